From an optimization exercise on the open Yosys and OpenROAD flow, aimed at small area and a short achievable clock period; shortcuts taken in it are not production practice.
Where RTL was checked, it was by simulation tests only, not by an equivalence proof against the original.
Runs are listed by start time; runs that overlapped did not see each other's results, and the first one shown may already differ from the original design.
Not every run is shown, and edits may drop behaviour that the tests do not exercise.
For runs 5 to 16, 18, 21, 23 to 36, 41, 43 to 46, 49, 53, 54 and 60, only the layout was checked, not whether the RTL still works.
Power figures rest on the tool's default switching activity, not on a simulated workload.

===== design/flow/run.sh =====
#!/bin/bash
# synth_recipe.tcl (not shown) runs the flow's synth.tcl, then flattens the netlist and writes it again
# the make line also repeats each setting of config.mk as NAME=value (left out here)
make -C /OpenROAD-flow-scripts/flow DESIGN_CONFIG=/design/flow/config.mk WORK_HOME=/design/flow/orfs CLKGATE_MAP_FILE= SYNTH_SCRIPT=/design/flow/synth_recipe.tcl finish

===== design/flow/design.v =====
module FSM (clk, reset, mode, valid_in, last_in, enable_mode0, enable_mode1, valid_out, done);
input wire clk, reset;
input wire mode, valid_in, last_in;
output reg enable_mode0, enable_mode1, valid_out, done;
parameter MODE_0 = 1'b0;
parameter MODE_1 = 1'b1;
reg old_valid, last_input;
always @ (posedge clk or posedge reset) begin
	if (reset == 1'b1) begin
		enable_mode0 <= 1'b0;
		enable_mode1 <= 1'b0;
		valid_out <= 1'b0;
		last_input <= 1'b0;
		old_valid <= 1'b0;
		done <= 1'b0;
	end
	else begin
		case (mode)
		MODE_0: begin
			enable_mode0 <= 1'b1;
			enable_mode1 <= 1'b0;
			valid_out <= old_valid;
			last_input <= 1'b0;
			old_valid <= valid_in;
			done <= 0;
		end
		MODE_1: begin
			enable_mode0 <= 1'b0;
			enable_mode1 <= 1'b1;
			valid_out <= last_input;
			last_input <= last_in;
			old_valid <= valid_in;
			done <= last_in;
		end
		endcase
	end
end
endmodule
module Quadratic_Equation (clk, reset, enable,in_a, in_x, in_b, in_c, result);
input wire clk, reset, enable;
input wire [7:0]in_a;
input wire [7:0]in_x;
input wire [7:0]in_b;
input wire [7:0]in_c;
output reg [15:0]result;
reg [7:0]C;
reg [7:0]rX;
reg [15:0]R;
always @ ( posedge clk or posedge reset ) begin
    if (reset == 1) begin
        R <= 16'b0;
        C <= 8'b0;
        result <= 16'b0;
    end
    else begin
        if (enable == 1) begin
            rX <= in_x;
            C <= in_c;
            R <= (in_a * in_x) + in_b;
        end
        else begin
            rX <= 0;
            C <= 0;
            R <= 0;
        end
        result <= (R * rX) + C;
    end
end
endmodule  
module Product_Sum (clk, reset, enable, valid_in, done, in_ai, in_xi, result);
input wire clk, reset;
input wire done, enable, valid_in;
input wire [7:0]in_ai;
input wire [7:0]in_xi;
output reg [15:0]result;
reg [15:0]mult_reg;
reg [15:0]register;
wire [15:0]mult_result;
wire [15:0]result_w;
assign mult_result = in_ai*in_xi;
assign result_w = mult_reg + register;
always @ (posedge clk or posedge reset) begin
	if (reset == 1'b1) begin
		register <= 16'b0;
		mult_reg <= 16'b0;
	end
	else begin
		if (enable == 1) begin
			if (valid_in == 1) begin
				mult_reg <= mult_result;
			end
			else begin
				mult_reg <= 16'b0;
			end
			if (done == 0) begin
				register <= result_w;
			end
			else begin
				register <= 16'b0;
			end
			result <= result_w;
		end
		else begin
			register <= 16'b0;
		end
	end
end
endmodule
module QE_M (clk, reset, in_a, in_b, in_c, in_x, mode, valid_in, last_input, valid_out, result);
input wire clk, reset, mode;
input wire [7:0]in_a;
input wire [7:0]in_b;
input wire [7:0]in_c;
input wire [7:0]in_x;
input wire valid_in, last_input;
output wire valid_out;
output wire [15:0]result;
wire [15:0]result_0;
wire [15:0]result_1;
wire enable_mode0, enable_mode1, done;
assign result = (mode == 1'b0) ? result_0 : result_1;
Quadratic_Equation Quadratic_Equation (
	.clk		(clk),
	.reset 		(reset),
	.enable		(enable_mode0),
	.in_a 		(in_a),
	.in_x 		(in_x),
	.in_b 		(in_b),
	.in_c 		(in_c),
	.result		(result_0)
);
Product_Sum Product_Sum (
	.clk 		(clk),
	.reset 		(reset),
	.enable		(enable_mode1),
	.valid_in	(valid_in),
	.done		(done),
	.in_ai 		(in_a),
	.in_xi		(in_x),
	.result		(result_1)
);
FSM FSM (
	.clk			(clk),
	.reset 			(reset),
	.mode 			(mode),
	.valid_in 		(valid_in),
	.last_in		(last_input),
	.enable_mode0 	(enable_mode0),
	.enable_mode1 	(enable_mode1),
	.valid_out 		(valid_out),
	.done			(done)
);
endmodule

===== design/flow/constraint.sdc =====
create_clock -name core_clock -period 6.5 [get_ports {clk}]
set_input_delay 1.3000 -clock core_clock [delete_from_list [all_inputs] [get_ports {clk}]]
set_output_delay 1.3000 -clock core_clock [all_outputs]
set_load 0.01 [all_outputs]

===== design/flow/config.mk =====
export PLATFORM = sky130hd
export DESIGN_NAME = QE_M
export DESIGN_NICKNAME = QE_M
export VERILOG_FILES = /design/flow/design.v
export SDC_FILE = /design/flow/constraint.sdc
export NUM_CORES = 4
export LEC_CHECK = 0
export CAP_MARGIN = 20
export CORE_MARGIN = 2
export CORE_UTILIZATION = 40
export SLEW_MARGIN = 20

==> out/metrics.cfg, run 1 <==
[status]
status=no timing/DRC/antenna violations

[floorplanning]
die_area_mm2=0.02555
initial_core_util_pct=40.30
die_w_um=159.9
core_area_mm2=0.02411
die_h_um=159.9
pin_count=54
rows=57

[global_route]
grt_pass1_vias=7186
grt_pass1_wl_um=36510
grtUsageMet1_pct=23.77
gr-usage-met2_pct=31.46
grt-ovfl-total=0
met3_usage_pct=1.818
busiest_layer=met2
antenna_found_initial=0
grt_max_degree=48
grt.total_usage_pct=17.94

[clock_tree]
htreeDepth=3
cts_tree=done
cts_setup_buffers=0
clk_pin_slew_ns=0.07
cts_sinks=101
post_cts_resized=0
clkLatencyLatePin_ns=0.35
clockBufferDepth=2
hold_buffers=0
cts-root-buf=clkbuf_16
cts_made_buffers=9

[routing]
routed_wl_um=21580
drtPass1Iterations=4
initialDrtViolationCount=285
wire_per_inst_um=15.75
vias_per_cell=4.928
drcViolationCount=0
ant_nets=0
vias=6752

[logic_synthesis]
synth_cells=981
synth.distinct_cells=56
synth-edff-count=24
syn_avg_cell_area_um2=9.904
ys_ff_latch=101
ys_warn_count=3
seq_area_frac_synth_pct=27.25
synthArstFlopShare_pct=76.24
netlist_area_mm2=0.009716
synth_ff_type=dfrtp_1

[setup_path]
critical-path-top-delay-family=adder cells
critPathMaxFanout=6
arrival_ns=6.26
cp-end-kind=flop
rr_worst_depth=13
critPathRequiredTime_ns=6.72
crit_type=primary input to flop
crit_chain=clkdlybuf4s50_1, and2_1, fa_1, fa_1, inv_1, fa_1, fa_1, inv_1, ha_1, a21oi_1, xnor2_1, ha_1, o21ai_0, nand2b_1, inv_1, a211o_1, or4_4, nor4_1, nor3_1
path_buf_inv=4
worstReg2RegStart=Quadratic_Equation.rX[0]
start_kind=primary input
regToRegSetupSlack_ns=1.30
slowest_delay_ns=0.53
slowest_stage=clkdlybuf4s50_1
crit_path_frequent_cell=fa_1
r2r_end=Quadratic_Equation.result[13]

[hold_path]
hold_class=flop to flop
hp-start=Quadratic_Equation.C[0]
min_to=Quadratic_Equation.result[0]
holdPathStages=1

[timing]
maxSlewHeadroom_pct=39.70
fin_hold_ws_ns=0.4881
worst-slew-pin-transition_ns=0.9017
fin_crit_sh_pct=92.87
tns_ns=0
grt_setup_unrepaired=no
hold_viol=0
finalCriticalPeriod_ns=6.037
setup_viol=0
final_max_slew_viol_count=0
fmax_mhz=165.7
fin_skew_ns=0.006529

[power_and_ir_drop]
p_int_w=0.002442
sequentialPowerShare_pct=22.0
total_leakage_power_nw=5.214
p_sw_share_pct=45.26
power_density_mw_per_mm2=404.9
clkPwrFrac_pct=12.8
comb_power_share_pct=65.2
switchingPower_w=0.002019
ir_drop_mv=0.2172

[placement]
gp_congestion=0.8369
portBuffers=53
dp_hpwl_um=17460

[flow_run]
max_cap_violations=0

[finish]
fillers=2366
multi_input_area_mm2=0.006356
fin_nets=1274
diodes=0
drive_above_1_share_pct=5.832
area_growth_pct=13.42
seq_area_mm2=0.002648

[layer usage]
layer	wire length, um	share of wire (%)	vias up
li1	-	-	3274
met1	9573	44	3353
met2	11130	52	108
met3	610	2.8	17
met4	261	1.2	0
met5	0	0	-
[kinds of logic after synthesis]
logic type                 synth area share (%)
AOI/OAI and AO/OA                         7.920
xor gates and xnor gates                  4.688
adders and majority gates                 33.35
buffers and inverters                     7.328
DFF                                       27.25
muxes                                     2.176
and+or+nand+nor                           17.28
[layout make-up]
class,count,share of cell area (%)
timing repair buffer,70,5.973
clock inverter,7,0.8630
tap,324,3.679
multi-input combinational,691,57.68
clock buffer,9,2.044
inverter,168,5.734
sequential,101,24.03
[cell usage in the layout, fill, tap and decap left out, types with 20 or more instances in the layout]
cell type / synthesis / final
clkdlybuf4s50_1: 0 / 53
inv_1: 168 / 167
dfrtp_1: 77 / 77
a21oi_1: 20 / 20
and2_1: 130 / 130
nor2_1: 30 / 30
fa_1: 105 / 105
xnor2_1: 32 / 32
o21ai_0: 31 / 31
nand2_1: 75 / 75
edfxtp_1: 24 / 24
ha_1: 91 / 91
xor2_1: 20 / 20
[power groups by stage]
stage / logic (W) / clock network (W) / registers, W
6_report: 0.00291 / 0.000571 / 0.000984
5_1_grt: 0.00330 / 0.000608 / 0.00100
4_1_cts: 0.00296 / 0.000586 / 0.000989
3_5_place_dp: 0.00294 / 0 / 0.00100
3_3_place_gp: 0.00291 / 0 / 0.00100
2_1_floorplan: 0.00214 / 0 / 0.000925
[stage by stage]
step                      area [um^2]  worst slack [ns]  total power [W]  utilization [%]  cells
after floorplan                  9716            0.8885         0.003068                -    981
after global placement          10700            0.1457         0.003907            44.38   1354
after detailed placement        10700           0.06255         0.003944            44.38   1354
after CTS                       11020            0.4307         0.004538            45.71   1370
after global routing            11020            0.1208         0.004911            45.71   1370
final                           11020            0.4632         0.004461            45.71   1370
[worst max path at each step]
stage,from,end,slack [ns],cells after the start
after floorplan,in_a[3],Quadratic_Equation.R[15],0.89,18
after global placement,in_x[3],Quadratic_Equation.R[15],0.15,19
after detailed placement,in_x[3],Quadratic_Equation.R[15],0.06,19
after CTS,in_x[3],Quadratic_Equation.R[15],0.43,17
after global routing,in_x[3],Quadratic_Equation.R[15],0.12,19
final,in_a[3],Quadratic_Equation.R[15],0.46,19
[cells in the mapped netlist (17+ instances only)]
cell	number	share of area, %
a21oi_1	20	1.0
and2_1	130	8.4
clkbuf_1	19	0.73
dfrtp_1	77	20
edfxtp_1	24	7.4
fa_1	105	22
ha_1	91	12
inv_1	168	6.5
mux2_2	17	2.0
nand2_1	75	2.9
nor2_1	30	1.2
o21ai_0	31	1.6
xnor2_1	32	2.9
xor2_1	20	1.8
==> inputs of run 2 (changes only) <==
==> design/flow/design.v (replaced) <==
module QE_M (clk, reset, in_a, in_b, in_c, in_x, mode, valid_in, last_input, valid_out, result);
input wire clk, reset, mode;
input wire [7:0] in_a;
input wire [7:0] in_b;
input wire [7:0] in_c;
input wire [7:0] in_x;
input wire valid_in, last_input;
output reg valid_out;
output wire [15:0] result;
reg [15:0] R;
reg [7:0]  X1;
reg [7:0]  C1;
reg [15:0] Y;
reg        q1;      
reg        fresh;   
wire       clr = valid_out | fresh;
wire [15:0] Z = mode ? (clr ? 16'd0 : Y) : {8'd0, C1};
always @(posedge clk) begin
	R  <= in_a * in_x + (mode ? 8'd0 : in_b);
	X1 <= mode ? {7'd0, valid_in} : in_x;
	C1 <= in_c;
	Y  <= R * X1 + Z;
end
always @(posedge clk or posedge reset) begin
	if (reset) begin
		q1 <= 1'b0;
		valid_out <= 1'b0;
		fresh <= 1'b1;
	end else begin
		q1 <= mode ? last_input : valid_in;
		valid_out <= q1;
		fresh <= fresh & ~valid_in;
	end
end
assign result = Y;
endmodule
==> run 2 against run 1 <==
Effect of this change: routed wire length decreased by 39%; clock skew increased by 0.0017 ns; die area decreased by 30%.
==> out/metrics.cfg, run 2 <==
[setup_path]
slowest_delay_ns=0.54  ; about the same
critical-path-top-delay-family=adder cells
cp-end-kind=flop
start_kind=primary input
arrival_ns=6.06  ; -0.20 ns
path_buf_inv=5  ; +1
slowest_stage=fa_1
crit_type=primary input to flop
crit_chain=clkdlybuf4s50_1, nor3b_4, buf_4, nand2_1, fa_1, inv_1, fa_1, fa_1, inv_1, fa_1, inv_1, ha_1, or3_1, a31oi_1, a21oi_1, a31o_1, xor2_1
critPathMaxFanout=9  ; +3
crit_path_frequent_cell=fa_1
critPathRequiredTime_ns=6.68  ; -0.04 ns

[logic_synthesis]
synth.distinct_cells=37  ; -34%
synth-edff-count=0  ; -100%
synth_ff_type=dfxtp_1
ys_warn_count=1  ; -2
syn_avg_cell_area_um2=9.328  ; -5.8%
yosysTopAreaCell=fa_1
seq_area_frac_synth_pct=15.49  ; -12 points
ys_top_cells_by_area=fa_1, dfxtp_1, ha_1, inv_1, and2_1
synthArstFlopShare_pct=5.882  ; -70 points
netlist_area_mm2=0.006698  ; -31%
synth.most_common_cell=inv_1
synth_commonest_cells=inv_1, fa_1, and2_1
ys_ff_latch=51  ; -50%
synth_cells=718  ; -27%
synth_top_area_share_pct=35.27  ; +14 points

[routing]
wire_per_inst_um=13.22  ; -16%
drcViolationCount=0  ; unchanged
dr_wl_met2_um=6521  ; -41%
vias_per_cell=4.587  ; -6.9%
vias=4541  ; -33%
route.met3.wl_um=330  ; -46%
initialDrtViolationCount=168  ; -41%
ant_nets=0  ; unchanged
met1Wirelength_um=6145  ; -36%
drtPass1Iterations=4  ; unchanged
routed.top_layer=met4
routed_wl_um=13080  ; -39%

[finish]
diodes=0  ; unchanged
layout_commonest_cell=inv_1
drive_above_1_share_pct=2.468  ; -3.4 points
fin_nets=985  ; -23%
area_growth_pct=13.92
reg_top3=R x16, Y x16
final_cell_mix=inv_1, fa_1, and2_1

[floorplanning]
die_w_um=133.4  ; -17%
initial_core_util_pct=40.68  ; +0.37 points
core_area_mm2=0.01647  ; -32%
rows=47  ; -18%
pin_count=54  ; unchanged
die_h_um=133.4  ; -17%
die_area_mm2=0.01780  ; -30%

[global_route]
grt-ovfl-total=0  ; unchanged
grt_pass1_wl_um=22980  ; -37%
grt.total_usage_pct=15.69  ; -2.3 points
grt_max_degree=26  ; -46%
antenna_found_initial=0  ; unchanged
grt_pass1_vias=4988  ; -31%

[clock_tree]
clockBufferDepth=2  ; unchanged
cts_sinks=51  ; -50%
cts_setup_buffers=0  ; unchanged
cts-root-buf=clkbuf_16
cts_made_buffers=5  ; -4
htreeDepth=2  ; -1
hold_buffers=0  ; unchanged
clk_pin_slew_ns=0.08  ; about the same
cts_tree=done
clkLatencyLatePin_ns=0.30  ; -0.05 ns
post_cts_resized=0  ; unchanged

[flow_run]
max_cap_violations=0  ; unchanged

[timing]
fin_crit_sh_pct=90.35  ; -2.5 points
finalCriticalPeriod_ns=5.873  ; -0.1643 ns
fin_skew_ns=0.008184  ; +0.001655 ns
grt_setup_unrepaired=no
setup_viol=0  ; unchanged
fmax_mhz=170.3  ; +2.8%
tns_ns=0  ; unchanged
final_max_slew_viol_count=0  ; unchanged
maxSlewHeadroom_pct=58.59  ; +19 points
worst-slew-pin-transition_ns=0.6203  ; -0.2814 ns
hold_viol=0  ; unchanged

[placement]
portBuffers=53  ; unchanged
dp_hpwl_um=11180  ; -36%
gp_congestion=0.8159  ; -2.5%

[status]
status=no timing/DRC/antenna violations

[hold_path]
hold_class=flop to flop

[run 2: through the flow]
step	area [um^2]	setup slack, ns	util, %	instances	hold WS [ns]
2_1_floorplan	6698	0.9275	-	718	0.3312
3_3_place_gp	7477	0.3375	45.41	982	0.3322
3_5_place_dp	7477	0.2599	45.41	982	0.3458
4_1_cts	7630	0.5860	46.34	990	0.3648
5_1_grt	7630	0.3539	46.34	990	0.3817
6_report	7630	0.6275	46.34	990	0.3584
[run 2: final cells by class]
class | count | area, um^2
fillers | 1573 | 8836
multi-input cells | 487 | 4985
flip-flops and latches | 51 | 1037
inverters | 169 | 634.4
repair buffers | 55 | 545.5
well taps | 220 | 275.3
clock buffers | 5 | 125.1
clock inverters | 3 | 27.53
[run 2: path summary, 6_finish.rpt]
path                       startpoint  slack (ns)  cells after the start         to
min in group asynchronous       reset        1.15                      2         q1
max reg2reg                 valid_out        1.68                     16      Y[14]
min                                q1        0.36                      0  valid_out
max in group asynchronous       reset        5.14                      2      fresh
max                              mode        0.63                     17      Y[14]
min reg2reg                        q1        0.36                      0  valid_out
[run 2: worst reg2reg max path, delay by kind of cell, from the launching register on]
family          cells  cell delay, ns
fa+ha+maj           5            2.24
simple gates        3            0.87
compound gates      3            0.67
flops               1            0.41
buf+inv             4            0.38
xor+xnor            1            0.13
[run 2: kinds of logic (layout without fill, tap and decap cells)]
logic type                 after synthesis  in the layout  synth area share, %
adders and majority gates              179            179                46.67
and+or+nand+nor                        218            218                17.49
DFF                                     51             51                15.49
AOI/OAI and AO/OA                       53             53                5.362
buffers and inverters                  180            232                10.09
muxes                                    2              2               0.3362
xor gates and xnor gates                35             35                4.577
[run 2: per-layer routing]
layer / up-vias / track usage [%]
li1: 2219 / -
met1: 2260 / 20.67
met2: 55 / 28.41
met3: 7 / 1.560
met4: 0 / 2.660
met5: - / 0
Power of run 2 is not shown: the default activity estimate is doubtful for this run.
==> inputs of run 3 (changes only) <==
--- a/design/flow/config.mk
+++ b/design/flow/config.mk
@@ -9,3 +9,4 @@
 export CORE_MARGIN = 2
 export CORE_UTILIZATION = 40
+export SETUP_SLACK_MARGIN = 1.5
 export SLEW_MARGIN = 20
==> run 3 against run 2 <==
Effect of this change: worst hold slack lost 0.0058 ns; first-iteration DRC count shrank 18%; critical path type unchanged; clock skew grew 0.00080 ns; via count grew 4.0%; critical path depth grew 1; routed wire length grew 9.0%; global-route usage grew 1.5 points; fmax grew 15%; worst setup slack gained 0.75 ns; sequential cell count is the same; still clean; cell area grew 6.2%.
==> out/metrics.cfg, run 3 <==
[clock_tree]
post_cts_resized=76  ; +76
cts_sinks=51  ; unchanged
htreeDepth=2  ; unchanged
cts-root-buf=clkbuf_16
cts_tree=done
clockBufferDepth=2  ; unchanged
clkLatencyLatePin_ns=0.30  ; about the same
hold_buffers=0  ; unchanged
clk_pin_slew_ns=0.07  ; about the same
cts_made_buffers=5  ; unchanged
cts_setup_buffers=11  ; +11

[floorplanning]
pin_count=54  ; unchanged
initial_core_util_pct=40.68  ; unchanged
die_w_um=133.4  ; unchanged
die_area_mm2=0.01780  ; unchanged
core_area_mm2=0.01647  ; unchanged
rows=47  ; unchanged
die_h_um=133.4  ; unchanged

[setup_path]
cp-end-kind=flop
arrival_ns=5.31  ; -0.75 ns
critPathMaxFanout=8  ; -1
start_kind=primary input
crit_type=primary input to flop
worstReg2RegStart=fresh
regToRegSetupSlack_ns=2.00  ; +0.32 ns
rr_worst_depth=17  ; +1
critPathRequiredTime_ns=6.68  ; about the same
r2r_end=Y[15]

[placement]
portBuffers=53  ; unchanged
dp_hpwl_um=11580  ; +3.6%
gp_congestion=0.8263  ; +1.3%

[timing]
worst-slew-pin-transition_ns=0.6386  ; +0.01831 ns
maxSlewHeadroom_pct=57.37  ; -1.2 points
fin_skew_ns=0.008987  ; +0.0008027 ns
grt_setup_unrepaired=yes
tns_ns=0  ; unchanged
setup_viol=0  ; unchanged
final_max_slew_viol_count=0  ; unchanged
fin_crit_sh_pct=78.83  ; -12 points
fmax_mhz=195.2  ; +15%
hold_viol=0  ; unchanged
finalCriticalPeriod_ns=5.124  ; -0.7485 ns

[finish]
seq_area_mm2=0.001037  ; unchanged
area_growth_pct=20.94
reg_top3=R x16, Y x16
fillers=1568  ; -0.32%
fin_nets=1005  ; +2.0%
diodes=0  ; unchanged
multi_input_area_mm2=0.005320  ; +6.7%
layout_commonest_cell=inv_1
final_cell_mix=inv_1, fa_1, and2_1
drive_above_1_share_pct=14.94  ; +12 points

[global_route]
grt_max_degree=26  ; unchanged
grt-ovfl-total=0  ; unchanged
grt_pass1_vias=5244  ; +5.1%
grt_pass1_wl_um=24980  ; +8.7%
grt.total_usage_pct=17.21  ; +1.5 points
antenna_found_initial=0  ; unchanged

[logic_synthesis]
synth_ff_type=dfxtp_1
ys_top_cells_by_area=fa_1, dfxtp_1, ha_1, inv_1, and2_1
synth_cells=718  ; unchanged
ys_warn_count=1  ; unchanged
ys_ff_latch=51  ; unchanged
synthArstFlopShare_pct=5.882  ; unchanged
netlist_area_mm2=0.006698  ; unchanged
seq_area_frac_synth_pct=15.49  ; unchanged
syn_avg_cell_area_um2=9.328  ; unchanged
synth.most_common_cell=inv_1
synth_commonest_cells=inv_1, fa_1, and2_1
synth_top_area_share_pct=35.27  ; unchanged
yosysTopAreaCell=fa_1
synth.distinct_cells=37  ; unchanged
synth-edff-count=0  ; unchanged

[hold_path]
hp-start=q1
min_to=valid_out
hold_class=flop to flop
holdPathStages=0  ; unchanged

[routing]
drtPass1Iterations=4  ; unchanged
routed_wl_um=14250  ; +9.0%
initialDrtViolationCount=137  ; -18%
ant_nets=0  ; unchanged
vias_per_cell=4.675  ; +1.9%
drcViolationCount=0  ; unchanged
wire_per_inst_um=14.11  ; +6.8%
vias=4722  ; +4.0%

[flow_run]
max_cap_violations=0  ; unchanged

[status]
status=no timing/DRC/antenna violations

[run 3: worst max path at each step]
stage | end | slack, ns | cells after the start | from
floorplan | Y[15] | 1.22 | 18 | mode
global placement | Y[14] | 0.47 | 18 | mode
detailed placement | Y[14] | 0.33 | 18 | mode
CTS | Y[14] | 1.49 | 17 | mode
global route | Y[15] | 1.29 | 22 | mode
finish | Y[15] | 1.38 | 18 | mode
[run 3: routing by layer]
metal / share of wire (%) / wire length (um) / track usage (%) / up-vias
met3: 1.8 / 253 / 1.408 / 12
met2: 52 / 7343 / 31.44 / 61
met4: 1.1 / 153 / 3.369 / 0
li1: - / - / - / 2260
met1: 46 / 6503 / 22.47 / 2389
met5: 0 / 0 / 0 / -
[run 3: final cells by class]
cell class                      count  share of cell area, %
Clock buffer                        5                  1.545
Clock inverter                      3                 0.3398
Inverter                          169                  7.831
Multi-Input combinational cell    487                  65.68
Sequential cell                    51                  12.81
Tap cell                          220                  3.398
Timing Repair Buffer               75                  8.403
[run 3: worst max-delay path, stage by stage]
cell	delay, ns
buf_8	0.10
nor3b_4	0.15
buf_12	0.15
buf_8	0.12
buf_4	0.12
buf_4	0.13
and2_1	0.19
fa_1	0.53
inv_1	0.05
fa_1	0.47
fa_1	0.50
fa_1	0.40
xor2_1	0.17
xnor2_1	0.21
xnor2_1	0.16
xnor2_1	0.11
xnor2_1	0.32
xnor2_1	0.11
[run 3: cell families after synthesis]
logic type / after synthesis / share of synthesized area, %
simple gates: 218 / 17.49
buf+inv: 180 / 10.09
fa+ha+maj: 179 / 46.67
compound gates: 53 / 5.362
flops: 51 / 15.49
xor+xnor: 35 / 4.577
mux: 2 / 0.3362
[run 3: through the flow]
stage          cell area (um^2)  cells  utilization [%]  hold WS [ns]  worst slack (ns)
6_report                   8100   1010            49.19        0.3527             1.376
3_5_place_dp               7567    982            45.96        0.3371            0.3297
3_3_place_gp               7567    982            45.96        0.3339            0.4698
4_1_cts                    7896   1001            47.96        0.3551             1.489
2_1_floorplan              6800    718                -        0.3312             1.222
5_1_grt                    8100   1010            49.19        0.3664             1.286
Power of run 3 is not shown: the default activity estimate is doubtful for this run.
==> inputs of run 4 (changes only) <==
--- a/design/flow/config.mk
+++ b/design/flow/config.mk
@@ -6,7 +6,7 @@
 export NUM_CORES = 4
 export LEC_CHECK = 0
+export ABC_AREA = 1
 export CAP_MARGIN = 20
 export CORE_MARGIN = 2
 export CORE_UTILIZATION = 40
-export SETUP_SLACK_MARGIN = 1.5
 export SLEW_MARGIN = 20
==> run 4 against run 3 <==
Effect of this change: synthesized cell count rose by 31%; die area rose by 6.4%; via count rose by 14%; sequential cell count did not move.
==> out/metrics.cfg, run 4 <==
[routing]
routed_wl_um=14760  ; +3.5%
ant_nets=0  ; unchanged
wire_per_inst_um=12.42  ; -12%
vias_per_cell=4.521  ; -3.3%
drtPass1Iterations=4  ; unchanged
drcViolationCount=0  ; unchanged
vias=5371  ; +14%
initialDrtViolationCount=174  ; +27%

[logic_synthesis]
yosysTopAreaCell=fa_1
synth.distinct_cells=36  ; -2.7%
ys_ff_latch=51  ; unchanged
synth-edff-count=0  ; unchanged
synth.most_common_cell=inv_1
synth_top_area_share_pct=33.08  ; -2.2 points
syn_avg_cell_area_um2=7.596  ; -19%
seq_area_frac_synth_pct=14.53  ; -0.96 points
ys_top_cells_by_area=fa_1, inv_1, dfxtp_1, nand2_1, ha_1
synthArstFlopShare_pct=5.882  ; unchanged
synth_ff_type=dfxtp_1
ys_warn_count=1  ; unchanged
netlist_area_mm2=0.007141  ; +6.6%
synth_cells=940  ; +31%
synth_commonest_cells=inv_1, nand2_1, fa_1

[setup_path]
critPathMaxFanout=17  ; +9
start_kind=primary input
cp-end-kind=flop
endpoint=Y[14]
worstReg2RegStart=valid_out
arrival_ns=5.82  ; +0.51 ns
slowest_delay_ns=0.54  ; about the same
regToRegSetupSlack_ns=1.93  ; -0.07 ns
crit_chain=clkdlybuf4s50_1, buf_4, inv_2, a22o_1, inv_1, fa_1, inv_1, fa_1, fa_1, inv_1, fa_1, inv_1, ha_1, nand2_1, nor2_1, nand2_1, o211ai_2, nand4_1, nand2_1, xor2_1
crit_path_start=mode
critPathRequiredTime_ns=6.72  ; +0.04 ns
slowest_stage=fa_1
r2r_end=Y[14]
rr_worst_depth=19  ; +2
crit_type=primary input to flop

[floorplanning]
core_area_mm2=0.01736  ; +5.4%
rows=48  ; +2.1%
die_area_mm2=0.01894  ; +6.4%
initial_core_util_pct=41.14  ; +0.46 points
pin_count=54  ; unchanged
die_h_um=137.6  ; +3.2%
die_w_um=137.6  ; +3.2%

[timing]
finalCriticalPeriod_ns=5.596  ; +0.4719 ns
grt_setup_unrepaired=no
worst-slew-pin-transition_ns=0.6533  ; +0.01473 ns
fin_skew_ns=0.01086  ; +0.001875 ns
hold_viol=0  ; unchanged
maxSlewHeadroom_pct=56.39  ; -0.98 points
tns_ns=0  ; unchanged
setup_viol=0  ; unchanged
fin_crit_sh_pct=86.09  ; +7.3 points
fmax_mhz=178.7  ; -8.4%
final_max_slew_viol_count=0  ; unchanged

[global_route]
grt_pass1_wl_um=26350  ; +5.5%
antenna_found_initial=0  ; unchanged
grt_max_degree=19  ; -27%
grt.total_usage_pct=17.71  ; +0.49 points
grt-ovfl-total=0  ; unchanged
grt_pass1_vias=5682  ; +8.4%

[finish]
diodes=0  ; unchanged
fin_nets=1178  ; +17%
layout_commonest_cell=inv_1
area_growth_pct=11.39
reg_top3=R x16, Y x16
postLayoutCellArea_mm2=0.007954  ; -1.8%
drive_above_1_share_pct=2.596  ; -12 points
fillers=1781  ; +14%
final_cell_mix=inv_1, nand2_1, fa_1

[status]
status=no timing/DRC/antenna violations

[placement]
gp_congestion=0.8067  ; -2.4%
dp_hpwl_um=12420  ; +7.2%
portBuffers=53  ; unchanged
placed_cell_area_mm2=0.007804  ; +3.1%

[clock_tree]
cts_tree=done
clkLatencyLatePin_ns=0.31  ; about the same
hold_buffers=0  ; unchanged
cts_made_buffers=5  ; unchanged
cts-root-buf=clkbuf_16
clk_pin_slew_ns=0.08  ; about the same
htreeDepth=2  ; unchanged
cts_sinks=51  ; unchanged
cts_setup_buffers=0  ; -11
post_cts_resized=0  ; -100%
clockBufferDepth=2  ; unchanged

[hold_path]
hold_class=flop to flop

[flow_run]
max_cap_violations=0  ; unchanged

## run 4: cell count changes after synthesis, sizes merged, moves of 8 or more
cell / change
nor2: +20
xnor2: -16
inv: +132
clkbuf: +22
nand3: +20
and2: -97
nand2: +164
nand2b: -8
o21a: -8
nor2b: -15
## run 4: cells by family after synthesis
family                   share of synthesized area [%]
adder cells (fa/ha/maj)                          43.77
AO/OA/AOI/OAI                                    3.907
XOR/XNOR                                         2.926
AND/OR/NAND/NOR                                  16.68
flip-flops                                       14.53
buffers and inverters                            18.19
## run 4: worst min path at each step
stage	start	end	slack [ns]	depth (start not counted)
after floorplan	q1	valid_out	0.33	0
after global placement	q1	valid_out	0.34	0
after detailed placement	q1	valid_out	0.35	0
after CTS	q1	valid_out	0.38	0
after global routing	q1	valid_out	0.40	0
final	q1	valid_out	0.38	0
## run 4: layout make-up
class                      instances  area (um^2)  area share [%]
timing repair buffer              54        538.0           6.764
clock inverter                     3        25.02          0.3146
multi-input combinational        546         4805           60.41
inverter                         304         1142           14.36
tap                              225        281.5           3.539
sequential                        51         1037           13.04
clock buffer                       5        125.1           1.573
## run 4: critical path: cells and delay by family
family,cells,cell delay (ns)
AO/OA/AOI/OAI,2,0.31
XOR/XNOR,1,0.17
adder cells (fa/ha/maj),5,2.41
buffers and inverters,7,1.15
AND/OR/NAND/NOR,5,0.45
## run 4: metal layers
layer	up-vias	wire length (um)	global-route usage (%)	share of wire [%]
met4	0	176	3.952	1.2
met3	15	524	2.355	3.6
met2	80	7281	31.37	49
met1	2589	6774	22.98	46
met5	-	0	0	0
li1	2687	-	-	-
## run 4: through the flow
| step | setup slack, ns | hold WS (ns) | cells | utilization [%] |
|---|---|---|---|---|
| after global routing | 0.6649 | 0.4002 | 1188 | 45.83 |
| after global placement | 0.6805 | 0.3393 | 1180 | 44.96 |
| final | 0.9041 | 0.3803 | 1188 | 45.83 |
| after floorplan | 1.483 | 0.3312 | 940 | - |
| after CTS | 0.9248 | 0.3834 | 1188 | 45.83 |
| after detailed placement | 0.6170 | 0.3543 | 1180 | 44.96 |
Power of run 4 is not shown: the default activity estimate is doubtful for this run.
==> inputs of run 5 (changes only) <==
==> design/flow/design.v (replaced) <==
module QE_M (clk, reset, in_a, in_b, in_c, in_x, mode, valid_in, last_input, valid_out, result);
input wire clk, reset, mode;
input wire [7:0] in_a;
input wire [7:0] in_b;
input wire [7:0] in_c;
input wire [7:0] in_x;
input wire valid_in, last_input;
output reg valid_out;
output wire [15:0] result;
reg [7:0]  A0, B0, C0, X0;
reg        m0, v0, f0;
reg [15:0] R;
reg [7:0]  X1;
reg [7:0]  C1;
reg        m1, f1;
reg [15:0] Y;
reg        q0, q1;     
reg        lastd;      
wire [15:0] Z = m1 ? (f1 ? 16'd0 : Y) : {8'd0, C1};
always @(posedge clk) begin
	A0 <= in_a;
	B0 <= in_b;
	C0 <= in_c;
	X0 <= in_x;
	m0 <= mode;
	v0 <= valid_in;
	f0 <= lastd;
	R  <= A0 * X0 + (m0 ? 8'd0 : B0);
	X1 <= m0 ? {7'd0, v0} : X0;
	C1 <= C0;
	m1 <= m0;
	f1 <= f0;
	Y  <= R * X1 + Z;
end
always @(posedge clk or posedge reset) begin
	if (reset) begin
		q0 <= 1'b0;
		q1 <= 1'b0;
		valid_out <= 1'b0;
		lastd <= 1'b1;
	end else begin
		q0 <= mode ? last_input : valid_in;
		q1 <= q0;
		valid_out <= q1;
		lastd <= last_input;
	end
end
assign result = Y;
endmodule
--- a/design/flow/config.mk
+++ b/design/flow/config.mk
@@ -6,7 +6,7 @@
 export NUM_CORES = 4
 export LEC_CHECK = 0
-export ABC_AREA = 1
 export CAP_MARGIN = 20
 export CORE_MARGIN = 2
 export CORE_UTILIZATION = 40
+export SETUP_SLACK_MARGIN = 1.5
 export SLEW_MARGIN = 20
==> run 5 against run 4 <==
Effect of this change: fmax is 23% higher; count of clock-buffer cells in the layout increased by 4; cell area rose by 7.9%; worst setup slack improved by 1.0 ns.
==> out/metrics.cfg, run 5 <==
[routing]
drtPass1Iterations=5  ; +1
ant_nets=0  ; unchanged
routed_wl_um=13990  ; -5.2%
initialDrtViolationCount=161  ; -7.5%
wire_per_inst_um=13.17  ; +6.0%
dr_wl_met2_um=6525  ; -10%
routed.top_layer=met4
vias=4782  ; -11%
route.met3.wl_um=353  ; -33%
met1Wirelength_um=6947  ; +2.6%
vias_per_cell=4.503  ; -0.40%
drcViolationCount=0  ; unchanged

[finish]
layout_commonest_cell=inv_1
reg_top3=R x16, Y x16
area_growth_pct=14.69
drive_above_1_share_pct=3.019  ; +0.42 points
fin_nets=1039  ; -12%
fillers=1786  ; +0.28%
final_cell_mix=inv_1, fa_1, and2_1
diodes=0  ; unchanged

[setup_path]
crit_path_start=m0
crit_type=flop to flop
rr_worst_depth=14  ; -5
slowest_delay_ns=0.55  ; about the same
cp-end-kind=flop
crit_path_frequent_cell=fa_1
regToRegSetupSlack_ns=1.95  ; +0.02 ns
r2r_end=R[15]
endpoint=R[15]
critPathMaxFanout=17  ; unchanged
critical-path-top-delay-family=adder cells
arrival_ns=4.79  ; -1.03 ns
worstReg2RegStart=m0
start_kind=flop
crit_chain=nand2b_1, fa_1, inv_1, fa_1, inv_1, fa_1, fa_1, inv_1, ha_1, o21ai_0, a21boi_1, o21ai_1, a311o_1, xnor2_1
slowest_stage=fa_1
path_depth=14  ; -30%
critPathRequiredTime_ns=6.74  ; +0.02 ns
path_buf_inv=3  ; -4

[global_route]
grt-ovfl-total=0  ; unchanged
grt_pass1_wl_um=25190  ; -4.4%
met3_usage_pct=2.853  ; +0.50 points
grt_pass1_vias=5271  ; -7.2%
busiest_layer=met2
grt.total_usage_pct=15.86  ; -1.8 points
antenna_found_initial=0  ; unchanged
grtUsageMet1_pct=21.53  ; -1.4 points
grt_max_degree=20  ; +1
gr-usage-met2_pct=26.50  ; -4.9 points

[timing]
grt_setup_unrepaired=no
worst-slew-pin-transition_ns=0.6395  ; -0.01382 ns
setup_viol=0  ; unchanged
hold_viol=0  ; unchanged
fin_skew_ns=0.01284  ; +0.001983 ns
tns_ns=0  ; unchanged
final_max_slew_viol_count=0  ; unchanged
maxSlewHeadroom_pct=57.31  ; +0.92 points
finalCriticalPeriod_ns=4.554  ; -1.042 ns
fmax_mhz=219.6  ; +23%
fin_crit_sh_pct=70.06  ; -16 points

[clock_tree]
cts_setup_buffers=0  ; unchanged
clkLatencyLatePin_ns=0.36  ; +0.05 ns
hold_buffers=0  ; unchanged
cts_made_buffers=9  ; +4
clockBufferDepth=2  ; unchanged
clk_pin_slew_ns=0.07  ; about the same
cts-root-buf=clkbuf_16
htreeDepth=3  ; +1
cts_sinks=89  ; +75%
cts_tree=done

[floorplanning]
die_area_mm2=0.01982  ; +4.7%
rows=50  ; +4.2%
initial_core_util_pct=40.43  ; -0.71 points
die_h_um=140.8  ; +2.3%
die_w_um=140.8  ; +2.3%
pin_count=54  ; unchanged
core_area_mm2=0.01852  ; +6.7%

[placement]
dp_hpwl_um=11470  ; -7.6%
portBuffers=53  ; unchanged
gp_congestion=0.7827  ; -3.0%

[logic_synthesis]
ys_top_cells_by_area=fa_1, dfxtp_1, ha_1, inv_1, and2_1
synth_commonest_cells=inv_1, fa_1, and2_1
synth_ff_type=dfxtp_1
yosysTopAreaCell=fa_1
synth_cells=769  ; -18%
seq_area_frac_synth_pct=24.08  ; +9.6 points
ys_ff_latch=89  ; +75%
netlist_area_mm2=0.007486  ; +4.8%
synth_top_area_share_pct=31.56  ; -1.5 points
synth-edff-count=0  ; unchanged
synth.most_common_cell=inv_1
synthArstFlopShare_pct=4.494  ; -1.4 points
synth.distinct_cells=35  ; -2.8%
syn_avg_cell_area_um2=9.735  ; +28%
ys_warn_count=1  ; unchanged

[hold_path]
hold_class=flop to flop

[flow_run]
max_cap_violations=0  ; unchanged

[status]
status=no timing/DRC/antenna violations

## run 5: cell types whose count changed in the layout (fill, tap and decap cells not counted), moves of 10 or more
cell / before / now
and2_1: 0 / 92
dfxtp_1: 48 / 83
inv_1: 298 / 171
nand2_1: 239 / 86
nand2b_1: 0 / 10
nand3_1: 19 / 1
nor2_1: 27 / 12
nor2b_1: 0 / 20
xnor2_1: 10 / 27
## run 5: cell families (layout without fill, tap and decap cells)
| group | after synthesis | count (layout) | synth area share [%] |
|---|---|---|---|
| and+or+nand+nor | 229 | 229 | 15.83 |
| buffers and inverters | 181 | 240 | 9.076 |
| adders and majority gates | 179 | 179 | 41.75 |
| DFF | 89 | 89 | 24.08 |
| AOI/OAI and AO/OA | 53 | 53 | 4.730 |
| xor gates and xnor gates | 35 | 35 | 4.095 |
| muxes | 3 | 3 | 0.4345 |
## run 5: worst min-delay path by stage
stage / from / endpoint / cells after the start
2_1_floorplan: C0[0] / C1[0] / 0
5_1_grt: C0[6] / C1[6] / 0
3_3_place_gp: C0[1] / C1[1] / 0
3_5_place_dp: C0[0] / C1[0] / 0
4_1_cts: C0[4] / C1[4] / 0
6_report: C0[0] / C1[0] / 0
## run 5: what timing repair did
item	in CTS	in global routing
resized for setup	1	4
setup endpoints to repair	1	2
pin swaps	0	0
## run 5: layout make-up
cell class,instances,area (um^2),area share (%)
Multi-Input combinational cell,499,5011,58.36
Clock inverter,7,78.83,0.9181
Timing Repair Buffer,53,530.5,6.179
Clock buffer,9,225.2,2.623
Inverter,171,641.9,7.476
Sequential cell,89,1805,21.03
Tap cell,234,292.8,3.410
## run 5: per-stage QoR
stage	cells	utilization, %	cell area, um^2	hold slack, ns	setup WS, ns
floorplan	769	-	7486	0.3096	1.912
finish	1062	46.36	8586	0.3288	1.946
global placement	1046	44.67	8272	0.3097	1.635
detailed placement	1046	44.67	8272	0.3121	1.481
global route	1062	46.36	8586	0.3373	1.580
CTS	1062	46.32	8577	0.3312	1.647
Power of run 5 is not shown: the default activity estimate is doubtful for this run.
==> inputs of run 6 (changes only) <==
--- a/design/flow/config.mk
+++ b/design/flow/config.mk
@@ -9,4 +9,3 @@
 export CORE_MARGIN = 2
 export CORE_UTILIZATION = 40
-export SETUP_SLACK_MARGIN = 1.5
 export SLEW_MARGIN = 20
==> run 6 against run 5 <==
Effect of this change: still clean; count of clock-buffer cells in the layout is the same; utilization down 0.054 points; fmax shrank 9.3%; clock skew fell by 0.00073 ns; critical path type unchanged; highest routed layer unchanged.
==> out/metrics.cfg, run 6 <==
[finish]
area_growth_pct=14.56
fillers=1791  ; +0.28%
fin_nets=1039  ; unchanged
postLayoutCellArea_mm2=0.008576  ; -0.12%
multi_input_area_mm2=0.005004  ; -0.15%
final_cell_mix=inv_1, fa_1, and2_1

[hold_path]
hold_class=flop to flop
holdPathStages=0  ; unchanged
min_to=C1[4]
hp-start=C0[4]

[clock_tree]
clockBufferDepth=2  ; unchanged
clk_pin_slew_ns=0.07  ; about the same
cts_tree=done
cts-root-buf=clkbuf_16
cts_sinks=89  ; unchanged
hold_buffers=0  ; unchanged
cts_made_buffers=9  ; unchanged
clkLatencyLatePin_ns=0.36  ; about the same

[logic_synthesis]
netlist_area_mm2=0.007486  ; unchanged
synth.distinct_cells=35  ; unchanged
synth_xor_xnor_area_share_pct=4.095  ; unchanged
synth_top_family_by_area=adder cells
synth_commonest_cells=inv_1, fa_1, and2_1
synth_compound_area_share_pct=4.730  ; unchanged
synth.most_common_cell=inv_1
synthAdderAreaFrac_pct=41.75  ; unchanged
ys_ff_latch=89  ; unchanged
syn_avg_cell_area_um2=9.735  ; unchanged

[routing]
ant_nets=0  ; unchanged
initialDrtViolationCount=146  ; -9.3%
drtPass1Iterations=4  ; -1
met1Wirelength_um=6951  ; about the same
vias=4780  ; -0.042%
dr_wl_met2_um=6532  ; +0.11%
route.met3.wl_um=347  ; -1.7%
wire_per_inst_um=13.18  ; about the same

[setup_path]
arrival_ns=5.26  ; +0.47 ns
crit_type=flop to flop
critical-path-top-delay-family=adder cells
critPathRequiredTime_ns=6.73  ; about the same
slowest_stage=fa_1
path_buf_inv=3  ; unchanged
critPathMaxFanout=15  ; -2
slowest_delay_ns=0.56  ; about the same
crit_path_frequent_cell=fa_1

[global_route]
busiest_layer=met2
gr-usage-met2_pct=26.50  ; unchanged
grt_pass1_wl_um=25190  ; unchanged
grt-ovfl-total=0  ; unchanged
met3_usage_pct=2.853  ; unchanged
antenna_found_initial=0  ; unchanged
grt_max_degree=20  ; unchanged
grt_pass1_vias=5271  ; unchanged

[floorplanning]
die_w_um=140.8  ; unchanged
die_h_um=140.8  ; unchanged
rows=50  ; unchanged
die_area_mm2=0.01982  ; unchanged
core_area_mm2=0.01852  ; unchanged

[timing]
fin_skew_ns=0.01212  ; -0.0007256 ns
final_max_slew_viol_count=0  ; unchanged
worst-slew-pin-transition_ns=0.6417  ; +0.002201 ns
setup_viol=0  ; unchanged
fin_crit_sh_pct=77.27  ; +7.2 points
tns_ns=0  ; unchanged
maxSlewHeadroom_pct=57.16  ; -0.15 points
hold_viol=0  ; unchanged

[placement]
dpl_worst_slack_ns=1.481  ; unchanged
placed_cell_area_mm2=0.008272  ; unchanged
portBuffers=53  ; unchanged

[status]
status=no timing/DRC/antenna violations

[flow_run]
max_cap_violations=0  ; unchanged

==> run 6: cell types whose count changed in the layout (fill, tap and decap cells not counted) <==
cell     previous run  this run
dfxtp_2             2         0
dfxtp_1            83        85
and2b_4             1         0
o31ai_2             1         0
o31ai_1             1         2
and2b_1             0         1
==> run 6: per-stage QoR <==
step                hold slack, ns  cells  utilization [%]
CTS                         0.3312   1062            46.31
global route                0.3373   1062            46.31
global placement            0.3097   1046            44.67
detailed placement          0.3121   1046            44.67
finish                      0.3286   1062            46.31
floorplan                   0.3096    769                -
==> run 6: worst max-delay path by stage <==
stage          from  endpoint  slack (ns)  cells past startpoint
2_1_floorplan    m1     Y[15]        1.91                     17
3_3_place_gp     m1     Y[15]        1.64                     17
3_5_place_dp     m1     Y[15]        1.48                     16
4_1_cts          m1     Y[15]        1.47                     16
5_1_grt          m1     Y[15]        1.07                     16
6_report         m1     Y[15]        1.48                     16
==> run 6: worst reg2reg max path, cell delays in order, from the launching register on <==
cell	delay, ns
dfxtp_1	0.49
and2b_1	0.52
a21oi_1	0.21
fa_1	0.56
inv_1	0.05
fa_1	0.49
inv_1	0.05
fa_1	0.49
fa_1	0.49
inv_1	0.04
ha_1	0.32
o21ai_0	0.16
nor2_1	0.08
o21a_1	0.20
o31ai_1	0.41
o21ai_0	0.20
xnor2_1	0.15
==> run 6: kinds of logic after synthesis <==
| kind of cell | after synthesis |
|---|---|
| xor gates and xnor gates | 35 |
| DFF | 89 |
| muxes | 3 |
| buffers and inverters | 181 |
| and+or+nand+nor | 229 |
| adders and majority gates | 179 |
| AOI/OAI and AO/OA | 53 |
==> run 6: final cells by class <==
cell class	count	share of cell area [%]
Inverter	171	7.485
Multi-Input combinational cell	499	58.35
Clock buffer	9	2.626
Clock inverter	7	0.9192
Tap cell	234	3.414
Sequential cell	89	21.02
Timing Repair Buffer	53	6.186
==> run 6: power by group <==
part | internal [W] | switching, W | total, W | leakage, nW
logic | 0.00132 | 0.00144 | 0.00276 | 3.27
clock network | 0.000273 | 0.000252 | 0.000525 | 0.148
registers | 0.000705 | 0.000148 | 0.000853 | 0.762
--- run 7: outline of the changes from run 6 ---
design/flow/design.v: 49 -> 535 lines; modules unchanged: 0
  QE_M: edited, 49 -> 535 lines, not shown
==> run 7 against run 6 <==
Effect of this change: die area shrank 2.9%; non-clock buffer count stayed put; critical path depth down 3; critical path type unchanged; sequential share of layout area hardly changed; final cell count decreased by 3.8%; clock skew down 0.0045 ns; count of clock-buffer cells in the layout increased by 1; synthesized cell count down 3.9%; worst setup slack better by 0.48 ns; fmax grew 11%; still clean; worst hold slack got worse by 0.0015 ns.
==> out/metrics.cfg, run 7 <==
[status]
status=no timing/DRC/antenna violations

[setup_path]
slowest_stage=dfxtp_1
crit_chain=nand2_1, fa_1, fa_1, inv_1, fa_1, fa_1, fa_1, ha_1, nand2_1, or3_1, o21a_1, a211o_1, o211ai_1
arrival_ns=4.82  ; -0.44 ns
crit_type=flop to flop
critPathMaxFanout=16  ; +1
start_kind=flop
crit_path_frequent_cell=fa_1
path_buf_inv=1  ; -2
critical-path-top-delay-family=adder cells
cp-end-kind=flop
slowest_delay_ns=0.62  ; +0.06 ns
critPathRequiredTime_ns=6.78  ; +0.05 ns

[global_route]
grt_max_degree=20  ; unchanged
met3_usage_pct=2.693  ; -0.16 points
grt.total_usage_pct=15.94
grt_pass1_vias=5248  ; -0.44%
grt_pass1_wl_um=24760  ; -1.7%
antenna_found_initial=0  ; unchanged
gr-usage-met2_pct=27.31  ; +0.81 points
grtUsageMet1_pct=20.60
busiest_layer=met2
grt-ovfl-total=0  ; unchanged

[clock_tree]
hold_buffers=0  ; unchanged
post_cts_resized=0
cts-root-buf=clkbuf_16
cts_setup_buffers=0
cts_tree=done
cts_sinks=87  ; -2.2%
clockBufferDepth=2  ; unchanged
clkLatencyLatePin_ns=0.35  ; about the same
cts_made_buffers=9  ; unchanged
htreeDepth=3
clk_pin_slew_ns=0.07  ; about the same

[finish]
layout_commonest_cell=inv_1
final_cell_mix=inv_1, fa_1, and2_1
area_growth_pct=15.19
diodes=0
reg_top3=R x16, Y x16
drive_above_1_share_pct=3.026
fin_nets=983  ; -5.4%

[logic_synthesis]
synth_top_area_share_pct=31.42
seq_area_frac_synth_pct=24.27
synth_commonest_cells=inv_1, fa_1, and2_1
synth_ff_type=dfxtp_1
synth.distinct_cells=46  ; +31%
ys_ff_latch=87  ; -2.2%
synth-edff-count=0
yosysTopAreaCell=fa_1
ys_top_cells_by_area=fa_1, dfxtp_1, and2_1, ha_1, inv_1
synth_cells=739
synthArstFlopShare_pct=4.598
ys_warn_count=1
synth.most_common_cell=inv_1
netlist_area_mm2=0.007263  ; -3.0%
syn_avg_cell_area_um2=9.828  ; +0.96%

[placement]
dp_hpwl_um=11180
portBuffers=53  ; unchanged
gp_congestion=0.8407

[timing]
setup_viol=0  ; unchanged
fmax_mhz=220.1
worst-slew-pin-transition_ns=0.7286  ; +0.08689 ns
tns_ns=0  ; unchanged
hold_viol=0  ; unchanged
fin_crit_sh_pct=69.91  ; -7.4 points
finalCriticalPeriod_ns=4.544
maxSlewHeadroom_pct=51.36  ; -5.8 points
grt_setup_unrepaired=no
fin_skew_ns=0.007650  ; -0.004468 ns
final_max_slew_viol_count=0  ; unchanged

[routing]
met1Wirelength_um=6546  ; -5.8%
drcViolationCount=0
initialDrtViolationCount=152  ; +4.1%
vias=4793  ; +0.27%
routed.top_layer=met4
route.met3.wl_um=378  ; +8.9%
vias_per_cell=4.690
dr_wl_met2_um=6693  ; +2.5%
routed_wl_um=13850
wire_per_inst_um=13.55  ; +2.9%
ant_nets=0  ; unchanged
drtPass1Iterations=4  ; unchanged

[flow_run]
max_cap_violations=0  ; unchanged

[floorplanning]
die_w_um=138.8  ; -1.5%
pin_count=54
die_area_mm2=0.01925  ; -2.9%
initial_core_util_pct=40.57
core_area_mm2=0.01790  ; -3.3%
rows=49  ; -2.0%
die_h_um=138.8  ; -1.5%

[hold_path]
hold_class=flop to flop

[run 7: cell count changes in the layout (fill, tap and decap cells not counted), sizes merged, moves of 4 or more]
cell | before | now
and2 | 92 | 105
ha | 61 | 44
inv | 175 | 121
nor2b | 20 | 28
fa | 118 | 114
nor2 | 12 | 7
nand3 | 1 | 7
nand2b | 10 | 3
xor2 | 8 | 12
a21o | 5 | 19
[run 7: cells by family after synthesis]
family	synth area share [%]
flip-flops	24.27
AND/OR/NAND/NOR	17.85
XOR/XNOR	4.462
adder cells (fa/ha/maj)	39.00
buffers and inverters	7.011
multiplexers	0.1550
AO/OA/AOI/OAI	7.253
[run 7: cell type report]
| type | count | area (um^2) |
|---|---|---|
| multi-input combinational | 517 | 4991 |
| inverter | 120 | 450.4 |
| tap | 229 | 286.5 |
| sequential | 87 | 1763 |
| clock inverter | 6 | 116.4 |
| clock buffer | 10 | 229.0 |
| timing repair buffer | 53 | 530.5 |
| fill | 1753 | 9535 |
[run 7: metrics by stage]
| step | instances | util, % | instance area (um^2) | worst slack [ns] | hold WS [ns] |
|---|---|---|---|---|---|
| after floorplan | 739 | - | 7263 | 2.263 | 0.3096 |
| after global placement | 1006 | 44.81 | 8021 | 2.084 | 0.3119 |
| after detailed placement | 1006 | 44.81 | 8021 | 1.966 | 0.3144 |
| after CTS | 1022 | 46.74 | 8367 | 1.948 | 0.3303 |
| after global routing | 1022 | 46.74 | 8367 | 1.707 | 0.3340 |
| final | 1022 | 46.74 | 8367 | 1.956 | 0.3271 |
[run 7: final timing paths]
path / from / to / slack, ns / cells after the start
max in group asynchronous: reset / lastd / 5.15 / 2
setup / recovery: X1[0] / Y[14] / 1.96 / 13
setup reg to reg: X1[0] / Y[14] / 1.96 / 13
min in group asynchronous: reset / q0 / 1.12 / 2
hold reg to reg: C0[6] / C1[6] / 0.33 / 0
hold / removal: C0[6] / C1[6] / 0.33 / 0
Power of run 7 is not shown: the default activity estimate is doubtful for this run.
==> inputs of run 8 (changes only) <==
--- a/design/flow/config.mk
+++ b/design/flow/config.mk
@@ -9,3 +9,4 @@
 export CORE_MARGIN = 2
 export CORE_UTILIZATION = 40
+export SETUP_SLACK_MARGIN = 2.5
 export SLEW_MARGIN = 20
==> run 8 against run 7 <==
Effect of this change: cell area is 6.3% higher; worst hold slack better by 0.0015 ns; global-route usage is 0.57 points higher; via count is 5.2% higher; sequential share of layout area is 0.13 points lower; largest cell class unchanged; highest routed layer unchanged; critical path depth is 1 higher; critical path type unchanged; worst setup slack better by 0.48 ns; count of clock-buffer cells in the layout stayed put; routed wire length is 10% higher; utilization is 2.9 points higher; sequential cell count stayed put; synthesized area stayed put.
==> out/metrics.cfg, run 8 <==
[placement]
gp_congestion=0.8525  ; +1.4%
portBuffers=53  ; unchanged
dpl_worst_slack_ns=2.028  ; +0.06168 ns
dp_cells=1006  ; unchanged
dp_hpwl_um=11840  ; +5.9%

[setup_path]
rr_worst_depth=14  ; +1
slowest_delay_ns=0.49  ; -0.13 ns
regToRegSetupSlack_ns=2.44  ; +0.48 ns
path_depth=14  ; +1
cp-end-kind=flop
critPathMaxFanout=6  ; -10
critical-path-top-delay-family=adder cells
crit_chain=buf_6, nand2_4, fa_2, fa_2, inv_2, fa_1, fa_2, fa_1, ha_4, nand2_2, or3_1, o21a_1, a211o_1, o211ai_1
worstReg2RegStart=X1[0]
r2r_end=Y[14]
start_kind=flop
critPathRequiredTime_ns=6.77  ; about the same
arrival_ns=4.33  ; -0.49 ns
crit_type=flop to flop
path_buf_inv=2  ; +1
slowest_stage=fa_1
crit_path_frequent_cell=fa_2

[routing]
wire_per_inst_um=14.55  ; +7.4%
drcViolationCount=0  ; unchanged
vias_per_cell=4.802  ; +2.4%
ant_nets=0  ; unchanged
drtPass1Iterations=8  ; +4
initialDrtViolationCount=199  ; +31%
routed_wl_um=15280  ; +10%
vias=5042  ; +5.2%

[status]
status=no timing/DRC/antenna violations

[logic_synthesis]
synth_ff_type=dfxtp_1
synth-edff-count=0  ; unchanged
netlist_area_mm2=0.007263  ; unchanged
ys_top_cells_by_area=fa_1, dfxtp_1, and2_1, ha_1, inv_1
synth_top_area_share_pct=31.42  ; unchanged
synth_commonest_cells=inv_1, fa_1, and2_1
synthArstFlopShare_pct=4.598  ; unchanged
yosysTopAreaCell=fa_1
synth.most_common_cell=inv_1
ys_warn_count=1  ; unchanged
ys_ff_latch=87  ; unchanged
synth.distinct_cells=46  ; unchanged
synth_cells=739  ; unchanged
seq_area_frac_synth_pct=24.27  ; unchanged
syn_avg_cell_area_um2=9.828  ; unchanged

[timing]
hold_viol=0  ; unchanged
fmax_mhz=246.2  ; +12%
grt_setup_unrepaired=yes
worst-slew-pin-transition_ns=0.6703  ; -0.05826 ns
final_max_slew_viol_count=0  ; unchanged
fin_crit_sh_pct=62.49  ; -7.4 points
setup_viol=0  ; unchanged
tns_ns=0  ; unchanged
fin_skew_ns=0.009432  ; +0.001782 ns
fin_ws_ns=2.438  ; +0.4821 ns
finalCriticalPeriod_ns=4.062  ; -0.4821 ns
maxSlewHeadroom_pct=55.17  ; +3.8 points

[floorplanning]
core_area_mm2=0.01790  ; unchanged
die_w_um=138.8  ; unchanged
rows=49  ; unchanged
die_h_um=138.8  ; unchanged
pin_count=54  ; unchanged
die_area_mm2=0.01925  ; unchanged
initial_core_util_pct=40.57  ; unchanged

[clock_tree]
cts-root-buf=clkbuf_16
clkLatencyLatePin_ns=0.35  ; about the same
cts_made_buffers=9  ; unchanged
clk_pin_slew_ns=0.07  ; about the same
clockBufferDepth=2  ; unchanged
cts_sinks=87  ; unchanged
cts_tree=done
htreeDepth=3  ; unchanged

[global_route]
grt-ovfl-total=0  ; unchanged
grt_max_degree=20  ; unchanged
grt_pass1_wl_um=25850  ; +4.4%
grt_pass1_vias=5527  ; +5.3%
antenna_found_initial=0  ; unchanged
grt.total_usage_pct=16.51  ; +0.57 points

[finish]
fin_nets=1011  ; +2.8%
drive_above_1_share_pct=15.83  ; +13 points
multi_input_area_mm2=0.005228  ; +4.7%
layout_commonest_cell=inv_1
fillers=1657  ; -5.5%
reg_top3=R x16, Y x16
final_cell_mix=inv_1, fa_1, and2_1
area_growth_pct=22.43
instances_no_fill=1050  ; +2.7%
seq_area_mm2=0.001862  ; +5.6%
diodes=0  ; unchanged

[hold_path]
holdPathStages=0  ; unchanged
min_to=C1[2]
hold_class=flop to flop
hp-start=C0[2]

[flow_run]
max_cap_violations=0  ; unchanged

## run 8: layout make-up
cell class | instances | share of cell area, %
well taps | 229 | 3.222
repair buffers | 81 | 8.442
clock buffers | 10 | 2.814
flip-flops and latches | 87 | 20.94
inverters | 120 | 5.065
multi-input cells | 517 | 58.79
clock inverters | 6 | 0.7317
## run 8: worst max path at each step
stage           from     to  slack, ns
6_report       X1[0]  Y[14]       2.44
5_1_grt        X1[0]  Y[14]       2.35
4_1_cts        X1[0]  Y[14]       2.47
3_5_place_dp   keep1  Y[15]       2.03
3_3_place_gp   keep1  Y[14]       2.22
2_1_floorplan  X1[3]  Y[14]       2.50
## run 8: per-stage QoR
stage	hold slack, ns	utilization, %	area (um^2)
after global routing	0.3335	49.67	8892
after detailed placement	0.3121	45.03	8061
after CTS	0.3292	48.17	8623
final	0.3286	49.67	8892
after global placement	0.3163	45.03	8061
after floorplan	0.3096	-	7355
## run 8: metal layers
metal | part of all wire, % | global-route usage [%] | wire length [um]
met2 | 51 | 29.70 | 7830
met3 | 3.0 | 3.280 | 457
met1 | 44 | 20.10 | 6764
met5 | 0 | 0 | 0
met4 | 1.5 | 4.838 | 222
## run 8: logic make-up (layout without fill, tap and decap cells)
family	Yosys count	after routing	synth area share, %
and+or+nand+nor	246	246	17.85
adders and majority gates	158	158	39.00
buffers and inverters	135	217	7.011
DFF	87	87	24.27
AOI/OAI and AO/OA	75	75	7.253
xor gates and xnor gates	37	37	4.462
muxes	1	1	0.1550
## run 8: what timing repair did
item,4_1_cts,5_1_grt
resized for setup,63,44
pin swaps,8,19
hold buffers,0,0
endpoints found under the setup margin,12,14
setup buffers,12,16
Power of run 8 is not shown: the default activity estimate is doubtful for this run.
--- run 9: outline of the changes from run 8 ---
design/flow/design.v: 535 -> 412 lines; modules unchanged: 0
  QE_M: edited, 535 -> 402 lines, shown in part
  qe_fa: new, 5 lines
  qe_ha: new, 5 lines
==> module QE_M as of run 9, first 21 of 402 lines <==
module QE_M (clk, reset, in_a, in_b, in_c, in_x, mode, valid_in, last_input, valid_out, result);
input wire clk, reset, mode;
input wire [7:0] in_a;
input wire [7:0] in_b;
input wire [7:0] in_c;
input wire [7:0] in_x;
input wire valid_in, last_input;
output reg valid_out;
output wire [15:0] result;
reg [7:0]  A0, B0, C0, X0;
reg        m0, f0;
reg [15:0] R;
reg [7:0]  X1, C1;
reg        keep1;      
reg [15:0] Y;
reg        q0, q1;     
reg        lastd;      
wire [15:0] Z = (Y & {16{keep1}}) | {8'd0, C1};
wire p1_0_0, p1_0_1, p1_0_2, p1_0_3, p1_0_4, p1_0_5, p1_0_6, p1_0_7;
wire p1_1_0, p1_1_1, p1_1_2, p1_1_3, p1_1_4, p1_1_5, p1_1_6, p1_1_7;
wire p1_2_0, p1_2_1, p1_2_2, p1_2_3, p1_2_4, p1_2_5, p1_2_6, p1_2_7;
==> module qe_fa as of run 9 <==
module qe_fa (a, b, c, s, co);
input wire a, b, c;
output wire s, co;
assign {co, s} = a + b + c;
endmodule
==> module qe_ha as of run 9 <==
module qe_ha (a, b, s, co);
input wire a, b;
output wire s, co;
assign {co, s} = a + b;
endmodule
--- a/design/flow/config.mk
+++ b/design/flow/config.mk
@@ -9,4 +9,4 @@
 export CORE_MARGIN = 2
 export CORE_UTILIZATION = 40
-export SETUP_SLACK_MARGIN = 2.5
 export SLEW_MARGIN = 20
+export SYNTH_HIERARCHICAL = 1
==> run 9 against run 8 <==
Effect of this change: count of clock-buffer cells in the layout unchanged; cell area down 7.2%; routed wire length down 3.3%; worst setup slack worse by 0.21 ns; synthesized cell count down 13%; largest cell class unchanged; final cell count down 12%; sequential share of layout area up 0.42 points; critical path type unchanged; utilization down 3.2 points.
==> out/metrics.cfg, run 9 <==
[routing]
wire_per_inst_um=15.90  ; +9.3%
drcViolationCount=0  ; unchanged
drtPass1Iterations=4  ; -4
vias_per_cell=5.081  ; +5.8%

[floorplanning]
pin_count=54  ; unchanged
die_h_um=138.1  ; -0.50%
initial_core_util_pct=40.43  ; -0.14 points
core_area_mm2=0.01778  ; -0.68%

[placement]
dp_hpwl_um=12120  ; +2.4%
placed_cell_area_mm2=0.007965  ; -1.2%
gp_congestion=0.9100  ; +6.7%
portBuffers=53  ; unchanged
dpl_worst_slack_ns=2.207  ; +0.1789 ns

[setup_path]
arrival_ns=4.54  ; +0.21 ns
crit_chain=and2_1, fa_1, fa_1, fa_1, fa_1, fa_1, ha_1, nand2_1, a2111oi_2, o21bai_1, and4_1, a211oi_1
crit_type=flop to flop
slowest_stage=dfxtp_1
slowest_delay_ns=0.46  ; -0.03 ns
critPathMaxFanout=16  ; +10
crit_path_frequent_cell=fa_1
path_buf_inv=0  ; -2
start_kind=flop
cp-end-kind=flop

[finish]
fillers=1658  ; +0.060%
diodes=0  ; unchanged
fin_util_pct=46.43  ; -3.2 points
reg_top3=R x16, Y x16
drive_above_1_share_pct=3.857  ; -12 points
final_cell_mix=and2_1, fa_1, dfxtp_1
multi_input_area_mm2=0.005348  ; +2.3%
layout_commonest_cell=and2_1
area_growth_pct=14.83
fin_nets=897  ; -11%
postLayoutCellArea_mm2=0.008254  ; -7.2%

[logic_synthesis]
synthArstFlopShare_pct=4.598  ; unchanged
synth.distinct_cells=49  ; +6.5%
synth.most_common_cell=and2_1
synth_top_family_by_area=adder cells
synth_cells=641  ; -13%
synthAdderAreaFrac_pct=41.36  ; +2.4 points
synth_top_area_share_pct=33.70  ; +2.3 points
seq_area_frac_synth_pct=24.53  ; +0.25 points
synth_commonest_cells=and2_1, fa_1, dfxtp_1
yosysTopAreaCell=fa_1
synth_compound_area_share_pct=8.164  ; +0.91 points
syn_avg_cell_area_um2=11.21  ; +14%
muxShareOfSynthArea_pct=0.1567  ; +0.0016 points

[timing]
maxSlewHeadroom_pct=59.72  ; +4.5 points
worst-slew-pin-transition_ns=0.6023  ; -0.06803 ns
grt_setup_unrepaired=no
tns_ns=0  ; unchanged
fin_skew_ns=0.01011  ; +0.0006808 ns
fin_ws_ns=2.232  ; -0.2059 ns
hold_viol=0  ; unchanged
fmax_mhz=234.3  ; -4.8%
fin_crit_sh_pct=65.66  ; +3.2 points
setup_viol=0  ; unchanged
finalCriticalPeriod_ns=4.268  ; +0.2059 ns

[clock_tree]
cts_made_buffers=9  ; unchanged
clk_pin_slew_ns=0.07  ; about the same
hold_buffers=0  ; unchanged
cts_tree=done
cts_setup_buffers=0  ; -12
clockBufferDepth=2  ; unchanged

[global_route]
grt-ovfl-total=0  ; unchanged
grt_pass1_vias=5335  ; -3.5%
grt_max_degree=20  ; unchanged
antenna_found_initial=0  ; unchanged
grt.total_usage_pct=16.68  ; +0.17 points

[hold_path]
hold_class=flop to flop

[status]
status=no timing/DRC/antenna violations

==> run 9: cell count changes after synthesis, moves of 5 or more <==
cell / delta
inv_1: -110
nor2_1: +8
fa_1: +7
clkbuf_1: -5
xnor2_1: -10
and2_1: +76
nand2_1: -70
==> run 9: cells by family (layout without fill, tap and decap cells) <==
logic type,Yosys count,after routing
mux,1,1
fa+ha+maj,165,165
xor+xnor,24,24
buf+inv,20,79
compound gates,80,80
flops,87,87
simple gates,264,264
==> run 9: through the flow <==
step	std cells	hold slack, ns
3_3_place_gp	913	0.3170
2_1_floorplan	641	0.3096
4_1_cts	929	0.3241
5_1_grt	929	0.3268
3_5_place_dp	913	0.3136
6_report	929	0.3201
==> run 9: routing by layer <==
layer | up-vias | global-route usage [%] | share of wire [%]
li1 | 2218 | - | -
met1 | 2386 | 20.55 | 44
met2 | 95 | 30.35 | 51
met3 | 21 | 2.459 | 2.7
met4 | 0 | 4.887 | 1.6
met5 | - | 0 | 0
==> run 9: final timing paths <==
kind / startpoint / to / slack, ns / cells after the start
worst max-delay path: X1[0] / Y[15] / 2.23 / 12
worst min-delay path: C0[5] / C1[5] / 0.32 / 0
worst max register to register: X1[0] / Y[15] / 2.23 / 12
worst min register to register: C0[5] / C1[5] / 0.32 / 0
max in group asynchronous: reset / lastd / 5.15 / 2
min in group asynchronous: reset / q0 / 1.13 / 2
==> run 9: per-module statistics from Yosys (local to each module, per instance) <==
module	cells	flip-flops and latches	cell area, um^2
QE_M	508	87	4631
qe_fa	1	0	20.02
qe_ha	1	0	12.51
==> run 9: final cells by class <==
type | count | share of cell area, %
inverter | 10 | 0.4548
multi-input combinational | 534 | 64.79
clock inverter | 6 | 0.6063
sequential | 87 | 21.36
timing repair buffer | 53 | 6.427
tap | 229 | 3.471
clock buffer | 10 | 2.895
==> run 9: worst register-to-register path, stage by stage, from the launching register on <==
cell and delay [ns]:
dfxtp_1 0.46, and2_1 0.24, fa_1 0.45, fa_1 0.39, fa_1 0.46, fa_1 0.40
fa_1 0.45, ha_1 0.40, nand2_1 0.13, a2111oi_2 0.30, o21bai_1 0.17, and4_1 0.20
a211oi_1 0.16
Power of run 9 is not shown: the default activity estimate is doubtful for this run.
==> inputs of run 10 (changes only) <==
--- a/design/flow/config.mk
+++ b/design/flow/config.mk
@@ -9,4 +9,5 @@
 export CORE_MARGIN = 2
 export CORE_UTILIZATION = 40
+export SETUP_SLACK_MARGIN = 3
 export SLEW_MARGIN = 20
 export SYNTH_HIERARCHICAL = 1
==> run 10 against run 9 <==
Effect of this change: highest routed layer unchanged; global-route usage increased by 1.1 points; cell area increased by 12%; still clean on timing, DRC and antenna; critical path depth unchanged.
==> out/metrics.cfg, run 10 <==
[placement]
gp_congestion=0.8422  ; -7.5%
portBuffers=53  ; unchanged
dp_hpwl_um=12220  ; +0.82%
dpl_worst_slack_ns=2.349  ; +0.1425 ns
placed_cell_area_mm2=0.008152  ; +2.3%
dp_cells=913  ; unchanged

[timing]
tns_ns=0  ; unchanged
fin_crit_sh_pct=58.63  ; -7.0 points
final_max_slew_viol_count=0
setup_viol=0  ; unchanged
finalCriticalPeriod_ns=3.811  ; -0.4572 ns
fin_hold_ws_ns=0.3257  ; +0.005603 ns
fin_skew_ns=0.01020  ; +0.00009080 ns
fin_ws_ns=2.689  ; +0.4572 ns
worst-slew-pin-transition_ns=0.6541  ; +0.05183 ns
maxSlewHeadroom_pct=56.25  ; -3.5 points
grt_setup_unrepaired=yes
fmax_mhz=262.4  ; +12%
hold_viol=0  ; unchanged

[setup_path]
worstReg2RegStart=R[5]
start_kind=flop
arrival_ns=4.09  ; -0.45 ns
crit_type=flop to flop
rr_worst_depth=12  ; unchanged
regToRegSetupSlack_ns=2.69  ; +0.46 ns
cp-end-kind=flop
critPathRequiredTime_ns=6.77
critPathMaxFanout=8  ; -8
r2r_end=Y[15]

[hold_path]
hold_class=flop to flop
hp-start=C0[0]
holdPathStages=0  ; unchanged
min_to=C1[0]

[finish]
multi_input_area_mm2=0.005904  ; +10%
fillers=1557  ; -6.1%
seq_area_mm2=0.001849
instances_no_fill=969  ; +4.3%
drive_above_1_share_pct=26.49  ; +23 points
layout_commonest_cell=and2_1
diodes=0  ; unchanged
postLayoutCellArea_mm2=0.009256  ; +12%
area_growth_pct=28.77
reg_top3=R x16, Y x16
fin_util_pct=52.06  ; +5.6 points
fin_nets=938  ; +4.6%
final_cell_mix=and2_1, fa_1, clkdlybuf4s50_1

[logic_synthesis]
seq_area_frac_synth_pct=24.53  ; unchanged
synth_cells=641  ; unchanged
synthArstFlopShare_pct=4.598  ; unchanged
synth.most_common_cell=and2_1
netlist_area_mm2=0.007188
synth-edff-count=0
synth.distinct_cells=49  ; unchanged
synth_ff_type=dfxtp_1
syn_avg_cell_area_um2=11.21  ; unchanged
ys_ff_latch=87
synth_commonest_cells=and2_1, fa_1, dfxtp_1
synth_top_area_share_pct=33.70  ; unchanged
ys_warn_count=7
ys_top_cells_by_area=fa_1, dfxtp_1, and2_1, ha_1, a21o_1
yosysTopAreaCell=fa_1

[global_route]
grt_pass1_vias=5512  ; +3.3%
grt_pass1_wl_um=27330
grt-ovfl-total=0  ; unchanged
grt_max_degree=20  ; unchanged
antenna_found_initial=0  ; unchanged
grt.total_usage_pct=17.73  ; +1.1 points

[clock_tree]
cts_tree=done
clockBufferDepth=2  ; unchanged
clk_pin_slew_ns=0.07  ; about the same
cts_made_buffers=9  ; unchanged
cts_sinks=87
hold_buffers=0  ; unchanged
htreeDepth=3
cts-root-buf=clkbuf_16
clkLatencyLatePin_ns=0.35

[floorplanning]
core_area_mm2=0.01778  ; unchanged
die_h_um=138.1  ; unchanged
die_area_mm2=0.01906
initial_core_util_pct=40.43  ; unchanged
rows=49
pin_count=54  ; unchanged
die_w_um=138.1

[routing]
routed_wl_um=15730
ant_nets=0
vias=4799
initialDrtViolationCount=195
drcViolationCount=0  ; unchanged
vias_per_cell=4.953  ; -2.5%
wire_per_inst_um=16.23  ; +2.1%
drtPass1Iterations=4  ; unchanged

[status]
status=no timing/DRC/antenna violations

[flow_run]
max_cap_violations=0

run 10: cell count changes in the layout (fill, tap and decap cells not counted), sizes merged:
cell / before / now
inv: 14 / 11
clkinvlp: 2 / 0
buf: 0 / 41
bufinv: 0 / 1
clkinv: 0 / 3
run 10: worst max path at each step:
stage | depth (start not counted) | to | startpoint | slack [ns]
after floorplan | 13 | Y[14] | X1[2] | 2.73
after detailed placement | 11 | Y[15] | keep1 | 2.35
final | 12 | Y[15] | R[5] | 2.69
after global routing | 12 | Y[15] | X1[1] | 2.56
after CTS | 11 | Y[15] | X1[0] | 2.67
after global placement | 11 | Y[14] | keep1 | 2.43
run 10: worst max-delay path, cell delays in order, from the launching register on:
cell       delay (ns)
dfxtp_4          0.37
and2_4           0.17
fa_2             0.39
fa_2             0.35
fa_1             0.46
fa_2             0.37
fa_1             0.52
ha_4             0.33
nand2_4          0.07
a2111oi_4        0.25
o21bai_2         0.13
and4_1           0.20
a211oi_2         0.15
run 10: routing by layer:
| metal | track usage (%) | up-vias | routed length [um] |
|---|---|---|---|
| met4 | 5.908 | 0 | 265 |
| li1 | - | 2295 | - |
| met2 | 32.31 | 66 | 8199 |
| met1 | 21.46 | 2416 | 6946 |
| met3 | 2.667 | 22 | 317 |
| met5 | 0 | - | 0 |
run 10: repair_timing:
item	in CTS	in global routing
endpoints found under the hold margin	0	0
pin swaps	52	26
setup buffers	33	8
endpoints found under the setup margin	16	16
gates resized for setup	106	26
run 10: cell families (layout without fill, tap and decap cells):
kind of cell / count (synthesis) / count (layout) / synth area share (%)
and+or+nand+nor: 264 / 264 / 21.79
buffers and inverters: 20 / 119 / 1.079
muxes: 1 / 1 / 0.1566
adders and majority gates: 165 / 165 / 41.36
DFF: 87 / 87 / 24.53
xor gates and xnor gates: 24 / 24 / 2.924
AOI/OAI and AO/OA: 80 / 80 / 8.164
run 10: final cells by class:
class	count	share of cell area, %
inverters	10	0.4055
well taps	229	3.095
clock inverters	5	0.7029
flip-flops and latches	87	19.98
repair buffers	94	9.327
multi-input cells	534	63.79
clock buffers	10	2.703
Power of run 10 is not shown: the default activity estimate is doubtful for this run.
--- run 11: outline of the changes from run 10 ---
design/flow/design.v: 412 -> 509 lines; modules unchanged: 2
  QE_M: edited, 402 -> 499 lines, not shown
--- a/design/flow/config.mk
+++ b/design/flow/config.mk
@@ -9,5 +9,4 @@
 export CORE_MARGIN = 2
 export CORE_UTILIZATION = 40
-export SETUP_SLACK_MARGIN = 3
 export SLEW_MARGIN = 20
 export SYNTH_HIERARCHICAL = 1
==> run 11 against run 10 <==
Effect of this change: die area grew 24%; non-clock buffer count down 41; final cell count grew 11%; routed wire length shrank 2.0%; highest routed layer unchanged.
==> out/metrics.cfg, run 11 <==
[setup_path]
cp-end-kind=flop
critical-path-top-delay-family=simple AND/OR/NAND/NOR gates
slowest_stage=dfxtp_1
crit_type=flop to flop
slowest_delay_ns=0.57  ; +0.05 ns
start_kind=flop
rr_worst_depth=9  ; -3
arrival_ns=3.42  ; -0.67 ns
r2r_end=Y[15]
crit_chain=and2_1, fa_1, ha_1, a21oi_2, o21ai_0, nor2_1, o21ai_2, or4_1, and3_1
regToRegSetupSlack_ns=3.41  ; +0.72 ns
critPathMaxFanout=16  ; +8
critPathRequiredTime_ns=6.82  ; +0.05 ns
worstReg2RegStart=keep3
path_buf_inv=0  ; unchanged

[clock_tree]
cts_setup_buffers=0  ; -100%
post_cts_resized=0  ; -100%
cts-root-buf=clkbuf_16
clkLatencyLatePin_ns=0.43  ; +0.08 ns
clk_pin_slew_ns=0.07  ; about the same
cts_sinks=169  ; +94%
clockBufferDepth=2  ; unchanged
cts_tree=done
hold_buffers=0  ; unchanged
htreeDepth=4  ; +1
cts_made_buffers=17  ; +8

[finish]
instances_no_fill=1073  ; +11%
final_cell_mix=and2_1, dfxtp_1, fa_1
seq_area_mm2=0.003415  ; +85%
multi_input_area_mm2=0.005451  ; -7.7%
area_growth_pct=16.34
layout_commonest_cell=and2_1
reg_top3=R x16, Y x16
fillers=1999  ; +28%
diodes=0  ; unchanged
fin_util_pct=47.48  ; -4.6 points
postLayoutCellArea_mm2=0.01039  ; +12%
drive_above_1_share_pct=5.044  ; -21 points
fin_nets=999  ; +6.5%

[logic_synthesis]
synth_ff_type=dfxtp_1
synth.distinct_cells=41  ; -16%
synthArstFlopShare_pct=3.550  ; -1.0 points
synth_cells=717  ; +12%
synth-edff-count=0  ; unchanged
ys_ff_latch=169  ; +94%
seq_area_frac_synth_pct=38.22  ; +14 points
synth_top_area_share_pct=36.53  ; +2.8 points
yosysTopAreaCell=dfxtp_1
synth_commonest_cells=and2_1, dfxtp_1, fa_1
netlist_area_mm2=0.008934  ; +24%
ys_top_cells_by_area=dfxtp_1, fa_1, and2_1, ha_1, nor2b_1
syn_avg_cell_area_um2=12.46  ; +11%
ys_warn_count=7  ; unchanged
synth.most_common_cell=and2_1

[timing]
fin_hold_ws_ns=0.3149  ; -0.01083 ns
fin_crit_sh_pct=47.59  ; -11 points
hold_viol=0  ; unchanged
fin_ws_ns=3.407  ; +0.7177 ns
grt_setup_unrepaired=no
final_max_slew_viol_count=0  ; unchanged
setup_viol=0  ; unchanged
worst-slew-pin-transition_ns=0.6846  ; +0.03042 ns
tns_ns=0  ; unchanged
finalCriticalPeriod_ns=3.093  ; -0.7177 ns
fin_skew_ns=0.01475  ; +0.004550 ns
fmax_mhz=323.3  ; +23%
maxSlewHeadroom_pct=54.22  ; -2.0 points

[floorplanning]
die_area_mm2=0.02355  ; +24%
die_w_um=153.4  ; +11%
rows=54  ; +10%
initial_core_util_pct=40.81  ; +0.38 points
pin_count=54  ; unchanged
core_area_mm2=0.02189  ; +23%
die_h_um=153.4  ; +11%

[placement]
placed_cell_area_mm2=0.009784  ; +20%
dpl_worst_slack_ns=3.378  ; +1.028 ns
portBuffers=53  ; unchanged
gp_congestion=0.8189  ; -2.8%
dp_cells=1042  ; +14%
dp_hpwl_um=12080  ; -1.1%

[routing]
drcViolationCount=0  ; unchanged
initialDrtViolationCount=233  ; +19%
drtPass1Iterations=4  ; unchanged
wire_per_inst_um=14.37  ; -11%
routed_wl_um=15420  ; -2.0%
ant_nets=0  ; unchanged
vias_per_cell=4.722  ; -4.6%
vias=5067  ; +5.6%

[global_route]
grt.total_usage_pct=14.03  ; -3.7 points
grt_max_degree=20  ; unchanged
grt-ovfl-total=0  ; unchanged
antenna_found_initial=0  ; unchanged
grt_pass1_wl_um=26680  ; -2.4%
grt_pass1_vias=5640  ; +2.3%

[power_and_ir_drop]
total_leakage_power_nw=4.724
finalPower_w=0.004293
ir_drop_mv=0.1784
power_density_mw_per_mm2=413.0

[hold_path]
min_to=X2[2]
holdPathStages=0  ; unchanged
hp-start=X1[2]
hold_class=flop to flop

[flow_run]
max_cap_violations=0  ; unchanged

[status]
status=no timing/DRC/antenna violations

## run 11: cell types whose count changed in the layout (fill, tap and decap cells not counted), sizes merged, moves of 5 or more
cell | previous run | this run
dfxtp | 83 | 163
a21o | 20 | 14
ha | 44 | 53
o21a | 0 | 5
and2 | 180 | 188
nand2 | 16 | 9
fa | 121 | 128
buf | 41 | 0
clkbuf | 10 | 19
## run 11: cells by family after synthesis
group / Yosys count / share of synthesized area [%]
XOR/XNOR: 23 / 2.255
multiplexers: 2 / 0.2521
AND/OR/NAND/NOR: 263 / 17.73
flip-flops: 169 / 38.22
buffers and inverters: 18 / 0.7564
AO/OA/AOI/OAI: 61 / 4.678
adder cells (fa/ha/maj): 181 / 36.11
## run 11: power by group
| group | switching (W) | internal [W] | total (W) |
|---|---|---|---|
| Clock | 0.000414 | 0.000618 | 0.00103 |
| Sequential | 0.000175 | 0.00131 | 0.00148 |
| Combinational | 0.000892 | 0.000887 | 0.00178 |
## run 11: per-module statistics from Yosys (local to each module, per instance)
module / area (um^2) / cells inside / flops+latches / times used
qe_fa: 20.02 / 1 / 0 / 126
qe_ha: 12.51 / 1 / 0 / 23
QE_M: 6123 / 568 / 169 / 1
## run 11: metal layers
metal	vias up	share of wire, %	track usage, %
met3	19	3.0	2.920
li1	2438	-	-
met1	2511	47	17.53
met2	99	49	23.94
met4	0	1.6	5.461
met5	-	0	0
## run 11: area by class of cell
type	count	area share [%]
Clock buffer	19	4.261
Clock inverter	12	1.601
Inverter	10	0.3611
Multi-Input combinational cell	530	52.45
Sequential cell	169	32.85
Tap cell	280	3.371
Timing Repair Buffer	53	5.104
## run 11: worst max-delay path by stage
stage             to   from  slack (ns)  cells past startpoint
2_1_floorplan  S3b10  X2[1]        3.62                      7
3_3_place_gp   Y[15]  keep3        3.46                      9
3_5_place_dp   Y[15]  keep3        3.38                      9
4_1_cts        Y[15]  keep3        3.39                      9
5_1_grt        Y[15]  keep3        3.11                      9
6_report       Y[15]  keep3        3.41                      9
## Run 12: large edit since run 11, in outline
design/flow/design.v: 509 -> 488 lines; modules unchanged: 2
  QE_M: edited, 499 -> 478 lines, not shown
==> run 12 against run 11 <==
Effect of this change: largest cell class unchanged; critical path depth shrank 4; non-clock buffer count grew 1; via count grew 2.7%; critical endpoint is now T1b7; register-to-register slack lost 0.24 ns; die area shrank 7.5%; worst hold slack gained 0.0057 ns; final cell count shrank 3.8%; worst setup slack lost 0.59 ns; clock skew shrank 0.0086 ns.
==> out/metrics.cfg, run 12 <==
[timing]
finalCriticalPeriod_ns=3.686  ; +0.5927 ns
fin_skew_ns=0.006132  ; -0.008621 ns
final_max_slew_viol_count=0  ; unchanged
hold_viol=0  ; unchanged
worst-slew-pin-transition_ns=0.9801  ; +0.2956 ns
fmax_mhz=271.3  ; -16%
fin_hold_ws_ns=0.3206  ; +0.005695 ns
maxSlewHeadroom_pct=34.45  ; -20 points
grt_setup_unrepaired=no
tns_ns=0  ; unchanged
fin_crit_sh_pct=56.70  ; +9.1 points

[setup_path]
critPathMaxFanout=26  ; +10
arrival_ns=3.98  ; +0.56 ns
slowest_delay_ns=1.11  ; +0.54 ns
critPathRequiredTime_ns=6.80  ; -0.02 ns
critical-path-top-delay-family=adder cells

[power_and_ir_drop]
sequentialPowerShare_pct=31.9  ; -2.6 points
total_leakage_power_nw=4.222  ; -11%
switchingPower_w=0.001522  ; +2.8%
comb_power_share_pct=45.7  ; +4.3 points
clkPwrFrac_pct=22.4  ; -1.7 points
finalPower_w=0.004068  ; -5.2%
power_density_mw_per_mm2=423.5  ; +2.5%
p_sw_share_pct=37.42  ; +2.9 points
ir_drop_mv=0.1329  ; -25%
p_int_w=0.002546  ; -9.5%

[global_route]
grtUsageMet1_pct=19.95  ; +2.4 points
met3_usage_pct=3.117  ; +0.20 points
grt.total_usage_pct=16.02  ; +2.0 points
antenna_found_initial=0  ; unchanged
busiest_layer=met2
grt_max_degree=33  ; +65%

[finish]
reg_top3=R x16, Y x16
final_cell_mix=and2_1, dfxtp_1, fa_1
layout_commonest_cell=and2_1
area_growth_pct=16.55
fin_nets=953  ; -4.6%
postLayoutCellArea_mm2=0.009607  ; -7.6%
drive_above_1_share_pct=4.856  ; -0.19 points
diodes=0  ; unchanged

[hold_path]
hold_class=flop to flop

[clock_tree]
htreeDepth=4  ; unchanged
hold_buffers=0  ; unchanged
post_cts_resized=0  ; unchanged
cts_tree=done
clockBufferDepth=2  ; unchanged
clkLatencyLatePin_ns=0.42  ; about the same
clk_pin_slew_ns=0.06  ; about the same

[logic_synthesis]
synth-edff-count=0  ; unchanged
ys_ff_latch=140  ; -17%
synth_cells=692  ; -3.5%
synth_commonest_cells=and2_1, dfxtp_1, fa_1
synth.most_common_cell=and2_1
synth_top_area_share_pct=32.79  ; -3.7 points
synth_ff_type=dfxtp_1
synth.distinct_cells=50  ; +22%
synthArstFlopShare_pct=3.571  ; +0.021 points
seq_area_frac_synth_pct=34.32  ; -3.9 points
netlist_area_mm2=0.008243  ; -7.7%
yosysTopAreaCell=dfxtp_1

[floorplanning]
die_area_mm2=0.02177  ; -7.5%
die_w_um=147.6  ; -3.8%
rows=52  ; -3.7%
pin_count=54  ; unchanged

[status]
status=no timing/DRC/antenna violations

[routing]
routed.top_layer=met4
vias=5204  ; +2.7%
route.met3.wl_um=570  ; +23%
routed_wl_um=16420  ; +6.5%
met1Wirelength_um=7414  ; +2.6%

[placement]
gp_congestion=0.8752  ; +6.9%

run 12: cell types whose count changed after synthesis, moves of 3 or more:
cell	delta
fa_1	-12
buf_2	+3
clkbuf_1	+4
a41oi_1	+3
o21ai_1	+11
nand3_1	+7
a211oi_1	+4
a22o_1	+29
a21o_1	-5
dfxtp_1	-28
and2_1	-49
nand2_1	+8
run 12: path summary, 6_finish.rpt:
check	start	slack, ns	endpoint	cells past startpoint
min reg2reg	C1[6]	0.32	C2[6]	0
max	mode	2.81	T1b7	5
min	C1[6]	0.32	C2[6]	0
min in group asynchronous	reset	1.07	valid_out	2
max reg2reg	X2[1]	3.17	S3b11	6
max in group asynchronous	reset	5.19	lastd	2
run 12: cells by family after synthesis:
family	count (synthesis)	synth area share, %
compound gates	113	10.22
xor+xnor	20	2.125
fa+ha+maj	167	35.91
buf+inv	25	1.275
flops	140	34.32
mux	2	0.2732
simple gates	225	15.88
run 12: stage by stage:
step / cells / worst slack [ns] / utilization (%)
4_1_cts: 1032 / 2.767 / 47.48
3_5_place_dp: 1000 / 2.311 / 44.71
6_report: 1032 / 2.814 / 47.48
3_3_place_gp: 1000 / 2.384 / 44.71
2_1_floorplan: 692 / 3.221 / -
5_1_grt: 1032 / 2.651 / 47.48
run 12: power by group through the flow:
stage	clock [W]	combinational, W	sequential (W)
after global placement	0	0.00179	0.00131
after floorplan	0	0.00138	0.00126
after CTS	0.000933	0.00187	0.00130
after detailed placement	0	0.00186	0.00132
final	0.000911	0.00186	0.00130
after global routing	0.000975	0.00214	0.00133
run 12: final cells by class:
| class | instances | area (um^2) | area share, % |
|---|---|---|---|
| sequential | 140 | 2829 | 29.45 |
| clock buffer | 21 | 450.4 | 4.689 |
| tap | 270 | 337.8 | 3.517 |
| clock inverter | 11 | 108.9 | 1.133 |
| inverter | 9 | 33.78 | 0.3517 |
| multi-input combinational | 527 | 5309 | 55.26 |
| timing repair buffer | 54 | 538.0 | 5.600 |
## Run 13: large edit since run 12, in outline
design/flow/design.v: 488 -> 495 lines; modules unchanged: 2
  QE_M: edited, 478 -> 485 lines, not shown
==> run 13 against run 12 <==
Effect of this change: worst setup slack gained 0.42 ns; final cell count grew 0.58%; via count shrank 0.90%; die area grew 1.6%; largest power group unchanged; first-iteration DRC count shrank 34%.
==> out/metrics.cfg, run 13 <==
[logic_synthesis]
synthArstFlopShare_pct=3.425  ; -0.15 points
synth_commonest_cells=dfxtp_1, and2_1, fa_1
ys_top_cells_by_area=dfxtp_1, fa_1, and2_1, ha_1, a22o_1
ys_ff_latch=146  ; +4.3%
yosysTopAreaCell=dfxtp_1
synth-edff-count=0  ; unchanged
synth.distinct_cells=50  ; unchanged
netlist_area_mm2=0.008376  ; +1.6%
ys_warn_count=7
synth.most_common_cell=dfxtp_1
syn_avg_cell_area_um2=11.98
seq_area_frac_synth_pct=35.21  ; +0.89 points
synth_top_area_share_pct=33.70  ; +0.91 points
synth_ff_type=dfxtp_1
synth_cells=699  ; +1.0%

[timing]
grt_setup_unrepaired=no
finalCriticalPeriod_ns=3.265  ; -0.4211 ns
fin_crit_sh_pct=50.23  ; -6.5 points
worst-slew-pin-transition_ns=0.9473  ; -0.03282 ns
fin_skew_ns=0.008722  ; +0.002590 ns
maxSlewHeadroom_pct=36.65  ; +2.2 points
hold_viol=0  ; unchanged
fmax_mhz=306.3  ; +13%
fin_ws_ns=3.235  ; +0.4211 ns
fin_hold_ws_ns=0.3253  ; +0.004657 ns
setup_viol=0
final_max_slew_viol_count=0  ; unchanged
tns_ns=0  ; unchanged

[setup_path]
cp-end-kind=flop
slowest_delay_ns=1.09  ; -0.02 ns
start_kind=primary input
slowest_stage=clkdlybuf4s50_1
crit_type=primary input to flop
arrival_ns=3.57  ; -0.41 ns
crit_path_frequent_cell=fa_1
critical-path-top-delay-family=buffers and inverters
crit_path_start=mode
critPathRequiredTime_ns=6.80  ; about the same
regToRegSetupSlack_ns=3.40  ; +0.23 ns
path_buf_inv=1
critPathMaxFanout=26  ; unchanged
worstReg2RegStart=X2[1]
crit_chain=clkdlybuf4s50_1, nor2b_1, fa_1, fa_1

[finish]
fin_util_pct=47.89  ; +0.42 points
reg_top3=R x16, Y x16
final_cell_mix=dfxtp_1, and2_1, fa_1
area_growth_pct=16.45  ; about the same
diodes=0  ; unchanged
postLayoutCellArea_mm2=0.009753  ; +1.5%
instances_no_fill=1038  ; +0.58%
drive_above_1_share_pct=4.818  ; -0.038 points
layout_commonest_cell=dfxtp_1
fin_nets=960  ; +0.73%

[power_and_ir_drop]
finalPower_w=0.004162  ; +2.3%
ir_drop_mv=0.2112  ; +59%
power_density_mw_per_mm2=426.7  ; +0.77%
total_leakage_power_nw=4.293  ; +1.7%

[global_route]
grt_pass1_vias=5740
grt_pass1_wl_um=28260
grt.total_usage_pct=16.31  ; +0.29 points
grt_max_degree=33  ; unchanged
antenna_found_initial=0  ; unchanged
grt-ovfl-total=0

[floorplanning]
die_area_mm2=0.02211  ; +1.6%
initial_core_util_pct=41.13
rows=52  ; unchanged
die_h_um=148.7
die_w_um=148.7  ; +0.78%
pin_count=54  ; unchanged
core_area_mm2=0.02036

[placement]
placed_cell_area_mm2=0.009173
dpl_worst_slack_ns=2.741  ; +0.4301 ns
dp_cells=1006  ; +0.60%
portBuffers=53
dp_hpwl_um=13060
gp_congestion=0.8747  ; about the same

[clock_tree]
clkLatencyLatePin_ns=0.43  ; about the same
post_cts_resized=0  ; unchanged
cts_sinks=146
clockBufferDepth=2  ; unchanged
cts_tree=done
cts-root-buf=clkbuf_16
cts_setup_buffers=0
hold_buffers=0  ; unchanged
htreeDepth=4  ; unchanged
cts_made_buffers=17
clk_pin_slew_ns=0.06  ; about the same

[routing]
vias_per_cell=4.968
ant_nets=0
initialDrtViolationCount=181
drtPass1Iterations=4
wire_per_inst_um=15.98
drcViolationCount=0
vias=5157  ; -0.90%
routed_wl_um=16580  ; +0.98%

[status]
status=no timing/DRC/antenna violations

[hold_path]
hold_class=flop to flop
hp-start=X1[2]

[flow_run]
max_cap_violations=0

[run 13: changes by cell type after synthesis, sizes merged]
cell / previous run / this run
dfxtp: 135 / 141
ha: 51 / 52
[run 13: modules after synthesis, one instance, submodules excluded]
module / flops+latches / cell area [um^2] / cells / copies in the design
qe_fa: 0 / 20.02 / 1 / 114
qe_ha: 0 / 12.51 / 1 / 22
QE_M: 146 / 5818 / 563 / 1
[run 13: power breakdown]
group	total (W)	internal [W]	switching, W	leakage, nW
Combinational	0.00186	0.000882	0.000978	2.78
Sequential	0.00135	0.00116	0.000187	1.24
Clock	0.000956	0.000577	0.000379	0.278
[run 13: logic make-up (layout without fill, tap and decap cells)]
| family | after synthesis | after routing | share of synthesized area (%) |
|---|---|---|---|
| AOI/OAI and AO/OA | 113 | 113 | 10.05 |
| xor gates and xnor gates | 20 | 20 | 2.091 |
| adders and majority gates | 168 | 168 | 35.49 |
| buffers and inverters | 25 | 94 | 1.255 |
| DFF | 146 | 146 | 35.21 |
| muxes | 2 | 2 | 0.2689 |
| and+or+nand+nor | 225 | 225 | 15.63 |
[run 13: final timing paths]
check | endpoint | cells after the start
setup / recovery | T1c7 | 4
hold / removal | X2[2] | 0
setup reg to reg | S3b10 | 5
hold reg to reg | X2[2] | 0
max in group asynchronous | lastd | 2
min in group asynchronous | q3 | 2
[run 13: layer usage]
layer	wire length (um)	global-route usage (%)
met1	7458	20.19
met2	8222	27.89
met3	674	3.957
met4	227	5.810
met5	0	0
[run 13: area by class of cell]
cell class | count | area [um^2]
fill | 1796 | 10610
multi-input combinational | 528 | 5321
sequential | 146 | 2950
timing repair buffer | 53 | 530.5
clock buffer | 21 | 450.4
tap | 270 | 337.8
clock inverter | 11 | 128.9
inverter | 9 | 33.78
==> inputs of run 14 (changes only) <==
--- a/design/flow/design.v
+++ b/design/flow/design.v
@@ -8,5 +8,5 @@
 output reg valid_out;
 output wire [15:0] result;
-reg T1a14, T1a13, T1b13, T1c13, T1a12, T1b12, T1c12, T1a11, T1b11, T1c11, T1a10, T1b10, T1c10, T1a9, T1b9, T1c9, T1a8, T1b8, T1c8, T1a7, T1b7, T1c7, T1a6, T1b6, T1c6, T1a5, T1b5, T1c5, T1a4, T1b4, T1c4, T1a3, T1b3, T1c3, T1a2, T1b2, T1c2, T1a1, T1b1, T1c1, T1a0, T1b0;
+reg T1a14, T1a13, T1b13, T1a12, T1b12, T1c12, T1d12, T1a11, T1b11, T1c11, T1d11, T1a10, T1b10, T1c10, T1d10, T1a9, T1b9, T1c9, T1d9, T1a8, T1b8, T1c8, T1d8, T1a7, T1b7, T1c7, T1d7, T1a6, T1b6, T1c6, T1d6, T1a5, T1b5, T1c5, T1d5, T1a4, T1b4, T1c4, T1d4, T1a3, T1b3, T1c3, T1d3, T1a2, T1b2, T1c2, T1d2, T1a1, T1b1, T1c1, T1a0, T1b0;
 reg [7:0]  X1, C1;
 reg        m1, f1;
@@ -112,7 +112,5 @@
 wire ta_33, ta_34, ta_35, ta_36, ta_37, ta_38, ta_39, ta_40;
 wire ta_41, ta_42, ta_43, ta_44, ta_45, ta_46, ta_47, ta_48;
-wire ta_49, ta_50, ta_51, ta_52, ta_53, ta_54, ta_55, ta_56;
-wire ta_57, ta_58, ta_59, ta_60, ta_61, ta_62, ta_63, ta_64;
-wire ta_65, ta_66, ta_67, ta_68, ta_69, ta_70, ta_71, ta_72;
+wire ta_49, ta_50;
 qe_ha ta_ha0 (.a(pa_0_5), .b(pa_1_4), .s(ta_1), .co(ta_2));
 qe_fa ta_fa0 (.a(pa_0_6), .b(pa_1_5), .c(pa_2_4), .s(ta_3), .co(ta_4));
@@ -140,34 +138,36 @@
 qe_fa ta_fa18 (.a(pa_6_4), .b(pa_7_3), .c(ta_18), .s(ta_47), .co(ta_48));
 qe_fa ta_fa19 (.a(pa_4_7), .b(pa_5_6), .c(pa_6_5), .s(ta_49), .co(ta_50));
-qe_ha ta_ha5 (.a(pa_0_2), .b(pa_1_1), .s(ta_51), .co(ta_52));
-qe_fa ta_fa20 (.a(pa_2_1), .b(pa_3_0), .c(bg[3]), .s(ta_53), .co(ta_54));
-qe_fa ta_fa21 (.a(bg[4]), .b(ta_20), .c(ta_23), .s(ta_55), .co(ta_56));
-qe_fa ta_fa22 (.a(ta_24), .b(ta_22), .c(ta_25), .s(ta_57), .co(ta_58));
-qe_fa ta_fa23 (.a(ta_26), .b(ta_29), .c(ta_28), .s(ta_59), .co(ta_60));
-qe_fa ta_fa24 (.a(ta_30), .b(ta_33), .c(ta_32), .s(ta_61), .co(ta_62));
-qe_fa ta_fa25 (.a(ta_34), .b(ta_36), .c(ta_37), .s(ta_63), .co(ta_64));
-qe_fa ta_fa26 (.a(ta_41), .b(ta_38), .c(ta_40), .s(ta_65), .co(ta_66));
-qe_fa ta_fa27 (.a(ta_42), .b(ta_45), .c(ta_44), .s(ta_67), .co(ta_68));
-qe_fa ta_fa28 (.a(pa_7_4), .b(ta_46), .c(ta_49), .s(ta_69), .co(ta_70));
-qe_fa ta_fa29 (.a(pa_5_7), .b(pa_6_6), .c(pa_7_5), .s(ta_71), .co(ta_72));
 wire tb_1, tb_2, tb_3, tb_4, tb_5, tb_6, tb_7, tb_8;
 wire tb_9, tb_10, tb_11, tb_12, tb_13, tb_14, tb_15, tb_16;
 wire tb_17, tb_18, tb_19, tb_20, tb_21, tb_22, tb_23, tb_24;
-wire tb_25, tb_26;
-qe_ha tb_ha0 (.a(T1a1), .b(T1b1), .s(tb_1), .co(tb_2));
-qe_fa tb_fa0 (.a(T1a2), .b(T1b2), .c(T1c2), .s(tb_3), .co(tb_4));
-qe_fa tb_fa1 (.a(T1a3), .b(T1b3), .c(T1c3), .s(tb_5), .co(tb_6));
-qe_fa tb_fa2 (.a(T1a4), .b(T1b4), .c(T1c4), .s(tb_7), .co(tb_8));
-qe_fa tb_fa3 (.a(T1a5), .b(T1b5), .c(T1c5), .s(tb_9), .co(tb_10));
-qe_fa tb_fa4 (.a(T1a6), .b(T1b6), .c(T1c6), .s(tb_11), .co(tb_12));
-qe_fa tb_fa5 (.a(T1a7), .b(T1b7), .c(T1c7), .s(tb_13), .co(tb_14));
-qe_fa tb_fa6 (.a(T1a8), .b(T1b8), .c(T1c8), .s(tb_15), .co(tb_16));
-qe_fa tb_fa7 (.a(T1a9), .b(T1b9), .c(T1c9), .s(tb_17), .co(tb_18));
-qe_fa tb_fa8 (.a(T1a10), .b(T1b10), .c(T1c10), .s(tb_19), .co(tb_20));
-qe_fa tb_fa9 (.a(T1a11), .b(T1b11), .c(T1c11), .s(tb_21), .co(tb_22));
-qe_fa tb_fa10 (.a(T1a12), .b(T1b12), .c(T1c12), .s(tb_23), .co(tb_24));
-qe_fa tb_fa11 (.a(T1a13), .b(T1b13), .c(T1c13), .s(tb_25), .co(tb_26));
-wire [15:0] SBa = {1'b0, T1a14, tb_24, tb_22, tb_20, tb_18, tb_16, tb_14, tb_12, tb_10, tb_8, tb_6, tb_4, tb_2, T1c1, T1a0};
-wire [15:0] SBb = {1'b0, tb_26, tb_25, tb_23, tb_21, tb_19, tb_17, tb_15, tb_13, tb_11, tb_9, tb_7, tb_5, tb_3, tb_1, T1b0};
+wire tb_25, tb_26, tb_27, tb_28, tb_29, tb_30, tb_31, tb_32;
+wire tb_33, tb_34, tb_35, tb_36, tb_37, tb_38, tb_39, tb_40;
+wire tb_41, tb_42, tb_43, tb_44, tb_45, tb_46, tb_47, tb_48;
+qe_ha tb_ha0 (.a(T1a2), .b(T1b2), .s(tb_1), .co(tb_2));
+qe_fa tb_fa0 (.a(T1a3), .b(T1b3), .c(T1c3), .s(tb_3), .co(tb_4));
+qe_fa tb_fa1 (.a(T1a4), .b(T1b4), .c(T1c4), .s(tb_5), .co(tb_6));
+qe_fa tb_fa2 (.a(T1a5), .b(T1b5), .c(T1c5), .s(tb_7), .co(tb_8));
+qe_fa tb_fa3 (.a(T1a6), .b(T1b6), .c(T1c6), .s(tb_9), .co(tb_10));
+qe_fa tb_fa4 (.a(T1a7), .b(T1b7), .c(T1c7), .s(tb_11), .co(tb_12));
+qe_fa tb_fa5 (.a(T1a8), .b(T1b8), .c(T1c8), .s(tb_13), .co(tb_14));
+qe_fa tb_fa6 (.a(T1a9), .b(T1b9), .c(T1c9), .s(tb_15), .co(tb_16));
+qe_fa tb_fa7 (.a(T1a10), .b(T1b10), .c(T1c10), .s(tb_17), .co(tb_18));
+qe_fa tb_fa8 (.a(T1a11), .b(T1b11), .c(T1c11), .s(tb_19), .co(tb_20));
+qe_fa tb_fa9 (.a(T1a12), .b(T1b12), .c(T1c12), .s(tb_21), .co(tb_22));
+qe_ha tb_ha1 (.a(T1a1), .b(T1b1), .s(tb_23), .co(tb_24));
+qe_fa tb_fa10 (.a(T1c2), .b(T1d2), .c(tb_1), .s(tb_25), .co(tb_26));
+qe_fa tb_fa11 (.a(T1d3), .b(tb_2), .c(tb_3), .s(tb_27), .co(tb_28));
+qe_fa tb_fa12 (.a(T1d4), .b(tb_4), .c(tb_5), .s(tb_29), .co(tb_30));
+qe_fa tb_fa13 (.a(T1d5), .b(tb_6), .c(tb_7), .s(tb_31), .co(tb_32));
+qe_fa tb_fa14 (.a(T1d6), .b(tb_8), .c(tb_9), .s(tb_33), .co(tb_34));
+qe_fa tb_fa15 (.a(T1d7), .b(tb_10), .c(tb_11), .s(tb_35), .co(tb_36));
+qe_fa tb_fa16 (.a(T1d8), .b(tb_12), .c(tb_13), .s(tb_37), .co(tb_38));
+qe_fa tb_fa17 (.a(T1d9), .b(tb_14), .c(tb_15), .s(tb_39), .co(tb_40));
+qe_fa tb_fa18 (.a(T1d10), .b(tb_16), .c(tb_17), .s(tb_41), .co(tb_42));
+qe_fa tb_fa19 (.a(T1d11), .b(tb_18), .c(tb_19), .s(tb_43), .co(tb_44));
+qe_fa tb_fa20 (.a(T1d12), .b(tb_20), .c(tb_21), .s(tb_45), .co(tb_46));
+qe_fa tb_fa21 (.a(T1a13), .b(T1b13), .c(tb_22), .s(tb_47), .co(tb_48));
+wire [15:0] SBa = {1'b0, T1a14, tb_46, tb_44, tb_42, tb_40, tb_38, tb_36, tb_34, tb_32, tb_30, tb_28, tb_26, tb_24, T1c1, T1a0};
+wire [15:0] SBb = {1'b0, tb_48, tb_47, tb_45, tb_43, tb_41, tb_39, tb_37, tb_35, tb_33, tb_31, tb_29, tb_27, tb_25, tb_23, T1b0};
 assign pc_0_0 = R[0] & X2[0];
 assign pc_1_0 = R[1] & X2[0];
@@ -386,38 +386,48 @@
 	T1a13 <= pa_6_7;
 	T1b13 <= pa_7_6;
-	T1c13 <= ta_72;
-	T1a12 <= ta_50;
-	T1b12 <= ta_71;
-	T1c12 <= ta_70;
-	T1a11 <= ta_48;
-	T1b11 <= ta_69;
-	T1c11 <= ta_68;
-	T1a10 <= ta_47;
-	T1b10 <= ta_66;
-	T1c10 <= ta_67;
-	T1a9 <= ta_43;
-	T1b9 <= ta_64;
-	T1c9 <= ta_65;
-	T1a8 <= ta_39;
-	T1b8 <= ta_62;
-	T1c8 <= ta_63;
-	T1a7 <= ta_35;
-	T1b7 <= ta_60;
-	T1c7 <= ta_61;
-	T1a6 <= ta_58;
-	T1b6 <= ta_31;
-	T1c6 <= ta_59;
-	T1a5 <= ta_56;
-	T1b5 <= ta_27;
-	T1c5 <= ta_57;
-	T1a4 <= ta_54;
-	T1b4 <= ta_21;
-	T1c4 <= ta_55;
-	T1a3 <= ta_52;
-	T1b3 <= ta_19;
-	T1c3 <= ta_53;
-	T1a2 <= pa_2_0;
-	T1b2 <= bg[2];
-	T1c2 <= ta_51;
+	T1a12 <= pa_5_7;
+	T1b12 <= pa_6_6;
+	T1c12 <= pa_7_5;
+	T1d12 <= ta_50;
+	T1a11 <= pa_7_4;
+	T1b11 <= ta_46;
+	T1c11 <= ta_49;
+	T1d11 <= ta_48;
+	T1a10 <= ta_42;
+	T1b10 <= ta_45;
+	T1c10 <= ta_44;
+	T1d10 <= ta_47;
+	T1a9 <= ta_41;
+	T1b9 <= ta_38;
+	T1c9 <= ta_40;
+	T1d9 <= ta_43;
+	T1a8 <= ta_34;
+	T1b8 <= ta_36;
+	T1c8 <= ta_37;
+	T1d8 <= ta_39;
+	T1a7 <= ta_30;
+	T1b7 <= ta_33;
+	T1c7 <= ta_32;
+	T1d7 <= ta_35;
+	T1a6 <= ta_26;
+	T1b6 <= ta_29;
+	T1c6 <= ta_28;
+	T1d6 <= ta_31;
+	T1a5 <= ta_24;
+	T1b5 <= ta_22;
+	T1c5 <= ta_25;
+	T1d5 <= ta_27;
+	T1a4 <= bg[4];
+	T1b4 <= ta_20;
+	T1c4 <= ta_23;
+	T1d4 <= ta_21;
+	T1a3 <= pa_2_1;
+	T1b3 <= pa_3_0;
+	T1c3 <= bg[3];
+	T1d3 <= ta_19;
+	T1a2 <= pa_0_2;
+	T1b2 <= pa_1_1;
+	T1c2 <= pa_2_0;
+	T1d2 <= bg[2];
 	T1a1 <= pa_0_1;
 	T1b1 <= pa_1_0;
==> run 14 against run 13 <==
Effect of this change: highest routed layer unchanged; critical path depth rose by 1; sequential share of layout area rose by 1.4 points; power rose by 1.2%; clock power fell by 1%; final cell count rose by 1.4%; die area rose by 2.3%; still clean; worst hold slack got worse by 0.0016 ns; first-iteration DRC count rose by 100%; global-route usage rose by 0.19 points.
==> out/metrics.cfg, run 14 <==
[power_and_ir_drop]
total_leakage_power_nw=4.372  ; +1.8%
power_density_mw_per_mm2=423.5  ; -0.75%
ir_drop_mv=0.2140  ; +1.3%

[finish]
seq_area_mm2=0.003151  ; +6.8%
final_cell_mix=dfxtp_1, and2_1, fa_1
fin_util_pct=47.31  ; -0.59 points
fin_nets=971  ; +1.1%
diodes=0  ; unchanged
multi_input_area_mm2=0.005321  ; unchanged
reg_top3=R x16, Y x16
area_growth_pct=15.96
fillers=1896  ; +5.6%
drive_above_1_share_pct=4.884  ; +0.067 points
postLayoutCellArea_mm2=0.009945  ; +2.0%
layout_commonest_cell=dfxtp_1

[routing]
vias_per_cell=5.019  ; +1.0%
drtPass1Iterations=4  ; unchanged
vias=5285  ; +2.5%
wire_per_inst_um=16.29  ; +2.0%
initialDrtViolationCount=370  ; +100%
drcViolationCount=0  ; unchanged
routed_wl_um=17160  ; +3.4%
ant_nets=0  ; unchanged

[clock_tree]
clkLatencyLatePin_ns=0.42  ; about the same
clockBufferDepth=2  ; unchanged
clk_pin_slew_ns=0.06  ; about the same
cts-root-buf=clkbuf_16
cts_made_buffers=17  ; unchanged
post_cts_resized=0  ; unchanged
cts_sinks=156  ; +6.8%
cts_setup_buffers=0  ; unchanged
hold_buffers=0  ; unchanged
cts_tree=done
htreeDepth=4  ; unchanged

[floorplanning]
initial_core_util_pct=40.80  ; -0.33 points
die_h_um=150.4  ; +1.2%
die_area_mm2=0.02263  ; +2.3%
pin_count=54  ; unchanged
rows=53  ; +1.9%
die_w_um=150.4  ; +1.2%
core_area_mm2=0.02102  ; +3.2%

[logic_synthesis]
ys_warn_count=7  ; unchanged
ys_ff_latch=156  ; +6.8%
synth.distinct_cells=50  ; unchanged
ys_top_cells_by_area=dfxtp_1, fa_1, and2_1, ha_1, a22o_1
syn_avg_cell_area_um2=12.10  ; +0.95%
synth_ff_type=dfxtp_1
netlist_area_mm2=0.008576  ; +2.4%
synth.most_common_cell=dfxtp_1
synth-edff-count=0  ; unchanged
synth_commonest_cells=dfxtp_1, and2_1, fa_1
synth_cells=709  ; +1.4%
synth_top_area_share_pct=35.25  ; +1.5 points
seq_area_frac_synth_pct=36.72  ; +1.5 points
yosysTopAreaCell=dfxtp_1
synthArstFlopShare_pct=3.205  ; -0.22 points

[timing]
fmax_mhz=331.1  ; +8.1%
fin_crit_sh_pct=46.46  ; -3.8 points
hold_viol=0  ; unchanged
fin_hold_ws_ns=0.3236  ; -0.001607 ns
fin_skew_ns=0.01031  ; +0.001586 ns
finalCriticalPeriod_ns=3.020  ; -0.2449 ns
setup_viol=0  ; unchanged
final_max_slew_viol_count=0  ; unchanged
grt_setup_unrepaired=no
maxSlewHeadroom_pct=52.63  ; +16 points
worst-slew-pin-transition_ns=0.7096  ; -0.2377 ns
tns_ns=0  ; unchanged

[setup_path]
start_kind=flop
cp-end-kind=flop
arrival_ns=3.31  ; -0.26 ns
critPathMaxFanout=15  ; -42%
crit_type=flop to flop
critPathRequiredTime_ns=6.79  ; about the same

[global_route]
grt-ovfl-total=0  ; unchanged
antenna_found_initial=0  ; unchanged
grt_max_degree=33  ; unchanged
grt_pass1_wl_um=28970  ; +2.5%
grt.total_usage_pct=16.50  ; +0.19 points
grt_pass1_vias=5928  ; +3.3%

[status]
status=no timing/DRC/antenna violations

[placement]
placed_cell_area_mm2=0.009387  ; +2.3%
gp_congestion=0.8299  ; -5.1%
dp_hpwl_um=13160  ; +0.73%
portBuffers=53  ; unchanged

[hold_path]
hold_class=flop to flop

[flow_run]
max_cap_violations=0  ; unchanged

-- run 14: changes by cell type in the layout (fill, tap and decap cells not counted) --
cell | previous run | this run
buf_4 | 0 | 1
bufinv_16 | 2 | 1
clkbuf_1 | 3 | 2
clkinv_4 | 3 | 1
dfxtp_1 | 140 | 150
inv_6 | 2 | 4
inv_8 | 0 | 1
-- run 14: worst max-delay path, stage by stage (launching register included) --
cell	delay (ns)
dfxtp_1	0.78
a22o_1	0.29
fa_1	0.46
fa_1	0.43
fa_1	0.53
fa_1	0.41
-- run 14: logic make-up (layout without fill, tap and decap cells) --
kind of cell,after synthesis,in the layout,synth area share [%]
adder cells (fa/ha/maj),168,168,34.67
buffers and inverters,25,94,1.225
flip-flops,156,156,36.72
AO/OA/AOI/OAI,113,113,9.819
multiplexers,2,2,0.2626
AND/OR/NAND/NOR,225,225,15.26
XOR/XNOR,20,20,2.043
-- run 14: power by group --
| group | internal (W) | switching (W) |
|---|---|---|
| Sequential | 0.00121 | 0.000192 |
| Combinational | 0.000881 | 0.000981 |
| Clock | 0.000542 | 0.000402 |
-- run 14: per-layer routing --
metal	global-route usage, %	wire length, um	vias up
li1	-	-	2505
met1	20.40	7682	2641
met2	28.66	8512	118
met3	3.636	707	21
met4	5.330	252	0
met5	0	0	-
-- run 14: through the flow --
stage                     worst slack (ns)  std cells  total power [W]
after detailed placement             3.210       1022         0.003280
after CTS                            3.199       1053         0.004248
after global routing                 3.415       1053         0.004571
after global placement               3.248       1022         0.003211
final                                3.480       1053         0.004212
after floorplan                      3.731        709         0.002746
-- run 14: layout make-up --
cell class	count	area share, %
clock buffer	20	4.492
timing repair buffer	54	5.410
tap	275	3.460
sequential	156	31.68
clock inverter	11	1.107
multi-input combinational	528	53.51
inverter	9	0.3397
-- run 14: final timing paths --
check                      start    end  slack, ns  cells after the start
max                        X2[1]  S3b15       3.48                      5
min                        X1[0]  X2[0]       0.32                      0
max reg2reg                X2[1]  S3b15       3.48                      5
min reg2reg                X1[0]  X2[0]       0.32                      0
max in group asynchronous  reset  lastd       5.18                      2
min in group asynchronous  reset     q3       1.08                      2
==> inputs of run 15 (changes only) <==
==> design/flow/flow/run.sh (new file) <==
#!/bin/bash
# The standard layout, with buf_2 cells as the port buffers.
bash standard.sh "BUFFER_PORTS_ARGS=-buffer_cell sky130_fd_sc_hd__buf_2" finish > standard.log 2>&1
==> design/flow/standard.sh (new file) <==
#!/bin/bash
# synth_recipe.tcl (not shown) runs the flow's synth.tcl, then flattens the netlist and writes it again
# the make line also repeats each setting of config.mk as NAME=value (left out here)
make -C /OpenROAD-flow-scripts/flow DESIGN_CONFIG=/design/flow/config.mk WORK_HOME=/design/flow/orfs CLKGATE_MAP_FILE= SYNTH_SCRIPT=/design/flow/synth_recipe.tcl "${@:-finish}"
removed: design/flow/run.sh
==> run 15 against run 14 <==
Effect of this change: still clean on timing, DRC and antenna; synthesized cell count is the same; count of clock-buffer cells in the layout did not move; clock skew down 0.00071 ns; via count up 0.49%; fmax is 0.11% lower; sequential cell count unchanged; synthesized area unchanged; cell area is 2.2% lower; critical endpoint is now S3b10; highest routed layer unchanged.
==> out/metrics.cfg, run 15 <==
[status]
status=no timing/DRC/antenna violations

[floorplanning]
die_area_mm2=0.02263  ; unchanged
die_w_um=150.4  ; unchanged
core_area_mm2=0.02102  ; unchanged
rows=53  ; unchanged
die_h_um=150.4  ; unchanged

[power_and_ir_drop]
sequentialPowerShare_pct=33.1  ; -0.3 points
p_comb_w=0.00182  ; -2%
clock_power_w=0.00102  ; +8%
seq_cell_power_w=0.00140  ; about the same
finalPower_w=0.004243  ; +0.75%
power_density_mw_per_mm2=436.3  ; +3.0%
total_leakage_power_nw=4.389  ; +0.39%
p_int_w=0.002651  ; +0.56%
top_power_group=combinational logic

[logic_synthesis]
yosysTopAreaCell=dfxtp_1
synth_top_family_by_area=adder cells
synth_top_area_share_pct=35.25  ; unchanged
ys_top_cells_by_area=dfxtp_1, fa_1, and2_1, ha_1, a22o_1
synth_xor_xnor_area_share_pct=2.043  ; unchanged
synth.most_common_cell=dfxtp_1
netlist_area_mm2=0.008576  ; unchanged
synthSimpleGateAreaFrac_pct=15.26  ; unchanged
synthAdderAreaFrac_pct=34.67  ; unchanged
synthArstFlopShare_pct=3.205  ; unchanged
synth_commonest_cells=dfxtp_1, and2_1, fa_1
syn_avg_cell_area_um2=12.10  ; unchanged
synth_compound_area_share_pct=9.819  ; unchanged
ys_ff_latch=156  ; unchanged
muxShareOfSynthArea_pct=0.2626  ; unchanged

[flow_run]
max_cap_violations=0  ; unchanged

[hold_path]
hp-start=C1[0]
holdPathStages=0  ; unchanged
hold_class=flop to flop

[clock_tree]
clk_pin_slew_ns=0.07  ; about the same
clockBufferDepth=2  ; unchanged
htreeDepth=4  ; unchanged
post_cts_resized=0  ; unchanged
cts_tree=done
cts_setup_buffers=0  ; unchanged
cts_sinks=156  ; unchanged
clkLatencyLatePin_ns=0.42  ; about the same

[global_route]
grt_pass1_wl_um=28820  ; -0.50%
grt.total_usage_pct=16.52  ; +0.021 points
grt_pass1_vias=5805  ; -2.1%
grt_max_degree=33  ; unchanged
grt-ovfl-total=0  ; unchanged

[setup_path]
critPathMaxFanout=15  ; unchanged
regToRegSetupSlack_ns=3.48  ; about the same
cp-end-kind=flop
r2r_end=S3b10
worstReg2RegStart=X2[1]
crit_type=flop to flop
critPathRequiredTime_ns=6.80  ; about the same
arrival_ns=3.32  ; about the same
rr_worst_depth=5  ; unchanged

[routing]
ant_nets=0  ; unchanged
wire_per_inst_um=16.44  ; +0.91%
initialDrtViolationCount=182  ; -51%
vias_per_cell=5.048  ; +0.59%
vias=5311  ; +0.49%

[finish]
layout_commonest_cell=dfxtp_1
fin_nets=970  ; -0.10%
drive_above_1_share_pct=11.84  ; +7.0 points
diodes=0  ; unchanged

[timing]
final_max_slew_viol_count=0  ; unchanged
finalCriticalPeriod_ns=3.023  ; +0.003470 ns

[placement]
dp_hpwl_um=13250  ; +0.72%
gp_congestion=0.8314  ; +0.18%
portBuffers=53  ; unchanged
dp_cells=1021  ; -0.098%

[run 15: cell types whose count changed in the layout (fill, tap and decap cells not counted), sizes merged]
cell | previous run | this run
clkinv | 3 | 2
inv | 14 | 12
buf | 1 | 53
bufinv | 1 | 2
clkdlybuf4s50 | 53 | 0
clkinvlp | 2 | 4
[run 15: stage by stage]
step                worst slack [ns]  utilization (%)  cell area, um^2
finish                         3.477            46.27             9726
global route                   3.374            46.27             9726
CTS                            3.170            46.26             9724
detailed placement             3.195            43.35             9114
global placement               3.255            43.35             9114
floorplan                      3.731                -             8576
[run 15: layer usage]
| metal | vias to the layer above | share of wire [%] | global-route usage, % |
|---|---|---|---|
| met3 | 28 | 4.2 | 3.788 |
| met4 | 0 | 2.1 | 5.566 |
| met5 | - | 0 | 0 |
| met1 | 2640 | 45 | 20.49 |
| li1 | 2504 | - | - |
| met2 | 139 | 49 | 28.41 |
[run 15: worst max path at each step]
stage,startpoint,endpoint,slack [ns],depth (start not counted)
after global routing,X2[1],S3b14,3.37,5
after CTS,keep2,S3b11,3.17,5
after detailed placement,keep2,S3b11,3.20,5
final,X2[1],S3b10,3.48,5
after global placement,keep2,S3b14,3.25,5
after floorplan,X2[1],S3b10,3.73,6
[run 15: cell families (layout without fill, tap and decap cells)]
group | Yosys count | after routing
multiplexers | 2 | 2
flip-flops | 156 | 156
adder cells (fa/ha/maj) | 168 | 168
buffers and inverters | 25 | 93
AND/OR/NAND/NOR | 225 | 225
AO/OA/AOI/OAI | 113 | 113
XOR/XNOR | 20 | 20
[run 15: worst max-delay path: stages (launching register included)]
cell and delay [ns]:
dfxtp_1 0.76, a22o_1 0.29, fa_1 0.45, fa_1 0.43, fa_1 0.54, fa_1 0.42
[run 15: final cells by class]
type | count | area (um^2)
well taps | 275 | 344.1
flip-flops and latches | 156 | 3151
repair buffers | 53 | 265.3
clock buffers | 20 | 478.0
inverters | 9 | 33.78
multi-input cells | 528 | 5321
clock inverters | 11 | 132.6
fillers | 1914 | 11300
==> inputs of run 16 (changes only) <==
--- a/design/flow/config.mk
+++ b/design/flow/config.mk
@@ -6,4 +6,5 @@
 export NUM_CORES = 4
 export LEC_CHECK = 0
+export ABC_CLOCK_PERIOD_IN_PS = 1500
 export CAP_MARGIN = 20
 export CORE_MARGIN = 2
==> run 16 against run 15 <==
Effect of this change: still clean on timing, DRC and antenna; combinational power barely moved; worst setup slack did not move; routed wire length unchanged; utilization stayed put; final cell count stayed put; sequential power barely moved; register-to-register slack about the same; global-route usage unchanged; count of clock-buffer cells in the layout is the same; critical path depth unchanged; non-clock buffer count is the same; power unchanged; largest cell class unchanged; largest power group unchanged.
==> out/metrics.cfg, run 16 <==
[status]
status=no timing/DRC/antenna violations

[setup_path]
start_kind=flop
arrival_ns=3.32  ; about the same
crit_type=flop to flop
rr_worst_depth=5  ; unchanged
critPathMaxFanout=15  ; unchanged
worstReg2RegStart=X2[1]
regToRegSetupSlack_ns=3.48  ; about the same
cp-end-kind=flop
critPathRequiredTime_ns=6.80  ; about the same
r2r_end=S3b10

[logic_synthesis]
ys_warn_count=7
syn_avg_cell_area_um2=12.10  ; unchanged
ys_top_cells_by_area=dfxtp_1, fa_1, and2_1, ha_1, a22o_1
synth_top_area_share_pct=35.25  ; unchanged
yosysTopAreaCell=dfxtp_1
synth_cells=709
ys_ff_latch=156  ; unchanged
synth_ff_type=dfxtp_1
synth.distinct_cells=50
seq_area_frac_synth_pct=36.72
synthArstFlopShare_pct=3.205  ; unchanged
netlist_area_mm2=0.008576  ; unchanged
synth_commonest_cells=dfxtp_1, and2_1, fa_1
synth-edff-count=0
synth.most_common_cell=dfxtp_1

[floorplanning]
initial_core_util_pct=40.80
die_w_um=150.4  ; unchanged
die_h_um=150.4  ; unchanged
core_area_mm2=0.02102  ; unchanged
pin_count=54
rows=53  ; unchanged
die_area_mm2=0.02263  ; unchanged

[global_route]
grt.total_usage_pct=16.52  ; unchanged
grt_pass1_wl_um=28820  ; unchanged
antenna_found_initial=0
grt-ovfl-total=0  ; unchanged
busiest_layer=met2
gr-usage-met2_pct=28.41  ; unchanged
grt_pass1_vias=5805  ; unchanged
grtUsageMet1_pct=20.49  ; unchanged
grt_max_degree=33  ; unchanged
met3_usage_pct=3.788  ; unchanged

[clock_tree]
cts_made_buffers=17
cts_setup_buffers=0  ; unchanged
htreeDepth=4  ; unchanged
cts_sinks=156  ; unchanged
clkLatencyLatePin_ns=0.42  ; about the same
cts-root-buf=clkbuf_16
post_cts_resized=0  ; unchanged
clk_pin_slew_ns=0.07  ; about the same
cts_tree=done
clockBufferDepth=2  ; unchanged
hold_buffers=0

[hold_path]
hp-start=C1[0]
min_to=C2[0]
hold_class=flop to flop
holdPathStages=0  ; unchanged

[finish]
layout_commonest_cell=dfxtp_1
postLayoutCellArea_mm2=0.009726  ; unchanged
instances_no_fill=1052
area_growth_pct=13.41
diodes=0  ; unchanged
drive_above_1_share_pct=11.84  ; unchanged
reg_top3=R x16, Y x16
fillers=1914  ; unchanged
fin_nets=970  ; unchanged
fin_util_pct=46.27  ; unchanged
final_cell_mix=dfxtp_1, and2_1, fa_1

[timing]
fin_crit_sh_pct=46.51
final_max_slew_viol_count=0  ; unchanged
hold_viol=0
maxSlewHeadroom_pct=53.66
setup_viol=0
grt_setup_unrepaired=no
fmax_mhz=330.8
fin_skew_ns=0.009601
tns_ns=0
worst-slew-pin-transition_ns=0.6941
finalCriticalPeriod_ns=3.023  ; unchanged

[routing]
vias=5311  ; unchanged
dr_wl_met2_um=8417  ; unchanged
route.met3.wl_um=730  ; unchanged
routed.top_layer=met4
vias_per_cell=5.048  ; unchanged
drtPass1Iterations=6
drcViolationCount=0
wire_per_inst_um=16.44  ; unchanged
routed_wl_um=17300
met1Wirelength_um=7782  ; unchanged
ant_nets=0  ; unchanged
initialDrtViolationCount=182  ; unchanged

[placement]
placed_cell_area_mm2=0.009114  ; unchanged
dp_hpwl_um=13250  ; unchanged
portBuffers=53  ; unchanged
dp_cells=1021  ; unchanged
gp_congestion=0.8314  ; unchanged

[power_and_ir_drop]
ir_drop_mv=0.2155
power_density_mw_per_mm2=436.3  ; unchanged
total_leakage_power_nw=4.389  ; unchanged

[flow_run]
max_cap_violations=0  ; unchanged

## run 16: cell counts in the layout (fill, tap and decap cells not counted)
Identical to the previous run, type by type.
## run 16: cell type report
cell class	count	area (um^2)	area share (%)
Multi-Input combinational cell	528	5321	54.71
Clock buffer	20	478.0	4.914
Sequential cell	156	3151	32.39
Clock inverter	11	132.6	1.364
Inverter	9	33.78	0.3474
Tap cell	275	344.1	3.538
Timing Repair Buffer	53	265.3	2.727
## run 16: kinds of logic (layout without fill, tap and decap cells)
logic type / Yosys count / count (layout) / share of synthesized area, %
compound gates: 113 / 113 / 9.819
simple gates: 225 / 225 / 15.26
xor+xnor: 20 / 20 / 2.043
fa+ha+maj: 168 / 168 / 34.67
flops: 156 / 156 / 36.72
buf+inv: 25 / 93 / 1.225
mux: 2 / 2 / 0.2626
## run 16: Yosys stat by module, one instance, submodules excluded
module | cells inside | cell area [um^2]
qe_fa | 1 | 20.02
QE_M | 573 | 6018
qe_ha | 1 | 12.51
## run 16: critical path, cell delays in order, from the launching register on
cell     delay [ns]
dfxtp_1        0.76
a22o_1         0.29
fa_1           0.45
fa_1           0.43
fa_1           0.54
fa_1           0.42
## run 16: worst max-delay path by stage
stage / slack (ns) / from / endpoint / cells past startpoint
after detailed placement: 3.20 / keep2 / S3b11 / 5
after CTS: 3.17 / keep2 / S3b11 / 5
after global routing: 3.37 / X2[1] / S3b14 / 5
after floorplan: 3.73 / X2[1] / S3b10 / 6
final: 3.48 / X2[1] / S3b10 / 5
after global placement: 3.25 / keep2 / S3b14 / 5
## run 16: power breakdown
group | internal, W | switching [W]
clock | 0.000612 | 0.000412
sequential | 0.00121 | 0.000191
combinational | 0.000826 | 0.000990
total | 0.00265 | 0.00159
## run 16: per-stage QoR
step | total power (W) | worst slack, ns | hold WS, ns
2_1_floorplan | 0.002746 | 3.731 | 0.3096
3_3_place_gp | 0.003136 | 3.255 | 0.3107
3_5_place_dp | 0.003236 | 3.195 | 0.3121
4_1_cts | 0.004269 | 3.170 | 0.3211
5_1_grt | 0.004587 | 3.374 | 0.3256
6_report | 0.004243 | 3.477 | 0.3191
==> run 17: too many edits to list; what changed since run 16 <==
design/flow/design.v: 505 -> 441 lines; modules unchanged: 2
  QE_M: edited, 495 -> 431 lines, not shown
--- a/design/flow/config.mk
+++ b/design/flow/config.mk
@@ -6,5 +6,4 @@
 export NUM_CORES = 4
 export LEC_CHECK = 0
-export ABC_CLOCK_PERIOD_IN_PS = 1500
 export CAP_MARGIN = 20
 export CORE_MARGIN = 2
==> run 17 against run 16 <==
Effect of this change: still clean; critical path depth is the same; global-route usage grew 0.16 points; utilization shrank 0.68 points; clock power shrank 6%; routed wire length shrank 0.31%; synthesized cell count grew 0.99%; clock skew is essentially flat; count of clock-buffer cells in the layout is the same.
==> out/metrics.cfg, run 17 <==
[placement]
portBuffers=53  ; unchanged
dp_cells=1011  ; -0.98%
dp_hpwl_um=12880  ; -2.8%
gp_congestion=0.8576  ; +3.2%

[timing]
final_max_slew_viol_count=0  ; unchanged
fin_crit_sh_pct=45.19  ; -1.3 points
worst-slew-pin-transition_ns=1.059  ; +0.3645 ns
fin_hold_ws_ns=0.3220  ; +0.002890 ns
setup_viol=0  ; unchanged
finalCriticalPeriod_ns=2.938  ; -0.08569 ns
fin_skew_ns=0.009727  ; +0.0001265 ns
tns_ns=0  ; unchanged

[routing]
routed.top_layer=met4
routed_wl_um=17240  ; -0.31%
initialDrtViolationCount=553  ; +200%
met1Wirelength_um=7759  ; -0.30%
ant_nets=0  ; unchanged
drcViolationCount=0  ; unchanged
drtPass1Iterations=9  ; +3
vias=5386  ; +1.4%

[status]
status=no timing/DRC/antenna violations

[global_route]
grt_max_degree=33  ; unchanged
grt_pass1_wl_um=29370  ; +1.9%
antenna_found_initial=0  ; unchanged
grt_pass1_vias=5971  ; +2.9%
gr-usage-met2_pct=28.46  ; +0.054 points
grt-ovfl-total=0  ; unchanged
grtUsageMet1_pct=21.11  ; +0.62 points

[logic_synthesis]
synth_top_area_share_pct=36.59  ; +1.3 points
seq_area_frac_synth_pct=38.08  ; +1.4 points
synth-edff-count=0  ; unchanged
ys_top_cells_by_area=dfxtp_1, fa_1, ha_1, xnor2_1, and2_1
synth_cells=716  ; +0.99%
synth.distinct_cells=57  ; +14%
ys_warn_count=7  ; unchanged
synth_commonest_cells=dfxtp_1, fa_1, and2_1

[finish]
fin_nets=931  ; -4.0%
area_growth_pct=12.29
reg_top3=R x16, Y x16
instances_no_fill=1043  ; -0.86%
final_cell_mix=dfxtp_1, fa_1, and2_1
fillers=1946  ; +1.7%
diodes=0  ; unchanged

[flow_run]
max_cap_violations=0  ; unchanged

[power_and_ir_drop]
p_sw_share_pct=38.43  ; +0.91 points
p_int_w=0.002712  ; +2.3%
ir_drop_mv=0.2212  ; +2.6%
finalPower_w=0.004404  ; +3.8%
sequentialPowerShare_pct=33.9  ; +0.8 points
power_density_mw_per_mm2=462.5  ; +6.0%

[clock_tree]
clockBufferDepth=2  ; unchanged
cts-root-buf=clkbuf_16
hold_buffers=0  ; unchanged
cts_setup_buffers=0  ; unchanged
cts_tree=done
clkLatencyLatePin_ns=0.42  ; about the same
cts_made_buffers=17  ; unchanged

[setup_path]
start_kind=flop
critPathRequiredTime_ns=6.80  ; about the same
critPathMaxFanout=32  ; +17
crit_type=flop to flop
regToRegSetupSlack_ns=3.56  ; +0.09 ns
critical-path-top-delay-family=adder cells
path_buf_inv=0  ; unchanged
slowest_stage=dfxtp_1
cp-end-kind=flop

[floorplanning]
die_area_mm2=0.02238  ; -1.1%
die_h_um=149.6  ; -0.54%
pin_count=54  ; unchanged
die_w_um=149.6  ; -0.54%
core_area_mm2=0.02089  ; -0.63%

-- run 17: cell types whose count changed after synthesis, sizes merged, moves of 8 or more --
cell | before | now
a21oi | 17 | 28
a222oi | 0 | 24
a22o | 29 | 0
a22oi | 0 | 26
and2 | 139 | 79
clkbuf | 12 | 26
fa | 116 | 86
nor2 | 17 | 9
xnor2 | 12 | 63
-- run 17: worst paths after layout --
check,from,endpoint,cells past startpoint
worst max register to register,keep2,S3b11,5
min in group asynchronous,reset,valid_out,2
worst max-delay path,keep2,S3b11,5
worst min register to register,C1[6],C2[6],0
worst min-delay path,C1[6],C2[6],0
max in group asynchronous,reset,lastd,2
-- run 17: cell type report --
cell class	count	area [um^2]	share of cell area, %
clock buffers	20	467.9	4.914
clock inverters	12	98.84	1.038
inverters	7	26.28	0.2759
multi-input cells	516	5091	53.46
flip-flops and latches	160	3229	33.91
well taps	275	344.1	3.613
repair buffers	53	265.3	2.785
-- run 17: power groups by stage --
stage	Clock (W)	Sequential, W	Combinational, W
6_report	0.000955	0.00149	0.00195
5_1_grt	0.00102	0.00152	0.00223
4_1_cts	0.000980	0.00149	0.00196
3_5_place_dp	0	0.00151	0.00194
3_3_place_gp	0	0.00151	0.00187
2_1_floorplan	0	0.00140	0.00157
-- run 17: through the flow --
stage | util [%] | setup WS, ns
floorplan | - | 3.843
global placement | 42.88 | 3.647
detailed placement | 42.88 | 3.627
CTS | 45.59 | 3.622
global route | 45.59 | 3.434
finish | 45.59 | 3.562
-- run 17: worst register-to-register path: stages (launching register included) --
cell and delay (ns):
dfxtp_1 1.02, a222oi_1 0.26, xnor2_1 0.20, fa_1 0.43, fa_1 0.51, fa_1 0.40
-- run 17: cell families after synthesis --
kind of cell	after synthesis	share of synthesized area, %
flip-flops	160	38.08
buffers and inverters	40	1.888
XOR/XNOR	77	7.952
AO/OA/AOI/OAI	137	12.28
AND/OR/NAND/NOR	159	11.15
adder cells (fa/ha/maj)	139	28.12
multiplexers	4	0.5311
==> inputs of run 18 (changes only) <==
==> design/flow/design.v: back to that of run 14 <==
--- a/design/flow/config.mk
+++ b/design/flow/config.mk
@@ -9,4 +9,5 @@
 export CORE_MARGIN = 2
 export CORE_UTILIZATION = 40
+export SETUP_SLACK_MARGIN = 4
 export SLEW_MARGIN = 20
 export SYNTH_HIERARCHICAL = 1
==> run 18 against run 17 <==
Effect of this change: synthesized cell count is 0.98% lower; worst hold slack better by 0.0026 ns; die area is 1.1% higher; highest routed layer unchanged; critical endpoint is now S3b10; clock power is 8% higher; sequential power is 5% lower; utilization is 2.9 points higher.
==> out/metrics.cfg, run 18 <==
[logic_synthesis]
synthSimpleGateAreaFrac_pct=15.26  ; +4.1 points
ys_warn_count=7  ; unchanged
synth_top_family_by_area=adder cells
synthArstFlopShare_pct=3.205
ys_ff_latch=156
synth.distinct_cells=50  ; -12%
syn_avg_cell_area_um2=12.10
synthAdderAreaFrac_pct=34.67  ; +6.5 points
yosysTopAreaCell=dfxtp_1
synth_cells=709  ; -0.98%
synth_compound_area_share_pct=9.819  ; -2.5 points
synth.most_common_cell=dfxtp_1
synth_top_area_share_pct=35.25  ; -1.3 points
synth_commonest_cells=dfxtp_1, and2_1, fa_1
ys_top_cells_by_area=dfxtp_1, fa_1, and2_1, ha_1, a22o_1
muxShareOfSynthArea_pct=0.2626  ; -0.27 points
netlist_area_mm2=0.008576
synth_xor_xnor_area_share_pct=2.043  ; -5.9 points
seq_area_frac_synth_pct=36.72  ; -1.4 points
synth-edff-count=0  ; unchanged
synth_ff_type=dfxtp_1

[floorplanning]
rows=53
pin_count=54  ; unchanged
core_area_mm2=0.02102  ; +0.63%
die_area_mm2=0.02263  ; +1.1%
die_w_um=150.4  ; +0.54%
initial_core_util_pct=40.80
die_h_um=150.4  ; +0.54%

[setup_path]
crit_type=flop to flop
critPathMaxFanout=16  ; -50%
arrival_ns=3.04
start_kind=flop
slowest_stage=fa_2
path_buf_inv=1  ; +1
critical-path-top-delay-family=adder cells
crit_chain=buf_12, a22o_4, fa_2, fa_2, fa_1, fa_2
cp-end-kind=flop
regToRegSetupSlack_ns=3.83  ; +0.27 ns
critPathRequiredTime_ns=6.87  ; +0.07 ns
crit_path_frequent_cell=fa_2
slowest_delay_ns=0.55

[clock_tree]
htreeDepth=4
cts_setup_buffers=11  ; +11
clkLatencyLatePin_ns=0.43  ; about the same
post_cts_resized=46
hold_buffers=0  ; unchanged
clockBufferDepth=2  ; unchanged
clk_pin_slew_ns=0.06
cts_made_buffers=17  ; unchanged
cts_sinks=156
cts_tree=done
cts-root-buf=clkbuf_16

[routing]
vias_per_cell=5.039
drtPass1Iterations=4  ; -5
drcViolationCount=0  ; unchanged
vias=5377  ; -0.17%
initialDrtViolationCount=329  ; -41%
ant_nets=0  ; unchanged
routed_wl_um=17620  ; +2.2%
wire_per_inst_um=16.51

[power_and_ir_drop]
p_sw_share_pct=37.16  ; -1.3 points
comb_power_share_pct=45.7
sequentialPowerShare_pct=31.4  ; -2.5 points
ir_drop_mv=0.2000  ; -9.6%
clock_power_w=0.00103  ; +8%
top_power_group=combinational logic
seq_cell_power_w=0.00142  ; -5%
total_leakage_power_nw=4.464
p_comb_w=0.00206  ; +6%
power_density_mw_per_mm2=441.7  ; -4.5%
switchingPower_w=0.001674
p_int_w=0.002831  ; +4.4%
clkPwrFrac_pct=22.9

[finish]
area_growth_pct=18.94
instances_no_fill=1067  ; +2.3%
drive_above_1_share_pct=23.11
diodes=0  ; unchanged
reg_top3=R x16, Y x16
final_cell_mix=and2_1, dfxtp_1, fa_1
fin_nets=984  ; +5.7%
layout_commonest_cell=and2_1
fillers=1851  ; -4.9%

[placement]
gp_congestion=0.8428  ; -1.7%
portBuffers=53  ; unchanged
dp_hpwl_um=13130  ; +1.9%
dp_cells=1021  ; +0.99%

[global_route]
grt-ovfl-total=0  ; unchanged
grt_max_degree=27  ; -18%
grt_pass1_vias=5986  ; +0.25%
grt_pass1_wl_um=29970  ; +2.0%
antenna_found_initial=0  ; unchanged
grt.total_usage_pct=17.20

[status]
status=no timing/DRC/antenna violations

[timing]
fin_crit_sh_pct=41.07  ; -4.1 points
tns_ns=0  ; unchanged
fmax_mhz=374.6
maxSlewHeadroom_pct=65.94
fin_skew_ns=0.007628  ; -0.002100 ns
final_max_slew_viol_count=0  ; unchanged
grt_setup_unrepaired=yes
worst-slew-pin-transition_ns=0.5109  ; -0.5477 ns
setup_viol=0  ; unchanged
finalCriticalPeriod_ns=2.669  ; -0.2682 ns
hold_viol=0

[flow_run]
max_cap_violations=0  ; unchanged

[hold_path]
hold_class=flop to flop

run 18: cell types whose count changed after synthesis, sizes merged, moves of 5 or more:
cell / delta
a21oi: -11
a222oi: -24
a22o: +29
a22oi: -26
and2: +60
clkbuf: -14
fa: +30
nand3: +5
nand3b: -5
nor2: +8
xnor2: -51
xor2: -6
run 18: path summary, 6_finish.rpt:
check	startpoint	end	cells past startpoint
worst max-delay path	keep2	S3b10	6
worst min-delay path	X1[1]	X2[1]	0
worst max register to register	keep2	S3b10	6
worst min register to register	X1[1]	X2[1]	0
max in group asynchronous	reset	lastd	2
min in group asynchronous	reset	q3	2
run 18: per-module statistics from Yosys, one instance, submodules excluded:
module,cells inside,times used
qe_ha,1,22
QE_M,573,1
qe_fa,1,114
run 18: routing by layer:
metal | up-vias | track usage, % | part of all wire [%]
li1 | 2526 | - | -
met1 | 2701 | 21.60 | 45
met2 | 129 | 29.39 | 49
met3 | 21 | 3.667 | 4.6
met4 | 0 | 5.943 | 1.6
met5 | - | 0 | 0
run 18: logic make-up (layout without fill, tap and decap cells):
| group | Yosys count | count (layout) |
|---|---|---|
| fa+ha+maj | 168 | 168 |
| mux | 2 | 2 |
| simple gates | 225 | 225 |
| xor+xnor | 20 | 20 |
| flops | 156 | 156 |
| buf+inv | 25 | 108 |
| compound gates | 113 | 113 |
run 18: cell type report:
type	instances	area [um^2]	area share, %
clock buffer	20	456.7	4.477
clock inverter	12	158.9	1.558
inverter	9	33.78	0.3312
multi-input combinational	528	5619	55.09
sequential	156	3184	31.22
tap	275	344.1	3.373
timing repair buffer	67	402.9	3.950
run 18: metrics by stage:
step	total power (W)	area [um^2]	hold slack (ns)	worst slack [ns]	util, %
2_1_floorplan	0.002803	8730	0.3095	3.951	-
3_3_place_gp	0.003218	9224	0.3108	3.728	43.88
3_5_place_dp	0.003282	9224	0.3121	3.678	43.88
4_1_cts	0.004464	10110	0.3235	3.836	48.07
5_1_grt	0.004881	10200	0.3279	3.733	48.52
6_report	0.004505	10200	0.3247	3.831	48.52
==> inputs of run 19 (changes only) <==
==> design/flow/design.v: back to that of run 17 <==
--- a/design/flow/config.mk
+++ b/design/flow/config.mk
@@ -9,5 +9,5 @@
 export CORE_MARGIN = 2
 export CORE_UTILIZATION = 40
-export SETUP_SLACK_MARGIN = 4
+export SETUP_SLACK_MARGIN = 3
 export SLEW_MARGIN = 20
 export SYNTH_HIERARCHICAL = 1
==> run 19 against run 18 <==
Effect of this change: still clean; synthesized area decreased by 1.1%; worst setup slack got worse by 0.27 ns; register-to-register slack got worse by 0.27 ns; largest power group unchanged; highest routed layer unchanged.
==> out/metrics.cfg, run 19 <==
[clock_tree]
clk_pin_slew_ns=0.06  ; about the same
cts_made_buffers=17  ; unchanged
cts_setup_buffers=0  ; -11
htreeDepth=4  ; unchanged
cts_tree=done
cts_sinks=160  ; +2.6%
post_cts_resized=0  ; -100%
clkLatencyLatePin_ns=0.42  ; about the same
hold_buffers=0  ; unchanged
cts-root-buf=clkbuf_16
clockBufferDepth=2  ; unchanged

[timing]
maxSlewHeadroom_pct=29.33  ; -37 points
worst-slew-pin-transition_ns=1.059  ; +0.5477 ns
grt_setup_unrepaired=no
tns_ns=0  ; unchanged
finalCriticalPeriod_ns=2.938  ; +0.2682 ns
setup_viol=0  ; unchanged
fin_skew_ns=0.009727  ; +0.002100 ns
final_max_slew_viol_count=0  ; unchanged
hold_viol=0  ; unchanged
fmax_mhz=340.4  ; -9.1%
fin_crit_sh_pct=45.19  ; +4.1 points

[setup_path]
path_depth=5  ; -1
worstReg2RegStart=keep2
crit_chain=a222oi_1, xnor2_1, fa_1, fa_1, fa_1
rr_worst_depth=5  ; -1
critPathRequiredTime_ns=6.80  ; -0.07 ns
start_kind=flop
arrival_ns=3.24  ; +0.20 ns
r2r_end=S3b11
critical-path-top-delay-family=adder cells
path_buf_inv=0  ; -1
crit_type=flop to flop
slowest_stage=dfxtp_1
cp-end-kind=flop
crit_path_frequent_cell=fa_1
regToRegSetupSlack_ns=3.56  ; -0.27 ns
slowest_delay_ns=1.02  ; +0.47 ns

[placement]
dp_hpwl_um=12880  ; -1.9%
gp_congestion=0.8576  ; +1.8%
dp_cells=1011  ; -0.98%
portBuffers=53  ; unchanged
dpl_worst_slack_ns=3.627  ; -0.05131 ns

[routing]
wire_per_inst_um=16.53  ; +0.11%
drcViolationCount=0  ; unchanged
initialDrtViolationCount=553  ; +68%
routed_wl_um=17240  ; -2.1%
vias=5386  ; +0.17%
ant_nets=0  ; unchanged
drtPass1Iterations=9  ; +5

[global_route]
grt_max_degree=33  ; +22%
grt.total_usage_pct=16.68  ; -0.51 points
grt-ovfl-total=0  ; unchanged
grt_pass1_vias=5971  ; -0.25%
grt_pass1_wl_um=29370  ; -2.0%
antenna_found_initial=0  ; unchanged

[logic_synthesis]
ys_warn_count=7  ; unchanged
ys_ff_latch=160  ; +2.6%
synth.distinct_cells=57  ; +14%
synth_cells=716  ; +0.99%
synthArstFlopShare_pct=3.125  ; -0.080 points
netlist_area_mm2=0.008481  ; -1.1%
synth_commonest_cells=dfxtp_1, fa_1, and2_1
synth_ff_type=dfxtp_1
ys_top_cells_by_area=dfxtp_1, fa_1, ha_1, xnor2_1, and2_1
yosysTopAreaCell=dfxtp_1
seq_area_frac_synth_pct=38.08  ; +1.4 points
synth-edff-count=0  ; unchanged
synth.most_common_cell=dfxtp_1
synth_top_area_share_pct=36.59  ; +1.3 points
syn_avg_cell_area_um2=11.84  ; -2.1%

[status]
status=no timing/DRC/antenna violations

[power_and_ir_drop]
sequentialPowerShare_pct=33.9  ; +2.5 points
p_sw_share_pct=38.43  ; +1.3 points
total_leakage_power_nw=4.015  ; -10%
p_int_w=0.002712  ; -4.2%
switchingPower_w=0.001692  ; +1.1%
ir_drop_mv=0.2212  ; +11%
comb_power_share_pct=44.4  ; -1.3 points
finalPower_w=0.004404  ; -2.2%
clkPwrFrac_pct=21.7  ; -1.2 points

[finish]
drive_above_1_share_pct=13.41  ; -9.7 points
layout_commonest_cell=dfxtp_1
diodes=0  ; unchanged
fin_nets=931  ; -5.4%
seq_area_mm2=0.003229  ; +1.4%
multi_input_area_mm2=0.005091  ; -9.4%
instances_no_fill=1043  ; -2.2%
fillers=1946  ; +5.1%
final_cell_mix=dfxtp_1, fa_1, and2_1
reg_top3=R x16, Y x16
area_growth_pct=12.29

[hold_path]
hp-start=C1[6]
hold_class=flop to flop
min_to=C2[6]

[floorplanning]
initial_core_util_pct=40.60  ; -0.20 points
die_h_um=149.6  ; -0.54%
die_area_mm2=0.02238  ; -1.1%
pin_count=54  ; unchanged
rows=53  ; unchanged
core_area_mm2=0.02089  ; -0.63%

[flow_run]
max_cap_violations=0  ; unchanged

## run 19: changes by cell type after synthesis, sizes merged, moves of 6 or more
| cell | delta |
|---|---|
| a21oi | +11 |
| a222oi | +24 |
| a22oi | +26 |
| xor2 | +6 |
| nor2 | -8 |
| clkbuf | +14 |
| fa | -30 |
| xnor2 | +51 |
| and2 | -60 |
| a22o | -29 |
## run 19: how the worst max path moves through the flow
stage	start	end
3_3_place_gp	keep2	S3b8
4_1_cts	keep2	S3b11
2_1_floorplan	T1a6	R[15]
6_report	keep2	S3b11
3_5_place_dp	keep2	S3b8
5_1_grt	keep2	S3b15
## run 19: metrics by stage
step           cell area (um^2)  util, %
6_report                   9523    45.59
3_5_place_dp               8956    42.88
4_1_cts                    9523    45.59
2_1_floorplan              8481        -
3_3_place_gp               8956    42.88
5_1_grt                    9523    45.59
## run 19: cell type report
class | instances | share of cell area (%)
Tap cell | 275 | 3.613
Timing Repair Buffer | 53 | 2.785
Inverter | 7 | 0.2759
Clock inverter | 12 | 1.038
Multi-Input combinational cell | 516 | 53.46
Clock buffer | 20 | 4.914
Sequential cell | 160 | 33.91
## run 19: cells by family after synthesis
logic type / count (synthesis) / synth area share (%)
AO/OA/AOI/OAI: 137 / 12.28
AND/OR/NAND/NOR: 159 / 11.15
buffers and inverters: 40 / 1.888
multiplexers: 4 / 0.5311
adder cells (fa/ha/maj): 139 / 28.12
XOR/XNOR: 77 / 7.952
flip-flops: 160 / 38.08
## run 19: power groups by stage
stage          logic, W  registers (W)  clock network (W)
2_1_floorplan   0.00157        0.00140                  0
3_3_place_gp    0.00187        0.00151                  0
3_5_place_dp    0.00194        0.00151                  0
4_1_cts         0.00196        0.00149           0.000980
5_1_grt         0.00223        0.00152            0.00102
6_report        0.00195        0.00149           0.000955
## run 19: metal layers
layer  GRT usage (%)  wire length (um)  vias up
met3           2.927               789       24
li1                -                 -     2563
met1           21.11              7759     2640
met2           28.46              8388      159
met4           6.429               303        0
met5               0                 0        -
==> inputs of run 20 (changes only) <==
--- a/design/flow/config.mk
+++ b/design/flow/config.mk
@@ -9,5 +9,5 @@
 export CORE_MARGIN = 2
 export CORE_UTILIZATION = 40
-export SETUP_SLACK_MARGIN = 3
+export SETUP_SLACK_MARGIN = 4.5
 export SLEW_MARGIN = 20
 export SYNTH_HIERARCHICAL = 1
==> run 20 against run 19 <==
Effect of this change: global-route usage increased by 1.0 points; sequential cell count is the same; first-iteration DRC count down 9.9%; non-clock buffer count grew 41; count of clock-buffer cells in the layout fell by 1; fmax increased by 7.9%; combinational power increased by 21%; final cell count up 3.9%; clock skew barely moved; die area is the same; via count grew 3.6%.
==> out/metrics.cfg, run 20 <==
[setup_path]
critical-path-top-delay-family=adder cells
slowest_stage=fa_1
crit_path_start=T1b3
arrival_ns=3.08  ; -0.16 ns
critPathRequiredTime_ns=6.86  ; +0.06 ns
crit_chain=fa_1, fa_1, ha_4, a211oi_4, o21a_1, o211ai_2, a2111oi_2, nand3b_1
critPathMaxFanout=5
start_kind=flop
crit_type=flop to flop
slowest_delay_ns=0.58  ; -0.44 ns
cp-end-kind=flop
worstReg2RegStart=T1b3
crit_path_frequent_cell=fa_1
path_buf_inv=0  ; unchanged

[status]
status=no timing/DRC/antenna violations

[global_route]
grt.total_usage_pct=17.73  ; +1.0 points
grt-ovfl-total=0  ; unchanged
grt_pass1_wl_um=30890  ; +5.2%
grt_max_degree=27  ; -18%
antenna_found_initial=0  ; unchanged
grt_pass1_vias=6091  ; +2.0%

[clock_tree]
cts-root-buf=clkbuf_16
cts_made_buffers=17  ; unchanged
hold_buffers=0  ; unchanged
post_cts_resized=105  ; +105
clockBufferDepth=2  ; unchanged
cts_tree=done
clk_pin_slew_ns=0.07  ; about the same
cts_sinks=160  ; unchanged
cts_setup_buffers=35  ; +35
clkLatencyLatePin_ns=0.42  ; about the same
htreeDepth=4  ; unchanged

[finish]
fin_nets=972  ; +4.4%
reg_top3=R x16, Y x16
area_growth_pct=25.14
drive_above_1_share_pct=33.99  ; +21 points
final_cell_mix=dfxtp_1, xnor2_1, and2_1
layout_commonest_cell=dfxtp_1
diodes=0  ; unchanged
postLayoutCellArea_mm2=0.01061  ; +11%
fin_util_pct=50.81  ; +5.2 points
fillers=1799  ; -7.6%

[timing]
grt_setup_unrepaired=yes
fin_ws_ns=3.777
fmax_mhz=367.3  ; +7.9%
final_max_slew_viol_count=0  ; unchanged
fin_hold_ws_ns=0.3226
setup_viol=0  ; unchanged
fin_crit_sh_pct=41.89  ; -3.3 points
maxSlewHeadroom_pct=61.47  ; +32 points
worst-slew-pin-transition_ns=0.5780  ; -0.4806 ns
hold_viol=0  ; unchanged
finalCriticalPeriod_ns=2.723  ; -0.2148 ns
fin_skew_ns=0.009808  ; +0.00008099 ns
tns_ns=0  ; unchanged

[logic_synthesis]
ys_warn_count=7  ; unchanged
ys_top_cells_by_area=dfxtp_1, fa_1, ha_1, xnor2_1, and2_1
seq_area_frac_synth_pct=38.08  ; unchanged
synth_cells=716  ; unchanged
syn_avg_cell_area_um2=11.84  ; unchanged
synth.distinct_cells=57  ; unchanged
ys_ff_latch=160  ; unchanged
netlist_area_mm2=0.008481  ; unchanged
synthArstFlopShare_pct=3.125  ; unchanged
synth.most_common_cell=dfxtp_1
synth-edff-count=0  ; unchanged
synth_top_area_share_pct=36.59  ; unchanged
yosysTopAreaCell=dfxtp_1
synth_ff_type=dfxtp_1
synth_commonest_cells=dfxtp_1, fa_1, and2_1

[routing]
drcViolationCount=0  ; unchanged
vias_per_cell=5.149
wire_per_inst_um=17.41  ; +5.3%
drtPass1Iterations=8  ; -1
vias=5582  ; +3.6%
routed_wl_um=18870  ; +9.5%
initialDrtViolationCount=498  ; -9.9%
ant_nets=0  ; unchanged

[floorplanning]
die_h_um=149.6  ; unchanged
die_w_um=149.6
initial_core_util_pct=40.60  ; unchanged
pin_count=54  ; unchanged
core_area_mm2=0.02089  ; unchanged
die_area_mm2=0.02238  ; unchanged
rows=53  ; unchanged

[placement]
portBuffers=53  ; unchanged
gp_congestion=0.8252  ; -3.8%
placed_cell_area_mm2=0.009228  ; +3.0%
dpl_worst_slack_ns=3.706  ; +0.07891 ns
dp_hpwl_um=13270  ; +3.0%

[flow_run]
max_cap_violations=0  ; unchanged

[hold_path]
hold_class=flop to flop
hp-start=C1[6]

[power_and_ir_drop]
total_leakage_power_nw=4.332  ; +7.9%
power_density_mw_per_mm2=458.9
ir_drop_mv=0.2024  ; -8.5%

run 20: metrics by stage:
| stage | total power [W] | instances |
|---|---|---|
| 3_3_place_gp | 0.003532 | 1011 |
| 6_report | 0.004870 | 1084 |
| 4_1_cts | 0.004765 | 1078 |
| 2_1_floorplan | 0.003125 | 716 |
| 3_5_place_dp | 0.003615 | 1011 |
| 5_1_grt | 0.005222 | 1084 |
run 20: kinds of logic (layout without fill, tap and decap cells):
family	Yosys count	in the layout	synth area share (%)
compound gates	137	137	12.28
flops	160	160	38.08
xor+xnor	77	77	7.952
simple gates	159	159	11.15
mux	4	4	0.5311
buf+inv	40	133	1.888
fa+ha+maj	139	139	28.12
run 20: per-layer routing:
| metal | track usage, % | up-vias | part of all wire (%) |
|---|---|---|---|
| met5 | 0 | - | 0 |
| met4 | 6.381 | 0 | 1.7 |
| met3 | 3.323 | 25 | 3.9 |
| met2 | 31.10 | 149 | 51 |
| met1 | 21.73 | 2757 | 44 |
| li1 | - | 2651 | - |
run 20: cell type report:
cell class,count,area [um^2],share of cell area (%)
Multi-Input combinational cell,516,5555,52.35
Sequential cell,160,3281,30.91
Clock inverter,13,151.4,1.427
Tap cell,275,344.1,3.242
Inverter,7,26.28,0.2476
Timing Repair Buffer,94,822.0,7.746
Clock buffer,19,432.9,4.079
run 20: modules after synthesis, one instance, submodules excluded:
module  cells  flops+latches
QE_M      609            160
qe_fa       1              0
qe_ha       1              0
run 20: where the power goes:
part,switching [W],internal [W]
clock network,0.000427,0.000574
logic,0.00118,0.00118
registers,0.000240,0.00127
run 20: worst reg2reg max path: cells and delay by family (launching register included):
family | cells | cell delay [ns]
fa+ha+maj | 3 | 1.26
simple gates | 1 | 0.15
compound gates | 4 | 0.93
flops | 1 | 0.32
run 20: final timing paths:
kind                             end  slack [ns]  cells after the start
min reg2reg                    C2[6]        0.32                      0
min in group asynchronous  valid_out        0.76                      2
max                            R[12]        3.78                      8
min                            C2[6]        0.32                      0
max in group asynchronous      lastd        5.50                      2
max reg2reg                    R[12]        3.78                      8
--- run 21: outline of the changes from run 20 ---
design/flow/design.v: 441 -> 533 lines; modules unchanged: 2
  QE_M: edited, 431 -> 513 lines, not shown
  qe_fs: new, 5 lines
  qe_fc: new, 5 lines
==> module qe_fs as of run 21 <==
module qe_fs (a, b, c, s);
input wire a, b, c;
output wire s;
assign s = a ^ b ^ c;
endmodule
==> module qe_fc as of run 21 <==
module qe_fc (a, b, c, co);
input wire a, b, c;
output wire co;
assign co = (a & b) | (c & (a | b));
endmodule
--- a/design/flow/config.mk
+++ b/design/flow/config.mk
@@ -9,5 +9,5 @@
 export CORE_MARGIN = 2
 export CORE_UTILIZATION = 40
-export SETUP_SLACK_MARGIN = 4.5
+export SETUP_SLACK_MARGIN = 4
 export SLEW_MARGIN = 20
 export SYNTH_HIERARCHICAL = 1
==> run 21 against run 20 <==
Effect of this change: final cell count increased by 2.1%; highest routed layer unchanged; count of clock-buffer cells in the layout down 1; routed wire length increased by 0.30%; worst hold slack worse by 0.0012 ns; non-clock buffer count is 39 lower; critical path depth stayed put; still clean on timing, DRC and antenna.
==> out/metrics.cfg, run 21 <==
[timing]
hold_viol=0  ; unchanged
worst-slew-pin-transition_ns=0.9316  ; +0.3535 ns
grt_setup_unrepaired=yes
finalCriticalPeriod_ns=2.505  ; -0.2173 ns
fin_skew_ns=0.01025  ; +0.0004411 ns
fmax_mhz=399.1  ; +8.7%
tns_ns=0  ; unchanged
final_max_slew_viol_count=0  ; unchanged

[clock_tree]
htreeDepth=4  ; unchanged
cts_tree=done
clockBufferDepth=2  ; unchanged
hold_buffers=0  ; unchanged
cts_made_buffers=17  ; unchanged
cts-root-buf=clkbuf_16

[setup_path]
start_kind=flop
slowest_delay_ns=0.43  ; -0.15 ns
slowest_stage=xor3_1
cp-end-kind=flop
crit_type=flop to flop
crit_chain=xor3_1, maj3_2, ha_4, o21ai_0, o21ai_1, a2111oi_1, or3_1, xnor2_1
arrival_ns=2.82  ; -0.26 ns
critPathMaxFanout=5  ; unchanged
critPathRequiredTime_ns=6.81  ; -0.05 ns

[finish]
multi_input_comb_cells=572  ; +11%
postLayoutCellArea_mm2=0.01050  ; -1.0%
fin_nets=920  ; -5.3%
diodes=0  ; unchanged
n_sequential_cell=160  ; unchanged
seq_share_pct=30.81  ; -0.10 points
fin_util_pct=46.24  ; -4.6 points
bufAreaShareNonClock_pct=2.669  ; -5.1 points
buffers=55  ; -41%
reg_top3=R x16, Y x16

[floorplanning]
pin_count=54  ; unchanged
die_h_um=156.4  ; +4.5%
die_w_um=156.4  ; +4.5%
die_area_mm2=0.02446  ; +9.3%

[logic_synthesis]
muxShareOfSynthArea_pct=0.5792  ; +0.048 points
synth.distinct_cells=52  ; -8.8%
netlist_area_mm2=0.009289  ; +9.5%
ys_top_cells_by_area=dfxtp_1, xor3_1, maj3_2, ha_1, xnor2_1
synth_commonest_cells=dfxtp_1, and2_1, xnor2_1
yosysTopAreaCell=dfxtp_1
synth_top_area_share_pct=33.41  ; -3.2 points
ys_ff_latch=160  ; unchanged
synthArstFlopShare_pct=3.125  ; unchanged
synth_xor_xnor_area_share_pct=24.02  ; +16 points
seq_area_frac_synth_pct=34.77  ; -3.3 points
ys_warn_count=7  ; unchanged
synth_ff_type=dfxtp_1
synthAdderAreaFrac_pct=19.14  ; -9.0 points
synth.most_common_cell=dfxtp_1
synth-edff-count=0  ; unchanged
synth_top_family_by_area=XOR/XNOR gates

[hold_path]
hold_class=flop to flop

[routing]
routed_wl_um=18930  ; +0.30%
wire_per_inst_um=17.10  ; -1.8%
vias_per_cell=5.253  ; +2.0%
vias=5815  ; +4.2%
initialDrtViolationCount=439  ; -12%
drcViolationCount=0  ; unchanged

[power_and_ir_drop]
power_density_mw_per_mm2=488.7  ; +6.5%
ir_drop_mv=0.1867  ; -7.8%

[global_route]
grt-ovfl-total=0  ; unchanged
grt.total_usage_pct=16.22  ; -1.5 points
grt_pass1_vias=5871  ; -3.6%
grt_pass1_wl_um=30770  ; -0.40%
antenna_found_initial=0  ; unchanged

[status]
status=no timing/DRC/antenna violations

[placement]
placed_cell_area_mm2=0.009796  ; +6.2%
dp_cells=1073  ; +6.1%

[run 21: cell count changes after synthesis, sizes merged, moves of 3 or more]
cell and delta:
fa -64, xor3 +64, maj3 +61, nor2 +9
a21oi -5, nand3 +5, inv -4, xnor2 +4
buf -3
[run 21: worst max-delay path: cells and delay by family (launching register included)]
family	cells	cell delay [ns]
flip-flops	1	0.33
AND/OR/NAND/NOR	1	0.34
adder cells (fa/ha/maj)	2	0.64
AO/OA/AOI/OAI	3	0.52
XOR/XNOR	2	0.56
[run 21: path summary, 6_finish.rpt]
check                           cells after the start    end  slack (ns)   from
worst max-delay path                                8  R[12]        3.99   T1b3
worst min-delay path                                0  C2[4]        0.32  C1[4]
worst max register to register                      8  R[12]        3.99   T1b3
worst min register to register                      0  C2[4]        0.32  C1[4]
max in group asynchronous                           2  lastd        5.50  reset
min in group asynchronous                           2     q3        0.76  reset
[run 21: repair_timing]
| action | in CTS | in global routing |
|---|---|---|
| pin swaps | 6 | 6 |
| cloned | 0 | 0 |
| resized for setup | 10 | 13 |
| setup endpoints to repair | 26 | 18 |
| setup buffers | 0 | 2 |
[run 21: power by group]
group	switching, W	internal (W)
registers	0.000262	0.00126
clock network	0.000445	0.000554
logic	0.00108	0.00152
[run 21: cells by family (layout without fill, tap and decap cells)]
kind of cell,count (synthesis),after routing
AOI/OAI and AO/OA,119,119
xor gates and xnor gates,145,145
adders and majority gates,135,135
buffers and inverters,34,90
DFF,160,160
muxes,5,5
and+or+nand+nor,168,168
[run 21: metrics by stage]
step,setup WS (ns),hold WS (ns)
finish,3.995,0.3215
global route,3.875,0.3260
CTS,3.958,0.3239
detailed placement,3.719,0.3121
global placement,3.714,0.3118
floorplan,3.977,0.3096
[run 21: layer usage]
metal / global-route usage [%] / part of all wire, % / wire (um)
met5: 0 / 0 / 0
met4: 4.718 / 1.3 / 250
met1: 21.66 / 47 / 8918
met3: 3.655 / 4.9 / 932
met2: 26.41 / 47 / 8826
==> inputs of run 22 (changes only) <==
==> design/flow/design.v: back to that of run 17 <==
==> run 22 against run 21 <==
Effect of this change: power decreased by 6.0%; die area decreased by 8.5%; non-clock buffer count increased by 24; sequential share of layout area increased by 1.6 points; synthesized cell count decreased by 6.5%; critical path type unchanged.
==> out/metrics.cfg, run 22 <==
[global_route]
busiest_layer=met2
grt_max_degree=33
gr-usage-met2_pct=29.68  ; +3.3 points
grt-ovfl-total=0  ; unchanged
grt_pass1_wl_um=29730  ; -3.4%
grtUsageMet1_pct=20.77  ; -0.89 points
antenna_found_initial=0  ; unchanged
grt.total_usage_pct=16.99  ; +0.77 points
met3_usage_pct=3.780  ; +0.12 points
grt_pass1_vias=5922  ; +0.87%

[clock_tree]
cts_tree=done
cts-root-buf=clkbuf_16
clk_pin_slew_ns=0.07
clkLatencyLatePin_ns=0.42
clockBufferDepth=2  ; unchanged
htreeDepth=4  ; unchanged
cts_made_buffers=17  ; unchanged

[routing]
route.met3.wl_um=1065  ; +14%
met1Wirelength_um=7723  ; -13%
drcViolationCount=0  ; unchanged
vias=5571  ; -4.2%
dr_wl_met2_um=9363  ; +6.1%
wire_per_inst_um=17.36  ; +1.5%
routed.top_layer=met4
ant_nets=0
routed_wl_um=18560  ; -1.9%
initialDrtViolationCount=480  ; +9.3%
vias_per_cell=5.211  ; -0.79%
drtPass1Iterations=8

[placement]
dp_hpwl_um=13320
portBuffers=53
gp_congestion=0.8473
dp_cells=1011  ; -5.8%

[setup_path]
crit_path_frequent_cell=fa_1
critPathMaxFanout=5  ; unchanged
slowest_delay_ns=0.55  ; +0.12 ns
arrival_ns=2.98  ; +0.16 ns
critPathRequiredTime_ns=6.81  ; about the same
path_buf_inv=0  ; unchanged
crit_chain=fa_1, fa_1, ha_4, a21oi_2, nor2_1, nor3_4, o21ai_2, a221o_1
start_kind=flop
slowest_stage=fa_1
cp-end-kind=flop
crit_type=flop to flop
critical-path-top-delay-family=adder cells

[logic_synthesis]
yosysTopAreaCell=dfxtp_1
synth_top_area_share_pct=36.59  ; +3.2 points
synth_ff_type=dfxtp_1
seq_area_frac_synth_pct=38.08  ; +3.3 points
ys_ff_latch=160  ; unchanged
synth_compound_area_share_pct=12.28
netlist_area_mm2=0.008481  ; -8.7%
synth_xor_xnor_area_share_pct=7.952  ; -16 points
synthAdderAreaFrac_pct=28.12  ; +9.0 points
synth_top_family_by_area=adder cells
ys_top_cells_by_area=dfxtp_1, fa_1, ha_1, xnor2_1, and2_1
synth_cells=716
synth_commonest_cells=dfxtp_1, fa_1, and2_1
muxShareOfSynthArea_pct=0.5311  ; -0.048 points
ys_warn_count=7  ; unchanged
synth.distinct_cells=57  ; +9.6%
synth.most_common_cell=dfxtp_1
synthArstFlopShare_pct=3.125  ; unchanged
syn_avg_cell_area_um2=11.84
synth-edff-count=0  ; unchanged

[timing]
worst-slew-pin-transition_ns=0.5225  ; -0.4091 ns
tns_ns=0  ; unchanged
fin_skew_ns=0.008245  ; -0.002005 ns
finalCriticalPeriod_ns=2.664  ; +0.1585 ns
setup_viol=0
final_max_slew_viol_count=0  ; unchanged
fmax_mhz=375.4  ; -5.9%
fin_crit_sh_pct=40.98
maxSlewHeadroom_pct=64.27
hold_viol=0  ; unchanged
grt_setup_unrepaired=yes

[power_and_ir_drop]
switchingPower_w=0.001849  ; +3.3%
power_density_mw_per_mm2=479.2  ; -1.9%
clkPwrFrac_pct=20.1  ; +0.6 points
sequentialPowerShare_pct=31.2  ; +1.5 points
seq_cell_power_w=0.00150  ; about the same
top_power_group=combinational logic
p_sw_share_pct=38.32  ; +3.4 points
clock_power_w=0.000969  ; about the same
ir_drop_mv=0.2202  ; +18%
p_int_w=0.002976  ; -11%
comb_power_share_pct=48.7  ; -2.1 points
p_comb_w=0.00235  ; -10%

[finish]
fin_nets=957  ; +4.0%
layout_commonest_cell=dfxtp_1
reg_top3=R x16, Y x16
multi_input_area_mm2=0.005375
final_cell_mix=dfxtp_1, and2_1, fa_1
diodes=0  ; unchanged

[status]
status=no timing/DRC/antenna violations

[floorplanning]
die_w_um=149.6  ; -4.3%
pin_count=54  ; unchanged
initial_core_util_pct=40.60
die_h_um=149.6  ; -4.3%
die_area_mm2=0.02238  ; -8.5%

[hold_path]
hold_class=flop to flop

[flow_run]
max_cap_violations=0

run 22: cell types whose count changed in the layout (fill, tap and decap cells not counted), moves of 6 or more:
| cell | delta |
|---|---|
| buf_4 | +18 |
| buf_6 | +6 |
| dfxtp_1 | -17 |
| dfxtp_2 | +14 |
| fa_1 | +54 |
| fa_2 | +10 |
| maj3_2 | -61 |
| nor2_1 | -8 |
| xnor2_1 | -6 |
| xor3_1 | -63 |
run 22: final timing paths:
| path | to | cells after the start | slack, ns | from |
|---|---|---|---|---|
| setup / recovery | R[15] | 8 | 3.84 | T1c4 |
| max in group asynchronous | lastd | 2 | 5.50 | reset |
| hold / removal | C2[5] | 0 | 0.32 | C1[5] |
| hold reg to reg | C2[5] | 0 | 0.32 | C1[5] |
| min in group asynchronous | q3 | 2 | 0.76 | reset |
| setup reg to reg | R[15] | 8 | 3.84 | T1c4 |
run 22: timing repair:
action / CTS / global route
hold endpoints to repair: 0 / 0
endpoints found under the setup margin: 33 / 23
setup buffers: 6 / 20
pin swaps: 12 / 52
gates resized for setup: 28 / 53
gates cloned: 0 / 0
hold buffers: 0 / 0
run 22: modules after synthesis, one instance, submodules excluded:
| module | flip-flops and latches | copies in the design | cells inside |
|---|---|---|---|
| qe_fa | 0 | 84 | 1 |
| QE_M | 160 | 1 | 609 |
| qe_ha | 0 | 23 | 1 |
run 22: cell type report:
class | instances | area share (%)
Clock buffer | 18 | 4.262
Clock inverter | 14 | 1.429
Inverter | 7 | 0.2982
Multi-Input combinational cell | 516 | 53.38
Sequential cell | 160 | 32.42
Tap cell | 275 | 3.417
Timing Repair Buffer | 79 | 4.796
run 22: stage by stage:
step	instance area, um^2	power, W	worst slack, ns	util [%]	hold WS [ns]
after floorplan	8564	0.003035	3.975	-	0.3096
after global placement	9040	0.003452	3.623	43.28	0.3108
after detailed placement	9040	0.003535	3.519	43.28	0.3121
after CTS	9751	0.004633	3.847	46.68	0.3232
after global routing	10070	0.005211	3.759	48.21	0.3323
final	10070	0.004826	3.836	48.21	0.3208
==> run 23: too many edits to list; what changed since run 22 <==
design/flow/design.v: 441 -> 558 lines; modules unchanged: 2
  QE_M: edited, 431 -> 538 lines, shown in part
  qe_fs: new, 5 lines
  qe_fc: new, 5 lines
==> module QE_M as of run 23, first 17 of 538 lines <==
module QE_M (clk, reset, in_a, in_b, in_c, in_x, mode, valid_in, last_input, valid_out, result);
input wire clk, reset, mode;
input wire [7:0] in_a;
input wire [7:0] in_b;
input wire [7:0] in_c;
input wire [7:0] in_x;
input wire valid_in, last_input;
output reg valid_out;
output wire [15:0] result;
reg T1a14, T1a13, T1b13, T1a12, T1b12, T1c12, T1d12, T1a11, T1b11, T1c11, T1d11, T1a10, T1b10, T1c10, T1d10, T1a9, T1b9, T1c9, T1d9, T1a8, T1b8, T1c8, T1d8, T1a7, T1b7, T1c7, T1d7, T1a6, T1b6, T1c6, T1d6, T1a5, T1b5, T1c5, T1d5, T1a4, T1b4, T1c4, T1d4, T1a3, T1b3, T1c3, T1d3, T1a2, T1b2, T1c2, T1d2, T1a1, T1b1, T1c1, T1a0, T1b0;
reg [7:0]  X1, C1;
reg        m1, f1;
reg [15:0] R;
reg [3:0]  bo, bt, bn;   
reg        x7;
reg [7:0]  C2;
reg        keep2;
==> module qe_fs as of run 23 <==
module qe_fs (a, b, c, s);
input wire a, b, c;
output wire s;
assign s = a ^ b ^ c;
endmodule
==> module qe_fc as of run 23 <==
module qe_fc (a, b, c, co);
input wire a, b, c;
output wire co;
assign co = (a & b) | (c & (a | b));
endmodule
==> run 23 against run 22 <==
Effect of this change: die area is 14% higher; final cell count is 12% higher; clock power is 5% higher; via count is 12% higher; utilization is 2.0 points lower; global-route usage is 0.82 points lower; combinational power is 26% higher; synthesized cell count is 14% higher; critical path type unchanged; routed wire length is 9.4% higher; critical path depth stayed put; highest routed layer unchanged; sequential cell count stayed put; largest power group unchanged; sequential share of layout area is 3.3 points lower.
==> out/metrics.cfg, run 23 <==
[status]
status=no timing/DRC/antenna violations

[logic_synthesis]
synth_commonest_cells=dfxtp_1, xor3_1, and2_1, maj3_2, xnor2_1
synth_xor_xnor_area_share_pct=27.36  ; +19 points
netlist_area_mm2=0.009731  ; +15%
synth_top_area_share_pct=31.89  ; -4.7 points
ys_ff_latch=160  ; unchanged
muxShareOfSynthArea_pct=0.4500  ; -0.081 points
synth_top_family_by_area=XOR/XNOR gates
seq_area_frac_synth_pct=33.19  ; -4.9 points
synth-edff-count=0  ; unchanged
synth.most_common_cell=dfxtp_1
synth_compound_area_share_pct=10.08  ; -2.2 points
synthArstFlopShare_pct=3.125  ; unchanged
syn_avg_cell_area_um2=11.95  ; +0.93%
synth_cells=814  ; +14%
synthAdderAreaFrac_pct=16.47  ; -12 points

[setup_path]
cp-end-kind=flop
critPathRequiredTime_ns=6.85  ; +0.04 ns
slowest_stage=xor3_1
critPathMaxFanout=5  ; unchanged
crit_type=flop to flop
slowest_delay_ns=0.43  ; -0.12 ns
arrival_ns=2.84  ; -0.14 ns
path_buf_inv=0  ; unchanged
start_kind=flop
crit_path_start=T1c7
critical-path-top-delay-family=adder cells
worstReg2RegStart=T1c7

[timing]
fin_skew_ns=0.01620  ; +0.007954 ns
worst-slew-pin-transition_ns=0.9086  ; +0.3861 ns
final_max_slew_viol_count=0  ; unchanged
fin_ws_ns=4.011  ; +0.1754 ns
fin_crit_sh_pct=38.29  ; -2.7 points
setup_viol=0  ; unchanged
fmax_mhz=401.8  ; +7.0%
maxSlewHeadroom_pct=39.35  ; -25 points
hold_viol=0  ; unchanged
finalCriticalPeriod_ns=2.489  ; -0.1754 ns

[global_route]
grt.total_usage_pct=16.17  ; -0.82 points
grt_max_degree=33  ; unchanged
grt_pass1_wl_um=32660  ; +9.9%
antenna_found_initial=0  ; unchanged

[routing]
initialDrtViolationCount=481  ; +0.21%
drtPass1Iterations=9  ; +1
routed_wl_um=20300  ; +9.4%
ant_nets=0  ; unchanged
vias=6216  ; +12%

[flow_run]
max_cap_violations=0  ; unchanged

[finish]
fin_nets=956  ; -0.10%
final_cell_mix=dfxtp_1, xor3_1, and2_1, maj3_2, xnor2_1

[clock_tree]
htreeDepth=4  ; unchanged
post_cts_resized=8  ; -71%
cts_setup_buffers=0  ; -6
clockBufferDepth=2  ; unchanged
cts_tree=done

[power_and_ir_drop]
p_sw_share_pct=35.72  ; -2.6 points
top_power_group=combinational logic
p_int_w=0.003536  ; +19%
clkPwrFrac_pct=18.5  ; -1.6 points
switchingPower_w=0.001965  ; +6.2%
clock_power_w=0.00102  ; +5%
power_density_mw_per_mm2=493.8  ; +3.0%

[placement]
dp_cells=1159  ; +15%
dp_hpwl_um=14760  ; +11%
dpl_worst_slack_ns=3.873  ; +0.3540 ns
portBuffers=53  ; unchanged
gp_congestion=0.7711  ; -9.0%

[floorplanning]
initial_core_util_pct=40.37  ; -0.23 points
die_area_mm2=0.02559  ; +14%

[hold_path]
hold_class=flop to flop
hp-start=C1[7]

run 23: cell types whose count changed in the layout (fill, tap and decap cells not counted), moves of 6 or more:
cell | before | now
xor3_1 | 0 | 84
maj3_2 | 0 | 81
fa_1 | 76 | 2
dfxtp_1 | 133 | 146
dfxtp_2 | 19 | 8
fa_2 | 10 | 0
buf_4 | 20 | 11
a21oi_2 | 7 | 0
nor2_1 | 9 | 16
buf_6 | 6 | 0
o21ai_2 | 6 | 0
run 23: worst paths after layout:
check | to | slack [ns] | depth (start not counted)
worst max-delay path | R[15] | 4.01 | 8
worst min-delay path | C2[7] | 0.32 | 0
worst max register to register | R[15] | 4.01 | 8
worst min register to register | C2[7] | 0.32 | 0
max in group asynchronous | lastd | 5.49 | 2
min in group asynchronous | valid_out | 0.77 | 2
run 23: layout make-up:
| type | instances | area, um^2 | share of cell area (%) |
|---|---|---|---|
| clock buffer | 18 | 439.2 | 3.943 |
| clock inverter | 14 | 166.4 | 1.494 |
| inverter | 7 | 26.28 | 0.2359 |
| multi-input combinational | 614 | 6491 | 58.27 |
| sequential | 160 | 3243 | 29.11 |
| tap | 324 | 405.4 | 3.639 |
| timing repair buffer | 65 | 367.9 | 3.302 |
run 23: per-module statistics from Yosys (local to each module, per instance):
module / times used / cells inside / flops+latches / area, um^2
qe_fc: 81 / 1 / 0 / 11.26
qe_fs: 84 / 1 / 0 / 23.77
QE_M: 1 / 649 / 160 / 6822
run 23: worst register-to-register path, stage by stage, from the launching register on:
cell and delay [ns]:
dfxtp_2 0.34, xor3_1 0.43, maj3_2 0.35, ha_4 0.32, nand2_4 0.07, or3_4 0.40, o31ai_4 0.24, nand4_1 0.13
a21oi_1 0.15
run 23: routing by layer:
metal  wire, um  global-route usage, %
met3        937                  2.987
met5          0                      0
met2       9695                  27.17
met4        251                  4.627
met1       9415                  21.38
run 23: stage by stage:
step,area (um^2),hold WS (ns)
finish,11140,0.3242
global route,11140,0.3344
CTS,10920,0.3278
detailed placement,10270,0.3121
global placement,10270,0.3121
floorplan,9731,0.3096
==> run 24: too many edits to list; what changed since run 23 <==
design/flow/design.v: 558 -> 615 lines; modules unchanged: 4
  QE_M: edited, 538 -> 585 lines, shown in part
  qe_x2: new, 5 lines
  qe_cy: new, 5 lines
==> module QE_M as of run 24, first 17 of 585 lines <==
module QE_M (clk, reset, in_a, in_b, in_c, in_x, mode, valid_in, last_input, valid_out, result);
input wire clk, reset, mode;
input wire [7:0] in_a;
input wire [7:0] in_b;
input wire [7:0] in_c;
input wire [7:0] in_x;
input wire valid_in, last_input;
output reg valid_out;
output wire [15:0] result;
reg T1a14, T1a13, T1b13, T1a12, T1b12, T1c12, T1d12, T1a11, T1b11, T1c11, T1d11, T1a10, T1b10, T1c10, T1d10, T1a9, T1b9, T1c9, T1d9, T1a8, T1b8, T1c8, T1d8, T1a7, T1b7, T1c7, T1d7, T1a6, T1b6, T1c6, T1d6, T1a5, T1b5, T1c5, T1d5, T1a4, T1b4, T1c4, T1d4, T1a3, T1b3, T1c3, T1d3, T1a2, T1b2, T1c2, T1d2, T1a1, T1b1, T1c1, T1a0, T1b0;
reg [7:0]  X1, C1;
reg        m1, f1;
reg [15:0] R;
reg [3:0]  bo, bt, bn;   
reg        x7;
reg [7:0]  C2;
reg        keep2;
==> module qe_x2 as of run 24 <==
module qe_x2 (a, b, y);
input wire a, b;
output wire y;
assign y = a ^ b;
endmodule
==> module qe_cy as of run 24 <==
module qe_cy (a, b, c, p, co);
input wire a, b, c, p;
output wire co;
assign co = (a & b) | (c & p);
endmodule
==> run 24 against run 23 <==
Effect of this change: critical endpoint is now R[12]; highest routed layer unchanged; largest power group unchanged; worst setup slack got worse by 0.066 ns; combinational power fell by 19%; sequential cell count did not move; still clean on timing, DRC and antenna; synthesized cell count rose by 2.1%.
==> out/metrics.cfg, run 24 <==
[logic_synthesis]
ys_top_cells_by_area=dfxtp_1, xor2_1, ha_1, xnor2_1, a22o_1
yosysTopAreaCell=dfxtp_1
syn_avg_cell_area_um2=10.52  ; -12%
ys_ff_latch=160  ; unchanged
synthArstFlopShare_pct=3.125  ; unchanged
synth_cells=831  ; +2.1%
synth_top_area_share_pct=35.50  ; +3.6 points
synth.most_common_cell=dfxtp_1
synth_commonest_cells=dfxtp_1, xor2_1, and2_1
ys_warn_count=7
synth_ff_type=dfxtp_1
netlist_area_mm2=0.008741  ; -10%
synth.distinct_cells=50
seq_area_frac_synth_pct=36.95  ; +3.8 points
synth-edff-count=0  ; unchanged

[timing]
fin_hold_ws_ns=0.3267  ; +0.002433 ns
tns_ns=0
hold_viol=0  ; unchanged
fmax_mhz=391.4  ; -2.6%
setup_viol=0  ; unchanged
grt_setup_unrepaired=yes
fin_crit_sh_pct=39.30  ; +1.0 points
final_max_slew_viol_count=0  ; unchanged
fin_skew_ns=0.01160  ; -0.004596 ns
fin_ws_ns=3.945  ; -0.06605 ns
finalCriticalPeriod_ns=2.555  ; +0.06605 ns
worst-slew-pin-transition_ns=0.9828  ; +0.07425 ns
maxSlewHeadroom_pct=34.39  ; -5.0 points

[global_route]
grt_pass1_vias=5922
antenna_found_initial=0  ; unchanged
busiest_layer=met2
gr-usage-met2_pct=26.47  ; -0.71 points
grt_max_degree=33  ; unchanged
grt-ovfl-total=0
met3_usage_pct=3.508  ; +0.52 points
grt_pass1_wl_um=30020  ; -8.1%
grt.total_usage_pct=16.04  ; -0.14 points
grtUsageMet1_pct=21.25  ; -0.13 points

[clock_tree]
clkLatencyLatePin_ns=0.42
cts_tree=done
cts_made_buffers=17
hold_buffers=0
cts-root-buf=clkbuf_16
clk_pin_slew_ns=0.07
clockBufferDepth=2  ; unchanged
htreeDepth=4  ; unchanged

[finish]
reg_top3=R x16, Y x16
instances_no_fill=1172
final_cell_mix=dfxtp_1, xor2_1, and2_1
fillers=2041
drive_above_1_share_pct=16.03
seq_area_mm2=0.003241  ; about the same
multi_input_area_mm2=0.005597  ; -14%
fin_nets=991  ; +3.7%
postLayoutCellArea_mm2=0.01012  ; -9.1%

[setup_path]
start_kind=flop
critPathRequiredTime_ns=6.81  ; -0.04 ns
slowest_stage=ha_2
cp-end-kind=flop
critical-path-top-delay-family=compound AO/OA/AOI/OAI gates
crit_type=flop to flop
crit_chain=xor2_2, a22o_1, xor2_2, a22o_1, ha_2, a21oi_1, o21ai_2, a2111oi_0, or3_1, xnor2_1
slowest_delay_ns=0.39  ; -0.04 ns
path_buf_inv=0  ; unchanged
critPathMaxFanout=6  ; +1
arrival_ns=2.86  ; +0.02 ns

[power_and_ir_drop]
clkPwrFrac_pct=20.3  ; +1.8 points
top_power_group=combinational logic
clock_power_w=0.000999  ; about the same
switchingPower_w=0.001921  ; -2.2%
total_leakage_power_nw=4.452
sequentialPowerShare_pct=30.7
seq_cell_power_w=0.00151
p_sw_share_pct=38.94  ; +3.2 points
power_density_mw_per_mm2=487.4  ; -1.3%
p_int_w=0.003012  ; -15%
p_comb_w=0.00242

[routing]
routed.top_layer=met4
met1Wirelength_um=8496  ; -9.8%
route.met3.wl_um=865  ; -7.7%
vias_per_cell=5.243
vias=6145  ; -1.1%
dr_wl_met2_um=8889  ; -8.3%
routed_wl_um=18440  ; -9.2%
drtPass1Iterations=7  ; -2
drcViolationCount=0
ant_nets=0  ; unchanged
initialDrtViolationCount=453  ; -5.8%

[floorplanning]
die_h_um=151.8
initial_core_util_pct=40.43  ; +0.062 points
die_area_mm2=0.02305  ; -9.9%
rows=54
die_w_um=151.8

[hold_path]
hold_class=flop to flop

[placement]
dp_hpwl_um=13680  ; -7.3%
placed_cell_area_mm2=0.009249  ; -10%
dpl_worst_slack_ns=3.767  ; -0.1053 ns
portBuffers=53  ; unchanged
dp_cells=1134  ; -2.2%
gp_congestion=0.7976  ; +3.4%

[status]
status=no timing/DRC/antenna violations

[flow_run]
max_cap_violations=0  ; unchanged

-- run 24: cell count changes in the layout (fill, tap and decap cells not counted), moves of 14 or more --
cell,previous run,this run
a22o_1,0,60
xor2_2,0,14
xor3_1,84,0
fa_1,2,22
xor2_1,12,128
maj3_2,81,0
-- run 24: per-module statistics from Yosys, one instance, submodules excluded --
module	area, um^2	flops+latches	cells
qe_x2	8.758	0	1
qe_cy	8.758	0	1
qe_fa	20.02	0	1
qe_ha	12.51	0	1
QE_M	6623	160	617
-- run 24: final cells by class --
class | count | area share (%)
Inverter | 3 | 0.1113
Clock inverter | 12 | 1.483
Tap cell | 280 | 3.461
Timing Repair Buffer | 61 | 3.251
Multi-Input combinational cell | 637 | 55.30
Sequential cell | 160 | 32.02
Clock buffer | 19 | 4.376
-- run 24: cells by family (layout without fill, tap and decap cells) --
group           after synthesis  count (layout)  share of synthesized area (%)
compound gates              181             181                          16.52
buf+inv                      34              95                          1.503
fa+ha+maj                    74              74                          12.48
flops                       160             160                          36.95
simple gates                168             168                          10.99
mux                           5               5                         0.6155
xor+xnor                    209             209                          20.94
-- run 24: what timing repair did --
action	4_1_cts	5_1_grt
buffers inserted	2	5
gates cloned	0	0
pin swaps	3	17
resized for setup	3	44
setup endpoints to repair	5	21
-- run 24: worst paths after layout --
path	slack, ns	end	startpoint	cells after the start
worst max-delay path	3.95	R[12]	T1b5	10
worst min-delay path	0.33	C2[0]	C1[0]	0
worst max register to register	3.95	R[12]	T1b5	10
worst min register to register	0.33	C2[0]	C1[0]	0
max in group asynchronous	5.48	lastd	reset	2
min in group asynchronous	0.77	valid_out	reset	2
-- run 24: worst reg2reg max path, cell delays in order (launching register included) --
cell,delay [ns]
dfxtp_1,0.33
xor2_2,0.18
a22o_1,0.25
xor2_2,0.20
a22o_1,0.21
ha_2,0.39
a21oi_1,0.11
o21ai_2,0.21
a2111oi_0,0.09
or3_1,0.34
xnor2_1,0.13
==> inputs of run 25 (changes only) <==
--- a/design/flow/design.v
+++ b/design/flow/design.v
@@ -110,30 +110,77 @@
 wire ta_33, ta_34, ta_35, ta_36, ta_37, ta_38, ta_39, ta_40;
 wire ta_41, ta_42, ta_43, ta_44, ta_45, ta_46, ta_47, ta_48;
-wire ta_49, ta_50;
-qe_ha ta_ha0 (.a(pa_0_5), .b(pa_1_4), .s(ta_1), .co(ta_2));
-qe_fa ta_fa0 (.a(pa_0_6), .b(pa_1_5), .c(pa_2_4), .s(ta_3), .co(ta_4));
-qe_ha ta_ha1 (.a(pa_3_3), .b(pa_4_2), .s(ta_5), .co(ta_6));
-qe_fa ta_fa1 (.a(pa_0_7), .b(pa_1_6), .c(pa_2_5), .s(ta_7), .co(ta_8));
-qe_fa ta_fa2 (.a(pa_3_4), .b(pa_4_3), .c(pa_5_2), .s(ta_9), .co(ta_10));
-qe_ha ta_ha2 (.a(pa_6_1), .b(pa_7_0), .s(ta_11), .co(ta_12));
-qe_fa ta_fa3 (.a(pa_1_7), .b(pa_2_6), .c(pa_3_5), .s(ta_13), .co(ta_14));
-qe_fa ta_fa4 (.a(pa_4_4), .b(pa_5_3), .c(pa_6_2), .s(ta_15), .co(ta_16));
-qe_fa ta_fa5 (.a(pa_2_7), .b(pa_3_6), .c(pa_4_5), .s(ta_17), .co(ta_18));
-qe_ha ta_ha3 (.a(pa_0_3), .b(pa_1_2), .s(ta_19), .co(ta_20));
-qe_fa ta_fa6 (.a(pa_0_4), .b(pa_1_3), .c(pa_2_2), .s(ta_21), .co(ta_22));
-qe_ha ta_ha4 (.a(pa_3_1), .b(pa_4_0), .s(ta_23), .co(ta_24));
-qe_fa ta_fa7 (.a(pa_2_3), .b(pa_3_2), .c(pa_4_1), .s(ta_25), .co(ta_26));
-qe_fa ta_fa8 (.a(pa_5_0), .b(bg[5]), .c(ta_1), .s(ta_27), .co(ta_28));
-qe_fa ta_fa9 (.a(pa_5_1), .b(pa_6_0), .c(bg[6]), .s(ta_29), .co(ta_30));
-qe_fa ta_fa10 (.a(ta_2), .b(ta_5), .c(ta_3), .s(ta_31), .co(ta_32));
-qe_fa ta_fa11 (.a(bg[7]), .b(ta_6), .c(ta_11), .s(ta_33), .co(ta_34));
-qe_fa ta_fa12 (.a(ta_4), .b(ta_7), .c(ta_9), .s(ta_35), .co(ta_36));
-qe_fa ta_fa13 (.a(pa_7_1), .b(ta_12), .c(ta_8), .s(ta_37), .co(ta_38));
-qe_fa ta_fa14 (.a(ta_10), .b(ta_13), .c(ta_15), .s(ta_39), .co(ta_40));
-qe_fa ta_fa15 (.a(pa_5_4), .b(pa_6_3), .c(pa_7_2), .s(ta_41), .co(ta_42));
-qe_fa ta_fa16 (.a(ta_14), .b(ta_16), .c(ta_17), .s(ta_43), .co(ta_44));
-qe_fa ta_fa17 (.a(pa_3_7), .b(pa_4_6), .c(pa_5_5), .s(ta_45), .co(ta_46));
-qe_fa ta_fa18 (.a(pa_6_4), .b(pa_7_3), .c(ta_18), .s(ta_47), .co(ta_48));
-qe_fa ta_fa19 (.a(pa_4_7), .b(pa_5_6), .c(pa_6_5), .s(ta_49), .co(ta_50));
+wire ta_49, ta_50, ta_51, ta_52, ta_53, ta_54, ta_55, ta_56;
+wire ta_57, ta_58, ta_59, ta_60, ta_61, ta_62, ta_63, ta_64;
+wire ta_65, ta_66, ta_67, ta_68, ta_69, ta_70;
+assign ta_1 = pa_0_5 ^ pa_1_4;
+assign ta_2 = pa_0_5 & pa_1_4;
+qe_x2 ta_xp0 (.a(pa_0_6), .b(pa_1_5), .y(ta_5));
+qe_x2 ta_xs0 (.a(ta_5), .b(pa_2_4), .y(ta_3));
+qe_cy ta_cy0 (.a(pa_0_6), .b(pa_1_5), .c(pa_2_4), .p(ta_5), .co(ta_4));
+assign ta_6 = pa_3_3 ^ pa_4_2;
+assign ta_7 = pa_3_3 & pa_4_2;
+qe_x2 ta_xp1 (.a(pa_0_7), .b(pa_1_6), .y(ta_10));
+qe_x2 ta_xs1 (.a(ta_10), .b(pa_2_5), .y(ta_8));
+qe_cy ta_cy1 (.a(pa_0_7), .b(pa_1_6), .c(pa_2_5), .p(ta_10), .co(ta_9));
+qe_x2 ta_xp2 (.a(pa_3_4), .b(pa_4_3), .y(ta_13));
+qe_x2 ta_xs2 (.a(ta_13), .b(pa_5_2), .y(ta_11));
+qe_cy ta_cy2 (.a(pa_3_4), .b(pa_4_3), .c(pa_5_2), .p(ta_13), .co(ta_12));
+assign ta_14 = pa_6_1 ^ pa_7_0;
+assign ta_15 = pa_6_1 & pa_7_0;
+qe_x2 ta_xp3 (.a(pa_1_7), .b(pa_2_6), .y(ta_18));
+qe_x2 ta_xs3 (.a(ta_18), .b(pa_3_5), .y(ta_16));
+qe_cy ta_cy3 (.a(pa_1_7), .b(pa_2_6), .c(pa_3_5), .p(ta_18), .co(ta_17));
+qe_x2 ta_xp4 (.a(pa_4_4), .b(pa_5_3), .y(ta_21));
+qe_x2 ta_xs4 (.a(ta_21), .b(pa_6_2), .y(ta_19));
+qe_cy ta_cy4 (.a(pa_4_4), .b(pa_5_3), .c(pa_6_2), .p(ta_21), .co(ta_20));
+qe_x2 ta_xp5 (.a(pa_2_7), .b(pa_3_6), .y(ta_24));
+qe_x2 ta_xs5 (.a(ta_24), .b(pa_4_5), .y(ta_22));
+qe_cy ta_cy5 (.a(pa_2_7), .b(pa_3_6), .c(pa_4_5), .p(ta_24), .co(ta_23));
+assign ta_25 = pa_0_3 ^ pa_1_2;
+assign ta_26 = pa_0_3 & pa_1_2;
+qe_x2 ta_xp6 (.a(pa_0_4), .b(pa_1_3), .y(ta_29));
+qe_x2 ta_xs6 (.a(ta_29), .b(pa_2_2), .y(ta_27));
+qe_cy ta_cy6 (.a(pa_0_4), .b(pa_1_3), .c(pa_2_2), .p(ta_29), .co(ta_28));
+assign ta_30 = pa_3_1 ^ pa_4_0;
+assign ta_31 = pa_3_1 & pa_4_0;
+qe_x2 ta_xp7 (.a(pa_2_3), .b(pa_3_2), .y(ta_34));
+qe_x2 ta_xs7 (.a(ta_34), .b(pa_4_1), .y(ta_32));
+qe_cy ta_cy7 (.a(pa_2_3), .b(pa_3_2), .c(pa_4_1), .p(ta_34), .co(ta_33));
+qe_x2 ta_xp8 (.a(pa_5_0), .b(bg[5]), .y(ta_37));
+qe_x2 ta_xs8 (.a(ta_37), .b(ta_1), .y(ta_35));
+qe_cy ta_cy8 (.a(pa_5_0), .b(bg[5]), .c(ta_1), .p(ta_37), .co(ta_36));
+qe_x2 ta_xp9 (.a(pa_5_1), .b(pa_6_0), .y(ta_40));
+qe_x2 ta_xs9 (.a(ta_40), .b(bg[6]), .y(ta_38));
+qe_cy ta_cy9 (.a(pa_5_1), .b(pa_6_0), .c(bg[6]), .p(ta_40), .co(ta_39));
+qe_x2 ta_xp10 (.a(ta_2), .b(ta_6), .y(ta_43));
+qe_x2 ta_xs10 (.a(ta_43), .b(ta_3), .y(ta_41));
+qe_cy ta_cy10 (.a(ta_2), .b(ta_6), .c(ta_3), .p(ta_43), .co(ta_42));
+qe_x2 ta_xp11 (.a(bg[7]), .b(ta_7), .y(ta_46));
+qe_x2 ta_xs11 (.a(ta_46), .b(ta_14), .y(ta_44));
+qe_cy ta_cy11 (.a(bg[7]), .b(ta_7), .c(ta_14), .p(ta_46), .co(ta_45));
+qe_x2 ta_xp12 (.a(ta_4), .b(ta_8), .y(ta_49));
+qe_x2 ta_xs12 (.a(ta_49), .b(ta_11), .y(ta_47));
+qe_cy ta_cy12 (.a(ta_4), .b(ta_8), .c(ta_11), .p(ta_49), .co(ta_48));
+qe_x2 ta_xp13 (.a(pa_7_1), .b(ta_15), .y(ta_52));
+qe_x2 ta_xs13 (.a(ta_52), .b(ta_9), .y(ta_50));
+qe_cy ta_cy13 (.a(pa_7_1), .b(ta_15), .c(ta_9), .p(ta_52), .co(ta_51));
+qe_x2 ta_xp14 (.a(ta_12), .b(ta_16), .y(ta_55));
+qe_x2 ta_xs14 (.a(ta_55), .b(ta_19), .y(ta_53));
+qe_cy ta_cy14 (.a(ta_12), .b(ta_16), .c(ta_19), .p(ta_55), .co(ta_54));
+qe_x2 ta_xp15 (.a(pa_5_4), .b(pa_6_3), .y(ta_58));
+qe_x2 ta_xs15 (.a(ta_58), .b(pa_7_2), .y(ta_56));
+qe_cy ta_cy15 (.a(pa_5_4), .b(pa_6_3), .c(pa_7_2), .p(ta_58), .co(ta_57));
+qe_x2 ta_xp16 (.a(ta_17), .b(ta_20), .y(ta_61));
+qe_x2 ta_xs16 (.a(ta_61), .b(ta_22), .y(ta_59));
+qe_cy ta_cy16 (.a(ta_17), .b(ta_20), .c(ta_22), .p(ta_61), .co(ta_60));
+qe_x2 ta_xp17 (.a(pa_3_7), .b(pa_4_6), .y(ta_64));
+qe_x2 ta_xs17 (.a(ta_64), .b(pa_5_5), .y(ta_62));
+qe_cy ta_cy17 (.a(pa_3_7), .b(pa_4_6), .c(pa_5_5), .p(ta_64), .co(ta_63));
+qe_x2 ta_xp18 (.a(pa_6_4), .b(pa_7_3), .y(ta_67));
+qe_x2 ta_xs18 (.a(ta_67), .b(ta_23), .y(ta_65));
+qe_cy ta_cy18 (.a(pa_6_4), .b(pa_7_3), .c(ta_23), .p(ta_67), .co(ta_66));
+qe_x2 ta_xp19 (.a(pa_4_7), .b(pa_5_6), .y(ta_70));
+qe_x2 ta_xs19 (.a(ta_70), .b(pa_6_5), .y(ta_68));
+qe_cy ta_cy19 (.a(pa_4_7), .b(pa_5_6), .c(pa_6_5), .p(ta_70), .co(ta_69));
 wire [7:0] xm = {X1[6:0], 1'b0};   
 integer i;
@@ -474,41 +521,41 @@
 	T1b12 <= pa_6_6;
 	T1c12 <= pa_7_5;
-	T1d12 <= ta_50;
+	T1d12 <= ta_69;
 	T1a11 <= pa_7_4;
-	T1b11 <= ta_46;
-	T1c11 <= ta_49;
-	T1d11 <= ta_48;
-	T1a10 <= ta_42;
-	T1b10 <= ta_45;
-	T1c10 <= ta_44;
-	T1d10 <= ta_47;
-	T1a9 <= ta_41;
-	T1b9 <= ta_38;
-	T1c9 <= ta_40;
-	T1d9 <= ta_43;
-	T1a8 <= ta_34;
-	T1b8 <= ta_36;
-	T1c8 <= ta_37;
-	T1d8 <= ta_39;
-	T1a7 <= ta_30;
-	T1b7 <= ta_33;
-	T1c7 <= ta_32;
-	T1d7 <= ta_35;
-	T1a6 <= ta_26;
-	T1b6 <= ta_29;
-	T1c6 <= ta_28;
-	T1d6 <= ta_31;
-	T1a5 <= ta_24;
-	T1b5 <= ta_22;
-	T1c5 <= ta_25;
-	T1d5 <= ta_27;
+	T1b11 <= ta_63;
+	T1c11 <= ta_68;
+	T1d11 <= ta_66;
+	T1a10 <= ta_57;
+	T1b10 <= ta_62;
+	T1c10 <= ta_60;
+	T1d10 <= ta_65;
+	T1a9 <= ta_56;
+	T1b9 <= ta_51;
+	T1c9 <= ta_54;
+	T1d9 <= ta_59;
+	T1a8 <= ta_45;
+	T1b8 <= ta_48;
+	T1c8 <= ta_50;
+	T1d8 <= ta_53;
+	T1a7 <= ta_39;
+	T1b7 <= ta_44;
+	T1c7 <= ta_42;
+	T1d7 <= ta_47;
+	T1a6 <= ta_33;
+	T1b6 <= ta_38;
+	T1c6 <= ta_36;
+	T1d6 <= ta_41;
+	T1a5 <= ta_31;
+	T1b5 <= ta_28;
+	T1c5 <= ta_32;
+	T1d5 <= ta_35;
 	T1a4 <= bg[4];
-	T1b4 <= ta_20;
-	T1c4 <= ta_23;
-	T1d4 <= ta_21;
+	T1b4 <= ta_26;
+	T1c4 <= ta_30;
+	T1d4 <= ta_27;
 	T1a3 <= pa_2_1;
 	T1b3 <= pa_3_0;
 	T1c3 <= bg[3];
-	T1d3 <= ta_19;
+	T1d3 <= ta_25;
 	T1a2 <= pa_0_2;
 	T1b2 <= pa_1_1;
==> run 25 against run 24 <==
Effect of this change: still clean; non-clock buffer count increased by 1; register-to-register slack hardly changed; worst setup slack better by 0.0043 ns; cell area rose by 2.9%; critical path type unchanged; critical endpoint is now R[11]; highest routed layer unchanged.
==> out/metrics.cfg, run 25 <==
[status]
status=no timing/DRC/antenna violations

[clock_tree]
clk_pin_slew_ns=0.07  ; about the same
htreeDepth=4  ; unchanged
cts_tree=done
post_cts_resized=21  ; +18
cts_made_buffers=17  ; unchanged

[timing]
grt_setup_unrepaired=yes
setup_viol=0  ; unchanged
tns_ns=0  ; unchanged
finalCriticalPeriod_ns=2.550  ; -0.004260 ns
final_max_slew_viol_count=0  ; unchanged
fmax_mhz=392.1  ; +0.17%
fin_crit_sh_pct=39.24  ; -0.066 points
worst-slew-pin-transition_ns=0.9809  ; -0.001922 ns
fin_skew_ns=0.007646  ; -0.003956 ns
maxSlewHeadroom_pct=34.52  ; +0.13 points

[placement]
gp_congestion=0.8137  ; +2.0%
dp_hpwl_um=14110  ; +3.1%

[logic_synthesis]
seq_area_frac_synth_pct=35.87  ; -1.1 points
synth_commonest_cells=xor2_1, dfxtp_1, a22o_1, and2_1, xnor2_1
ys_top_cells_by_area=dfxtp_1, xor2_1, a22o_1, ha_1, xnor2_1
netlist_area_mm2=0.009002  ; +3.0%
synth_ff_type=dfxtp_1
yosysTopAreaCell=dfxtp_1
synth_top_area_share_pct=34.47  ; -1.0 points
synth.most_common_cell=xor2_1
ys_ff_latch=160  ; unchanged
synth.distinct_cells=60  ; +20%
synthArstFlopShare_pct=3.125  ; unchanged

[power_and_ir_drop]
p_int_w=0.003077  ; +2.2%
power_density_mw_per_mm2=496.6  ; +1.9%
p_comb_w=0.00267  ; +10%
p_sw_share_pct=40.49  ; +1.5 points
clkPwrFrac_pct=19.3  ; -1.0 points
total_leakage_power_nw=4.654  ; +4.6%
top_power_group=combinational logic

[setup_path]
r2r_end=R[11]
path_depth=10  ; unchanged
crit_type=flop to flop
rr_worst_depth=10  ; unchanged
path_buf_inv=1  ; +1
critPathRequiredTime_ns=6.81  ; about the same
critical-path-top-delay-family=compound AO/OA/AOI/OAI gates
slowest_stage=dfxtp_2
start_kind=flop
critPathMaxFanout=7  ; +1
slowest_delay_ns=0.34  ; -0.05 ns
crit_path_start=T1a7
cp-end-kind=flop
endpoint=R[11]

[routing]
initialDrtViolationCount=470  ; +3.8%
drcViolationCount=0  ; unchanged
routed_wl_um=19200  ; +4.1%
vias_per_cell=5.303  ; +1.1%
drtPass1Iterations=8  ; +1

[finish]
reg_top3=R x16, Y x16
drive_above_1_share_pct=15.22  ; -0.81 points
seq_area_mm2=0.003244  ; +0.12%
fin_nets=1037  ; +4.6%
final_cell_mix=xor2_1, dfxtp_1, and2_1, a22o_1, xnor2_1
fillers=2065  ; +1.2%

[global_route]
grt_max_degree=33  ; unchanged
grt_pass1_wl_um=31240  ; +4.1%
grt_pass1_vias=6368  ; +7.5%
grt-ovfl-total=0  ; unchanged
grt.total_usage_pct=16.51  ; +0.47 points

[floorplanning]
die_h_um=154.0  ; +1.4%
die_area_mm2=0.02372  ; +2.9%
die_w_um=154.0  ; +1.4%
initial_core_util_pct=41.00  ; +0.57 points

[flow_run]
max_cap_violations=0  ; unchanged

[run 25: worst reg2reg max path: stages (launching register included)]
cell	delay (ns)
dfxtp_2	0.34
xor2_2	0.18
a22o_1	0.22
xor2_2	0.20
a22o_1	0.23
ha_4	0.28
a41o_4	0.28
a221oi_4	0.32
o31ai_4	0.12
buf_4	0.15
xor2_1	0.13
[run 25: worst min path at each step]
| stage | start | end | cells past startpoint |
|---|---|---|---|
| 4_1_cts | C1[1] | C2[1] | 0 |
| 3_3_place_gp | C1[1] | C2[1] | 0 |
| 3_5_place_dp | C1[1] | C2[1] | 0 |
| 5_1_grt | C1[2] | C2[2] | 0 |
| 6_report | C1[1] | C2[1] | 0 |
| 2_1_floorplan | C1[0] | C2[0] | 0 |
[run 25: stage by stage]
stage / util, % / cell area [um^2] / hold WS [ns] / std cells
2_1_floorplan: - / 9002 / 0.3096 / 898
3_3_place_gp: 43.22 / 9490 / 0.3105 / 1199
3_5_place_dp: 43.22 / 9490 / 0.3132 / 1199
4_1_cts: 46.62 / 10240 / 0.3297 / 1235
5_1_grt: 47.41 / 10410 / 0.3404 / 1239
6_report: 47.41 / 10410 / 0.3272 / 1239
[run 25: kinds of logic (layout without fill, tap and decap cells)]
family | after synthesis | after routing | synth area share (%)
and+or+nand+nor | 183 | 183 | 11.66
muxes | 4 | 4 | 0.4864
adders and majority gates | 54 | 54 | 7.672
xor gates and xnor gates | 244 | 244 | 23.74
buffers and inverters | 40 | 101 | 1.793
AOI/OAI and AO/OA | 213 | 213 | 18.78
DFF | 160 | 160 | 35.87
[run 25: layout make-up]
type,count,share of cell area [%]
Tap cell,280,3.365
Sequential cell,160,31.16
Timing Repair Buffer,62,3.197
Multi-Input combinational cell,698,56.29
Clock inverter,14,1.610
Inverter,7,0.2524
Clock buffer,18,4.122
[run 25: routing by layer]
| layer | GRT usage, % | up-vias | wire, um |
|---|---|---|---|
| met5 | 0 | - | 0 |
| met1 | 20.69 | 3104 | 8917 |
| li1 | - | 3294 | - |
| met2 | 28.57 | 150 | 9305 |
| met3 | 3.157 | 22 | 695 |
| met4 | 5.385 | 0 | 282 |
==> run 26: too many edits to list; what changed since run 25 <==
design/flow/design.v: 662 -> 845 lines; modules unchanged: 6
  QE_M: edited, 632 -> 815 lines, not shown
==> run 26 against run 25 <==
Effect of this change: critical path depth up 1; sequential power about the same; via count down 12%.
==> out/metrics.cfg, run 26 <==
[routing]
drtPass1Iterations=6  ; -2
drcViolationCount=0  ; unchanged
routed_wl_um=16930  ; -12%
initialDrtViolationCount=352  ; -25%
vias=5767
vias_per_cell=5.041  ; -4.9%

[finish]
largest_cell_class=multi-input combinational cells
seq_share_pct=32.86  ; +1.7 points
fillers=1919  ; -7.1%
buffers=75  ; +21%
layout.clock_buffers=18  ; unchanged
area_growth_pct=16.61
bufAreaShareNonClock_pct=4.400  ; +1.2 points
seq_area_mm2=0.003242  ; about the same
fin_nets=935  ; -9.8%
inverters=11  ; +4
final_cell_mix=xor2_1, dfxtp_1, and2_1
instances_no_fill=1144  ; -7.7%
drive_above_1_share_pct=17.49  ; +2.3 points
clock_tree_area_fraction_pct=6.112  ; +0.38 points
reg_top3=R x16, Y x16
n_sequential_cell=160  ; unchanged
fin_util_pct=47.24  ; -0.18 points
multi_input_comb_cells=591  ; -15%
multi_input_area_share_pct=52.73  ; -3.6 points
multi_input_area_mm2=0.005202
postLayoutCellArea_mm2=0.009867  ; -5.2%

[placement]
gp_congestion=0.7931  ; -2.5%
dp_cells=1091  ; -9.0%
dp_hpwl_um=12190  ; -14%
dpl_worst_slack_ns=3.696
placed_cell_area_mm2=0.008977  ; -5.4%

[global_route]
gr-usage-met2_pct=25.18  ; -3.4 points
met3_usage_pct=3.323  ; +0.17 points
grt_max_degree=33  ; unchanged
grt_pass1_wl_um=27770  ; -11%
grtUsageMet1_pct=21.13  ; +0.44 points
grt_pass1_vias=5651  ; -11%
antenna_found_initial=0
busiest_layer=met2
grt.total_usage_pct=15.76  ; -0.75 points
grt-ovfl-total=0  ; unchanged

[logic_synthesis]
synth_ff_type=dfxtp_1
seq_area_frac_synth_pct=38.16  ; +2.3 points
yosysTopAreaCell=dfxtp_1
synth-edff-count=0
netlist_area_mm2=0.008462  ; -6.0%
synth.distinct_cells=39  ; -35%
ys_top_cells_by_area=dfxtp_1, xor2_1, a22o_1, and2_1, xnor2_1
ys_warn_count=7
synth.most_common_cell=xor2_1
ys_ff_latch=160  ; unchanged
synth_top_area_share_pct=36.67  ; +2.2 points
synthArstFlopShare_pct=3.125  ; unchanged
synth_commonest_cells=xor2_1, dfxtp_1, and2_1
synth_cells=789

[power_and_ir_drop]
total_leakage_power_nw=4.452  ; -4.3%
p_sw_share_pct=38.65  ; -1.8 points
clock_power_w=0.00102
sequentialPowerShare_pct=32.9
top_power_group=combinational logic
clkPwrFrac_pct=21.6  ; +2.3 points
finalPower_w=0.004698
p_comb_w=0.00214  ; -20%
p_int_w=0.002882  ; -6.3%
seq_cell_power_w=0.00154
power_density_mw_per_mm2=476.2  ; -4.1%
comb_power_share_pct=45.5

[timing]
worst-slew-pin-transition_ns=0.9985  ; +0.01756 ns
fmax_mhz=384.4  ; -2.0%
tns_ns=0  ; unchanged
maxSlewHeadroom_pct=33.34  ; -1.2 points
final_max_slew_viol_count=0  ; unchanged
finalCriticalPeriod_ns=2.602  ; +0.05120 ns
fin_hold_ws_ns=0.3264  ; -0.0007650 ns
grt_setup_unrepaired=yes
setup_viol=0  ; unchanged
fin_skew_ns=0.008204  ; +0.0005581 ns
fin_crit_sh_pct=40.02  ; +0.79 points

[setup_path]
start_kind=flop
cp-end-kind=flop
crit_type=flop to flop
slowest_stage=dfxtp_2
critPathMaxFanout=3  ; -4
arrival_ns=2.91
slowest_delay_ns=0.34  ; about the same
critPathRequiredTime_ns=6.81  ; about the same

[clock_tree]
hold_buffers=0
cts_made_buffers=17  ; unchanged
cts_tree=done
htreeDepth=4  ; unchanged
cts-root-buf=clkbuf_16
clk_pin_slew_ns=0.07  ; about the same

[floorplanning]
die_area_mm2=0.02233  ; -5.9%
rows=53
initial_core_util_pct=40.51  ; -0.49 points
tap_cells=275  ; -1.8%
die_w_um=149.4  ; -3.0%
die_h_um=149.4  ; -3.0%
pin_count=54

[flow_run]
max_cap_violations=0  ; unchanged

[status]
status=no timing/DRC/antenna violations

[run 26: changes by cell type after synthesis, moves of 5 or more]
| cell | change |
|---|---|
| xor2_1 | +16 |
| a211oi_1 | -5 |
| nor2_1 | -14 |
| nor2b_1 | -5 |
| ha_1 | -30 |
| xnor2_1 | -12 |
| a32o_1 | +6 |
| a21o_1 | -8 |
| a21oi_1 | -23 |
| a22o_1 | -16 |
| nor3_1 | -7 |
| fa_1 | +18 |
[run 26: routing by layer]
metal | vias up | share of wire [%]
met3 | 15 | 4.6
met4 | 0 | 1.1
met1 | 2730 | 48
met5 | - | 0
met2 | 140 | 46
li1 | 2882 | -
[run 26: final timing paths]
| kind | start | cells after the start | endpoint | slack [ns] |
|---|---|---|---|---|
| setup reg to reg | T1a3 | 11 | R[10] | 3.90 |
| hold / removal | C1[0] | 0 | C2[0] | 0.33 |
| setup / recovery | T1a3 | 11 | R[10] | 3.90 |
| hold reg to reg | C1[0] | 0 | C2[0] | 0.33 |
| min in group asynchronous | reset | 2 | valid_out | 0.75 |
| max in group asynchronous | reset | 2 | lastd | 5.51 |
[run 26: critical path, delay by kind of cell, from the launching register on]
family	cells	cell delay, ns
buf+inv	1	0.18
xor+xnor	4	0.67
compound gates	6	1.28
flops	1	0.34
[run 26: Yosys stat by module (local to each module, per instance)]
module	flops+latches	cells inside
QE_M	160	511
qe_ha	0	1
qe_x2	0	1
qe_cy	0	1
qe_fa	0	1
[run 26: what timing repair did]
| item | 4_1_cts | 5_1_grt |
|---|---|---|
| gates resized for setup | 12 | 21 |
| pin swaps | 22 | 19 |
| buffers inserted | 16 | 5 |
| setup endpoints to repair | 8 | 21 |
[run 26: kinds of logic (layout without fill, tap and decap cells)]
family                   count (synthesis)  after routing  synth area share (%)
AO/OA/AOI/OAI                          158            158                 16.35
XOR/XNOR                               248            248                 25.67
adder cells (fa/ha/maj)                 42             42                 7.985
buffers and inverters                   41            118                 1.878
flip-flops                             160            160                 38.16
multiplexers                             2              2                0.2661
other                                    1              4               0.04432
AND/OR/NAND/NOR                        137            137                 9.641
==> inputs of run 27 (changes only) <==
==> design/flow/design.v: back to that of run 24 <==
--- a/design/flow/config.mk
+++ b/design/flow/config.mk
@@ -9,4 +9,5 @@
 export CORE_MARGIN = 2
 export CORE_UTILIZATION = 40
+export CTS_BUF_LIST = sky130_fd_sc_hd__clkbuf_8
 export SETUP_SLACK_MARGIN = 4
 export SLEW_MARGIN = 20
==> run 27 against run 26 <==
Effect of this change: still clean; worst hold slack improved by 0.0046 ns; non-clock buffer count decreased by 14; synthesized cell count increased by 5.3%; cell area decreased by 0.16%; final cell count increased by 2.4%.
==> out/metrics.cfg, run 27 <==
[status]
status=no timing/DRC/antenna violations

[timing]
fmax_mhz=397.4  ; +3.4%
hold_viol=0
final_max_slew_viol_count=0  ; unchanged
setup_viol=0  ; unchanged
maxSlewHeadroom_pct=34.46  ; +1.1 points
fin_skew_ns=0.01650  ; +0.008294 ns
finalCriticalPeriod_ns=2.516  ; -0.08518 ns
tns_ns=0  ; unchanged
fin_crit_sh_pct=38.71  ; -1.3 points
worst-slew-pin-transition_ns=0.9817  ; -0.01678 ns
grt_setup_unrepaired=yes

[setup_path]
crit_type=flop to flop
cp-end-kind=flop
critPathMaxFanout=6  ; +3
rr_worst_depth=10  ; -1
critPathRequiredTime_ns=6.84  ; +0.03 ns
arrival_ns=2.86  ; -0.05 ns
start_kind=flop

[logic_synthesis]
syn_avg_cell_area_um2=10.52
synth_ff_type=dfxtp_1
synth-edff-count=0  ; unchanged
synth.distinct_cells=50  ; +28%
synth_cells=831  ; +5.3%
ys_top_cells_by_area=dfxtp_1, xor2_1, ha_1, xnor2_1, a22o_1
netlist_area_mm2=0.008741  ; +3.3%
synth.most_common_cell=dfxtp_1
yosysTopAreaCell=dfxtp_1
synthArstFlopShare_pct=3.125  ; unchanged
synth_commonest_cells=dfxtp_1, xor2_1, and2_1
ys_ff_latch=160  ; unchanged
synth_top_area_share_pct=35.50  ; -1.2 points
ys_warn_count=7  ; unchanged
seq_area_frac_synth_pct=36.95  ; -1.2 points

[finish]
instances_no_fill=1172  ; +2.4%
fin_nets=991  ; +6.0%
diodes=0
postLayoutCellArea_mm2=0.009851  ; -0.16%
drive_above_1_share_pct=15.02  ; -2.5 points
reg_top3=R x16, Y x16
fillers=2075  ; +8.1%
layout_commonest_cell=dfxtp_1
area_growth_pct=12.70
final_cell_mix=dfxtp_1, xor2_1, and2_1

[global_route]
antenna_found_initial=0  ; unchanged
grt.total_usage_pct=16.05  ; +0.29 points
busiest_layer=met2
grt_pass1_vias=5912  ; +4.6%
gr-usage-met2_pct=26.49  ; +1.3 points
grt-ovfl-total=0  ; unchanged
grtUsageMet1_pct=21.32  ; +0.20 points
grt_max_degree=33  ; unchanged
met3_usage_pct=3.166  ; -0.16 points
grt_pass1_wl_um=29980  ; +8.0%

[floorplanning]
core_area_mm2=0.02162
pin_count=54  ; unchanged
initial_core_util_pct=40.43  ; -0.081 points
die_area_mm2=0.02305  ; +3.2%
die_h_um=151.8  ; +1.6%
rows=54  ; +1.9%
die_w_um=151.8  ; +1.6%

[power_and_ir_drop]
total_leakage_power_nw=4.352  ; -2.2%
ir_drop_mv=0.1582
power_density_mw_per_mm2=469.0  ; -1.5%

[hold_path]
hold_class=flop to flop
holdPathStages=0  ; unchanged

[clock_tree]
cts-root-buf=clkbuf_8
clockBufferDepth=2
post_cts_resized=3  ; -9
clk_pin_slew_ns=0.08  ; about the same
hold_buffers=0  ; unchanged
htreeDepth=4  ; unchanged
cts_sinks=160
cts_setup_buffers=2  ; -14
cts_tree=done
clkLatencyLatePin_ns=0.46
cts_made_buffers=17  ; unchanged

[routing]
met1Wirelength_um=8457  ; +3.6%
routed.top_layer=met4
initialDrtViolationCount=490  ; +39%
routed_wl_um=18300  ; +8.1%
vias=6120  ; +6.1%
wire_per_inst_um=15.61
vias_per_cell=5.222  ; +3.6%
drcViolationCount=0  ; unchanged
dr_wl_met2_um=8733  ; +12%
route.met3.wl_um=857  ; +9.6%
ant_nets=0
drtPass1Iterations=7  ; +1

[placement]
dp_cells=1134  ; +3.9%
portBuffers=53
dp_hpwl_um=13680  ; +12%
gp_congestion=0.7976  ; +0.57%
placed_cell_area_mm2=0.009249  ; +3.0%

[flow_run]
max_cap_violations=0  ; unchanged

[run 27: worst paths after layout]
| check | slack [ns] | startpoint | end |
|---|---|---|---|
| worst max-delay path | 3.98 | T1b7 | R[12] |
| worst min-delay path | 0.33 | C1[0] | C2[0] |
| worst max register to register | 3.98 | T1b7 | R[12] |
| worst min register to register | 0.33 | C1[0] | C2[0] |
| max in group asynchronous | 5.52 | reset | lastd |
| min in group asynchronous | 0.73 | reset | q1 |
[run 27: area by class of cell]
cell class              instances  area (um^2)  share of cell area [%]
multi-input cells             637         5520                   56.04
flip-flops and latches        160         3238                   32.87
well taps                     280        350.3                   3.556
repair buffers                 61        329.1                   3.341
clock buffers                  18        247.7                   2.515
clock inverters                13        153.9                   1.562
inverters                       3        11.26                  0.1143
[run 27: worst max-delay path, cell delays in order, from the launching register on]
cell and delay, ns:
dfxtp_1 0.34, xor2_2 0.19, a22o_1 0.21, xor2_1 0.18
a22o_1 0.19, ha_2 0.40, nand2_1 0.12, nor3_2 0.20
a2111oi_0 0.12, or3_1 0.33, xnor2_1 0.13
[run 27: where the power goes]
part           switching, W  total (W)  internal, W
Clock              0.000387   0.000745     0.000358
Combinational       0.00123    0.00237      0.00113
Sequential         0.000245    0.00151      0.00126
Total               0.00187    0.00462      0.00275
[run 27: metrics by stage]
stage	util, %	hold WS, ns	setup WS [ns]	total power, W
after floorplan	-	0.3096	3.977	0.003322
after global placement	42.78	0.3117	3.803	0.003764
after detailed placement	42.78	0.3121	3.767	0.003789
after CTS	44.75	0.3323	3.932	0.004560
after global routing	45.56	0.3368	3.867	0.004993
final	45.56	0.3310	3.984	0.004620
[run 27: kinds of logic (layout without fill, tap and decap cells)]
kind of cell / count (synthesis) / after routing / synth area share [%]
xor gates and xnor gates: 209 / 209 / 20.94
and+or+nand+nor: 168 / 168 / 10.99
AOI/OAI and AO/OA: 181 / 181 / 16.52
adders and majority gates: 74 / 74 / 12.48
DFF: 160 / 160 / 36.95
buffers and inverters: 34 / 95 / 1.503
muxes: 5 / 5 / 0.6155
==> run 28: too many edits to list; what changed since run 27 <==
design/flow/design.v: 615 -> 850 lines; modules unchanged: 6
  QE_M: edited, 585 -> 820 lines, not shown
==> run 28 against run 27 <==
Effect of this change: sequential share of layout area shrank 0.19 points; first-iteration DRC count grew 3.9%; combinational power grew 8%; clock skew is essentially flat; count of clock-buffer cells in the layout shrank 1; still clean; global-route usage is essentially flat; worst setup slack lost 0.44 ns; die area shrank 0.61%.
==> out/metrics.cfg, run 28 <==
[setup_path]
worstReg2RegStart=T1a4
slowest_delay_ns=0.35  ; -0.05 ns
start_kind=flop
cp-end-kind=flop
critPathMaxFanout=3  ; -3
critPathRequiredTime_ns=6.84  ; about the same
critical-path-top-delay-family=compound AO/OA/AOI/OAI gates
arrival_ns=3.29  ; +0.43 ns
regToRegSetupSlack_ns=3.55  ; -0.44 ns
crit_chain=xor2_2, a22o_1, xor2_2, xor2_1, buf_4, buf_4, buf_4, buf_4, o22ai_2, o221a_4, o41ai_4, buf_4, o21bai_4, nand2_2, o21ai_0, xor2_1

[placement]
portBuffers=53  ; unchanged
dp_hpwl_um=12320  ; -10%
dp_cells=1181  ; +4.1%
gp_congestion=0.7898  ; -0.98%

[routing]
initialDrtViolationCount=509  ; +3.9%
vias_per_cell=4.935  ; -5.5%
ant_nets=0  ; unchanged
routed_wl_um=17520  ; -4.3%
drcViolationCount=0  ; unchanged
vias=6109  ; -0.18%

[logic_synthesis]
synth-edff-count=0  ; unchanged
synthArstFlopShare_pct=3.125  ; unchanged
ys_warn_count=7  ; unchanged
ys_ff_latch=160  ; unchanged
seq_area_frac_synth_pct=37.18  ; +0.23 points
ys_top_cells_by_area=dfxtp_1, xor2_1, a22o_1, fa_1, xnor2_1
syn_avg_cell_area_um2=9.748  ; -7.3%
synth_top_area_share_pct=35.72  ; +0.23 points

[power_and_ir_drop]
clock_power_w=0.000762  ; +2%
seq_cell_power_w=0.00154  ; about the same
p_comb_w=0.00256  ; +8%
finalPower_w=0.004867  ; +5.4%
switchingPower_w=0.001999  ; +7.1%
sequentialPowerShare_pct=31.7  ; -1.0 points
ir_drop_mv=0.1530  ; -3.2%
top_power_group=combinational logic
power_density_mw_per_mm2=490.0  ; +4.5%
clkPwrFrac_pct=15.7  ; -0.4 points
p_int_w=0.002868  ; +4.1%
total_leakage_power_nw=4.323  ; -0.65%

[status]
status=no timing/DRC/antenna violations

[floorplanning]
core_area_mm2=0.02115  ; -2.2%
die_area_mm2=0.02291  ; -0.61%
die_w_um=151.4  ; -0.31%
rows=53  ; -1.9%

[finish]
fin_util_pct=46.95  ; +1.4 points
layout_commonest_cell=xor2_1
final_cell_mix=xor2_1, dfxtp_1, inv_1
instances_no_fill=1238  ; +5.6%
fillers=1988  ; -4.2%
reg_top3=R x16, Y x16
fin_nets=1029  ; +3.8%
diodes=0  ; unchanged
drive_above_1_share_pct=17.13  ; +2.1 points
area_growth_pct=14.35

[timing]
fmax_mhz=338.5  ; -15%
worst-slew-pin-transition_ns=0.6633  ; -0.3184 ns
maxSlewHeadroom_pct=55.72  ; +21 points
tns_ns=0  ; unchanged
grt_setup_unrepaired=yes
final_max_slew_viol_count=0  ; unchanged
fin_skew_ns=0.01640  ; -0.0001019 ns

[flow_run]
max_cap_violations=0  ; unchanged

[clock_tree]
clk_pin_slew_ns=0.09  ; about the same
cts-root-buf=clkbuf_8
cts_tree=done
hold_buffers=0  ; unchanged
cts_sinks=160  ; unchanged
clockBufferDepth=2  ; unchanged

[global_route]
antenna_found_initial=0  ; unchanged

[hold_path]
hp-start=C1[0]

[run 28: cell type report]
cell class	instances	area, um^2	share of cell area (%)
inverters	86	326.6	3.288
well taps	275	344.1	3.464
multi-input cells	606	5145	51.80
repair buffers	79	464.2	4.674
clock buffers	17	234.0	2.356
flip-flops and latches	160	3246	32.68
clock inverters	15	172.7	1.738
[run 28: Yosys stat by module (local to each module, per instance)]
module	cells inside	flip-flops and latches	cell area, um^2	copies in the design
qe_cy	1	0	8.758	61
qe_x2	1	0	8.758	192
qe_fa	1	0	20.02	20
QE_M	618	160	6070	1
[run 28: through the flow]
stage	instance area (um^2)	hold WS (ns)	setup WS, ns
2_1_floorplan	8870	0.3096	3.827
3_5_place_dp	9208	0.3128	3.589
5_1_grt	9932	0.3440	3.361
3_3_place_gp	9208	0.3119	3.660
6_report	9932	0.3289	3.546
4_1_cts	9774	0.3306	3.697
[run 28: per-layer routing]
layer | track usage [%] | wire, um | share of wire (%)
met3 | 3.072 | 788 | 4.5
met4 | 4.533 | 161 | 0.92
met2 | 26.52 | 8281 | 47
met1 | 21.43 | 8289 | 47
met5 | 0 | 0 | 0
[run 28: logic make-up (layout without fill, tap and decap cells)]
logic type	count (synthesis)	count (layout)	share of synthesized area [%]
buf+inv	127	197	5.503
flops	160	160	37.18
xor+xnor	248	248	25.01
other cells	2	4	0.08646
compound gates	157	157	15.54
mux	2	2	0.2593
fa+ha+maj	42	42	7.779
simple gates	153	153	8.643
[run 28: worst max-delay path by stage]
| stage | depth (start not counted) | endpoint | slack [ns] | start |
|---|---|---|---|---|
| floorplan | 12 | R[15] | 3.83 | T1a3 |
| global placement | 12 | R[15] | 3.66 | T1b5 |
| detailed placement | 12 | R[15] | 3.59 | T1a3 |
| CTS | 13 | R[15] | 3.70 | T1a4 |
| global route | 13 | R[15] | 3.36 | T1b4 |
| finish | 16 | R[13] | 3.55 | T1a4 |
[run 28: repair_timing]
item | 4_1_cts | 5_1_grt
buffers inserted | 16 | 9
cloned | 0 | 0
endpoints found under the setup margin | 8 | 32
endpoints found under the hold margin | 0 | 0
resized for setup | 8 | 22
pin swaps | 5 | 15
==> run 29: too many edits to list; what changed since run 28 <==
design/flow/design.v: 850 -> 882 lines; modules unchanged: 6
  QE_M: edited, 820 -> 852 lines, not shown
==> run 29 against run 28 <==
Effect of this change: clock skew is 0.0039 ns lower; worst setup slack better by 0.49 ns; critical path depth shrank 8; synthesized cell count increased by 3.1%; largest power group unchanged; count of clock-buffer cells in the layout rose by 2; critical endpoint is now T1c8; non-clock buffer count fell by 16.
==> out/metrics.cfg, run 29 <==
[status]
status=no timing/DRC/antenna violations

[logic_synthesis]
synth.distinct_cells=50
synth_cells=919
seq_area_frac_synth_pct=34.98  ; -2.2 points
synthArstFlopShare_pct=3.333  ; +0.21 points
synth.most_common_cell=xor2_1
ys_ff_latch=150  ; -6.3%
synth-edff-count=0  ; unchanged
netlist_area_mm2=0.008660
ys_top_cells_by_area=dfxtp_1, xor2_1, a22o_1, xnor2_1, inv_1
synth_commonest_cells=xor2_1, dfxtp_1, a22o_1
yosysTopAreaCell=dfxtp_1
syn_avg_cell_area_um2=9.423  ; -3.3%
ys_warn_count=7  ; unchanged
synth_top_area_share_pct=33.52  ; -2.2 points
synth_ff_type=dfxtp_1

[power_and_ir_drop]
power_density_mw_per_mm2=495.1  ; +1.0%
ir_drop_mv=0.1614  ; +5.5%
total_leakage_power_nw=4.283  ; -0.94%

[placement]
placed_cell_area_mm2=0.009223  ; +0.16%
dp_cells=1209  ; +2.4%
dpl_worst_slack_ns=3.559  ; -0.03060 ns
gp_congestion=0.7982  ; +1.1%
portBuffers=53  ; unchanged
dp_hpwl_um=12850  ; +4.3%

[timing]
finalCriticalPeriod_ns=2.468
hold_viol=0
fin_hold_ws_ns=0.3328  ; +0.003837 ns
fin_skew_ns=0.01255  ; -0.003850 ns
worst-slew-pin-transition_ns=0.6916  ; +0.02830 ns
final_max_slew_viol_count=0  ; unchanged
maxSlewHeadroom_pct=53.83  ; -1.9 points
tns_ns=0  ; unchanged
fin_ws_ns=4.032  ; +0.4858 ns
grt_setup_unrepaired=no
fmax_mhz=405.1  ; +20%
fin_crit_sh_pct=37.97
setup_viol=0

[setup_path]
worstReg2RegStart=T1b5
cp-end-kind=flop
crit_type=primary input to flop
start_kind=primary input
critPathRequiredTime_ns=6.89  ; +0.05 ns
endpoint=T1c8
rr_worst_depth=9
arrival_ns=2.86  ; -0.43 ns
regToRegSetupSlack_ns=4.11  ; +0.56 ns
slowest_delay_ns=0.23  ; -0.12 ns
critical-path-top-delay-family=XOR/XNOR gates
crit_chain=buf_2, nand2_2, xor2_2, xor2_2, xor2_1, a22o_1, xor2_1, xor2_1
crit_path_frequent_cell=xor2_1
path_buf_inv=1
path_depth=8  ; -8
r2r_end=R[14]
critPathMaxFanout=9  ; +6
crit_path_start=in_x[7]
slowest_stage=xor2_2

[clock_tree]
cts_made_buffers=17
htreeDepth=4
cts-root-buf=clkbuf_8
clk_pin_slew_ns=0.09  ; about the same
cts_tree=done
clockBufferDepth=2  ; unchanged
cts_sinks=150  ; -6.3%
clkLatencyLatePin_ns=0.46

[floorplanning]
initial_core_util_pct=40.94
die_w_um=151.1  ; -0.15%
rows=53  ; unchanged
die_area_mm2=0.02284  ; -0.30%
die_h_um=151.1
core_area_mm2=0.02115  ; unchanged
pin_count=54

[global_route]
grt-ovfl-total=0
antenna_found_initial=0  ; unchanged
grt_pass1_wl_um=28980
grt_max_degree=33
grt.total_usage_pct=16.08
grt_pass1_vias=6024

[routing]
drcViolationCount=0  ; unchanged
initialDrtViolationCount=405  ; -20%
wire_per_inst_um=13.93
drtPass1Iterations=7
vias_per_cell=4.993  ; +1.2%
ant_nets=0  ; unchanged
routed_wl_um=17410  ; -0.65%
vias=6241  ; +2.2%

[flow_run]
max_cap_violations=0  ; unchanged

[finish]
reg_top3=R x16, Y x16
multi_input_area_mm2=0.005400  ; +5.0%
fin_nets=1021  ; -0.78%
seq_area_mm2=0.003038  ; -6.4%
layout_commonest_cell=xor2_1
area_growth_pct=13.45
instances_no_fill=1250  ; +0.97%
final_cell_mix=xor2_1, dfxtp_1, a22o_1
postLayoutCellArea_mm2=0.009824  ; -1.1%
drive_above_1_share_pct=16.21  ; -0.93 points
fillers=2031  ; +2.2%
diodes=0  ; unchanged

[hold_path]
hold_class=flop to flop

## run 29: final cells by class
type                       instances  share of cell area, %
tap                              275                  3.502
sequential                       150                  30.92
inverter                          80                  3.095
clock inverter                    13                  1.388
multi-input combinational        650                  54.97
clock buffer                      19                  2.662
timing repair buffer              63                  3.464
## run 29: cell families (layout without fill, tap and decap cells)
kind of cell	after synthesis	after routing	synth area share [%]
XOR/XNOR	288	288	29.13
other	2	4	0.08673
AND/OR/NAND/NOR	158	158	9.377
buffers and inverters	121	175	5.303
AO/OA/AOI/OAI	176	176	17.69
multiplexers	2	2	0.2601
adder cells (fa/ha/maj)	22	22	3.179
flip-flops	150	150	34.98
## run 29: modules after synthesis, one instance, submodules excluded
module / flops+latches / times used / cell area, um^2
QE_M: 150 / 1 / 5918
qe_x2: 0 / 232 / 8.758
qe_cy: 0 / 81 / 8.758
## run 29: metal layers
layer / global-route usage [%] / part of all wire (%)
met4: 5.467 / 1.1
met2: 26.86 / 47
met5: 0 / 0
met3: 2.922 / 3.7
met1: 20.94 / 48
## run 29: repair_timing
action                                  in CTS  in global routing
pin swaps                                    1                 14
setup buffers                                1                  8
hold buffers                                 0                  0
gates resized for setup                      0                 26
endpoints found under the setup margin       1                 30
hold endpoints to repair                     0                  0
## run 29: metrics by stage
step	power, W	util [%]
3_3_place_gp	0.003982	43.60
4_1_cts	0.004769	45.51
3_5_place_dp	0.004023	43.60
2_1_floorplan	0.003573	-
5_1_grt	0.005308	46.44
6_report	0.004864	46.44
## run 29: worst min-delay path by stage
stage	startpoint	end	slack [ns]	cells after the start
2_1_floorplan	C1[0]	C2[0]	0.31	0
3_3_place_gp	C1[1]	C2[1]	0.31	0
3_5_place_dp	C1[0]	C2[0]	0.31	0
4_1_cts	C1[0]	C2[0]	0.34	0
5_1_grt	C1[4]	C2[4]	0.34	0
6_report	C1[0]	C2[0]	0.33	0
## run 29: power breakdown
part	total [W]	switching (W)	internal (W)	leakage, nW
registers	0.00152	0.000271	0.00125	1.28
logic	0.00262	0.00138	0.00124	2.80
clock network	0.000725	0.000389	0.000336	0.205
==> run 30: too many edits to list; what changed since run 29 <==
design/flow/design.v: 882 -> 845 lines; modules unchanged: 6
  QE_M: edited, 852 -> 815 lines, not shown
==> run 30 against run 29 <==
Effect of this change: sequential cell count rose by 10; via count fell by 4.1%; worst hold slack worse by 0.0016 ns; non-clock buffer count grew 12; register-to-register slack lost 0.35 ns; first-iteration DRC count increased by 8.9%; worst setup slack lost 0.28 ns; utilization about the same; synthesized area about the same.
==> out/metrics.cfg, run 30 <==
[placement]
placed_cell_area_mm2=0.009189  ; -0.37%
gp_congestion=0.7860  ; -1.5%
dp_hpwl_um=12300  ; -4.2%
portBuffers=53  ; unchanged
dpl_worst_slack_ns=3.587  ; +0.02818 ns

[status]
status=no timing/DRC/antenna violations

[finish]
seq_share_pct=32.97  ; +2.0 points
multi_input_area_mm2=0.005166  ; -4.3%
layout_commonest_cell=xor2_1
largest_cell_class=multi-input combinational cells
multi_input_area_share_pct=52.54  ; -2.4 points
reg_top3=R x16, Y x16
fin_nets=1005  ; -1.6%
layout.clock_buffers=17  ; -2
n_sequential_cell=160  ; +6.7%
drive_above_1_share_pct=15.25  ; -0.96 points
area_growth_pct=13.59
fillers=2028  ; -0.15%
clock_tree_area_fraction_pct=3.830  ; -0.22 points
diodes=0  ; unchanged

[clock_tree]
cts_tree=done
cts-root-buf=clkbuf_8
clkLatencyLatePin_ns=0.45  ; about the same
hold_buffers=0  ; unchanged
cts_sinks=160  ; +6.7%
cts_made_buffers=17  ; unchanged
clk_pin_slew_ns=0.09  ; about the same

[global_route]
grt_pass1_vias=5773  ; -4.2%
grt_max_degree=33  ; unchanged
grt_pass1_wl_um=28030  ; -3.3%
grt.total_usage_pct=15.65  ; -0.44 points

[logic_synthesis]
synth.distinct_cells=48  ; -4.0%
ys_ff_latch=160  ; +6.7%
synth_ff_type=dfxtp_1
netlist_area_mm2=0.008657  ; about the same
synth-edff-count=0  ; unchanged
ys_top_cells_by_area=dfxtp_1, xor2_1, a22o_1, and2_1, fa_1
seq_area_frac_synth_pct=37.30  ; +2.3 points
synth_top_area_share_pct=35.84  ; +2.3 points
yosysTopAreaCell=dfxtp_1

[routing]
wire_per_inst_um=14.00  ; +0.55%
vias_per_cell=4.936  ; -1.1%
drtPass1Iterations=6  ; -1
drcViolationCount=0  ; unchanged
vias=5987  ; -4.1%
ant_nets=0  ; unchanged
routed_wl_um=16990  ; -2.4%

[hold_path]
holdPathStages=0  ; unchanged
hold_class=flop to flop

[power_and_ir_drop]
finalPower_w=0.004591  ; -5.6%
ir_drop_mv=0.1415  ; -12%
total_leakage_power_nw=4.478  ; +4.6%
power_density_mw_per_mm2=466.9  ; -5.7%

[timing]
fin_skew_ns=0.01266  ; +0.0001150 ns
fin_crit_sh_pct=42.23  ; +4.3 points
maxSlewHeadroom_pct=56.37  ; +2.5 points
fmax_mhz=364.3  ; -10%
setup_viol=0  ; unchanged
finalCriticalPeriod_ns=2.745  ; +0.2765 ns
fin_hold_ws_ns=0.3311  ; -0.001633 ns
hold_viol=0  ; unchanged

[floorplanning]
die_w_um=151.1  ; about the same
die_area_mm2=0.02284  ; about the same
pin_count=54  ; unchanged
core_area_mm2=0.02115  ; unchanged

[setup_path]
crit_type=flop to flop
critPathMaxFanout=3  ; -6
start_kind=flop
path_depth=12  ; +4
slowest_delay_ns=0.35  ; +0.12 ns
path_buf_inv=2  ; +1

## run 30: logic make-up after synthesis
logic type	count (synthesis)	share of synthesized area (%)
XOR/XNOR	248	25.09
flip-flops	160	37.30
AO/OA/AOI/OAI	157	15.22
AND/OR/NAND/NOR	148	9.886
buffers and inverters	100	4.394
adder cells (fa/ha/maj)	42	7.805
multiplexers	2	0.2601
other	1	0.04332
## run 30: power breakdown
part	switching [W]	total, W	internal (W)
Combinational	0.00123	0.00234	0.00111
Sequential	0.000253	0.00154	0.00128
Clock	0.000372	0.000710	0.000338
Total	0.00185	0.00459	0.00274
## run 30: layer usage
| layer | up-vias | global-route usage (%) | part of all wire [%] |
|---|---|---|---|
| met2 | 124 | 25.77 | 47 |
| met3 | 13 | 2.771 | 3.8 |
| met5 | - | 0 | 0 |
| li1 | 3007 | - | - |
| met4 | 0 | 4.626 | 1.1 |
| met1 | 2843 | 21.03 | 48 |
## run 30: final timing paths
path,startpoint,end,slack (ns)
max,T1a3,R[10],3.76
min,C1[4],C2[4],0.33
max reg2reg,T1a3,R[10],3.76
min reg2reg,C1[4],C2[4],0.33
max in group asynchronous,reset,lastd,5.54
min in group asynchronous,reset,valid_out,0.73
## run 30: modules after synthesis (local to each module, per instance)
module | times used | flip-flops and latches | cells | area, um^2
QE_M | 1 | 160 | 580 | 5978
qe_fa | 20 | 0 | 1 | 20.02
qe_ha | 5 | 0 | 1 | 12.51
qe_cy | 61 | 0 | 1 | 8.758
qe_x2 | 192 | 0 | 1 | 8.758
## run 30: timing repair
item	4_1_cts	5_1_grt
endpoints found under the hold margin	0	0
buffers inserted	16	5
endpoints found under the setup margin	8	27
gates cloned	0	0
resized for setup	3	19
pin swaps	12	20
## run 30: stage by stage
| stage | utilization [%] | cells |
|---|---|---|
| after global placement | 43.44 | 1161 |
| final | 46.48 | 1213 |
| after global routing | 46.48 | 1213 |
| after detailed placement | 43.44 | 1161 |
| after floorplan | - | 861 |
| after CTS | 45.83 | 1208 |
==> inputs of run 31 (changes only) <==
==> design/flow/design.v: back to that of run 26 <==
==> run 31 against run 30 <==
Effect of this change: fmax rose by 4.5%; worst setup slack improved by 0.12 ns; clock skew rose by 0.0060 ns; register-to-register slack improved by 0.12 ns; critical path depth did not move; cell area fell by 1.6%; combinational power fell by 8.5%; final cell count fell by 5.9%; utilization fell by 0.14 points; non-clock buffer count fell by 2; worst hold slack barely moved; sequential power barely moved; highest routed layer unchanged.
==> out/metrics.cfg, run 31 <==
[finish]
layout_commonest_cell=xor2_1
reg_top3=R x16, Y x16
drive_above_1_share_pct=17.53  ; +2.3 points
diodes=0  ; unchanged
area_growth_pct=14.40
fin_nets=933  ; -7.2%

[floorplanning]
die_w_um=149.4  ; -1.1%
pin_count=54  ; unchanged
die_area_mm2=0.02233  ; -2.2%
core_area_mm2=0.02089  ; -1.3%

[logic_synthesis]
synthAdderAreaFrac_pct=7.985  ; +0.18 points
seq_area_frac_synth_pct=38.16  ; +0.86 points
netlist_area_mm2=0.008462  ; -2.3%
synth_xor_xnor_area_share_pct=25.67  ; +0.58 points
muxShareOfSynthArea_pct=0.2662  ; +0.0060 points
synth_top_area_share_pct=36.67  ; +0.83 points
synth.most_common_cell=xor2_1
synthSimpleGateAreaFrac_pct=9.641  ; -0.25 points
synth_ff_type=dfxtp_1
ys_top_cells_by_area=dfxtp_1, xor2_1, a22o_1, and2_1, xnor2_1
synth_compound_area_share_pct=16.35  ; +1.1 points
synth-edff-count=0  ; unchanged
yosysTopAreaCell=dfxtp_1
synth.distinct_cells=39  ; -19%
ys_ff_latch=160  ; unchanged

[timing]
hold_viol=0  ; unchanged
fin_skew_ns=0.01865  ; +0.005993 ns
fmax_mhz=380.5  ; +4.5%
fin_crit_sh_pct=40.43  ; -1.8 points
finalCriticalPeriod_ns=2.628  ; -0.1170 ns
setup_viol=0  ; unchanged

[setup_path]
path_depth=12  ; unchanged
slowest_delay_ns=0.35  ; about the same
crit_path_start=T1a3
crit_type=flop to flop
path_buf_inv=2  ; unchanged
r2r_end=R[10]
worstReg2RegStart=T1a3
start_kind=flop

[routing]
wire_per_inst_um=14.70  ; +5.0%
route.met3.wl_um=706  ; +8.6%
routed.top_layer=met4
drtPass1Iterations=6  ; unchanged
drcViolationCount=0  ; unchanged
vias=5732  ; -4.3%

[clock_tree]
cts_setup_buffers=15  ; -1
cts_made_buffers=17  ; unchanged
clk_pin_slew_ns=0.10  ; about the same
cts_sinks=160  ; unchanged
post_cts_resized=11  ; +8
cts-root-buf=clkbuf_8
clkLatencyLatePin_ns=0.46  ; about the same

[placement]
placed_cell_area_mm2=0.008977  ; -2.3%
dpl_worst_slack_ns=3.696  ; +0.1093 ns
portBuffers=53  ; unchanged

[status]
status=no timing/DRC/antenna violations

[global_route]
busiest_layer=met2
grt.total_usage_pct=15.57  ; -0.077 points
grt_pass1_vias=5634  ; -2.4%
gr-usage-met2_pct=25.09  ; -0.68 points
grt_max_degree=33  ; unchanged
grtUsageMet1_pct=21.09  ; +0.055 points
grt_pass1_wl_um=27620  ; -1.5%

[power_and_ir_drop]
clkPwrFrac_pct=17.1  ; +1.6 points
total_leakage_power_nw=4.357  ; -2.7%
ir_drop_mv=0.1783  ; +26%
power_density_mw_per_mm2=459.4  ; -1.6%
p_int_w=0.002656  ; -2.9%
switchingPower_w=0.001792  ; -3.4%
sequentialPowerShare_pct=34.7  ; +1.2 points
comb_power_share_pct=48.2  ; -2.9 points

run 31: cell count changes after synthesis, moves of 8 or more:
cell,previous run,this run
nand2_1,26,18
nand2b_1,13,3
inv_1,70,11
xnor2_1,39,52
xor2_1,209,196
and2_1,66,78
run 31: per-module statistics from Yosys, one instance, submodules excluded:
| module | flops+latches | cells inside | times used | cell area (um^2) |
|---|---|---|---|---|
| qe_cy | 0 | 1 | 61 | 8.758 |
| qe_ha | 0 | 1 | 5 | 12.51 |
| qe_fa | 0 | 1 | 20 | 20.02 |
| QE_M | 160 | 511 | 1 | 5783 |
| qe_x2 | 0 | 1 | 192 | 8.758 |
run 31: power by group through the flow:
| stage | Sequential (W) | Combinational [W] | Clock [W] |
|---|---|---|---|
| 6_report | 0.00154 | 0.00214 | 0.000760 |
| 5_1_grt | 0.00158 | 0.00240 | 0.000827 |
| 4_1_cts | 0.00154 | 0.00209 | 0.000789 |
| 3_5_place_dp | 0.00156 | 0.00198 | 0 |
| 3_3_place_gp | 0.00156 | 0.00196 | 0 |
| 2_1_floorplan | 0.00144 | 0.00171 | 0 |
run 31: stage by stage:
stage | std cells | hold slack (ns) | power, W
detailed placement | 1091 | 0.3121 | 0.003542
global route | 1142 | 0.3400 | 0.004799
CTS | 1138 | 0.3337 | 0.004416
finish | 1142 | 0.3316 | 0.004448
floorplan | 792 | 0.3096 | 0.003158
global placement | 1091 | 0.3112 | 0.003520
run 31: how the worst min path moves through the flow:
stage          depth (start not counted)  endpoint  startpoint
6_report                               0     C2[0]       C1[0]
3_3_place_gp                           0     C2[0]       C1[0]
2_1_floorplan                          0     C2[0]       C1[0]
5_1_grt                                0     C2[0]       C1[0]
4_1_cts                                0     C2[3]       C1[3]
3_5_place_dp                           0     C2[0]       C1[0]
run 31: final cells by class:
| type | instances | area, um^2 |
|---|---|---|
| clock buffers | 17 | 234.0 |
| clock inverters | 15 | 177.7 |
| fillers | 1945 | 11210 |
| inverters | 11 | 41.29 |
| multi-input cells | 591 | 5226 |
| flip-flops and latches | 160 | 3242 |
| well taps | 275 | 344.1 |
| repair buffers | 73 | 415.4 |
==> run 32: too many edits to list; what changed since run 31 <==
design/flow/design.v: 845 -> 887 lines; modules unchanged: 6
  QE_M: edited, 815 -> 852 lines, not shown
  qe_xn: new, 5 lines
==> module qe_xn as of run 32 <==
module qe_xn (a, b, y);
input wire a, b;
output wire y;
assign y = ~(a ^ b);
endmodule
==> run 32 against run 31 <==
Effect of this change: via count grew 8.6%; worst setup slack gained 0.18 ns; routed wire length grew 2.9%; combinational power grew 18%; worst hold slack lost 0.0022 ns; count of clock-buffer cells in the layout is the same; sequential share of layout area shrank 2.1 points; cell area is essentially flat; fmax grew 7.3%; synthesized cell count grew 16%.
==> out/metrics.cfg, run 32 <==
[routing]
drtPass1Iterations=5  ; -1
wire_per_inst_um=13.84  ; -5.8%
vias=6224  ; +8.6%
vias_per_cell=4.991
routed_wl_um=17260

[finish]
drive_above_1_share_pct=16.36  ; -1.2 points
area_growth_pct=12.98
fillers=2031  ; +4.4%
fin_util_pct=46.01
diodes=0  ; unchanged
instances_no_fill=1247  ; +9.2%
layout_commonest_cell=xor2_1
reg_top3=R x16, Y x16

[clock_tree]
clk_pin_slew_ns=0.08  ; -0.02 ns
cts-root-buf=clkbuf_8
cts_sinks=150  ; -6.3%
clkLatencyLatePin_ns=0.46  ; about the same
cts_made_buffers=17  ; unchanged

[setup_path]
worstReg2RegStart=T1a2
start_kind=primary input
crit_path_frequent_cell=xor2_1
critPathRequiredTime_ns=6.89
crit_type=primary input to flop
crit_path_start=in_a[0]
slowest_delay_ns=0.24  ; -0.11 ns

[timing]
fin_skew_ns=0.01223  ; -0.006427 ns
fin_crit_sh_pct=37.68  ; -2.7 points
fmax_mhz=408.3  ; +7.3%
setup_viol=0  ; unchanged
fin_hold_ws_ns=0.3294  ; -0.002238 ns

[power_and_ir_drop]
ir_drop_mv=0.1408  ; -21%
power_density_mw_per_mm2=500.3  ; +8.9%
p_comb_w=0.00252  ; +18%
sequentialPowerShare_pct=31.7  ; -3.0 points
seq_cell_power_w=0.00154  ; about the same
clock_power_w=0.000787  ; +3.6%
top_power_group=combinational logic
finalPower_w=0.004839  ; +8.8%
total_leakage_power_nw=3.871  ; -11%
comb_power_share_pct=52.0  ; +3.8 points
switchingPower_w=0.001993  ; +11%
p_int_w=0.002846  ; +7.2%

[placement]
placed_cell_area_mm2=0.009047  ; +0.78%
dpl_worst_slack_ns=3.523  ; -0.1731 ns
portBuffers=53  ; unchanged

[global_route]
grt_max_degree=27  ; -18%
grt-ovfl-total=0
grt.total_usage_pct=15.68  ; +0.12 points
grt_pass1_wl_um=28000  ; +1.4%

[logic_synthesis]
synthAdderAreaFrac_pct=0  ; -8.0 points
synth.most_common_cell=xor2_1
muxShareOfSynthArea_pct=0.2631  ; -0.0031 points
synth.distinct_cells=52  ; +33%
synth_compound_area_share_pct=18.25  ; +1.9 points
synth_top_area_share_pct=33.91  ; -2.8 points
netlist_area_mm2=0.008561  ; +1.2%
yosysTopAreaCell=dfxtp_1
synth_ff_type=dfxtp_1
seq_area_frac_synth_pct=35.38  ; -2.8 points
synth_xor_xnor_area_share_pct=31.72  ; +6.0 points
ys_ff_latch=150  ; -6.3%
synth_cells=919
ys_top_cells_by_area=dfxtp_1, xor2_1, a22o_1, xnor2_1, nand2_1
synth-edff-count=0  ; unchanged

[flow_run]
max_cap_violations=0

[floorplanning]
core_area_mm2=0.02102  ; +0.63%
die_area_mm2=0.02259  ; +1.1%
die_w_um=150.3  ; +0.57%
pin_count=54  ; unchanged

[hold_path]
hp-start=C1[7]

[status]
status=no timing/DRC/antenna violations

==> run 32: cell types whose count changed after synthesis, moves of 17 or more <==
| cell | delta |
|---|---|
| ha_1 | -22 |
| a222oi_1 | -24 |
| and2_1 | -78 |
| nor2_1 | +17 |
| xor2_1 | +39 |
| or2_2 | +17 |
| o21ai_0 | +28 |
| xnor2_1 | +23 |
| nand2_1 | +87 |
| nand2b_1 | +18 |
| fa_1 | -20 |
==> run 32: critical path: cells and delay by family <==
family / cells / cell delay [ns]
buffers and inverters: 1 / 0.20
and+or+nand+nor: 1 / 0.10
AOI/OAI and AO/OA: 1 / 0.23
xor gates and xnor gates: 5 / 1.00
==> run 32: cell type report <==
| class | count | area, um^2 | share of cell area [%] |
|---|---|---|---|
| sequential | 150 | 3040 | 31.44 |
| multi-input combinational | 714 | 5440 | 56.25 |
| inverter | 14 | 63.81 | 0.6598 |
| timing repair inverter | 2 | 15.01 | 0.1552 |
| tap | 275 | 344.1 | 3.558 |
| timing repair buffer | 60 | 330.3 | 3.415 |
| clock buffer | 17 | 234.0 | 2.419 |
| clock inverter | 15 | 203.9 | 2.109 |
==> run 32: layer usage <==
| layer | vias up | GRT usage, % | part of all wire [%] | wire, um |
|---|---|---|---|---|
| met5 | - | 0 | 0 | 0 |
| met4 | 0 | 5.991 | 1.5 | 261 |
| met3 | 19 | 2.848 | 3.4 | 588 |
| met2 | 120 | 24.82 | 46 | 7889 |
| met1 | 2899 | 21.25 | 49 | 8525 |
| li1 | 3186 | - | - | - |
==> run 32: final timing paths <==
kind | slack, ns | to | cells past startpoint
max | 4.05 | T1c8 | 8
min | 0.33 | C2[7] | 0
max reg2reg | 4.09 | R[15] | 9
min reg2reg | 0.33 | C2[7] | 0
max in group asynchronous | 5.54 | lastd | 2
min in group asynchronous | 0.71 | valid_out | 2
==> run 32: timing repair <==
item                                    CTS  global route
endpoints found under the hold margin     0             0
endpoints found under the setup margin   22            33
resized for setup                         7            24
buffers inserted                          2             5
cloned                                    1             1
pin swaps                                 5             6
==> inputs of run 33 (changes only) <==
==> design/flow/design.v: back to that of run 29 <==
--- a/design/flow/config.mk
+++ b/design/flow/config.mk
@@ -10,4 +10,6 @@
 export CORE_UTILIZATION = 40
 export CTS_BUF_LIST = sky130_fd_sc_hd__clkbuf_8
+export CTS_CLUSTER_DIAMETER = 100
+export CTS_CLUSTER_SIZE = 40
 export SETUP_SLACK_MARGIN = 4
 export SLEW_MARGIN = 20
==> run 33 against run 32 <==
Effect of this change: critical path depth stayed put; combinational power grew 4%; highest routed layer unchanged; synthesized area rose by 1.2%; synthesized cell count is the same; clock power fell by 7.9%; critical path type unchanged.
==> out/metrics.cfg, run 33 <==
[power_and_ir_drop]
power_density_mw_per_mm2=495.1  ; -1.0%
p_int_w=0.002829  ; -0.62%
ir_drop_mv=0.1614  ; +15%
switchingPower_w=0.002036  ; +2.2%
sequentialPowerShare_pct=31.3  ; -0.4 points
finalPower_w=0.004864  ; +0.52%
comb_power_share_pct=53.8  ; +1.8 points
total_leakage_power_nw=4.283  ; +11%
clkPwrFrac_pct=14.9

[logic_synthesis]
muxShareOfSynthArea_pct=0.2601  ; -0.0030 points
synth_ff_type=dfxtp_1
seq_area_frac_synth_pct=34.98  ; -0.40 points
synth_top_area_share_pct=33.52  ; -0.39 points
synth_compound_area_share_pct=17.69  ; -0.57 points
netlist_area_mm2=0.008660  ; +1.2%
synth_commonest_cells=xor2_1, dfxtp_1, a22o_1
ys_ff_latch=150  ; unchanged
synthAdderAreaFrac_pct=3.179  ; +3.2 points
syn_avg_cell_area_um2=9.423
synth_cells=919  ; unchanged
ys_top_cells_by_area=dfxtp_1, xor2_1, a22o_1, xnor2_1, inv_1
synth_xor_xnor_area_share_pct=29.13  ; -2.6 points
synth.distinct_cells=50  ; -3.8%
synth.most_common_cell=xor2_1
synth-edff-count=0  ; unchanged
synthArstFlopShare_pct=3.333
yosysTopAreaCell=dfxtp_1

[setup_path]
regToRegSetupSlack_ns=4.11  ; +0.02 ns
arrival_ns=2.86
start_kind=primary input
worstReg2RegStart=T1b5
endpoint=T1c8
rr_worst_depth=9  ; unchanged
r2r_end=R[14]
crit_path_start=in_x[7]
critPathRequiredTime_ns=6.89  ; about the same
crit_type=primary input to flop
cp-end-kind=flop

[routing]
route.met3.wl_um=645  ; +9.7%
vias_per_cell=4.993  ; about the same
initialDrtViolationCount=405
met1Wirelength_um=8381  ; -1.7%
dr_wl_met2_um=8182  ; +3.7%
drtPass1Iterations=7  ; +2
vias=6241  ; +0.27%
ant_nets=0
drcViolationCount=0
routed.top_layer=met4
routed_wl_um=17410  ; +0.83%
wire_per_inst_um=13.93  ; +0.59%

[timing]
grt_setup_unrepaired=no
fin_hold_ws_ns=0.3328  ; +0.003378 ns
finalCriticalPeriod_ns=2.468
final_max_slew_viol_count=0
hold_viol=0
tns_ns=0
maxSlewHeadroom_pct=53.83
setup_viol=0  ; unchanged
fin_crit_sh_pct=37.97  ; +0.29 points
fin_skew_ns=0.01255  ; +0.0003192 ns
fmax_mhz=405.1  ; -0.77%

[floorplanning]
pin_count=54  ; unchanged
die_area_mm2=0.02284  ; +1.1%
rows=53
core_area_mm2=0.02115  ; +0.63%
die_w_um=151.1  ; +0.56%
initial_core_util_pct=40.94

[clock_tree]
clkLatencyLatePin_ns=0.46  ; about the same
cts_sinks=150  ; unchanged
htreeDepth=4
cts_made_buffers=17  ; unchanged
cts-root-buf=clkbuf_8
hold_buffers=0
cts_tree=done
clk_pin_slew_ns=0.09  ; about the same
clockBufferDepth=2

[global_route]
gr-usage-met2_pct=26.86  ; +2.0 points
grt_pass1_wl_um=28980  ; +3.5%
grt-ovfl-total=0  ; unchanged
met3_usage_pct=2.922  ; +0.073 points
busiest_layer=met2
grtUsageMet1_pct=20.94  ; -0.31 points
grt_max_degree=33  ; +22%
grt.total_usage_pct=16.08  ; +0.40 points

[finish]
instances_no_fill=1250  ; +0.24%
diodes=0  ; unchanged
fin_util_pct=46.44  ; +0.43 points
postLayoutCellArea_mm2=0.009824
drive_above_1_share_pct=16.21  ; -0.15 points
layout_commonest_cell=xor2_1
area_growth_pct=13.45
reg_top3=R x16, Y x16
fin_nets=1021

[placement]
portBuffers=53  ; unchanged
dp_hpwl_um=12850
placed_cell_area_mm2=0.009223  ; +1.9%
dpl_worst_slack_ns=3.559  ; +0.03557 ns
gp_congestion=0.7982
dp_cells=1209

[flow_run]
max_cap_violations=0  ; unchanged

[status]
status=no timing/DRC/antenna violations

[hold_path]
hold_class=flop to flop

run 33: cell count changes after synthesis, sizes merged, moves of 8 or more:
cell / before / now
a21oi: 16 / 0
a222oi: 0 / 24
a22oi: 34 / 26
and2: 0 / 12
ha: 0 / 22
inv: 13 / 79
nand2: 105 / 77
nor2: 19 / 11
o21ai: 40 / 15
or2: 17 / 2
xnor2: 75 / 39
xor2: 235 / 249
run 33: how the worst min path moves through the flow:
stage          cells past startpoint    end  slack [ns]  startpoint
3_3_place_gp                       0  C2[1]        0.31       C1[1]
2_1_floorplan                      0  C2[0]        0.31       C1[0]
5_1_grt                            0  C2[4]        0.34       C1[4]
4_1_cts                            0  C2[0]        0.34       C1[0]
3_5_place_dp                       0  C2[0]        0.31       C1[0]
6_report                           0  C2[0]        0.33       C1[0]
run 33: repair_timing:
action | in CTS | in global routing
pin swaps | 1 | 14
buffers inserted | 1 | 8
gates resized for setup | 0 | 26
endpoints found under the setup margin | 1 | 30
gates cloned | 0 | 0
run 33: final cells by class:
cell class / count / area [um^2]
Tap cell: 275 / 344.1
Sequential cell: 150 / 3038
Timing Repair Buffer: 63 / 340.3
Multi-Input combinational cell: 650 / 5400
Fill cell: 2031 / 11330
Clock buffer: 19 / 261.5
Inverter: 80 / 304.0
Clock inverter: 13 / 136.4
run 33: power by group through the flow:
stage | combinational, W | sequential (W) | clock, W
finish | 0.00262 | 0.00152 | 0.000725
global route | 0.00295 | 0.00156 | 0.000792
CTS | 0.00250 | 0.00152 | 0.000751
detailed placement | 0.00248 | 0.00154 | 0
global placement | 0.00245 | 0.00153 | 0
floorplan | 0.00214 | 0.00144 | 0
run 33: per-module statistics from Yosys, one instance, submodules excluded:
module,area (um^2),times used
qe_cy,8.758,81
QE_M,5918,1
qe_x2,8.758,232
run 33: critical path, cell delays in order:
cell and delay (ns):
buf_2 0.20, nand2_2 0.11, xor2_2 0.23, xor2_2 0.19, xor2_1 0.23, a22o_1 0.22
xor2_1 0.22, xor2_1 0.16
## Run 34: large edit since run 33, in outline
design/flow/design.v: 882 -> 887 lines; modules unchanged: 6
  QE_M: edited, 852 -> 852 lines, not shown
  qe_xn: new, 5 lines
==> module qe_xn as of run 34 <==
module qe_xn (a, b, y);
input wire a, b;
output wire y;
assign y = ~(a ^ b);
endmodule
--- a/design/flow/config.mk
+++ b/design/flow/config.mk
@@ -10,6 +10,4 @@
 export CORE_UTILIZATION = 40
 export CTS_BUF_LIST = sky130_fd_sc_hd__clkbuf_8
-export CTS_CLUSTER_DIAMETER = 100
-export CTS_CLUSTER_SIZE = 40
 export SETUP_SLACK_MARGIN = 4
 export SLEW_MARGIN = 20
==> run 34 against run 33 <==
Effect of this change: sequential power hardly changed; via count is 0.91% higher; still clean; critical path type is now flop to flop; worst hold slack worse by 0.0050 ns; count of clock-buffer cells in the layout is 1 lower; critical endpoint is now S3a9.
==> out/metrics.cfg, run 34 <==
[timing]
final_max_slew_viol_count=0  ; unchanged
tns_ns=0  ; unchanged
fmax_mhz=414.4  ; +2.3%
fin_crit_sh_pct=37.13  ; -0.85 points
hold_viol=0  ; unchanged

[routing]
route.met3.wl_um=735  ; +14%
drtPass1Iterations=5  ; -2
routed.top_layer=met4
initialDrtViolationCount=376  ; -7.2%
vias_per_cell=5.038  ; +0.91%
wire_per_inst_um=14.00  ; +0.56%
vias=6298  ; +0.91%
dr_wl_met2_um=8022  ; -2.0%
routed_wl_um=17510  ; +0.56%

[finish]
seq_area_mm2=0.003042  ; +0.12%
buffers=65  ; +3.2%
multi_input_area_share_pct=56.60  ; +1.6 points
multi_input_area_mm2=0.005494  ; +1.7%
inverters=16  ; -80%
clock_tree_area_fraction_pct=3.919  ; -0.13 points
area_growth_pct=13.39  ; about the same
seq_share_pct=31.34  ; +0.41 points
largest_cell_class=multi-input combinational cells
reg_top3=R x16, Y x16
layout.clock_buffers=18  ; -1

[setup_path]
crit_chain=clkinvlp_4, buf_4, o21ai_0, xnor2_1, or2_2, xor2_1, a22o_1, xor2_1, a22o_1
regToRegSetupSlack_ns=4.09  ; -0.02 ns
arrival_ns=2.76  ; -0.10 ns
rr_worst_depth=9  ; unchanged
cp-end-kind=flop
slowest_stage=dfxtp_4
path_buf_inv=2  ; +1
r2r_end=S3a9
critical-path-top-delay-family=compound AO/OA/AOI/OAI gates
start_kind=flop
crit_type=flop to flop

[floorplanning]
die_area_mm2=0.02259  ; -1.1%
initial_core_util_pct=40.72  ; -0.21 points
rows=53  ; unchanged
pin_count=54  ; unchanged
tap_cells=275  ; unchanged
core_area_mm2=0.02102  ; -0.63%

[power_and_ir_drop]
power_density_mw_per_mm2=498.1  ; +0.60%
ir_drop_mv=0.1514  ; -6.2%
total_leakage_power_nw=3.909  ; -8.7%

[flow_run]
max_cap_violations=0  ; unchanged

[logic_synthesis]
yosysTopAreaCell=dfxtp_1
muxShareOfSynthArea_pct=0.2631  ; +0.0030 points
synth_cells=919  ; unchanged
synth.distinct_cells=52  ; +4.0%
netlist_area_mm2=0.008561  ; -1.1%
synth.most_common_cell=xor2_1
synth_commonest_cells=xor2_1, dfxtp_1, nand2_1
ys_top_cells_by_area=dfxtp_1, xor2_1, a22o_1, xnor2_1, nand2_1
synth_top_area_share_pct=33.91  ; +0.39 points
seq_area_frac_synth_pct=35.38  ; +0.40 points
synth-edff-count=0  ; unchanged
synth_ff_type=dfxtp_1

[clock_tree]
clockBufferDepth=2  ; unchanged
cts_tree=done
clk_pin_slew_ns=0.09  ; about the same
htreeDepth=4  ; unchanged
clkLatencyLatePin_ns=0.45  ; about the same

[hold_path]
hold_class=flop to flop
hp-start=C1[7]
holdPathStages=0  ; unchanged

[global_route]
grt_pass1_wl_um=29080  ; +0.36%
busiest_layer=met2
gr-usage-met2_pct=26.07  ; -0.80 points

[placement]
gp_congestion=0.8123  ; +1.8%

[status]
status=no timing/DRC/antenna violations

[run 34: changes by cell type after synthesis, sizes merged, moves of 14 or more]
| cell | change |
|---|---|
| or2 | +15 |
| xnor2 | +36 |
| xor2 | -14 |
| nand2 | +28 |
| ha | -22 |
| a222oi | -24 |
| o21ai | +25 |
| inv | -66 |
| a21oi | +16 |
[run 34: per-module statistics from Yosys, one instance, submodules excluded]
| module | cells | cell area [um^2] | times used |
|---|---|---|---|
| qe_xn | 1 | 8.758 | 23 |
| QE_M | 583 | 5618 | 1 |
| qe_x2 | 1 | 8.758 | 232 |
| qe_cy | 1 | 8.758 | 81 |
[run 34: power breakdown]
part	total [W]	switching (W)	internal [W]
registers	0.00154	0.000291	0.00125
logic	0.00260	0.00138	0.00122
clock network	0.000698	0.000349	0.000349
[run 34: worst max-delay path by stage]
stage	start	to	slack [ns]	cells past startpoint
detailed placement	mode	T1c7	3.68	6
floorplan	in_a[3]	T1b9	3.98	7
global placement	mode	T1c7	3.74	6
global route	T1a2	R[13]	3.93	9
CTS	keep2	S3a14	4.00	8
finish	keep2	S3a9	4.09	9
[run 34: kinds of logic (layout without fill, tap and decap cells)]
family | count (synthesis) | in the layout
AO/OA/AOI/OAI | 199 | 199
XOR/XNOR | 310 | 310
buffers and inverters | 57 | 111
flip-flops | 150 | 150
multiplexers | 2 | 2
other | 2 | 4
AND/OR/NAND/NOR | 199 | 199
[run 34: repair_timing]
| item | 4_1_cts | 5_1_grt |
|---|---|---|
| gates cloned | 1 | 1 |
| endpoints found under the setup margin | 21 | 32 |
| pin swaps | 6 | 10 |
| buffers inserted | 4 | 8 |
| resized for setup | 4 | 24 |
[run 34: through the flow]
stage | instance area [um^2] | util [%] | total power, W | instances | setup WS, ns
finish | 9707 | 46.18 | 0.004835 | 1250 | 4.087
global route | 9707 | 46.18 | 0.005245 | 1250 | 3.930
CTS | 9525 | 45.31 | 0.004839 | 1241 | 3.999
detailed placement | 9097 | 43.28 | 0.004113 | 1206 | 3.678
global placement | 9097 | 43.28 | 0.004064 | 1206 | 3.744
floorplan | 8825 | - | 0.003686 | 921 | 3.978
==> inputs of run 35 (changes only) <==
==> design/flow/design.v: back to that of run 32 <==
--- a/design/flow/config.mk
+++ b/design/flow/config.mk
@@ -8,5 +8,5 @@
 export CAP_MARGIN = 20
 export CORE_MARGIN = 2
-export CORE_UTILIZATION = 40
+export CORE_UTILIZATION = 60
 export CTS_BUF_LIST = sky130_fd_sc_hd__clkbuf_8
 export SETUP_SLACK_MARGIN = 4
==> run 35 against run 34 <==
Effect of this change: sequential power is essentially flat; clock power is 5.4% higher; final cell count down 7.6%; synthesized area unchanged; non-clock buffer count shrank 1; register-to-register slack got worse by 0.13 ns; cell area fell by 1.4%; die area shrank 33%; global-route usage rose by 7.8 points.
==> out/metrics.cfg, run 35 <==
[routing]
drtPass1Iterations=5  ; unchanged
routed.top_layer=met4
drcViolationCount=0
vias=6405  ; +1.7%
vias_per_cell=5.545  ; +10%
initialDrtViolationCount=342  ; -9.0%
wire_per_inst_um=15.21  ; +8.6%
routed_wl_um=17570  ; +0.35%
route.met3.wl_um=663  ; -9.8%
dr_wl_met2_um=8836  ; +10%

[power_and_ir_drop]
switchingPower_w=0.002047  ; +1.6%
total_leakage_power_nw=3.879  ; -0.75%
clkPwrFrac_pct=15.1  ; +0.7 points
power_density_mw_per_mm2=508.5  ; +2.1%
finalPower_w=0.004865  ; +0.61%
comb_power_share_pct=53.3  ; -0.4 points
p_int_w=0.002818  ; about the same
ir_drop_mv=0.1704  ; +13%
sequentialPowerShare_pct=31.6  ; -0.3 points
p_sw_share_pct=42.08  ; +0.39 points

[finish]
area_growth_pct=11.75
fillers=1134
reg_top3=R x16, Y x16
seq_area_mm2=0.003044  ; about the same
postLayoutCellArea_mm2=0.009567  ; -1.4%
diodes=0
fin_util_pct=68.65  ; +22 points
drive_above_1_share_pct=16.72
final_cell_mix=xor2_1, dfxtp_1, nand2_1
multi_input_area_mm2=0.005458  ; -0.66%
instances_no_fill=1155  ; -7.6%
layout_commonest_cell=xor2_1

[logic_synthesis]
syn_avg_cell_area_um2=9.315
synth.most_common_cell=xor2_1
synth-edff-count=0  ; unchanged
ys_ff_latch=150
synth_cells=919  ; unchanged
synth_ff_type=dfxtp_1
ys_top_cells_by_area=dfxtp_1, xor2_1, a22o_1, xnor2_1, nand2_1
synthArstFlopShare_pct=3.333
seq_area_frac_synth_pct=35.38  ; unchanged
synth.distinct_cells=52  ; unchanged
synth_top_area_share_pct=33.91  ; unchanged
netlist_area_mm2=0.008561  ; unchanged
ys_warn_count=7
synth_commonest_cells=xor2_1, dfxtp_1, nand2_1
yosysTopAreaCell=dfxtp_1

[clock_tree]
clk_pin_slew_ns=0.09  ; about the same
htreeDepth=4  ; unchanged
cts_tree=done
clockBufferDepth=2  ; unchanged
clkLatencyLatePin_ns=0.45  ; about the same
cts_sinks=150
cts_setup_buffers=3  ; -1
cts-root-buf=clkbuf_8
post_cts_resized=10  ; +6
hold_buffers=0

[timing]
worst-slew-pin-transition_ns=0.7146
fin_crit_sh_pct=39.19  ; +2.1 points
grt_setup_unrepaired=yes
tns_ns=0  ; unchanged
setup_viol=0
fin_ws_ns=3.952  ; -0.1343 ns
maxSlewHeadroom_pct=52.29
hold_viol=0  ; unchanged
final_max_slew_viol_count=0  ; unchanged
fmax_mhz=392.5  ; -5.3%
fin_skew_ns=0.01224

[global_route]
antenna_found_initial=0
busiest_layer=met2
grt_max_degree=27
grt-ovfl-total=0
gr-usage-met2_pct=41.79  ; +16 points
grtUsageMet1_pct=29.53
grt_pass1_vias=6132
grt_pass1_wl_um=28700  ; -1.3%
grt.total_usage_pct=24.03

[floorplanning]
die_w_um=123.5
initial_core_util_pct=61.43  ; +21 points
die_area_mm2=0.01524  ; -33%
core_area_mm2=0.01393  ; -34%
die_h_um=123.5
pin_count=54  ; unchanged
rows=43  ; -19%

[setup_path]
crit_chain=xor2_1, xor2_2, xor2_1, o21bai_1, o311ai_4, o221ai_4, buf_4, a21oi_1, o22ai_1, xor2_1
slowest_delay_ns=0.35
arrival_ns=2.93  ; +0.17 ns
crit_type=flop to flop
critPathMaxFanout=4
cp-end-kind=flop
slowest_stage=dfxtp_1
start_kind=flop
crit_path_frequent_cell=xor2_1
critPathRequiredTime_ns=6.88

[placement]
dpl_worst_slack_ns=3.535  ; -0.1429 ns
gp_congestion=0.8558  ; +5.4%
dp_cells=1111  ; -7.9%
dp_hpwl_um=12710
placed_cell_area_mm2=0.008929  ; -1.9%

[flow_run]
max_cap_violations=0  ; unchanged

[status]
status=no timing/DRC/antenna violations

[hold_path]
hold_class=flop to flop

-- run 35: cell counts after synthesis --
No cell type changed its count.
-- run 35: path summary, 6_finish.rpt --
kind | depth (start not counted) | slack [ns] | endpoint | startpoint
worst max-delay path | 10 | 3.95 | R[10] | T1a3
worst min register to register | 0 | 0.33 | C2[6] | C1[6]
min in group asynchronous | 2 | 0.73 | valid_out | reset
max in group asynchronous | 2 | 5.54 | lastd | reset
worst min-delay path | 0 | 0.33 | C2[6] | C1[6]
worst max register to register | 10 | 3.95 | R[10] | T1a3
-- run 35: critical path: cells and delay by family, from the launching register on --
| kind | cells | cell delay [ns] |
|---|---|---|
| XOR/XNOR | 4 | 1.07 |
| buffers and inverters | 1 | 0.17 |
| flip-flops | 1 | 0.35 |
| AO/OA/AOI/OAI | 5 | 0.90 |
-- run 35: logic make-up (layout without fill, tap and decap cells) --
kind of cell    after synthesis  in the layout  synth area share, %
compound gates              199            199                18.26
xor+xnor                    310            310                31.72
flops                       150            150                35.38
buf+inv                      57            111                2.601
other cells                   2              4              0.08773
mux                           2              2               0.2631
simple gates                199            199                11.69
-- run 35: per-module statistics from Yosys, one instance, submodules excluded --
module,copies in the design,cells,flip-flops and latches,area (um^2)
QE_M,1,583,150,5618
qe_cy,81,1,0,8.758
qe_x2,232,1,0,8.758
qe_xn,23,1,0,8.758
-- run 35: final cells by class --
| cell class | count | share of cell area (%) |
|---|---|---|
| inverters | 14 | 0.6670 |
| repair inverters | 1 | 0.07847 |
| repair buffers | 64 | 3.714 |
| clock buffers | 18 | 2.590 |
| multi-input cells | 714 | 57.05 |
| clock inverters | 14 | 1.726 |
| flip-flops and latches | 150 | 31.82 |
| well taps | 180 | 2.354 |
-- run 35: power groups by stage --
| stage | logic (W) | registers (W) | clock network (W) |
|---|---|---|---|
| after floorplan | 0.00218 | 0.00144 | 0 |
| after global placement | 0.00241 | 0.00154 | 0 |
| after detailed placement | 0.00251 | 0.00155 | 0 |
| after CTS | 0.00254 | 0.00153 | 0.000754 |
| after global routing | 0.00287 | 0.00158 | 0.000799 |
| final | 0.00259 | 0.00153 | 0.000736 |
==> inputs of run 36 (changes only) <==
==> design/flow/design.v: back to that of run 34 <==
--- a/design/flow/config.mk
+++ b/design/flow/config.mk
@@ -8,5 +8,5 @@
 export CAP_MARGIN = 20
 export CORE_MARGIN = 2
-export CORE_UTILIZATION = 60
+export CORE_UTILIZATION = 30
 export CTS_BUF_LIST = sky130_fd_sc_hd__clkbuf_8
 export SETUP_SLACK_MARGIN = 4
==> run 36 against run 35 <==
Effect of this change: routed wire length grew 5.0%; still clean; highest routed layer unchanged; critical endpoint is now S3b8; first-iteration DRC count shrank 0.58%; combinational power grew 4%; via count shrank 0.36%; synthesized area is the same; die area grew 96%; synthesized cell count is the same; sequential power is essentially flat; fmax grew 5.3%.
==> out/metrics.cfg, run 36 <==
[status]
status=no timing/DRC/antenna violations

[timing]
maxSlewHeadroom_pct=55.92  ; +3.6 points
hold_viol=0  ; unchanged
finalCriticalPeriod_ns=2.420
fin_skew_ns=0.01630  ; +0.004068 ns
tns_ns=0  ; unchanged
fin_hold_ws_ns=0.3305
fin_crit_sh_pct=37.23  ; -2.0 points
final_max_slew_viol_count=0  ; unchanged
grt_setup_unrepaired=yes
setup_viol=0  ; unchanged
fmax_mhz=413.2  ; +5.3%
worst-slew-pin-transition_ns=0.6603  ; -0.05431 ns
fin_ws_ns=4.080  ; +0.1274 ns

[clock_tree]
cts_sinks=150  ; unchanged
cts-root-buf=clkbuf_8
cts_made_buffers=17
clockBufferDepth=2  ; unchanged
cts_tree=done
hold_buffers=0  ; unchanged
clkLatencyLatePin_ns=0.45  ; about the same
htreeDepth=4  ; unchanged
clk_pin_slew_ns=0.08  ; about the same

[power_and_ir_drop]
total_leakage_power_nw=3.984  ; +2.7%
power_density_mw_per_mm2=510.2  ; +0.35%
ir_drop_mv=0.1915  ; +12%
finalPower_w=0.005100  ; +4.8%

[logic_synthesis]
synth_top_area_share_pct=33.91  ; unchanged
ys_top_cells_by_area=dfxtp_1, xor2_1, a22o_1, xnor2_1, nand2_1
synth_commonest_cells=xor2_1, dfxtp_1, nand2_1
synth_cells=919  ; unchanged
syn_avg_cell_area_um2=9.315  ; unchanged
synth.most_common_cell=xor2_1
netlist_area_mm2=0.008561  ; unchanged
seq_area_frac_synth_pct=35.38  ; unchanged
synth.distinct_cells=52  ; unchanged
ys_ff_latch=150  ; unchanged
synth_ff_type=dfxtp_1
synthArstFlopShare_pct=3.333  ; unchanged
ys_warn_count=7  ; unchanged
synth-edff-count=0  ; unchanged
yosysTopAreaCell=dfxtp_1

[placement]
portBuffers=53
dp_cells=1309  ; +18%
placed_cell_area_mm2=0.009226  ; +3.3%
gp_congestion=0.7954  ; -7.1%
dpl_worst_slack_ns=3.660  ; +0.1251 ns
dp_hpwl_um=13490  ; +6.2%

[floorplanning]
rows=61  ; +42%
die_w_um=172.9  ; +40%
pin_count=54  ; unchanged
die_area_mm2=0.02990  ; +96%
initial_core_util_pct=30.65  ; -31 points
die_h_um=172.9  ; +40%
core_area_mm2=0.02793  ; +100%

[setup_path]
critPathMaxFanout=10  ; +6
critPathRequiredTime_ns=6.88  ; about the same
slowest_delay_ns=0.45  ; +0.10 ns
path_buf_inv=2  ; +1
start_kind=flop
slowest_stage=dfxtp_4
cp-end-kind=flop
crit_path_frequent_cell=xor2_1
critical-path-top-delay-family=XOR/XNOR gates
crit_type=flop to flop
crit_chain=clkinvlp_4, buf_4, o21ai_0, xnor2_1, or2_2, xor2_1, a22o_1, xor2_1, xor2_1
arrival_ns=2.80  ; -0.13 ns

[flow_run]
max_cap_violations=0  ; unchanged

[finish]
fin_nets=1006
area_growth_pct=16.75
postLayoutCellArea_mm2=0.009995  ; +4.5%
reg_top3=R x16, Y x16
diodes=0  ; unchanged
layout_commonest_cell=xor2_1
instances_no_fill=1360  ; +18%
final_cell_mix=xor2_1, dfxtp_1, nand2_1
drive_above_1_share_pct=18.02  ; +1.3 points
fin_util_pct=35.78  ; -33 points
fillers=2948  ; +160%

[global_route]
grt-ovfl-total=0  ; unchanged
grt.total_usage_pct=12.25  ; -12 points
grt_pass1_vias=6033  ; -1.6%
grt_pass1_wl_um=29980  ; +4.5%
antenna_found_initial=0  ; unchanged
grt_max_degree=27  ; unchanged

[routing]
drcViolationCount=0  ; unchanged
vias=6382  ; -0.36%
routed_wl_um=18440  ; +5.0%
ant_nets=0
vias_per_cell=4.693  ; -15%
initialDrtViolationCount=340  ; -0.58%
wire_per_inst_um=13.56  ; -11%
drtPass1Iterations=5  ; unchanged

[hold_path]
hold_class=flop to flop

[run 36: cell counts after synthesis]
No cell type changed its count.
[run 36: per-module statistics from Yosys, one instance, submodules excluded]
| module | flops+latches | cell area [um^2] | times used |
|---|---|---|---|
| qe_xn | 0 | 8.758 | 23 |
| QE_M | 150 | 5618 | 1 |
| qe_cy | 0 | 8.758 | 81 |
| qe_x2 | 0 | 8.758 | 232 |
[run 36: layout make-up]
type                            count  area [um^2]  area share (%)
Clock buffer                       17        234.0           2.341
Timing Repair Buffer               70        392.9           3.931
Sequential cell                   150         3045           30.47
Multi-Input combinational cell    714         5519           55.22
Timing Repair inverter              2        15.01          0.1502
Inverter                           14        63.81          0.6385
Clock inverter                     15        251.5           2.516
Tap cell                          378        473.0           4.732
[run 36: worst paths after layout]
path	startpoint	end	depth (start not counted)	slack, ns
worst max-delay path	keep2	S3b8	9	4.08
max in group asynchronous	reset	lastd	2	5.54
worst min-delay path	C1[0]	C2[0]	0	0.33
min in group asynchronous	reset	q3	2	0.72
worst min register to register	C1[0]	C2[0]	0	0.33
worst max register to register	keep2	S3b8	9	4.08
[run 36: report_power, final]
part | switching, W | total [W] | internal [W]
Combinational | 0.00143 | 0.00269 | 0.00127
Clock | 0.000359 | 0.000860 | 0.000501
Sequential | 0.000295 | 0.00155 | 0.00125
Total | 0.00208 | 0.00510 | 0.00302
[run 36: logic make-up (layout without fill, tap and decap cells)]
group / after synthesis / after routing / synth area share (%)
xor gates and xnor gates: 310 / 310 / 31.72
AOI/OAI and AO/OA: 199 / 199 / 18.26
and+or+nand+nor: 199 / 199 / 11.69
DFF: 150 / 150 / 35.38
buffers and inverters: 57 / 118 / 2.601
other: 2 / 4 / 0.08773
muxes: 2 / 2 / 0.2631
[run 36: layer usage]
metal,GRT usage [%],wire length [um]
met4,3.672,193
met3,2.661,713
met5,0,0
met2,20.55,8675
met1,15.75,8857
[run 36: timing repair]
| item | CTS | global route |
|---|---|---|
| buffers inserted | 5 | 12 |
| resized for setup | 8 | 24 |
| endpoints found under the setup margin | 20 | 31 |
| pin swaps | 5 | 13 |
| gates cloned | 1 | 1 |
## Run 37: large edit since run 36, in outline
design/flow/design.v: 887 -> 809 lines; modules unchanged: 7
  QE_M: edited, 852 -> 774 lines, shown in part
==> module QE_M as of run 37, first 17 of 774 lines <==
module QE_M (clk, reset, in_a, in_b, in_c, in_x, mode, valid_in, last_input, valid_out, result);
input wire clk, reset, mode;
input wire [7:0] in_a;
input wire [7:0] in_b;
input wire [7:0] in_c;
input wire [7:0] in_x;
input wire valid_in, last_input;
output reg valid_out;
output wire [15:0] result;
reg T1a14, T1a13, T1b13, T1c13, T1a12, T1b12, T1c12, T1a11, T1b11, T1c11, T1a10, T1b10, T1c10, T1a9, T1b9, T1c9, T1a8, T1b8, T1c8, T1a7, T1b7, T1c7, T1a6, T1b6, T1c6, T1a5, T1b5, T1c5, T1a4, T1b4, T1c4, T1a3, T1b3, T1c3, T1a2, T1b2, T1c2, T1a1, T1b1, T1c1, T1a0, T1b0;
reg [7:0]  X1, C1;
reg        m1, f1;
reg [15:0] R;
reg [3:0]  bo, bt, bn;   
reg        x7;
reg [7:0]  C2;
reg        keep2;
--- a/design/flow/config.mk
+++ b/design/flow/config.mk
@@ -8,7 +8,7 @@
 export CAP_MARGIN = 20
 export CORE_MARGIN = 2
-export CORE_UTILIZATION = 30
+export CORE_UTILIZATION = 40
 export CTS_BUF_LIST = sky130_fd_sc_hd__clkbuf_8
-export SETUP_SLACK_MARGIN = 4
+export SETUP_SLACK_MARGIN = 3.8
 export SLEW_MARGIN = 20
 export SYNTH_HIERARCHICAL = 1
==> run 37 against run 36 <==
Effect of this change: still clean; die area decreased by 26%; via count decreased by 9.8%; utilization grew 9.6 points; synthesized area fell by 2.6%; register-to-register slack worse by 0.14 ns.
==> out/metrics.cfg, run 37 <==
[status]
status=no timing/DRC/antenna violations

[timing]
setup_viol=0  ; unchanged
maxSlewHeadroom_pct=55.30  ; -0.62 points
worst-slew-pin-transition_ns=0.6696  ; +0.009294 ns
fmax_mhz=390.4  ; -5.5%
fin_crit_sh_pct=39.41  ; +2.2 points
final_max_slew_viol_count=0  ; unchanged
hold_viol=0  ; unchanged
tns_ns=0  ; unchanged
fin_skew_ns=0.01554  ; -0.0007674 ns

[global_route]
grt-ovfl-total=0  ; unchanged
grt.total_usage_pct=16.17  ; +3.9 points
grt_pass1_vias=5710  ; -5.4%
grt_pass1_wl_um=28370  ; -5.4%

[power_and_ir_drop]
ir_drop_mv=0.1673  ; -13%
clkPwrFrac_pct=15.4  ; -1.5 points
finalPower_w=0.004514  ; -11%
sequentialPowerShare_pct=33.6  ; +3.3 points
power_density_mw_per_mm2=488.5  ; -4.3%

[floorplanning]
die_w_um=148.4  ; -14%
pin_count=54  ; unchanged
die_h_um=148.4  ; -14%
initial_core_util_pct=40.94  ; +10 points
die_area_mm2=0.02202  ; -26%
core_area_mm2=0.02036  ; -27%

[setup_path]
crit_chain=xor2_2, xor2_2, xor2_1, nor3b_2, o311ai_4, o221ai_4, a211oi_4, o221ai_2, xor2_1
r2r_end=R[15]
critPathMaxFanout=4  ; -6
crit_type=flop to flop
regToRegSetupSlack_ns=3.94  ; -0.14 ns
cp-end-kind=flop
arrival_ns=2.90  ; +0.10 ns
start_kind=flop
slowest_delay_ns=0.38  ; -0.07 ns
critical-path-top-delay-family=compound AO/OA/AOI/OAI gates
worstReg2RegStart=T1a2
path_buf_inv=0  ; -2
rr_worst_depth=9  ; unchanged
path_depth=9  ; unchanged

[finish]
fin_util_pct=45.38  ; +9.6 points
reg_top3=R x16, Y x16
final_cell_mix=xor2_1, dfxtp_1, nand2_1
fillers=1989  ; -33%
area_growth_pct=10.83
drive_above_1_share_pct=15.05  ; -3.0 points
diodes=0  ; unchanged
layout_commonest_cell=xor2_1
postLayoutCellArea_mm2=0.009241  ; -7.5%

[clock_tree]
cts_tree=done
htreeDepth=4  ; unchanged
clkLatencyLatePin_ns=0.46  ; about the same
cts_made_buffers=17  ; unchanged
hold_buffers=0  ; unchanged

[hold_path]
hold_class=flop to flop
hp-start=C1[4]
holdPathStages=0  ; unchanged

[routing]
initialDrtViolationCount=347  ; +2.1%
vias_per_cell=4.932  ; +5.1%
vias=5756  ; -9.8%
wire_per_inst_um=14.24  ; +5.0%

[placement]
dp_hpwl_um=11920  ; -12%

[logic_synthesis]
synth-edff-count=0  ; unchanged
seq_area_frac_synth_pct=36.33  ; +0.95 points
ys_top_cells_by_area=dfxtp_1, xor2_1, fa_1, xnor2_1, a22o_1
synth.distinct_cells=53  ; +1.9%
synth_ff_type=dfxtp_1
synth_commonest_cells=xor2_1, dfxtp_1, nand2_1
syn_avg_cell_area_um2=9.856  ; +5.8%
ys_ff_latch=150  ; unchanged
synthArstFlopShare_pct=3.333  ; unchanged

[flow_run]
max_cap_violations=0  ; unchanged

run 37: layout make-up:
class                           instances  area, um^2  share of cell area (%)
Multi-Input combinational cell        641        5114                   55.33
Sequential cell                       150        3033                   32.82
Tap cell                              270       337.8                   3.656
Timing Repair Buffer                   58       302.8                   3.276
Clock buffer                           18       247.7                   2.681
Clock inverter                         14       133.9                   1.449
Inverter                               14       60.06                  0.6499
Timing Repair inverter                  2       12.51                  0.1354
run 37: metal layers:
| layer | up-vias | routed length (um) | global-route usage, % |
|---|---|---|---|
| met1 | 2717 | 8138 | 22.37 |
| met4 | 0 | 180 | 4.905 |
| met3 | 17 | 742 | 3.742 |
| met5 | - | 0 | 0 |
| met2 | 130 | 7557 | 25.23 |
| li1 | 2892 | - | - |
run 37: repair_timing:
action,4_1_cts,5_1_grt
endpoints found under the setup margin,1,22
gates resized for setup,3,5
buffers inserted,0,5
cloned,1,1
pin swaps,0,7
run 37: power by group through the flow:
stage	Clock [W]	Sequential [W]	Combinational (W)
floorplan	0	0.00142	0.00199
global placement	0	0.00153	0.00226
detailed placement	0	0.00154	0.00230
CTS	0.000710	0.00151	0.00231
global route	0.000763	0.00156	0.00262
finish	0.000694	0.00152	0.00230
run 37: cell families after synthesis:
family / count (synthesis) / share of synthesized area, %
buffers and inverters: 57 / 2.671
AND/OR/NAND/NOR: 199 / 12.00
adder cells (fa/ha/maj): 37 / 8.884
AO/OA/AOI/OAI: 163 / 14.96
other: 2 / 0.09007
flip-flops: 150 / 36.33
multiplexers: 2 / 0.2701
XOR/XNOR: 236 / 24.79
run 37: through the flow:
step,std cells,setup slack (ns)
after floorplan,848,3.812
after global placement,1128,3.680
after detailed placement,1128,3.654
after CTS,1161,3.806
after global routing,1167,3.792
final,1167,3.938
run 37: how the worst max path moves through the flow:
stage	from	end
6_report	T1a2	R[15]
5_1_grt	T1a2	R[15]
4_1_cts	bn[1]	S3a10
3_5_place_dp	mode	T1c7
3_3_place_gp	in_x[6]	T1c9
2_1_floorplan	in_a[5]	T1a8
==> inputs of run 38 (changes only) <==
--- a/design/flow/config.mk
+++ b/design/flow/config.mk
@@ -10,5 +10,5 @@
 export CORE_UTILIZATION = 40
 export CTS_BUF_LIST = sky130_fd_sc_hd__clkbuf_8
-export SETUP_SLACK_MARGIN = 3.8
+export SETUP_SLACK_MARGIN = 4.2
 export SLEW_MARGIN = 20
 export SYNTH_HIERARCHICAL = 1
==> run 38 against run 37 <==
Effect of this change: still clean; fmax increased by 6.5%; sequential share of layout area decreased by 2.2 points; final cell count increased by 1.5%; routed wire length increased by 4.1%; critical path type unchanged; critical endpoint unchanged; highest routed layer unchanged.
==> out/metrics.cfg, run 38 <==
[power_and_ir_drop]
ir_drop_mv=0.1384  ; -17%
finalPower_w=0.004858  ; +7.6%
total_leakage_power_nw=3.885
power_density_mw_per_mm2=487.5  ; -0.20%

[floorplanning]
initial_core_util_pct=40.94  ; unchanged
pin_count=54  ; unchanged
die_area_mm2=0.02202  ; unchanged
core_area_mm2=0.02036  ; unchanged
die_w_um=148.4  ; unchanged
die_h_um=148.4  ; unchanged
rows=52

[timing]
final_max_slew_viol_count=0  ; unchanged
worst-slew-pin-transition_ns=0.4978  ; -0.1718 ns
grt_setup_unrepaired=yes
setup_viol=0  ; unchanged
fin_ws_ns=4.096  ; +0.1572 ns
fin_crit_sh_pct=36.99  ; -2.4 points
hold_viol=0  ; unchanged
finalCriticalPeriod_ns=2.404
fin_skew_ns=0.01454  ; -0.0009976 ns
maxSlewHeadroom_pct=66.76  ; +11 points
tns_ns=0  ; unchanged
fmax_mhz=415.9  ; +6.5%
fin_hold_ws_ns=0.3298

[clock_tree]
htreeDepth=4  ; unchanged
clkLatencyLatePin_ns=0.45  ; about the same
cts_tree=done
cts-root-buf=clkbuf_8
hold_buffers=0  ; unchanged
clk_pin_slew_ns=0.09
clockBufferDepth=2
cts_made_buffers=17  ; unchanged
cts_sinks=150

[placement]
dp_cells=1128  ; unchanged
dpl_worst_slack_ns=3.652  ; -0.002060 ns
dp_hpwl_um=12130  ; +1.8%
gp_congestion=0.8002
portBuffers=53
placed_cell_area_mm2=0.008932

[setup_path]
crit_type=flop to flop
crit_path_start=T1b2
worstReg2RegStart=T1b2
start_kind=flop
cp-end-kind=flop
critPathMaxFanout=4  ; unchanged
critPathRequiredTime_ns=6.84
arrival_ns=2.74  ; -0.16 ns

[global_route]
grt-ovfl-total=0  ; unchanged
antenna_found_initial=0
grt_pass1_vias=5778  ; +1.2%
grt_pass1_wl_um=28550  ; +0.61%
grt.total_usage_pct=16.32  ; +0.16 points
grt_max_degree=27

[logic_synthesis]
muxShareOfSynthArea_pct=0.2701  ; unchanged
syn_avg_cell_area_um2=9.856  ; unchanged
seq_area_frac_synth_pct=36.33  ; unchanged
synth.most_common_cell=xor2_1
synthArstFlopShare_pct=3.333  ; unchanged
yosysTopAreaCell=dfxtp_1
ys_top_cells_by_area=dfxtp_1, xor2_1, fa_1, xnor2_1, a22o_1
synth_top_area_share_pct=34.81
synth_compound_area_share_pct=14.96  ; unchanged
synth_xor_xnor_area_share_pct=24.79  ; unchanged
synth_cells=846
synthAdderAreaFrac_pct=8.884  ; unchanged
synth.distinct_cells=53  ; unchanged
netlist_area_mm2=0.008338
synthSimpleGateAreaFrac_pct=12.00  ; unchanged
ys_warn_count=7
synth_ff_type=dfxtp_1
synth-edff-count=0  ; unchanged
synth_commonest_cells=xor2_1, dfxtp_1, nand2_1
synth_top_family_by_area=XOR/XNOR gates
ys_ff_latch=150  ; unchanged

[flow_run]
max_cap_violations=0  ; unchanged

[finish]
fin_util_pct=48.93  ; +3.6 points
fin_nets=975
postLayoutCellArea_mm2=0.009965  ; +7.8%
instances_no_fill=1184  ; +1.5%
diodes=0  ; unchanged
layout_commonest_cell=dfxtp_1
reg_top3=R x16, Y x16
area_growth_pct=19.51
drive_above_1_share_pct=26.48  ; +11 points
final_cell_mix=dfxtp_1, xor2_1, nand2_1

[routing]
ant_nets=0
drcViolationCount=0
routed_wl_um=17300
initialDrtViolationCount=258  ; -26%
drtPass1Iterations=5
vias=5846  ; +1.6%
wire_per_inst_um=14.61  ; +2.6%
vias_per_cell=4.938  ; +0.11%

[hold_path]
hp-start=C1[3]
hold_class=flop to flop

[status]
status=no timing/DRC/antenna violations

run 38: cell counts after synthesis:
Identical to the previous run, type by type.
run 38: Yosys stat by module (local to each module, per instance):
module,flops+latches,copies in the design,cells
qe_cy,0,45,1
qe_fa,0,37,1
qe_xn,0,23,1
QE_M,150,1,583
qe_x2,0,158,1
run 38: routing by layer:
layer,global-route usage (%),up-vias,routed length (um)
li1,-,2893,-
met1,22.18,2801,8275
met2,26.25,128,8086
met3,2.945,24,634
met4,5.667,0,303
met5,0,-,0
run 38: area by class of cell:
type	count	area (um^2)
flip-flops and latches	150	3050
multi-input cells	641	5624
clock buffers	18	247.7
fillers	1899	10400
repair inverters	3	22.52
clock inverters	14	150.1
repair buffers	74	469.2
inverters	14	62.56
well taps	270	337.8
run 38: kinds of logic after synthesis:
group / after synthesis
XOR/XNOR: 236
adder cells (fa/ha/maj): 37
multiplexers: 2
AND/OR/NAND/NOR: 199
other: 2
buffers and inverters: 57
AO/OA/AOI/OAI: 163
flip-flops: 150
run 38: repair_timing:
item / in CTS / in global routing
pin swaps: 14 / 56
setup buffers: 9 / 12
resized for setup: 25 / 89
setup endpoints to repair: 40 / 48
gates cloned: 3 / 0
run 38: path summary, 6_finish.rpt:
| check | to | slack (ns) | cells past startpoint |
|---|---|---|---|
| min in group asynchronous | q3 | 0.73 | 2 |
| setup / recovery | R[15] | 4.10 | 9 |
| max in group asynchronous | lastd | 5.53 | 2 |
| hold / removal | C2[3] | 0.33 | 0 |
| hold reg to reg | C2[3] | 0.33 | 0 |
| setup reg to reg | R[15] | 4.10 | 9 |
run 38: report_power, final:
group / switching [W] / internal (W)
logic: 0.00134 / 0.00126
registers: 0.000293 / 0.00124
clock network: 0.000371 / 0.000356
run 38: worst max-delay path, cell delays in order, from the launching register on:
cell and delay, ns:
dfxtp_2 0.36, xor2_2 0.21, xor2_2 0.23, xor2_2 0.13
nor3b_4 0.18, o311ai_4 0.34, o221ai_4 0.18, a211oi_4 0.36
o221ai_2 0.15, xor2_1 0.15
==> inputs of run 39 (changes only) <==
--- a/design/flow/config.mk
+++ b/design/flow/config.mk
@@ -10,5 +10,5 @@
 export CORE_UTILIZATION = 40
 export CTS_BUF_LIST = sky130_fd_sc_hd__clkbuf_8
-export SETUP_SLACK_MARGIN = 4.2
+export SETUP_SLACK_MARGIN = 4
 export SLEW_MARGIN = 20
 export SYNTH_HIERARCHICAL = 1
==> run 39 against run 38 <==
Effect of this change: clock power down 2%; first-iteration DRC count grew 9.7%; global-route usage down 0.14 points; die area unchanged; worst setup slack improved by 0.0031 ns; register-to-register slack about the same; count of clock-buffer cells in the layout grew 2.
==> out/metrics.cfg, run 39 <==
[setup_path]
crit_chain=xor2_2, xor2_2, buf_4, buf_4, o32ai_2, o311ai_4, o221ai_4, a211oi_4, o22ai_1, xor2_1
critical-path-top-delay-family=compound AO/OA/AOI/OAI gates
path_buf_inv=2  ; +2
start_kind=flop
slowest_stage=o311ai_4
crit_type=flop to flop
arrival_ns=2.74  ; about the same
worstReg2RegStart=T1a2
rr_worst_depth=10  ; +1

[timing]
setup_viol=0  ; unchanged
fin_ws_ns=4.099  ; +0.003100 ns
fin_hold_ws_ns=0.3309  ; +0.001079 ns
maxSlewHeadroom_pct=54.93  ; -12 points
fin_skew_ns=0.01529  ; +0.0007523 ns
final_max_slew_viol_count=0  ; unchanged
worst-slew-pin-transition_ns=0.6751  ; +0.1773 ns
fin_crit_sh_pct=36.94  ; -0.048 points
tns_ns=0  ; unchanged

[logic_synthesis]
ys_top_cells_by_area=dfxtp_1, xor2_1, fa_1, xnor2_1, a22o_1
synth_ff_type=dfxtp_1
synth_commonest_cells=xor2_1, dfxtp_1, nand2_1
syn_avg_cell_area_um2=9.856  ; unchanged
yosysTopAreaCell=dfxtp_1
seq_area_frac_synth_pct=36.33  ; unchanged
synth-edff-count=0  ; unchanged
ys_warn_count=7  ; unchanged
synth.distinct_cells=53  ; unchanged
synth_top_area_share_pct=34.81  ; unchanged
netlist_area_mm2=0.008338  ; unchanged
ys_ff_latch=150  ; unchanged

[power_and_ir_drop]
p_int_w=0.002768  ; -2.9%
p_sw_share_pct=41.17  ; -0.12 points
sequentialPowerShare_pct=32.3  ; +0.7 points
ir_drop_mv=0.1690  ; +22%
top_power_group=combinational logic
clkPwrFrac_pct=15.1  ; about the same

[routing]
routed_wl_um=16850  ; -2.6%
initialDrtViolationCount=283  ; +9.7%
vias=5791  ; -0.94%
vias_per_cell=4.920  ; -0.35%
wire_per_inst_um=14.32  ; -2.0%

[flow_run]
max_cap_violations=0  ; unchanged

[clock_tree]
clk_pin_slew_ns=0.08  ; about the same
clkLatencyLatePin_ns=0.47  ; +0.02 ns
cts_made_buffers=17  ; unchanged
cts_tree=done
cts_sinks=150  ; unchanged
clockBufferDepth=2  ; unchanged
htreeDepth=4  ; unchanged

[floorplanning]
initial_core_util_pct=40.94  ; unchanged
die_h_um=148.4  ; unchanged
core_area_mm2=0.02036  ; unchanged
die_w_um=148.4  ; unchanged
rows=52  ; unchanged

[global_route]
antenna_found_initial=0  ; unchanged
grt_pass1_vias=5776  ; -0.035%
grt_max_degree=27  ; unchanged
grt.total_usage_pct=16.18  ; -0.14 points
grt-ovfl-total=0  ; unchanged
grt_pass1_wl_um=28430  ; -0.39%

[finish]
seq_area_mm2=0.003045  ; -0.16%
layout_commonest_cell=xor2_1
final_cell_mix=xor2_1, dfxtp_1, nand2_1
area_growth_pct=15.43
diodes=0  ; unchanged

[placement]
dp_hpwl_um=12180  ; +0.39%
portBuffers=53  ; unchanged
gp_congestion=0.8164  ; +2.0%
dpl_worst_slack_ns=3.658  ; +0.005220 ns
placed_cell_area_mm2=0.008891  ; -0.46%

[status]
status=no timing/DRC/antenna violations

-- run 39: cell counts after synthesis --
Identical to the previous run, type by type.
-- run 39: per-layer routing --
layer / GRT usage, % / up-vias / share of wire (%)
li1: - / 2893 / -
met3: 2.853 / 21 / 3.2
met4: 5.571 / 0 / 1.6
met2: 26.09 / 113 / 47
met1: 22.01 / 2764 / 49
met5: 0 / - / 0
-- run 39: cells by family after synthesis --
logic type	share of synthesized area (%)
AOI/OAI and AO/OA	14.96
adders and majority gates	8.884
and+or+nand+nor	12.00
other	0.09007
buffers and inverters	2.671
muxes	0.2701
DFF	36.33
xor gates and xnor gates	24.79
-- run 39: repair_timing --
item | 4_1_cts | 5_1_grt
hold endpoints to repair | 0 | 0
cloned | 1 | 0
pin swaps | 7 | 22
resized for setup | 5 | 42
hold buffers | 0 | 0
setup buffers | 9 | 7
endpoints found under the setup margin | 28 | 27
-- run 39: area by class of cell --
| class | instances | share of cell area, % |
|---|---|---|
| Clock inverter | 12 | 1.248 |
| Timing Repair Buffer | 69 | 4.004 |
| Timing Repair inverter | 1 | 0.07800 |
| Clock buffer | 20 | 2.860 |
| Sequential cell | 150 | 31.64 |
| Tap cell | 270 | 3.510 |
| Inverter | 14 | 0.6370 |
| Multi-Input combinational cell | 641 | 56.02 |
-- run 39: Yosys stat by module, one instance, submodules excluded --
module / cell area (um^2) / flops+latches / copies in the design / cells
qe_xn: 8.758 / 0 / 23 / 1
QE_M: 5618 / 150 / 1 / 583
qe_cy: 8.758 / 0 / 45 / 1
qe_fa: 20.02 / 0 / 37 / 1
qe_x2: 8.758 / 0 / 158 / 1
-- run 39: worst max path at each step --
stage | start | endpoint | slack [ns] | cells past startpoint
6_report | T1a2 | R[13] | 4.10 | 10
5_1_grt | T1a2 | R[13] | 3.95 | 10
4_1_cts | T1b2 | R[15] | 4.00 | 9
3_5_place_dp | in_x[7] | T1b9 | 3.66 | 7
3_3_place_gp | mode | T1b7 | 3.70 | 5
2_1_floorplan | in_x[2] | T1a8 | 3.97 | 4
==> inputs of run 40 (changes only) <==
--- a/design/flow/config.mk
+++ b/design/flow/config.mk
@@ -10,4 +10,5 @@
 export CORE_UTILIZATION = 40
 export CTS_BUF_LIST = sky130_fd_sc_hd__clkbuf_8
+export PLACE_DENSITY = 0.8
 export SETUP_SLACK_MARGIN = 4
 export SLEW_MARGIN = 20
==> run 40 against run 39 <==
Effect of this change: sequential cell count unchanged; critical path depth decreased by 1; sequential power about the same; register-to-register slack got worse by 0.02 ns; non-clock buffer count decreased by 5; worst setup slack got worse by 0.023 ns; synthesized area unchanged; highest routed layer unchanged; cell area decreased by 0.58%; via count increased by 3.7%; clock skew decreased by 0.0044 ns; routed wire length increased by 2.6%; count of clock-buffer cells in the layout decreased by 2.
==> out/metrics.cfg, run 40 <==
[finish]
area_growth_pct=14.75
diodes=0  ; unchanged
drive_above_1_share_pct=19.91
postLayoutCellArea_mm2=0.009568
layout_commonest_cell=xor2_1
fin_util_pct=46.98
final_cell_mix=xor2_1, dfxtp_1, nand2_1
fin_nets=965
instances_no_fill=1174
reg_top3=R x16, Y x16

[timing]
maxSlewHeadroom_pct=50.96  ; -4.0 points
setup_viol=0  ; unchanged
tns_ns=0  ; unchanged
hold_viol=0
fin_ws_ns=4.075  ; -0.02339 ns
fin_skew_ns=0.01093  ; -0.004363 ns
fmax_mhz=412.4
grt_setup_unrepaired=yes
fin_crit_sh_pct=37.30  ; +0.36 points
fin_hold_ws_ns=0.3327  ; +0.001825 ns
finalCriticalPeriod_ns=2.425
worst-slew-pin-transition_ns=0.7346  ; +0.05953 ns
final_max_slew_viol_count=0  ; unchanged

[global_route]
antenna_found_initial=0  ; unchanged
grt_pass1_vias=6059  ; +4.9%
grt_max_degree=27  ; unchanged
grt_pass1_wl_um=28660  ; +0.80%
grt.total_usage_pct=16.10  ; -0.083 points
grt-ovfl-total=0  ; unchanged

[logic_synthesis]
synth-edff-count=0  ; unchanged
ys_top_cells_by_area=dfxtp_1, xor2_1, fa_1, xnor2_1, a22o_1
muxShareOfSynthArea_pct=0.2701  ; unchanged
ys_warn_count=7  ; unchanged
synthArstFlopShare_pct=3.333
synth_cells=846
synth_xor_xnor_area_share_pct=24.79  ; unchanged
synth.distinct_cells=53  ; unchanged
synthSimpleGateAreaFrac_pct=12.00  ; unchanged
synthAdderAreaFrac_pct=8.884  ; unchanged
synth_commonest_cells=xor2_1, dfxtp_1, nand2_1
synth_compound_area_share_pct=14.96  ; unchanged
seq_area_frac_synth_pct=36.33  ; unchanged
netlist_area_mm2=0.008338  ; unchanged
yosysTopAreaCell=dfxtp_1
synth.most_common_cell=xor2_1
ys_ff_latch=150  ; unchanged
syn_avg_cell_area_um2=9.856  ; unchanged
synth_top_family_by_area=XOR/XNOR gates
synth_ff_type=dfxtp_1
synth_top_area_share_pct=34.81  ; unchanged

[power_and_ir_drop]
total_leakage_power_nw=3.748
finalPower_w=0.004708
ir_drop_mv=0.1905  ; +13%
power_density_mw_per_mm2=492.0

[routing]
ant_nets=0
drcViolationCount=0
wire_per_inst_um=14.73  ; +2.9%
vias=6008  ; +3.7%
vias_per_cell=5.118  ; +4.0%
routed_wl_um=17300  ; +2.6%
initialDrtViolationCount=402  ; +42%
drtPass1Iterations=6

[setup_path]
cp-end-kind=flop
critPathRequiredTime_ns=6.86
regToRegSetupSlack_ns=4.08
worstReg2RegStart=T1a2
arrival_ns=2.78  ; +0.04 ns
r2r_end=R[15]
crit_type=flop to flop
critPathMaxFanout=4
rr_worst_depth=9  ; -1
start_kind=flop

[clock_tree]
clk_pin_slew_ns=0.08  ; about the same
htreeDepth=4  ; unchanged
hold_buffers=0  ; unchanged
clkLatencyLatePin_ns=0.47  ; about the same
cts_sinks=150  ; unchanged
clockBufferDepth=2  ; unchanged
cts-root-buf=clkbuf_8
cts_made_buffers=17  ; unchanged
cts_tree=done

[floorplanning]
die_h_um=148.4  ; unchanged
die_area_mm2=0.02202
initial_core_util_pct=40.94  ; unchanged
core_area_mm2=0.02036  ; unchanged
rows=52  ; unchanged
die_w_um=148.4  ; unchanged
pin_count=54

[hold_path]
holdPathStages=0
hold_class=flop to flop
min_to=C2[1]
hp-start=C1[1]

[placement]
dp_hpwl_um=12070  ; -0.92%
dpl_worst_slack_ns=3.665  ; +0.007690 ns
dp_cells=1128
gp_congestion=0.8574  ; +5.0%
portBuffers=53  ; unchanged
placed_cell_area_mm2=0.008891  ; unchanged

[status]
status=no timing/DRC/antenna violations

[flow_run]
max_cap_violations=0  ; unchanged

-- run 40: cell counts after synthesis --
Identical to the previous run, type by type.
-- run 40: cell families after synthesis --
| group | after synthesis |
|---|---|
| xor+xnor | 236 |
| mux | 2 |
| fa+ha+maj | 37 |
| compound gates | 163 |
| simple gates | 199 |
| flops | 150 |
| other cells | 2 |
| buf+inv | 57 |
-- run 40: worst max-delay path by stage --
stage	startpoint	endpoint	slack (ns)
5_1_grt	T1b5	R[15]	3.96
3_5_place_dp	mode	T1b7	3.67
2_1_floorplan	in_x[2]	T1a8	3.97
3_3_place_gp	mode	T1b7	3.69
6_report	T1a2	R[15]	4.08
4_1_cts	T1b2	R[15]	4.00
-- run 40: layer usage --
metal  share of wire (%)  GRT usage, %
met1                  44         20.53
met2                  48         26.90
met3                 6.0         3.742
met4                 2.3         5.571
met5                   0             0
-- run 40: per-module statistics from Yosys, one instance, submodules excluded --
module,times used,area [um^2],cells inside,flops+latches
qe_xn,23,8.758,1,0
qe_cy,45,8.758,1,0
QE_M,1,5618,583,150
qe_fa,37,20.02,1,0
qe_x2,158,8.758,1,0
-- run 40: repair_timing --
action / in CTS / in global routing
pin swaps: 4 / 12
gates resized for setup: 6 / 31
setup endpoints to repair: 26 / 26
cloned: 1 / 2
setup buffers: 3 / 8
-- run 40: final cells by class --
class	instances	area (um^2)
fillers	1856	10800
multi-input cells	641	5319
flip-flops and latches	150	3048
repair buffers	64	347.8
well taps	270	337.8
clock buffers	18	247.7
clock inverters	14	186.4
inverters	14	61.31
repair inverters	3	20.02
-- run 40: critical path, cell delays in order, from the launching register on --
cell	delay [ns]
dfxtp_4	0.37
xor2_4	0.20
xor2_2	0.23
xor2_2	0.13
nor3b_2	0.20
o311ai_4	0.35
o221ai_4	0.20
a211oi_4	0.33
o221ai_2	0.14
xor2_1	0.17
-- run 40: report_power, final --
group / total (W) / internal [W] / switching, W
clock network: 0.000778 / 0.000401 / 0.000377
registers: 0.00152 / 0.00124 / 0.000281
logic: 0.00241 / 0.00113 / 0.00129
==> run 41: too many edits to list; what changed since run 40 <==
design/flow/design.v: 809 -> 822 lines; modules unchanged: 7
  QE_M: edited, 774 -> 787 lines, not shown
--- a/design/flow/config.mk
+++ b/design/flow/config.mk
@@ -10,5 +10,4 @@
 export CORE_UTILIZATION = 40
 export CTS_BUF_LIST = sky130_fd_sc_hd__clkbuf_8
-export PLACE_DENSITY = 0.8
 export SETUP_SLACK_MARGIN = 4
 export SLEW_MARGIN = 20
==> run 41 against run 40 <==
Effect of this change: power down 3.6%; highest routed layer unchanged; combinational power down 4%; clock power fell by 14%; largest power group unchanged; register-to-register slack barely moved.
==> out/metrics.cfg, run 41 <==
[floorplanning]
pin_count=54  ; unchanged
die_h_um=149.4  ; +0.66%
initial_core_util_pct=40.46  ; -0.49 points
die_w_um=149.4  ; +0.66%
core_area_mm2=0.02089  ; +2.6%

[timing]
maxSlewHeadroom_pct=63.11  ; +12 points
grt_setup_unrepaired=yes
worst-slew-pin-transition_ns=0.5527  ; -0.1820 ns
tns_ns=0  ; unchanged
setup_viol=0  ; unchanged
finalCriticalPeriod_ns=2.416  ; -0.008840 ns
hold_viol=0  ; unchanged

[hold_path]
min_to=C2[1]
holdPathStages=0  ; unchanged
hold_class=flop to flop

[power_and_ir_drop]
switchingPower_w=0.001851  ; -4.7%
power_density_mw_per_mm2=475.7  ; -3.3%
total_leakage_power_nw=3.790  ; +1.1%
sequentialPowerShare_pct=34.1  ; +1.9 points
clkPwrFrac_pct=14.8  ; -1.7 points
top_power_group=combinational logic
finalPower_w=0.004539  ; -3.6%
clock_power_w=0.000672  ; -14%
p_sw_share_pct=40.79  ; -0.50 points
comb_power_share_pct=51.1  ; about the same
ir_drop_mv=0.1440  ; -24%

[logic_synthesis]
synth_top_area_share_pct=35.53  ; +0.72 points
ys_warn_count=7  ; unchanged
synth_top_family_by_area=XOR/XNOR gates
synthArstFlopShare_pct=3.226  ; -0.11 points
muxShareOfSynthArea_pct=0.2665  ; -0.0036 points
ys_ff_latch=155  ; +3.3%
synthSimpleGateAreaFrac_pct=11.52  ; -0.49 points
seq_area_frac_synth_pct=37.03  ; +0.70 points
synth_xor_xnor_area_share_pct=25.50  ; +0.71 points
yosysTopAreaCell=dfxtp_1

[setup_path]
crit_chain=clkinvlp_4, buf_4, o21ai_0, xnor2_1, or2_2, xor2_1, xor2_1, xor2_1, xor2_1
crit_path_frequent_cell=xor2_1
start_kind=flop
critPathRequiredTime_ns=6.88  ; +0.02 ns
slowest_stage=dfxtp_2
cp-end-kind=flop
path_depth=9  ; unchanged
r2r_end=S3a13
worstReg2RegStart=keep2
slowest_delay_ns=0.39  ; +0.02 ns

[finish]
drive_above_1_share_pct=19.07  ; -0.84 points
fillers=2023  ; +9.0%
fin_nets=964  ; -0.10%
area_growth_pct=12.90
reg_top3=R x16, Y x16
layout_commonest_cell=xor2_1
final_cell_mix=xor2_1, dfxtp_1, nand2_1
diodes=0  ; unchanged
fin_util_pct=45.67  ; -1.3 points

[routing]
vias_per_cell=4.850  ; -5.2%
initialDrtViolationCount=225  ; -44%
drtPass1Iterations=4  ; -2
wire_per_inst_um=13.61  ; -7.6%
ant_nets=0  ; unchanged

[placement]
dp_hpwl_um=12120  ; +0.42%
gp_congestion=0.7946  ; -7.3%
dpl_worst_slack_ns=3.679  ; +0.01347 ns

[clock_tree]
clk_pin_slew_ns=0.09  ; about the same
cts-root-buf=clkbuf_8
cts_tree=done
cts_made_buffers=17  ; unchanged
cts_sinks=155  ; +3.3%

[status]
status=no timing/DRC/antenna violations

[global_route]
grt_max_degree=27  ; unchanged
grt_pass1_vias=5542  ; -8.5%

## run 41: cell count changes in the layout (fill, tap and decap cells not counted), moves of 5 or more
cell,before,now
inv_1,10,15
or2_2,17,22
nand2_1,92,82
a21oi_1,16,9
xor2_1,148,178
fa_1,35,30
xnor2_1,74,58
or2b_1,5,0
dfxtp_1,136,142
nor2_1,19,25
## run 41: per-stage QoR
stage          hold WS (ns)  cell area [um^2]
2_1_floorplan        0.3096              8860
3_3_place_gp         0.3121              9001
3_5_place_dp         0.3135              9001
4_1_cts              0.3347              9408
5_1_grt              0.3354              9540
6_report             0.3325              9540
## run 41: area by class of cell
cell class	instances	area [um^2]	share of cell area [%]
flip-flops and latches	155	3144	32.96
clock inverters	13	118.9	1.246
clock buffers	18	247.7	2.597
well taps	275	344.1	3.607
multi-input cells	642	5280	55.34
inverters	15	60.06	0.6295
repair buffers	64	345.3	3.620
## run 41: kinds of logic after synthesis
| family | after synthesis |
|---|---|
| other | 2 |
| flip-flops | 155 |
| AO/OA/AOI/OAI | 163 |
| buffers and inverters | 61 |
| multiplexers | 2 |
| adder cells (fa/ha/maj) | 32 |
| XOR/XNOR | 246 |
| AND/OR/NAND/NOR | 195 |
## run 41: per-layer routing
layer / vias up / part of all wire (%) / wire [um] / track usage (%)
met1: 2690 / 50 / 8090 / 20.25
met5: - / 0 / 0 / 0
li1: 2922 / - / - / -
met2: 96 / 44 / 7133 / 23.62
met3: 25 / 3.2 / 516 / 2.936
met4: 0 / 2.1 / 342 / 5.714
## run 41: repair_timing
action	in CTS	in global routing
setup buffers	4	7
resized for setup	5	19
pin swaps	7	13
setup endpoints to repair	20	22
## run 41: worst max path at each step
| stage | from | end | slack [ns] |
|---|---|---|---|
| final | keep2 | S3a13 | 4.08 |
| after detailed placement | mode | T1b7 | 3.68 |
| after floorplan | in_x[2] | T1a8 | 3.97 |
| after CTS | T1b2 | R[15] | 4.01 |
| after global routing | bt[0] | S3a12 | 3.98 |
| after global placement | mode | T1b7 | 3.70 |
==> run 42: too many edits to list; what changed since run 41 <==
design/flow/design.v: 822 -> 811 lines; modules unchanged: 7
  QE_M: edited, 787 -> 776 lines, not shown
==> run 42 against run 41 <==
Effect of this change: final cell count shrank 1.0%; sequential cell count is 1 lower; still clean; clock power hardly changed; routed wire length is 2.0% higher; power fell by 0.24%; largest cell class unchanged; critical endpoint is now T1b7; critical path depth fell by 4; worst setup slack gained 0.028 ns; sequential power barely moved; global-route usage is 0.93 points higher; clock skew fell by 0.0016 ns; cell area fell by 0.89%.
==> out/metrics.cfg, run 42 <==
[timing]
fin_crit_sh_pct=36.73
setup_viol=0  ; unchanged
grt_setup_unrepaired=yes
finalCriticalPeriod_ns=2.388  ; -0.02817 ns
final_max_slew_viol_count=0
worst-slew-pin-transition_ns=0.5529  ; +0.0002499 ns
fmax_mhz=418.8
maxSlewHeadroom_pct=63.09  ; about the same
fin_skew_ns=0.01042
hold_viol=0  ; unchanged
tns_ns=0  ; unchanged

[hold_path]
holdPathStages=0  ; unchanged
hold_class=flop to flop
min_to=C2[4]
hp-start=C1[4]

[setup_path]
cp-end-kind=flop
path_buf_inv=1
critPathMaxFanout=26
rr_worst_depth=7
regToRegSetupSlack_ns=4.13
crit_type=primary input to flop
start_kind=primary input
arrival_ns=2.72
worstReg2RegStart=keep2
slowest_stage=fa_1
r2r_end=S3b3
critPathRequiredTime_ns=6.83  ; -0.05 ns
crit_chain=buf_2, nand2b_4, fa_1, xor2_1, a22o_1
critical-path-top-delay-family=adder cells
slowest_delay_ns=0.44  ; +0.05 ns

[clock_tree]
cts_tree=done
clk_pin_slew_ns=0.08  ; about the same
cts-root-buf=clkbuf_8
clkLatencyLatePin_ns=0.45
htreeDepth=4
cts_made_buffers=17  ; unchanged
hold_buffers=0
clockBufferDepth=2
cts_sinks=154  ; -0.65%

[logic_synthesis]
synthArstFlopShare_pct=3.247  ; +0.021 points
synth.distinct_cells=52
ys_ff_latch=154  ; -0.65%
synthAdderAreaFrac_pct=8.832
synth_compound_area_share_pct=14.75
synth_xor_xnor_area_share_pct=24.65  ; -0.85 points
synth_ff_type=dfxtp_1
synth.most_common_cell=xor2_1
yosysTopAreaCell=dfxtp_1
muxShareOfSynthArea_pct=0.2685  ; +0.0020 points
netlist_area_mm2=0.008387
synth_cells=851
synth_top_family_by_area=XOR/XNOR gates
seq_area_frac_synth_pct=37.07  ; +0.043 points
synth_commonest_cells=xor2_1, dfxtp_1, nand2_1
synthSimpleGateAreaFrac_pct=11.26  ; -0.26 points
synth_top_area_share_pct=35.57  ; about the same
ys_warn_count=7  ; unchanged
ys_top_cells_by_area=dfxtp_1, xor2_1, fa_1, xnor2_1, a22o_1
synth-edff-count=0
syn_avg_cell_area_um2=9.855

[routing]
routed.top_layer=met4
routed_wl_um=16410
dr_wl_met2_um=7345  ; +3.0%
ant_nets=0  ; unchanged
vias_per_cell=4.916  ; +1.4%
vias=5752
drtPass1Iterations=5  ; +1
route.met3.wl_um=722  ; +40%
drcViolationCount=0
met1Wirelength_um=8066  ; -0.30%
wire_per_inst_um=14.03  ; +3.1%
initialDrtViolationCount=340  ; +51%

[global_route]
busiest_layer=met2
gr-usage-met2_pct=25.28  ; +1.7 points
grt.total_usage_pct=15.89
grtUsageMet1_pct=21.62  ; +1.4 points
grt-ovfl-total=0
grt_max_degree=27  ; unchanged
antenna_found_initial=0
grt_pass1_wl_um=28140
met3_usage_pct=3.333  ; +0.40 points
grt_pass1_vias=5737  ; +3.5%

[finish]
instances_no_fill=1170
drive_above_1_share_pct=18.33  ; -0.74 points
fin_nets=961  ; -0.31%
reg_top3=R x16, Y x16
diodes=0  ; unchanged
layout_commonest_cell=xor2_1
fillers=1953  ; -3.5%
area_growth_pct=12.74
final_cell_mix=xor2_1, dfxtp_1, nand2_1

[placement]
portBuffers=53
gp_congestion=0.8104  ; +2.0%
dp_cells=1129
dp_hpwl_um=12090  ; -0.25%

[floorplanning]
die_w_um=148.8  ; -0.37%
core_area_mm2=0.02043  ; -2.2%
die_h_um=148.8  ; -0.37%
rows=52
initial_core_util_pct=41.05  ; +0.60 points
die_area_mm2=0.02214
pin_count=54  ; unchanged

[power_and_ir_drop]
total_leakage_power_nw=3.772  ; -0.47%
power_density_mw_per_mm2=478.9  ; +0.66%
ir_drop_mv=0.1573  ; +9.3%

[status]
status=no timing/DRC/antenna violations

[flow_run]
max_cap_violations=0

==> run 42: report_power, final <==
group | switching (W) | total, W | internal (W)
clock network | 0.000360 | 0.000674 | 0.000314
logic | 0.00122 | 0.00231 | 0.00110
registers | 0.000277 | 0.00154 | 0.00126
total | 0.00185 | 0.00453 | 0.00267
==> run 42: cell families after synthesis <==
group	Yosys count
xor gates and xnor gates	236
and+or+nand+nor	195
AOI/OAI and AO/OA	158
DFF	154
buffers and inverters	67
adders and majority gates	37
other	2
muxes	2
==> run 42: area by class of cell <==
class	count	area [um^2]	share of cell area, %
inverter	20	78.83	0.8337
clock buffer	18	247.7	2.620
multi-input combinational	632	5201	55.01
timing repair inverter	2	15.01	0.1588
timing repair buffer	60	330.3	3.493
sequential	154	3122	33.02
tap	270	337.8	3.573
clock inverter	14	122.6	1.297
==> run 42: worst max-delay path by stage <==
stage | from | to | cells past startpoint
final | mode | T1b7 | 5
after floorplan | in_x[2] | T1a8 | 4
after detailed placement | mode | T1b7 | 5
after CTS | T1b2 | R[15] | 9
after global placement | mode | T1b7 | 5
after global routing | T1b2 | R[10] | 9
==> run 42: timing repair <==
action,4_1_cts,5_1_grt
buffers inserted,3,4
resized for setup,8,15
gates cloned,1,1
pin swaps,6,6
setup endpoints to repair,29,23
==> run 42: per-stage QoR <==
stage          hold slack, ns  utilization (%)  instance area [um^2]  setup WS [ns]  power, W
2_1_floorplan          0.3096                -                  8796          3.968  0.003438
3_3_place_gp           0.3125            43.70                  8927          3.684  0.003797
3_5_place_dp           0.3121            43.70                  8927          3.650  0.003840
4_1_cts                0.3325            45.77                  9350          4.013  0.004543
5_1_grt                0.3271            46.28                  9455          3.952  0.004950
6_report               0.3264            46.28                  9455          4.112  0.004528
==> run 42: per-module statistics from Yosys, one instance, submodules excluded <==
module / cells / copies in the design / area, um^2 / flip-flops and latches
qe_fa: 1 / 37 / 20.02 / 0
qe_cy: 1 / 45 / 8.758 / 0
qe_x2: 1 / 158 / 8.758 / 0
qe_xn: 1 / 23 / 8.758 / 0
QE_M: 588 / 1 / 5667 / 154
==> inputs of run 43 (changes only) <==
--- a/design/flow/design.v
+++ b/design/flow/design.v
@@ -138,5 +138,5 @@
 qe_x2 td_cp_sx14 (.a(td_cp_p[14]), .b(td_cp_c[14]), .y(S3s[14]));
 qe_x2 td_cp_sx15 (.a(td_cp_p[15]), .b(td_cp_c[15]), .y(S3s[15]));
-wire [7:0] bg = ~(in_b & {8{~mode}});
+wire [7:0] bg = ~(in_b & {8{~m1}});
 wire pa_0_0, pa_0_1, pa_0_2, pa_0_3, pa_0_4, pa_0_5, pa_0_6, pa_0_7;
 wire pa_1_0, pa_1_1, pa_1_2, pa_1_3, pa_1_4, pa_1_5, pa_1_6, pa_1_7;
==> run 43 against run 42 <==
Effect of this change: clock power shrank 3%; count of clock-buffer cells in the layout is the same; synthesized area is essentially flat; sequential power is essentially flat; worst setup slack lost 0.026 ns; cell area is essentially flat; non-clock buffer count grew 2; sequential cell count is the same; utilization is essentially flat; routed wire length grew 2.2%; register-to-register slack lost 0.04 ns; critical endpoint is now S3a15.
==> out/metrics.cfg, run 43 <==
[timing]
fmax_mhz=414.4  ; -1.1%
fin_crit_sh_pct=37.13  ; +0.39 points
fin_skew_ns=0.009300  ; -0.001125 ns
finalCriticalPeriod_ns=2.413  ; +0.02563 ns
hold_viol=0  ; unchanged
worst-slew-pin-transition_ns=0.5865  ; +0.03356 ns

[routing]
routed.top_layer=met4
drcViolationCount=0  ; unchanged
drtPass1Iterations=6  ; +1
ant_nets=0  ; unchanged
dr_wl_met2_um=7629  ; +3.9%
initialDrtViolationCount=357  ; +5.0%
vias=5831  ; +1.4%
vias_per_cell=4.975  ; +1.2%
route.met3.wl_um=748  ; +3.6%

[logic_synthesis]
synth_ff_type=dfxtp_1
netlist_area_mm2=0.008383  ; about the same
seq_area_frac_synth_pct=37.09  ; about the same
yosysTopAreaCell=dfxtp_1
synth_commonest_cells=xor2_1, dfxtp_1, nand2_1
synthArstFlopShare_pct=3.247  ; unchanged
synth_cells=850  ; -0.12%
ys_ff_latch=154  ; unchanged
ys_top_cells_by_area=dfxtp_1, xor2_1, fa_1, xnor2_1, a22o_1
synth-edff-count=0  ; unchanged
synth_top_area_share_pct=35.58  ; about the same

[power_and_ir_drop]
finalPower_w=0.004520  ; -0.17%
sequentialPowerShare_pct=34.2  ; +0.2 points
p_comb_w=0.00232  ; about the same
p_sw_share_pct=40.99  ; +0.069 points
switchingPower_w=0.001853  ; about the same
top_power_group=combinational logic
comb_power_share_pct=51.2  ; about the same
clkPwrFrac_pct=14.5  ; -0.4 points
total_leakage_power_nw=3.791  ; +0.48%

[setup_path]
crit_chain=clkinvlp_4, clkbuf_2, o21ai_0, a21oi_1, xor2_1, fa_1, xor2_1, xor2_1, xor2_1
regToRegSetupSlack_ns=4.09  ; -0.04 ns
slowest_stage=fa_1
arrival_ns=2.80  ; +0.08 ns
critPathRequiredTime_ns=6.89  ; +0.06 ns
cp-end-kind=flop
crit_type=flop to flop

[finish]
postLayoutCellArea_mm2=0.009458  ; about the same
final_cell_mix=xor2_1, dfxtp_1, nand2_1
layout_commonest_cell=xor2_1
fillers=2014  ; +3.1%
reg_top3=R x16, Y x16
instances_no_fill=1172  ; +0.17%
area_growth_pct=12.82  ; about the same
fin_util_pct=46.29  ; about the same

[floorplanning]
initial_core_util_pct=41.03  ; about the same
core_area_mm2=0.02043  ; unchanged
die_area_mm2=0.02213  ; about the same

[placement]
dp_cells=1129  ; unchanged
placed_cell_area_mm2=0.008920  ; about the same
gp_congestion=0.8008  ; -1.2%
dp_hpwl_um=12230  ; +1.2%

[clock_tree]
cts_made_buffers=17  ; unchanged
cts-root-buf=clkbuf_8
clockBufferDepth=2  ; unchanged
htreeDepth=4  ; unchanged
clk_pin_slew_ns=0.08  ; about the same
cts_sinks=154  ; unchanged

[global_route]
antenna_found_initial=0  ; unchanged
grtUsageMet1_pct=21.53  ; -0.092 points
grt_pass1_wl_um=27960  ; -0.64%
gr-usage-met2_pct=25.37  ; +0.093 points
grt-ovfl-total=0  ; unchanged
met3_usage_pct=3.058  ; -0.28 points

[flow_run]
max_cap_violations=0  ; unchanged

[status]
status=no timing/DRC/antenna violations

-- run 43: cells by family after synthesis --
| logic type | synth area share, % |
|---|---|
| DFF | 37.09 |
| muxes | 0.2686 |
| xor gates and xnor gates | 24.66 |
| and+or+nand+nor | 11.27 |
| buffers and inverters | 3.030 |
| AOI/OAI and AO/OA | 14.76 |
| other | 0.08959 |
| adders and majority gates | 8.836 |
-- run 43: worst max-delay path: cells and delay by family (launching register included) --
family                   cells  cell delay [ns]
AO/OA/AOI/OAI                2             0.27
XOR/XNOR                     4             0.68
adder cells (fa/ha/maj)      1             0.51
buffers and inverters        2             0.41
flip-flops                   1             0.47
-- run 43: path summary, 6_finish.rpt --
| check | cells after the start | start | to |
|---|---|---|---|
| min in group asynchronous | 2 | reset | valid_out |
| setup reg to reg | 9 | keep2 | S3a15 |
| setup / recovery | 9 | keep2 | S3a15 |
| hold reg to reg | 0 | C1[4] | C2[4] |
| max in group asynchronous | 2 | reset | lastd |
| hold / removal | 0 | C1[4] | C2[4] |
-- run 43: Yosys stat by module, one instance, submodules excluded --
module  cells inside  flip-flops and latches
QE_M             587                     154
qe_cy              1                       0
qe_xn              1                       0
qe_fa              1                       0
qe_x2              1                       0
-- run 43: cell type report --
cell class | count | area, um^2 | area share, %
Clock inverter | 14 | 108.9 | 1.151
Timing Repair Buffer | 62 | 330.3 | 3.493
Sequential cell | 154 | 3120 | 32.99
Inverter | 20 | 78.83 | 0.8334
Clock buffer | 18 | 247.7 | 2.619
Multi-Input combinational cell | 632 | 5219 | 55.18
Tap cell | 270 | 337.8 | 3.572
Timing Repair inverter | 2 | 15.01 | 0.1588
-- run 43: per-stage QoR --
stage	hold slack, ns	worst slack [ns]
floorplan	0.3096	3.968
global placement	0.3120	3.688
detailed placement	0.3151	3.655
CTS	0.3316	4.007
global route	0.3365	3.938
finish	0.3284	4.087
-- run 43: repair_timing --
item / CTS / global route
pin swaps: 1 / 11
hold endpoints to repair: 0 / 0
setup buffers: 1 / 8
endpoints found under the setup margin: 28 / 20
cloned: 1 / 1
resized for setup: 5 / 23
## Run 44: large edit since run 43, in outline
design/flow/design.v: 811 -> 822 lines; modules unchanged: 7
  QE_M: edited, 776 -> 787 lines, not shown
==> run 44 against run 43 <==
Effect of this change: still clean; worst hold slack got worse by 0.0040 ns; sequential cell count rose by 1; register-to-register slack got worse by 0.02 ns; worst setup slack got worse by 0.015 ns; sequential power barely moved; sequential share of layout area fell by 0.23 points; clock skew rose by 0.0036 ns; combinational power barely moved; synthesized area rose by 0.76%; synthesized cell count rose by 0.59%; critical path depth did not move; global-route usage fell by 0.15 points; highest routed layer unchanged.
==> out/metrics.cfg, run 44 <==
[timing]
maxSlewHeadroom_pct=64.18
fin_hold_ws_ns=0.3245  ; -0.003966 ns
grt_setup_unrepaired=yes
worst-slew-pin-transition_ns=0.5366  ; -0.04991 ns
tns_ns=0
fmax_mhz=411.8  ; -0.63%
fin_ws_ns=4.071  ; -0.01536 ns
final_max_slew_viol_count=0
fin_crit_sh_pct=37.36  ; +0.24 points
fin_skew_ns=0.01286  ; +0.003563 ns
finalCriticalPeriod_ns=2.429  ; +0.01536 ns
hold_viol=0  ; unchanged
setup_viol=0

[finish]
seq_area_mm2=0.003149  ; +0.92%
reg_top3=R x16, Y x16
fillers=1987  ; -1.3%
final_cell_mix=xor2_1, dfxtp_1, nand2_1
area_growth_pct=13.81
instances_no_fill=1187  ; +1.3%
drive_above_1_share_pct=20.07
layout_commonest_cell=xor2_1
fin_util_pct=46.02  ; -0.27 points
fin_nets=968
diodes=0
multi_input_area_mm2=0.005295  ; +1.5%
postLayoutCellArea_mm2=0.009613  ; +1.6%

[logic_synthesis]
synthArstFlopShare_pct=3.226  ; -0.021 points
syn_avg_cell_area_um2=9.879
yosysTopAreaCell=dfxtp_1
ys_warn_count=7
synth_cells=855  ; +0.59%
seq_area_frac_synth_pct=37.05  ; -0.043 points
netlist_area_mm2=0.008447  ; +0.76%
synth_commonest_cells=xor2_1, dfxtp_1, nand2_1
ys_top_cells_by_area=dfxtp_1, xor2_1, fa_1, xnor2_1, a22o_1
synth.distinct_cells=49
ys_ff_latch=155  ; +0.65%
synth_top_area_share_pct=35.55  ; about the same
synth_ff_type=dfxtp_1
synth.most_common_cell=xor2_1
synth-edff-count=0  ; unchanged

[placement]
dp_cells=1140  ; +0.97%
dpl_worst_slack_ns=3.699  ; +0.04340 ns
portBuffers=53
gp_congestion=0.8163  ; +1.9%
dp_hpwl_um=12330  ; +0.81%
placed_cell_area_mm2=0.008994  ; +0.83%

[routing]
drcViolationCount=0  ; unchanged
ant_nets=0  ; unchanged
routed_wl_um=16720
vias_per_cell=4.908  ; -1.3%
vias=5826  ; -0.086%
wire_per_inst_um=14.08
drtPass1Iterations=5  ; -1
initialDrtViolationCount=276  ; -23%

[power_and_ir_drop]
total_leakage_power_nw=3.821  ; +0.80%
finalPower_w=0.004614  ; +2.1%
power_density_mw_per_mm2=480.0
ir_drop_mv=0.1421

[setup_path]
slowest_stage=o311ai_4
start_kind=flop
path_buf_inv=0  ; -2
critPathRequiredTime_ns=6.83  ; -0.06 ns
slowest_delay_ns=0.36
crit_path_frequent_cell=xor2_2
arrival_ns=2.76  ; -0.04 ns
crit_chain=xor2_2, xor2_2, xor2_2, nor3b_4, o311ai_4, o221ai_4, a211oi_4, o22ai_1, xor2_1
critical-path-top-delay-family=compound AO/OA/AOI/OAI gates
crit_type=flop to flop
critPathMaxFanout=4
cp-end-kind=flop

[flow_run]
max_cap_violations=0  ; unchanged

[clock_tree]
clkLatencyLatePin_ns=0.46
clk_pin_slew_ns=0.09  ; about the same
cts_sinks=155  ; +0.65%
htreeDepth=4  ; unchanged
cts_made_buffers=17  ; unchanged
cts-root-buf=clkbuf_8
cts_tree=done
clockBufferDepth=2  ; unchanged

[floorplanning]
die_w_um=149.3
die_area_mm2=0.02230  ; +0.74%
pin_count=54
die_h_um=149.3
rows=53
core_area_mm2=0.02089  ; +2.2%
initial_core_util_pct=40.44  ; -0.60 points

[hold_path]
hold_class=flop to flop

[global_route]
grt_pass1_wl_um=27720  ; -0.86%
antenna_found_initial=0  ; unchanged
grt_pass1_vias=5688
grt-ovfl-total=0  ; unchanged
grt.total_usage_pct=15.73
grt_max_degree=19

[status]
status=no timing/DRC/antenna violations

run 44: modules after synthesis (local to each module, per instance):
module	flip-flops and latches	cells	area, um^2	copies in the design
qe_cy	0	1	8.758	49
QE_M	155	583	5704	1
qe_fa	0	1	20.02	32
qe_xn	0	1	8.758	23
qe_x2	0	1	8.758	168
run 44: timing repair:
| item | CTS | global route |
|---|---|---|
| pin swaps | 1 | 22 |
| hold buffers | 0 | 0 |
| resized for setup | 4 | 26 |
| gates cloned | 0 | 0 |
| buffers inserted | 1 | 14 |
| endpoints found under the setup margin | 18 | 21 |
run 44: layout make-up:
class                      count  area share, %
clock buffer                  20          2.863
sequential                   155          32.76
multi-input combinational    642          55.08
inverter                      15         0.6248
timing repair buffer          68          3.905
tap                          275          3.579
clock inverter                12          1.184
run 44: per-layer routing:
layer | up-vias | part of all wire [%] | track usage, %
met1 | 2762 | 48 | 20.63
met5 | - | 0 | 0
li1 | 2933 | - | -
met2 | 111 | 47 | 25.81
met4 | 0 | 2.0 | 6.000
met3 | 20 | 3.3 | 2.875
run 44: final timing paths:
path                       startpoint         to  slack, ns  depth (start not counted)
hold / removal                  C1[5]      C2[5]       0.32                          0
min in group asynchronous       reset  valid_out       0.71                          2
setup reg to reg                 T1a2      R[13]       4.07                          9
setup / recovery                 T1a2      R[13]       4.07                          9
max in group asynchronous       reset      lastd       5.54                          2
hold reg to reg                 C1[5]      C2[5]       0.32                          0
run 44: kinds of logic (layout without fill, tap and decap cells):
| kind of cell | after synthesis | after routing | share of synthesized area (%) |
|---|---|---|---|
| other cells | 2 | 4 | 0.08891 |
| xor+xnor | 246 | 246 | 25.51 |
| flops | 155 | 155 | 37.05 |
| fa+ha+maj | 32 | 32 | 7.584 |
| compound gates | 163 | 163 | 15.24 |
| simple gates | 195 | 195 | 11.52 |
| buf+inv | 60 | 115 | 2.740 |
| mux | 2 | 2 | 0.2666 |
run 44: where the power goes:
part | internal (W) | switching (W)
registers | 0.00127 | 0.000284
logic | 0.00113 | 0.00122
clock network | 0.000338 | 0.000371
## Run 45: large edit since run 44, in outline
design/flow/design.v: 822 -> 811 lines; modules unchanged: 7
  QE_M: edited, 787 -> 776 lines, not shown
==> run 45 against run 44 <==
Effect of this change: first-iteration DRC count is 17% lower; sequential power fell by 3%; final cell count down 2.7%; via count decreased by 2.0%; cell area is 1.5% lower; count of clock-buffer cells in the layout decreased by 1; sequential share of layout area down 0.26 points; non-clock buffer count fell by 4; sequential cell count decreased by 3; routed wire length down 3.9%; synthesized cell count fell by 2.3%; combinational power about the same; largest cell class unchanged.
==> out/metrics.cfg, run 45 <==
[finish]
layout_commonest_cell=xor2_1
drive_above_1_share_pct=17.97  ; -2.1 points
final_cell_mix=xor2_1, dfxtp_1, nand2_1
reg_top3=R x16, Y x16
fin_util_pct=46.78  ; +0.76 points
fin_nets=949  ; -2.0%
area_growth_pct=14.45
postLayoutCellArea_mm2=0.009467  ; -1.5%
diodes=0  ; unchanged
fillers=1932  ; -2.8%
instances_no_fill=1155  ; -2.7%

[logic_synthesis]
synth_commonest_cells=xor2_1, dfxtp_1, nand2_1
seq_area_frac_synth_pct=37.10  ; +0.058 points
synth-edff-count=0  ; unchanged
synthArstFlopShare_pct=3.289  ; +0.064 points
synth.most_common_cell=xor2_1
ys_warn_count=7  ; unchanged
synth.distinct_cells=47  ; -4.1%
syn_avg_cell_area_um2=9.906  ; +0.27%
synth_ff_type=dfxtp_1

[power_and_ir_drop]
clock_power_w=0.000738  ; +4.1%
p_int_w=0.002764  ; +0.80%
p_comb_w=0.00236  ; about the same
clkPwrFrac_pct=16.0  ; +0.6 points
p_sw_share_pct=40.02  ; -0.56 points
power_density_mw_per_mm2=486.7  ; +1.4%
top_power_group=combinational logic
switchingPower_w=0.001844  ; -1.5%
ir_drop_mv=0.1489  ; +4.8%

[timing]
fin_crit_sh_pct=37.16  ; -0.21 points
fin_ws_ns=4.085  ; +0.01345 ns
final_max_slew_viol_count=0  ; unchanged
maxSlewHeadroom_pct=63.76  ; -0.42 points
fmax_mhz=414.1  ; +0.56%
finalCriticalPeriod_ns=2.415  ; -0.01345 ns
tns_ns=0  ; unchanged
grt_setup_unrepaired=yes

[routing]
drcViolationCount=0  ; unchanged
drtPass1Iterations=6  ; +1
vias_per_cell=4.942  ; +0.69%
initialDrtViolationCount=229  ; -17%
wire_per_inst_um=13.90  ; -1.3%

[setup_path]
arrival_ns=2.75  ; about the same
crit_type=flop to flop
rr_worst_depth=8  ; -1
critPathRequiredTime_ns=6.84  ; about the same
start_kind=flop
cp-end-kind=flop

[floorplanning]
die_w_um=147.8  ; -1.0%
die_h_um=147.8  ; -1.0%
pin_count=54  ; unchanged
rows=52  ; -1.9%

[clock_tree]
cts_tree=done
clk_pin_slew_ns=0.08  ; about the same
hold_buffers=0  ; unchanged
htreeDepth=4  ; unchanged
cts_sinks=152  ; -1.9%
cts-root-buf=clkbuf_8

[placement]
dp_cells=1116  ; -2.1%
portBuffers=53  ; unchanged
gp_congestion=0.8102  ; -0.75%

[status]
status=no timing/DRC/antenna violations

[global_route]
gr-usage-met2_pct=24.51  ; -1.3 points
grtUsageMet1_pct=20.58  ; -0.049 points
grt_pass1_wl_um=26850  ; -3.1%
grt.total_usage_pct=15.22  ; -0.51 points
busiest_layer=met2
grt_pass1_vias=5554  ; -2.4%

[hold_path]
holdPathStages=0  ; unchanged
hold_class=flop to flop

[flow_run]
max_cap_violations=0  ; unchanged

==> run 45: metal layers <==
layer  vias up  part of all wire [%]
li1       2858                     -
met3        18                   3.1
met2       113                    46
met4         0                   1.3
met5         -                     0
met1      2719                    49
==> run 45: worst max-delay path, stage by stage (launching register included) <==
cell and delay (ns):
dfxtp_1 0.41, xor2_2 0.23, xor2_2 0.31, o32ai_2 0.17
o311ai_4 0.38, o221ai_4 0.18, a211oi_4 0.30, o221ai_2 0.15
xor2_1 0.17
==> run 45: cell type report <==
class	count	area [um^2]	share of cell area, %
Multi-Input combinational cell	627	5248	55.43
Clock inverter	10	146.4	1.546
Timing Repair Buffer	64	347.8	3.674
Inverter	13	48.80	0.5155
Clock buffer	19	261.5	2.762
Sequential cell	152	3077	32.50
Tap cell	270	337.8	3.569
==> run 45: worst paths after layout <==
kind / from / end / slack, ns
setup / recovery: T1b3 / R[15] / 4.08
hold / removal: C1[5] / C2[5] / 0.33
setup reg to reg: T1b3 / R[15] / 4.08
hold reg to reg: C1[5] / C2[5] / 0.33
max in group asynchronous: reset / lastd / 5.54
min in group asynchronous: reset / q2 / 0.73
==> run 45: kinds of logic (layout without fill, tap and decap cells) <==
family	Yosys count	in the layout	synth area share, %
muxes	2	2	0.2723
and+or+nand+nor	185	185	10.94
xor gates and xnor gates	236	236	24.99
other	2	4	0.09079
adders and majority gates	37	37	8.955
buffers and inverters	58	106	2.647
AOI/OAI and AO/OA	163	163	15.01
DFF	152	152	37.10
==> run 45: Yosys stat by module, one instance, submodules excluded <==
| module | times used | cells | area [um^2] | flops+latches |
|---|---|---|---|---|
| QE_M | 1 | 572 | 5552 | 152 |
| qe_fa | 37 | 1 | 20.02 | 0 |
| qe_x2 | 158 | 1 | 8.758 | 0 |
| qe_cy | 45 | 1 | 8.758 | 0 |
| qe_xn | 23 | 1 | 8.758 | 0 |
==> run 45: stage by stage <==
stage	total power, W	hold WS [ns]
2_1_floorplan	0.003389	0.3096
3_5_place_dp	0.003767	0.3128
6_report	0.004608	0.3289
4_1_cts	0.004581	0.3306
5_1_grt	0.005006	0.3367
3_3_place_gp	0.003727	0.3108
==> inputs of run 46 (changes only) <==
--- a/design/flow/design.v
+++ b/design/flow/design.v
@@ -383,51 +383,85 @@
 assign te_cp_g[15] = ~(SBa[15] | SBb[15]);
 wire te_cp_G0_1 = te_cp_g[1] | (te_cp_p[1] & te_cp_g[0]);
+wire te_cp_G0_2 = te_cp_g[2] | (te_cp_p[2] & te_cp_g[1]);
+wire te_cp_P0_2 = te_cp_p[2] & te_cp_p[1];
 wire te_cp_G0_3 = te_cp_g[3] | (te_cp_p[3] & te_cp_g[2]);
 wire te_cp_P0_3 = te_cp_p[3] & te_cp_p[2];
+wire te_cp_G0_4 = te_cp_g[4] | (te_cp_p[4] & te_cp_g[3]);
+wire te_cp_P0_4 = te_cp_p[4] & te_cp_p[3];
 wire te_cp_G0_5 = te_cp_g[5] | (te_cp_p[5] & te_cp_g[4]);
 wire te_cp_P0_5 = te_cp_p[5] & te_cp_p[4];
+wire te_cp_G0_6 = te_cp_g[6] | (te_cp_p[6] & te_cp_g[5]);
+wire te_cp_P0_6 = te_cp_p[6] & te_cp_p[5];
 wire te_cp_G0_7 = te_cp_g[7] | (te_cp_p[7] & te_cp_g[6]);
 wire te_cp_P0_7 = te_cp_p[7] & te_cp_p[6];
+wire te_cp_G0_8 = te_cp_g[8] | (te_cp_p[8] & te_cp_g[7]);
+wire te_cp_P0_8 = te_cp_p[8] & te_cp_p[7];
 wire te_cp_G0_9 = te_cp_g[9] | (te_cp_p[9] & te_cp_g[8]);
 wire te_cp_P0_9 = te_cp_p[9] & te_cp_p[8];
+wire te_cp_G0_10 = te_cp_g[10] | (te_cp_p[10] & te_cp_g[9]);
+wire te_cp_P0_10 = te_cp_p[10] & te_cp_p[9];
 wire te_cp_G0_11 = te_cp_g[11] | (te_cp_p[11] & te_cp_g[10]);
 wire te_cp_P0_11 = te_cp_p[11] & te_cp_p[10];
+wire te_cp_G0_12 = te_cp_g[12] | (te_cp_p[12] & te_cp_g[11]);
+wire te_cp_P0_12 = te_cp_p[12] & te_cp_p[11];
 wire te_cp_G0_13 = te_cp_g[13] | (te_cp_p[13] & te_cp_g[12]);
 wire te_cp_P0_13 = te_cp_p[13] & te_cp_p[12];
+wire te_cp_G0_14 = te_cp_g[14] | (te_cp_p[14] & te_cp_g[13]);
+wire te_cp_P0_14 = te_cp_p[14] & te_cp_p[13];
 wire te_cp_G0_15 = te_cp_g[15] | (te_cp_p[15] & te_cp_g[14]);
 wire te_cp_P0_15 = te_cp_p[15] & te_cp_p[14];
-wire te_cp_G1_2 = te_cp_g[2] | (te_cp_p[2] & te_cp_G0_1);
+wire te_cp_G1_2 = te_cp_G0_2 | (te_cp_P0_2 & te_cp_g[0]);
 wire te_cp_G1_3 = te_cp_G0_3 | (te_cp_P0_3 & te_cp_G0_1);
-wire te_cp_G1_6 = te_cp_g[6] | (te_cp_p[6] & te_cp_G0_5);
-wire te_cp_P1_6 = te_cp_p[6] & te_cp_P0_5;
+wire te_cp_G1_4 = te_cp_G0_4 | (te_cp_P0_4 & te_cp_G0_2);
+wire te_cp_P1_4 = te_cp_P0_4 & te_cp_P0_2;
+wire te_cp_G1_5 = te_cp_G0_5 | (te_cp_P0_5 & te_cp_G0_3);
+wire te_cp_P1_5 = te_cp_P0_5 & te_cp_P0_3;
+wire te_cp_G1_6 = te_cp_G0_6 | (te_cp_P0_6 & te_cp_G0_4);
+wire te_cp_P1_6 = te_cp_P0_6 & te_cp_P0_4;
 wire te_cp_G1_7 = te_cp_G0_7 | (te_cp_P0_7 & te_cp_G0_5);
 wire te_cp_P1_7 = te_cp_P0_7 & te_cp_P0_5;
-wire te_cp_G1_10 = te_cp_g[10] | (te_cp_p[10] & te_cp_G0_9);
-wire te_cp_P1_10 = te_cp_p[10] & te_cp_P0_9;
+wire te_cp_G1_8 = te_cp_G0_8 | (te_cp_P0_8 & te_cp_G0_6);
+wire te_cp_P1_8 = te_cp_P0_8 & te_cp_P0_6;
+wire te_cp_G1_9 = te_cp_G0_9 | (te_cp_P0_9 & te_cp_G0_7);
+wire te_cp_P1_9 = te_cp_P0_9 & te_cp_P0_7;
+wire te_cp_G1_10 = te_cp_G0_10 | (te_cp_P0_10 & te_cp_G0_8);
+wire te_cp_P1_10 = te_cp_P0_10 & te_cp_P0_8;
 wire te_cp_G1_11 = te_cp_G0_11 | (te_cp_P0_11 & te_cp_G0_9);
 wire te_cp_P1_11 = te_cp_P0_11 & te_cp_P0_9;
-wire te_cp_G1_14 = te_cp_g[14] | (te_cp_p[14] & te_cp_G0_13);
-wire te_cp_P1_14 = te_cp_p[14] & te_cp_P0_13;
+wire te_cp_G1_12 = te_cp_G0_12 | (te_cp_P0_12 & te_cp_G0_10);
+wire te_cp_P1_12 = te_cp_P0_12 & te_cp_P0_10;
+wire te_cp_G1_13 = te_cp_G0_13 | (te_cp_P0_13 & te_cp_G0_11);
+wire te_cp_P1_13 = te_cp_P0_13 & te_cp_P0_11;
+wire te_cp_G1_14 = te_cp_G0_14 | (te_cp_P0_14 & te_cp_G0_12);
+wire te_cp_P1_14 = te_cp_P0_14 & te_cp_P0_12;
 wire te_cp_G1_15 = te_cp_G0_15 | (te_cp_P0_15 & te_cp_G0_13);
 wire te_cp_P1_15 = te_cp_P0_15 & te_cp_P0_13;
-wire te_cp_G2_4 = te_cp_g[4] | (te_cp_p[4] & te_cp_G1_3);
-wire te_cp_G2_5 = te_cp_G0_5 | (te_cp_P0_5 & te_cp_G1_3);
-wire te_cp_G2_6 = te_cp_G1_6 | (te_cp_P1_6 & te_cp_G1_3);
+wire te_cp_G2_4 = te_cp_G1_4 | (te_cp_P1_4 & te_cp_g[0]);
+wire te_cp_G2_5 = te_cp_G1_5 | (te_cp_P1_5 & te_cp_G0_1);
+wire te_cp_G2_6 = te_cp_G1_6 | (te_cp_P1_6 & te_cp_G1_2);
 wire te_cp_G2_7 = te_cp_G1_7 | (te_cp_P1_7 & te_cp_G1_3);
-wire te_cp_G2_12 = te_cp_g[12] | (te_cp_p[12] & te_cp_G1_11);
-wire te_cp_P2_12 = te_cp_p[12] & te_cp_P1_11;
-wire te_cp_G2_13 = te_cp_G0_13 | (te_cp_P0_13 & te_cp_G1_11);
-wire te_cp_P2_13 = te_cp_P0_13 & te_cp_P1_11;
-wire te_cp_G2_14 = te_cp_G1_14 | (te_cp_P1_14 & te_cp_G1_11);
-wire te_cp_P2_14 = te_cp_P1_14 & te_cp_P1_11;
+wire te_cp_G2_8 = te_cp_G1_8 | (te_cp_P1_8 & te_cp_G1_4);
+wire te_cp_P2_8 = te_cp_P1_8 & te_cp_P1_4;
+wire te_cp_G2_9 = te_cp_G1_9 | (te_cp_P1_9 & te_cp_G1_5);
+wire te_cp_P2_9 = te_cp_P1_9 & te_cp_P1_5;
+wire te_cp_G2_10 = te_cp_G1_10 | (te_cp_P1_10 & te_cp_G1_6);
+wire te_cp_P2_10 = te_cp_P1_10 & te_cp_P1_6;
+wire te_cp_G2_11 = te_cp_G1_11 | (te_cp_P1_11 & te_cp_G1_7);
+wire te_cp_P2_11 = te_cp_P1_11 & te_cp_P1_7;
+wire te_cp_G2_12 = te_cp_G1_12 | (te_cp_P1_12 & te_cp_G1_8);
+wire te_cp_P2_12 = te_cp_P1_12 & te_cp_P1_8;
+wire te_cp_G2_13 = te_cp_G1_13 | (te_cp_P1_13 & te_cp_G1_9);
+wire te_cp_P2_13 = te_cp_P1_13 & te_cp_P1_9;
+wire te_cp_G2_14 = te_cp_G1_14 | (te_cp_P1_14 & te_cp_G1_10);
+wire te_cp_P2_14 = te_cp_P1_14 & te_cp_P1_10;
 wire te_cp_G2_15 = te_cp_G1_15 | (te_cp_P1_15 & te_cp_G1_11);
 wire te_cp_P2_15 = te_cp_P1_15 & te_cp_P1_11;
-wire te_cp_G3_8 = te_cp_g[8] | (te_cp_p[8] & te_cp_G2_7);
-wire te_cp_G3_9 = te_cp_G0_9 | (te_cp_P0_9 & te_cp_G2_7);
-wire te_cp_G3_10 = te_cp_G1_10 | (te_cp_P1_10 & te_cp_G2_7);
-wire te_cp_G3_11 = te_cp_G1_11 | (te_cp_P1_11 & te_cp_G2_7);
-wire te_cp_G3_12 = te_cp_G2_12 | (te_cp_P2_12 & te_cp_G2_7);
-wire te_cp_G3_13 = te_cp_G2_13 | (te_cp_P2_13 & te_cp_G2_7);
-wire te_cp_G3_14 = te_cp_G2_14 | (te_cp_P2_14 & te_cp_G2_7);
+wire te_cp_G3_8 = te_cp_G2_8 | (te_cp_P2_8 & te_cp_g[0]);
+wire te_cp_G3_9 = te_cp_G2_9 | (te_cp_P2_9 & te_cp_G0_1);
+wire te_cp_G3_10 = te_cp_G2_10 | (te_cp_P2_10 & te_cp_G1_2);
+wire te_cp_G3_11 = te_cp_G2_11 | (te_cp_P2_11 & te_cp_G1_3);
+wire te_cp_G3_12 = te_cp_G2_12 | (te_cp_P2_12 & te_cp_G2_4);
+wire te_cp_G3_13 = te_cp_G2_13 | (te_cp_P2_13 & te_cp_G2_5);
+wire te_cp_G3_14 = te_cp_G2_14 | (te_cp_P2_14 & te_cp_G2_6);
 wire te_cp_G3_15 = te_cp_G2_15 | (te_cp_P2_15 & te_cp_G2_7);
 assign te_cp_c[0] = 1'b0;
==> run 46 against run 45 <==
Effect of this change: utilization is 0.75 points lower; cell area is 1.9% lower; worst hold slack worse by 0.0054 ns; register-to-register slack worse by 0.02 ns; first-iteration DRC count is 2.2% lower; critical endpoint is now R[14]; sequential cell count stayed put; die area is 0.84% lower; worst setup slack worse by 0.025 ns.
==> out/metrics.cfg, run 46 <==
[clock_tree]
cts_sinks=152  ; unchanged
cts_made_buffers=17
clk_pin_slew_ns=0.10  ; +0.02 ns
htreeDepth=4  ; unchanged
hold_buffers=0  ; unchanged
cts-root-buf=clkbuf_8
cts_tree=done
clkLatencyLatePin_ns=0.46
clockBufferDepth=2

[routing]
routed_wl_um=15830
vias=5538
drtPass1Iterations=5  ; -1
vias_per_cell=4.816  ; -2.6%
initialDrtViolationCount=224  ; -2.2%
ant_nets=0
wire_per_inst_um=13.76  ; -1.0%
drcViolationCount=0  ; unchanged

[finish]
drive_above_1_share_pct=14.77  ; -3.2 points
fin_nets=941  ; -0.84%
area_growth_pct=13.21
fin_util_pct=46.03  ; -0.75 points
seq_area_mm2=0.003082  ; +0.16%
layout_commonest_cell=xor2_1
instances_no_fill=1150  ; -0.43%
multi_input_area_mm2=0.005090  ; -3.0%
final_cell_mix=xor2_1, dfxtp_1, nand2_1
diodes=0  ; unchanged
reg_top3=R x16, Y x16
fillers=1986  ; +2.8%

[logic_synthesis]
synth.most_common_cell=xor2_1
synth_ff_type=dfxtp_1
seq_area_frac_synth_pct=37.43  ; +0.32 points
synth_cells=833
ys_warn_count=7  ; unchanged
synth.distinct_cells=41  ; -13%
synthArstFlopShare_pct=3.289  ; unchanged
ys_top_cells_by_area=dfxtp_1, xor2_1, fa_1, a22o_1, a22oi_1
synth_commonest_cells=xor2_1, dfxtp_1, nand2_1
syn_avg_cell_area_um2=9.844  ; -0.62%
netlist_area_mm2=0.008200
yosysTopAreaCell=dfxtp_1
ys_ff_latch=152
synth_top_area_share_pct=35.89
synth-edff-count=0  ; unchanged

[flow_run]
max_cap_violations=0  ; unchanged

[placement]
dp_cells=1114  ; -0.18%
portBuffers=53  ; unchanged
gp_congestion=0.8114  ; +0.15%
dp_hpwl_um=11670

[floorplanning]
die_w_um=147.2  ; -0.42%
pin_count=54  ; unchanged
initial_core_util_pct=40.66
rows=52  ; unchanged
core_area_mm2=0.02017
die_h_um=147.2  ; -0.42%
die_area_mm2=0.02166

[hold_path]
hp-start=C1[1]
min_to=C2[1]
holdPathStages=0  ; unchanged
hold_class=flop to flop

[setup_path]
critPathRequiredTime_ns=6.88  ; +0.04 ns
worstReg2RegStart=T1b2
arrival_ns=2.82  ; +0.07 ns
start_kind=flop
r2r_end=R[14]
crit_chain=xor2_4, xor2_2, xor2_1, or3b_4, a31oi_4, o211ai_2, a31oi_4, a41oi_4, o21bai_1, xor2_1
cp-end-kind=flop
slowest_delay_ns=0.42  ; about the same
regToRegSetupSlack_ns=4.06  ; -0.02 ns
endpoint=R[14]
crit_type=flop to flop
rr_worst_depth=10  ; +2
slowest_stage=or3b_4
critPathMaxFanout=5
crit_path_start=T1b2

[timing]
grt_setup_unrepaired=yes
final_max_slew_viol_count=0  ; unchanged
fin_crit_sh_pct=37.53  ; +0.38 points
fin_skew_ns=0.01725
fmax_mhz=409.9  ; -1.0%
fin_hold_ws_ns=0.3235  ; -0.005418 ns
tns_ns=0  ; unchanged
hold_viol=0
finalCriticalPeriod_ns=2.440  ; +0.02450 ns
setup_viol=0
worst-slew-pin-transition_ns=0.5344
maxSlewHeadroom_pct=64.32  ; +0.56 points

[global_route]
grt_pass1_vias=5473  ; -1.5%
grt_pass1_wl_um=26820  ; -0.13%
antenna_found_initial=0
grt-ovfl-total=0
grt_max_degree=36
grt.total_usage_pct=15.36  ; +0.14 points

[power_and_ir_drop]
power_density_mw_per_mm2=488.0  ; +0.26%
ir_drop_mv=0.2020  ; +36%
total_leakage_power_nw=3.716

[status]
status=no timing/DRC/antenna violations

==> run 46: cell count changes after synthesis, moves of 4 or more <==
cell / change
o21ai_0: -20
or2_2: -10
nor3b_1: -4
o21ai_1: +22
a21o_1: +4
or2_1: +9
==> run 46: through the flow <==
step | setup slack [ns] | cell area, um^2 | total power (W)
3_3_place_gp | 3.689 | 8762 | 0.003739
6_report | 4.060 | 9284 | 0.004530
4_1_cts | 4.002 | 9239 | 0.004563
3_5_place_dp | 3.654 | 8762 | 0.003796
2_1_floorplan | 3.968 | 8610 | 0.003404
5_1_grt | 3.885 | 9284 | 0.004923
==> run 46: layout make-up <==
class                      instances  area share, %
clock buffer                      17          2.520
tap                              270          3.639
sequential                       152          33.19
inverter                          14         0.5660
timing repair buffer              58          3.261
multi-input combinational        624          54.82
clock inverter                    15          1.995
==> run 46: critical path: cells and delay by family (launching register included) <==
kind            cells  cell delay (ns)
flops               1             0.37
xor+xnor            4             0.69
simple gates        1             0.42
compound gates      5             0.89
==> run 46: where the power goes <==
group | internal [W] | leakage (nW) | switching [W]
Combinational | 0.00106 | 2.23 | 0.00121
Clock | 0.000325 | 0.196 | 0.000414
Sequential | 0.00125 | 1.29 | 0.000269
Total | 0.00264 | 3.72 | 0.00189
==> run 46: metal layers <==
metal / part of all wire, % / GRT usage [%] / routed length [um] / up-vias
met2: 46 / 24.84 / 7248 / 77
met1: 50 / 20.85 / 7941 / 2608
met4: 1.4 / 5.048 / 228 / 0
met5: 0 / 0 / 0 / -
met3: 2.6 / 2.826 / 410 / 13
li1: - / - / - / 2840
==> run 46: what timing repair did <==
action | 4_1_cts | 5_1_grt
setup buffers | 4 | 0
setup endpoints to repair | 7 | 20
gates resized for setup | 6 | 11
pin swaps | 7 | 7
==> run 46: logic make-up (layout without fill, tap and decap cells) <==
logic type      Yosys count  count (layout)  share of synthesized area, %
compound gates          167             167                         14.98
other cells               2               4                       0.09158
fa+ha+maj                37              37                         9.033
buf+inv                  59             104                         2.701
xor+xnor                236             236                         25.21
simple gates            178             178                         10.28
flops                   152             152                         37.43
mux                       2               2                        0.2746
==> inputs of run 47 (changes only) <==
--- a/design/flow/design.v
+++ b/design/flow/design.v
@@ -16,5 +16,5 @@
 reg        x7;
 reg [7:0]  C2;
-reg        nkeep2;       
+reg        keep2;
 reg S3a15, S3b15, S3a14, S3b14, S3a13, S3b13, S3a12, S3b12, S3a11, S3b11, S3a10, S3b10, S3a9, S3b9, S3a8, S3b8, S3a7, S3b7, S3a6, S3b6, S3a5, S3b5, S3a4, S3b4, S3a3, S3b3, S3a2, S3b2, S3a1, S3b1, S3a0, S3b0;
 reg [15:0] Y;
@@ -514,31 +514,31 @@
 assign pc_0_15 = ~(((bo[0] & R[15]) | (bt[0] & R[14])) ^ bn[0]);
 assign pc_neg_0 = bnn[0];
-assign pc_1_2 = ~(((bo[1] & R[0])) ^ ~(bnn[1] & (S3a[2] | nkeep2)));
-assign pc_1_3 = ~(((bo[1] & R[1]) | (bt[1] & R[0])) ^ ~(bnn[1] & (S3a[3] | nkeep2)));
-assign pc_1_4 = ~(((bo[1] & R[2]) | (bt[1] & R[1])) ^ ~(bnn[1] & (S3a[4] | nkeep2)));
-assign pc_1_5 = ~(((bo[1] & R[3]) | (bt[1] & R[2])) ^ ~(bnn[1] & (S3a[5] | nkeep2)));
-assign pc_1_6 = ~(((bo[1] & R[4]) | (bt[1] & R[3])) ^ ~(bnn[1] & (S3a[6] | nkeep2)));
-assign pc_1_7 = ~(((bo[1] & R[5]) | (bt[1] & R[4])) ^ ~(bnn[1] & (S3a[7] | nkeep2)));
-assign pc_1_8 = ~(((bo[1] & R[6]) | (bt[1] & R[5])) ^ ~(bnn[1] & (S3a[8] | nkeep2)));
-assign pc_1_9 = ~(((bo[1] & R[7]) | (bt[1] & R[6])) ^ ~(bnn[1] & (S3a[9] | nkeep2)));
-assign pc_1_10 = ~(((bo[1] & R[8]) | (bt[1] & R[7])) ^ ~(bnn[1] & (S3a[10] | nkeep2)));
-assign pc_1_11 = ~(((bo[1] & R[9]) | (bt[1] & R[8])) ^ ~(bnn[1] & (S3a[11] | nkeep2)));
-assign pc_1_12 = ~(((bo[1] & R[10]) | (bt[1] & R[9])) ^ ~(bnn[1] & (S3a[12] | nkeep2)));
-assign pc_1_13 = ~(((bo[1] & R[11]) | (bt[1] & R[10])) ^ ~(bnn[1] & (S3a[13] | nkeep2)));
-assign pc_1_14 = ~(((bo[1] & R[12]) | (bt[1] & R[11])) ^ ~(bnn[1] & (S3a[14] | nkeep2)));
-assign pc_1_15 = ~(((bo[1] & R[13]) | (bt[1] & R[12])) ^ ~(bnn[1] & (S3a[15] | nkeep2)));
+assign pc_1_2 = ((bo[1] & R[0]) | (keep2 & ~S3a[2])) ^ bnn[1];
+assign pc_1_3 = ((bo[1] & R[1]) | (bt[1] & R[0]) | (keep2 & ~S3a[3])) ^ bnn[1];
+assign pc_1_4 = ((bo[1] & R[2]) | (bt[1] & R[1]) | (keep2 & ~S3a[4])) ^ bnn[1];
+assign pc_1_5 = ((bo[1] & R[3]) | (bt[1] & R[2]) | (keep2 & ~S3a[5])) ^ bnn[1];
+assign pc_1_6 = ((bo[1] & R[4]) | (bt[1] & R[3]) | (keep2 & ~S3a[6])) ^ bnn[1];
+assign pc_1_7 = ((bo[1] & R[5]) | (bt[1] & R[4]) | (keep2 & ~S3a[7])) ^ bnn[1];
+assign pc_1_8 = ((bo[1] & R[6]) | (bt[1] & R[5]) | (keep2 & ~S3a[8])) ^ bnn[1];
+assign pc_1_9 = ~(((bo[1] & R[7]) | (bt[1] & R[6]) | (keep2 & ~S3a[9])) ^ bn[1]);
+assign pc_1_10 = ~(((bo[1] & R[8]) | (bt[1] & R[7]) | (keep2 & ~S3a[10])) ^ bn[1]);
+assign pc_1_11 = ~(((bo[1] & R[9]) | (bt[1] & R[8]) | (keep2 & ~S3a[11])) ^ bn[1]);
+assign pc_1_12 = ~(((bo[1] & R[10]) | (bt[1] & R[9]) | (keep2 & ~S3a[12])) ^ bn[1]);
+assign pc_1_13 = ~(((bo[1] & R[11]) | (bt[1] & R[10]) | (keep2 & ~S3a[13])) ^ bn[1]);
+assign pc_1_14 = ~(((bo[1] & R[12]) | (bt[1] & R[11]) | (keep2 & ~S3a[14])) ^ bn[1]);
+assign pc_1_15 = ~(((bo[1] & R[13]) | (bt[1] & R[12]) | (keep2 & ~S3a[15])) ^ bn[1]);
 assign pc_neg_1 = bnn[1];
-assign pc_2_4 = ~(((bo[2] & R[0])) ^ ~(bnn[2] & (S3b[4] | nkeep2)));
-assign pc_2_5 = ~(((bo[2] & R[1]) | (bt[2] & R[0])) ^ ~(bnn[2] & (S3b[5] | nkeep2)));
-assign pc_2_6 = ~(((bo[2] & R[2]) | (bt[2] & R[1])) ^ ~(bnn[2] & (S3b[6] | nkeep2)));
-assign pc_2_7 = ~(((bo[2] & R[3]) | (bt[2] & R[2])) ^ ~(bnn[2] & (S3b[7] | nkeep2)));
-assign pc_2_8 = ~(((bo[2] & R[4]) | (bt[2] & R[3])) ^ ~(bnn[2] & (S3b[8] | nkeep2)));
-assign pc_2_9 = ~(((bo[2] & R[5]) | (bt[2] & R[4])) ^ ~(bnn[2] & (S3b[9] | nkeep2)));
-assign pc_2_10 = ~(((bo[2] & R[6]) | (bt[2] & R[5])) ^ ~(bnn[2] & (S3b[10] | nkeep2)));
-assign pc_2_11 = ~(((bo[2] & R[7]) | (bt[2] & R[6])) ^ ~(bnn[2] & (S3b[11] | nkeep2)));
-assign pc_2_12 = ~(((bo[2] & R[8]) | (bt[2] & R[7])) ^ ~(bnn[2] & (S3b[12] | nkeep2)));
-assign pc_2_13 = ~(((bo[2] & R[9]) | (bt[2] & R[8])) ^ ~(bnn[2] & (S3b[13] | nkeep2)));
-assign pc_2_14 = ~(((bo[2] & R[10]) | (bt[2] & R[9])) ^ ~(bnn[2] & (S3b[14] | nkeep2)));
-assign pc_2_15 = ~(((bo[2] & R[11]) | (bt[2] & R[10])) ^ ~(bnn[2] & (S3b[15] | nkeep2)));
+assign pc_2_4 = ((bo[2] & R[0]) | (keep2 & ~S3b[4])) ^ bnn[2];
+assign pc_2_5 = ((bo[2] & R[1]) | (bt[2] & R[0]) | (keep2 & ~S3b[5])) ^ bnn[2];
+assign pc_2_6 = ((bo[2] & R[2]) | (bt[2] & R[1]) | (keep2 & ~S3b[6])) ^ bnn[2];
+assign pc_2_7 = ((bo[2] & R[3]) | (bt[2] & R[2]) | (keep2 & ~S3b[7])) ^ bnn[2];
+assign pc_2_8 = ((bo[2] & R[4]) | (bt[2] & R[3]) | (keep2 & ~S3b[8])) ^ bnn[2];
+assign pc_2_9 = ((bo[2] & R[5]) | (bt[2] & R[4]) | (keep2 & ~S3b[9])) ^ bnn[2];
+assign pc_2_10 = ~(((bo[2] & R[6]) | (bt[2] & R[5]) | (keep2 & ~S3b[10])) ^ bn[2]);
+assign pc_2_11 = ~(((bo[2] & R[7]) | (bt[2] & R[6]) | (keep2 & ~S3b[11])) ^ bn[2]);
+assign pc_2_12 = ~(((bo[2] & R[8]) | (bt[2] & R[7]) | (keep2 & ~S3b[12])) ^ bn[2]);
+assign pc_2_13 = ~(((bo[2] & R[9]) | (bt[2] & R[8]) | (keep2 & ~S3b[13])) ^ bn[2]);
+assign pc_2_14 = ~(((bo[2] & R[10]) | (bt[2] & R[9]) | (keep2 & ~S3b[14])) ^ bn[2]);
+assign pc_2_15 = ~(((bo[2] & R[11]) | (bt[2] & R[10]) | (keep2 & ~S3b[15])) ^ bn[2]);
 assign pc_neg_2 = bnn[2];
 assign pc_3_6 = ((bo[3] & R[0])) ^ bnn[3];
@@ -561,10 +561,10 @@
 assign pc_4_14 = ~(x7 & R[6]);
 assign pc_4_15 = ~(x7 & R[7]);
-assign pc_acc_1_0 = nkeep2 | S3a[0];
-assign pc_acc_1_1 = nkeep2 | S3a[1];
-assign pc_acc_2_0 = nkeep2 | S3b[0];
-assign pc_acc_2_1 = nkeep2 | S3b[1];
-assign pc_acc_2_2 = nkeep2 | S3b[2];
-assign pc_acc_2_3 = nkeep2 | S3b[3];
+assign pc_acc_1_0 = ~(keep2 & ~S3a[0]);
+assign pc_acc_1_1 = ~(keep2 & ~S3a[1]);
+assign pc_acc_2_0 = ~(keep2 & ~S3b[0]);
+assign pc_acc_2_1 = ~(keep2 & ~S3b[1]);
+assign pc_acc_2_2 = ~(keep2 & ~S3b[2]);
+assign pc_acc_2_3 = ~(keep2 & ~S3b[3]);
 wire tc_1, tc_2, tc_3, tc_4, tc_5, tc_6, tc_7, tc_8;
 wire tc_9, tc_10, tc_11, tc_12, tc_13, tc_14, tc_15, tc_16;
@@ -757,5 +757,5 @@
 	x7 <= X1[7];
 	C2 <= C1;
-	nkeep2 <= ~m1 | f1;
+	keep2 <= m1 & ~f1;
 	S3a15 <= tc_115;
 	S3b15 <= tc_114;
==> run 47 against run 46 <==
Effect of this change: clock skew up 0.0033 ns; count of clock-buffer cells in the layout up 2; largest power group unchanged; non-clock buffer count down 1; highest routed layer unchanged; worst hold slack better by 0.0076 ns; still clean on timing, DRC and antenna; register-to-register slack better by 0.12 ns; synthesized area up 3.0%; critical path depth down 3; global-route usage up 0.67 points.
==> out/metrics.cfg, run 47 <==
[power_and_ir_drop]
clock_power_w=0.000669  ; -9.5%
p_comb_w=0.00242  ; +7%
seq_cell_power_w=0.00155  ; about the same
top_power_group=combinational logic
switchingPower_w=0.001940  ; +2.7%
sequentialPowerShare_pct=33.3  ; -0.2 points
comb_power_share_pct=52.3  ; +2.1 points
power_density_mw_per_mm2=490.6  ; +0.54%
finalPower_w=0.004640  ; +2.4%

[timing]
hold_viol=0  ; unchanged
maxSlewHeadroom_pct=59.35  ; -5.0 points
fin_ws_ns=4.175  ; +0.1150 ns
tns_ns=0  ; unchanged
fin_skew_ns=0.02051  ; +0.003260 ns
fin_hold_ws_ns=0.3311  ; +0.007592 ns
finalCriticalPeriod_ns=2.325  ; -0.1150 ns
fin_crit_sh_pct=35.76  ; -1.8 points
setup_viol=0  ; unchanged
final_max_slew_viol_count=0  ; unchanged

[global_route]
grt-ovfl-total=0  ; unchanged
grt_max_degree=27  ; -25%
grt.total_usage_pct=16.03  ; +0.67 points

[setup_path]
endpoint=T1b9
cp-end-kind=flop
arrival_ns=2.71  ; -0.11 ns
worstReg2RegStart=T1a8
crit_path_start=in_x[7]
regToRegSetupSlack_ns=4.18  ; +0.12 ns
crit_type=primary input to flop
start_kind=primary input
rr_worst_depth=8  ; -2
critPathRequiredTime_ns=6.89  ; about the same
critPathMaxFanout=9  ; +4
r2r_end=R[14]

[finish]
area_growth_pct=11.95
fillers=2026  ; +2.0%
fin_nets=981  ; +4.3%
postLayoutCellArea_mm2=0.009458  ; +1.9%
drive_above_1_share_pct=15.65  ; +0.88 points
layout_commonest_cell=xor2_1

[floorplanning]
pin_count=54  ; unchanged
rows=53  ; +1.9%
core_area_mm2=0.02089  ; +3.6%
die_h_um=149.3  ; +1.5%
die_w_um=149.3  ; +1.5%

[logic_synthesis]
synth_ff_type=dfxtp_1
synth-edff-count=0  ; unchanged
synth_top_area_share_pct=35.31  ; -0.58 points
ys_warn_count=7  ; unchanged
synth_cells=876  ; +5.2%
synth_commonest_cells=xor2_1, dfxtp_1, nand2_1
synth.distinct_cells=53  ; +29%
syn_avg_cell_area_um2=9.644  ; -2.0%
synthArstFlopShare_pct=3.247  ; -0.043 points
seq_area_frac_synth_pct=36.80  ; -0.62 points
ys_ff_latch=154  ; +1.3%

[clock_tree]
cts-root-buf=clkbuf_8
cts_tree=done
cts_made_buffers=17  ; unchanged
cts_sinks=154  ; +1.3%
clk_pin_slew_ns=0.09  ; about the same

[hold_path]
min_to=C2[6]
holdPathStages=0  ; unchanged

[routing]
routed_wl_um=16830  ; +6.4%
initialDrtViolationCount=262  ; +17%
vias_per_cell=4.871  ; +1.2%

[flow_run]
max_cap_violations=0  ; unchanged

[placement]
dp_cells=1159  ; +4.0%
placed_cell_area_mm2=0.008999  ; +2.7%
gp_congestion=0.8226  ; +1.4%

[status]
status=no timing/DRC/antenna violations

[run 47: cell count changes after synthesis, moves of 7 or more]
cell / change
a21oi_1: +14
or2_2: +7
o21ai_1: -19
xor2_1: -16
a22oi_1: -19
o21ai_0: +16
nand2b_1: +7
or2_1: -9
nand2_1: +26
xnor2_1: +16
[run 47: worst max-delay path, stage by stage]
cell     delay (ns)
buf_2          0.27
nand2_4        0.09
xor2_2         0.19
xor2_1         0.24
xor2_1         0.23
xor2_1         0.24
xor2_1         0.15
[run 47: modules after synthesis (local to each module, per instance)]
module | cell area (um^2) | times used | flops+latches
QE_M | 5728 | 1 | 154
qe_fa | 20.02 | 37 | 0
qe_cy | 8.758 | 45 | 0
qe_x2 | 8.758 | 158 | 0
qe_xn | 8.758 | 23 | 0
[run 47: what timing repair did]
item	CTS	global route
cloned	0	0
setup buffers	0	4
setup endpoints to repair	17	22
pin swaps	0	4
gates resized for setup	3	12
[run 47: logic make-up (layout without fill, tap and decap cells)]
logic type,Yosys count,after routing,synth area share [%]
AOI/OAI and AO/OA,165,165,14.40
xor gates and xnor gates,236,236,24.47
adders and majority gates,37,37,8.768
buffers and inverters,59,101,2.651
DFF,154,154,36.80
muxes,2,2,0.2666
other,2,4,0.08890
and+or+nand+nor,221,221,12.56
[run 47: metal layers]
layer	vias up	track usage [%]	part of all wire [%]
met5	-	0	0
met4	0	4.476	0.91
met3	11	2.691	3.2
met2	105	26.36	46
met1	2753	21.82	49
li1	2952	-	-
[run 47: cell type report]
| cell class | instances | area (um^2) | share of cell area [%] |
|---|---|---|---|
| multi-input combinational | 665 | 5285 | 55.88 |
| clock buffer | 19 | 261.5 | 2.765 |
| sequential | 154 | 3117 | 32.95 |
| clock inverter | 13 | 105.1 | 1.111 |
| timing repair buffer | 57 | 297.8 | 3.149 |
| inverter | 12 | 47.55 | 0.5027 |
| tap | 275 | 344.1 | 3.638 |
==> inputs of run 48 (changes only) <==
--- a/design/flow/config.mk
+++ b/design/flow/config.mk
@@ -10,5 +10,5 @@
 export CORE_UTILIZATION = 40
 export CTS_BUF_LIST = sky130_fd_sc_hd__clkbuf_8
-export SETUP_SLACK_MARGIN = 4
+export SETUP_SLACK_MARGIN = 4.2
 export SLEW_MARGIN = 20
 export SYNTH_HIERARCHICAL = 1
==> run 48 against run 47 <==
Effect of this change: count of clock-buffer cells in the layout did not move; clock skew fell by 0.0067 ns; critical path type unchanged; worst hold slack got worse by 0.00058 ns; non-clock buffer count rose by 16; sequential cell count did not move; critical path depth fell by 2; largest cell class unchanged.
==> out/metrics.cfg, run 48 <==
[status]
status=no timing/DRC/antenna violations

[power_and_ir_drop]
clock_power_w=0.000711  ; +6.3%
p_comb_w=0.00265  ; +9.5%
p_sw_share_pct=41.63
power_density_mw_per_mm2=493.4  ; +0.58%
switchingPower_w=0.002049  ; +5.6%
total_leakage_power_nw=3.930
top_power_group=combinational logic
seq_cell_power_w=0.00156  ; about the same
sequentialPowerShare_pct=31.7  ; -1.6 points
clkPwrFrac_pct=14.4
p_int_w=0.002874
ir_drop_mv=0.1694
comb_power_share_pct=53.8  ; +1.5 points

[setup_path]
critPathRequiredTime_ns=6.86  ; -0.03 ns
critical-path-top-delay-family=adder cells
slowest_delay_ns=0.55  ; +0.28 ns
regToRegSetupSlack_ns=4.29  ; +0.11 ns
slowest_stage=fa_1
path_buf_inv=1  ; unchanged
critPathMaxFanout=10  ; +1
arrival_ns=2.62  ; -0.09 ns
crit_chain=buf_2, nand2_1, fa_1, xor2_2, a22o_1
crit_type=primary input to flop
start_kind=primary input
cp-end-kind=flop

[logic_synthesis]
synth_top_area_share_pct=35.31  ; unchanged
synthArstFlopShare_pct=3.247  ; unchanged
ys_ff_latch=154  ; unchanged
syn_avg_cell_area_um2=9.644  ; unchanged
synth.most_common_cell=xor2_1
seq_area_frac_synth_pct=36.80  ; unchanged
synth_ff_type=dfxtp_1
ys_top_cells_by_area=dfxtp_1, xor2_1, fa_1, xnor2_1, nand2_1
synth_commonest_cells=xor2_1, dfxtp_1, nand2_1
ys_warn_count=7  ; unchanged
synth_cells=876  ; unchanged
synth.distinct_cells=53  ; unchanged
synth-edff-count=0  ; unchanged
yosysTopAreaCell=dfxtp_1
netlist_area_mm2=0.008448

[finish]
drive_above_1_share_pct=23.48  ; +7.8 points
area_growth_pct=18.10
fillers=1997  ; -1.4%
seq_area_mm2=0.003138  ; +0.68%
final_cell_mix=xor2_1, dfxtp_1, nand2_1
layout_commonest_cell=xor2_1
fin_nets=998  ; +1.7%
postLayoutCellArea_mm2=0.009977  ; +5.5%
diodes=0
multi_input_area_mm2=0.005578  ; +5.5%
reg_top3=R x16, Y x16

[global_route]
grt_max_degree=27  ; unchanged
grt-ovfl-total=0  ; unchanged
grt_pass1_vias=5801
grt.total_usage_pct=15.98  ; -0.047 points
antenna_found_initial=0
grt_pass1_wl_um=28210

[floorplanning]
die_h_um=149.3  ; unchanged
pin_count=54  ; unchanged
initial_core_util_pct=40.44
rows=53  ; unchanged
die_w_um=149.3  ; unchanged
die_area_mm2=0.02230
core_area_mm2=0.02089  ; unchanged

[routing]
routed_wl_um=17230  ; +2.3%
vias_per_cell=4.921  ; +1.0%
drcViolationCount=0
drtPass1Iterations=6
initialDrtViolationCount=318  ; +21%
vias=5964
ant_nets=0
wire_per_inst_um=14.21

[placement]
placed_cell_area_mm2=0.009034  ; +0.39%
portBuffers=53
gp_congestion=0.8242  ; +0.19%
dp_hpwl_um=12590

[timing]
worst-slew-pin-transition_ns=0.5765
tns_ns=0  ; unchanged
grt_setup_unrepaired=yes
hold_viol=0  ; unchanged
fmax_mhz=441.9
final_max_slew_viol_count=0  ; unchanged
finalCriticalPeriod_ns=2.263  ; -0.06147 ns
setup_viol=0  ; unchanged
maxSlewHeadroom_pct=61.52  ; +2.2 points
fin_crit_sh_pct=34.82  ; -0.95 points
fin_skew_ns=0.01384  ; -0.006675 ns

[flow_run]
max_cap_violations=0  ; unchanged

[clock_tree]
hold_buffers=0
clk_pin_slew_ns=0.09  ; about the same
cts_tree=done
cts-root-buf=clkbuf_8
clkLatencyLatePin_ns=0.46
cts_sinks=154  ; unchanged
clockBufferDepth=2
htreeDepth=4
cts_made_buffers=17  ; unchanged

[hold_path]
hold_class=flop to flop

[run 48: cell counts after synthesis]
No cell type changed its count.
[run 48: worst paths after layout]
path,depth (start not counted),endpoint,from
setup / recovery,5,T1c10,in_x[4]
hold / removal,0,C2[1],C1[1]
setup reg to reg,8,S3b12,keep2
hold reg to reg,0,C2[1],C1[1]
max in group asynchronous,2,lastd,reset
min in group asynchronous,2,valid_out,reset
[run 48: layer usage]
layer  track usage, %  share of wire (%)
met1            20.99                 47
met2            26.36                 48
met3            2.905                4.2
met4            5.857                1.4
met5                0                  0
[run 48: what timing repair did]
action | CTS | global route
setup buffers | 4 | 16
gates resized for setup | 15 | 71
setup endpoints to repair | 36 | 38
gates cloned | 0 | 1
pin swaps | 5 | 33
[run 48: cells by family after synthesis]
group	count (synthesis)	synth area share (%)
adder cells (fa/ha/maj)	37	8.768
flip-flops	154	36.80
other	2	0.08890
XOR/XNOR	236	24.47
AO/OA/AOI/OAI	165	14.40
buffers and inverters	59	2.651
multiplexers	2	0.2666
AND/OR/NAND/NOR	221	12.56
[run 48: layout make-up]
cell class / instances / area share [%]
multi-input combinational: 665 / 55.91
sequential: 154 / 31.45
timing repair buffer: 73 / 4.540
tap: 275 / 3.449
clock buffer: 19 / 2.621
clock inverter: 13 / 1.367
inverter: 12 / 0.5769
timing repair inverter: 1 / 0.08779
[run 48: worst register-to-register path, stage by stage (launching register included)]
cell	delay (ns)
dfxtp_4	0.45
clkinv_8	0.11
o21ai_0	0.19
a21oi_1	0.08
xor2_1	0.21
fa_1	0.51
xor2_2	0.22
xor2_2	0.18
a22o_1	0.18
[run 48: stage by stage]
stage | util (%) | total power [W] | cells | hold slack [ns] | setup WS (ns)
floorplan | - | 0.003482 | 878 | 0.3096 | 3.968
global placement | 43.25 | 0.003861 | 1159 | 0.3119 | 3.705
detailed placement | 43.25 | 0.003904 | 1159 | 0.3121 | 3.642
CTS | 45.53 | 0.004705 | 1195 | 0.3328 | 4.202
global route | 47.76 | 0.005314 | 1212 | 0.3414 | 4.150
finish | 47.76 | 0.004923 | 1212 | 0.3305 | 4.237
--- run 49: outline of the changes from run 48 ---
design/flow/design.v: 845 -> 832 lines; modules unchanged: 7
  QE_M: edited, 810 -> 797 lines, not shown
--- a/design/flow/config.mk
+++ b/design/flow/config.mk
@@ -10,5 +10,5 @@
 export CORE_UTILIZATION = 40
 export CTS_BUF_LIST = sky130_fd_sc_hd__clkbuf_8
-export SETUP_SLACK_MARGIN = 4.2
+export SETUP_SLACK_MARGIN = 4
 export SLEW_MARGIN = 20
 export SYNTH_HIERARCHICAL = 1
==> run 49 against run 48 <==
Effect of this change: still clean on timing, DRC and antenna; critical path depth shrank 1; die area shrank 0.43%; synthesized area down 0.44%; critical endpoint is now T1c6; largest power group unchanged; highest routed layer unchanged.
==> out/metrics.cfg, run 49 <==
[timing]
final_max_slew_viol_count=0  ; unchanged
fin_hold_ws_ns=0.3233  ; -0.007195 ns
fin_crit_sh_pct=37.65  ; +2.8 points
worst-slew-pin-transition_ns=0.6071  ; +0.03067 ns
fin_ws_ns=4.053  ; -0.1840 ns
maxSlewHeadroom_pct=59.47  ; -2.0 points
fmax_mhz=408.6  ; -7.5%
grt_setup_unrepaired=no
finalCriticalPeriod_ns=2.447  ; +0.1840 ns
setup_viol=0  ; unchanged
fin_skew_ns=0.01811  ; +0.004271 ns
hold_viol=0  ; unchanged
tns_ns=0  ; unchanged

[routing]
drcViolationCount=0  ; unchanged
wire_per_inst_um=14.06  ; -1.0%
initialDrtViolationCount=257  ; -19%
drtPass1Iterations=4  ; -2
ant_nets=0  ; unchanged
vias_per_cell=4.880  ; -0.83%
vias=5778  ; -3.1%
routed_wl_um=16650  ; -3.3%

[placement]
dp_hpwl_um=12520  ; -0.63%
dp_cells=1147  ; -1.0%
dpl_worst_slack_ns=3.581  ; -0.06035 ns
portBuffers=53  ; unchanged
placed_cell_area_mm2=0.008939  ; -1.1%
gp_congestion=0.8049  ; -2.3%

[hold_path]
min_to=C2[1]
hp-start=C1[1]
holdPathStages=0  ; unchanged
hold_class=flop to flop

[logic_synthesis]
synthArstFlopShare_pct=3.247  ; unchanged
yosysTopAreaCell=dfxtp_1
seq_area_frac_synth_pct=36.97  ; +0.16 points
ys_warn_count=7  ; unchanged
ys_ff_latch=154  ; unchanged
synth_top_area_share_pct=35.47  ; +0.16 points
synth-edff-count=0  ; unchanged
syn_avg_cell_area_um2=9.734  ; +0.94%
synth_ff_type=dfxtp_1
synth.distinct_cells=53  ; unchanged
ys_top_cells_by_area=dfxtp_1, xor2_1, fa_1, xnor2_1, nand2_1
netlist_area_mm2=0.008411  ; -0.44%
synth_commonest_cells=xor2_1, dfxtp_1, nand2_1
synth_cells=864  ; -1.4%
synth.most_common_cell=xor2_1

[clock_tree]
cts_made_buffers=17  ; unchanged
cts_sinks=154  ; unchanged
htreeDepth=4  ; unchanged
cts-root-buf=clkbuf_8
cts_tree=done
clockBufferDepth=2  ; unchanged
clk_pin_slew_ns=0.09  ; about the same
clkLatencyLatePin_ns=0.45  ; about the same

[status]
status=no timing/DRC/antenna violations

[setup_path]
worstReg2RegStart=bo[1]
critPathMaxFanout=26  ; +16
crit_type=primary input to flop
cp-end-kind=flop
regToRegSetupSlack_ns=4.11  ; -0.18 ns
r2r_end=S3b8
critPathRequiredTime_ns=6.88  ; +0.02 ns
start_kind=primary input
rr_worst_depth=5  ; -3
arrival_ns=2.83  ; +0.21 ns

[floorplanning]
initial_core_util_pct=40.39  ; -0.051 points
core_area_mm2=0.02082  ; -0.32%
pin_count=54  ; unchanged
die_w_um=149.0  ; -0.22%
die_h_um=149.0  ; -0.22%
die_area_mm2=0.02220  ; -0.43%
rows=53  ; unchanged

[finish]
drive_above_1_share_pct=15.95  ; -7.5 points
final_cell_mix=xor2_1, dfxtp_1, nand2_1
postLayoutCellArea_mm2=0.009514  ; -4.6%
instances_no_fill=1184  ; -2.3%
fillers=2040  ; +2.2%
area_growth_pct=13.12
diodes=0  ; unchanged
multi_input_area_mm2=0.005244  ; -6.0%
fin_nets=976  ; -2.2%
reg_top3=R x16, Y x16
layout_commonest_cell=xor2_1
seq_area_mm2=0.003118  ; -0.64%
fin_util_pct=45.69  ; -2.1 points

[global_route]
grt_pass1_vias=5681  ; -2.1%
antenna_found_initial=0  ; unchanged
grt_pass1_wl_um=28190  ; about the same
grt-ovfl-total=0  ; unchanged
grt_max_degree=27  ; unchanged
grt.total_usage_pct=16.00  ; about the same

[power_and_ir_drop]
ir_drop_mv=0.1802  ; +6.4%
total_leakage_power_nw=3.776  ; -3.9%
finalPower_w=0.004741  ; -3.7%
power_density_mw_per_mm2=498.3  ; +0.98%

[flow_run]
max_cap_violations=0  ; unchanged

## run 49: cell count changes in the layout (fill, tap and decap cells not counted), moves of 5 or more
cell / change
xor2_2: -32
xor2_1: +20
buf_4: -19
dfxtp_1: +12
buf_2: +10
dfxtp_2: -10
fa_1: +8
nand2_1: +7
a22o_1: -6
clkbuf_4: -5
o21ai_0: +5
## run 49: power by group
group          leakage, nW  internal, W  switching [W]
Combinational         2.24      0.00112        0.00125
Sequential            1.31      0.00126       0.000284
Clock                0.232     0.000460       0.000362
## run 49: kinds of logic after synthesis
logic type,Yosys count,synth area share [%]
xor+xnor,224,23.33
simple gates,221,12.62
compound gates,159,13.84
flops,154,36.97
buf+inv,59,2.663
fa+ha+maj,43,10.24
other cells,2,0.08929
mux,2,0.2678
## run 49: layout make-up
class	count	share of cell area, %
timing repair buffer	58	3.183
multi-input combinational	653	55.12
inverter	12	0.4997
tap	275	3.617
sequential	154	32.77
clock buffer	17	2.459
clock inverter	15	2.354
## run 49: metal layers
layer	track usage, %	part of all wire [%]	vias up	routed length, um
met2	26.61	47	104	7875
li1	-	-	2922	-
met1	21.60	49	2743	8094
met5	0	0	-	0
met3	2.966	3.3	9	552
met4	3.905	0.77	0	129
## run 49: repair_timing
item	CTS	global route
setup endpoints to repair	9	25
hold buffers	0	0
resized for setup	3	16
cloned	0	0
setup buffers	0	5
pin swaps	0	11
## run 49: critical path, cell delays in order
cell	delay [ns]
buf_2	0.35
nand2b_4	0.21
fa_1	0.43
fa_2	0.53
## run 49: worst max-delay path by stage
stage                       start  endpoint  cells past startpoint  slack, ns
final                        mode      T1c6                      4       4.05
after global placement       mode      T1c6                      4       3.63
after global routing         T1b4     R[15]                      8       4.00
after floorplan           in_a[2]      T1b9                      6       3.85
after detailed placement     mode      T1c6                      4       3.58
after CTS                   bo[0]      S3b8                      5       3.97
## run 49: Yosys stat by module (local to each module, per instance)
module / flops+latches / cells inside
QE_M: 154 / 613
qe_cy: 0 / 1
qe_fa: 0 / 1
qe_x2: 0 / 1
qe_xn: 0 / 1
==> inputs of run 50 (changes only) <==
==> design/flow/design.v: back to that of run 47 <==
--- a/design/flow/config.mk
+++ b/design/flow/config.mk
@@ -10,4 +10,5 @@
 export CORE_UTILIZATION = 40
 export CTS_BUF_LIST = sky130_fd_sc_hd__clkbuf_8
+export PLACE_DENSITY = 0.7
 export SETUP_SLACK_MARGIN = 4
 export SLEW_MARGIN = 20
==> run 50 against run 49 <==
Effect of this change: still clean on timing, DRC and antenna; synthesized cell count rose by 1.4%; sequential power is essentially flat; clock skew is 0.00069 ns higher; utilization increased by 0.42 points; via count increased by 4.8%; cell area increased by 1.2%; fmax up 2.0%; synthesized area is 0.45% higher; die area increased by 0.44%; global-route usage down 0.36 points; largest cell class unchanged; largest power group unchanged; highest routed layer unchanged.
==> out/metrics.cfg, run 50 <==
[status]
status=no timing/DRC/antenna violations

[floorplanning]
die_area_mm2=0.02230  ; +0.44%
rows=53  ; unchanged
pin_count=54  ; unchanged
core_area_mm2=0.02089  ; +0.32%

[clock_tree]
cts_made_buffers=17  ; unchanged
clkLatencyLatePin_ns=0.46  ; about the same
cts-root-buf=clkbuf_8
clockBufferDepth=2  ; unchanged
htreeDepth=4  ; unchanged
cts_sinks=154  ; unchanged
hold_buffers=0  ; unchanged

[global_route]
grt.total_usage_pct=15.64  ; -0.36 points
antenna_found_initial=0  ; unchanged
met3_usage_pct=3.609  ; +0.64 points
grt-ovfl-total=0  ; unchanged
grt_pass1_vias=5735  ; +0.95%
grt_pass1_wl_um=27700  ; -1.7%
busiest_layer=met2
grt_max_degree=27  ; unchanged

[timing]
fin_skew_ns=0.01880  ; +0.0006906 ns
final_max_slew_viol_count=0  ; unchanged
fin_crit_sh_pct=36.89  ; -0.76 points
fin_ws_ns=4.102  ; +0.04911 ns
setup_viol=0  ; unchanged
grt_setup_unrepaired=no
hold_viol=0  ; unchanged

[logic_synthesis]
synthArstFlopShare_pct=3.247  ; unchanged
synth_cells=876  ; +1.4%
syn_avg_cell_area_um2=9.644  ; -0.93%
seq_area_frac_synth_pct=36.80  ; -0.16 points
ys_top_cells_by_area=dfxtp_1, xor2_1, fa_1, xnor2_1, nand2_1
synth_ff_type=dfxtp_1
synth_commonest_cells=xor2_1, dfxtp_1, nand2_1
synth.distinct_cells=53  ; unchanged
synth.most_common_cell=xor2_1
ys_warn_count=7  ; unchanged

[setup_path]
critPathMaxFanout=9  ; -65%
critPathRequiredTime_ns=6.88  ; about the same
critical-path-top-delay-family=XOR/XNOR gates
slowest_stage=xor2_1
cp-end-kind=flop
worstReg2RegStart=T1a9
arrival_ns=2.78  ; -0.05 ns
crit_chain=buf_2, nand2_4, xor2_2, xor2_1, xor2_1, xor2_1, xor2_1

[finish]
drive_above_1_share_pct=16.59  ; +0.64 points
seq_area_mm2=0.003118  ; unchanged
diodes=0  ; unchanged
reg_top3=R x16, Y x16
postLayoutCellArea_mm2=0.009633  ; +1.2%
fin_nets=989  ; +1.3%

[routing]
vias_per_cell=5.033  ; +3.1%
routed.top_layer=met4
drtPass1Iterations=5  ; +1
routed_wl_um=16860  ; +1.2%
ant_nets=0  ; unchanged
wire_per_inst_um=14.01  ; -0.38%
dr_wl_met2_um=8017  ; +1.8%

[power_and_ir_drop]
clkPwrFrac_pct=17.2  ; about the same
p_sw_share_pct=39.88  ; -0.12 points
sequentialPowerShare_pct=31.3  ; -1.3 points
comb_power_share_pct=51.5  ; +1.4 points
total_leakage_power_nw=3.859  ; +2.2%
ir_drop_mv=0.1803  ; about the same
switchingPower_w=0.001968  ; +3.8%
p_int_w=0.002967  ; +4.3%

[placement]
portBuffers=53  ; unchanged
gp_congestion=0.8075  ; +0.32%

[flow_run]
max_cap_violations=0  ; unchanged

[hold_path]
hold_class=flop to flop
hp-start=C1[1]

-- run 50: cell types whose count changed after synthesis, sizes merged --
cell | before | now
xor2 | 172 | 184
fa | 43 | 37
a22o | 39 | 45
-- run 50: kinds of logic (layout without fill, tap and decap cells) --
logic type | after synthesis | after routing | synth area share (%)
and+or+nand+nor | 221 | 221 | 12.56
AOI/OAI and AO/OA | 165 | 165 | 14.40
DFF | 154 | 154 | 36.80
muxes | 2 | 2 | 0.2666
xor gates and xnor gates | 236 | 236 | 24.47
adders and majority gates | 37 | 37 | 8.768
other | 2 | 4 | 0.08890
buffers and inverters | 59 | 109 | 2.651
-- run 50: power by group through the flow --
stage | Clock (W) | Sequential [W] | Combinational (W)
after floorplan | 0 | 0.00145 | 0.00203
after global placement | 0 | 0.00156 | 0.00228
after global routing | 0.000914 | 0.00159 | 0.00285
after detailed placement | 0 | 0.00156 | 0.00234
after CTS | 0.000871 | 0.00154 | 0.00236
final | 0.000847 | 0.00154 | 0.00254
-- run 50: area by class of cell --
| type | count | share of cell area [%] |
|---|---|---|
| Inverter | 12 | 0.4936 |
| Tap cell | 275 | 3.572 |
| Timing Repair Buffer | 65 | 3.689 |
| Multi-Input combinational cell | 665 | 54.94 |
| Clock inverter | 13 | 2.221 |
| Sequential cell | 154 | 32.37 |
| Clock buffer | 19 | 2.715 |
-- run 50: how the worst min path moves through the flow --
stage | end | cells past startpoint | slack, ns
after CTS | C2[1] | 0 | 0.33
after floorplan | C2[0] | 0 | 0.31
after global placement | C2[0] | 0 | 0.31
after global routing | C2[5] | 0 | 0.34
final | C2[1] | 0 | 0.33
after detailed placement | C2[3] | 0 | 0.31
-- run 50: what timing repair did --
| action | 4_1_cts | 5_1_grt |
|---|---|---|
| endpoints found under the setup margin | 6 | 20 |
| cloned | 0 | 0 |
| resized for setup | 3 | 15 |
| pin swaps | 0 | 6 |
| buffers inserted | 0 | 12 |
-- run 50: through the flow --
step           utilization, %  std cells
5_1_grt                 46.12       1203
4_1_cts                 45.43       1191
3_3_place_gp            43.08       1159
2_1_floorplan               -        878
3_5_place_dp            43.08       1159
6_report                46.12       1203
==> inputs of run 51 (changes only) <==
--- a/design/flow/config.mk
+++ b/design/flow/config.mk
@@ -8,7 +8,6 @@
 export CAP_MARGIN = 20
 export CORE_MARGIN = 2
-export CORE_UTILIZATION = 40
+export CORE_UTILIZATION = 45
 export CTS_BUF_LIST = sky130_fd_sc_hd__clkbuf_8
-export PLACE_DENSITY = 0.7
 export SETUP_SLACK_MARGIN = 4
 export SLEW_MARGIN = 20
==> run 51 against run 50 <==
Effect of this change: final cell count down 4.0%; via count down 3.6%; critical path depth is the same; fmax increased by 1.2%; critical path type unchanged; critical endpoint unchanged.
==> out/metrics.cfg, run 51 <==
[status]
status=no timing/DRC/antenna violations

[logic_synthesis]
synth_ff_type=dfxtp_1
seq_area_frac_synth_pct=36.80  ; unchanged
synthArstFlopShare_pct=3.247  ; unchanged
synth_xor_xnor_area_share_pct=24.47  ; unchanged
synth.distinct_cells=53  ; unchanged
synth_compound_area_share_pct=14.40  ; unchanged
ys_warn_count=7  ; unchanged
synth_top_family_by_area=XOR/XNOR gates
synthAdderAreaFrac_pct=8.768  ; unchanged
synth.most_common_cell=xor2_1
ys_top_cells_by_area=dfxtp_1, xor2_1, fa_1, xnor2_1, nand2_1
yosysTopAreaCell=dfxtp_1
synth_cells=876  ; unchanged
synthSimpleGateAreaFrac_pct=12.56  ; unchanged
netlist_area_mm2=0.008448
ys_ff_latch=154
synth_commonest_cells=xor2_1, dfxtp_1, nand2_1
muxShareOfSynthArea_pct=0.2666  ; unchanged
syn_avg_cell_area_um2=9.644  ; unchanged

[routing]
vias_per_cell=5.055  ; +0.42%
wire_per_inst_um=14.44  ; +3.1%
drcViolationCount=0
ant_nets=0  ; unchanged
drtPass1Iterations=6  ; +1
vias=5838
routed_wl_um=16680  ; -1.0%
initialDrtViolationCount=287

[power_and_ir_drop]
p_int_w=0.002727  ; -8.1%
seq_cell_power_w=0.00155  ; about the same
top_power_group=combinational logic
ir_drop_mv=0.1856  ; +2.9%
p_comb_w=0.00245  ; -4%
switchingPower_w=0.001958  ; -0.49%
sequentialPowerShare_pct=33.0  ; +1.7 points
p_sw_share_pct=41.80  ; +1.9 points
comb_power_share_pct=52.3  ; +0.8 points
clock_power_w=0.000691  ; -18%
clkPwrFrac_pct=14.7  ; -2.5 points
total_leakage_power_nw=3.774  ; -2.2%

[floorplanning]
die_h_um=141.0
initial_core_util_pct=45.47
rows=50  ; -5.7%
die_area_mm2=0.01989  ; -11%
die_w_um=141.0
core_area_mm2=0.01858  ; -11%
pin_count=54  ; unchanged

[timing]
fin_crit_sh_pct=36.44  ; -0.46 points
finalCriticalPeriod_ns=2.368
final_max_slew_viol_count=0  ; unchanged
fin_skew_ns=0.01505  ; -0.003751 ns
fmax_mhz=422.2
tns_ns=0
maxSlewHeadroom_pct=59.48
grt_setup_unrepaired=yes
hold_viol=0  ; unchanged
fin_ws_ns=4.132  ; +0.02958 ns
setup_viol=0  ; unchanged
worst-slew-pin-transition_ns=0.6070

[setup_path]
critPathRequiredTime_ns=6.90  ; +0.02 ns
critical-path-top-delay-family=XOR/XNOR gates
path_depth=7
cp-end-kind=flop
slowest_delay_ns=0.26
crit_chain=buf_2, nand2_4, xor2_2, xor2_1, xor2_1, xor2_1, xor2_1
slowest_stage=buf_2
arrival_ns=2.77  ; about the same
start_kind=primary input
rr_worst_depth=6
critPathMaxFanout=9  ; unchanged
regToRegSetupSlack_ns=4.18
worstReg2RegStart=bo[1]
r2r_end=S3a10

[clock_tree]
hold_buffers=0  ; unchanged
cts-root-buf=clkbuf_8
cts_made_buffers=17  ; unchanged
clockBufferDepth=2  ; unchanged
cts_sinks=154  ; unchanged
clkLatencyLatePin_ns=0.46  ; about the same
htreeDepth=4  ; unchanged
cts_tree=done

[finish]
reg_top3=R x16, Y x16
area_growth_pct=11.67
drive_above_1_share_pct=16.07  ; -0.53 points
diodes=0  ; unchanged
layout_commonest_cell=xor2_1
fin_nets=982  ; -0.71%
instances_no_fill=1155  ; -4.0%
fillers=1740

[placement]
dp_cells=1118  ; -3.5%
portBuffers=53  ; unchanged
dpl_worst_slack_ns=3.659
gp_congestion=0.7935  ; -1.7%

[global_route]
antenna_found_initial=0  ; unchanged
grt.total_usage_pct=17.66  ; +2.0 points
grt_pass1_vias=5658  ; -1.3%
grt-ovfl-total=0  ; unchanged
grt_pass1_wl_um=27970  ; +0.95%
grt_max_degree=27  ; unchanged

[hold_path]
holdPathStages=0  ; unchanged
hold_class=flop to flop

[flow_run]
max_cap_violations=0  ; unchanged

-- run 51: cell types whose count changed in the layout (fill, tap and decap cells not counted), sizes merged --
cell      delta
inv          +2
clkinvlp     +2
bufinv       -5
buf          -8
clkbuf       +2
-- run 51: cell type report --
cell class	count	area (um^2)	share of cell area, %
clock inverter	12	102.6	1.088
multi-input combinational	665	5293	56.10
inverter	12	47.55	0.5040
timing repair buffer	58	305.3	3.236
sequential	154	3118	33.05
clock buffer	20	275.3	2.918
tap	234	292.8	3.103
-- run 51: repair_timing --
action / CTS / global route
endpoints found under the setup margin: 15 / 22
resized for setup: 2 / 16
pin swaps: 0 / 3
gates cloned: 0 / 0
setup buffers: 0 / 5
-- run 51: modules after synthesis, one instance, submodules excluded --
| module | cells inside | flops+latches | cell area (um^2) |
|---|---|---|---|
| qe_fa | 1 | 0 | 20.02 |
| qe_xn | 1 | 0 | 8.758 |
| qe_cy | 1 | 0 | 8.758 |
| qe_x2 | 1 | 0 | 8.758 |
| QE_M | 613 | 154 | 5728 |
-- run 51: worst reg2reg max path, cell delays in order (launching register included) --
cell,delay [ns]
dfxtp_1,0.71
a21oi_1,0.18
xor2_1,0.18
fa_1,0.55
xor2_1,0.23
xor2_1,0.24
xor2_1,0.16
-- run 51: metrics by stage --
stage / utilization [%] / instance area (um^2) / hold WS, ns / total power [W]
global placement: 48.15 / 8947 / 0.3115 / 0.003860
CTS: 50.24 / 9334 / 0.3318 / 0.004601
detailed placement: 48.15 / 8947 / 0.3121 / 0.003894
finish: 50.77 / 9434 / 0.3322 / 0.004685
floorplan: - / 8857 / 0.3096 / 0.003479
global route: 50.77 / 9434 / 0.3420 / 0.005092
-- run 51: worst min path at each step --
stage | from | to
CTS | C1[1] | C2[1]
global placement | C1[3] | C2[3]
finish | C1[6] | C2[6]
global route | C1[2] | C2[2]
floorplan | C1[0] | C2[0]
detailed placement | C1[1] | C2[1]
-- run 51: layer usage --
layer  global-route usage (%)  vias up  part of all wire, %
met2                    28.55      111                   46
met4                    5.421        0                 0.79
met5                        0        -                    0
met3                    3.974       10                  3.7
li1                         -     2964                    -
met1                    23.72     2753                   49
## Run 52: large edit since run 51, in outline
design/flow/design.v: 845 -> 892 lines; modules unchanged: 7
  QE_M: edited, 810 -> 847 lines, not shown
  qe_aoi: new, 5 lines
  qe_oai: new, 5 lines
==> module qe_aoi as of run 52 <==
module qe_aoi (a, b, c, y);
input wire a, b, c;
output wire y;
assign y = ~(a | (b & c));
endmodule
==> module qe_oai as of run 52 <==
module qe_oai (a, b, c, y);
input wire a, b, c;
output wire y;
assign y = ~(a & (b | c));
endmodule
--- a/design/flow/config.mk
+++ b/design/flow/config.mk
@@ -8,5 +8,5 @@
 export CAP_MARGIN = 20
 export CORE_MARGIN = 2
-export CORE_UTILIZATION = 45
+export CORE_UTILIZATION = 40
 export CTS_BUF_LIST = sky130_fd_sc_hd__clkbuf_8
 export SETUP_SLACK_MARGIN = 4
==> run 52 against run 51 <==
Effect of this change: sequential cell count shrank 2; clock power grew 2%; die area grew 12%; sequential share of layout area shrank 0.45 points; final cell count grew 3.4%; register-to-register slack is essentially flat; sequential power shrank 3%; non-clock buffer count shrank 5; critical path depth shrank 2; routed wire length grew 4.2%.
==> out/metrics.cfg, run 52 <==
[status]
status=no timing/DRC/antenna violations

[clock_tree]
clkLatencyLatePin_ns=0.46  ; about the same
cts_tree=done
cts-root-buf=clkbuf_8
clockBufferDepth=2  ; unchanged
cts_made_buffers=17  ; unchanged
cts_setup_buffers=0  ; unchanged

[floorplanning]
die_area_mm2=0.02232  ; +12%
pin_count=54  ; unchanged
initial_core_util_pct=40.49  ; -5.0 points
core_area_mm2=0.02089  ; +12%

[finish]
multi_input_area_share_pct=56.40  ; +0.30 points
largest_cell_class=multi-input combinational cells
inverters=11  ; -1
seq_share_pct=32.60  ; -0.45 points
multi_input_comb_cells=671  ; +0.90%
seq_area_mm2=0.003078  ; -1.3%
area_growth_pct=11.64  ; about the same
layout.clock_buffers=17  ; -15%
fillers=2040  ; +17%
fin_nets=980  ; -0.20%
multi_input_area_mm2=0.005325  ; +0.61%
clock_tree_area_fraction_pct=4.108  ; +0.10 points
n_sequential_cell=152  ; -1.3%

[logic_synthesis]
yosysTopAreaCell=dfxtp_1
syn_avg_cell_area_um2=9.632  ; -0.12%
synth_commonest_cells=xor2_1, dfxtp_1, nand2_1
ys_ff_latch=152  ; -1.3%
synthArstFlopShare_pct=3.289  ; +0.043 points
synth_ff_type=dfxtp_1
synth_xor_xnor_area_share_pct=24.34  ; -0.13 points
synth.most_common_cell=xor2_1
synth.distinct_cells=42  ; -21%
synthAdderAreaFrac_pct=8.759  ; -0.0091 points
seq_area_frac_synth_pct=36.29  ; -0.51 points
ys_top_cells_by_area=dfxtp_1, xor2_1, fa_1, a22o_1, nand2_1
synth_top_family_by_area=XOR/XNOR gates
synth_cells=878  ; +0.23%
muxShareOfSynthArea_pct=0.2663  ; -0.00028 points
ys_warn_count=7  ; unchanged
synth_compound_area_share_pct=16.36  ; +2.0 points
netlist_area_mm2=0.008457  ; +0.10%

[placement]
portBuffers=53  ; unchanged
gp_congestion=0.8550  ; +7.8%
placed_cell_area_mm2=0.009007  ; +0.67%

[setup_path]
regToRegSetupSlack_ns=4.17  ; about the same
critPathMaxFanout=26  ; +17
critPathRequiredTime_ns=6.85  ; -0.05 ns
arrival_ns=2.69  ; -0.08 ns
cp-end-kind=flop

[routing]
vias_per_cell=4.997  ; -1.1%
routed_wl_um=17380  ; +4.2%
drcViolationCount=0  ; unchanged
initialDrtViolationCount=288  ; +0.35%
drtPass1Iterations=5  ; -1
wire_per_inst_um=14.56  ; +0.82%

[global_route]
grt_pass1_wl_um=29590  ; +5.8%
antenna_found_initial=0  ; unchanged
grt_max_degree=36  ; +33%
grt.total_usage_pct=16.70  ; -0.96 points
grt-ovfl-total=0  ; unchanged
grt_pass1_vias=5905  ; +4.4%

[timing]
hold_viol=0  ; unchanged
fmax_mhz=426.8  ; +1.1%
finalCriticalPeriod_ns=2.343  ; -0.02562 ns
final_max_slew_viol_count=0  ; unchanged
tns_ns=0  ; unchanged
fin_skew_ns=0.01636  ; +0.001316 ns
setup_viol=0  ; unchanged

[power_and_ir_drop]
total_leakage_power_nw=3.713  ; -1.6%

[flow_run]
max_cap_violations=0  ; unchanged

run 52: changes by cell type in the layout (fill, tap and decap cells not counted), moves of 11 or more:
cell	change
a21oi_1	-16
a21oi_2	+23
a22oi_1	+19
nand2_1	-14
nor2_1	+11
o21ai_1	+14
xnor2_1	-11
run 52: what timing repair did:
item                                    CTS  global route
resized for setup                         1            10
hold buffers                              0             0
endpoints found under the setup margin   21            18
pin swaps                                 0             0
cloned                                    0             0
run 52: routing by layer:
metal	share of wire, %	global-route usage [%]	vias up	wire [um]
met1	49	22.73	2848	8494
met5	0	0	-	0
li1	-	-	2978	-
met2	46	26.88	121	8054
met3	3.6	3.609	19	622
met4	1.2	4.476	0	212
run 52: through the flow:
stage	utilization (%)	worst slack (ns)	total power [W]	cells	hold slack [ns]
after detailed placement	43.12	3.664	0.004033	1162	0.3144
after CTS	44.98	4.028	0.004738	1194	0.3359
after global routing	45.20	3.935	0.005149	1194	0.3406
final	45.20	4.157	0.004716	1194	0.3331
after global placement	43.12	3.687	0.003977	1162	0.3109
after floorplan	-	3.968	0.003572	879	0.3096
run 52: critical path, stage by stage:
cell      delay, ns
buf_2          0.35
nand2b_4       0.22
fa_1           0.44
xor2_1         0.20
a22o_1         0.18
run 52: modules after synthesis (local to each module, per instance):
module / cells inside / times used / flops+latches
QE_M: 571 / 1 / 152
qe_fa: 1 / 37 / 0
qe_aoi: 1 / 25 / 0
qe_cy: 1 / 45 / 0
qe_x2: 1 / 152 / 0
qe_xn: 1 / 28 / 0
qe_oai: 1 / 20 / 0
run 52: worst paths after layout:
path | from | to | cells after the start
min reg2reg | C1[4] | C2[4] | 0
min in group asynchronous | reset | valid_out | 2
max | mode | T1b7 | 5
min | C1[4] | C2[4] | 0
max reg2reg | bo[1] | S3a12 | 6
max in group asynchronous | reset | lastd | 2
run 52: power breakdown:
group	switching [W]	internal (W)
logic	0.00140	0.00111
clock network	0.000414	0.000290
registers	0.000256	0.00125
--- run 53: outline of the changes from run 52 ---
design/flow/design.v: 892 -> 963 lines; modules unchanged: 9
  QE_M: edited, 847 -> 918 lines, not shown
==> run 53 against run 52 <==
Effect of this change: final cell count increased by 4.4%; synthesized area increased by 3.9%; cell area increased by 2.3%; clock power decreased by 2%; register-to-register slack got worse by 0.02 ns; global-route usage decreased by 0.53 points; count of clock-buffer cells in the layout increased by 1; power increased by 5.1%; via count increased by 4.2%; critical path depth unchanged; synthesized cell count increased by 5.4%; sequential power about the same; largest power group unchanged.
==> out/metrics.cfg, run 53 <==
[finish]
clock_tree_area_fraction_pct=3.912  ; -0.20 points
seq_share_pct=31.87  ; -0.73 points
multi_input_area_share_pct=57.27  ; +0.87 points
multi_input_area_mm2=0.005532  ; +3.9%
inverters=13  ; +2
fillers=2114  ; +3.6%
largest_cell_class=multi-input combinational cells
area_growth_pct=9.909
n_sequential_cell=152  ; unchanged

[global_route]
gr-usage-met2_pct=28.10  ; +1.2 points
busiest_layer=met2
grt_max_degree=36  ; unchanged
grt_pass1_vias=6228  ; +5.5%
grt-ovfl-total=0  ; unchanged
grt_pass1_wl_um=30520  ; +3.1%
met3_usage_pct=2.986  ; -0.62 points
grt.total_usage_pct=16.17  ; -0.53 points

[status]
status=no timing/DRC/antenna violations

[routing]
wire_per_inst_um=14.55  ; about the same
met1Wirelength_um=8396  ; -1.2%
routed_wl_um=18140  ; +4.3%
drcViolationCount=0  ; unchanged
route.met3.wl_um=582  ; -6.4%
dr_wl_met2_um=8848  ; +9.9%
vias_per_cell=4.985  ; -0.24%
initialDrtViolationCount=282  ; -2.1%
routed.top_layer=met4

[timing]
finalCriticalPeriod_ns=2.352  ; +0.009050 ns
fin_skew_ns=0.01719  ; +0.0008308 ns
fmax_mhz=425.2  ; -0.39%
final_max_slew_viol_count=0  ; unchanged
setup_viol=0  ; unchanged
fin_ws_ns=4.148  ; -0.009050 ns
tns_ns=0  ; unchanged
hold_viol=0  ; unchanged

[setup_path]
crit_chain=buf_2, nand2b_4, fa_1, xor2_1, a22o_1
cp-end-kind=flop
arrival_ns=2.71  ; +0.02 ns
r2r_end=S3a9
worstReg2RegStart=bt[1]
regToRegSetupSlack_ns=4.15  ; -0.02 ns
crit_path_start=mode
critPathRequiredTime_ns=6.86  ; about the same
endpoint=T1b7
rr_worst_depth=6  ; unchanged
slowest_stage=fa_1
critPathMaxFanout=26  ; unchanged

[logic_synthesis]
synthArstFlopShare_pct=3.289  ; unchanged
ys_top_cells_by_area=dfxtp_1, xor2_1, fa_1, nand2_1, a21oi_2
synth_cells=925  ; +5.4%
synth_commonest_cells=xor2_1, dfxtp_1, nand2_1
synth.most_common_cell=xor2_1
synth_ff_type=dfxtp_1
netlist_area_mm2=0.008788  ; +3.9%
ys_ff_latch=152  ; unchanged
synth.distinct_cells=30  ; -29%
ys_warn_count=7  ; unchanged

[power_and_ir_drop]
switchingPower_w=0.002250  ; +8.9%
total_leakage_power_nw=3.710  ; about the same
clkPwrFrac_pct=13.9  ; -1.0 points
p_sw_share_pct=45.40  ; +1.6 points
p_int_w=0.002706  ; +2.2%

[floorplanning]
pin_count=54  ; unchanged
initial_core_util_pct=40.52  ; about the same

[clock_tree]
cts-root-buf=clkbuf_8
clockBufferDepth=2  ; unchanged
post_cts_resized=1  ; unchanged
cts_made_buffers=17  ; unchanged
hold_buffers=0  ; unchanged

[placement]
gp_congestion=0.8409  ; -1.6%

[flow_run]
max_cap_violations=0  ; unchanged

[run 53: cell count changes after synthesis, moves of 5 or more]
| cell | delta |
|---|---|
| nor2_1 | +15 |
| buf_2 | +8 |
| buf_6 | +9 |
| clkbuf_1 | -21 |
| o21ai_1 | +21 |
| a22oi_2 | +8 |
| a21oi_2 | +25 |
| xnor2_1 | +5 |
| nand2_1 | +19 |
| xor2_1 | -6 |
| a22oi_1 | -8 |
| o21ai_0 | -9 |
[run 53: worst min-delay path by stage]
stage | start | end | slack, ns | cells after the start
2_1_floorplan | C1[0] | C2[0] | 0.31 | 0
3_3_place_gp | C1[0] | C2[0] | 0.31 | 0
3_5_place_dp | C1[4] | C2[4] | 0.32 | 0
6_report | C1[2] | C2[2] | 0.33 | 0
4_1_cts | C1[4] | C2[4] | 0.34 | 0
5_1_grt | C1[6] | C2[6] | 0.34 | 0
[run 53: stage by stage]
step / total power (W) / hold slack (ns) / utilization (%) / cells / instance area (um^2)
after floorplan: 0.003789 / 0.3096 / - / 926 / 9194
after global placement: 0.004248 / 0.3122 / 42.72 / 1215 / 9265
after detailed placement: 0.004291 / 0.3154 / 42.72 / 1215 / 9265
after CTS: 0.004984 / 0.3374 / 44.47 / 1247 / 9644
after global routing: 0.005402 / 0.3435 / 44.54 / 1247 / 9659
final: 0.004956 / 0.3321 / 44.54 / 1247 / 9659
[run 53: cells by family after synthesis]
logic type | synth area share [%]
adders and majority gates | 8.428
xor gates and xnor gates | 23.32
buffers and inverters | 3.545
other | 0.04267
muxes | 0.2562
and+or+nand+nor | 11.45
AOI/OAI and AO/OA | 18.04
DFF | 34.92
[run 53: power groups by stage]
stage               clock network, W  registers, W  logic [W]
finish                      0.000690       0.00151    0.00276
global route                0.000751       0.00155    0.00310
CTS                         0.000708       0.00151    0.00276
detailed placement                 0       0.00153    0.00276
global placement                   0       0.00152    0.00272
floorplan                          0       0.00143    0.00236
[run 53: worst max-delay path: cells and delay by family]
kind                       cells  cell delay, ns
adders and majority gates      1            0.44
AOI/OAI and AO/OA              1            0.19
xor gates and xnor gates       1            0.20
and+or+nand+nor                1            0.22
buffers and inverters          1            0.35
==> run 54: too many edits to list; what changed since run 53 <==
design/flow/design.v: 963 -> 892 lines; modules unchanged: 9
  QE_M: edited, 918 -> 847 lines, not shown
==> run 54 against run 53 <==
Effect of this change: register-to-register slack better by 0.04 ns; largest cell class unchanged; first-iteration DRC count up 9.2%; non-clock buffer count unchanged; critical path depth up 2; highest routed layer unchanged; critical path type unchanged; combinational power down 8.3%; utilization up 0.61 points; still clean on timing, DRC and antenna; cell area down 2.4%; clock power up 4.5%; power down 4.1%; critical endpoint is now T1c8; clock skew down 0.00091 ns.
==> out/metrics.cfg, run 54 <==
[status]
status=no timing/DRC/antenna violations

[finish]
area_growth_pct=11.57
instances_no_fill=1195  ; -4.2%
fin_nets=981
diodes=0
drive_above_1_share_pct=17.39
postLayoutCellArea_mm2=0.009432  ; -2.4%
final_cell_mix=xor2_1, dfxtp_1, nand2_1
layout_commonest_cell=xor2_1
reg_top3=R x16, Y x16

[hold_path]
min_to=C2[0]
hold_class=flop to flop
holdPathStages=0  ; unchanged
hp-start=C1[0]

[floorplanning]
die_w_um=149.4
die_area_mm2=0.02231
initial_core_util_pct=40.47  ; -0.054 points
die_h_um=149.4
rows=53
pin_count=54  ; unchanged
core_area_mm2=0.02089

[setup_path]
crit_path_start=in_a[1]
slowest_stage=xor2_1
endpoint=T1c8
cp-end-kind=flop
crit_path_frequent_cell=xor2_1
crit_chain=buf_2, nand2_4, xor2_2, xor2_1, xor2_1, xor2_1, xor2_1
slowest_delay_ns=0.28
critPathRequiredTime_ns=6.88  ; +0.02 ns
rr_worst_depth=6  ; unchanged
arrival_ns=2.79  ; +0.08 ns
critPathMaxFanout=11  ; -58%
crit_type=primary input to flop
regToRegSetupSlack_ns=4.19  ; +0.04 ns
r2r_end=S3a12
worstReg2RegStart=bo[1]
start_kind=primary input

[logic_synthesis]
ys_top_cells_by_area=dfxtp_1, xor2_1, fa_1, a22o_1, nand2_1
ys_ff_latch=152  ; unchanged
synth_top_area_share_pct=34.81
syn_avg_cell_area_um2=9.639
synth_cells=877  ; -5.2%
synth.distinct_cells=42  ; +40%
netlist_area_mm2=0.008453  ; -3.8%
synth-edff-count=0
synthArstFlopShare_pct=3.289  ; unchanged
seq_area_frac_synth_pct=36.31
ys_warn_count=7  ; unchanged
synth.most_common_cell=xor2_1
synth_ff_type=dfxtp_1
yosysTopAreaCell=dfxtp_1
synth_commonest_cells=xor2_1, dfxtp_1, nand2_1

[global_route]
grt_pass1_wl_um=29580  ; -3.1%
grt-ovfl-total=0  ; unchanged
antenna_found_initial=0
grt_max_degree=36  ; unchanged
grt_pass1_vias=6010  ; -3.5%
grt.total_usage_pct=16.70  ; +0.54 points

[power_and_ir_drop]
clkPwrFrac_pct=15.2  ; +1.3 points
sequentialPowerShare_pct=31.6
p_sw_share_pct=43.73  ; -1.7 points
p_int_w=0.002675  ; -1.2%
ir_drop_mv=0.1992
power_density_mw_per_mm2=504.0
total_leakage_power_nw=3.709  ; about the same
switchingPower_w=0.002078  ; -7.6%
comb_power_share_pct=53.2

[timing]
fin_skew_ns=0.01629  ; -0.0009059 ns
tns_ns=0  ; unchanged
maxSlewHeadroom_pct=62.90
fin_hold_ws_ns=0.3263  ; -0.005842 ns
worst-slew-pin-transition_ns=0.5558
grt_setup_unrepaired=no
finalCriticalPeriod_ns=2.407  ; +0.05565 ns
final_max_slew_viol_count=0  ; unchanged
fin_crit_sh_pct=37.04
fmax_mhz=415.4  ; -2.3%
setup_viol=0  ; unchanged
hold_viol=0  ; unchanged

[routing]
vias_per_cell=4.956  ; -0.58%
ant_nets=0
vias=5922
drcViolationCount=0  ; unchanged
initialDrtViolationCount=308  ; +9.2%
routed_wl_um=17530  ; -3.4%
drtPass1Iterations=5
wire_per_inst_um=14.67  ; +0.82%

[placement]
dp_cells=1163  ; -4.3%
gp_congestion=0.9004  ; +7.1%
dp_hpwl_um=13370
portBuffers=53
placed_cell_area_mm2=0.009007  ; -2.8%

[clock_tree]
clockBufferDepth=2  ; unchanged
htreeDepth=4
clkLatencyLatePin_ns=0.45
cts_setup_buffers=0
post_cts_resized=0  ; -1
cts_sinks=152
cts-root-buf=clkbuf_8
cts_tree=done
hold_buffers=0  ; unchanged
cts_made_buffers=17  ; unchanged
clk_pin_slew_ns=0.09

[flow_run]
max_cap_violations=0  ; unchanged

## run 54: cell count changes after synthesis, sizes merged, moves of 5 or more
cell / previous run / this run
clkbuf: 21 / 39
nor2: 51 / 36
o21ai: 69 / 57
xnor2: 46 / 41
nand2: 118 / 99
a21oi: 50 / 27
xor2: 188 / 194
buf: 24 / 5
## run 54: layer usage
layer,vias to the layer above,wire (um),track usage (%)
li1,2979,-,-
met1,2834,8672,22.70
met2,99,8170,26.93
met3,10,536,3.456
met4,0,146,4.714
met5,-,0,0
## run 54: logic make-up after synthesis
logic type	after synthesis	share of synthesized area, %
XOR/XNOR	235	24.35
AND/OR/NAND/NOR	205	11.34
AO/OA/AOI/OAI	189	16.37
flip-flops	152	36.31
buffers and inverters	55	2.516
adder cells (fa/ha/maj)	37	8.763
other	2	0.08884
multiplexers	2	0.2664
## run 54: through the flow
step	setup slack [ns]	power, W	utilization (%)
2_1_floorplan	3.968	0.003572	-
6_report	4.093	0.004753	45.15
3_5_place_dp	3.673	0.004037	43.12
4_1_cts	4.058	0.004772	45.00
5_1_grt	4.015	0.005183	45.15
3_3_place_gp	3.757	0.003987	43.12
## run 54: worst max-delay path: cells and delay by family
| family | cells | cell delay, ns |
|---|---|---|
| buffers and inverters | 1 | 0.25 |
| XOR/XNOR | 5 | 1.14 |
| AND/OR/NAND/NOR | 1 | 0.09 |
## run 54: area by class of cell
cell class                 instances  area, um^2
tap                              275       344.1
clock buffer                      17       234.0
timing repair buffer              54       272.8
sequential                       152        3074
multi-input combinational        671        5308
clock inverter                    15       157.7
inverter                          11       41.29
fill                            2087       11460
## run 54: power groups by stage
| stage | logic, W | registers (W) | clock network [W] |
|---|---|---|---|
| after CTS | 0.00252 | 0.00151 | 0.000747 |
| after detailed placement | 0.00251 | 0.00153 | 0 |
| after global placement | 0.00247 | 0.00152 | 0 |
| after floorplan | 0.00214 | 0.00143 | 0 |
| final | 0.00253 | 0.00150 | 0.000721 |
| after global routing | 0.00284 | 0.00155 | 0.000791 |
==> inputs of run 55 (changes only) <==
--- a/design/flow/design.v
+++ b/design/flow/design.v
@@ -138,5 +138,5 @@
 qe_x2 td_cp_sx14 (.a(td_cp_p[14]), .b(td_cp_c[14]), .y(S3s[14]));
 qe_x2 td_cp_sx15 (.a(td_cp_p[15]), .b(td_cp_c[15]), .y(S3s[15]));
-wire [7:0] bg = ~(in_b & {8{~m1}});
+wire [7:0] bg = ~(in_b & {8{~mode}});
 wire pa_0_0, pa_0_1, pa_0_2, pa_0_3, pa_0_4, pa_0_5, pa_0_6, pa_0_7;
 wire pa_1_0, pa_1_1, pa_1_2, pa_1_3, pa_1_4, pa_1_5, pa_1_6, pa_1_7;
==> design/flow/flow/run.sh (replaced) <==
#!/bin/bash
# The standard layout, with buf_4 cells as the input port buffers and buf_2
# cells as the output port buffers (the outputs are buffered by a hook that
# runs just before the flow buffers the inputs).
export PRE_GLOBAL_PLACE_TCL="$PWD/flow/buffer_outputs.tcl"
bash standard.sh "BUFFER_PORTS_ARGS=-inputs -buffer_cell sky130_fd_sc_hd__buf_4" finish > standard.log 2>&1
==> design/flow/flow/buffer_outputs.tcl (new file) <==
# Buffer the output ports with buf_2 cells; the flow then buffers the inputs.
buffer_ports -outputs -buffer_cell sky130_fd_sc_hd__buf_2
==> run 55 against run 54 <==
Effect of this change: die area about the same; combinational power fell by 3%; worst hold slack better by 0.0060 ns; non-clock buffer count is 17 lower; count of clock-buffer cells in the layout unchanged; routed wire length is 1.5% lower; power down 1.1%; critical path type is now flop to flop; largest cell class unchanged.
==> out/metrics.cfg, run 55 <==
[routing]
routed.top_layer=met4
vias_per_cell=4.992  ; +0.72%
initialDrtViolationCount=265  ; -14%
route.met3.wl_um=552  ; +3.0%
ant_nets=0  ; unchanged
drcViolationCount=0  ; unchanged

[logic_synthesis]
ys_warn_count=7  ; unchanged
synth-edff-count=0  ; unchanged
syn_avg_cell_area_um2=9.632  ; about the same
ys_ff_latch=152  ; unchanged
synth_ff_type=dfxtp_1
netlist_area_mm2=0.008457  ; about the same

[timing]
final_max_slew_viol_count=0  ; unchanged
grt_setup_unrepaired=yes
maxSlewHeadroom_pct=62.37  ; -0.53 points
fmax_mhz=423.7  ; +2.0%
tns_ns=0  ; unchanged
hold_viol=0  ; unchanged
fin_crit_sh_pct=36.31  ; -0.73 points
fin_skew_ns=0.01469  ; -0.001594 ns
fin_ws_ns=4.140  ; +0.04734 ns
worst-slew-pin-transition_ns=0.5637  ; +0.007906 ns

[placement]
portBuffers=53  ; unchanged
gp_congestion=0.8888  ; -1.3%

[finish]
drive_above_1_share_pct=15.96  ; -1.4 points
layout.clock_buffers=17  ; unchanged
inverters=11  ; unchanged
final_cell_mix=xor2_1, dfxtp_1, nand2_1
seq_area_mm2=0.003073  ; about the same
fillers=2032  ; -2.6%
buffers=37  ; -31%
multi_input_area_mm2=0.005325  ; +0.33%
reg_top3=R x16, Y x16
fin_nets=964  ; -1.7%
multi_input_comb_cells=671  ; unchanged
multi_input_area_share_pct=56.36  ; +0.081 points
diodes=0  ; unchanged

[global_route]
grt_pass1_wl_um=29230  ; -1.2%
grt.total_usage_pct=16.47  ; -0.23 points
gr-usage-met2_pct=26.31  ; -0.62 points
grtUsageMet1_pct=22.37  ; -0.32 points
busiest_layer=met2
met3_usage_pct=3.425  ; -0.031 points

[clock_tree]
clk_pin_slew_ns=0.09  ; about the same
clockBufferDepth=2  ; unchanged
cts-root-buf=clkbuf_8
clkLatencyLatePin_ns=0.45  ; about the same

[power_and_ir_drop]
clkPwrFrac_pct=15.1  ; about the same
seq_cell_power_w=0.00154  ; +3%
p_sw_share_pct=43.62  ; -0.11 points
clock_power_w=0.000709  ; -2%
ir_drop_mv=0.1595  ; -20%
power_density_mw_per_mm2=497.4  ; -1.3%

[setup_path]
r2r_end=S3b13
slowest_delay_ns=0.68  ; +0.40 ns
start_kind=flop
worstReg2RegStart=bt[0]
critical-path-top-delay-family=flip-flops
arrival_ns=2.75  ; -0.04 ns
critPathRequiredTime_ns=6.89  ; about the same
crit_chain=a22oi_1, xor2_1, fa_1, xor2_1, xor2_1, a22o_1
crit_path_frequent_cell=xor2_1
rr_worst_depth=6  ; unchanged
critPathMaxFanout=15  ; +4
cp-end-kind=flop

[status]
status=no timing/DRC/antenna violations

[floorplanning]
rows=53  ; unchanged
die_h_um=149.4  ; about the same
core_area_mm2=0.02089  ; unchanged
tap_cells=275  ; unchanged

[flow_run]
max_cap_violations=0  ; unchanged

==> run 55: cell count changes in the layout (fill, tap and decap cells not counted), sizes merged <==
cell,before,now
buf,54,37
clkinv,3,4
inv,21,19
==> run 55: what timing repair did <==
| action | 4_1_cts | 5_1_grt |
|---|---|---|
| setup endpoints to repair | 2 | 12 |
| pin swaps | 0 | 0 |
| resized for setup | 1 | 7 |
| cloned | 0 | 0 |
==> run 55: metrics by stage <==
stage | instance area (um^2) | hold WS (ns) | instances | total power [W]
2_1_floorplan | 8862 | 0.3096 | 879 | 0.003572
4_1_cts | 9409 | 0.3348 | 1177 | 0.004722
6_report | 9449 | 0.3323 | 1177 | 0.004700
3_3_place_gp | 9020 | 0.3128 | 1146 | 0.003943
3_5_place_dp | 9020 | 0.3128 | 1146 | 0.004002
5_1_grt | 9449 | 0.3409 | 1177 | 0.005099
==> run 55: worst max path at each step <==
stage             to  cells after the start     from
2_1_floorplan   T1a8                      4  in_x[2]
3_3_place_gp    T1b7                      5     mode
3_5_place_dp    T1c8                      7  in_x[7]
4_1_cts        S3a14                      7   bnn[2]
5_1_grt        S3a13                      6    bt[0]
6_report       S3b13                      6    bt[0]
==> run 55: Yosys stat by module, one instance, submodules excluded <==
module  copies in the design  cell area (um^2)  flip-flops and latches
QE_M                       1              5426                     152
qe_fa                     37             20.02                       0
qe_aoi                    25             8.758                       0
qe_cy                     45             8.758                       0
qe_x2                    152             8.758                       0
qe_xn                     28             8.758                       0
qe_oai                    20             5.005                       0
==> run 55: cell families (layout without fill, tap and decap cells) <==
| kind of cell | after synthesis | after routing | synth area share (%) |
|---|---|---|---|
| XOR/XNOR | 235 | 235 | 24.34 |
| AND/OR/NAND/NOR | 205 | 205 | 11.33 |
| AO/OA/AOI/OAI | 189 | 189 | 16.36 |
| flip-flops | 152 | 152 | 36.29 |
| buffers and inverters | 56 | 79 | 2.559 |
| adder cells (fa/ha/maj) | 37 | 37 | 8.759 |
| other | 2 | 3 | 0.08880 |
| multiplexers | 2 | 2 | 0.2663 |
==> inputs of run 56 (changes only) <==
==> design/flow/flow/run.sh (replaced) <==
#!/bin/bash
# The standard layout, with buf_4 cells as the port buffers.
bash standard.sh "BUFFER_PORTS_ARGS=-buffer_cell sky130_fd_sc_hd__buf_4" finish > standard.log 2>&1
removed: design/flow/flow/buffer_outputs.tcl
==> run 56 against run 55 <==
Effect of this change: sequential share of layout area is 0.48 points lower; critical endpoint is now R[15]; routed wire length about the same; power up 1.5%; worst setup slack gained 0.043 ns.
==> out/metrics.cfg, run 56 <==
[status]
status=no timing/DRC/antenna violations

[hold_path]
min_to=C2[2]
hold_class=flop to flop
holdPathStages=0
hp-start=C1[2]

[logic_synthesis]
ys_top_cells_by_area=dfxtp_1, xor2_1, fa_1, a22o_1, nand2_1
synth_xor_xnor_area_share_pct=24.34  ; unchanged
synth_ff_type=dfxtp_1
synth.distinct_cells=42
yosysTopAreaCell=dfxtp_1
syn_avg_cell_area_um2=9.632  ; unchanged
seq_area_frac_synth_pct=36.29
synth_cells=878
synth_commonest_cells=xor2_1, dfxtp_1, nand2_1
ys_ff_latch=152  ; unchanged
netlist_area_mm2=0.008457  ; unchanged
synthArstFlopShare_pct=3.289
synthSimpleGateAreaFrac_pct=11.33  ; unchanged
synth_compound_area_share_pct=16.36  ; unchanged
synthAdderAreaFrac_pct=8.759  ; unchanged
synth_top_family_by_area=XOR/XNOR gates
synth-edff-count=0  ; unchanged
ys_warn_count=7  ; unchanged
muxShareOfSynthArea_pct=0.2663  ; unchanged
synth_top_area_share_pct=34.80
synth.most_common_cell=xor2_1

[placement]
dp_hpwl_um=13260
placed_cell_area_mm2=0.009148  ; +1.4%
portBuffers=53  ; unchanged
dp_cells=1163  ; +1.5%
dpl_worst_slack_ns=3.809
gp_congestion=0.8898  ; +0.11%

[clock_tree]
clkLatencyLatePin_ns=0.45  ; about the same
clockBufferDepth=2  ; unchanged
cts_sinks=152
clk_pin_slew_ns=0.10  ; about the same
hold_buffers=0
cts-root-buf=clkbuf_8
htreeDepth=4
cts_tree=done
cts_made_buffers=17

[routing]
drtPass1Iterations=4
dr_wl_met2_um=8161
drcViolationCount=0  ; unchanged
vias=5872
met1Wirelength_um=8515
route.met3.wl_um=417  ; -24%
ant_nets=0  ; unchanged
routed.top_layer=met4
wire_per_inst_um=14.45
initialDrtViolationCount=238  ; -10%
routed_wl_um=17270
vias_per_cell=4.914  ; -1.6%

[finish]
multi_input_area_mm2=0.005330  ; about the same
fin_util_pct=45.94
area_growth_pct=13.46
fin_nets=981  ; +1.8%
seq_area_mm2=0.003074  ; about the same
final_cell_mix=xor2_1, dfxtp_1, nand2_1
diodes=0  ; unchanged
layout_commonest_cell=xor2_1
fillers=2038  ; +0.30%
postLayoutCellArea_mm2=0.009595  ; +1.5%
instances_no_fill=1195  ; +1.5%
reg_top3=R x16, Y x16
drive_above_1_share_pct=17.83  ; +1.9 points

[global_route]
busiest_layer=met2
grt_pass1_vias=6082
grt_max_degree=36
grt_pass1_wl_um=29530  ; +1.0%
antenna_found_initial=0
grt-ovfl-total=0
gr-usage-met2_pct=27.39  ; +1.1 points
met3_usage_pct=3.272  ; -0.15 points
grtUsageMet1_pct=21.82  ; -0.55 points
grt.total_usage_pct=16.50  ; +0.029 points

[timing]
fin_ws_ns=4.183  ; +0.04308 ns
fin_hold_ws_ns=0.3330  ; +0.0007390 ns
worst-slew-pin-transition_ns=0.5427  ; -0.02098 ns
grt_setup_unrepaired=yes
maxSlewHeadroom_pct=63.77  ; +1.4 points
fmax_mhz=431.6  ; +1.9%
fin_crit_sh_pct=35.65  ; -0.66 points
hold_viol=0  ; unchanged
finalCriticalPeriod_ns=2.317
fin_skew_ns=0.01442  ; -0.0002710 ns
setup_viol=0
tns_ns=0  ; unchanged
final_max_slew_viol_count=0  ; unchanged

[setup_path]
crit_type=flop to flop
critPathRequiredTime_ns=6.88  ; about the same
r2r_end=R[15]
worstReg2RegStart=T1a2
critPathMaxFanout=5  ; -10
start_kind=flop
cp-end-kind=flop
regToRegSetupSlack_ns=4.18
rr_worst_depth=8  ; +2
arrival_ns=2.69  ; -0.06 ns

[floorplanning]
core_area_mm2=0.02089  ; unchanged
die_w_um=149.4
initial_core_util_pct=40.49
die_area_mm2=0.02232
die_h_um=149.4  ; unchanged
rows=53  ; unchanged
pin_count=54

[power_and_ir_drop]
power_density_mw_per_mm2=497.4  ; about the same
total_leakage_power_nw=3.766
ir_drop_mv=0.1753  ; +9.9%
finalPower_w=0.004772  ; +1.5%

[flow_run]
max_cap_violations=0  ; unchanged

-- run 56: worst max-delay path, cell delays in order (launching register included) --
cell and delay (ns):
dfxtp_1 0.36, xor2_1 0.22, xor2_1 0.30, xor2_1 0.45, nand2_1 0.14, o21ai_1 0.33, a21oi_2 0.13, o21ai_1 0.18
xor2_1 0.14
-- run 56: power breakdown --
group	switching [W]	internal (W)	total [W]
Combinational	0.00142	0.00114	0.00256
Sequential	0.000253	0.00125	0.00150
Clock	0.000408	0.000301	0.000708
-- run 56: worst max-delay path by stage --
stage	start	to	slack, ns	depth (start not counted)
after floorplan	in_x[2]	T1a8	3.97	4
after global placement	in_x[7]	T1c8	3.86	7
after detailed placement	in_x[7]	T1b9	3.81	7
after CTS	bnn[1]	S3b9	4.02	6
after global routing	nkeep2	S3a14	4.00	8
final	T1a2	R[15]	4.18	8
-- run 56: final cells by class --
cell class,count,area share [%]
clock inverter,14,1.591
sequential,152,32.04
multi-input combinational,671,55.55
timing repair buffer,54,4.225
tap,275,3.586
inverter,11,0.4303
clock buffer,18,2.582
-- run 56: Yosys stat by module (local to each module, per instance) --
module,cell area [um^2],flip-flops and latches,copies in the design,cells
qe_xn,8.758,0,28,1
qe_fa,20.02,0,37,1
qe_oai,5.005,0,20,1
QE_M,5426,152,1,571
qe_x2,8.758,0,152,1
qe_cy,8.758,0,45,1
qe_aoi,8.758,0,25,1
-- run 56: logic make-up (layout without fill, tap and decap cells) --
kind of cell             after synthesis  count (layout)
buffers and inverters                 56              97
XOR/XNOR                             235             235
other                                  2               3
flip-flops                           152             152
AND/OR/NAND/NOR                      205             205
AO/OA/AOI/OAI                        189             189
adder cells (fa/ha/maj)               37              37
multiplexers                           2               2
-- run 56: what timing repair did --
item,in CTS,in global routing
resized for setup,0,10
endpoints found under the setup margin,0,16
setup buffers,0,0
==> inputs of run 57 (changes only) <==
--- a/design/flow/config.mk
+++ b/design/flow/config.mk
@@ -10,5 +10,5 @@
 export CORE_UTILIZATION = 40
 export CTS_BUF_LIST = sky130_fd_sc_hd__clkbuf_8
-export SETUP_SLACK_MARGIN = 4
+export SETUP_SLACK_MARGIN = 4.1
 export SLEW_MARGIN = 20
 export SYNTH_HIERARCHICAL = 1
==> run 57 against run 56 <==
Effect of this change: still clean; power increased by 0.78%; register-to-register slack better by 0.097 ns; synthesized area is the same; clock power is 2% higher; worst setup slack better by 0.067 ns; via count rose by 0.51%; synthesized cell count unchanged; critical path depth is 7 lower; fmax grew 3.0%; die area unchanged; largest cell class unchanged; highest routed layer unchanged.
==> out/metrics.cfg, run 57 <==
[routing]
routed_wl_um=17420  ; +0.90%
vias_per_cell=4.943  ; +0.60%
vias=5902  ; +0.51%
initialDrtViolationCount=236  ; -0.84%
drcViolationCount=0  ; unchanged
drtPass1Iterations=5  ; +1

[logic_synthesis]
ys_top_cells_by_area=dfxtp_1, xor2_1, fa_1, a22o_1, nand2_1
synth.distinct_cells=42  ; unchanged
synth.most_common_cell=xor2_1
synth_top_area_share_pct=34.80  ; unchanged
synth_cells=878  ; unchanged
ys_warn_count=7  ; unchanged
synthArstFlopShare_pct=3.289  ; unchanged

[setup_path]
arrival_ns=0.95  ; -1.74 ns
slowest_delay_ns=0.37  ; -0.08 ns
r2r_end=S3b14
worstReg2RegStart=nkeep2
rr_worst_depth=8  ; unchanged
crit_chain=buf_4
critical-path-top-delay-family=flip-flops
start_kind=flop
critPathMaxFanout=1  ; -4
path_buf_inv=1  ; +1

[timing]
final_max_slew_viol_count=0  ; unchanged
maxSlewHeadroom_pct=64.67  ; +0.90 points
fin_skew_ns=0.01963  ; +0.005210 ns
grt_setup_unrepaired=yes
fin_ws_ns=4.250  ; +0.06727 ns
fmax_mhz=444.5  ; +3.0%
finalCriticalPeriod_ns=2.250  ; -0.06727 ns
tns_ns=0  ; unchanged
fin_hold_ws_ns=0.3278  ; -0.005228 ns
setup_viol=0  ; unchanged

[floorplanning]
initial_core_util_pct=40.49  ; unchanged
die_area_mm2=0.02232  ; unchanged
die_w_um=149.4  ; unchanged
pin_count=54  ; unchanged
die_h_um=149.4  ; unchanged

[power_and_ir_drop]
power_density_mw_per_mm2=497.6  ; about the same
finalPower_w=0.004810  ; +0.78%
ir_drop_mv=0.1674  ; -4.5%

[clock_tree]
clk_pin_slew_ns=0.09  ; about the same
cts_sinks=152  ; unchanged
cts_tree=done
clockBufferDepth=2  ; unchanged
cts_made_buffers=17  ; unchanged
cts_setup_buffers=0  ; unchanged
htreeDepth=4  ; unchanged

[global_route]
met3_usage_pct=2.966  ; -0.31 points
grtUsageMet1_pct=22.62  ; +0.80 points
busiest_layer=met2
grt-ovfl-total=0  ; unchanged
antenna_found_initial=0  ; unchanged
grt_pass1_vias=6068  ; -0.23%
grt.total_usage_pct=16.79  ; +0.29 points
gr-usage-met2_pct=27.39  ; unchanged
grt_pass1_wl_um=29860  ; +1.1%

[placement]
dp_hpwl_um=13340  ; +0.60%
gp_congestion=0.8838  ; -0.67%
dpl_worst_slack_ns=3.814  ; +0.005100 ns

[status]
status=no timing/DRC/antenna violations

[hold_path]
hold_class=flop to flop
min_to=C2[7]
holdPathStages=0  ; unchanged

[finish]
drive_above_1_share_pct=19.37  ; +1.5 points
final_cell_mix=xor2_1, dfxtp_1, nand2_1
postLayoutCellArea_mm2=0.009666  ; +0.73%
layout_commonest_cell=xor2_1
fin_nets=981  ; unchanged
diodes=0  ; unchanged
area_growth_pct=14.29

[run 57: cell types whose count changed in the layout (fill, tap and decap cells not counted), sizes merged]
cell	before	now
bufinv	0	1
clkinv	4	2
[run 57: report_power, final]
group	leakage [nW]	switching [W]	internal, W
clock network	0.204	0.000393	0.000331
registers	1.29	0.000258	0.00125
logic	2.29	0.00142	0.00115
[run 57: area by class of cell]
cell class                      count  area, um^2  share of cell area [%]
Inverter                           11       41.29                  0.4272
Clock inverter                     13       150.1                   1.553
Clock buffer                       18       247.7                   2.563
Multi-Input combinational cell    671        5395                   55.82
Sequential cell                   152        3078                   31.84
Timing Repair Buffer               54       409.1                   4.233
Tap cell                          275       344.1                   3.560
[run 57: worst max-delay path by stage]
stage                            to  startpoint  cells past startpoint  slack (ns)
after floorplan                T1a8     in_x[2]                      4        3.97
after global routing          S3a12      nkeep2                      7        4.07
after global placement         T1c8     in_a[1]                      7        3.85
final                     valid_out   valid_out                      1        4.25
after CTS                     R[10]        T1a9                      8        4.15
after detailed placement       T1c8     in_a[1]                      7        3.81
[run 57: what timing repair did]
| item | in CTS | in global routing |
|---|---|---|
| resized for setup | 2 | 16 |
| hold buffers | 0 | 0 |
| endpoints found under the setup margin | 12 | 21 |
[run 57: metal layers]
metal | vias up | part of all wire (%)
li1 | 2980 | -
met1 | 2824 | 49
met2 | 90 | 47
met3 | 8 | 2.9
met4 | 0 | 0.80
met5 | - | 0
[run 57: cells by family after synthesis]
group | count (synthesis) | synth area share, %
AND/OR/NAND/NOR | 205 | 11.33
multiplexers | 2 | 0.2663
adder cells (fa/ha/maj) | 37 | 8.759
other | 2 | 0.08880
XOR/XNOR | 235 | 24.34
AO/OA/AOI/OAI | 189 | 16.36
buffers and inverters | 56 | 2.559
flip-flops | 152 | 36.29
[run 57: modules after synthesis (local to each module, per instance)]
module / cells inside / area, um^2 / times used
qe_cy: 1 / 8.758 / 45
QE_M: 571 / 5426 / 1
qe_xn: 1 / 8.758 / 28
qe_aoi: 1 / 8.758 / 25
qe_oai: 1 / 5.005 / 20
qe_x2: 1 / 8.758 / 152
qe_fa: 1 / 20.02 / 37
==> inputs of run 58 (changes only) <==
--- a/design/flow/config.mk
+++ b/design/flow/config.mk
@@ -10,5 +10,5 @@
 export CORE_UTILIZATION = 40
 export CTS_BUF_LIST = sky130_fd_sc_hd__clkbuf_8
-export SETUP_SLACK_MARGIN = 4.1
+export SETUP_SLACK_MARGIN = 4.2
 export SLEW_MARGIN = 20
 export SYNTH_HIERARCHICAL = 1
==> run 58 against run 57 <==
Effect of this change: clock skew rose by 0.0074 ns; synthesized cell count stayed put; clock power rose by 2%; power up 2.1%; worst hold slack better by 0.0048 ns; sequential share of layout area is 0.38 points lower; sequential power about the same; non-clock buffer count is 5 higher; sequential cell count did not move; combinational power rose by 3%.
==> out/metrics.cfg, run 58 <==
[status]
status=no timing/DRC/antenna violations

[routing]
dr_wl_met2_um=7982  ; -3.5%
route.met3.wl_um=535  ; +7.4%
drtPass1Iterations=9  ; +4
routed.top_layer=met4
met1Wirelength_um=8528  ; +0.13%
ant_nets=0
vias_per_cell=4.949  ; +0.12%
vias=5939  ; +0.63%
initialDrtViolationCount=244  ; +3.4%
routed_wl_um=17320  ; -0.63%
wire_per_inst_um=14.43
drcViolationCount=0  ; unchanged

[timing]
hold_viol=0
grt_setup_unrepaired=yes
fin_skew_ns=0.02700  ; +0.007371 ns
worst-slew-pin-transition_ns=0.5200
fmax_mhz=441.6  ; -0.64%
finalCriticalPeriod_ns=2.264  ; +0.01451 ns
tns_ns=0  ; unchanged
maxSlewHeadroom_pct=65.29  ; +0.62 points
fin_crit_sh_pct=34.84
setup_viol=0  ; unchanged
final_max_slew_viol_count=0  ; unchanged

[power_and_ir_drop]
clkPwrFrac_pct=15.1  ; about the same
switchingPower_w=0.002121  ; +2.2%
seq_cell_power_w=0.00151  ; about the same
sequentialPowerShare_pct=30.8  ; -0.6 points
top_power_group=combinational logic
p_comb_w=0.00266  ; +3%
clock_power_w=0.000741  ; +2%
total_leakage_power_nw=3.838
ir_drop_mv=0.1886  ; +13%
comb_power_share_pct=54.1  ; +0.5 points
p_int_w=0.002791  ; +2.1%
finalPower_w=0.004912  ; +2.1%
power_density_mw_per_mm2=500.7  ; +0.63%
p_sw_share_pct=43.18  ; about the same

[global_route]
grt_pass1_vias=5907  ; -2.7%
grt_max_degree=36
grt-ovfl-total=0  ; unchanged
grt_pass1_wl_um=29280  ; -1.9%
grt.total_usage_pct=16.40  ; -0.39 points
antenna_found_initial=0  ; unchanged

[placement]
dp_cells=1163
portBuffers=53
gp_congestion=0.9024  ; +2.1%
dp_hpwl_um=13200  ; -1.0%

[logic_synthesis]
synth.distinct_cells=42  ; unchanged
seq_area_frac_synth_pct=36.29
synth.most_common_cell=xor2_1
ys_top_cells_by_area=dfxtp_1, xor2_1, fa_1, a22o_1, nand2_1
synthArstFlopShare_pct=3.289  ; unchanged
synth-edff-count=0
syn_avg_cell_area_um2=9.632
netlist_area_mm2=0.008457
ys_ff_latch=152
synth_ff_type=dfxtp_1
yosysTopAreaCell=dfxtp_1
synth_top_area_share_pct=34.80  ; unchanged
ys_warn_count=7  ; unchanged
synth_cells=878  ; unchanged
synth_commonest_cells=xor2_1, dfxtp_1, nand2_1

[setup_path]
r2r_end=S3b9
critical-path-top-delay-family=flip-flops
path_buf_inv=1  ; unchanged
rr_worst_depth=7  ; -1
crit_type=flop to primary output
worstReg2RegStart=nkeep2
cp-end-kind=primary output
arrival_ns=0.96  ; about the same
critPathMaxFanout=1  ; unchanged
slowest_stage=dfrtp_1
critPathRequiredTime_ns=5.20
regToRegSetupSlack_ns=4.35
slowest_delay_ns=0.38  ; about the same
crit_chain=buf_6
start_kind=flop

[floorplanning]
die_h_um=149.4  ; unchanged
die_area_mm2=0.02232  ; unchanged
die_w_um=149.4  ; unchanged
rows=53
initial_core_util_pct=40.49  ; unchanged
pin_count=54  ; unchanged
core_area_mm2=0.02089

[clock_tree]
hold_buffers=0  ; unchanged
clkLatencyLatePin_ns=0.47
clockBufferDepth=2  ; unchanged
cts-root-buf=clkbuf_8
cts_tree=done
clk_pin_slew_ns=0.09  ; about the same
htreeDepth=4  ; unchanged
cts_sinks=152  ; unchanged
cts_made_buffers=17  ; unchanged

[hold_path]
min_to=C2[7]
hold_class=flop to flop
holdPathStages=0  ; unchanged
hp-start=C1[7]

[finish]
final_cell_mix=xor2_1, dfxtp_1, nand2_1
diodes=0  ; unchanged
layout_commonest_cell=xor2_1
drive_above_1_share_pct=21.30  ; +1.9 points
area_growth_pct=15.99
fin_util_pct=46.96
instances_no_fill=1200
reg_top3=R x16, Y x16
fin_nets=986  ; +0.51%

[flow_run]
max_cap_violations=0

-- run 58: cell types whose count changed in the layout (fill, tap and decap cells not counted), sizes merged --
cell and change:
inv -1, clkinvlp +1, clkinv +2, clkbuf -1, buf +5
-- run 58: through the flow --
stage | hold slack [ns] | instance area, um^2 | setup WS (ns)
after floorplan | 0.3096 | 8897 | 3.968
after global placement | 0.3105 | 9183 | 3.849
after detailed placement | 0.3121 | 9183 | 3.807
after CTS | 0.3357 | 9623 | 4.201
after global routing | 0.3461 | 9809 | 4.151
final | 0.3326 | 9809 | 4.236
-- run 58: routing by layer --
layer,global-route usage (%),up-vias
li1,-,2973
met1,22.45,2852
met2,26.08,94
met3,3.211,20
met4,5.286,0
met5,0,-
-- run 58: cells by family after synthesis --
family	count (synthesis)	synth area share [%]
adders and majority gates	37	8.759
and+or+nand+nor	205	11.33
other	2	0.08880
AOI/OAI and AO/OA	189	16.36
buffers and inverters	56	2.559
DFF	152	36.29
muxes	2	0.2663
xor gates and xnor gates	235	24.34
-- run 58: worst max path at each step --
| stage | to | from | cells past startpoint | slack, ns |
|---|---|---|---|---|
| 2_1_floorplan | T1a8 | in_x[2] | 4 | 3.97 |
| 3_3_place_gp | T1b7 | mode | 5 | 3.85 |
| 3_5_place_dp | T1b9 | in_x[7] | 7 | 3.81 |
| 4_1_cts | S3a14 | bt[1] | 6 | 4.20 |
| 5_1_grt | T1b9 | in_a[1] | 7 | 4.15 |
| 6_report | valid_out | valid_out | 1 | 4.24 |
-- run 58: final cells by class --
type,instances,area (um^2)
fillers,2023,11080
flip-flops and latches,152,3087
clock inverters,15,181.4
repair buffers,59,462.9
clock buffers,17,234.0
inverters,11,41.29
well taps,275,344.1
multi-input cells,671,5459
-- run 58: modules after synthesis (local to each module, per instance) --
module	cells inside	copies in the design
qe_fa	1	37
QE_M	571	1
qe_oai	1	20
qe_x2	1	152
qe_aoi	1	25
qe_xn	1	28
qe_cy	1	45
-- run 58: repair_timing --
item | CTS | global route
setup buffers | 0 | 5
resized for setup | 8 | 34
pin swaps | 0 | 15
endpoints found under the setup margin | 16 | 29
==> inputs of run 59 (changes only) <==
==> design/flow/design.v: back to that of run 47 <==
--- a/design/flow/config.mk
+++ b/design/flow/config.mk
@@ -10,5 +10,5 @@
 export CORE_UTILIZATION = 40
 export CTS_BUF_LIST = sky130_fd_sc_hd__clkbuf_8
-export SETUP_SLACK_MARGIN = 4.2
+export SETUP_SLACK_MARGIN = 4.1
 export SLEW_MARGIN = 20
 export SYNTH_HIERARCHICAL = 1
==> run 59 against run 58 <==
Effect of this change: critical path type unchanged; die area down 0.10%; largest cell class unchanged; synthesized cell count down 0.23%; cell area down 0.55%; clock skew down 0.016 ns; sequential share of layout area up 0.55 points; sequential power up 3%; register-to-register slack worse by 0.099 ns; highest routed layer unchanged; first-iteration DRC count up 3.7%; worst setup slack better by 0.015 ns; final cell count up 0.25%; clock power down 4.0%; count of clock-buffer cells in the layout up 2.
==> out/metrics.cfg, run 59 <==
[placement]
portBuffers=53  ; unchanged
placed_cell_area_mm2=0.009166  ; -0.18%
dp_hpwl_um=12710  ; -3.7%
dp_cells=1159  ; -0.34%

[finish]
final_cell_mix=xor2_1, dfxtp_1, nand2_1
diodes=0  ; unchanged
area_growth_pct=15.48
fillers=1990  ; -1.6%
fin_nets=989  ; +0.30%
instances_no_fill=1203  ; +0.25%
postLayoutCellArea_mm2=0.009756  ; -0.55%

[setup_path]
r2r_end=S3a9
arrival_ns=0.95  ; about the same
critical-path-top-delay-family=flip-flops
slowest_delay_ns=0.37  ; about the same
crit_chain=buf_4
path_buf_inv=1  ; unchanged
slowest_stage=dfrtp_1
crit_path_start=valid_out

[logic_synthesis]
ys_warn_count=7  ; unchanged
synth_commonest_cells=xor2_1, dfxtp_1, nand2_1
synth_cells=876  ; -0.23%
ys_top_cells_by_area=dfxtp_1, xor2_1, fa_1, xnor2_1, nand2_1
synthArstFlopShare_pct=3.247  ; -0.043 points
synth_top_area_share_pct=35.31  ; +0.51 points
seq_area_frac_synth_pct=36.80  ; +0.51 points
yosysTopAreaCell=dfxtp_1
synth.distinct_cells=53  ; +26%
synth.most_common_cell=xor2_1
synth_ff_type=dfxtp_1
netlist_area_mm2=0.008448  ; -0.10%

[hold_path]
hold_class=flop to flop
hp-start=C1[1]
min_to=C2[1]

[global_route]
grt.total_usage_pct=16.08  ; -0.32 points
grt_max_degree=27  ; -25%
antenna_found_initial=0  ; unchanged
grt-ovfl-total=0  ; unchanged
grt_pass1_wl_um=28400  ; -3.0%

[floorplanning]
die_area_mm2=0.02230  ; -0.10%
initial_core_util_pct=40.44  ; -0.042 points

[status]
status=no timing/DRC/antenna violations

[flow_run]
max_cap_violations=0  ; unchanged

[routing]
wire_per_inst_um=14.04  ; -2.7%
drtPass1Iterations=5  ; -4
routed_wl_um=16900  ; -2.4%
ant_nets=0  ; unchanged
vias=5848  ; -1.5%
drcViolationCount=0  ; unchanged
vias_per_cell=4.861  ; -1.8%

[power_and_ir_drop]
ir_drop_mv=0.1740  ; -7.8%
power_density_mw_per_mm2=494.7  ; -1.2%
total_leakage_power_nw=3.883  ; +1.2%

[timing]
fmax_mhz=444.6  ; +0.67%
grt_setup_unrepaired=yes
final_max_slew_viol_count=0  ; unchanged
fin_hold_ws_ns=0.3294  ; -0.003270 ns
worst-slew-pin-transition_ns=0.5593  ; +0.03926 ns
maxSlewHeadroom_pct=62.66  ; -2.6 points
fin_skew_ns=0.01078  ; -0.01622 ns
fin_crit_sh_pct=34.60  ; -0.23 points
hold_viol=0  ; unchanged
fin_ws_ns=4.251  ; +0.01501 ns

[clock_tree]
post_cts_resized=5  ; -3
hold_buffers=0  ; unchanged
cts_tree=done
cts_setup_buffers=2  ; +2
clk_pin_slew_ns=0.09  ; about the same
clockBufferDepth=2  ; unchanged
cts-root-buf=clkbuf_8
cts_made_buffers=17  ; unchanged

## run 59: changes by cell type after synthesis, moves of 4 or more
cell	before	now
a21oi_1	2	19
a21oi_2	25	1
a22oi_1	48	29
a311o_1	0	4
a31oi_1	0	4
nand2_1	99	113
nand2b_1	20	27
nor2_1	36	25
o21ai_1	20	6
or2_2	14	9
xnor2_1	41	52
xor2_1	194	184
## run 59: how the worst max path moves through the flow
stage / to / slack, ns / depth (start not counted)
final: valid_out / 4.25 / 1
after global routing: R[15] / 4.06 / 9
after CTS: S3a13 / 4.10 / 8
after detailed placement: T1b9 / 3.82 / 7
after global placement: T1b7 / 3.84 / 5
after floorplan: T1a8 / 3.97 / 4
## run 59: metrics by stage
stage	total power (W)	utilization [%]
2_1_floorplan	0.003482	-
3_3_place_gp	0.003904	43.88
3_5_place_dp	0.003940	43.88
4_1_cts	0.004715	45.95
5_1_grt	0.005230	46.70
6_report	0.004826	46.70
## run 59: per-layer routing
layer	track usage, %	up-vias	share of wire (%)
met5	0	-	0
met4	5.143	0	1.4
met3	2.844	20	3.4
met2	25.85	111	46
met1	22.03	2742	49
li1	-	2975	-
## run 59: area by class of cell
class / instances / area (um^2) / area share [%]
inverters: 12 / 50.05 / 0.5130
clock inverters: 13 / 132.6 / 1.359
flip-flops and latches: 154 / 3123 / 32.01
clock buffers: 19 / 261.5 / 2.681
well taps: 275 / 344.1 / 3.527
multi-input cells: 665 / 5356 / 54.91
repair buffers: 65 / 488.0 / 5.002
## run 59: cells by family (layout without fill, tap and decap cells)
| logic type | after synthesis | after routing | synth area share [%] |
|---|---|---|---|
| xor+xnor | 236 | 236 | 24.47 |
| simple gates | 221 | 221 | 12.56 |
| compound gates | 165 | 165 | 14.40 |
| flops | 154 | 154 | 36.80 |
| buf+inv | 59 | 109 | 2.651 |
| fa+ha+maj | 37 | 37 | 8.768 |
| other cells | 2 | 4 | 0.08890 |
| mux | 2 | 2 | 0.2666 |
## run 59: power breakdown
part / switching, W / internal [W] / total (W)
clock network: 0.000376 / 0.000335 / 0.000711
registers: 0.000292 / 0.00127 / 0.00156
logic: 0.00131 / 0.00125 / 0.00256
==> inputs of run 60 (changes only) <==
==> design/flow/design.v: back to that of run 54 <==
==> run 60 against run 59 <==
Effect of this change: fmax decreased by 1.3%; sequential cell count decreased by 2; routed wire length increased by 4.6%; count of clock-buffer cells in the layout decreased by 2; clock power increased by 6.0%; utilization decreased by 0.44 points; sequential power decreased by 3%; cell area decreased by 0.95%; power about the same; first-iteration DRC count increased by 34%; register-to-register slack got worse by 0.03 ns; final cell count decreased by 0.75%; critical endpoint is now R[10]; largest power group unchanged.
==> out/metrics.cfg, run 60 <==
[status]
status=no timing/DRC/antenna violations

[setup_path]
arrival_ns=2.65  ; +1.70 ns
crit_path_start=T1a9
endpoint=R[10]
r2r_end=R[10]
path_depth=8  ; +7
path_buf_inv=0  ; -1
crit_chain=xor2_1, xor2_1, xor2_2, nand2_1, nor3_1, nand3_1, o21ai_1, xor2_1

[finish]
multi_input_area_mm2=0.005386  ; +0.56%
instances_no_fill=1194  ; -0.75%
final_cell_mix=xor2_1, dfxtp_1, nand2_1
seq_area_mm2=0.003082  ; -1.3%
postLayoutCellArea_mm2=0.009663  ; -0.95%
fillers=2057  ; +3.4%
fin_nets=980  ; -0.91%

[global_route]
grt_max_degree=36  ; +33%
antenna_found_initial=0  ; unchanged
grt_pass1_wl_um=30000  ; +5.6%
grt-ovfl-total=0  ; unchanged

[logic_synthesis]
synth_commonest_cells=xor2_1, dfxtp_1, nand2_1
synth_top_family_by_area=XOR/XNOR gates
ys_warn_count=7  ; unchanged
synthSimpleGateAreaFrac_pct=11.34  ; -1.2 points
synth_ff_type=dfxtp_1
muxShareOfSynthArea_pct=0.2664  ; about the same
netlist_area_mm2=0.008453  ; about the same
synth_compound_area_share_pct=16.37  ; +2.0 points
synth_top_area_share_pct=34.81  ; -0.49 points
synth_cells=877  ; +0.11%
synthAdderAreaFrac_pct=8.763  ; about the same
synth_xor_xnor_area_share_pct=24.35  ; -0.12 points
synth.most_common_cell=xor2_1
synthArstFlopShare_pct=3.289  ; +0.043 points
synth.distinct_cells=42  ; -21%
yosysTopAreaCell=dfxtp_1
seq_area_frac_synth_pct=36.31  ; -0.50 points

[clock_tree]
hold_buffers=0  ; unchanged
cts_made_buffers=17  ; unchanged
clockBufferDepth=2  ; unchanged
cts-root-buf=clkbuf_8
clk_pin_slew_ns=0.08  ; about the same

[power_and_ir_drop]
clkPwrFrac_pct=15.6  ; +0.9 points
comb_power_share_pct=52.8  ; -0.2 points
ir_drop_mv=0.1609  ; -7.5%
switchingPower_w=0.002043  ; +3.4%
power_density_mw_per_mm2=499.3  ; +0.94%
total_leakage_power_nw=3.785  ; -2.5%
sequentialPowerShare_pct=31.5  ; -0.8 points
p_sw_share_pct=42.33  ; +1.4 points

[timing]
grt_setup_unrepaired=no
fmax_mhz=439.0  ; -1.3%
fin_ws_ns=4.222  ; -0.02853 ns
final_max_slew_viol_count=0  ; unchanged
hold_viol=0  ; unchanged
worst-slew-pin-transition_ns=0.5388  ; -0.02045 ns

[routing]
dr_wl_met2_um=8376  ; +6.7%
vias=5941  ; +1.6%
vias_per_cell=4.976  ; +2.4%
route.met3.wl_um=632  ; +11%
wire_per_inst_um=14.81  ; +5.4%
ant_nets=0  ; unchanged
met1Wirelength_um=8520  ; +3.4%
drtPass1Iterations=5  ; unchanged
routed.top_layer=met4
drcViolationCount=0  ; unchanged

[placement]
dp_hpwl_um=13390  ; +5.4%
dp_cells=1162  ; +0.26%
placed_cell_area_mm2=0.009168  ; about the same

[floorplanning]
die_area_mm2=0.02231  ; about the same

[hold_path]
hold_class=flop to flop
hp-start=C1[7]

run 60: per-stage QoR:
stage	total power, W	hold slack, ns
4_1_cts	0.004834	0.3390
3_3_place_gp	0.004036	0.3108
2_1_floorplan	0.003576	0.3096
3_5_place_dp	0.004071	0.3178
6_report	0.004825	0.3327
5_1_grt	0.005250	0.3512
run 60: worst min path at each step:
stage          endpoint  slack (ns)  depth (start not counted)
6_report          C2[7]        0.33                          0
5_1_grt           C2[2]        0.35                          0
4_1_cts           C2[0]        0.34                          0
3_5_place_dp      C2[6]        0.32                          0
3_3_place_gp      C2[5]        0.31                          0
2_1_floorplan     C2[0]        0.31                          0
run 60: power by group through the flow:
| stage | clock (W) | sequential (W) | combinational, W |
|---|---|---|---|
| after global placement | 0 | 0.00154 | 0.00249 |
| after detailed placement | 0 | 0.00154 | 0.00253 |
| final | 0.000754 | 0.00152 | 0.00255 |
| after floorplan | 0 | 0.00143 | 0.00214 |
| after global routing | 0.000817 | 0.00157 | 0.00286 |
| after CTS | 0.000778 | 0.00152 | 0.00253 |
run 60: per-layer routing:
metal | track usage [%] | up-vias
met3 | 3.089 | 15
met5 | 0 | -
met4 | 4.571 | 0
met2 | 27.89 | 120
met1 | 22.95 | 2836
li1 | - | 2970
run 60: cell type report:
class / instances / share of cell area [%]
clock buffers: 17 / 2.421
clock inverters: 15 / 1.839
inverters: 11 / 0.4273
multi-input cells: 671 / 55.74
flip-flops and latches: 152 / 31.89
well taps: 275 / 3.561
repair buffers: 53 / 4.118
run 60: per-module statistics from Yosys, one instance, submodules excluded:
module | cells inside | area [um^2] | copies in the design | flops+latches
QE_M | 570 | 5423 | 1 | 152
qe_aoi | 1 | 8.758 | 25 | 0
qe_cy | 1 | 8.758 | 45 | 0
qe_fa | 1 | 20.02 | 37 | 0
qe_oai | 1 | 5.005 | 20 | 0
qe_x2 | 1 | 8.758 | 152 | 0
qe_xn | 1 | 8.758 | 28 | 0
run 60: timing repair:
item | 4_1_cts | 5_1_grt
pin swaps | 0 | 2
hold endpoints to repair | 0 | 0
gates resized for setup | 1 | 18
setup buffers | 0 | 0
setup endpoints to repair | 23 | 23

-- separate check: timing with driven ports --
The flow's constraints put no driver on any port. The routed layouts listed below were extracted and timed again, unchanged, in two steps. Step 1 assumes that a clkbuf_16 drives the clock port and a buf_2 every other input. Step 2 moves the port delays by t, midway between the first and last clock arrival at a register: inputs arrive t later, outputs are due t later. That takes back most of the time a late clock gives input paths. a / b / c = no drivers / after step 1 / after step 2; a / b = the first two.
| run | shift t [ns] | setup WS [ns] | worst register clock-pin slew, ns | worst slew at a driven data input, ns | pins driven straight from the clock port |
|---|---|---|---|---|---|
| run 1 | 0.396 | 0.463 / 0.481 / 0.085 | 0.08 / 0.08 | 0.03 | 1 |
| run 2 | 0.331 | 0.627 / 0.632 / 0.301 | 0.08 / 0.08 | 0.04 | 1 |
| run 3 | 0.341 | 1.376 / 1.378 / 1.037 | 0.08 / 0.08 | 0.05 | 1 |
| run 4 | 0.341 | 0.904 / 0.921 / 0.580 | 0.08 / 0.08 | 0.04 | 1 |
| run 5 | 0.394 | 1.946 / 1.946 / 1.946 | 0.08 / 0.08 | 0.04 | 1 |
| run 6 | 0.393 | 1.477 / 1.477 / 1.477 | 0.08 / 0.08 | 0.04 | 1 |
| run 7 | 0.390 | 1.956 / 1.956 / 1.956 | 0.07 / 0.07 | 0.04 | 1 |
| run 8 | 0.389 | 2.438 / 2.438 / 2.438 | 0.07 / 0.07 | 0.04 | 1 |
| run 9 | 0.385 | 2.232 / 2.232 / 2.232 | 0.07 / 0.07 | 0.04 | 1 |
| run 10 | 0.389 | 2.689 / 2.689 / 2.689 | 0.07 / 0.07 | 0.04 | 1 |
| run 11 | 0.468 | 3.407 / 3.407 / 3.407 | 0.07 / 0.07 | 0.04 | 1 |
| run 12 | 0.459 | 2.814 / 2.828 / 2.369 | 0.06 / 0.06 | 0.03 | 1 |
| run 13 | 0.461 | 3.235 / 3.251 / 2.790 | 0.06 / 0.06 | 0.04 | 1 |
| run 14 | 0.456 | 3.480 / 3.480 / 3.227 | 0.07 / 0.07 | 0.03 | 1 |
| run 15 | 0.462 | 3.477 / 3.477 / 3.477 | 0.07 / 0.07 | 0.03 | 1 |
| run 16 | 0.462 | 3.477 / 3.477 / 3.477 | 0.07 / 0.07 | 0.03 | 1 |
| run 17 | 0.462 | 3.562 / 3.562 / 3.562 | 0.07 / 0.07 | 0.03 | 1 |
| run 18 | 0.470 | 3.831 / 3.831 / 3.722 | 0.06 / 0.06 | 0.03 | 1 |
| run 19 | 0.462 | 3.562 / 3.562 / 3.562 | 0.07 / 0.07 | 0.03 | 1 |
| run 20 | 0.463 | 3.777 / 3.777 / 3.777 | 0.07 / 0.07 | 0.07 | 1 |
| run 21 | 0.473 | 3.995 / 3.995 / 3.725 | 0.07 / 0.07 | 0.03 | 1 |
| run 22 | 0.465 | 3.836 / 3.836 / 3.735 | 0.07 / 0.07 | 0.03 | 1 |
| run 23 | 0.471 | 4.011 / 4.011 / 3.877 | 0.08 / 0.08 | 0.04 | 1 |
| run 24 | 0.461 | 3.945 / 3.945 / 3.770 | 0.07 / 0.07 | 0.03 | 1 |
| run 25 | 0.461 | 3.950 / 3.950 / 3.874 | 0.07 / 0.07 | 0.04 | 1 |
| run 26 | 0.464 | 3.898 / 3.898 / 3.760 | 0.07 / 0.07 | 0.04 | 1 |
| run 27 | 0.490 | 3.984 / 3.984 / 3.776 | 0.10 / 0.10 | 0.04 | 1 |
| run 28 | 0.489 | 3.546 / 3.546 / 3.546 | 0.10 / 0.10 | 0.04 | 1 |
| run 29 | 0.492 | 4.032 / 4.048 / 3.556 | 0.09 / 0.09 | 0.04 | 1 |
| run 30 | 0.483 | 3.755 / 3.755 / 3.755 | 0.09 / 0.09 | 0.04 | 1 |
| run 31 | 0.486 | 3.872 / 3.872 / 3.757 | 0.10 / 0.10 | 0.04 | 1 |
| run 32 | 0.489 | 4.051 / 4.065 / 3.576 | 0.09 / 0.09 | 0.03 | 1 |
| run 33 | 0.492 | 4.032 / 4.048 / 3.556 | 0.09 / 0.09 | 0.04 | 1 |
| run 34 | 0.479 | 4.087 / 4.087 / 3.681 | 0.09 / 0.09 | 0.03 | 1 |
| run 35 | 0.479 | 3.952 / 3.952 / 3.549 | 0.09 / 0.09 | 0.03 | 1 |
| run 36 | 0.477 | 4.080 / 4.080 / 3.674 | 0.09 / 0.09 | 0.05 | 1 |
| run 37 | 0.488 | 3.938 / 3.938 / 3.660 | 0.09 / 0.09 | 0.03 | 1 |
| run 38 | 0.480 | 4.096 / 4.096 / 3.782 | 0.09 / 0.09 | 0.05 | 1 |
| run 39 | 0.496 | 4.099 / 4.099 / 3.657 | 0.09 / 0.09 | 0.04 | 1 |
| run 40 | 0.500 | 4.075 / 4.075 / 3.637 | 0.09 / 0.09 | 0.04 | 1 |
| run 41 | 0.477 | 4.084 / 4.084 / 3.686 | 0.09 / 0.09 | 0.04 | 1 |
| run 42 | 0.476 | 4.112 / 4.128 / 3.652 | 0.09 / 0.09 | 0.03 | 1 |
| run 43 | 0.481 | 4.087 / 4.087 / 3.647 | 0.08 / 0.08 | 0.05 | 1 |
| run 44 | 0.492 | 4.071 / 4.071 / 3.676 | 0.09 / 0.09 | 0.04 | 1 |
| run 45 | 0.478 | 4.085 / 4.085 / 3.666 | 0.08 / 0.08 | 0.04 | 1 |
| run 46 | 0.486 | 4.060 / 4.060 / 3.666 | 0.10 / 0.10 | 0.04 | 1 |
| run 47 | 0.482 | 4.175 / 4.182 / 3.708 | 0.10 / 0.10 | 0.03 | 1 |
| run 48 | 0.492 | 4.237 / 4.216 / 3.763 | 0.09 / 0.09 | 0.04 | 1 |
| run 49 | 0.474 | 4.053 / 4.063 / 3.589 | 0.09 / 0.09 | 0.04 | 1 |
| run 50 | 0.482 | 4.102 / 4.114 / 3.632 | 0.10 / 0.10 | 0.04 | 1 |
| run 51 | 0.492 | 4.132 / 4.148 / 3.655 | 0.09 / 0.09 | 0.04 | 1 |
| run 52 | 0.491 | 4.157 / 4.173 / 3.686 | 0.10 / 0.10 | 0.04 | 1 |
| run 53 | 0.503 | 4.148 / 4.149 / 3.664 | 0.09 / 0.09 | 0.04 | 1 |
| run 54 | 0.489 | 4.093 / 4.115 / 3.626 | 0.10 / 0.10 | 0.04 | 1 |
| run 55 | 0.486 | 4.140 / 4.140 / 3.803 | 0.10 / 0.10 | 0.04 | 1 |
| run 56 | 0.476 | 4.183 / 4.183 / 3.784 | 0.10 / 0.10 | 0.05 | 1 |
| run 57 | 0.475 | 4.250 / 4.214 / 3.811 | 0.10 / 0.10 | 0.04 | 1 |
| run 58 | 0.497 | 4.236 / 4.197 / 3.756 | 0.11 / 0.11 | 0.04 | 1 |
| run 59 | 0.478 | 4.251 / 4.215 / 3.794 | 0.09 / 0.09 | 0.05 | 1 |
| run 60 | 0.481 | 4.222 / 4.196 / 3.785 | 0.09 / 0.09 | 0.04 | 1 |
After both steps every run listed still meets setup and hold. The setup slack of run 53, which loses most, moves by +0.001 ns with the drivers and by -0.484 ns with both steps.
